From an optimization exercise on the open Yosys and OpenROAD flow, aimed at small area, a short achievable clock period and few clock cycles; shortcuts taken in it are not production practice.
Where RTL was checked, it was by simulation tests only, not by an equivalence proof against the original.
The runs stand in the order in which they began. Some may have run side by side, so a run need not build on the results above it, and the first need not be the original design.
The series may have gaps, and a smaller design here may also do less where the tests do not look.
No functional check of the RTL was part of runs 2 to 12, 19, 26, 27, 34 to 38, 40, 43, 45, 51, 55, 58, 59, 61 and 63.
Power figures rest on the tool's default switching activity, not on a simulated workload.

==> flow/design.v <==
module mac(
    input [15:0] m,
    input [15:0] x,
    input [15:0] k,
    output [15:0] s,
    output o
);
    reg [20:0] acc;
    reg [15:0] row;
    reg hi;
    integer i;
    always @(*) begin
        acc = {5'd0, k};
        hi = 1'b0;
        for (i = 0; i < 16; i = i + 1) begin
            row = x << i;
            acc = acc + {5'd0, {16{m[i]}} & row};
            if (i > 0) hi = hi | (m[i] & (|(x >> (16 - i))));
        end
    end
    assign s = acc[15:0];
    assign o = hi | (|acc[20:16]);
endmodule
module projeto(
    input ck,
    input inicio,
    input rst,
    input [15:0] X,
    input [15:0] A,
    input [15:0] B,
    input [15:0] C,
    output pronto,
    output overflow,
    output [15:0] resultado
);
    reg busy, pr, ov;
    reg [15:0] r;
    wire [15:0] m = busy ? r : A;
    wire [15:0] k = busy ? C : B;
    wire [15:0] s;
    wire o;
    mac u(.m(m), .x(X), .k(k), .s(s), .o(o));
    always @(posedge ck) begin
        r  <= s;
        ov <= o | (busy & ov);
        if (rst) begin
            busy <= 1'b0;
            pr   <= 1'b0;
        end else begin
            busy <= ~busy & inicio;
            pr   <= busy;
        end
    end
    assign pronto = pr;
    assign resultado = r;
    assign overflow = ov;
endmodule
==> flow/run.sh <==
#!/bin/bash
# synth_recipe.tcl (not shown) runs the flow's synth.tcl, then flattens the netlist and writes it again
# the make line also repeats each setting of config.mk as NAME=value (left out here)
make -C /OpenROAD-flow-scripts/flow DESIGN_CONFIG=/design/flow/config.mk WORK_HOME=/design/flow/orfs CLKGATE_MAP_FILE= SYNTH_SCRIPT=/design/flow/synth_recipe.tcl finish
==> flow/config.mk <==
export PLATFORM = sky130hd
export DESIGN_NAME = projeto
export DESIGN_NICKNAME = projeto
export VERILOG_FILES = /design/flow/design.v
export SDC_FILE = /design/flow/constraint.sdc
export NUM_CORES = 4
export LEC_CHECK = 0
export CAP_MARGIN = 20
export CORE_MARGIN = 2
export CORE_UTILIZATION = 40
export SLEW_MARGIN = 20
==> flow/constraint.sdc <==
create_clock -name core_clock -period 9.5 [get_ports {ck}]
set_input_delay 1.9000 -clock core_clock [delete_from_list [all_inputs] [get_ports {ck}]]
set_output_delay 1.9000 -clock core_clock [all_outputs]
set_load 0.01 [all_outputs]
==> results of run 1 <==
## cells by family after synthesis
group           synth area share
compound gates            0.0910
xor+xnor                  0.0240
fa+ha+maj                  0.505
buf+inv                   0.0781
flops                     0.0652
mux                       0.0624
simple gates               0.175
## per-layer routing
metal	track usage	vias to the layer above	wire [um]
met5	0	-	0
met4	0.0364	0	242
met3	0.0309	16	1070
met2	0.360	169	7660
met1	0.287	2316	7070
li1	-	2195	-
## flip-flops by register name (all words and copies together) (netlist names)
name  flops
ov        1
busy      1
pr        1
r        16
## synth_stat cells (all sizes together) (6+ instances only)
library cell / count / area [um2]
nor2: 27 / 101
fa: 107 / 2140
o21ai: 17 / 85.1
xor2: 6 / 52.6
nor2b: 55 / 344
a21o: 6 / 45.0
ha: 64 / 801
mux2i: 6 / 60.1
and2: 25 / 156
a211oi: 9 / 67.6
clkbuf: 15 / 56.3
nand2: 67 / 251
mux2: 27 / 304
a21oi: 15 / 75.1
inv: 100 / 375
dfxtp: 19 / 380
xnor2: 10 / 87.6
## cells in the final DEF (no fill, tap or decap), drive strengths merged, types with 3 or more instances in the layout
cell           instances
ha                    64
xor2                   6
fa                   107
a21o                   6
mux2i                  6
nor3b                  3
o21a                   5
o21ai                 17
a2bb2oi                3
a22oi                  3
mux2                  27
a21oi                 15
nor3                   5
and2                  25
nor2b                 55
nand2                 67
dfxtp                 19
nor2                  27
nand2b                 3
inv                  100
xnor2                 10
clkbuf                 3
buf                   15
clkdlybuf4s50         84
a211oi                 9
## cell type report
cell class	count	area [um2]	area share
Tap cell	184	230	0.0328
Inverter	100	375	0.0534
Clock inverter	1	5.00	0.000712
Multi-Input combinational cell	494	5000	0.712
Sequential cell	19	382	0.0543
Clock buffer	3	75.1	0.0107
Timing Repair Buffer	99	953	0.136
## worst register-to-register path: stages, from the launching register on
cell	delay, ps
dfxtp_2	970
mux2_2	430
ha_1	250
fa_1	490
a211oi_1	240
nor2_1	120
o41ai_1	260
buf_4	190
o311ai_1	140
a21oi_1	190
xor2_1	240
fa_1	460
fa_1	580
fa_1	450
fa_1	450
fa_1	430
fa_1	510
inv_1	40
ha_1	350
a21oi_1	200
nor3b_2	180
o221ai_1	140
a2111oi_2	290
and4bb_1	230
o2111ai_1	90
## final timing paths
| path | to | slack [ps] | cells past startpoint |
|---|---|---|---|
| worst max-delay path | ov | 550 | 25 |
| worst min-delay path | r[0] | 690 | 3 |
| worst max register to register | ov | 1460 | 24 |
| worst min register to register | r[0] | 690 | 3 |
## through the flow
step	hold slack, ps	std cells
after floorplan	695	633
after global placement	697	896
after detailed placement	688	896
after CTS	712	900
after global routing	789	900
final	695	900
==> impl_metrics.json, run 1 <==
{
  "cts.sinks": 19,
  "ys_warn_count": 2,
  "synth_flop_cell": "dfxtp_1",
  "final-setup-viol-count": 0,
  "clock-root-buffer": "clkbuf_16",
  "core-area_um2": 14400,
  "grt_pass1_vias": 4935,
  "die_x_um": 125,
  "overflow": 0,
  "ios": 85,
  "via_per_inst": 5.22,
  "fin_ws_ps": 546,
  "drt_wl_total_um": 16000,
  "async_flop_share": 0,
  "worst_ep_required_time_ps": 9630,
  "crit_type": "in2reg",
  "hold_buffers": 0,
  "portBuffers": 84,
  "hp-start": "r[0]",
  "grt.total_usage": 0.210,
  "syn_inst": 633,
  "path_clk_slew_ps": 70,
  "grt_max_degree": 43,
  "diodes": 0,
  "rows": 44,
  "post-cts-setup-buffer-count": 0,
  "fin_crit_sh": 0.943,
  "syn_avg_cell_area_um2": 9.21,
  "clockBufferDepth": 2,
  "drt_iter0_markers": 203,
  "cts_max_level": 1,
  "post-place-ws_ps": 152,
  "crit_path_start": "C[0]",
  "max_freq_mhz": 112,
  "path_max_fanout": 5,
  "place_congestion": 0.901,
  "ys_seq_area_frac": 0.0652,
  "rsz0062_at_grt": "no",
  "grt_pass1_wl_um": 25800,
  "arrival_ps": 9090,
  "fin_crit_ps": 8950,
  "drt_pass1_iterations": 4,
  "drive_gt1_frac": 0.0754,
  "synth_edf_count": 0,
  "fin_area_um2": 7030,
  "final_util": 0.489,
  "worst_setup_path_end_kind": "flop",
  "synth-seq-cells": 19,
  "nets": 955,
  "post-route-drc-count": 0,
  "outcome": "complete, no violations",
  "worstReg2RegStart": "busy",
  "post_drt_wl_per_cell_um": 17.8,
  "maxSlewHeadroom": 0.346,
  "cpPeakStageDelay_ps": 580,
  "antenna_found_initial": 0,
  "crit_path_frequent_cell": "fa_1",
  "start_util": 0.406,
  "dp_hpwl_um": 13100,
  "area_growth_pct": 20.5,
  "hold_path.class": "reg2reg",
  "yosysUniqueCellTypes": 48,
  "vias": 4696,
  "path_buf_inv": 3,
  "syn_area_um2": 5830,
  "ctsResizeCount": 0,
  "syn-num-nets": 871,
  "dieHeight_um": 125,
  "cts_made_buffers": 3,
  "crit_family": "adder cells",
  "clk-insertion-delay-late_ps": 260,
  "clock_skew_ps": 10.1,
  "cts_tree": "built",
  "slew_violations": 0,
  "dpl_cell_area_um2": 6940,
  "drv_cap": 0,
  "critPathLaunchType": "input port",
  "tns_ps": 0,
  "critPathSlowestCell": "fa_1",
  "die_area_um2": 15600,
  "fillCellCount": 1376,
  "hold_violations": 0,
  "ant_nets": 0,
  "worst_pin_slew_ps": 981
}
Testbench counts, summed over its fixed seeds: cycles 4,800.
Power of run 1 is not shown: default switching activity piles up to over one toggle a cycle in this logic, so the estimate is an artifact.
--- run 2: outline of the changes from run 1 ---
flow/design.v: 57 -> 424 lines; modules unchanged: 1
  mac: edited, 23 -> 390 lines, shown in part
==> module mac, changes in run 2, first 37 of 401 lines <==
@@ -6,18 +6,385 @@
     output o
 );
-    reg [20:0] acc;
-    reg [15:0] row;
-    reg hi;
-    integer i;
-    always @(*) begin
-        acc = {5'd0, k};
-        hi = 1'b0;
-        for (i = 0; i < 16; i = i + 1) begin
-            row = x << i;
-            acc = acc + {5'd0, {16{m[i]}} & row};
-            if (i > 0) hi = hi | (m[i] & (|(x >> (16 - i))));
-        end
-    end
-    assign s = acc[15:0];
-    assign o = hi | (|acc[20:16]);
+    wire pp_0_0 = m[0] & x[0];
+    wire pp_0_1 = m[0] & x[1];
+    wire pp_0_2 = m[0] & x[2];
+    wire pp_0_3 = m[0] & x[3];
+    wire pp_0_4 = m[0] & x[4];
+    wire pp_0_5 = m[0] & x[5];
+    wire pp_0_6 = m[0] & x[6];
+    wire pp_0_7 = m[0] & x[7];
+    wire pp_0_8 = m[0] & x[8];
+    wire pp_0_9 = m[0] & x[9];
+    wire pp_0_10 = m[0] & x[10];
+    wire pp_0_11 = m[0] & x[11];
+    wire pp_0_12 = m[0] & x[12];
+    wire pp_0_13 = m[0] & x[13];
+    wire pp_0_14 = m[0] & x[14];
+    wire pp_0_15 = m[0] & x[15];
+    wire pp_1_0 = m[1] & x[0];
+    wire pp_1_1 = m[1] & x[1];
+    wire pp_1_2 = m[1] & x[2];
==> run 2 against run 1 <==
Global-route usage rose by 2.5 points. Critical path depth fell by 6. Core utilization rose by 0.75 points. Via count fell by 8.0%. Final cell count fell by 9.8%. Die area fell by 10%. First-iteration DRC count rose by 30%. Design area fell by 10%. Critical path type unchanged. Register-to-register slack improved by 1000 ps. Synthesized cell count fell by 11%. Critical endpoint unchanged.
==> impl_metrics.json, run 2 <==
{
  "outcome": "complete, no violations",
  "antenna_found_initial": 0,
  "rr_worst_depth": 19,
  "synth-seq-cells": 19,
  "place_congestion": 0.919,
  "nets": 845,
  "synthMostInstantiatedCell": "fa_1",
  "worst_setup_path_end_kind": "flop",
  "whs_endpoint": "ov",
  "clock-root-buffer": "clkbuf_16",
  "core-area_um2": 12700,
  "grt.total_usage": 0.236,
  "syn_area_um2": 5200,
  "cpPeakStageDelay_ps": 640,
  "die_area_um2": 13900,
  "critPathLaunchType": "input port",
  "grt_pass1_vias": 4580,
  "die_x_um": 118,
  "hold_violations": 0,
  "worst_pin_slew_ps": 844,
  "final-setup-viol-count": 0,
  "synth_flop_cell": "dfxtp_1",
  "max_flop_register": "r",
  "final_cell_mix": "106 x fa_1, 102 x inv_1, 84 x clkdlybuf4s50_1",
  "grt_pass1_wl_um": 25400,
  "rsz0062_at_grt": "no",
  "dp_hpwl_um": 12100,
  "drt_wl_total_um": 15900,
  "ys_seq_area_frac": 0.0731,
  "drt_iter0_markers": 264,
  "worst_ep_required_time_ps": 9630,
  "diodes": 0,
  "clk-insertion-delay-late_ps": 250,
  "path_buf_inv": 5,
  "yosys-top-cells-area": "fa_1 41%, ha_1 7.5%, inv_1 7.4%",
  "portBuffers": 84,
  "yosys.area.top_type": "fa_1",
  "hold_depth": 5,
  "slew_violations": 0,
  "synth_commonest_cells": "106 x fa_1, 102 x inv_1, 56 x nand2_1, 41 x and2_1, 32 x nor2b_1",
  "path_max_fanout": 8,
  "tns_ps": 0,
  "rows": 41,
  "path_clk_slew_ps": 60,
  "final_common_cell": "fa_1",
  "synth_top_area_frac": 0.408,
  "fin_crit_sh": 0.815,
  "largest_reg_flops": 16,
  "hp-start": "ov",
  "overflow": 0,
  "ios": 85,
  "area_growth_pct": 20.9,
  "ctsResizeCount": 0,
  "crit_path_start": "A[0]",
  "syn_avg_cell_area_um2": 9.21,
  "ant_nets": 0,
  "start_util": 0.411,
  "cp_cell_sequence": "clkdlybuf4s50_1 -> mux2i_1 -> nor2b_1 -> fa_1 -> fa_1 -> inv_1 -> fa_1 -> inv_1 -> fa_1 -> inv_1 -> fa_1 -> inv_1 -> fa_1 -> ha_1 -> a22oi_2 -> nand3_1 -> a2111oi_0 -> nand4_1 -> or4_1",
  "ys_warn_count": 1,
  "vias": 4320,
  "async_flop_share": 0,
  "worstReg2RegStart": "busy",
  "crit_type": "in2reg",
  "crit_path_frequent_cell": "fa_1",
  "syn-num-nets": 769,
  "drive_gt1_frac": 0.0547,
  "max_freq_mhz": 129,
  "via_per_inst": 5.32,
  "post-cts-setup-buffer-count": 0,
  "r2r_slack_ps": 2480,
  "arrival_ps": 7870,
  "hold_buffers": 0,
  "clockBufferDepth": 2,
  "cts_max_level": 1,
  "drt_pass1_iterations": 7,
  "cts_tree": "built",
  "post_drt_wl_per_cell_um": 19.6,
  "dieHeight_um": 118,
  "hold_path.class": "reg2reg",
  "fin_crit_ps": 7740,
  "critPathSlowestCell": "mux2i_1",
  "drv_cap": 0,
  "crit_family": "adder cells",
  "synth_edf_count": 0,
  "grt_max_degree": 25,
  "cts.sinks": 19,
  "post-route-drc-count": 0,
  "syn_inst": 565,
  "maxSlewHeadroom": 0.421,
  "reg2reg_to": "ov",
  "clock_skew_ps": 5.03,
  "cts_made_buffers": 3,
  "yosysUniqueCellTypes": 47
}
## run 2: cell count changes after synthesis, sizes merged, moves of 6 or more
cell    delta
mux2i      +7
nand2b     +9
nand2     -11
and2      +16
mux2       -6
a211oi     -8
nor2b     -23
o21ai     -11
ha        -33
## run 2: per-stage QoR
stage               setup slack (ps)  std cells   util  area, um2  hold WS [ps]
floorplan                       2250        565      -       5200           708
global placement                1590        808  0.490       6210           750
detailed placement              1470        808  0.490       6210           760
CTS                             1740        812  0.496       6290           774
global route                    1430        812  0.496       6290           810
finish                          1760        812  0.496       6290           780
## run 2: how the worst max path moves through the flow
stage | slack, ps | cells past startpoint | endpoint
after floorplan | 2250 | 15 | ov
after global placement | 1590 | 19 | ov
after detailed placement | 1470 | 19 | ov
after CTS | 1740 | 19 | ov
after global routing | 1430 | 19 | ov
final | 1760 | 19 | ov
## run 2: cell type report
class	instances	area, um2
fillers	1244	6380
well taps	172	215
repair buffers	90	886
multi-input cells	425	4350
flip-flops and latches	19	382
inverters	102	383
clock buffers	4	78.8
## run 2: per-layer routing
layer | wire (um) | global-route usage | vias to the layer above
met5 | 0 | 0 | -
met4 | 505 | 0.0753 | 0
met3 | 932 | 0.0213 | 40
met2 | 7530 | 0.384 | 178
met1 | 6950 | 0.332 | 2182
li1 | - | - | 1920
## run 2: worst reg2reg max path, delay by kind of cell (launching register included)
kind | cells | cell delay, ps
DFF | 1 | 770
muxes | 1 | 760
AOI/OAI and AO/OA | 2 | 550
buffers and inverters | 5 | 640
and+or+nand+nor | 4 | 840
adders and majority gates | 7 | 3330
## run 2: cell families after synthesis
kind of cell / after synthesis / share of synthesized area
adders and majority gates: 137 / 0.482
muxes: 34 / 0.0734
DFF: 19 / 0.0731
and+or+nand+nor: 192 / 0.193
buffers and inverters: 121 / 0.0916
xor gates and xnor gates: 12 / 0.0202
AOI/OAI and AO/OA: 50 / 0.0666
Power of run 2 is left out for the same reason.
==> run 3, diff against run 2 <==
--- a/flow/config.mk
+++ b/flow/config.mk
@@ -6,6 +6,8 @@
 export NUM_CORES = 4
 export LEC_CHECK = 0
+export ABC_CLOCK_PERIOD_IN_PS = 5500
 export CAP_MARGIN = 20
 export CORE_MARGIN = 2
 export CORE_UTILIZATION = 40
+export SETUP_SLACK_MARGIN = 3.5
 export SLEW_MARGIN = 20
==> run 3 against run 2 <==
Die area unchanged. Hold slack better by 8.9 ps. Register-to-register slack better by 660 ps. Global-route usage increased by 1.7 points. Count of clock-buffer cells in the layout is the same. Via count is 4.7% higher. First-iteration DRC count is 2.3% higher. Non-clock buffer count increased by 48. Design area grew 13%. Wire length increased by 7.1%. Core utilization grew 6.3 points. Critical path type unchanged. Still clean on timing, DRC and antenna.
==> impl_metrics.json, run 3 <==
{
  "post_drt_wl_per_cell_um": 19.8,
  "drv_cap": 0,
  "grt.total_usage": 0.253,
  "tns_ps": 0,
  "synth-seq-cells": 19,
  "hold_path.class": "reg2reg",
  "ctsResizeCount": 104,
  "grt_max_degree": 23,
  "rows": 41,
  "post-cts-setup-buffer-count": 44,
  "post-route-drc-count": 0,
  "path_clk_slew_ps": 50,
  "yosys.area.top_type": "fa_1",
  "die_area_um2": 13900,
  "clock_skew_ps": 2.62,
  "critPathLaunchType": "input port",
  "core-area_um2": 12700,
  "antenna_found_initial": 0,
  "portBuffers": 84,
  "cts_max_level": 1,
  "start_util": 0.411,
  "dp_hpwl_um": 12000,
  "hold_buffers": 0,
  "final_cell_mix": "100 x fa_1, 88 x inv_1, 58 x clkdlybuf4s50_1",
  "async_flop_share": 0,
  "slew_violations": 0,
  "yosys-top-cells-area": "fa_1 41%, ha_1 7.5%, inv_1 7.4%",
  "crit_type": "in2reg",
  "syn_inst": 565,
  "diodes": 0,
  "clockBufferDepth": 2,
  "grt_pass1_wl_um": 26900,
  "syn_avg_cell_area_um2": 9.21,
  "worst_setup_path_end_kind": "flop",
  "drt_pass1_iterations": 5,
  "max_flop_register": "r",
  "cts.sinks": 19,
  "synth_flop_cell": "dfxtp_1",
  "max_freq_mhz": 145,
  "hold_violations": 0,
  "fin_area_um2": 7090,
  "drt_wl_total_um": 17100,
  "syn_area_um2": 5200,
  "largest_reg_flops": 16,
  "area_growth_pct": 36.2,
  "yosysUniqueCellTypes": 47,
  "ys_seq_area_frac": 0.0731,
  "drt_iter0_markers": 270,
  "via_per_inst": 5.26,
  "grt_pass1_vias": 4899,
  "clk-insertion-delay-late_ps": 250,
  "maxSlewHeadroom": 0.516,
  "outcome": "complete, no violations",
  "worst_ep_required_time_ps": 9630,
  "synth_top_area_frac": 0.408,
  "die_x_um": 118,
  "final_common_cell": "fa_1",
  "fillCellCount": 1152,
  "vias": 4525,
  "cts_tree": "built",
  "fin_crit_sh": 0.724,
  "arrival_ps": 7000,
  "dieHeight_um": 118,
  "dpl_cell_area_um2": 6330,
  "ys_warn_count": 1,
  "nets": 893,
  "synth_commonest_cells": "106 x fa_1, 102 x inv_1, 56 x nand2_1, 41 x and2_1, 32 x nor2b_1",
  "ios": 85,
  "synthMostInstantiatedCell": "fa_1",
  "worst_pin_slew_ps": 726,
  "syn-num-nets": 769,
  "place_congestion": 0.938,
  "clock-root-buffer": "clkbuf_16",
  "path_max_fanout": 3,
  "cts_made_buffers": 3,
  "rsz0062_at_grt": "yes",
  "final-setup-viol-count": 0,
  "timing.hold.ws_ps": 789,
  "ant_nets": 0,
  "overflow": 0,
  "drive_gt1_frac": 0.254,
  "synth_edf_count": 0,
  "fin_crit_ps": 6870
}
-- run 3: cells by family (layout without fill, tap and decap cells) --
| family | after synthesis | in the layout | share of synthesized area |
|---|---|---|---|
| simple gates | 192 | 192 | 0.193 |
| fa+ha+maj | 137 | 137 | 0.482 |
| buf+inv | 121 | 244 | 0.0916 |
| compound gates | 50 | 50 | 0.0666 |
| mux | 34 | 34 | 0.0734 |
| flops | 19 | 19 | 0.0731 |
| xor+xnor | 12 | 12 | 0.0202 |
-- run 3: area by class of cell --
class / instances / area (um2) / area share
multi-input combinational: 425 / 4760 / 0.671
inverter: 102 / 385 / 0.0544
timing repair buffer: 138 / 1270 / 0.179
sequential: 19 / 382 / 0.0538
clock buffer: 4 / 78.8 / 0.0111
tap: 172 / 215 / 0.0304
-- run 3: routing by layer --
layer | global-route usage | up-vias | part of all wire
li1 | - | 2018 | -
met1 | 0.333 | 2242 | 0.41
met2 | 0.426 | 213 | 0.48
met3 | 0.0286 | 52 | 0.070
met4 | 0.0979 | 0 | 0.042
met5 | 0 | - | 0
-- run 3: path summary, 6_finish.rpt --
check | slack [ps] | from | to | cells past startpoint
worst max-delay path | 2630 | A[2] | ov | 19
worst min-delay path | 790 | ov | ov | 5
worst max register to register | 3140 | busy | ov | 15
worst min register to register | 790 | ov | ov | 5
-- run 3: through the flow --
stage          utilization  setup slack, ps  std cells
5_1_grt              0.559             2500        860
3_3_place_gp         0.500             1910        805
4_1_cts              0.552             2510        853
3_5_place_dp         0.500             1810        805
6_report             0.559             2630        860
2_1_floorplan            -             2680        565
-- run 3: worst max-delay path: stages --
cell and delay [ps]:
buf_6 90, mux2_4 300, and2_4 170, fa_1 460, fa_1 510, inv_2 50, fa_2 570, inv_2 40
fa_2 520, inv_2 40, fa_1 490, inv_2 40, fa_2 350, ha_4 260, a22oi_2 180, nand3_1 110
a2111oi_2 290, nand4_1 110, or4_1 520
Power of run 3 is left out for the same reason.
==> run 4, diff against run 3 <==
==> flow/flow/run.sh (new file) <==
#!/bin/bash
# Standard ORFS layout with two changes: Yosys's early "abc -fast" is skipped so the
# explicit adder tree in the RTL maps straight onto full-adder cells, and port buffers
# use the smallest buffer.
set -euo pipefail
export SYNTH_ARGS="-noabc"
export BUFFER_PORTS_ARGS="-buffer_cell sky130_fd_sc_hd__buf_1"
bash standard.sh > standard.log 2>&1
==> flow/standard.sh (new file) <==
#!/bin/bash
# synth_recipe.tcl (not shown) runs the flow's synth.tcl, then flattens the netlist and writes it again
# the make line also repeats each setting of config.mk as NAME=value (left out here)
make -C /OpenROAD-flow-scripts/flow DESIGN_CONFIG=/design/flow/config.mk WORK_HOME=/design/flow/orfs CLKGATE_MAP_FILE= SYNTH_SCRIPT=/design/flow/synth_recipe.tcl "${@:-finish}"
--- a/flow/config.mk
+++ b/flow/config.mk
@@ -6,8 +6,6 @@
 export NUM_CORES = 4
 export LEC_CHECK = 0
-export ABC_CLOCK_PERIOD_IN_PS = 5500
 export CAP_MARGIN = 20
 export CORE_MARGIN = 2
 export CORE_UTILIZATION = 40
-export SETUP_SLACK_MARGIN = 3.5
 export SLEW_MARGIN = 20
removed: flow/run.sh
==> run 4 against run 3 <==
Still clean on timing, DRC and antenna. Die area is 5.4% lower. Final cell count is 19% lower. Design area is 23% lower. Global-route usage fell by 2.6 points. Core utilization is 10 points lower. Clock skew is essentially flat. First-iteration DRC count is 29% lower. Register-to-register slack gained 230 ps. Critical path depth fell by 7. Sequential share of layout area increased by 1.6 points. Via count down 15%.
==> impl_metrics.json, run 4 <==
{
  "outcome": "complete, no violations",
  "drt_wl_total_um": 14100,
  "drive_gt1_frac": 0.0402,
  "drt_pass1_iterations": 4,
  "cts_made_buffers": 3,
  "cts.sinks": 19,
  "async_flop_share": 0,
  "post-route-drc-count": 0,
  "synthMostInstantiatedCell": "nor2b_1",
  "overflow": 0,
  "largest_reg_flops": 16,
  "rows": 40,
  "fin_crit_sh": 0.716,
  "critPathLaunchType": "input port",
  "dp_hpwl_um": 11000,
  "ant_nets": 0,
  "clock_skew_ps": 3.02,
  "ios": 85,
  "grt.total_usage": 0.227,
  "fin_crit_ps": 6800,
  "cts_tree": "built",
  "ctsResizeCount": 0,
  "area_growth_pct": 11.7,
  "start_util": 0.409,
  "synth_top_area_frac": 0.432,
  "nets": 752,
  "ys_warn_count": 1,
  "yosys.area.top_type": "fa_1",
  "syn_avg_cell_area_um2": 10.4,
  "maxSlewHeadroom": 0.404,
  "max_freq_mhz": 147,
  "cp_cell_sequence": "buf_1 -> nor2b_1 -> fa_1 -> fa_1 -> fa_1 -> fa_1 -> fa_1 -> ha_1 -> nand2_1 -> nor4_1 -> nor4b_1 -> or3b_1",
  "post-cts-setup-buffer-count": 0,
  "crit_path_frequent_cell": "fa_1",
  "path_buf_inv": 1,
  "path_clk_slew_ps": 60,
  "final-setup-viol-count": 0,
  "grt_max_degree": 31,
  "yosys-top-cells-area": "fa_1 43%, nor2b_1 15%, ha_1 7.9%",
  "ys_seq_area_frac": 0.0775,
  "place_congestion": 0.870,
  "arrival_ps": 6930,
  "crit_type": "in2reg",
  "worst_pin_slew_ps": 894,
  "syn_inst": 471,
  "max_flop_register": "r",
  "diodes": 0,
  "crit_family": "adder cells",
  "hold_buffers": 0,
  "clock-root-buffer": "clkbuf_16",
  "yosysUniqueCellTypes": 45,
  "die_area_um2": 13200,
  "antenna_found_initial": 0,
  "grt_pass1_wl_um": 22600,
  "drt_iter0_markers": 191,
  "dieHeight_um": 115,
  "clk-insertion-delay-late_ps": 260,
  "fillCellCount": 1177,
  "synth_commonest_cells": "121 x nor2b_1, 106 x fa_1, 36 x nor2_1, 31 x ha_1",
  "vias": 3824,
  "cts_max_level": 1,
  "path_depth": 12,
  "core-area_um2": 12000,
  "syn-num-nets": 675,
  "final_cell_mix": "121 x nor2b_1, 106 x fa_1, 84 x buf_1",
  "hold_depth": 1,
  "final_common_cell": "nor2b_1",
  "via_per_inst": 5.51,
  "slew_violations": 0,
  "syn_area_um2": 4910,
  "path_max_fanout": 13,
  "worst_setup_path_end_kind": "flop",
  "synth-seq-cells": 19,
  "clockBufferDepth": 2,
  "worst_ep_required_time_ps": 9630,
  "critPathSlowestCell": "nor4_1",
  "drv_cap": 0,
  "die_x_um": 115,
  "cpPeakStageDelay_ps": 560,
  "hold_path.class": "reg2reg",
  "tns_ps": 0,
  "synth_edf_count": 0,
  "portBuffers": 84,
  "post_drt_wl_per_cell_um": 20.3,
  "hold_violations": 0,
  "rr_worst_depth": 16,
  "grt_pass1_vias": 4178,
  "synth_flop_cell": "dfxtp_1",
  "rsz0062_at_grt": "no"
}
[run 4: changes by cell type after synthesis, moves of 16 or more]
| cell | change |
|---|---|
| mux2_2 | -17 |
| and2_1 | -41 |
| mux2_1 | +16 |
| nand2_1 | -45 |
| inv_1 | -96 |
| nor2b_1 | +89 |
[run 4: kinds of logic after synthesis]
kind of cell | Yosys count | synth area share
AO/OA/AOI/OAI | 50 | 0.0665
XOR/XNOR | 12 | 0.0214
adder cells (fa/ha/maj) | 137 | 0.511
buffers and inverters | 29 | 0.0232
flip-flops | 19 | 0.0775
multiplexers | 32 | 0.0752
AND/OR/NAND/NOR | 192 | 0.225
[run 4: stage by stage]
| step | cells | cell area [um2] | utilization | worst slack, ps | hold WS (ps) |
|---|---|---|---|---|---|
| CTS | 694 | 5490 | 0.457 | 2700 | 594 |
| global placement | 690 | 5400 | 0.450 | 2570 | 568 |
| detailed placement | 690 | 5400 | 0.450 | 2440 | 582 |
| floorplan | 471 | 4910 | - | 2510 | 668 |
| global route | 694 | 5490 | 0.457 | 2440 | 611 |
| finish | 694 | 5490 | 0.457 | 2700 | 579 |
[run 4: layout make-up]
cell class,count,area [um2],share of cell area
clock buffer,3,75.1,0.0137
clock inverter,1,7.51,0.00137
inverter,6,22.5,0.00411
multi-input combinational,423,4420,0.805
sequential,19,382,0.0696
tap,147,184,0.0335
timing repair buffer,95,398,0.0725
[run 4: final timing paths]
| check | startpoint | endpoint | slack (ps) |
|---|---|---|---|
| min reg2reg | busy | busy | 580 |
| max | X[4] | r[13] | 2700 |
| max reg2reg | busy | ov | 3370 |
| min | busy | busy | 580 |
[run 4: per-layer routing]
metal	up-vias	wire [um]	global-route usage	share of wire
met4	0	271	0.0538	0.019
met1	1923	6040	0.323	0.43
met3	21	984	0.0395	0.070
met5	-	0	0	0
li1	1722	-	-	-
met2	158	6780	0.365	0.48
Power of run 4 is left out for the same reason.
## Run 5: large edit since run 4, in outline
flow/design.v: 424 -> 424 lines; modules unchanged: 1
  mac: edited, 390 -> 390 lines, shown in part
==> module mac as of run 5, first 37 of 390 lines <==
module mac(
    input [15:0] m,
    input [15:0] x,
    input [15:0] k,
    output [15:0] s,
    output o
);
    wire pp_0_0 = m[0] & x[0];
    wire pp_0_1 = m[0] & x[1];
    wire pp_0_2 = m[0] & x[2];
    wire pp_0_3 = m[0] & x[3];
    wire pp_0_4 = m[0] & x[4];
    wire pp_0_5 = m[0] & x[5];
    wire pp_0_6 = m[0] & x[6];
    wire pp_0_7 = m[0] & x[7];
    wire pp_0_8 = m[0] & x[8];
    wire pp_0_9 = m[0] & x[9];
    wire pp_0_10 = m[0] & x[10];
    wire pp_0_11 = m[0] & x[11];
    wire pp_0_12 = m[0] & x[12];
    wire pp_0_13 = m[0] & x[13];
    wire pp_0_14 = m[0] & x[14];
    wire pp_0_15 = m[0] & x[15];
    wire pp_1_0 = m[1] & x[0];
    wire pp_1_1 = m[1] & x[1];
    wire pp_1_2 = m[1] & x[2];
    wire pp_1_3 = m[1] & x[3];
    wire pp_1_4 = m[1] & x[4];
    wire pp_1_5 = m[1] & x[5];
    wire pp_1_6 = m[1] & x[6];
    wire pp_1_7 = m[1] & x[7];
    wire pp_1_8 = m[1] & x[8];
    wire pp_1_9 = m[1] & x[9];
    wire pp_1_10 = m[1] & x[10];
    wire pp_1_11 = m[1] & x[11];
    wire pp_1_12 = m[1] & x[12];
    wire pp_1_13 = m[1] & x[13];
==> run 5 against run 4 <==
Sequential share of layout area up 0.35 points. Critical endpoint is now ov. Via count shrank 8.1%. Critical path depth is 2 higher. Still clean.
==> impl_metrics.json, run 5 <==
{
  "max_freq_mhz": 145,
  "hold_violations": 0,
  "worst_pin_slew_ps": 950,
  "ios": 85,
  "syn_avg_cell_area_um2": 11.0,
  "fin_crit_sh": 0.728,
  "cts_made_buffers": 3,
  "syn_inst": 425,
  "nets": 695,
  "path_depth": 14,
  "final_cell_mix": "116 x fa_1, 97 x nor2b_1, 84 x buf_1",
  "crit_path_end": "ov",
  "drt_pass1_iterations": 4,
  "grt_max_degree": 42,
  "cts_max_level": 1,
  "crit_path_start": "A[5]",
  "clock-root-buffer": "clkbuf_16",
  "final-setup-viol-count": 0,
  "diodes": 0,
  "rsz0062_at_grt": "no",
  "fin_crit_ps": 6910,
  "ys_seq_area_frac": 0.0812,
  "rr_worst_depth": 14,
  "synth_edf_count": 0,
  "largest_reg_flops": 16,
  "grt_pass1_vias": 3909,
  "cts_tree": "built",
  "post-cts-setup-buffer-count": 0,
  "worst_ep_required_time_ps": 9630,
  "clk-insertion-delay-late_ps": 250,
  "timing.hold.ws_ps": 688,
  "critPathSlowestCell": "mux2i_2",
  "tns_ps": 0,
  "portBuffers": 84,
  "synth_commonest_cells": "116 x fa_1, 97 x nor2b_1, 46 x nor2_1, 19 x dfxtp_1, 16 x mux2_2",
  "dp.cells": 640,
  "clock_skew_ps": 9.67,
  "slew_violations": 0,
  "dieHeight_um": 112,
  "crit_path_frequent_cell": "fa_1",
  "worst_setup_path_end_kind": "flop",
  "hp-start": "ov",
  "synth_flop_cell": "dfxtp_1",
  "cp_cell_sequence": "buf_1 -> mux2i_2 -> nor2b_1 -> fa_1 -> fa_1 -> fa_1 -> fa_1 -> fa_1 -> fa_1 -> fa_1 -> a221oi_2 -> o2111ai_1 -> a2111oi_2 -> nand2_1",
  "critPathLaunchType": "input port",
  "maxSlewHeadroom": 0.348,
  "hold_path.class": "reg2reg",
  "antenna_found_initial": 0,
  "grt.total_usage": 0.218,
  "max_flop_register": "r",
  "arrival_ps": 7050,
  "synthMostInstantiatedCell": "fa_1",
  "drt_wl_total_um": 13000,
  "overflow": 0,
  "syn_area_um2": 4690,
  "final_util": 0.457,
  "die_x_um": 112,
  "r2r_slack_ps": 3340,
  "start_util": 0.410,
  "dp_hpwl_um": 9960,
  "cts.sinks": 19,
  "drive_gt1_frac": 0.0778,
  "post_drt_wl_per_cell_um": 20.2,
  "yosys.area.top_type": "fa_1",
  "die_area_um2": 12600,
  "syn-num-nets": 618,
  "layoutNonFillerInstCount": 644,
  "place_congestion": 0.879,
  "clockBufferDepth": 2,
  "reg2reg_to": "ov",
  "synth_top_area_frac": 0.495,
  "path_buf_inv": 1,
  "final_common_cell": "fa_1",
  "post-route-drc-count": 0,
  "drv_cap": 0,
  "core-area_um2": 11400,
  "ctsResizeCount": 0,
  "async_flop_share": 0,
  "crit_family": "adder cells",
  "yosys-top-cells-area": "fa_1 50%, nor2b_1 13%, dfxtp_1 8.1%",
  "path_clk_slew_ps": 60,
  "path_max_fanout": 12,
  "ant_nets": 0,
  "synth-seq-cells": 19,
  "rows": 39,
  "worstReg2RegStart": "busy",
  "crit_type": "in2reg",
  "outcome": "complete, no violations",
  "hold_buffers": 0,
  "area_growth_pct": 11.4,
  "vias": 3514,
  "cpPeakStageDelay_ps": 740,
  "yosysUniqueCellTypes": 47,
  "ys_warn_count": 1,
  "drt_iter0_markers": 180,
  "grt_pass1_wl_um": 21100,
  "via_per_inst": 5.46
}
[run 5: cells by family after synthesis]
| kind of cell | after synthesis | share of synthesized area |
|---|---|---|
| muxes | 32 | 0.0753 |
| buffers and inverters | 27 | 0.0299 |
| adders and majority gates | 126 | 0.522 |
| AOI/OAI and AO/OA | 29 | 0.0470 |
| and+or+nand+nor | 178 | 0.218 |
| DFF | 19 | 0.0812 |
| xor gates and xnor gates | 14 | 0.0262 |
[run 5: tightest hold or removal path: cells and delay by family (launching register included)]
family,cells,cell delay [ps]
flops,1,370
compound gates,3,230
simple gates,1,50
[run 5: cell type report]
cell class	count	area [um2]
Clock buffer	3	75.1
Multi-Input combinational cell	379	4170
Timing Repair Buffer	94	390
Tap cell	143	179
Fill cell	1125	6200
Inverter	5	18.8
Sequential cell	19	382
Clock inverter	1	7.51
[run 5: worst min-delay path by stage]
stage,endpoint,slack [ps],depth (start not counted)
floorplan,ov,650,4
global route,ov,730,4
finish,ov,690,4
CTS,ov,690,4
detailed placement,ov,660,4
global placement,ov,680,4
[run 5: layer usage]
metal / wire [um] / vias to the layer above / global-route usage
li1: - / 1537 / -
met5: 0 / - / 0
met3: 851 / 13 / 0.0232
met4: 210 / 0 / 0.0423
met1: 5400 / 1817 / 0.305
met2: 6520 / 147 / 0.371
[run 5: metrics by stage]
step	area, um2	setup WS (ps)
2_1_floorplan	4690	2740
3_3_place_gp	5140	2400
3_5_place_dp	5140	2340
4_1_cts	5220	2590
5_1_grt	5220	2290
6_report	5220	2590
Power of run 5 is not shown: the default activity estimate is doubtful for this run.
==> run 6, diff against run 5 <==
==> flow/design.v: back to that of run 2 <==
--- a/flow/config.mk
+++ b/flow/config.mk
@@ -9,3 +9,4 @@
 export CORE_MARGIN = 2
 export CORE_UTILIZATION = 40
+export SETUP_SLACK_MARGIN = 3.2
 export SLEW_MARGIN = 20
==> run 6 against run 5 <==
Register-to-register slack improved by 450 ps. Worst setup slack improved by 540 ps. First-iteration DRC count up 37%. Wire length up 17%. Clock skew decreased by 6.7 ps. Critical path type unchanged. Critical endpoint unchanged. Largest cell class unchanged. Highest routed layer unchanged.
==> impl_metrics.json, run 6 <==
{
  "core-area_um2": 12000,
  "synth_flop_cell": "dfxtp_1",
  "fin_crit_sh": 0.671,
  "drive_gt1_frac": 0.154,
  "hold_depth": 1,
  "path_max_fanout": 10,
  "max_freq_mhz": 157,
  "cts.sinks": 19,
  "slew_violations": 0,
  "final-setup-viol-count": 0,
  "seq_area_um2": 382,
  "drv_cap": 0,
  "reg2reg_to": "ov",
  "start_util": 0.409,
  "synth_commonest_cells": "121 x nor2b_1, 106 x fa_1, 36 x nor2_1, 31 x ha_1",
  "rsz0062_at_grt": "yes",
  "cpPeakStageDelay_ps": 580,
  "ios": 85,
  "post_drt_wl_per_cell_um": 21.0,
  "vias": 3960,
  "tns_ps": 0,
  "final_util": 0.501,
  "ys_warn_count": 1,
  "largest_reg_flops": 16,
  "crit_path_start": "X[7]",
  "clock_skew_ps": 2.98,
  "syn_inst": 471,
  "nets": 782,
  "grt_pass1_wl_um": 23900,
  "rr_worst_depth": 15,
  "multi_input_area_um2": 4650,
  "syn_area_um2": 4910,
  "grt_max_degree": 36,
  "final_cell_mix": "118 x nor2b_1, 104 x fa_1, 74 x buf_1",
  "synthMostInstantiatedCell": "nor2b_1",
  "overflow": 0,
  "synth_edf_count": 0,
  "grt.total_usage": 0.242,
  "place_congestion": 0.865,
  "final_common_cell": "nor2b_1",
  "async_flop_share": 0,
  "fin_crit_ps": 6370,
  "post-place-ws_ps": 2410,
  "area_growth_pct": 22.5,
  "crit_type": "in2reg",
  "antenna_found_initial": 0,
  "critPathSlowestCell": "fa_1",
  "path_clk_slew_ps": 60,
  "cts_max_level": 1,
  "via_per_inst": 5.47,
  "synth_top_area_frac": 0.432,
  "dp_hpwl_um": 11000,
  "diodes": 0,
  "ant_nets": 0,
  "arrival_ps": 6490,
  "dieHeight_um": 115,
  "maxSlewHeadroom": 0.514,
  "ys_seq_area_frac": 0.0775,
  "yosysUniqueCellTypes": 45,
  "yosys.area.top_type": "fa_1",
  "die_x_um": 115,
  "syn_avg_cell_area_um2": 10.4,
  "outcome": "complete, no violations",
  "crit_path_end": "ov",
  "r2r_slack_ps": 3790,
  "cts_made_buffers": 3,
  "die_area_um2": 13200,
  "worst_ep_required_time_ps": 9620,
  "max_flop_register": "r",
  "clock-root-buffer": "clkbuf_16",
  "drt_wl_total_um": 15200,
  "clk-insertion-delay-late_ps": 250,
  "timing.hold.ws_ps": 422,
  "worst_setup_path_end_kind": "flop",
  "yosys-top-cells-area": "fa_1 43%, nor2b_1 15%, ha_1 7.9%",
  "post-route-drc-count": 0,
  "fillCellCount": 1129,
  "hold_path.class": "reg2reg",
  "worstReg2RegStart": "busy",
  "drt_pass1_iterations": 4,
  "clockBufferDepth": 2,
  "portBuffers": 84,
  "fin_ws_ps": 3130,
  "cts_tree": "built",
  "hold_violations": 0,
  "grt_pass1_vias": 4308,
  "syn-num-nets": 675,
  "drt_iter0_markers": 246,
  "rows": 40,
  "crit_path_frequent_cell": "fa_1",
  "synth-seq-cells": 19,
  "cp_cell_sequence": "buf_2 -> nor2b_1 -> fa_1 -> fa_1 -> fa_1 -> fa_1 -> fa_1 -> fa_1 -> ha_4 -> nor4_2 -> o2111ai_1 -> a21oi_1 -> o2111a_1 -> nand4_1",
  "critPathLaunchType": "input port",
  "hold_buffers": 0,
  "worst_pin_slew_ps": 728
}
run 6: cell types whose count changed after synthesis, sizes merged, moves of 10 or more:
cell and change:
a21oi +14, ha +21, nor2 -10, nor2b +24
fa -10
run 6: how the worst min path moves through the flow:
| stage | start | to | slack [ps] |
|---|---|---|---|
| floorplan | ov | ov | 640 |
| global placement | busy | busy | 400 |
| detailed placement | busy | busy | 420 |
| CTS | busy | busy | 420 |
| global route | busy | busy | 440 |
| finish | busy | busy | 420 |
run 6: metal layers:
layer / wire length, um / part of all wire / GRT usage / vias up
li1: - / - / - / 1782
met1: 6560 / 0.43 / 0.337 / 1995
met2: 7340 / 0.48 / 0.409 / 159
met3: 960 / 0.063 / 0.0285 / 24
met4: 318 / 0.021 / 0.0538 / 0
met5: 0 / 0 / 0 / -
run 6: through the flow:
stage          cells  area [um2]
3_3_place_gp     685        5480
4_1_cts          712        5830
5_1_grt          724        6020
2_1_floorplan    471        5080
6_report         724        6020
3_5_place_dp     685        5480
run 6: cell type report:
cell class,instances,share of cell area
multi-input combinational,423,0.772
sequential,19,0.0634
tap,147,0.0306
timing repair buffer,125,0.116
clock buffer,4,0.0131
inverter,6,0.00437
run 6: timing repair:
action / in CTS / in global routing
gates cloned: 0 / 0
buffers inserted: 23 / 12
gates resized for setup: 21 / 23
setup endpoints to repair: 5 / 4
pin swaps: 0 / 15
run 6: cells by family after synthesis:
kind of cell    share of synthesized area
fa+ha+maj                           0.511
mux                                0.0752
simple gates                        0.225
buf+inv                            0.0232
xor+xnor                           0.0214
flops                              0.0775
compound gates                     0.0665
run 6: worst max-delay path: cells and delay by family:
kind / cells / cell delay [ps]
fa+ha+maj: 7 / 3170
simple gates: 3 / 650
compound gates: 3 / 510
buf+inv: 1 / 260
Power of run 6 is not shown: default switching activity piles up to over one toggle a cycle in this logic, so the estimate is an artifact.
==> run 7, diff against run 6 <==
==> flow/design.v: back to that of run 5 <==
--- a/flow/config.mk
+++ b/flow/config.mk
@@ -9,4 +9,4 @@
 export CORE_MARGIN = 2
 export CORE_UTILIZATION = 40
-export SETUP_SLACK_MARGIN = 3.2
+export SETUP_SLACK_MARGIN = 2.0
 export SLEW_MARGIN = 20
==> run 7 against run 6 <==
Synthesized cell count down 9.8%. Worst setup slack worse by 540 ps. Via count down 11%. Global-route usage down 2.4 points. Wire length down 14%. Non-clock buffer count down 31. Flip-flop and latch count unchanged. Die area down 4.4%. Clock skew up 6.7 ps.
==> impl_metrics.json, run 7 <==
{
  "syn_avg_cell_area_um2": 11.0,
  "synth_commonest_cells": "116 x fa_1, 97 x nor2b_1, 46 x nor2_1, 19 x dfxtp_1, 16 x mux2_2",
  "drive_gt1_frac": 0.0778,
  "via_per_inst": 5.46,
  "clockBufferDepth": 2,
  "dp.cells": 640,
  "maxSlewHeadroom": 0.348,
  "diodes": 0,
  "fin_area_um2": 5220,
  "cts_made_buffers": 3,
  "ant_nets": 0,
  "grt_max_degree": 42,
  "antenna_found_initial": 0,
  "tns_ps": 0,
  "clock_skew_ps": 9.67,
  "worst_pin_slew_ps": 950,
  "drv_cap": 0,
  "cts.sinks": 19,
  "yosys-top-cells-area": "fa_1 50%, nor2b_1 13%, dfxtp_1 8.1%",
  "hold_violations": 0,
  "final-setup-viol-count": 0,
  "area_growth_pct": 11.4,
  "async_flop_share": 0,
  "start_util": 0.410,
  "syn_inst": 425,
  "critPathLaunchType": "input port",
  "place_congestion": 0.879,
  "path_clk_slew_ps": 60,
  "portBuffers": 84,
  "clk-insertion-delay-late_ps": 250,
  "grt_pass1_vias": 3909,
  "slew_violations": 0,
  "nets": 695,
  "die_x_um": 112,
  "die_area_um2": 12600,
  "ios": 85,
  "drt_iter0_markers": 180,
  "path_max_fanout": 12,
  "largest_reg_flops": 16,
  "overflow": 0,
  "max_freq_mhz": 145,
  "max_flop_register": "r",
  "worst_setup_path_end_kind": "flop",
  "clock-root-buffer": "clkbuf_16",
  "rsz0062_at_grt": "no",
  "synth-seq-cells": 19,
  "syn-num-nets": 618,
  "ctsResizeCount": 0,
  "cts_max_level": 1,
  "fin_crit_sh": 0.728,
  "final_cell_mix": "116 x fa_1, 97 x nor2b_1, 84 x buf_1",
  "core-area_um2": 11400,
  "hold_path.class": "reg2reg",
  "outcome": "complete, no violations",
  "timing.hold.ws_ps": 688,
  "dpl_cell_area_um2": 5140,
  "grt.total_usage": 0.218,
  "synth_edf_count": 0,
  "cts_tree": "built",
  "synthMostInstantiatedCell": "fa_1",
  "vias": 3514,
  "post-cts-setup-buffer-count": 0,
  "rows": 39,
  "hold_buffers": 0,
  "yosysUniqueCellTypes": 47,
  "drt_wl_total_um": 13000,
  "layoutNonFillerInstCount": 644,
  "dieHeight_um": 112,
  "ys_seq_area_frac": 0.0812,
  "yosys.area.top_type": "fa_1",
  "post-route-drc-count": 0,
  "final_common_cell": "fa_1",
  "post_drt_wl_per_cell_um": 20.2,
  "worst_ep_required_time_ps": 9630,
  "synth_flop_cell": "dfxtp_1",
  "fin_crit_ps": 6910,
  "synth_top_area_frac": 0.495,
  "syn_area_um2": 4690,
  "ys_warn_count": 1,
  "arrival_ps": 7050,
  "dp_hpwl_um": 9960,
  "grt_pass1_wl_um": 21100,
  "crit_type": "in2reg",
  "drt_pass1_iterations": 4
}
run 7: cell count changes after synthesis, moves of 3 or more:
cell      delta
nand2_1      -5
clkbuf_1     -6
fa_1        +10
or3_1        -3
a31oi_1      +3
a21oi_1     -14
mux2_2      +16
nor2b_1     -24
o21ai_1      -4
nor2_1      +10
mux2_1      -16
xor2_1       +3
a21o_1       -5
ha_1        -21
run 7: worst max-delay path, stage by stage:
cell and delay [ps]:
buf_1 80, mux2i_2 740, nor2b_1 160, fa_1 480
fa_1 430, fa_1 430, fa_1 400, fa_1 470
fa_1 510, fa_1 570, a221oi_2 270, o2111ai_1 160
a2111oi_2 340, nand2_1 90
run 7: layout make-up:
| class | count | area (um2) |
|---|---|---|
| fillers | 1125 | 6200 |
| well taps | 143 | 179 |
| clock buffers | 3 | 75.1 |
| repair buffers | 94 | 390 |
| clock inverters | 1 | 7.51 |
| inverters | 5 | 18.8 |
| flip-flops and latches | 19 | 382 |
| multi-input cells | 379 | 4170 |
run 7: final timing paths:
kind / depth (start not counted) / slack, ps / end / from
max: 14 / 2590 / ov / A[5]
min: 4 / 690 / ov / ov
max reg2reg: 14 / 3340 / ov / busy
min reg2reg: 4 / 690 / ov / ov
run 7: kinds of logic after synthesis:
kind of cell / after synthesis / synth area share
adder cells (fa/ha/maj): 126 / 0.522
multiplexers: 32 / 0.0753
flip-flops: 19 / 0.0812
AO/OA/AOI/OAI: 29 / 0.0470
buffers and inverters: 27 / 0.0299
AND/OR/NAND/NOR: 178 / 0.218
XOR/XNOR: 14 / 0.0262
run 7: layer usage:
metal  global-route usage  share of wire
met5                    0              0
met4               0.0423          0.016
met3               0.0232          0.066
met2                0.371           0.50
met1                0.305           0.42
run 7: stage by stage:
stage / setup slack, ps / utilization
detailed placement: 2340 / 0.450
finish: 2590 / 0.457
CTS: 2590 / 0.457
global placement: 2400 / 0.450
floorplan: 2740 / -
global route: 2290 / 0.457
Power of run 7 is not shown: the default activity estimate is doubtful for this run.
==> run 8, diff against run 7 <==
--- a/flow/config.mk
+++ b/flow/config.mk
@@ -9,4 +9,4 @@
 export CORE_MARGIN = 2
 export CORE_UTILIZATION = 40
-export SETUP_SLACK_MARGIN = 2.0
+export SETUP_SLACK_MARGIN = 2.7
 export SLEW_MARGIN = 20
==> run 8 against run 7 <==
Clock skew is 1.6 ps lower. Register-to-register slack gained 270 ps. Fmax increased by 4.8%. Design area rose by 3.4%. Critical path depth stayed put. Hold slack lost 3.7 ps. Still clean. Count of clock-buffer cells in the layout unchanged. Non-clock buffer count up 9. Core utilization is 1.5 points higher.
==> impl_metrics.json, run 8 <==
{
  "outcome": "complete, no violations",
  "fin_crit_ps": 6590,
  "yosysUniqueCellTypes": 47,
  "synth_simple_gate_area_share": 0.218,
  "grt.total_usage": 0.220,
  "fin_crit_sh": 0.694,
  "largest_reg_flops": 16,
  "dieHeight_um": 112,
  "final-setup-viol-count": 0,
  "critPathLaunchType": "input port",
  "post-route-drc-count": 0,
  "arrival_ps": 6720,
  "die_area_um2": 12600,
  "worst_ep_required_time_ps": 9630,
  "path_clk_slew_ps": 60,
  "synth_fa_ha_area_frac": 0.522,
  "ios": 85,
  "diodes": 0,
  "drt_wl_total_um": 13100,
  "grt_pass1_wl_um": 21300,
  "synth_edf_count": 0,
  "synth-seq-cells": 19,
  "muxShareOfSynthArea": 0.0753,
  "syn_inst": 425,
  "yosys.area.top_type": "fa_1",
  "nets": 704,
  "syn-num-nets": 618,
  "slew_violations": 0,
  "drt_iter0_markers": 185,
  "max_freq_mhz": 152,
  "overflow": 0,
  "final_cell_mix": "116 x fa_1, 97 x nor2b_1, 79 x buf_1",
  "portBuffers": 84,
  "area_growth_pct": 15.2,
  "hold_violations": 0,
  "cts_made_buffers": 3,
  "reg2reg_to": "ov",
  "grt_pass1_vias": 3938,
  "rows": 39,
  "worst_pin_slew_ps": 855,
  "yosys-top-cells-area": "fa_1 50%, nor2b_1 13%, dfxtp_1 8.1%",
  "synth_flop_cell": "dfxtp_1",
  "ys_seq_area_frac": 0.0812,
  "rsz0062_at_grt": "no",
  "worstReg2RegStart": "busy",
  "place_congestion": 0.879,
  "ant_nets": 0,
  "crit_path_end": "ov",
  "synth_xor_area_frac": 0.0262,
  "tns_ps": 0,
  "drv_cap": 0,
  "drt_pass1_iterations": 4,
  "crit_path_start": "X[9]",
  "final_common_cell": "fa_1",
  "post_drt_wl_per_cell_um": 20.1,
  "synthMostInstantiatedCell": "fa_1",
  "ys_warn_count": 1,
  "hold_path.class": "reg2reg",
  "synth_top_family_by_area": "adder cells",
  "fin_area_um2": 5400,
  "synth_compound_area_frac": 0.0470,
  "clock-root-buffer": "clkbuf_16",
  "cts.sinks": 19,
  "vias": 3503,
  "max_flop_register": "r",
  "die_x_um": 112,
  "start_util": 0.410,
  "antenna_found_initial": 0,
  "syn_avg_cell_area_um2": 11.0,
  "dpl_cell_area_um2": 5140,
  "cts_tree": "built",
  "core-area_um2": 11400,
  "rr_worst_depth": 14,
  "worst_setup_path_end_kind": "flop",
  "async_flop_share": 0,
  "synth_commonest_cells": "116 x fa_1, 97 x nor2b_1, 46 x nor2_1, 19 x dfxtp_1, 16 x mux2_2",
  "clock_skew_ps": 8.12,
  "grt_max_degree": 42,
  "path_max_fanout": 8,
  "syn_area_um2": 4690,
  "via_per_inst": 5.36,
  "crit_type": "in2reg",
  "dp_hpwl_um": 9960,
  "cts_max_level": 1,
  "fillCellCount": 1099,
  "clockBufferDepth": 2,
  "synth_top_area_frac": 0.495,
  "maxSlewHeadroom": 0.425,
  "drive_gt1_frac": 0.114,
  "hold_depth": 4,
  "clk-insertion-delay-late_ps": 250,
  "r2r_slack_ps": 3610
}
## run 8: cell types whose count changed in the layout (fill, tap and decap cells not counted), moves of 2 or more
cell | before | now
buf_1 | 84 | 79
clkbuf_2 | 0 | 5
buf_4 | 10 | 14
mux2i_4 | 1 | 5
buf_12 | 0 | 3
mux2i_1 | 14 | 11
buf_6 | 0 | 2
## run 8: worst min-delay path by stage
stage          from  to  slack [ps]
3_3_place_gp     ov  ov         680
6_report         ov  ov         680
3_5_place_dp     ov  ov         660
4_1_cts          ov  ov         690
5_1_grt          ov  ov         730
2_1_floorplan    ov  ov         650
## run 8: per-stage QoR
| step | utilization | setup slack (ps) | hold WS, ps | instances |
|---|---|---|---|---|
| 2_1_floorplan | - | 2740 | 654 | 425 |
| 3_3_place_gp | 0.450 | 2400 | 680 | 640 |
| 3_5_place_dp | 0.450 | 2340 | 655 | 640 |
| 4_1_cts | 0.462 | 2750 | 687 | 647 |
| 5_1_grt | 0.473 | 2710 | 728 | 653 |
| 6_report | 0.473 | 2910 | 685 | 653 |
## run 8: worst max-delay path, cell delays in order
cell	delay, ps
buf_1	90
inv_1	350
nor2_1	130
fa_1	510
fa_1	470
fa_1	460
fa_1	400
fa_1	470
fa_1	510
fa_1	570
a221oi_2	270
o2111ai_1	160
a2111oi_2	340
nand2_1	90
## run 8: layout make-up
type,instances,area (um2),share of cell area
Multi-Input combinational cell,379,4220,0.782
Timing Repair Buffer,103,509,0.0943
Sequential cell,19,382,0.0707
Tap cell,143,179,0.0331
Clock buffer,3,75.1,0.0139
Inverter,5,22.5,0.00417
Clock inverter,1,7.51,0.00139
## run 8: timing repair
action                                  in CTS  in global routing
hold endpoints to repair                     0                  0
gates resized for setup                      4                 12
hold buffers                                 0                  0
endpoints found under the setup margin       2                  2
setup buffers                                3                  6
## run 8: per-layer routing
layer	vias to the layer above	wire length, um	GRT usage
li1	1554	-	-
met1	1798	5410	0.309
met2	135	6520	0.372
met3	16	915	0.0243
met4	0	252	0.0455
met5	-	0	0
Power of run 8 is not shown: the default activity estimate is doubtful for this run.
==> run 9, diff against run 8 <==
--- a/flow/config.mk
+++ b/flow/config.mk
@@ -9,4 +9,4 @@
 export CORE_MARGIN = 2
 export CORE_UTILIZATION = 40
-export SETUP_SLACK_MARGIN = 2.7
+export SETUP_SLACK_MARGIN = 3.2
 export SLEW_MARGIN = 20
==> run 9 against run 8 <==
Critical path depth up 2. Hold slack better by 43 ps. Register-to-register slack lost 110 ps. Non-clock buffer count rose by 35. Design area up 13%. Critical path type unchanged. Critical endpoint unchanged. Highest routed layer unchanged.
==> impl_metrics.json, run 9 <==
{
  "worst_ep_required_time_ps": 9640,
  "cts_max_level": 1,
  "crit_path_frequent_cell": "fa_1",
  "final-setup-viol-count": 0,
  "crit_type": "in2reg",
  "hold_depth": 4,
  "final_common_cell": "nor2b_1",
  "dieHeight_um": 112,
  "worst_pin_slew_ps": 737,
  "synth-seq-cells": 19,
  "syn_inst": 425,
  "drt_pass1_iterations": 5,
  "drv_cap": 0,
  "rr_worst_depth": 16,
  "syn_area_um2": 4690,
  "path_clk_slew_ps": 60,
  "slew_violations": 0,
  "yosys.area.top_type": "fa_1",
  "tns_ps": 0,
  "grt_max_degree": 35,
  "clock-root-buffer": "clkbuf_16",
  "max_flop_register": "r",
  "antenna_found_initial": 1,
  "fillCellCount": 1036,
  "cts_made_buffers": 3,
  "cpPeakStageDelay_ps": 570,
  "worst_setup_path_end_kind": "flop",
  "clockBufferDepth": 2,
  "clock_skew_ps": 3.18,
  "synth_top_area_frac": 0.495,
  "post-route-drc-count": 0,
  "final_cell_mix": "85 x nor2b_1, 83 x fa_1, 73 x buf_1",
  "arrival_ps": 6460,
  "multi_input_area_um2": 4540,
  "area_growth_pct": 30.6,
  "ios": 85,
  "synth_flop_cell": "dfxtp_1",
  "ys_seq_area_frac": 0.0812,
  "fin_crit_ps": 6320,
  "place_congestion": 0.901,
  "syn-num-nets": 618,
  "clk-insertion-delay-late_ps": 260,
  "drt_iter0_markers": 178,
  "ant_nets": 0,
  "synth_commonest_cells": "116 x fa_1, 97 x nor2b_1, 46 x nor2_1, 19 x dfxtp_1, 16 x mux2_2",
  "ys_warn_count": 1,
  "yosys-top-cells-area": "fa_1 50%, nor2b_1 13%, dfxtp_1 8.1%",
  "maxSlewHeadroom": 0.504,
  "critPathSlowestCell": "fa_1",
  "grt.total_usage": 0.239,
  "post_drt_wl_per_cell_um": 22.2,
  "synthMostInstantiatedCell": "fa_1",
  "core-area_um2": 11400,
  "rsz0062_at_grt": "yes",
  "vias": 3789,
  "die_area_um2": 12600,
  "die_x_um": 112,
  "path_max_fanout": 5,
  "nets": 739,
  "cts.sinks": 19,
  "diodes": 0,
  "seq_area_um2": 382,
  "max_freq_mhz": 158,
  "outcome": "complete, no violations",
  "fin_crit_sh": 0.665,
  "syn_avg_cell_area_um2": 11.0,
  "overflow": 0,
  "largest_reg_flops": 16,
  "hold_path.class": "reg2reg",
  "critPathLaunchType": "input port",
  "yosysUniqueCellTypes": 47,
  "cp_cell_sequence": "buf_6 -> mux2i_4 -> buf_6 -> clkbuf_16 -> nor2_4 -> fa_1 -> fa_2 -> fa_1 -> fa_1 -> fa_1 -> ha_2 -> fa_2 -> a221oi_2 -> o2111ai_2 -> a2111oi_2 -> nand2_1",
  "portBuffers": 84,
  "dp_hpwl_um": 10300,
  "grt_pass1_vias": 4143,
  "drt_wl_total_um": 15300,
  "hold_buffers": 0,
  "hold_violations": 0,
  "start_util": 0.410,
  "drive_gt1_frac": 0.312,
  "grt_pass1_wl_um": 22800,
  "via_per_inst": 5.51,
  "rows": 39,
  "async_flop_share": 0,
  "synth_edf_count": 0,
  "cts_tree": "built"
}
## run 9: cell counts after synthesis
No cell type changed its count.
## run 9: kinds of logic after synthesis
family                   after synthesis  synth area share
buffers and inverters                 27            0.0299
AND/OR/NAND/NOR                      178             0.218
flip-flops                            19            0.0812
XOR/XNOR                              14            0.0262
multiplexers                          32            0.0753
AO/OA/AOI/OAI                         29            0.0470
adder cells (fa/ha/maj)              126             0.522
## run 9: cell type report
type                    count  area share
flip-flops and latches     19      0.0623
inverters                   5     0.00388
clock inverters             1     0.00123
clock buffers               3      0.0123
well taps                 143      0.0292
multi-input cells         379       0.741
repair buffers            138       0.150
## run 9: through the flow
stage	cell area [um2]	hold slack [ps]	cells	utilization	setup slack [ps]
4_1_cts	5700	717	670	0.500	3160
6_report	6120	728	688	0.536	3180
5_1_grt	6120	728	688	0.536	3090
2_1_floorplan	4850	641	425	-	3180
3_3_place_gp	5160	675	631	0.452	2260
3_5_place_dp	5170	699	631	0.453	2190
## run 9: metal layers
metal | track usage | routed length (um)
met3 | 0.0200 | 822
met4 | 0.0650 | 437
met1 | 0.321 | 6100
met2 | 0.418 | 7890
met5 | 0 | 0
## run 9: what timing repair did
action	CTS	global route
resized for setup	27	67
pin swaps	3	51
cloned	0	2
setup buffers	35	16
setup endpoints to repair	6	6
## run 9: worst max-delay path, delay by kind of cell
kind	cells	cell delay, ps
fa+ha+maj	7	3040
buf+inv	3	400
compound gates	3	800
simple gates	2	140
mux	1	200
## run 9: path summary, 6_finish.rpt
check             start  to  slack (ps)
setup / recovery   A[4]  ov        3180
hold / removal       ov  ov         730
setup reg to reg   busy  ov        3500
hold reg to reg      ov  ov         730
Power of run 9 is not shown: the default activity estimate is doubtful for this run.
==> run 10, diff against run 9 <==
--- a/flow/config.mk
+++ b/flow/config.mk
@@ -9,4 +9,4 @@
 export CORE_MARGIN = 2
 export CORE_UTILIZATION = 40
-export SETUP_SLACK_MARGIN = 3.2
+export SETUP_SLACK_MARGIN = 3.7
 export SLEW_MARGIN = 20
==> run 10 against run 9 <==
Via count is 0.77% lower. Still clean on timing, DRC and antenna. Fmax rose by 2.6%. Non-clock buffer count is 3 higher.
==> impl_metrics.json, run 10 <==
{
  "fin_ws_ps": 3340,
  "drive_gt1_frac": 0.341,
  "hold_violations": 0,
  "yosysUniqueCellTypes": 47,
  "synth_commonest_cells": "116 x fa_1, 97 x nor2b_1, 46 x nor2_1, 19 x dfxtp_1, 16 x mux2_2",
  "critPathLaunchType": "input port",
  "grt_pass1_wl_um": 23400,
  "synth_edf_count": 0,
  "outcome": "complete, no violations",
  "drv_cap": 0,
  "worst_ep_required_time_ps": 9630,
  "clock_skew_ps": 2.72,
  "post_drt_wl_per_cell_um": 21.6,
  "syn_avg_cell_area_um2": 11.0,
  "cts.sinks": 19,
  "drt_wl_total_um": 14900,
  "rr_worst_depth": 15,
  "portBuffers": 84,
  "path_clk_slew_ps": 60,
  "worst_setup_path_end_kind": "flop",
  "yosys-top-cells-area": "fa_1 50%, nor2b_1 13%, dfxtp_1 8.1%",
  "synthMostInstantiatedCell": "fa_1",
  "reg2reg_to": "ov",
  "ys_seq_area_frac": 0.0812,
  "syn-num-nets": 618,
  "antenna_found_initial": 0,
  "die_area_um2": 12600,
  "syn_inst": 425,
  "clk-insertion-delay-late_ps": 250,
  "grt_pass1_vias": 4265,
  "hold_depth": 4,
  "hold_path.class": "reg2reg",
  "max_flop_register": "r",
  "async_flop_share": 0,
  "worst_pin_slew_ps": 927,
  "syn_area_um2": 4690,
  "rows": 39,
  "post-route-drc-count": 0,
  "diodes": 0,
  "tns_ps": 0,
  "via_per_inst": 5.44,
  "place_congestion": 0.876,
  "final_cell_mix": "88 x nor2b_1, 80 x fa_1, 72 x buf_1",
  "grtUsageMet2": 0.439,
  "yosys.area.top_type": "fa_1",
  "worstReg2RegStart": "busy",
  "critPathSlowestCell": "fa_1",
  "crit_type": "in2reg",
  "cts_tree": "built",
  "post-place-ws_ps": 2400,
  "overflow": 0,
  "ios": 85,
  "synth-seq-cells": 19,
  "grt_use_met1": 0.317,
  "clock-root-buffer": "clkbuf_16",
  "whs_endpoint": "ov",
  "vias": 3760,
  "maxSlewHeadroom": 0.382,
  "path_max_fanout": 3,
  "final_common_cell": "nor2b_1",
  "synth_flop_cell": "dfxtp_1",
  "fin_crit_ps": 6160,
  "slew_violations": 0,
  "synth_top_area_frac": 0.495,
  "clockBufferDepth": 2,
  "final-setup-viol-count": 0,
  "timing.hold.ws_ps": 707,
  "ant_nets": 0,
  "cts_max_level": 1,
  "max_freq_mhz": 162,
  "area_growth_pct": 34.1,
  "crit_path_frequent_cell": "fa_2",
  "ys_warn_count": 1,
  "nets": 742,
  "cts_made_buffers": 3,
  "cp_cell_sequence": "buf_6 -> mux2i_4 -> and2b_1 -> fa_1 -> fa_2 -> fa_2 -> fa_2 -> fa_1 -> fa_1 -> fa_2 -> a221oi_2 -> o2111ai_1 -> a2111oi_2 -> nand2_1",
  "dp_hpwl_um": 10500,
  "start_util": 0.410,
  "dieHeight_um": 112,
  "die_x_um": 112,
  "hp-start": "ov",
  "rsz0062_at_grt": "yes",
  "path_buf_inv": 1,
  "crit_family": "adder cells",
  "grt_max_degree": 27,
  "met3_usage": 0.0227,
  "fin_crit_sh": 0.649,
  "core-area_um2": 11400,
  "largest_reg_flops": 16,
  "final_util": 0.550,
  "arrival_ps": 6300,
  "r2r_slack_ps": 3490,
  "busiest_layer": "met2",
  "grt.total_usage": 0.245,
  "drt_iter0_markers": 209,
  "drt_pass1_iterations": 4,
  "cpPeakStageDelay_ps": 550
}
run 10: routing by layer:
| metal | wire, um | up-vias |
|---|---|---|
| met3 | 611 | 22 |
| met2 | 7850 | 134 |
| met1 | 6000 | 1967 |
| li1 | - | 1637 |
| met5 | 0 | - |
| met4 | 434 | 0 |
run 10: cell type report:
type | count | area, um2
multi-input combinational | 379 | 4630
fill | 1004 | 5130
tap | 143 | 179
sequential | 19 | 382
timing repair buffer | 141 | 993
inverter | 5 | 23.8
clock inverter | 1 | 5.00
clock buffer | 3 | 75.1
run 10: logic make-up after synthesis:
logic type,after synthesis,synth area share
adder cells (fa/ha/maj),126,0.522
multiplexers,32,0.0753
AO/OA/AOI/OAI,29,0.0470
AND/OR/NAND/NOR,178,0.218
buffers and inverters,27,0.0299
flip-flops,19,0.0812
XOR/XNOR,14,0.0262
run 10: worst max path at each step:
stage	startpoint	endpoint	cells after the start
6_report	A[12]	ov	14
5_1_grt	A[11]	ov	14
4_1_cts	A[12]	ov	14
3_5_place_dp	A[6]	ov	15
3_3_place_gp	A[9]	ov	14
2_1_floorplan	A[0]	ov	14
run 10: metrics by stage:
step,area (um2),instances
3_3_place_gp,5270,631
5_1_grt,6280,691
4_1_cts,6160,688
3_5_place_dp,5270,631
2_1_floorplan,4960,425
6_report,6280,691
run 10: worst register-to-register path, stage by stage, from the launching register on:
cell and delay (ps):
dfxtp_2 940, buf_4 510, mux2i_4 350, buf_12 160, nor2b_1 70, fa_1 510
fa_2 410, fa_2 370, fa_2 340, fa_1 460, fa_1 550, fa_2 460
a221oi_2 240, o2111ai_1 150, a2111oi_2 300, nand2_1 80
run 10: timing repair:
item | CTS | global route
setup endpoints to repair | 9 | 8
gates cloned | 1 | 0
resized for setup | 71 | 25
hold endpoints to repair | 0 | 0
setup buffers | 52 | 3
hold buffers | 0 | 0
pin swaps | 42 | 18
Power of run 10 is not shown: default switching activity piles up to over one toggle a cycle in this logic, so the estimate is an artifact.
==> run 11, diff against run 10 <==
--- a/flow/design.v
+++ b/flow/design.v
@@ -3,6 +3,7 @@
     input [15:0] x,
     input [15:0] k,
-    output [15:0] s,
-    output o
+    output [15:0] ra,
+    output [15:0] rb,
+    output po
 );
     wire pp_0_0 = m[0] & x[0];
@@ -382,10 +383,8 @@
     wire s239 = c208 ^ c210 ^ s237;
     wire c240 = (c208 & c210) | (c208 & s237) | (c210 & s237);
-    wire [15:0] ra = {s239, s209, s181, s155, s131, s109, s89, s71, s55, s41, s29, s19, s11, s5, s1, k[0]};
-    wire [15:0] rb = {1'b0, c182, 1'b0, c132, 1'b0, 1'b0, c72, 1'b0, 1'b0, c30, 1'b0, 1'b0, 1'b0, 1'b0, 1'b0, pp_0_0};
-    wire [16:0] sum = ra + rb;
-    assign s = sum[15:0];
+    assign ra = {s239, s209, s181, s155, s131, s109, s89, s71, s55, s41, s29, s19, s11, s5, s1, k[0]};
+    assign rb = {1'b0, c182, 1'b0, c132, 1'b0, 1'b0, c72, 1'b0, 1'b0, c30, 1'b0, 1'b0, 1'b0, 1'b0, 1'b0, pp_0_0};
     wire hi = (m[1] & (|x[15:15])) | (m[2] & (|x[15:14])) | (m[3] & (|x[15:13])) | (m[4] & (|x[15:12])) | (m[5] & (|x[15:11])) | (m[6] & (|x[15:10])) | (m[7] & (|x[15:9])) | (m[8] & (|x[15:8])) | (m[9] & (|x[15:7])) | (m[10] & (|x[15:6])) | (m[11] & (|x[15:5])) | (m[12] & (|x[15:4])) | (m[13] & (|x[15:3])) | (m[14] & (|x[15:2])) | (m[15] & (|x[15:1]));
-    assign o = hi | sum[16] | c212 | c214 | c216 | c218 | c220 | c222 | c224 | c226 | c228 | c230 | c232 | c234 | c236 | c238 | c240;
+    assign po = hi | c212 | c214 | c216 | c218 | c220 | c222 | c224 | c226 | c228 | c230 | c232 | c234 | c236 | c238 | c240;
 endmodule
 module projeto(
@@ -402,13 +401,15 @@
 );
     reg busy, pr, ov;
-    reg [15:0] r;
-    wire [15:0] m = busy ? r : A;
+    reg [15:0] qa, qb;
+    wire [16:0] v = qa + qb;
+    wire [15:0] m = busy ? v[15:0] : A;
     wire [15:0] k = busy ? C : B;
-    wire [15:0] s;
-    wire o;
-    mac u(.m(m), .x(X), .k(k), .s(s), .o(o));
+    wire [15:0] ra, rb;
+    wire po;
+    mac u(.m(m), .x(X), .k(k), .ra(ra), .rb(rb), .po(po));
     always @(posedge ck) begin
-        r  <= s;
-        ov <= o | (busy & ov);
+        qa <= ra;
+        qb <= rb;
+        ov <= po | (busy & (ov | v[16]));
         if (rst) begin
             busy <= 1'b0;
@@ -420,5 +421,5 @@
     end
     assign pronto = pr;
-    assign resultado = r;
-    assign overflow = ov;
+    assign resultado = v[15:0];
+    assign overflow = ov | v[16];
 endmodule
--- a/flow/config.mk
+++ b/flow/config.mk
@@ -9,4 +9,3 @@
 export CORE_MARGIN = 2
 export CORE_UTILIZATION = 40
-export SETUP_SLACK_MARGIN = 3.7
 export SLEW_MARGIN = 20
==> run 11 against run 10 <==
Design area fell by 10%. Hold slack improved by 110 ps. Clock skew rose by 0.88 ps. Global-route usage fell by 2.6 points. Flip-flop and latch count rose by 5. Register-to-register slack got worse by 660 ps. Still clean on timing, DRC and antenna. Synthesized cell count rose by 14%. Critical path depth rose by 3.
==> impl_metrics.json, run 11 <==
{
  "outcome": "complete, no violations",
  "synth_fa_ha_area_frac": 0.473,
  "dp.cells": 712,
  "ys_seq_area_frac": 0.0928,
  "synth_xor_area_frac": 0.0169,
  "synth_edf_count": 0,
  "ctsResizeCount": 0,
  "worst_setup_path_end_kind": "flop",
  "synth_simple_gate_area_share": 0.242,
  "fin_area_um2": 5660,
  "crit_path_start": "A[6]",
  "clock_skew_ps": 3.60,
  "drt_wl_total_um": 14500,
  "final_common_cell": "fa_1",
  "fin_crit_sh": 0.735,
  "rsz0062_at_grt": "no",
  "clock-root-buffer": "clkbuf_16",
  "die_area_um2": 13900,
  "maxSlewHeadroom": 0.300,
  "grt_max_degree": 53,
  "slew_violations": 0,
  "hold_buffers": 0,
  "critPathLaunchType": "input port",
  "syn_inst": 484,
  "grt.total_usage": 0.219,
  "fin_crit_ps": 6980,
  "cts_tree": "built",
  "leakage_nw": 2.21,
  "cp_cell_sequence": "buf_1 -> nor2_1 -> a31oi_1 -> and2_1 -> fa_1 -> fa_1 -> fa_1 -> fa_1 -> fa_1 -> ha_1 -> fa_1 -> nor4_1 -> nand2_1 -> nor4_2 -> nand4_1 -> a211oi_2 -> nand4_1",
  "area_growth_pct": 9.28,
  "worstReg2RegStart": "busy",
  "crit_path_frequent_cell": "fa_1",
  "yosysUniqueCellTypes": 63,
  "dpl_cell_area_um2": 5570,
  "largest_reg_flops": 16,
  "rows": 41,
  "muxShareOfSynthArea": 0.0554,
  "final-setup-viol-count": 0,
  "core-area_um2": 12600,
  "start_util": 0.410,
  "drv_cap": 0,
  "dieHeight_um": 118,
  "max_flop_register": "qa",
  "crit_type": "in2reg",
  "path_max_fanout": 11,
  "synth_top_family_by_area": "adder cells",
  "synth_top_area_frac": 0.449,
  "clk-insertion-delay-late_ps": 260,
  "diodes": 0,
  "nets": 738,
  "post_drt_wl_per_cell_um": 20.3,
  "drt_iter0_markers": 194,
  "fin_ws_ps": 2520,
  "antenna_found_initial": 0,
  "tns_ps": 0,
  "syn-num-nets": 677,
  "path_clk_slew_ps": 60,
  "arrival_ps": 7120,
  "die_x_um": 118,
  "critPathSlowestCell": "a31oi_1",
  "worst_ep_required_time_ps": 9640,
  "overflow": 0,
  "post-route-drc-count": 0,
  "drive_gt1_frac": 0.0956,
  "layoutNonFillerInstCount": 716,
  "cpPeakStageDelay_ps": 790,
  "r2r_slack_ps": 2830,
  "vias": 3843,
  "crit_path_end": "ov",
  "ios": 85,
  "grt_pass1_vias": 4341,
  "synth_flop_cell": "dfxtp_1",
  "final_cell_mix": "116 x fa_1, 89 x nor2b_1, 84 x buf_1",
  "portBuffers": 84,
  "rr_worst_depth": 17,
  "reg2reg_to": "ov",
  "worst_pin_slew_ps": 1050,
  "synth-seq-cells": 24,
  "syn_area_um2": 5180,
  "post-place-ws_ps": 2110,
  "cts.sinks": 24,
  "yosys-top-cells-area": "fa_1 45%, nor2b_1 11%, dfxtp_1 9.3%",
  "yosys.area.top_type": "fa_1",
  "max_freq_mhz": 143,
  "synth_compound_area_frac": 0.0742,
  "via_per_inst": 5.37,
  "drt_pass1_iterations": 4,
  "hold_violations": 0,
  "post-cts-setup-buffer-count": 0,
  "final_util": 0.448,
  "async_flop_share": 0,
  "cts_max_level": 1,
  "synth_commonest_cells": "116 x fa_1, 89 x nor2b_1, 33 x and2_1, 31 x nor2_1, 24 x dfxtp_1",
  "reg_top3": "qa: 16 flops, qb: 5 flops",
  "syn_avg_cell_area_um2": 10.7,
  "fillCellCount": 1254,
  "clockBufferDepth": 2,
  "cts_made_buffers": 3,
  "place_congestion": 0.892,
  "ys_warn_count": 1,
  "grt_pass1_wl_um": 23500,
  "timing.hold.ws_ps": 821
}
[run 11: changes by cell type after synthesis, moves of 5 or more]
cell | previous run | this run
and2_1 | 2 | 33
buf_4 | 0 | 16
dfxtp_1 | 19 | 24
nor2_1 | 46 | 31
nand2_1 | 6 | 12
nor2b_1 | 97 | 89
mux2i_1 | 15 | 7
[run 11: layer usage]
metal | share of wire | wire length [um] | global-route usage
met5 | 0 | 0 | 0
met4 | 0.022 | 320 | 0.0602
met3 | 0.054 | 776 | 0.0213
met2 | 0.50 | 7260 | 0.375
met1 | 0.42 | 6140 | 0.296
[run 11: layout make-up]
cell class                      instances  area [um2]  share of cell area
Sequential cell                        24         482              0.0852
Timing Repair Buffer                   93         383              0.0677
Inverter                                8        30.0             0.00531
Multi-Input combinational cell        415        4460               0.788
Tap cell                              172         215              0.0380
Clock buffer                            4        88.8              0.0157
[run 11: worst min-delay path by stage]
| stage | start | endpoint | cells past startpoint |
|---|---|---|---|
| 3_5_place_dp | ov | ov | 5 |
| 5_1_grt | ov | ov | 5 |
| 6_report | ov | ov | 5 |
| 4_1_cts | ov | ov | 5 |
| 2_1_floorplan | busy | pr | 3 |
| 3_3_place_gp | qa[15] | ov | 3 |
[run 11: cell families after synthesis]
group / after synthesis
adders and majority gates: 126
muxes: 25
xor gates and xnor gates: 10
AOI/OAI and AO/OA: 45
buffers and inverters: 45
DFF: 24
and+or+nand+nor: 209
[run 11: report_power, final]
group	internal, mW	switching (mW)	leakage, nW	total [mW]
registers	0.176	0.0436	0.202	0.220
logic	0.685	0.862	1.96	1.55
clock network	0.0644	0.0362	0.0442	0.101
[run 11: worst max-delay path: cells and delay by family]
| kind | cells | cell delay, ps |
|---|---|---|
| adders and majority gates | 7 | 2980 |
| and+or+nand+nor | 7 | 1140 |
| buffers and inverters | 1 | 110 |
| AOI/OAI and AO/OA | 2 | 1000 |
==> run 12, diff against run 11 <==
--- a/flow/design.v
+++ b/flow/design.v
@@ -5,5 +5,6 @@
     output [15:0] ra,
     output [15:0] rb,
-    output po
+    output po,
+    output [2:0] pl
 );
     wire pp_0_0 = m[0] & x[0];
@@ -386,5 +387,6 @@
     assign rb = {1'b0, c182, 1'b0, c132, 1'b0, 1'b0, c72, 1'b0, 1'b0, c30, 1'b0, 1'b0, 1'b0, 1'b0, 1'b0, pp_0_0};
     wire hi = (m[1] & (|x[15:15])) | (m[2] & (|x[15:14])) | (m[3] & (|x[15:13])) | (m[4] & (|x[15:12])) | (m[5] & (|x[15:11])) | (m[6] & (|x[15:10])) | (m[7] & (|x[15:9])) | (m[8] & (|x[15:8])) | (m[9] & (|x[15:7])) | (m[10] & (|x[15:6])) | (m[11] & (|x[15:5])) | (m[12] & (|x[15:4])) | (m[13] & (|x[15:3])) | (m[14] & (|x[15:2])) | (m[15] & (|x[15:1]));
-    assign po = hi | c212 | c214 | c216 | c218 | c220 | c222 | c224 | c226 | c228 | c230 | c232 | c234 | c236 | c238 | c240;
+    assign po = hi | c212 | c214 | c216 | c218 | c220 | c222 | c224 | c226 | c228 | c230 | c232 | c234;
+    assign pl = {c236, c238, c240};
 endmodule
 module projeto(
@@ -402,4 +404,5 @@
     reg busy, pr, ov;
     reg [15:0] qa, qb;
+    reg [2:0] ql;        
     wire [16:0] v = qa + qb;
     wire [15:0] m = busy ? v[15:0] : A;
@@ -407,9 +410,11 @@
     wire [15:0] ra, rb;
     wire po;
-    mac u(.m(m), .x(X), .k(k), .ra(ra), .rb(rb), .po(po));
+    wire [2:0] pl;
+    mac u(.m(m), .x(X), .k(k), .ra(ra), .rb(rb), .po(po), .pl(pl));
     always @(posedge ck) begin
         qa <= ra;
         qb <= rb;
-        ov <= po | (busy & (ov | v[16]));
+        ql <= pl;
+        ov <= po | (busy & (ov | v[16] | (|ql)));
         if (rst) begin
             busy <= 1'b0;
@@ -422,4 +427,4 @@
     assign pronto = pr;
     assign resultado = v[15:0];
-    assign overflow = ov | v[16];
+    assign overflow = ov | v[16] | (|ql);
 endmodule
==> run 12 against run 11 <==
Non-clock buffer count down 1. Worst setup slack better by 560 ps. Critical path depth down 1. Total power down 4.2%. Hold slack better by 69 ps. Largest cell class unchanged. Highest routed layer unchanged.
==> impl_metrics.json, run 12 <==
{
  "outcome": "complete, no violations",
  "worst_ep_required_time_ps": 9630,
  "post-route-drc-count": 0,
  "dp_hpwl_um": 11500,
  "fin_crit_ps": 6420,
  "synth_top_area_frac": 0.455,
  "nets": 736,
  "critPathSlowestCell": "nor2_1",
  "place_congestion": 0.907,
  "yosys.area.top_type": "fa_1",
  "crit_path_frequent_cell": "fa_1",
  "syn_avg_cell_area_um2": 10.6,
  "core-area_um2": 12500,
  "cp_cell_sequence": "buf_1 -> nor2b_1 -> a31o_2 -> nor2_1 -> nor2b_1 -> fa_1 -> fa_1 -> fa_1 -> fa_1 -> nor4_1 -> nand2_1 -> a311oi_1 -> o211ai_1 -> or4_4 -> a2111oi_2 -> nand4_1",
  "post-cts-setup-buffer-count": 0,
  "ios": 85,
  "synth_commonest_cells": "116 x fa_1, 85 x nor2b_1, 35 x nor2_1, 27 x dfxtp_1, 26 x and2_1",
  "fin_ws_ps": 3080,
  "drive_gt1_frac": 0.0849,
  "maxSlewHeadroom": 0.271,
  "synth-seq-cells": 27,
  "hold_path.class": "reg2reg",
  "overflow": 0,
  "max_freq_mhz": 156,
  "ys_warn_count": 1,
  "grt_max_degree": 32,
  "cpPeakStageDelay_ps": 720,
  "worst_pin_slew_ps": 1090,
  "drt_pass1_iterations": 5,
  "synthMostInstantiatedCell": "fa_1",
  "grt_pass1_wl_um": 23300,
  "cts.sinks": 27,
  "clkPwrFrac": 0.055,
  "grt_pass1_vias": 4162,
  "clock_skew_ps": 2.43,
  "reg_top3": "qa: 16 flops, qb: 5 flops, ql: 3 flops",
  "cts_max_level": 1,
  "ys_seq_area_frac": 0.106,
  "final-setup-viol-count": 0,
  "final_common_cell": "fa_1",
  "ant_nets": 0,
  "cts_made_buffers": 3,
  "final_cell_mix": "116 x fa_1, 85 x nor2b_1, 84 x buf_1",
  "rsz0062_at_grt": "no",
  "seq_power_share": 0.136,
  "ctsResizeCount": 0,
  "antenna_found_initial": 0,
  "portBuffers": 84,
  "synth_edf_count": 0,
  "vias": 3818,
  "largest_reg_flops": 16,
  "synth_flop_cell": "dfxtp_1",
  "critPathLaunchType": "input port",
  "dpl_cell_area_um2": 5490,
  "combPwrFrac": 0.809,
  "clk-insertion-delay-late_ps": 260,
  "path_buf_inv": 1,
  "multi_input_area_um2": 4330,
  "clockBufferDepth": 2,
  "rows": 41,
  "slew_violations": 0,
  "leakage_nw": 2.19,
  "syn_inst": 482,
  "async_flop_share": 0,
  "start_util": 0.408,
  "path_clk_slew_ps": 70,
  "crit_family": "simple AND/OR/NAND/NOR gates",
  "internal-power_mw": 0.903,
  "worst_setup_path_end_kind": "flop",
  "fin_area_um2": 5580,
  "area_growth_pct": 9.24,
  "max_flop_register": "qa",
  "cts_tree": "built",
  "hold_buffers": 0,
  "drt_iter0_markers": 207,
  "fin_crit_sh": 0.676,
  "final_util": 0.445,
  "seq_area_um2": 542,
  "via_per_inst": 5.35,
  "tns_ps": 0,
  "die_area_um2": 13700,
  "grt.total_usage": 0.231,
  "yosysUniqueCellTypes": 59,
  "drt_wl_total_um": 15000,
  "drv_cap": 0,
  "fillCellCount": 1258,
  "crit_type": "in2reg",
  "path_max_fanout": 11,
  "hold_violations": 0,
  "dieHeight_um": 117,
  "syn-num-nets": 675,
  "syn_area_um2": 5100,
  "max-vdd-ir-drop_mv": 0.202,
  "p_sw_frac": 0.495,
  "clock-root-buffer": "clkbuf_16",
  "yosys-top-cells-area": "fa_1 46%, dfxtp_1 11%, nor2b_1 10%",
  "post_drt_wl_per_cell_um": 20.9,
  "p_switching_mw": 0.885,
  "post-place-ws_ps": 2810,
  "diodes": 0,
  "die_x_um": 117,
  "arrival_ps": 6550
}
==> run 12: worst min-delay path, delay by kind of cell, from the launching register on <==
kind                       cells  cell delay (ps)
adders and majority gates      1              130
buffers and inverters          1              220
DFF                            1              310
muxes                          1               70
and+or+nand+nor                1              120
==> run 12: path summary, 6_finish.rpt <==
path / end / from / slack (ps) / cells after the start
max: ov / A[6] / 3080 / 16
min: qb[0] / qb[0] / 890 / 4
max reg2reg: ov / qa[0] / 3500 / 19
min reg2reg: qb[0] / qb[0] / 890 / 4
==> run 12: through the flow <==
stage | hold slack (ps) | cells | total power, mW
finish | 890 | 714 | 1.79
global route | 936 | 714 | 2.04
CTS | 903 | 713 | 1.81
detailed placement | 890 | 709 | 1.70
global placement | 869 | 709 | 1.66
floorplan | 505 | 482 | 1.36
==> run 12: power by group through the flow <==
stage	Combinational, mW	Sequential (mW)	Clock (mW)
2_1_floorplan	1.12	0.232	0
3_3_place_gp	1.41	0.244	0
3_5_place_dp	1.46	0.245	0
4_1_cts	1.47	0.244	0.0999
5_1_grt	1.69	0.250	0.104
6_report	1.45	0.244	0.0979
==> run 12: layer usage <==
layer	vias up	part of all wire	routed length, um	GRT usage
li1	1692	-	-	-
met1	1937	0.42	6290	0.316
met2	162	0.49	7380	0.394
met3	27	0.060	892	0.0268
met4	0	0.026	391	0.0604
met5	-	0	0	0
==> run 12: area by class of cell <==
cell class / instances / share of cell area
Clock buffer: 4 / 0.0141
Tap cell: 172 / 0.0386
Multi-Input combinational cell: 410 / 0.777
Sequential cell: 27 / 0.0972
Timing Repair Buffer: 92 / 0.0673
Inverter: 9 / 0.00606
==> run 12: kinds of logic (layout without fill, tap and decap cells) <==
kind of cell             count (synthesis)  count (layout)  synth area share
XOR/XNOR                                13              13            0.0223
flip-flops                              27              27             0.106
multiplexers                            25              25            0.0532
buffers and inverters                   45             105            0.0456
adder cells (fa/ha/maj)                126             126             0.480
AO/OA/AOI/OAI                           49              49            0.0706
AND/OR/NAND/NOR                        197             197             0.223
==> run 13, diff against run 12 <==
--- a/flow/design.v
+++ b/flow/design.v
@@ -5,6 +5,7 @@
     output [15:0] ra,
     output [15:0] rb,
+    output hi,
     output po,
-    output [2:0] pl
+    output [3:0] pl
 );
     wire pp_0_0 = m[0] & x[0];
@@ -386,7 +387,7 @@
     assign ra = {s239, s209, s181, s155, s131, s109, s89, s71, s55, s41, s29, s19, s11, s5, s1, k[0]};
     assign rb = {1'b0, c182, 1'b0, c132, 1'b0, 1'b0, c72, 1'b0, 1'b0, c30, 1'b0, 1'b0, 1'b0, 1'b0, 1'b0, pp_0_0};
-    wire hi = (m[1] & (|x[15:15])) | (m[2] & (|x[15:14])) | (m[3] & (|x[15:13])) | (m[4] & (|x[15:12])) | (m[5] & (|x[15:11])) | (m[6] & (|x[15:10])) | (m[7] & (|x[15:9])) | (m[8] & (|x[15:8])) | (m[9] & (|x[15:7])) | (m[10] & (|x[15:6])) | (m[11] & (|x[15:5])) | (m[12] & (|x[15:4])) | (m[13] & (|x[15:3])) | (m[14] & (|x[15:2])) | (m[15] & (|x[15:1]));
-    assign po = hi | c212 | c214 | c216 | c218 | c220 | c222 | c224 | c226 | c228 | c230 | c232 | c234;
-    assign pl = {c236, c238, c240};
+    assign hi = (m[1] & (|x[15:15])) | (m[2] & (|x[15:14])) | (m[3] & (|x[15:13])) | (m[4] & (|x[15:12])) | (m[5] & (|x[15:11])) | (m[6] & (|x[15:10])) | (m[7] & (|x[15:9])) | (m[8] & (|x[15:8])) | (m[9] & (|x[15:7])) | (m[10] & (|x[15:6])) | (m[11] & (|x[15:5])) | (m[12] & (|x[15:4])) | (m[13] & (|x[15:3])) | (m[14] & (|x[15:2])) | (m[15] & (|x[15:1]));
+    assign po = c212 | c214 | c216 | c218 | c220 | c222 | c224 | c226 | c228;
+    assign pl = {c230 | c232, c234 | c236, c238, c240};
 endmodule
 module projeto(
@@ -402,19 +403,21 @@
     output [15:0] resultado
 );
-    reg busy, pr, ov;
+    reg busy, pr, ov, qh;
     reg [15:0] qa, qb;
-    reg [2:0] ql;        
+    reg [3:0] ql;
     wire [16:0] v = qa + qb;
+    wire vo = ov | qh | (|ql) | v[16];
     wire [15:0] m = busy ? v[15:0] : A;
     wire [15:0] k = busy ? C : B;
     wire [15:0] ra, rb;
-    wire po;
-    wire [2:0] pl;
-    mac u(.m(m), .x(X), .k(k), .ra(ra), .rb(rb), .po(po), .pl(pl));
+    wire [3:0] pl;
+    wire hi, po;
+    mac u(.m(m), .x(X), .k(k), .ra(ra), .rb(rb), .hi(hi), .po(po), .pl(pl));
     always @(posedge ck) begin
         qa <= ra;
         qb <= rb;
+        qh <= hi;
         ql <= pl;
-        ov <= po | (busy & (ov | v[16] | (|ql)));
+        ov <= po | (busy & vo);
         if (rst) begin
             busy <= 1'b0;
@@ -427,4 +430,4 @@
     assign pronto = pr;
     assign resultado = v[15:0];
-    assign overflow = ov | v[16] | (|ql);
+    assign overflow = vo;
 endmodule
==> run 13 against run 12 <==
Core utilization is 0.82 points higher. Global-route usage is 0.64 points lower. Register-to-register slack better by 170 ps. Design area is 1.8% higher. Sequential share of layout area is 0.53 points higher. Hold slack worse by 310 ps. Critical endpoint is now qa[15]. Total power is 6.5% higher. Non-clock buffer count is 3 higher.
==> impl_metrics.json, run 13 <==
{
  "outcome": "complete, no violations",
  "fin_area_um2": 5680,
  "grt_use_met1": 0.300,
  "via_per_inst": 5.29,
  "ant_nets": 0,
  "path_max_fanout": 7,
  "slew_violations": 0,
  "core-area_um2": 12500,
  "cts_made_buffers": 5,
  "yosysUniqueCellTypes": 47,
  "synth_flop_cell": "dfxtp_1",
  "cp_cell_sequence": "buf_1 -> inv_1 -> o221ai_1 -> a211oi_2 -> nor2b_1 -> fa_1 -> fa_1 -> fa_1 -> fa_1 -> fa_1 -> fa_1 -> fa_1",
  "path_buf_inv": 2,
  "clock-root-buffer": "clkbuf_16",
  "max_freq_mhz": 166,
  "ctsResizeCount": 0,
  "worst_pin_slew_ps": 815,
  "max_flop_register": "qa",
  "start_util": 0.407,
  "rows": 41,
  "drt_wl_total_um": 14100,
  "yosys-top-cells-area": "fa_1 46%, nor2b_1 12%, dfxtp_1 11%",
  "synth-seq-cells": 29,
  "internal-power_mw": 1.01,
  "post_drt_wl_per_cell_um": 19.9,
  "critPathLaunchType": "input port",
  "r2r_slack_ps": 3670,
  "hold_violations": 0,
  "dp.cells": 704,
  "hold_path.class": "reg2reg",
  "worstReg2RegStart": "qb[0]",
  "grt_pass1_vias": 4078,
  "met3_usage": 0.0371,
  "grt_pass1_wl_um": 22500,
  "drt_iter0_markers": 288,
  "syn_area_um2": 5100,
  "arrival_ps": 6180,
  "synth_edf_count": 0,
  "antenna_found_initial": 0,
  "pg_comb_mw": 1.46,
  "hp-start": "ov",
  "final_cell_mix": "116 x fa_1, 98 x nor2b_1, 84 x buf_1",
  "grtUsageMet2": 0.392,
  "fin_crit_ps": 6020,
  "fin_ws_ps": 3480,
  "rsz0062_at_grt": "no",
  "tns_ps": 0,
  "crit_type": "in2reg",
  "worst_setup_path_end_kind": "flop",
  "grt.total_usage": 0.225,
  "seq_cell_power_mw": 0.263,
  "clkPwrFrac": 0.098,
  "final_common_cell": "fa_1",
  "syn-num-nets": 670,
  "clk-insertion-delay-late_ps": 280,
  "syn_avg_cell_area_um2": 10.7,
  "worst_ep_required_time_ps": 9660,
  "post-route-drc-count": 0,
  "cpPeakStageDelay_ps": 620,
  "whs_endpoint": "ov",
  "maxSlewHeadroom": 0.456,
  "critPathSlowestCell": "a211oi_2",
  "dieHeight_um": 117,
  "die_area_um2": 13700,
  "crit_path_frequent_cell": "fa_1",
  "synth_commonest_cells": "116 x fa_1, 98 x nor2b_1, 31 x and2_1, 29 x dfxtp_1, 22 x nor2_1",
  "drt_pass1_iterations": 4,
  "post-place-ws_ps": 3190,
  "async_flop_share": 0,
  "largest_reg_flops": 16,
  "combPwrFrac": 0.764,
  "clockBufferDepth": 2,
  "p_sw_frac": 0.470,
  "ys_warn_count": 1,
  "nets": 732,
  "fin_crit_sh": 0.634,
  "vias": 3763,
  "seq_power_share": 0.138,
  "post-cts-setup-buffer-count": 0,
  "rr_worst_depth": 14,
  "clock_skew_ps": 4.38,
  "dpl_cell_area_um2": 5510,
  "busiest_layer": "met2",
  "cts_tree": "built",
  "final-setup-viol-count": 0,
  "dp_hpwl_um": 11000,
  "synth_top_area_frac": 0.455,
  "synthMostInstantiatedCell": "fa_1",
  "p_switching_mw": 0.895,
  "syn_inst": 477,
  "diodes": 0,
  "path_clk_slew_ps": 50,
  "drive_gt1_frac": 0.0852,
  "reg_top3": "qa: 16 flops, qb: 5 flops, ql: 4 flops",
  "portBuffers": 84,
  "cts_max_level": 2,
  "pwr.group.clock_mw": 0.187,
  "ys_seq_area_frac": 0.114,
  "cts.sinks": 29,
  "hold_buffers": 0,
  "hold_depth": 4,
  "overflow": 0
}
==> run 13: cell count changes in the layout (fill, tap and decap cells not counted), moves of 3 or more <==
cell / previous run / this run
nor2_1: 35 / 22
nor2b_1: 85 / 98
and2_1: 26 / 31
and2_2: 5 / 0
o21ai_0: 5 / 10
o21ai_1: 5 / 0
a21oi_1: 11 / 7
nor3_1: 5 / 1
buf_4: 8 / 11
mux2_2: 17 / 20
or3_1: 3 / 6
==> run 13: how the worst max path moves through the flow <==
stage | slack (ps) | depth (start not counted) | endpoint | start
floorplan | 3580 | 11 | qa[15] | A[10]
CTS | 3480 | 12 | qa[15] | A[10]
detailed placement | 3190 | 12 | qa[15] | A[10]
finish | 3480 | 12 | qa[15] | A[10]
global route | 3240 | 12 | qa[15] | A[10]
global placement | 2850 | 12 | qa[15] | A[10]
==> run 13: area by class of cell <==
class | count | area, um2
clock buffers | 7 | 143
clock inverters | 1 | 30.0
fillers | 1230 | 6840
inverters | 7 | 26.3
multi-input cells | 401 | 4280
flip-flops and latches | 29 | 582
well taps | 172 | 215
repair buffers | 95 | 398
==> run 13: metal layers <==
layer / vias to the layer above / routed length [um]
met2: 124 / 7260
li1: 1663 / -
met3: 14 / 878
met1: 1962 / 5840
met5: - / 0
met4: 0 / 166
==> run 13: kinds of logic (layout without fill, tap and decap cells) <==
kind of cell,after synthesis,in the layout,share of synthesized area
AO/OA/AOI/OAI,42,42,0.0542
XOR/XNOR,11,11,0.0189
adder cells (fa/ha/maj),126,126,0.480
buffers and inverters,47,110,0.0471
flip-flops,29,29,0.114
multiplexers,27,27,0.0579
AND/OR/NAND/NOR,195,195,0.228
==> run 13: per-stage QoR <==
step	total power [mW]	utilization
2_1_floorplan	1.35	-
3_3_place_gp	1.69	0.439
3_5_place_dp	1.73	0.440
4_1_cts	1.94	0.454
5_1_grt	2.16	0.454
6_report	1.90	0.454
Testbench counts for the RTL of run 13, summed over its fixed seeds: cycles 4,800.
==> run 14, diff against run 13 <==
--- a/flow/config.mk
+++ b/flow/config.mk
@@ -9,3 +9,4 @@
 export CORE_MARGIN = 2
 export CORE_UTILIZATION = 40
+export SETUP_SLACK_MARGIN = 4.2
 export SLEW_MARGIN = 20
==> run 14 against run 13 <==
Synthesized area did not move. Critical endpoint unchanged. First-iteration DRC count shrank 21%. Hold slack better by 2.9 ps. Sequential power barely moved. Count of clock-buffer cells in the layout shrank 2. Global-route usage rose by 0.77 points. Combinational power up about 10%. Sequential share of layout area decreased by 0.86 points. Design area is 9.2% higher. Critical path depth increased by 1. Non-clock buffer count increased by 21. Wire length increased by 5.9%. Largest cell class unchanged.
==> impl_metrics.json, run 14 <==
{
  "drt_wl_total_um": 15000,
  "seq_cell_power_mw": 0.261,
  "drt_iter0_markers": 228,
  "combPwrFrac": 0.794,
  "area_growth_pct": 21.5,
  "synth_flop_cell": "dfxtp_1",
  "cts.sinks": 29,
  "dp.cells": 695,
  "yosysUniqueCellTypes": 47,
  "critPathSlowestCell": "fa_1",
  "start_util": 0.407,
  "drt_pass1_iterations": 6,
  "ant_nets": 0,
  "grt.total_usage": 0.233,
  "clkPwrFrac": 0.077,
  "rsz0062_at_grt": "yes",
  "ys_seq_area_frac": 0.114,
  "reg_top3": "qa: 16 flops, qb: 5 flops, ql: 4 flops",
  "syn_area_um2": 5100,
  "grt_pass1_vias": 4372,
  "arrival_ps": 5650,
  "max_flop_register": "qa",
  "drive_gt1_frac": 0.235,
  "place_congestion": 0.857,
  "yosys-top-cells-area": "fa_1 46%, nor2b_1 12%, dfxtp_1 11%",
  "dp_hpwl_um": 11200,
  "dpl_cell_area_um2": 5580,
  "clk-insertion-delay-late_ps": 280,
  "crit_path_frequent_cell": "fa_1",
  "largest_reg_flops": 16,
  "grt_pass1_wl_um": 23400,
  "pg_comb_mw": 1.61,
  "max-vdd-ir-drop_mv": 0.195,
  "final_cell_mix": "92 x fa_1, 90 x nor2b_1, 73 x buf_1",
  "via_per_inst": 5.25,
  "antenna_found_initial": 0,
  "max_freq_mhz": 182,
  "syn_avg_cell_area_um2": 10.7,
  "hold_depth": 4,
  "post-cts-setup-buffer-count": 30,
  "vias": 3848,
  "critPathLaunchType": "input port",
  "ios": 85,
  "ys_warn_count": 1,
  "path_max_fanout": 7,
  "synth_top_area_frac": 0.455,
  "grt_max_degree": 47,
  "pwr.group.clock_mw": 0.156,
  "dieHeight_um": 117,
  "crit_type": "in2reg",
  "synth-seq-cells": 29,
  "hold_buffers": 0,
  "clock-root-buffer": "clkbuf_16",
  "path_buf_inv": 3,
  "tns_ps": 0,
  "post_drt_wl_per_cell_um": 20.4,
  "outcome": "complete, no violations",
  "internal-power_mw": 1.06,
  "rows": 41,
  "yosys.area.top_type": "fa_1",
  "cts_made_buffers": 5,
  "die_area_um2": 13700,
  "diodes": 0,
  "fillCellCount": 1151,
  "nets": 753,
  "core-area_um2": 12500,
  "worst_pin_slew_ps": 769,
  "cp_cell_sequence": "buf_8 -> inv_8 -> o221ai_4 -> a211oi_4 -> buf_12 -> nor2b_4 -> fa_2 -> fa_2 -> fa_1 -> fa_1 -> fa_1 -> ha_2 -> fa_1",
  "async_flop_share": 0,
  "worst_setup_path_end_kind": "flop",
  "maxSlewHeadroom": 0.487
}
## run 14: changes by cell type in the layout (fill, tap and decap cells not counted), moves of 7 or more
| cell | change |
|---|---|
| fa_1 | -24 |
| fa_2 | +24 |
| buf_1 | -11 |
| buf_4 | +11 |
| buf_2 | +10 |
| nor2b_1 | -8 |
| nor2b_2 | +7 |
## run 14: through the flow
| step | hold WS (ps) | total power [mW] | utilization | setup slack [ps] |
|---|---|---|---|---|
| floorplan | 584 | 1.40 | - | 3900 |
| global placement | 576 | 1.73 | 0.446 | 3290 |
| detailed placement | 577 | 1.78 | 0.446 | 3180 |
| CTS | 590 | 2.03 | 0.494 | 4020 |
| global route | 631 | 2.24 | 0.495 | 3940 |
| finish | 580 | 2.03 | 0.495 | 4010 |
## run 14: cell type report
type,instances,area [um2],area share
clock buffer,5,125,0.0202
multi-input combinational,401,4560,0.735
inverter,7,33.8,0.00545
sequential,29,582,0.0939
clock inverter,3,17.5,0.00283
timing repair buffer,116,669,0.108
tap,172,215,0.0347
## run 14: routing by layer
metal | wire, um | vias to the layer above | part of all wire | track usage
met2 | 7960 | 115 | 0.53 | 0.418
met3 | 696 | 29 | 0.046 | 0.0340
li1 | - | 1699 | - | -
met5 | 0 | - | 0 | 0
met1 | 5970 | 2005 | 0.40 | 0.289
met4 | 355 | 0 | 0.024 | 0.0753
## run 14: worst register-to-register path: cells and delay by family, from the launching register on
kind	cells	cell delay (ps)
fa+ha+maj	9	3530
simple gates	3	960
compound gates	2	410
flops	1	310
## run 14: final timing paths
path | from | end | slack [ps]
max | A[10] | qa[15] | 4010
min | ov | ov | 580
max reg2reg | qa[0] | qa[15] | 4170
min reg2reg | ov | ov | 580
## run 14: cell families after synthesis
logic type,count (synthesis),share of synthesized area
AND/OR/NAND/NOR,195,0.228
adder cells (fa/ha/maj),126,0.480
buffers and inverters,47,0.0471
AO/OA/AOI/OAI,42,0.0542
flip-flops,29,0.114
multiplexers,27,0.0579
XOR/XNOR,11,0.0189
==> run 15, diff against run 14 <==
==> flow/flow/run.sh (replaced) <==
#!/bin/bash
# The standard layout (standard.sh) with three changes:
#  - synthesis skips Yosys's early "abc -fast" (SYNTH_ARGS=-noabc), so the
#    explicit full-adder tree of the RTL maps straight onto full-adder cells;
#  - extract_fa looks for full adders only (flow/synth_fa.tcl), so the
#    carry-propagate adder is left to abc instead of chains of half adders;
#  - port buffers use the smallest buffer.
# Registers and their names are the same as in the standard synthesis.
set -euo pipefail
export SYNTH_ARGS="-noabc"
export BUFFER_PORTS_ARGS="-buffer_cell sky130_fd_sc_hd__buf_1"
sed "s#SYNTH_SCRIPT=[^ ]*#SYNTH_SCRIPT=$PWD/flow/synth_fa.tcl#" standard.sh > standard_fa.sh
grep -q "SYNTH_SCRIPT=$PWD/flow/synth_fa.tcl" standard_fa.sh
bash standard_fa.sh > standard.log 2>&1
==> flow/flow/synth_fa.tcl (new file) <==
proc synth {args} { yosys synth -nofsm -noshare {*}$args }
proc extract_fa {args} { yosys extract_fa -fa }
source $::env(SCRIPTS_DIR)/synth.tcl
# left out here: clear keep_hierarchy, flatten, clean up, hide names made inside functions, write 1_2_yosys.v
--- a/flow/config.mk
+++ b/flow/config.mk
@@ -9,4 +9,3 @@
 export CORE_MARGIN = 2
 export CORE_UTILIZATION = 40
-export SETUP_SLACK_MARGIN = 4.2
 export SLEW_MARGIN = 20
==> run 15 against run 14 <==
Sequential power rose by 7%. Largest power group unchanged. Fmax decreased by 11%. Global-route usage is 0.12 points lower. Register-to-register slack got worse by 330 ps. Worst setup slack lost 680 ps. Still clean on timing, DRC and antenna. Critical endpoint unchanged. Critical path type unchanged. Count of clock-buffer cells in the layout is 2 higher. Clock skew decreased by 0.83 ps. Largest cell class unchanged. Design area decreased by 5.1%. Synthesized cell count is 7.1% higher.
==> impl_metrics.json, run 15 <==
{
  "vias": 4065,
  "worst_pin_slew_ps": 949,
  "synth_fa_ha_area_frac": 0.439,
  "maxSlewHeadroom": 0.368,
  "area_growth_pct": 10.7,
  "final-setup-viol-count": 0,
  "via_per_inst": 5.42,
  "cts_made_buffers": 5,
  "rows": 42,
  "die_x_um": 119,
  "hold_depth": 2,
  "path_clk_slew_ps": 50,
  "post-place-ws_ps": 3100,
  "crit_type": "in2reg",
  "tns_ps": 0,
  "worst_ep_required_time_ps": 9660,
  "cts_max_level": 2,
  "largest_reg_flops": 16,
  "synth_commonest_cells": "116 x fa_1, 82 x nor2b_1, 59 x and2_1, 29 x dfxtp_1, 29 x nor2_1",
  "ys_warn_count": 1,
  "synth_simple_gate_area_share": 0.258,
  "post-cts-setup-buffer-count": 0,
  "hold_violations": 0,
  "drv_cap": 0,
  "reg2reg_to": "qa[15]",
  "synth_xor_area_frac": 0.0330,
  "syn_area_um2": 5310,
  "muxShareOfSynthArea": 0.0473,
  "outcome": "complete, no violations",
  "slew_violations": 0,
  "whs_endpoint": "ov",
  "async_flop_share": 0,
  "syn_inst": 511,
  "grt.total_usage": 0.231,
  "max_freq_mhz": 162,
  "max_flop_register": "qa",
  "hold_path.class": "reg2reg",
  "clk-insertion-delay-late_ps": 280,
  "final_util": 0.449,
  "final_common_cell": "fa_1",
  "synth_compound_area_frac": 0.0716,
  "dieHeight_um": 119,
  "diodes": 0,
  "drt_iter0_markers": 228,
  "path_max_fanout": 13,
  "ctsResizeCount": 0,
  "fin_crit_ps": 6170,
  "clockBufferDepth": 2,
  "max-vdd-ir-drop_mv": 0.331,
  "hp-start": "ov",
  "core-area_um2": 13100,
  "reg_top3": "qa: 16 flops, qb: 5 flops, ql: 4 flops",
  "ios": 85,
  "grt_pass1_vias": 4529,
  "yosysUniqueCellTypes": 60,
  "synth_flop_cell": "dfxtp_1",
  "rsz0062_at_grt": "no",
  "fin_crit_sh": 0.650,
  "drive_gt1_frac": 0.0801,
  "portBuffers": 84,
  "power_mw": 1.93,
  "drt_pass1_iterations": 6,
  "worst_setup_path_end_kind": "flop",
  "yosys.area.top_type": "fa_1",
  "overflow": 0,
  "leakage_nw": 2.23,
  "antenna_found_initial": 0,
  "grt_pass1_wl_um": 24800,
  "post-route-drc-count": 0,
  "yosys-top-cells-area": "fa_1 44%, dfxtp_1 11%, nor2b_1 9.7%",
  "fin_ws_ps": 3330,
  "place_congestion": 0.886,
  "syn_avg_cell_area_um2": 10.4,
  "grt_max_degree": 30,
  "synth_top_family_by_area": "adder cells",
  "synthMostInstantiatedCell": "fa_1",
  "start_util": 0.406,
  "cts_tree": "built",
  "nets": 756,
  "synth_top_area_frac": 0.437,
  "synth-seq-cells": 29,
  "synth_edf_count": 0,
  "post_drt_wl_per_cell_um": 20.7,
  "syn-num-nets": 694,
  "clock-root-buffer": "clkbuf_16",
  "clock_skew_ps": 4.66,
  "r2r_slack_ps": 3840,
  "hold_buffers": 0,
  "dp_hpwl_um": 12000,
  "worstReg2RegStart": "busy",
  "arrival_ps": 6330,
  "ys_seq_area_frac": 0.109,
  "final_cell_mix": "116 x fa_1, 84 x buf_1, 82 x nor2b_1",
  "drt_wl_total_um": 15500,
  "powerDensity_nw_per_um2": 328,
  "cts.sinks": 29,
  "die_area_um2": 14200,
  "ant_nets": 0,
  "rr_worst_depth": 13,
  "critPathLaunchType": "input port"
}
==> run 15: worst max path at each step <==
stage,cells after the start,to,from
6_report,11,qa[15],A[2]
5_1_grt,11,qa[15],A[2]
4_1_cts,11,qa[15],A[2]
2_1_floorplan,10,qa[15],A[4]
3_5_place_dp,11,qa[15],A[2]
3_3_place_gp,11,qa[15],A[2]
==> run 15: kinds of logic after synthesis <==
group	count (synthesis)
compound gates	46
flops	29
buf+inv	43
fa+ha+maj	117
xor+xnor	20
mux	23
simple gates	233
==> run 15: power breakdown <==
group / switching, mW / internal, mW / total, mW
clock network: 0.0591 / 0.131 / 0.190
registers: 0.0660 / 0.213 / 0.279
logic: 0.801 / 0.660 / 1.46
==> run 15: worst max-delay path, cell delays in order <==
cell and delay [ps]:
buf_1 160, nor2_1 90, nor2_1 660, and2_1 250, fa_1 460, fa_1 480
fa_1 470, fa_1 400, fa_1 470, fa_1 510, fa_1 480
==> run 15: per-stage QoR <==
step	hold slack [ps]	instance area (um2)	instances
2_1_floorplan	570	5310	511
3_3_place_gp	525	5710	742
3_5_place_dp	532	5710	742
4_1_cts	545	5880	750
5_1_grt	566	5880	750
6_report	535	5880	750
==> run 15: cell type report <==
| type | count | area [um2] |
|---|---|---|
| Timing Repair Buffer | 91 | 368 |
| Inverter | 7 | 26.3 |
| Clock inverter | 1 | 30.0 |
| Tap cell | 176 | 220 |
| Multi-Input combinational cell | 439 | 4510 |
| Fill cell | 1286 | 7210 |
| Clock buffer | 7 | 143 |
| Sequential cell | 29 | 582 |
==> run 15: metal layers <==
| layer | vias to the layer above | GRT usage | share of wire | routed length, um |
|---|---|---|---|---|
| met1 | 2064 | 0.303 | 0.42 | 6540 |
| li1 | 1792 | - | - | - |
| met2 | 175 | 0.385 | 0.48 | 7430 |
| met3 | 34 | 0.0522 | 0.073 | 1140 |
| met5 | - | 0 | 0 | 0 |
| met4 | 0 | 0.0692 | 0.027 | 426 |
==> run 16, diff against run 15 <==
==> flow/flow/run.sh (replaced) <==
#!/bin/bash
# Standard ORFS layout with two changes: Yosys's early "abc -fast" is skipped so the
# explicit adder tree in the RTL maps straight onto full-adder cells, and port buffers
# use the smallest buffer.
set -euo pipefail
export SYNTH_ARGS="-noabc"
export BUFFER_PORTS_ARGS="-buffer_cell sky130_fd_sc_hd__buf_1"
bash standard.sh > standard.log 2>&1
--- a/flow/config.mk
+++ b/flow/config.mk
@@ -9,3 +9,4 @@
 export CORE_MARGIN = 2
 export CORE_UTILIZATION = 40
+export SETUP_SLACK_MARGIN = 3.8
 export SLEW_MARGIN = 20
removed: flow/flow/synth_fa.tcl
==> run 16 against run 15 <==
Flip-flop and latch count stayed put. Final cell count shrank 4.5%. Synthesized area is 4.0% lower. Design area shrank 1.4%. Global-route usage fell by 1.2 points. Still clean on timing, DRC and antenna. Worst setup slack better by 560 ps. Clock skew up 2.9 ps. First-iteration DRC count is 18% lower. Wire length shrank 10%. Count of clock-buffer cells in the layout unchanged. Non-clock buffer count is 7 higher. Critical path type unchanged. Fmax rose by 9.9%.
==> impl_metrics.json, run 16 <==
{
  "post_drt_wl_per_cell_um": 19.4,
  "synthMostInstantiatedCell": "fa_1",
  "power_mw": 1.89,
  "clockBufferDepth": 2,
  "dieHeight_um": 117,
  "rsz0062_at_grt": "yes",
  "final_common_cell": "fa_1",
  "max-vdd-ir-drop_mv": 0.287,
  "drt_iter0_markers": 188,
  "powerDensity_nw_per_um2": 326,
  "grt_max_degree": 27,
  "path_clk_slew_ps": 50,
  "hold_buffers": 0,
  "core-area_um2": 12500,
  "fillCellCount": 1229,
  "power_leader": "combinational logic",
  "yosysUniqueCellTypes": 47,
  "worst_pin_slew_ps": 697,
  "outcome": "complete, no violations",
  "cts.sinks": 29,
  "arrival_ps": 5770,
  "crit_type": "in2reg",
  "final_cell_mix": "113 x fa_1, 98 x nor2b_1, 77 x buf_1",
  "seq_cell_power_mw": 0.264,
  "diodes": 0,
  "syn_inst": 477,
  "nets": 736,
  "p_sw_frac": 0.474,
  "drv_cap": 0,
  "slew_violations": 0,
  "async_flop_share": 0,
  "synth-seq-cells": 29,
  "vias": 3753,
  "drt_wl_total_um": 13900,
  "portBuffers": 84,
  "seq_power_share": 0.140,
  "internal-power_mw": 0.995,
  "synth_commonest_cells": "116 x fa_1, 98 x nor2b_1, 31 x and2_1, 29 x dfxtp_1, 22 x nor2_1",
  "post-route-drc-count": 0,
  "antenna_found_initial": 0,
  "synth_edf_count": 0,
  "grt.total_usage": 0.220,
  "met3_usage": 0.0530,
  "path_max_fanout": 7,
  "syn_avg_cell_area_um2": 10.7,
  "place_congestion": 0.815,
  "ys_seq_area_frac": 0.114,
  "cts_tree": "built",
  "critPathLaunchType": "input port",
  "tns_ps": 0,
  "dp_hpwl_um": 10800,
  "leakage_nw": 2.30,
  "cts_made_buffers": 5,
  "ios": 85,
  "yosys.area.top_type": "fa_1",
  "hold_depth": 4,
  "post-place-ws_ps": 3130,
  "fin_crit_ps": 5610,
  "maxSlewHeadroom": 0.535,
  "clock_skew_ps": 7.55,
  "area_growth_pct": 13.6,
  "syn-num-nets": 670,
  "fin_crit_sh": 0.591,
  "yosys-top-cells-area": "fa_1 46%, nor2b_1 12%, dfxtp_1 11%",
  "die_area_um2": 13700,
  "cts_max_level": 2,
  "via_per_inst": 5.24,
  "synth_top_area_frac": 0.455,
  "final-setup-viol-count": 0,
  "hold_path.class": "reg2reg",
  "reg_top3": "qa: 16 flops, qb: 5 flops, ql: 4 flops",
  "grt_pass1_wl_um": 22100,
  "grt_pass1_vias": 4063,
  "max_freq_mhz": 178,
  "rows": 41,
  "busiest_layer": "met2",
  "grtUsageMet2": 0.376,
  "ctsResizeCount": 9,
  "pg_comb_mw": 1.46,
  "drt_pass1_iterations": 5,
  "combPwrFrac": 0.771,
  "clkPwrFrac": 0.089,
  "worst_setup_path_end_kind": "flop",
  "largest_reg_flops": 16,
  "overflow": 0,
  "rr_worst_depth": 14,
  "ys_warn_count": 1,
  "clock-root-buffer": "clkbuf_16",
  "post-cts-setup-buffer-count": 4,
  "p_switching_mw": 0.897,
  "drive_gt1_frac": 0.132,
  "synth_flop_cell": "dfxtp_1",
  "clk-insertion-delay-late_ps": 280,
  "dp.cells": 700,
  "start_util": 0.407,
  "die_x_um": 117,
  "syn_area_um2": 5100,
  "hold_violations": 0,
  "grt_use_met1": 0.288,
  "pwr.group.clock_mw": 0.168,
  "worst_ep_required_time_ps": 9660,
  "layoutNonFillerInstCount": 716,
  "max_flop_register": "qa",
  "fin_ws_ps": 3890,
  "ant_nets": 0
}
[run 16: changes by cell type in the layout (fill, tap and decap cells not counted), moves of 5 or more]
cell and delta:
xnor2_1 -5, clkbuf_2 +5, and2_1 -28, nor2b_1 +16
nor3_1 -11, mux2i_1 -5, nor2_1 -8, buf_1 -7
buf_4 +6, ha_1 +10
[run 16: metrics by stage]
stage,hold slack (ps),util,area [um2]
2_1_floorplan,584,-,5140
3_3_place_gp,568,0.439,5500
3_5_place_dp,561,0.439,5500
4_1_cts,573,0.459,5740
5_1_grt,601,0.463,5800
6_report,566,0.463,5800
[run 16: layer usage]
layer / routed length, um / share of wire
met1: 5770 / 0.41
met4: 167 / 0.012
met5: 0 / 0
met3: 868 / 0.062
met2: 7120 / 0.51
[run 16: worst paths after layout]
check	start	to	slack (ps)
setup reg to reg	qa[0]	qa[15]	4040
hold / removal	qh	ov	570
hold reg to reg	qh	ov	570
setup / recovery	A[10]	qa[15]	3890
[run 16: cells by family (layout without fill, tap and decap cells)]
family | after synthesis | after routing | synth area share
AOI/OAI and AO/OA | 42 | 42 | 0.0542
xor gates and xnor gates | 11 | 11 | 0.0189
adders and majority gates | 126 | 126 | 0.480
buffers and inverters | 47 | 113 | 0.0471
DFF | 29 | 29 | 0.114
muxes | 27 | 27 | 0.0579
and+or+nand+nor | 195 | 196 | 0.228
[run 16: layout make-up]
type	count	area (um2)	area share
clock inverter	1	5.00	0.000864
sequential	29	582	0.100
clock buffer	7	153	0.0263
tap	172	215	0.0371
inverter	7	26.3	0.00453
timing repair buffer	98	442	0.0762
multi-input combinational	402	4370	0.755
[run 16: worst max-delay path, stage by stage]
cell      delay [ps]
buf_1             70
inv_1             60
o221ai_2         120
a211oi_4         270
buf_12           160
nor2b_1           60
fa_1             490
fa_2             360
fa_1             450
fa_1             390
fa_1             520
fa_1             440
fa_1             480
==> run 17, diff against run 16 <==
--- a/flow/config.mk
+++ b/flow/config.mk
@@ -8,5 +8,5 @@
 export CAP_MARGIN = 20
 export CORE_MARGIN = 2
-export CORE_UTILIZATION = 40
+export CORE_UTILIZATION = 60
 export SETUP_SLACK_MARGIN = 3.8
 export SLEW_MARGIN = 20
==> run 17 against run 16 <==
Via count rose by 2.1%. Synthesized cell count did not move. Combinational power barely moved. Wire length fell by 1.1%. Fmax rose by 0.30%. Total power fell by 4.6%. Worst setup slack improved by 17 ps.
==> impl_metrics.json, run 17 <==
{
  "outcome": "complete, no violations",
  "portBuffers": 84,
  "nets": 738,
  "yosysUniqueCellTypes": 47,
  "start_util": 0.621,
  "place_congestion": 0.880,
  "fin_area_um2": 5650,
  "async_flop_share": 0,
  "ios": 85,
  "synthMostInstantiatedCell": "fa_1",
  "post-place-ws_ps": 3140,
  "cts.sinks": 29,
  "final-setup-viol-count": 0,
  "final_common_cell": "fa_1",
  "drt_wl_total_um": 13800,
  "leakage_nw": 2.27,
  "synth_edf_count": 0,
  "tns_ps": 0,
  "syn_area_um2": 5100,
  "clk-insertion-delay-late_ps": 290,
  "worstReg2RegStart": "qa[0]",
  "busiest_layer": "met2",
  "max-vdd-ir-drop_mv": 0.352,
  "rsz0062_at_grt": "no",
  "cts_tree": "built",
  "core-area_um2": 8220,
  "hold_path.class": "reg2reg",
  "power_mw": 1.80,
  "synth-seq-cells": 29,
  "reg_top3": "qa: 16 flops, qb: 5 flops, ql: 4 flops",
  "grtUsageMet2": 0.553,
  "clock_skew_ps": 3.45,
  "area_growth_pct": 10.9,
  "cts_made_buffers": 5,
  "arrival_ps": 5770,
  "grt_pass1_vias": 3970,
  "grt_pass1_wl_um": 21500,
  "hold_depth": 4,
  "post-cts-setup-buffer-count": 5,
  "ys_seq_area_frac": 0.114,
  "clock-root-buffer": "clkbuf_8",
  "via_per_inst": 5.88,
  "dpl_cell_area_um2": 5440,
  "post_drt_wl_per_cell_um": 21.2,
  "drt_pass1_iterations": 4,
  "syn_inst": 477,
  "diodes": 0,
  "synth_top_area_frac": 0.455,
  "hold_violations": 0,
  "synth_commonest_cells": "116 x fa_1, 98 x nor2b_1, 31 x and2_1, 29 x dfxtp_1, 22 x nor2_1",
  "maxSlewHeadroom": 0.527,
  "grt_use_met1": 0.427,
  "drv_cap": 0,
  "antenna_found_initial": 0,
  "slew_violations": 0,
  "clockBufferDepth": 2,
  "max_flop_register": "qa",
  "grt.total_usage": 0.324,
  "fin_crit_ps": 5600,
  "path_max_fanout": 11,
  "overflow": 0,
  "grt_max_degree": 26,
  "fillCellCount": 668,
  "cts_max_level": 2,
  "hp-start": "ov",
  "post-route-drc-count": 0,
  "die_area_um2": 9250,
  "path_clk_slew_ps": 70,
  "reg2reg_to": "qa[15]",
  "hold_buffers": 0,
  "max_freq_mhz": 179,
  "fin_crit_sh": 0.589,
  "rr_worst_depth": 14,
  "yosys.area.top_type": "fa_1",
  "fin_ws_ps": 3900,
  "synth_flop_cell": "dfxtp_1",
  "final_cell_mix": "114 x fa_1, 97 x nor2b_1, 80 x buf_1",
  "drive_gt1_frac": 0.125,
  "drt_iter0_markers": 251,
  "whs_endpoint": "ov",
  "worst_setup_path_end_kind": "flop",
  "syn-num-nets": 670,
  "ant_nets": 0,
  "vias": 3831,
  "rows": 33,
  "dp_hpwl_um": 10300,
  "worst_ep_required_time_ps": 9670,
  "ctsResizeCount": 5,
  "largest_reg_flops": 16,
  "critPathLaunchType": "input port",
  "powerDensity_nw_per_um2": 319,
  "met3_usage": 0.0595,
  "r2r_slack_ps": 4070,
  "crit_type": "in2reg",
  "worst_pin_slew_ps": 710,
  "die_x_um": 96.2,
  "yosys-top-cells-area": "fa_1 46%, nor2b_1 12%, dfxtp_1 11%",
  "dieHeight_um": 96.2,
  "ys_warn_count": 1,
  "syn_avg_cell_area_um2": 10.7
}
## run 17: cell counts after synthesis
No cell type changed its count.
## run 17: logic make-up (layout without fill, tap and decap cells)
logic type / Yosys count / in the layout / synth area share
mux: 27 / 27 / 0.0579
xor+xnor: 11 / 11 / 0.0189
flops: 29 / 29 / 0.114
simple gates: 195 / 195 / 0.228
compound gates: 42 / 42 / 0.0542
buf+inv: 47 / 116 / 0.0471
fa+ha+maj: 126 / 126 / 0.480
## run 17: critical path: stages
cell and delay, ps:
buf_1 530, nor2b_1 240, fa_1 460, fa_1 460, fa_1 490, fa_1 520, fa_1 490, ha_1 230
fa_1 440
## run 17: worst max-delay path by stage
stage	cells past startpoint	slack [ps]	end	start
after floorplan	11	3790	qa[15]	A[10]
after global placement	12	3160	qa[15]	A[6]
after detailed placement	10	3140	qa[15]	A[3]
after CTS	9	3820	qa[15]	X[2]
after global routing	9	3800	qa[15]	X[6]
final	9	3900	qa[15]	X[6]
## run 17: final cells by class
cell class                      instances  area [um2]  area share
Multi-Input combinational cell        401        4360       0.770
Clock buffer                            5        68.8      0.0122
Sequential cell                        29         582       0.103
Clock inverter                          3        17.5     0.00310
Tap cell                              105         131      0.0232
Timing Repair Buffer                  101         473      0.0836
Inverter                                7        26.3     0.00465
## run 17: stage by stage
step | std cells | util | hold slack (ps)
3_3_place_gp | 636 | 0.661 | 571
6_report | 651 | 0.688 | 595
5_1_grt | 651 | 0.688 | 642
2_1_floorplan | 477 | - | 584
3_5_place_dp | 636 | 0.661 | 576
4_1_cts | 649 | 0.683 | 592
## run 17: report_power, final
part / total, mW / leakage (nW) / internal, mW / switching (mW)
combinational: 1.44 / 1.99 / 0.659 / 0.781
clock: 0.102 / 0.0439 / 0.0504 / 0.0519
sequential: 0.262 / 0.244 / 0.215 / 0.0466
## run 17: per-layer routing
metal,up-vias,part of all wire
li1,1673,-
met1,1962,0.39
met2,167,0.51
met3,29,0.072
met4,0,0.025
met5,-,0
==> run 18, diff against run 17 <==
--- a/flow/config.mk
+++ b/flow/config.mk
@@ -6,7 +6,7 @@
 export NUM_CORES = 4
 export LEC_CHECK = 0
-export CAP_MARGIN = 20
+export CAP_MARGIN = 0
 export CORE_MARGIN = 2
-export CORE_UTILIZATION = 60
+export CORE_UTILIZATION = 40
 export SETUP_SLACK_MARGIN = 3.8
-export SLEW_MARGIN = 20
+export SLEW_MARGIN = 0
==> run 18 against run 17 <==
Still clean. Synthesized cell count unchanged. Fmax down 0.30%. Clock power up 65%. Count of clock-buffer cells in the layout up 2. Sequential power about the same. Die area up 48%. Global-route usage down 10 points. Total power up 4.9%. Design area up 2.5%. Clock skew up 4.1 ps. Critical path type unchanged.
==> impl_metrics.json, run 18 <==
{
  "synthMostInstantiatedCell": "fa_1",
  "worst_pin_slew_ps": 697,
  "outcome": "complete, no violations",
  "crit_family": "adder cells",
  "grt_use_met1": 0.288,
  "cp_cell_sequence": "buf_1 -> inv_1 -> o221ai_2 -> a211oi_4 -> buf_12 -> nor2b_1 -> fa_1 -> fa_2 -> fa_1 -> fa_1 -> fa_1 -> fa_1 -> fa_1",
  "post_drt_wl_per_cell_um": 19.4,
  "max_flop_register": "qa",
  "antenna_found_initial": 0,
  "maxSlewHeadroom": 0.535,
  "dp_hpwl_um": 10800,
  "dieHeight_um": 117,
  "seq_power_share": 0.140,
  "ant_nets": 0,
  "ys_seq_area_frac": 0.114,
  "p_sw_frac": 0.474,
  "busiest_layer": "met2",
  "drt_wl_total_um": 13900,
  "synth_top_area_frac": 0.455,
  "grt_pass1_vias": 4063,
  "cpPeakStageDelay_ps": 520,
  "post-route-drc-count": 0,
  "synth_commonest_cells": "116 x fa_1, 98 x nor2b_1, 31 x and2_1, 29 x dfxtp_1, 22 x nor2_1",
  "syn_area_um2": 5100,
  "critPathSlowestCell": "fa_1",
  "clockBufferDepth": 2,
  "largest_reg_flops": 16,
  "hold_path.class": "reg2reg",
  "crit_type": "in2reg",
  "synth_flop_cell": "dfxtp_1",
  "arrival_ps": 5770,
  "drt_iter0_markers": 188,
  "cts.sinks": 29,
  "reg_top3": "qa: 16 flops, qb: 5 flops, ql: 4 flops",
  "synth-seq-cells": 29,
  "drv_cap": 0,
  "worst_setup_path_end_kind": "flop",
  "powerDensity_nw_per_um2": 326,
  "final_cell_mix": "113 x fa_1, 98 x nor2b_1, 77 x buf_1",
  "drt_pass1_iterations": 5,
  "async_flop_share": 0,
  "place_congestion": 0.815,
  "final_common_cell": "fa_1",
  "p_switching_mw": 0.897,
  "ios": 85,
  "max-vdd-ir-drop_mv": 0.287,
  "via_per_inst": 5.24,
  "max_freq_mhz": 178,
  "final-setup-viol-count": 0,
  "syn_avg_cell_area_um2": 10.7,
  "grt_max_degree": 27,
  "die_area_um2": 13700,
  "fin_crit_sh": 0.591,
  "diodes": 0,
  "leakage_nw": 2.30,
  "fillCellCount": 1229,
  "path_buf_inv": 3,
  "clkPwrFrac": 0.089,
  "cts_tree": "built",
  "rows": 41,
  "cts_max_level": 2,
  "portBuffers": 84,
  "core-area_um2": 12500,
  "clock-root-buffer": "clkbuf_16",
  "grt.total_usage": 0.220,
  "die_x_um": 117,
  "clock_skew_ps": 7.55,
  "syn-num-nets": 670,
  "yosys.area.top_type": "fa_1",
  "ys_warn_count": 1,
  "met3_usage": 0.0530,
  "synth_edf_count": 0,
  "vias": 3753,
  "internal-power_mw": 0.995,
  "cts_made_buffers": 5,
  "nets": 736,
  "power_mw": 1.89,
  "clk-insertion-delay-late_ps": 280,
  "syn_inst": 477,
  "grtUsageMet2": 0.376,
  "fin_crit_ps": 5610,
  "drive_gt1_frac": 0.132,
  "path_max_fanout": 7,
  "yosysUniqueCellTypes": 47,
  "rsz0062_at_grt": "yes",
  "overflow": 0,
  "critPathLaunchType": "input port",
  "crit_path_frequent_cell": "fa_1",
  "slew_violations": 0,
  "tns_ps": 0,
  "worst_ep_required_time_ps": 9660,
  "start_util": 0.407,
  "hold_violations": 0,
  "combPwrFrac": 0.771,
  "yosys-top-cells-area": "fa_1 46%, nor2b_1 12%, dfxtp_1 11%",
  "area_growth_pct": 13.6,
  "grt_pass1_wl_um": 22100,
  "path_clk_slew_ps": 50
}
[run 18: cell counts after synthesis]
No cell type changed its count.
[run 18: repair_timing]
item,4_1_cts,5_1_grt
pin swaps,1,2
resized for setup,9,11
hold buffers,0,0
setup endpoints to repair,7,4
gates cloned,0,1
setup buffers,4,3
[run 18: cell families after synthesis]
kind of cell / count (synthesis) / share of synthesized area
AND/OR/NAND/NOR: 195 / 0.228
adder cells (fa/ha/maj): 126 / 0.480
buffers and inverters: 47 / 0.0471
AO/OA/AOI/OAI: 42 / 0.0542
flip-flops: 29 / 0.114
multiplexers: 27 / 0.0579
XOR/XNOR: 11 / 0.0189
[run 18: power by group through the flow]
stage	clock network, mW	registers (mW)	logic (mW)
3_3_place_gp	0	0.264	1.40
3_5_place_dp	0	0.265	1.44
2_1_floorplan	0	0.240	1.12
6_report	0.168	0.264	1.46
5_1_grt	0.178	0.268	1.68
4_1_cts	0.171	0.263	1.48
[run 18: final timing paths]
| kind | start | to | slack [ps] | cells after the start |
|---|---|---|---|---|
| max reg2reg | qa[0] | qa[15] | 4040 | 14 |
| min | qh | ov | 570 | 4 |
| min reg2reg | qh | ov | 570 | 4 |
| max | A[10] | qa[15] | 3890 | 13 |
[run 18: area by class of cell]
type                       instances  area (um2)  share of cell area
clock buffer                       7         153              0.0263
clock inverter                     1        5.00            0.000864
inverter                           7        26.3             0.00453
multi-input combinational        402        4370               0.755
sequential                        29         582               0.100
tap                              172         215              0.0371
timing repair buffer              98         442              0.0762
[run 18: metal layers]
layer,wire [um],vias up,share of wire
met2,7120,129,0.51
met5,0,-,0
li1,-,1667,-
met3,868,16,0.062
met1,5770,1941,0.41
met4,167,0,0.012
[run 18: stage by stage]
step                hold slack (ps)  instance area, um2   util  instances  setup slack [ps]
floorplan                       584                5140      -        477              3790
global placement                568                5500  0.439        700              3200
detailed placement              561                5500  0.439        700              3130
CTS                             573                5740  0.459        712              3810
global route                    601                5800  0.463        716              3790
finish                          566                5800  0.463        716              3890
## Run 19: large edit since run 18, in outline
flow/design.v: 433 -> 420 lines; modules unchanged: 0
  mac: edited, 392 -> 378 lines, not shown
  projeto: edited, 41 -> 42 lines, not shown
--- a/flow/config.mk
+++ b/flow/config.mk
@@ -6,7 +6,7 @@
 export NUM_CORES = 4
 export LEC_CHECK = 0
-export CAP_MARGIN = 0
+export CAP_MARGIN = 20
 export CORE_MARGIN = 2
 export CORE_UTILIZATION = 40
 export SETUP_SLACK_MARGIN = 3.8
-export SLEW_MARGIN = 0
+export SLEW_MARGIN = 20
==> run 19 against run 18 <==
Fmax is 3.6% higher. Critical path depth is 3 lower. Via count is 8.6% higher. Non-clock buffer count is 5 lower. Global-route usage is 1.6 points lower. Clock skew is 3.4 ps lower. Sequential share of layout area is 1.4 points higher. Largest cell class unchanged. Highest routed layer unchanged.
==> impl_metrics.json, run 19 <==
{
  "outcome": "complete, no violations",
  "reg_top3": "qa: 16 flops, qb: 10 flops, ql: 4 flops",
  "internal-power_mw": 1.04,
  "synth_compound_area_frac": 0.0858,
  "post-route-drc-count": 0,
  "worst_setup_path_end_kind": "flop",
  "hold_path.class": "reg2reg",
  "dieHeight_um": 122,
  "seq_power_share": 0.132,
  "slew_violations": 0,
  "final-setup-viol-count": 0,
  "fin_crit_sh": 0.570,
  "vias": 4076,
  "drv_cap": 0,
  "max-vdd-ir-drop_mv": 0.135,
  "diodes": 0,
  "yosysUniqueCellTypes": 60,
  "worst_pin_slew_ps": 904,
  "core-area_um2": 13800,
  "met3_usage": 0.0214,
  "rows": 43,
  "combPwrFrac": 0.789,
  "cts_tree": "built",
  "crit_type": "in2reg",
  "final_cell_mix": "121 x nor2b_1, 112 x fa_1, 84 x buf_1",
  "hold_violations": 0,
  "largest_reg_flops": 16,
  "synth-seq-cells": 35,
  "cts.sinks": 35,
  "fillCellCount": 1348,
  "ys_warn_count": 1,
  "clk-insertion-delay-late_ps": 280,
  "final_common_cell": "nor2b_1",
  "synth_fa_ha_area_frac": 0.444,
  "drt_wl_total_um": 14400,
  "ant_nets": 0,
  "critPathSlowestCell": "fa_1",
  "clkPwrFrac": 0.078,
  "worst_ep_required_time_ps": 9650,
  "syn_avg_cell_area_um2": 10.7,
  "grt_pass1_vias": 4310,
  "clock-root-buffer": "clkbuf_16",
  "whs_endpoint": "ov",
  "syn-num-nets": 724,
  "nets": 781,
  "path_buf_inv": 1,
  "ios": 85,
  "ys_seq_area_frac": 0.125,
  "powerDensity_nw_per_um2": 332,
  "cp_cell_sequence": "buf_1 -> nor2_1 -> a21o_1 -> nor2b_1 -> fa_1 -> fa_1 -> fa_1 -> fa_1 -> fa_1 -> fa_1",
  "leakage_nw": 2.46,
  "synthMostInstantiatedCell": "nor2b_1",
  "arrival_ps": 5570,
  "max_freq_mhz": 185,
  "tns_ps": 0,
  "cts_max_level": 2,
  "grtUsageMet2": 0.336,
  "drt_pass1_iterations": 4,
  "cts_made_buffers": 5,
  "async_flop_share": 0,
  "max_flop_register": "qa",
  "clock_skew_ps": 4.18,
  "via_per_inst": 5.35,
  "reg2reg_to": "qb[15]",
  "crit_family": "adder cells",
  "r2r_slack_ps": 4420,
  "met2_length_um": 6710,
  "synth_simple_gate_area_share": 0.236,
  "grt_max_degree": 47,
  "crit_path_frequent_cell": "fa_1",
  "synth_top_family_by_area": "adder cells",
  "synth_top_area_frac": 0.400,
  "p_sw_frac": 0.493,
  "maxSlewHeadroom": 0.395,
  "seq_area_um2": 702,
  "synth_xor_area_frac": 0.0172,
  "busiest_layer": "met2",
  "syn_inst": 525,
  "drt_iter0_markers": 238,
  "portBuffers": 84,
  "hp-start": "qh",
  "muxShareOfSynthArea": 0.0428,
  "synth_flop_cell": "dfxtp_1",
  "path_clk_slew_ps": 50,
  "hold_depth": 3,
  "routed.top_layer": "met4",
  "grt_pass1_wl_um": 23000,
  "area_growth_pct": 9.70,
  "multi_input_area_um2": 4650,
  "die_x_um": 122,
  "cpPeakStageDelay_ps": 520,
  "yosys-top-cells-area": "fa_1 40%, nor2b_1 13%, dfxtp_1 12%",
  "critPathLaunchType": "input port",
  "worstReg2RegStart": "qa[0]",
  "post_drt_wl_per_cell_um": 18.9,
  "rr_worst_depth": 14,
  "synth_commonest_cells": "121 x nor2b_1, 112 x fa_1, 35 x dfxtp_1, 24 x nor2_1, 20 x ha_1",
  "clockBufferDepth": 2,
  "rsz0062_at_grt": "no",
  "place_congestion": 0.858,
  "fin_crit_ps": 5420,
  "start_util": 0.407
}
## run 19: stage by stage
stage	utilization	instances	setup slack (ps)	total power [mW]	cell area, um2
final	0.447	762	4080	2.04	6160
after detailed placement	0.433	752	3370	1.90	5970
after global placement	0.433	752	3400	1.85	5970
after global routing	0.447	762	3940	2.28	6160
after CTS	0.444	759	3890	2.07	6120
after floorplan	-	525	3910	1.59	5610
## run 19: how the worst max path moves through the flow
stage / from / to / slack, ps / cells after the start
floorplan: A[5] / qb[15] / 3910 / 10
global placement: A[7] / qb[15] / 3400 / 9
detailed placement: A[7] / qb[15] / 3370 / 9
CTS: A[7] / qb[15] / 3890 / 9
global route: A[3] / qb[15] / 3940 / 10
finish: A[3] / qb[15] / 4080 / 10
## run 19: area by class of cell
cell class | instances | area share
Tap cell | 180 | 0.0366
Multi-Input combinational cell | 437 | 0.756
Clock inverter | 1 | 0.000813
Clock buffer | 6 | 0.0226
Timing Repair Buffer | 93 | 0.0642
Sequential cell | 35 | 0.114
Inverter | 10 | 0.00610
## run 19: what timing repair did
action / in CTS / in global routing
pin swaps: 0 / 1
resized for setup: 1 / 0
buffers inserted: 0 / 3
setup endpoints to repair: 2 / 1
## run 19: logic make-up (layout without fill, tap and decap cells)
| group | after synthesis | after routing |
|---|---|---|
| AND/OR/NAND/NOR | 218 | 218 |
| adder cells (fa/ha/maj) | 132 | 132 |
| AO/OA/AOI/OAI | 54 | 54 |
| buffers and inverters | 53 | 110 |
| flip-flops | 35 | 35 |
| multiplexers | 22 | 22 |
| XOR/XNOR | 11 | 11 |
## run 19: power groups by stage
stage          clock [mW]  combinational, mW  sequential (mW)
6_report            0.160               1.61            0.270
3_3_place_gp            0               1.58            0.272
5_1_grt             0.170               1.83            0.279
2_1_floorplan           0               1.33            0.266
4_1_cts             0.164               1.64            0.271
3_5_place_dp            0               1.62            0.274
==> run 20, diff against run 19 <==
==> flow/design.v: back to that of run 13 <==
--- a/flow/config.mk
+++ b/flow/config.mk
@@ -8,5 +8,6 @@
 export CAP_MARGIN = 20
 export CORE_MARGIN = 2
-export CORE_UTILIZATION = 40
+export CORE_UTILIZATION = 60
+export CTS_BUF_LIST = sky130_fd_sc_hd__clkbuf_4
 export SETUP_SLACK_MARGIN = 3.8
 export SLEW_MARGIN = 20
==> run 20 against run 19 <==
Still clean. Fmax down 2.9%. Count of clock-buffer cells in the layout fell by 1. Sequential power shrank 3%. Die area down 38%. Worst setup slack got worse by 160 ps. First-iteration DRC count shrank 23%. Critical path depth is 1 lower. Combinational power shrank 11%. Synthesized area down 9.1%. Via count shrank 6.3%. Highest routed layer unchanged.
==> impl_metrics.json, run 20 <==
{
  "outcome": "complete, no violations",
  "worst_pin_slew_ps": 703,
  "place_congestion": 0.880,
  "wl_met3_um": 837,
  "synth_xor_area_frac": 0.0189,
  "cts_made_buffers": 5,
  "busiest_layer": "met2",
  "overflow": 0,
  "ys_seq_area_frac": 0.114,
  "cts_max_level": 2,
  "max_flop_register": "qa",
  "drt_pass1_iterations": 7,
  "cts.sinks": 29,
  "hold_buffers": 0,
  "dp_hpwl_um": 10300,
  "cts_tree": "built",
  "ys_warn_count": 1,
  "via_per_inst": 5.89,
  "leakage_nw": 2.25,
  "drt_iter0_markers": 184,
  "core-area_um2": 8220,
  "p_sw_frac": 0.493,
  "grt_pass1_wl_um": 21400,
  "area_growth_pct": 9.81,
  "synthMostInstantiatedCell": "fa_1",
  "muxShareOfSynthArea": 0.0579,
  "final_cell_mix": "115 x fa_1, 98 x nor2b_1, 82 x buf_1",
  "hold_violations": 0,
  "clkPwrFrac": 0.043,
  "critPathLaunchType": "input port",
  "fin_crit_ps": 5580,
  "diodes": 0,
  "rows": 33,
  "post_drt_wl_per_cell_um": 21.2,
  "drt_wl_total_um": 13700,
  "drv_cap": 0,
  "maxSlewHeadroom": 0.531,
  "portBuffers": 84,
  "rr_worst_depth": 14,
  "syn_area_um2": 5100,
  "met3_usage": 0.0368,
  "clock_skew_ps": 2.89,
  "combPwrFrac": 0.810,
  "yosysUniqueCellTypes": 47,
  "arrival_ps": 5870,
  "die_x_um": 96.2,
  "routed.top_layer": "met4",
  "syn-num-nets": 670,
  "final_common_cell": "fa_1",
  "synth_compound_area_frac": 0.0542,
  "reg_top3": "qa: 16 flops, qb: 5 flops, ql: 4 flops",
  "fillCellCount": 671,
  "clk-insertion-delay-late_ps": 340,
  "p_switching_mw": 0.875,
  "async_flop_share": 0,
  "syn_inst": 477,
  "clock-root-buffer": "clkbuf_4",
  "met2_length_um": 7170,
  "power_mw": 1.77,
  "worst_ep_required_time_ps": 9790,
  "yosys.area.top_type": "fa_1",
  "multi_input_area_um2": 4350,
  "vias": 3820,
  "internal-power_mw": 0.899,
  "start_util": 0.621,
  "grt_use_met1": 0.437,
  "path_clk_slew_ps": 100,
  "rsz0062_at_grt": "no",
  "hold_path.class": "reg2reg",
  "powerDensity_nw_per_um2": 317,
  "dieHeight_um": 96.2,
  "path_max_fanout": 10,
  "tns_ps": 0,
  "grt.total_usage": 0.323,
  "clockBufferDepth": 2,
  "die_area_um2": 9250,
  "ios": 85,
  "grt_pass1_vias": 3919,
  "final-setup-viol-count": 0,
  "met1_length_um": 5460,
  "largest_reg_flops": 16,
  "hold_depth": 4,
  "worst_setup_path_end_kind": "flop",
  "post-route-drc-count": 0,
  "nets": 736,
  "slew_violations": 0,
  "syn_avg_cell_area_um2": 10.7,
  "antenna_found_initial": 0,
  "max_freq_mhz": 179,
  "max-vdd-ir-drop_mv": 0.351,
  "synth_edf_count": 0,
  "ant_nets": 0,
  "crit_type": "in2reg",
  "grt_max_degree": 26,
  "synth_top_area_frac": 0.455,
  "drive_gt1_frac": 0.114,
  "synth_simple_gate_area_share": 0.228,
  "synth-seq-cells": 29,
  "grtUsageMet2": 0.557,
  "yosys-top-cells-area": "fa_1 46%, nor2b_1 12%, dfxtp_1 11%",
  "synth_top_family_by_area": "adder cells",
  "synth_commonest_cells": "116 x fa_1, 98 x nor2b_1, 31 x and2_1, 29 x dfxtp_1, 22 x nor2_1",
  "seq_area_um2": 582,
  "fin_crit_sh": 0.587,
  "seq_power_share": 0.147,
  "synth_flop_cell": "dfxtp_1",
  "synth_fa_ha_area_frac": 0.480
}
run 20: cells by family after synthesis:
| family | Yosys count |
|---|---|
| AO/OA/AOI/OAI | 42 |
| XOR/XNOR | 11 |
| adder cells (fa/ha/maj) | 126 |
| buffers and inverters | 47 |
| flip-flops | 29 |
| multiplexers | 27 |
| AND/OR/NAND/NOR | 195 |
run 20: area by class of cell:
| class | count | share of cell area |
|---|---|---|
| multi-input combinational | 401 | 0.777 |
| tap | 105 | 0.0235 |
| sequential | 29 | 0.104 |
| clock inverter | 3 | 0.00313 |
| timing repair buffer | 99 | 0.0813 |
| clock buffer | 5 | 0.00670 |
| inverter | 7 | 0.00469 |
run 20: worst paths after layout:
check	start	slack (ps)	endpoint
worst max-delay path	X[8]	3920	qa[15]
worst min-delay path	ov	600	ov
worst max register to register	qa[0]	4010	qa[15]
worst min register to register	ov	600	ov
run 20: through the flow:
stage / hold WS, ps / utilization / cell area (um2) / setup slack (ps) / cells
6_report: 595 / 0.682 / 5600 / 3920 / 649
5_1_grt: 651 / 0.682 / 5600 / 3800 / 649
4_1_cts: 600 / 0.675 / 5550 / 3820 / 646
3_5_place_dp: 576 / 0.661 / 5440 / 3140 / 636
3_3_place_gp: 571 / 0.661 / 5440 / 3160 / 636
2_1_floorplan: 584 / - / 5140 / 3790 / 477
run 20: worst max-delay path, cell delays in order:
cell and delay, ps:
buf_1 460, nor2b_1 280, fa_1 450, fa_2 410, fa_1 480, fa_1 400
fa_1 510, fa_1 440, fa_1 530
run 20: power by group through the flow:
stage                     sequential (mW)  clock [mW]  combinational (mW)
after floorplan                     0.240           0                1.12
after global placement              0.262           0                1.39
after detailed placement            0.262           0                1.43
after CTS                           0.260      0.0767                1.45
after global routing                0.267      0.0839                1.65
final                               0.261      0.0763                1.44
run 20: what timing repair did:
item	4_1_cts	5_1_grt
endpoints found under the setup margin	6	6
pin swaps	1	0
resized for setup	5	5
endpoints found under the hold margin	0	0
buffers inserted	2	3
Testbench counts for the RTL of run 20, summed over its fixed seeds: cycles 4,800.
==> run 21, diff against run 20 <==
--- a/flow/config.mk
+++ b/flow/config.mk
@@ -9,5 +9,5 @@
 export CORE_MARGIN = 2
 export CORE_UTILIZATION = 60
-export CTS_BUF_LIST = sky130_fd_sc_hd__clkbuf_4
+export CTS_BUF_LIST = sky130_fd_sc_hd__clkbuf_8
 export SETUP_SLACK_MARGIN = 3.8
 export SLEW_MARGIN = 20
==> run 21 against run 20 <==
Total power increased by 1.7%. Critical path depth unchanged. Die area unchanged. Sequential share of layout area decreased by 0.099 points. Design area increased by 0.96%. Sequential power about the same. Final cell count increased by 0.31%. Critical path type unchanged. Largest power group unchanged. Highest routed layer unchanged.
==> impl_metrics.json, run 21 <==
{
  "pg_comb_mw": 1.44,
  "cts.sinks": 29,
  "fin_area_um2": 5650,
  "worst_pin_slew_ps": 710,
  "crit_family": "adder cells",
  "drt_iter0_markers": 251,
  "seq_area_um2": 582,
  "cts_made_buffers": 5,
  "syn-num-nets": 670,
  "slew_violations": 0,
  "final_cell_mix": "114 x fa_1, 97 x nor2b_1, 80 x buf_1",
  "die_area_um2": 9250,
  "yosys-top-cells-area": "fa_1 46%, nor2b_1 12%, dfxtp_1 11%",
  "cts_max_level": 2,
  "synth_commonest_cells": "116 x fa_1, 98 x nor2b_1, 31 x and2_1, 29 x dfxtp_1, 22 x nor2_1",
  "fin_crit_sh": 0.589,
  "yosys.area.top_type": "fa_1",
  "path_buf_inv": 1,
  "seq_cell_power_mw": 0.262,
  "drt_wl_total_um": 13800,
  "crit_type": "in2reg",
  "synth_flop_cell": "dfxtp_1",
  "max_freq_mhz": 179,
  "max_flop_register": "qa",
  "syn_area_um2": 5100,
  "rows": 33,
  "vias": 3831,
  "leakage_nw": 2.27,
  "synth-seq-cells": 29,
  "fillCellCount": 668,
  "dieHeight_um": 96.2,
  "clockBufferDepth": 2,
  "start_util": 0.621,
  "synth_top_area_frac": 0.455,
  "nets": 738,
  "drive_gt1_frac": 0.125,
  "clkPwrFrac": 0.057,
  "worst_setup_path_end_kind": "flop",
  "overflow": 0,
  "synth_top_family_by_area": "adder cells",
  "die_x_um": 96.2,
  "hold_violations": 0,
  "drv_cap": 0,
  "critPathSlowestCell": "buf_1",
  "drt_pass1_iterations": 4,
  "synth_simple_gate_area_share": 0.228,
  "ios": 85,
  "ant_nets": 0,
  "dpl_cell_area_um2": 5440,
  "via_per_inst": 5.88,
  "hold_buffers": 0,
  "grt_pass1_vias": 3970,
  "area_growth_pct": 10.9,
  "rsz0062_at_grt": "no",
  "largest_reg_flops": 16,
  "cpPeakStageDelay_ps": 530,
  "portBuffers": 84,
  "cp_cell_sequence": "buf_1 -> nor2b_1 -> fa_1 -> fa_1 -> fa_1 -> fa_1 -> fa_1 -> ha_1 -> fa_1",
  "pwr.group.clock_mw": 0.102,
  "synth_compound_area_frac": 0.0542,
  "muxShareOfSynthArea": 0.0579,
  "seq_power_share": 0.145,
  "p_switching_mw": 0.880,
  "clk-insertion-delay-late_ps": 290,
  "path_max_fanout": 11,
  "multi_input_area_um2": 4360,
  "post_drt_wl_per_cell_um": 21.2,
  "grt_max_degree": 26,
  "cts_tree": "built",
  "core-area_um2": 8220,
  "ys_warn_count": 1,
  "path_clk_slew_ps": 70,
  "post-route-drc-count": 0,
  "final-setup-viol-count": 0,
  "power_leader": "combinational logic",
  "synthMostInstantiatedCell": "fa_1",
  "grt_pass1_wl_um": 21500,
  "dp_hpwl_um": 10300,
  "hold_path.class": "reg2reg",
  "worst_ep_required_time_ps": 9670,
  "syn_avg_cell_area_um2": 10.7,
  "combPwrFrac": 0.798,
  "internal-power_mw": 0.924,
  "diodes": 0,
  "place_congestion": 0.880,
  "arrival_ps": 5770,
  "p_sw_frac": 0.488,
  "synth_edf_count": 0,
  "yosysUniqueCellTypes": 47,
  "maxSlewHeadroom": 0.527,
  "synth_fa_ha_area_frac": 0.480,
  "fin_crit_ps": 5600,
  "max-vdd-ir-drop_mv": 0.352,
  "outcome": "complete, no violations",
  "tns_ps": 0,
  "clock_skew_ps": 3.45,
  "clock-root-buffer": "clkbuf_8",
  "antenna_found_initial": 0,
  "ys_seq_area_frac": 0.114,
  "synth_xor_area_frac": 0.0189,
  "grt.total_usage": 0.324,
  "reg_top3": "qa: 16 flops, qb: 5 flops, ql: 4 flops"
}
==> run 21: area by class of cell <==
| class | instances | area share |
|---|---|---|
| Timing Repair Buffer | 101 | 0.0836 |
| Clock buffer | 5 | 0.0122 |
| Tap cell | 105 | 0.0232 |
| Sequential cell | 29 | 0.103 |
| Multi-Input combinational cell | 401 | 0.770 |
| Inverter | 7 | 0.00465 |
| Clock inverter | 3 | 0.00310 |
==> run 21: cell families (layout without fill, tap and decap cells) <==
logic type                 after synthesis  in the layout
buffers and inverters                   47            116
muxes                                   27             27
AOI/OAI and AO/OA                       42             42
xor gates and xnor gates                11             11
and+or+nand+nor                        195            195
DFF                                     29             29
adders and majority gates              126            126
==> run 21: what timing repair did <==
action	4_1_cts	5_1_grt
buffers inserted	5	2
resized for setup	5	9
pin swaps	1	2
endpoints found under the setup margin	6	4
==> run 21: routing by layer <==
layer,routed length (um),global-route usage,up-vias
met3,998,0.0595,29
met4,347,0.0821,0
met5,0,0,-
met2,7090,0.553,167
li1,-,-,1673
met1,5340,0.427,1962
==> run 21: worst register-to-register path, stage by stage, from the launching register on <==
cell	delay [ps]
dfxtp_1	320
ha_1	200
ha_1	310
and2_1	310
a21boi_0	150
o21ai_0	430
a31oi_4	200
and2_1	240
fa_1	540
fa_2	400
fa_2	420
fa_1	390
fa_1	510
fa_1	440
fa_1	470
==> run 21: per-stage QoR <==
step	util	hold slack (ps)	setup WS [ps]	instances	power, mW
detailed placement	0.661	576	3140	636	1.69
global placement	0.661	571	3160	636	1.65
floorplan	-	584	3790	477	1.36
global route	0.688	642	3800	651	2.04
finish	0.688	595	3900	651	1.80
CTS	0.683	592	3820	649	1.82
==> run 21: final timing paths <==
kind	slack, ps	to	from	cells past startpoint
worst max-delay path	3900	qa[15]	X[6]	9
worst min-delay path	600	ov	ov	4
worst max register to register	4070	qa[15]	qa[0]	14
worst min register to register	600	ov	ov	4
==> run 22, diff against run 21 <==
--- a/flow/config.mk
+++ b/flow/config.mk
@@ -8,6 +8,6 @@
 export CAP_MARGIN = 20
 export CORE_MARGIN = 2
-export CORE_UTILIZATION = 60
-export CTS_BUF_LIST = sky130_fd_sc_hd__clkbuf_8
+export CORE_UTILIZATION = 70
+export CTS_BUF_LIST = sky130_fd_sc_hd__clkbuf_4
 export SETUP_SLACK_MARGIN = 3.8
 export SLEW_MARGIN = 20
==> run 22 against run 21 <==
Die area down 14%. Clock power down 26%. Hold slack worse by 11 ps. Global-route usage up 3.9 points. Design area down 1.3%. Via count up 1.8%. Sequential power about the same. First-iteration DRC count up 1.6%. Sequential share of layout area up 0.13 points. Wire length down 0.99%.
==> impl_metrics.json, run 22 <==
{
  "area_growth_pct": 9.47,
  "synth_compound_area_frac": 0.0542,
  "synth_edf_count": 0,
  "rsz0062_at_grt": "no",
  "clockBufferDepth": 2,
  "leakage_nw": 2.24,
  "muxShareOfSynthArea": 0.0579,
  "synth_top_area_frac": 0.455,
  "synth-seq-cells": 29,
  "overflow": 0,
  "synth_xor_area_frac": 0.0189,
  "final-setup-viol-count": 0,
  "tns_ps": 0,
  "synth_flop_cell": "dfxtp_1",
  "antenna_found_initial": 0,
  "hold_buffers": 0,
  "via_per_inst": 6.07,
  "syn_avg_cell_area_um2": 10.7,
  "cts_made_buffers": 5,
  "place_congestion": 0.864,
  "outcome": "complete, no violations",
  "die_x_um": 89.4,
  "post_drt_wl_per_cell_um": 21.2,
  "crit_type": "in2reg",
  "synth_fa_ha_area_frac": 0.480,
  "grt_max_degree": 25,
  "start_util": 0.715,
  "fin_crit_ps": 5600,
  "max_flop_register": "qa",
  "path_clk_slew_ps": 100,
  "grt_pass1_wl_um": 20800,
  "synthMostInstantiatedCell": "fa_1",
  "ys_warn_count": 1,
  "worst_setup_path_end_kind": "flop",
  "drive_gt1_frac": 0.122,
  "ios": 85,
  "drv_cap": 0,
  "core-area_um2": 7140,
  "final_common_cell": "fa_1",
  "syn_area_um2": 5100,
  "maxSlewHeadroom": 0.461,
  "clock_skew_ps": 17.4,
  "fillCellCount": 521,
  "largest_reg_flops": 16,
  "die_area_um2": 7980,
  "cts_max_level": 2,
  "hold_violations": 0,
  "dieHeight_um": 89.4,
  "arrival_ps": 5820,
  "slew_violations": 0,
  "dp.cells": 628,
  "ant_nets": 0,
  "max-vdd-ir-drop_mv": 0.348,
  "max_freq_mhz": 179,
  "nets": 735,
  "dp_hpwl_um": 10300,
  "drt_iter0_markers": 255,
  "final_cell_mix": "114 x fa_1, 97 x nor2b_1, 80 x buf_1",
  "fin_crit_sh": 0.589,
  "rows": 31,
  "layoutNonFillerInstCount": 642,
  "multi_input_area_um2": 4360,
  "synth_commonest_cells": "116 x fa_1, 98 x nor2b_1, 31 x and2_1, 29 x dfxtp_1, 22 x nor2_1",
  "seq_area_um2": 582,
  "yosys-top-cells-area": "fa_1 46%, nor2b_1 12%, dfxtp_1 11%",
  "grt_pass1_vias": 4012,
  "ys_seq_area_frac": 0.114,
  "synth_top_family_by_area": "adder cells",
  "grt.total_usage": 0.362,
  "synth_simple_gate_area_share": 0.228,
  "drt_wl_total_um": 13600,
  "vias": 3900,
  "cts_tree": "built",
  "drt_pass1_iterations": 5,
  "async_flop_share": 0,
  "worst_pin_slew_ps": 808,
  "critPathLaunchType": "input port",
  "powerDensity_nw_per_um2": 323,
  "post-route-drc-count": 0,
  "path_max_fanout": 5,
  "clk-insertion-delay-late_ps": 340,
  "syn-num-nets": 670,
  "reg_top3": "qa: 16 flops, qb: 5 flops, ql: 4 flops",
  "portBuffers": 84,
  "cts.sinks": 29,
  "hold_path.class": "reg2reg",
  "yosysUniqueCellTypes": 47,
  "syn_inst": 477,
  "diodes": 0,
  "clock-root-buffer": "clkbuf_4",
  "worst_ep_required_time_ps": 9720,
  "yosys.area.top_type": "fa_1"
}
run 22: cell counts after synthesis:
No cell type changed its count.
run 22: layout make-up:
| class | count | share of cell area |
|---|---|---|
| inverters | 7 | 0.00471 |
| well taps | 99 | 0.0222 |
| repair buffers | 98 | 0.0784 |
| multi-input cells | 401 | 0.781 |
| clock buffers | 5 | 0.00672 |
| clock inverters | 3 | 0.00314 |
| flip-flops and latches | 29 | 0.104 |
run 22: per-stage QoR:
step	util	area [um2]	hold slack (ps)	setup WS, ps	power, mW
6_report	0.782	5580	584	3900	1.80
5_1_grt	0.782	5580	632	3790	2.01
4_1_cts	0.779	5560	576	3810	1.80
3_5_place_dp	0.758	5410	554	3120	1.70
3_3_place_gp	0.758	5410	551	3230	1.63
2_1_floorplan	-	5140	584	3790	1.36
run 22: metal layers:
layer / GRT usage / vias up / share of wire
met5: 0 / - / 0
li1: - / 1659 / -
met2: 0.626 / 225 / 0.52
met4: 0.126 / 0 / 0.036
met1: 0.457 / 1973 / 0.37
met3: 0.0729 / 43 / 0.075
run 22: what timing repair did:
| item | in CTS | in global routing |
|---|---|---|
| pin swaps | 1 | 0 |
| resized for setup | 7 | 9 |
| setup buffers | 6 | 0 |
| endpoints found under the setup margin | 6 | 3 |
run 22: power by group:
part | total (mW) | switching [mW] | internal (mW) | leakage, nW
registers | 0.261 | 0.0467 | 0.215 | 0.244
logic | 1.47 | 0.800 | 0.668 | 1.97
clock network | 0.0754 | 0.0475 | 0.0279 | 0.0310
run 22: worst max-delay path, stage by stage:
cell and delay (ps):
buf_1 70, inv_1 50, o221ai_2 210, a211oi_4 50
buf_4 190, buf_4 150, nor2b_1 160, fa_1 460
fa_1 430, fa_1 480, fa_1 520, fa_1 490
ha_1 230, fa_1 440
run 22: worst paths after layout:
check | end | start | slack [ps] | cells after the start
worst max-delay path | qa[15] | A[10] | 3900 | 14
worst min-delay path | ov | ov | 580 | 4
worst max register to register | qa[15] | qa[0] | 4030 | 14
worst min register to register | ov | ov | 580 | 4
==> run 23, diff against run 22 <==
--- a/flow/config.mk
+++ b/flow/config.mk
@@ -8,6 +8,6 @@
 export CAP_MARGIN = 20
 export CORE_MARGIN = 2
-export CORE_UTILIZATION = 70
+export CORE_UTILIZATION = 60
 export CTS_BUF_LIST = sky130_fd_sc_hd__clkbuf_4
-export SETUP_SLACK_MARGIN = 3.8
+export SETUP_SLACK_MARGIN = 4.0
 export SLEW_MARGIN = 20
==> run 23 against run 22 <==
Global-route usage down 4.5 points. Combinational power grew 3%. Die area is 16% higher. Core utilization down 6.3 points. Worst setup slack improved by 120 ps. Hold slack improved by 17 ps. Final cell count increased by 2.6%. Critical path depth decreased by 1. Register-to-register slack improved by 140 ps. Synthesized area did not move. Design area up 5.9%. Fmax increased by 2.3%. Critical path type unchanged.
==> impl_metrics.json, run 23 <==
{
  "outcome": "complete, no violations",
  "powerDensity_nw_per_um2": 318,
  "syn_inst": 477,
  "overflow": 0,
  "worst_pin_slew_ps": 747,
  "dp_hpwl_um": 10100,
  "worst_setup_path_end_kind": "flop",
  "p_switching_mw": 0.901,
  "reg_top3": "qa: 16 flops, qb: 5 flops, ql: 4 flops",
  "syn_area_um2": 5100,
  "yosys-top-cells-area": "fa_1 46%, nor2b_1 12%, dfxtp_1 11%",
  "clock-root-buffer": "clkbuf_4",
  "maxSlewHeadroom": 0.502,
  "start_util": 0.621,
  "via_per_inst": 5.86,
  "hp-start": "ov",
  "path_clk_slew_ps": 100,
  "hold_path.class": "reg2reg",
  "antenna_found_initial": 0,
  "synth_top_area_frac": 0.455,
  "clk-insertion-delay-late_ps": 330,
  "fin_crit_sh": 0.576,
  "grt_pass1_wl_um": 21100,
  "power_mw": 1.88,
  "worstReg2RegStart": "qa[0]",
  "fin_crit_ps": 5470,
  "diodes": 0,
  "die_x_um": 96.2,
  "final_common_cell": "fa_1",
  "nets": 746,
  "power_leader": "combinational logic",
  "core-area_um2": 8220,
  "cts_max_level": 2,
  "synthMostInstantiatedCell": "fa_1",
  "final_cell_mix": "102 x fa_1, 93 x nor2b_1, 75 x buf_1",
  "clkPwrFrac": 0.054,
  "grt_max_degree": 47,
  "seq_cell_power_mw": 0.260,
  "crit_path_start": "A[10]",
  "syn-num-nets": 670,
  "rows": 33,
  "synth-seq-cells": 29,
  "max-vdd-ir-drop_mv": 0.323,
  "crit_type": "in2reg",
  "final-setup-viol-count": 0,
  "portBuffers": 84,
  "async_flop_share": 0,
  "grt.total_usage": 0.317,
  "final_util": 0.720,
  "hold_buffers": 0,
  "synth_flop_cell": "dfxtp_1",
  "drt_pass1_iterations": 5,
  "p_sw_frac": 0.480,
  "seq_power_share": 0.138,
  "pwr.group.clock_mw": 0.102,
  "leakage_nw": 2.34,
  "place_congestion": 0.877,
  "rsz0062_at_grt": "yes",
  "combPwrFrac": 0.807,
  "drv_cap": 0,
  "largest_reg_flops": 16,
  "tns_ps": 0,
  "post_drt_wl_per_cell_um": 20.6,
  "ant_nets": 0,
  "ios": 85,
  "worst_ep_required_time_ps": 9710,
  "clockBufferDepth": 2,
  "synth_edf_count": 0,
  "cts.sinks": 29,
  "arrival_ps": 5680,
  "drt_wl_total_um": 13600,
  "yosysUniqueCellTypes": 47,
  "cts_tree": "built",
  "internal-power_mw": 0.978,
  "cts_made_buffers": 5,
  "max_freq_mhz": 183,
  "clock_skew_ps": 17.6,
  "post-route-drc-count": 0,
  "drive_gt1_frac": 0.190,
  "die_area_um2": 9250,
  "max_flop_register": "qa",
  "area_growth_pct": 15.9,
  "ys_warn_count": 1,
  "synth_commonest_cells": "116 x fa_1, 98 x nor2b_1, 31 x and2_1, 29 x dfxtp_1, 22 x nor2_1",
  "slew_violations": 0,
  "dieHeight_um": 96.2,
  "critPathLaunchType": "input port",
  "yosys.area.top_type": "fa_1",
  "ys_seq_area_frac": 0.114,
  "hold_violations": 0,
  "vias": 3862,
  "grt_pass1_vias": 3944,
  "syn_avg_cell_area_um2": 10.7,
  "pg_comb_mw": 1.52,
  "path_max_fanout": 7,
  "drt_iter0_markers": 286
}
-- run 23: cell counts after synthesis --
No cell type changed its count.
-- run 23: per-stage QoR --
stage	cells	hold WS, ps	cell area (um2)	worst slack, ps
2_1_floorplan	477	584	5280	3900
3_3_place_gp	628	584	5470	3260
3_5_place_dp	628	586	5470	3240
4_1_cts	655	612	5790	3960
5_1_grt	659	642	5910	3950
6_report	659	601	5910	4030
-- run 23: final timing paths --
path              endpoint  slack [ps]  cells past startpoint
hold reg to reg         ov         600                      4
hold / removal          ov         600                      4
setup reg to reg    qa[15]        4170                     14
setup / recovery    qa[15]        4030                     13
-- run 23: layer usage --
metal | vias to the layer above | part of all wire | GRT usage
li1 | 1690 | - | -
met1 | 1987 | 0.40 | 0.419
met2 | 158 | 0.50 | 0.538
met3 | 27 | 0.066 | 0.0697
met4 | 0 | 0.027 | 0.0738
met5 | - | 0 | 0
-- run 23: cell families (layout without fill, tap and decap cells) --
group                      after synthesis  in the layout  share of synthesized area
AOI/OAI and AO/OA                       42             42                     0.0542
xor gates and xnor gates                11             11                     0.0189
adders and majority gates              126            126                      0.480
buffers and inverters                   47            123                     0.0471
DFF                                     29             29                      0.114
muxes                                   27             27                     0.0579
and+or+nand+nor                        195            196                      0.228
-- run 23: critical path: stages --
cell and delay (ps):
buf_8 110, clkinv_8 40, o221ai_4 100, a211oi_4 270
buf_12 170, nor2b_4 40, fa_1 470, fa_2 360
fa_2 420, fa_2 360, fa_1 500, fa_1 530
fa_1 410
-- run 23: what timing repair did --
item | 4_1_cts | 5_1_grt
buffers inserted | 19 | 3
resized for setup | 9 | 30
cloned | 0 | 1
endpoints found under the setup margin | 8 | 6
pin swaps | 1 | 14
-- run 23: layout make-up --
cell class | count | area (um2)
clock buffer | 6 | 45.0
clock inverter | 2 | 33.8
fill | 643 | 2300
inverter | 7 | 38.8
multi-input combinational | 402 | 4510
sequential | 29 | 582
tap | 105 | 131
timing repair buffer | 108 | 567
--- run 24: outline of the changes from run 23 ---
flow/design.v: 433 -> 437 lines; modules unchanged: 0
  mac: edited, 392 -> 388 lines, not shown
  projeto: edited, 41 -> 49 lines, not shown
new, not shown: flow/flow/mac_cells.v
==> flow/flow/run.sh (replaced) <==
#!/bin/bash
# The standard layout (standard.sh) with these changes:
#  - the multiply-add tree, module mac, is laid out from flow/mac_cells.v, the
#    same circuit as mac in rtl/ula.v built from cells by hand (both are
#    generated by gen/mkhand.py), so that its partial products are single
#    NAND gates feeding full-adder cells of inverted polarity;
#  - synthesis skips Yosys's early "abc -fast" (SYNTH_ARGS=-noabc);
#  - port buffers use the smallest buffer.
# Registers and their names are those of the standard synthesis.
set -euo pipefail
export SYNTH_ARGS="-noabc"
export BUFFER_PORTS_ARGS="-buffer_cell sky130_fd_sc_hd__buf_1"
# design.v with module mac replaced by the cell-level one
awk '/^module mac\(/ {skip = 1} !skip {print} skip && /^endmodule/ {skip = 0}' design.v > design_cells.v
grep -q '^module mac(' design_cells.v && { echo "module mac still in design_cells.v"; exit 1; }
cat flow/mac_cells.v >> design_cells.v
sed "s#CLKGATE_MAP_FILE= #CLKGATE_MAP_FILE= VERILOG_FILES=$PWD/design_cells.v #" standard.sh > standard_cells.sh
grep -q "VERILOG_FILES=$PWD/design_cells.v" standard_cells.sh
bash standard_cells.sh > standard.log 2>&1
--- a/flow/config.mk
+++ b/flow/config.mk
@@ -10,4 +10,3 @@
 export CORE_UTILIZATION = 60
 export CTS_BUF_LIST = sky130_fd_sc_hd__clkbuf_4
-export SETUP_SLACK_MARGIN = 4.0
 export SLEW_MARGIN = 20
==> run 24 against run 23 <==
Total power up 5.0%. Synthesized area down 5.8%. Core utilization is 5.1 points lower. Synthesized cell count shrank 1.5%. Non-clock buffer count fell by 21. Die area decreased by 5.5%.
==> impl_metrics.json, run 24 <==
{
  "yosysUniqueCellTypes": 56,
  "ant_nets": 0,
  "overflow": 0,
  "post_drt_wl_per_cell_um": 20.7,
  "dp_hpwl_um": 10100,
  "ctsResizeCount": 0,
  "critPathSlowestCell": "fa_1",
  "fin_crit_sh": 0.616,
  "cts.sinks": 29,
  "tns_ps": 0,
  "max_flop_register": "qa",
  "via_per_inst": 6.13,
  "post-cts-setup-buffer-count": 0,
  "ios": 85,
  "final_util": 0.669,
  "reg_top3": "qa: 16 flops, qb: 5 flops, ql: 4 flops",
  "grt_use_met1": 0.416,
  "cpPeakStageDelay_ps": 530,
  "maxSlewHeadroom": 0.398,
  "start_util": 0.622,
  "path_max_fanout": 6,
  "crit_path_start": "A[7]",
  "worst_pin_slew_ps": 903,
  "met3_usage": 0.0685,
  "synth_edf_count": 0,
  "dieHeight_um": 93.5,
  "core-area_um2": 7730,
  "die_area_um2": 8740,
  "final_cell_mix": "152 x nand2_1, 116 x fa_1, 84 x buf_1",
  "portBuffers": 84,
  "cts_made_buffers": 5,
  "worst_ep_required_time_ps": 9700,
  "combPwrFrac": 0.832,
  "synth_commonest_cells": "152 x nand2_1, 116 x fa_1, 29 x dfxtp_1, 16 x buf_4, 16 x mux2i_1",
  "max-vdd-ir-drop_mv": 0.352,
  "yosys-top-cells-area": "fa_1 48%, dfxtp_1 12%, nand2_1 12%",
  "p_sw_frac": 0.504,
  "hold_buffers": 0,
  "hp-start": "ov",
  "ys_seq_area_frac": 0.121,
  "slew_violations": 0,
  "grt_pass1_wl_um": 21100,
  "grt_pass1_vias": 4193,
  "seq_power_share": 0.128,
  "clock-root-buffer": "clkbuf_4",
  "ys_warn_count": 1,
  "critPathLaunchType": "input port",
  "largest_reg_flops": 16,
  "arrival_ps": 6050,
  "internal-power_mw": 0.980,
  "drive_gt1_frac": 0.0500,
  "busiest_layer": "met2",
  "cp_cell_sequence": "buf_1 -> nor2b_1 -> a311oi_1 -> o211ai_1 -> buf_4 -> nand2_1 -> fa_1 -> fa_1 -> fa_1 -> fa_1 -> fa_1 -> or2_1 -> fa_1",
  "p_switching_mw": 0.994,
  "die_x_um": 93.5,
  "vias": 3935,
  "worstReg2RegStart": "busy",
  "synth_flop_cell": "dfxtp_1",
  "rsz0062_at_grt": "no",
  "layoutNonFillerInstCount": 642,
  "syn-num-nets": 659,
  "yosys.area.top_type": "fa_1",
  "area_growth_pct": 7.52,
  "synthMostInstantiatedCell": "nand2_1",
  "nets": 728,
  "grt.total_usage": 0.326,
  "drt_iter0_markers": 191,
  "post-route-drc-count": 0,
  "path_clk_slew_ps": 100,
  "timing.hold.ws_ps": 565,
  "hold_path.class": "reg2reg",
  "syn_inst": 470,
  "grt_max_degree": 45,
  "max_freq_mhz": 171,
  "crit_type": "in2reg",
  "hold_violations": 0,
  "final_common_cell": "nand2_1",
  "place_congestion": 0.928,
  "syn_avg_cell_area_um2": 10.2,
  "crit_path_frequent_cell": "fa_1",
  "final-setup-viol-count": 0,
  "drv_cap": 0,
  "clkPwrFrac": 0.040,
  "clk-insertion-delay-late_ps": 330,
  "fin_crit_ps": 5850,
  "worst_setup_path_end_kind": "flop",
  "grtUsageMet2": 0.543,
  "cts_max_level": 2,
  "drt_wl_total_um": 13300,
  "rows": 32,
  "clockBufferDepth": 2,
  "cts_tree": "built",
  "leakage_nw": 1.75,
  "synth-seq-cells": 29,
  "dp.cells": 633,
  "synth_top_area_frac": 0.483,
  "diodes": 0,
  "clock_skew_ps": 18.0,
  "outcome": "complete, no violations",
  "async_flop_share": 0,
  "antenna_found_initial": 0,
  "powerDensity_nw_per_um2": 382,
  "drt_pass1_iterations": 5,
  "syn_area_um2": 4810
}
==> run 24: logic make-up after synthesis <==
family / synth area share
xor gates and xnor gates: 0.0219
DFF: 0.121
muxes: 0.0521
adders and majority gates: 0.499
buffers and inverters: 0.0411
AOI/OAI and AO/OA: 0.0765
and+or+nand+nor: 0.189
==> run 24: final timing paths <==
path              endpoint  slack, ps  depth (start not counted)
hold reg to reg         ov        570                          2
setup / recovery    qa[15]       3650                         13
setup reg to reg    qa[15]       3660                         13
hold / removal          ov        570                          2
==> run 24: cell type report <==
cell class / instances / area [um2]
fillers: 645 / 2560
inverters: 10 / 37.5
multi-input cells: 406 / 4030
well taps: 102 / 128
repair buffers: 87 / 338
clock inverters: 2 / 10.0
flip-flops and latches: 29 / 582
clock buffers: 6 / 45.0
==> run 24: layer usage <==
metal  vias up  wire [um]
met2       228       6550
met1      1978       4960
met3        49       1200
met5         -          0
met4         0        565
li1       1680          -
==> run 24: through the flow <==
stage	setup WS [ps]	power (mW)	cell area, um2
floorplan	3820	1.50	4810
global placement	3370	1.82	5100
detailed placement	3210	1.89	5100
CTS	3440	1.97	5160
global route	3400	2.21	5170
finish	3650	1.97	5170
==> run 24: worst max-delay path, delay by kind of cell <==
kind	cells	cell delay (ps)
AO/OA/AOI/OAI	2	600
adder cells (fa/ha/maj)	6	2730
buffers and inverters	2	350
AND/OR/NAND/NOR	3	450
==> run 24: power by group through the flow <==
| stage | Combinational (mW) | Clock (mW) | Sequential (mW) |
|---|---|---|---|
| 2_1_floorplan | 1.26 | 0 | 0.240 |
| 3_3_place_gp | 1.57 | 0 | 0.254 |
| 3_5_place_dp | 1.63 | 0 | 0.255 |
| 4_1_cts | 1.64 | 0.0810 | 0.252 |
| 5_1_grt | 1.87 | 0.0849 | 0.259 |
| 6_report | 1.64 | 0.0786 | 0.252 |
Testbench counts for the RTL of run 24, summed over its fixed seeds: cycles 4,800.
==> run 25, diff against run 24 <==
--- a/flow/config.mk
+++ b/flow/config.mk
@@ -10,3 +10,4 @@
 export CORE_UTILIZATION = 60
 export CTS_BUF_LIST = sky130_fd_sc_hd__clkbuf_4
+export SETUP_SLACK_MARGIN = 3.8
 export SLEW_MARGIN = 20
==> run 25 against run 24 <==
Hold slack gained 1.5 ps. Core utilization grew 0.84 points. Flip-flop and latch count is the same. Synthesized area is the same. Global-route usage is essentially flat. Sequential power is essentially flat. Non-clock buffer count grew 4. Critical path type unchanged. Largest cell class unchanged.
==> impl_metrics.json, run 25 <==
{
  "final_cell_mix": "152 x nand2_1, 116 x fa_1, 78 x buf_1",
  "core-area_um2": 7730,
  "crit_type": "in2reg",
  "slew_violations": 0,
  "reg_top3": "qa: 16 flops, qb: 5 flops, ql: 4 flops",
  "ys_seq_area_frac": 0.121,
  "ios": 85,
  "power_mw": 2.00,
  "syn-num-nets": 659,
  "dp_hpwl_um": 10100,
  "cts.sinks": 29,
  "crit_path_frequent_cell": "fa_1",
  "yosys.area.top_type": "fa_1",
  "max_freq_mhz": 180,
  "dieHeight_um": 93.5,
  "drt_pass1_iterations": 4,
  "muxShareOfSynthArea": 0.0521,
  "synth_commonest_cells": "152 x nand2_1, 116 x fa_1, 29 x dfxtp_1, 16 x buf_4, 16 x mux2i_1",
  "clock_skew_ps": 20.7,
  "synth_simple_gate_area_share": 0.189,
  "grt_max_degree": 45,
  "async_flop_share": 0,
  "maxSlewHeadroom": 0.454,
  "critPathLaunchType": "input port",
  "multi_input_area_um2": 4050,
  "worst_ep_required_time_ps": 9700,
  "die_x_um": 93.5,
  "dpl_cell_area_um2": 5100,
  "rr_worst_depth": 14,
  "synthMostInstantiatedCell": "nand2_1",
  "worstReg2RegStart": "qa[3]",
  "path_max_fanout": 14,
  "syn_area_um2": 4810,
  "start_util": 0.622,
  "cts_made_buffers": 5,
  "powerDensity_nw_per_um2": 381,
  "antenna_found_initial": 0,
  "synth_edf_count": 0,
  "cp_cell_sequence": "buf_1 -> nand2_1 -> fa_1 -> fa_1 -> fa_1 -> fa_1 -> fa_1 -> fa_1 -> fa_1",
  "diodes": 0,
  "clock-root-buffer": "clkbuf_4",
  "clk-insertion-delay-late_ps": 340,
  "hold_violations": 0,
  "grt_pass1_wl_um": 21100,
  "post-route-drc-count": 0,
  "place_congestion": 0.928,
  "r2r_slack_ps": 4040,
  "ant_nets": 0,
  "final-setup-viol-count": 0,
  "grt.total_usage": 0.326,
  "layoutNonFillerInstCount": 647,
  "die_area_um2": 8740,
  "seq_area_um2": 582,
  "dp.cells": 633,
  "fin_crit_sh": 0.586,
  "cpPeakStageDelay_ps": 600,
  "max-vdd-ir-drop_mv": 0.357,
  "synth_compound_area_frac": 0.0765,
  "synth_top_family_by_area": "adder cells",
  "post_drt_wl_per_cell_um": 21.2,
  "leakage_nw": 1.79,
  "worst_setup_path_end_kind": "flop",
  "final_common_cell": "nand2_1",
  "largest_reg_flops": 16,
  "crit_path_start": "X[4]",
  "synth_xor_area_frac": 0.0219,
  "synth_flop_cell": "dfxtp_1",
  "synth_fa_ha_area_frac": 0.499,
  "via_per_inst": 6.15,
  "yosys-top-cells-area": "fa_1 48%, dfxtp_1 12%, nand2_1 12%",
  "syn_inst": 470,
  "syn_avg_cell_area_um2": 10.2,
  "arrival_ps": 5760,
  "reg2reg_to": "qa[15]",
  "cts_max_level": 2,
  "cts_tree": "built",
  "clockBufferDepth": 2,
  "path_clk_slew_ps": 100,
  "rows": 32,
  "vias": 3979,
  "drt_iter0_markers": 262,
  "ys_warn_count": 1,
  "synth_top_area_frac": 0.483,
  "tns_ps": 0,
  "nets": 733,
  "overflow": 0,
  "drv_cap": 0,
  "worst_pin_slew_ps": 819,
  "fillCellCount": 638,
  "outcome": "complete, no violations",
  "fin_area_um2": 5230,
  "yosysUniqueCellTypes": 56,
  "area_growth_pct": 8.88,
  "critPathSlowestCell": "buf_1",
  "drive_gt1_frac": 0.0771,
  "crit_path_end": "qa[15]",
  "portBuffers": 84,
  "synth-seq-cells": 29,
  "grt_pass1_vias": 4192,
  "fin_crit_ps": 5560,
  "hold_path.class": "reg2reg",
  "rsz0062_at_grt": "no"
}
[run 25: critical path: cells and delay by family]
kind,cells,cell delay [ps]
adder cells (fa/ha/maj),7,3050
buffers and inverters,1,600
AND/OR/NAND/NOR,1,210
[run 25: power breakdown]
group          switching [mW]  total (mW)  internal [mW]  leakage, nW
clock network          0.0476      0.0786         0.0310       0.0354
registers              0.0379       0.253          0.215        0.244
logic                   0.921        1.66          0.743         1.51
[run 25: worst min path at each step]
stage | from | end | slack (ps) | depth (start not counted)
detailed placement | ov | ov | 550 | 2
floorplan | ov | ov | 600 | 2
global route | ov | ov | 610 | 2
CTS | ov | ov | 570 | 2
finish | ov | ov | 570 | 2
global placement | ov | ov | 550 | 2
[run 25: final cells by class]
class / count / share of cell area
multi-input cells: 407 / 0.774
repair buffers: 91 / 0.0717
clock inverters: 2 / 0.00191
inverters: 10 / 0.00789
clock buffers: 6 / 0.00861
flip-flops and latches: 29 / 0.111
well taps: 102 / 0.0244
[run 25: through the flow]
step           hold WS, ps   util  worst slack (ps)
6_report               567  0.677              3940
5_1_grt                610  0.677              3810
4_1_cts                574  0.670              3800
3_5_place_dp           549  0.661              3210
3_3_place_gp           548  0.661              3370
2_1_floorplan          596      -              3820
[run 25: what timing repair did]
item | 4_1_cts | 5_1_grt
pin swaps | 1 | 1
hold buffers | 0 | 0
setup endpoints to repair | 6 | 5
gates resized for setup | 0 | 15
setup buffers | 2 | 3
gates cloned | 0 | 1
[run 25: metal layers]
metal / up-vias / track usage / share of wire
met5: - / 0 / 0
met4: 0 / 0.135 / 0.037
met3: 42 / 0.0661 / 0.090
met2: 246 / 0.544 / 0.50
met1: 1996 / 0.416 / 0.37
li1: 1695 / - / -
[run 25: logic make-up (layout without fill, tap and decap cells)]
| group | after synthesis | count (layout) |
|---|---|---|
| flops | 29 | 29 |
| simple gates | 207 | 207 |
| compound gates | 41 | 42 |
| xor+xnor | 12 | 12 |
| buf+inv | 35 | 109 |
| fa+ha+maj | 122 | 122 |
| mux | 24 | 24 |
==> run 26, diff against run 25 <==
--- a/flow/design.v
+++ b/flow/design.v
@@ -1,4 +1,7 @@
 module mac(
-    input [15:0] m,
+    input [15:0] a,
+    input [15:0] v,
+    input sel,
+    output [15:0] m,
     input [15:0] x,
     input [15:0] kn,
@@ -7,4 +10,5 @@
     output [14:0] cn
 );
+    assign m = sel ? v : a;
     wire pp_0_0 = ~(m[0] & x[0]);
     wire pp_0_1 = ~(m[0] & x[1]);
@@ -404,9 +408,9 @@
     wire [16:0] v = ~(qa + qb + 17'd1);
     wire vo = ov | qh | (|ql) | v[16];
-    wire [15:0] m = busy ? v[15:0] : A;
+    wire [15:0] m;       
     wire [15:0] kn = ~(busy ? C : B);
     wire [15:0] ra, rb;
     wire [14:0] cn;
-    mac u(.m(m), .x(X), .kn(kn), .ra(ra), .rb(rb), .cn(cn));
+    mac u(.a(A), .v(v[15:0]), .sel(busy), .m(m), .x(X), .kn(kn), .ra(ra), .rb(rb), .cn(cn));
     reg hi;
     integer i;
--- a/flow/flow/mac_cells.v
+++ b/flow/flow/mac_cells.v
@@ -2,5 +2,8 @@
 // rtl/ula.v (generated by mkhand.py), built from sky130_fd_sc_hd cells.
 module mac(
-    input [15:0] m,
+    input [15:0] a,
+    input [15:0] v,
+    input sel,
+    output [15:0] m,
     input [15:0] x,
     input [15:0] kn,
@@ -9,4 +12,20 @@
     output [14:0] cn
 );
+    sky130_fd_sc_hd__mux2_1 g_m0 (.A0(a[0]), .A1(v[0]), .S(sel), .X(m[0]));
+    sky130_fd_sc_hd__mux2_1 g_m1 (.A0(a[1]), .A1(v[1]), .S(sel), .X(m[1]));
+    sky130_fd_sc_hd__mux2_1 g_m2 (.A0(a[2]), .A1(v[2]), .S(sel), .X(m[2]));
+    sky130_fd_sc_hd__mux2_1 g_m3 (.A0(a[3]), .A1(v[3]), .S(sel), .X(m[3]));
+    sky130_fd_sc_hd__mux2_1 g_m4 (.A0(a[4]), .A1(v[4]), .S(sel), .X(m[4]));
+    sky130_fd_sc_hd__mux2_1 g_m5 (.A0(a[5]), .A1(v[5]), .S(sel), .X(m[5]));
+    sky130_fd_sc_hd__mux2_1 g_m6 (.A0(a[6]), .A1(v[6]), .S(sel), .X(m[6]));
+    sky130_fd_sc_hd__mux2_1 g_m7 (.A0(a[7]), .A1(v[7]), .S(sel), .X(m[7]));
+    sky130_fd_sc_hd__mux2_1 g_m8 (.A0(a[8]), .A1(v[8]), .S(sel), .X(m[8]));
+    sky130_fd_sc_hd__mux2_1 g_m9 (.A0(a[9]), .A1(v[9]), .S(sel), .X(m[9]));
+    sky130_fd_sc_hd__mux2_1 g_m10 (.A0(a[10]), .A1(v[10]), .S(sel), .X(m[10]));
+    sky130_fd_sc_hd__mux2_1 g_m11 (.A0(a[11]), .A1(v[11]), .S(sel), .X(m[11]));
+    sky130_fd_sc_hd__mux2_1 g_m12 (.A0(a[12]), .A1(v[12]), .S(sel), .X(m[12]));
+    sky130_fd_sc_hd__mux2_1 g_m13 (.A0(a[13]), .A1(v[13]), .S(sel), .X(m[13]));
+    sky130_fd_sc_hd__mux2_1 g_m14 (.A0(a[14]), .A1(v[14]), .S(sel), .X(m[14]));
+    sky130_fd_sc_hd__mux2_1 g_m15 (.A0(a[15]), .A1(v[15]), .S(sel), .X(m[15]));
     wire pp_0_0;
     sky130_fd_sc_hd__nand2_1 g_pp_0_0 (.A(m[0]), .B(x[0]), .Y(pp_0_0));
--- a/flow/config.mk
+++ b/flow/config.mk
@@ -9,5 +9,5 @@
 export CORE_MARGIN = 2
 export CORE_UTILIZATION = 60
-export CTS_BUF_LIST = sky130_fd_sc_hd__clkbuf_4
+export CTS_BUF_LIST = sky130_fd_sc_hd__clkbuf_4 sky130_fd_sc_hd__clkbuf_8
 export SETUP_SLACK_MARGIN = 3.8
 export SLEW_MARGIN = 20
==> run 26 against run 25 <==
Synthesized cell count fell by 3.8%. Count of clock-buffer cells in the layout grew 1. Register-to-register slack got worse by 30 ps. Highest routed layer unchanged.
==> impl_metrics.json, run 26 <==
{
  "hold_path.class": "reg2reg",
  "ios": 85,
  "fillCellCount": 641,
  "ys_seq_area_frac": 0.124,
  "routed.top_layer": "met4",
  "met1_length_um": 4740,
  "portBuffers": 84,
  "post_drt_wl_per_cell_um": 20.6,
  "die_area_um2": 8530,
  "hold_violations": 0,
  "arrival_ps": 5820,
  "grt_use_met1": 0.405,
  "via_per_inst": 6.08,
  "start_util": 0.613,
  "fin_crit_ps": 5660,
  "final-setup-viol-count": 0,
  "reg_top3": "qa: 16 flops, qb: 5 flops, ql: 4 flops",
  "drt_iter0_markers": 256,
  "worstReg2RegStart": "qa[9]",
  "ant_nets": 0,
  "syn_avg_cell_area_um2": 10.4,
  "crit_path_start": "X[7]",
  "die_x_um": 92.4,
  "cts_max_level": 2,
  "tns_ps": 0,
  "r2r_slack_ps": 4010,
  "yosys.area.top_type": "fa_1",
  "clock-root-buffer": "clkbuf_8",
  "diodes": 0,
  "cts_made_buffers": 5,
  "seq_area_um2": 582,
  "ys_warn_count": 1,
  "place_congestion": 0.938,
  "drv_cap": 0,
  "cts.sinks": 29,
  "syn-num-nets": 641,
  "syn_inst": 452,
  "path_clk_slew_ps": 70,
  "synth_top_area_frac": 0.496,
  "final_common_cell": "nand2_1",
  "met2_length_um": 6420,
  "dieHeight_um": 92.4,
  "maxSlewHeadroom": 0.518,
  "worst_ep_required_time_ps": 9660,
  "crit_type": "in2reg",
  "yosys-top-cells-area": "fa_1 50%, dfxtp_1 12%, nand2_1 12%",
  "hp-start": "ov",
  "async_flop_share": 0,
  "clockBufferDepth": 2,
  "grt.total_usage": 0.325,
  "drive_gt1_frac": 0.0531,
  "slew_violations": 0,
  "grt_pass1_vias": 4076,
  "rsz0062_at_grt": "no",
  "synthMostInstantiatedCell": "nand2_1",
  "overflow": 0,
  "vias": 3824,
  "wl_met3_um": 1360,
  "worst_setup_path_end_kind": "flop",
  "post-route-drc-count": 0,
  "dp_hpwl_um": 10100,
  "path_max_fanout": 12,
  "clock_skew_ps": 12.7,
  "synth_edf_count": 0,
  "nets": 715,
  "max_flop_register": "qa",
  "synth_flop_cell": "dfxtp_1",
  "clk-insertion-delay-late_ps": 290,
  "grt_max_degree": 37,
  "multi_input_area_um2": 3950,
  "max_freq_mhz": 177,
  "busiest_layer": "met2",
  "final_cell_mix": "146 x nand2_1, 116 x fa_1, 79 x buf_1",
  "synth_commonest_cells": "146 x nand2_1, 116 x fa_1, 29 x dfxtp_1",
  "core-area_um2": 7650,
  "area_growth_pct": 9.96,
  "drt_pass1_iterations": 5,
  "met3_usage": 0.0871,
  "worst_pin_slew_ps": 724,
  "cts_tree": "built",
  "largest_reg_flops": 16,
  "yosysUniqueCellTypes": 44,
  "synth-seq-cells": 29,
  "grtUsageMet2": 0.547,
  "antenna_found_initial": 0,
  "rows": 32,
  "grt_pass1_wl_um": 20400,
  "outcome": "complete, no violations",
  "fin_crit_sh": 0.596,
  "syn_area_um2": 4680,
  "critPathLaunchType": "input port",
  "drt_wl_total_um": 12900
}
[run 26: cell count changes in the layout (fill, tap and decap cells not counted), sizes merged, moves of 4 or more]
cell / delta
nor3: +6
or4: -4
nand2: -6
buf: -4
a211oi: -7
mux2: +8
o21ai: +9
[run 26: logic make-up after synthesis]
group,share of synthesized area
AOI/OAI and AO/OA,0.0470
adders and majority gates,0.512
DFF,0.124
muxes,0.0726
and+or+nand+nor,0.187
buffers and inverters,0.0329
xor gates and xnor gates,0.0243
[run 26: worst paths after layout]
kind	endpoint	depth (start not counted)
setup / recovery	qa[15]	9
hold / removal	ov	4
setup reg to reg	qa[15]	14
hold reg to reg	ov	4
[run 26: per-stage QoR]
stage           util  area [um2]  std cells  hold WS (ps)  setup WS (ps)
2_1_floorplan      -        4680        452           534           3920
5_1_grt        0.674        5150        629           722           3810
6_report       0.674        5150        629           638           3840
3_5_place_dp   0.655        5010        621           617           3420
4_1_cts        0.673        5150        629           635           3820
3_3_place_gp   0.655        5010        621           595           3550
[run 26: worst max-delay path, cell delays in order]
cell and delay (ps):
buf_1 520, nand2_1 180, fa_1 520, fa_1 490
fa_1 570, fa_1 430, fa_1 470, or2_1 260
fa_1 470
[run 26: area by class of cell]
cell class                 count  area share
timing repair buffer          86      0.0678
clock inverter                 1     0.00583
sequential                    29       0.113
clock buffer                   7      0.0175
inverter                       6     0.00437
multi-input combinational    398       0.767
tap                          102      0.0248
[run 26: what timing repair did]
| item | 4_1_cts | 5_1_grt |
|---|---|---|
| hold buffers | 0 | 0 |
| setup endpoints to repair | 2 | 5 |
| resized for setup | 5 | 10 |
| setup buffers | 0 | 0 |
Power of run 26 is not shown: the default activity estimate is doubtful for this run.
==> run 27: too many edits to list; what changed since run 26 <==
changed, not shown: flow/flow/mac_cells.v
==> run 27 against run 26 <==
First-iteration DRC count down 13%. Critical path type unchanged. Via count down 3.9%. Core utilization down 1.1 points. Flip-flop and latch count unchanged. Still clean on timing, DRC and antenna. Non-clock buffer count down 2. Hold slack worse by 8.2 ps. Critical endpoint is now qa[11]. Clock skew down 4.7 ps. Global-route usage down 1.2 points. Wire length down 2.2%. Die area up 1.5%.
==> impl_metrics.json, run 27 <==
{
  "fin_crit_sh": 0.586,
  "hold_path.class": "reg2reg",
  "slew_violations": 0,
  "crit_type": "in2reg",
  "yosysUniqueCellTypes": 44,
  "overflow": 0,
  "clock-root-buffer": "clkbuf_8",
  "dp_hpwl_um": 9920,
  "cts_max_level": 2,
  "cts_tree": "built",
  "outcome": "complete, no violations",
  "dieHeight_um": 93.1,
  "synth_commonest_cells": "146 x nand2_1, 116 x fa_1, 29 x dfxtp_1, 26 x buf_4",
  "portBuffers": 84,
  "hold_depth": 3,
  "die_area_um2": 8660,
  "post-route-drc-count": 0,
  "clockBufferDepth": 2,
  "vias": 3673,
  "drive_gt1_frac": 0.0667,
  "place_congestion": 0.914,
  "hp-start": "qa[15]",
  "via_per_inst": 5.86,
  "maxSlewHeadroom": 0.351,
  "ys_seq_area_frac": 0.122,
  "synthMostInstantiatedCell": "nand2_1",
  "worstReg2RegStart": "qa[0]",
  "crit_path_start": "X[4]",
  "clock_skew_ps": 7.95,
  "synth_top_area_frac": 0.488,
  "start_util": 0.619,
  "syn_area_um2": 4760,
  "final-setup-viol-count": 0,
  "ctsResizeCount": 0,
  "ys_warn_count": 1,
  "drt_wl_total_um": 12600,
  "ios": 85,
  "core-area_um2": 7690,
  "drt_pass1_iterations": 5,
  "max_flop_register": "qa",
  "final_cell_mix": "146 x nand2_1, 116 x fa_1, 79 x buf_1",
  "max_freq_mhz": 180,
  "reg2reg_to": "qa[15]",
  "rows": 32,
  "synth-seq-cells": 29,
  "r2r_slack_ps": 4170,
  "arrival_ps": 5730,
  "critPathLaunchType": "input port",
  "grt_pass1_wl_um": 20000,
  "syn-num-nets": 651,
  "syn_avg_cell_area_um2": 10.3,
  "syn_inst": 462,
  "tns_ps": 0,
  "clk-insertion-delay-late_ps": 290,
  "rsz0062_at_grt": "no",
  "cts_made_buffers": 5,
  "reg_top3": "qa: 16 flops, qb: 5 flops, ql: 4 flops",
  "fillCellCount": 667,
  "die_x_um": 93.1,
  "worst_pin_slew_ps": 974,
  "async_flop_share": 0,
  "hold_violations": 0,
  "worst_setup_path_end_kind": "flop",
  "fin_crit_ps": 5570,
  "grt_pass1_vias": 3839,
  "grt_max_degree": 37,
  "path_clk_slew_ps": 80,
  "path_max_fanout": 13,
  "synth_flop_cell": "dfxtp_1",
  "hold_buffers": 0,
  "rr_worst_depth": 15,
  "drv_cap": 0,
  "cts.sinks": 29,
  "yosys.area.top_type": "fa_1",
  "antenna_found_initial": 0,
  "nets": 713,
  "drt_iter0_markers": 224,
  "whs_endpoint": "ov",
  "post-cts-setup-buffer-count": 0,
  "grt.total_usage": 0.313,
  "ant_nets": 0,
  "diodes": 0,
  "area_growth_pct": 6.94,
  "yosys-top-cells-area": "fa_1 49%, dfxtp_1 12%, nand2_1 12%",
  "largest_reg_flops": 16,
  "synth_edf_count": 0,
  "worst_ep_required_time_ps": 9660,
  "final_common_cell": "nand2_1",
  "post_drt_wl_per_cell_um": 20.2
}
==> run 27: cell types whose count changed after synthesis <==
cell,delta
buf_4,+10
mux2_1,-16
mux2_2,+16
==> run 27: per-stage QoR <==
step           hold WS (ps)  setup slack [ps]  area (um2)  utilization  cells
5_1_grt                 707              3820        5090        0.662    627
3_5_place_dp            623              3520        5000        0.650    619
4_1_cts                 633              3850        5080        0.661    627
2_1_floorplan           534              4030        4760            -    462
3_3_place_gp            620              3580        5000        0.650    619
6_report                630              3930        5090        0.662    627
==> run 27: worst max-delay path by stage <==
stage,to
6_report,qa[11]
5_1_grt,qa[15]
4_1_cts,qa[15]
3_5_place_dp,qa[15]
3_3_place_gp,qa[15]
2_1_floorplan,qa[15]
==> run 27: layout make-up <==
cell class / instances / area [um2] / share of cell area
Clock inverter: 2 / 10.0 / 0.00197
Sequential cell: 29 / 582 / 0.114
Clock buffer: 6 / 76.3 / 0.0150
Multi-Input combinational cell: 398 / 3950 / 0.776
Inverter: 6 / 22.5 / 0.00442
Timing Repair Buffer: 84 / 322 / 0.0632
Tap cell: 102 / 128 / 0.0251
==> run 27: logic make-up (layout without fill, tap and decap cells) <==
group / after synthesis / in the layout / synth area share
flops: 29 / 29 / 0.122
compound gates: 32 / 32 / 0.0463
simple gates: 199 / 199 / 0.185
buf+inv: 35 / 98 / 0.0481
fa+ha+maj: 122 / 122 / 0.504
mux: 32 / 32 / 0.0715
xor+xnor: 13 / 13 / 0.0239
==> run 27: metal layers <==
layer  routed length (um)  track usage  part of all wire  vias to the layer above
li1                     -            -                 -                     1623
met1                 5120        0.431              0.40                     1827
met2                 6080        0.509              0.48                      192
met3                 1130       0.0645             0.089                       31
met4                  319       0.0907             0.025                        0
met5                    0            0                 0                        -
==> run 27: critical path, cell delays in order <==
cell and delay, ps:
buf_1 590, nand2_1 190, fa_1 440, fa_1 400, fa_1 400, fa_1 520, fa_1 440, fa_1 390
fa_1 450
Power of run 27 is not shown: the default activity estimate is doubtful for this run.
==> run 28, diff against run 27 <==
--- a/flow/design.v
+++ b/flow/design.v
@@ -403,9 +403,9 @@
     output [15:0] resultado
 );
-    reg busy, pr, ov, qh;
+    reg busy, pr, ov;
     reg [15:0] qa, qb;
-    reg [3:0] ql;
+    reg [1:0] ql;
     wire [16:0] v = ~(qa + qb + 17'd1);
-    wire vo = ov | qh | (|ql) | v[16];
+    wire vo = ov | (|ql) | v[16];
     wire [15:0] m;       
     wire [15:0] kn = ~(busy ? C : B);
@@ -420,10 +420,9 @@
             hi = hi | (m[i] & (|(X >> (16 - i))));
     end
-    wire po = ~&cn[8:0];
-    wire [3:0] pl = {~(cn[9] & cn[10]), ~(cn[11] & cn[12]), ~cn[13], ~cn[14]};
+    wire po = hi | ~&cn[11:0];
+    wire [1:0] pl = {~(cn[12] & cn[13]), ~cn[14]};
     always @(posedge ck) begin
         qa <= ra;
         qb <= rb;
-        qh <= hi;
         ql <= pl;
         ov <= po | (busy & vo);
==> run 28 against run 27 <==
Sequential share of layout area shrank 0.81 points. Still clean on timing, DRC and antenna. Largest cell class unchanged. Clock skew down 6.1 ps. Count of clock-buffer cells in the layout decreased by 3. Flip-flop and latch count is 3 lower. Worst setup slack worse by 49 ps. Fmax decreased by 0.87%. Synthesized cell count shrank 5.2%. Critical path depth decreased by 1. First-iteration DRC count increased by 14%.
==> impl_metrics.json, run 28 <==
{
  "post_drt_wl_per_cell_um": 20.2,
  "final_common_cell": "nand2_1",
  "synth_compound_area_frac": 0.0400,
  "worst_ep_required_time_ps": 9670,
  "worst_pin_slew_ps": 978,
  "hold_violations": 0,
  "crit_type": "in2reg",
  "dpl_cell_area_um2": 4830,
  "die_x_um": 91.6,
  "dp_hpwl_um": 9420,
  "clk-insertion-delay-late_ps": 270,
  "die_area_um2": 8380,
  "cts_max_level": 1,
  "hp-start": "ql[1]",
  "path_clk_slew_ps": 100,
  "synth_simple_gate_area_share": 0.168,
  "post-route-drc-count": 0,
  "hold_depth": 3,
  "synth_fa_ha_area_frac": 0.521,
  "slew_violations": 0,
  "drive_gt1_frac": 0.0584,
  "outcome": "complete, no violations",
  "grt.total_usage": 0.296,
  "final_cell_mix": "143 x nand2_1, 116 x fa_1, 81 x buf_1",
  "grt_max_degree": 36,
  "syn_area_um2": 4600,
  "r2r_slack_ps": 4090,
  "syn_avg_cell_area_um2": 10.5,
  "path_max_fanout": 13,
  "area_growth_pct": 6.77,
  "rows": 31,
  "synth_edf_count": 0,
  "cts_tree": "built",
  "portBuffers": 84,
  "syn_inst": 438,
  "arrival_ps": 5780,
  "syn-num-nets": 627,
  "synth_top_family_by_area": "adder cells",
  "cts_made_buffers": 3,
  "drt_iter0_markers": 255,
  "cts.sinks": 26,
  "tns_ps": 0,
  "drv_cap": 0,
  "ios": 85,
  "reg_top3": "qa: 16 flops, qb: 5 flops, ql: 2 flops",
  "grt_pass1_vias": 3587,
  "yosysUniqueCellTypes": 39,
  "synth-seq-cells": 26,
  "synth_xor_area_frac": 0.0305,
  "final_util": 0.670,
  "place_congestion": 0.916,
  "yosys.area.top_type": "fa_1",
  "max_flop_register": "qa",
  "fin_area_um2": 4910,
  "fillCellCount": 608,
  "grt_pass1_wl_um": 18600,
  "synth_top_area_frac": 0.505,
  "post-cts-setup-buffer-count": 0,
  "rsz0062_at_grt": "no",
  "whs_endpoint": "ov",
  "drt_wl_total_um": 12000,
  "synthMostInstantiatedCell": "nand2_1",
  "hold_path.class": "reg2reg",
  "worstReg2RegStart": "qa[3]",
  "overflow": 0,
  "core-area_um2": 7330,
  "reg2reg_to": "qa[15]",
  "fin_crit_ps": 5620,
  "yosys-top-cells-area": "fa_1 50%, nand2_1 12%, dfxtp_1 11%",
  "critPathLaunchType": "input port",
  "antenna_found_initial": 0,
  "nets": 687,
  "vias": 3548,
  "synth_commonest_cells": "143 x nand2_1, 116 x fa_1, 27 x buf_4, 26 x dfxtp_1, 17 x mux2i_1",
  "clock-root-buffer": "clkbuf_8",
  "hold_buffers": 0,
  "final-setup-viol-count": 0,
  "drt_pass1_iterations": 4,
  "fin_crit_sh": 0.591,
  "max_freq_mhz": 178,
  "ctsResizeCount": 0,
  "muxShareOfSynthArea": 0.0762,
  "clockBufferDepth": 2,
  "ys_seq_area_frac": 0.113,
  "dieHeight_um": 91.6,
  "maxSlewHeadroom": 0.348,
  "worst_setup_path_end_kind": "flop",
  "ys_warn_count": 1,
  "diodes": 0,
  "clock_skew_ps": 1.85,
  "ant_nets": 0,
  "largest_reg_flops": 16,
  "async_flop_share": 0,
  "synth_flop_cell": "dfxtp_1",
  "rr_worst_depth": 14,
  "start_util": 0.627,
  "via_per_inst": 5.95
}
-- run 28: changes by cell type after synthesis, moves of 3 or more --
cell      before  now
nand3_1        4    0
nor3_1         9    5
clkbuf_1       3    0
dfxtp_1       29   26
nand2_1      146  143
nor2_1         9    6
o21ai_1        3    0
-- run 28: critical path: stages --
cell     delay (ps)
buf_1           600
nand2_1         220
fa_1            630
fa_1            450
fa_1            610
fa_1            460
fa_1            510
fa_1            400
-- run 28: cell type report --
class / count / area, um2 / area share
Clock inverter: 1 / 30.0 / 0.00611
Inverter: 6 / 22.5 / 0.00459
Multi-Input combinational cell: 377 / 3850 / 0.784
Tap cell: 99 / 124 / 0.0252
Timing Repair Buffer: 84 / 319 / 0.0650
Sequential cell: 26 / 522 / 0.106
Clock buffer: 3 / 41.3 / 0.00841
-- run 28: through the flow --
step / instances / setup slack [ps] / hold slack [ps]
2_1_floorplan: 438 / 4030 / 556
3_5_place_dp: 592 / 3530 / 597
6_report: 596 / 3880 / 630
3_3_place_gp: 592 / 3600 / 610
4_1_cts: 596 / 3830 / 625
5_1_grt: 596 / 3820 / 673
-- run 28: routing by layer --
layer | track usage | part of all wire | vias to the layer above
li1 | - | - | 1529
met1 | 0.399 | 0.38 | 1771
met3 | 0.0398 | 0.081 | 36
met5 | 0 | 0 | -
met2 | 0.476 | 0.49 | 212
met4 | 0.141 | 0.047 | 0
-- run 28: how the worst max path moves through the flow --
stage	slack, ps	startpoint	depth (start not counted)	endpoint
after CTS	3830	X[0]	9	qa[15]
after global routing	3820	A[1]	10	qa[15]
after floorplan	4030	A[0]	9	qa[15]
final	3880	X[4]	8	qa[15]
after global placement	3600	X[2]	9	qa[15]
after detailed placement	3530	X[0]	9	qa[15]
-- run 28: kinds of logic after synthesis --
family,after synthesis
compound gates,24
xor+xnor,16
fa+ha+maj,122
buf+inv,35
flops,26
mux,33
simple gates,182
Testbench counts for the RTL of run 28, summed over its fixed seeds: cycles 4,800.
Power of run 28 is not shown: the default activity estimate is doubtful for this run.
==> run 29, diff against run 28 <==
--- a/flow/config.mk
+++ b/flow/config.mk
@@ -10,4 +10,4 @@
 export CORE_UTILIZATION = 60
 export CTS_BUF_LIST = sky130_fd_sc_hd__clkbuf_4 sky130_fd_sc_hd__clkbuf_8
-export SETUP_SLACK_MARGIN = 3.8
+export SETUP_SLACK_MARGIN = 4.3
 export SLEW_MARGIN = 20
==> run 29 against run 28 <==
Worst setup slack gained 340 ps. Clock skew is 2.3 ps higher. Synthesized cell count unchanged. Critical path type unchanged.
==> impl_metrics.json, run 29 <==
{
  "outcome": "complete, no violations",
  "die_x_um": 91.6,
  "clockBufferDepth": 2,
  "ios": 85,
  "r2r_slack_ps": 4310,
  "ys_seq_area_frac": 0.113,
  "tns_ps": 0,
  "core-area_um2": 7330,
  "hold_buffers": 0,
  "post_drt_wl_per_cell_um": 21.1,
  "antenna_found_initial": 0,
  "ant_nets": 0,
  "timing.hold.ws_ps": 653,
  "syn_inst": 438,
  "syn_area_um2": 4600,
  "grt_pass1_wl_um": 20300,
  "drt_wl_total_um": 13300,
  "drive_gt1_frac": 0.220,
  "start_util": 0.627,
  "cts_made_buffers": 3,
  "critPathSlowestCell": "fa_1",
  "cts_tree": "built",
  "synth_compound_area_frac": 0.0400,
  "drv_cap": 0,
  "drt_iter0_markers": 322,
  "max_freq_mhz": 190,
  "portBuffers": 84,
  "hold_violations": 0,
  "reg2reg_to": "qa[15]",
  "layoutNonFillerInstCount": 630,
  "arrival_ps": 5500,
  "worst_ep_required_time_ps": 9730,
  "synth_top_area_frac": 0.505,
  "post-route-drc-count": 0,
  "grt_pass1_vias": 3873,
  "worst_pin_slew_ps": 673,
  "rr_worst_depth": 14,
  "vias": 3790,
  "fin_crit_ps": 5280,
  "syn_avg_cell_area_um2": 10.5,
  "worstReg2RegStart": "qa[3]",
  "final_common_cell": "nand2_1",
  "clk-insertion-delay-late_ps": 280,
  "overflow": 0,
  "path_clk_slew_ps": 100,
  "critPathLaunchType": "input port",
  "hold_path.class": "reg2reg",
  "clock-root-buffer": "clkbuf_8",
  "slew_violations": 0,
  "synth_xor_area_frac": 0.0305,
  "via_per_inst": 6.02,
  "dp.cells": 592,
  "drt_pass1_iterations": 5,
  "final-setup-viol-count": 0,
  "cpPeakStageDelay_ps": 560,
  "fin_ws_ps": 4220,
  "yosysUniqueCellTypes": 39,
  "rows": 31,
  "dp_hpwl_um": 9490,
  "grt.total_usage": 0.324,
  "fillCellCount": 567,
  "cts_max_level": 1,
  "muxShareOfSynthArea": 0.0762,
  "synth_commonest_cells": "143 x nand2_1, 116 x fa_1, 27 x buf_4, 26 x dfxtp_1, 17 x mux2i_1",
  "max_flop_register": "qa",
  "hp-start": "ql[1]",
  "cp_cell_sequence": "clkbuf_2 -> mux2_4 -> nand2_2 -> fa_1 -> fa_2 -> fa_2 -> fa_1 -> fa_1 -> or2_1 -> fa_2",
  "crit_type": "in2reg",
  "hold_depth": 3,
  "yosys-top-cells-area": "fa_1 50%, nand2_1 12%, dfxtp_1 11%",
  "diodes": 0,
  "worst_setup_path_end_kind": "flop",
  "rsz0062_at_grt": "yes",
  "dieHeight_um": 91.6,
  "largest_reg_flops": 16,
  "post-place-ws_ps": 3530,
  "cts.sinks": 26,
  "die_area_um2": 8380,
  "path_max_fanout": 6,
  "synth_simple_gate_area_share": 0.168,
  "synth-seq-cells": 26,
  "synth_fa_ha_area_frac": 0.521,
  "yosys.area.top_type": "fa_1",
  "final_cell_mix": "130 x nand2_1, 97 x fa_1, 68 x buf_1",
  "reg_top3": "qa: 16 flops, qb: 5 flops, ql: 2 flops",
  "maxSlewHeadroom": 0.551,
  "clock_skew_ps": 4.16,
  "ys_warn_count": 1,
  "async_flop_share": 0,
  "area_growth_pct": 17.2,
  "synthMostInstantiatedCell": "nand2_1",
  "fin_crit_sh": 0.555,
  "place_congestion": 0.959,
  "grt_max_degree": 38,
  "synth_edf_count": 0,
  "multi_input_area_um2": 4080,
  "nets": 721,
  "seq_area_um2": 526,
  "whs_endpoint": "ov",
  "syn-num-nets": 627,
  "synth_flop_cell": "dfxtp_1",
  "synth_top_family_by_area": "adder cells"
}
[run 29: changes by cell type in the layout (fill, tap and decap cells not counted), sizes merged]
cell	previous run	this run
buf	81	108
clkbuf	6	10
bufinv	1	0
mux2	16	20
[run 29: stage by stage]
stage / utilization / cell area [um2]
2_1_floorplan: - / 4680
4_1_cts: 0.715 / 5240
5_1_grt: 0.736 / 5390
3_5_place_dp: 0.669 / 4910
6_report: 0.736 / 5390
3_3_place_gp: 0.669 / 4910
[run 29: what timing repair did]
action                     4_1_cts  5_1_grt
gates resized for setup         29       30
pin swaps                       21       24
cloned                           2        2
setup endpoints to repair        7        7
buffers inserted                25        5
[run 29: final cells by class]
| type | instances | share of cell area |
|---|---|---|
| clock buffer | 4 | 0.0102 |
| sequential | 26 | 0.0974 |
| multi-input combinational | 381 | 0.757 |
| tap | 99 | 0.0230 |
| inverter | 6 | 0.00418 |
| timing repair buffer | 114 | 0.108 |
[run 29: routing by layer]
layer,vias to the layer above,global-route usage,routed length [um]
met5,-,0,0
met4,0,0.136,579
met3,48,0.0797,1500
met2,277,0.507,6330
met1,1866,0.436,4880
li1,1599,-,-
[run 29: logic make-up (layout without fill, tap and decap cells)]
kind of cell,count (synthesis),count (layout)
XOR/XNOR,16,16
AND/OR/NAND/NOR,182,182
multiplexers,33,37
adder cells (fa/ha/maj),122,122
buffers and inverters,35,124
AO/OA/AOI/OAI,24,24
flip-flops,26,26
[run 29: worst max-delay path, delay by kind of cell]
family | cells | cell delay [ps]
adders and majority gates | 6 | 2780
and+or+nand+nor | 2 | 340
muxes | 1 | 360
buffers and inverters | 1 | 110
[run 29: worst max path at each step]
stage	from	to	slack [ps]	cells past startpoint
CTS	A[0]	qa[15]	4200	10
global route	qa[3]	qa[15]	4100	14
detailed placement	X[0]	qa[15]	3530	9
global placement	X[1]	qa[15]	3660	9
floorplan	A[9]	qa[15]	4190	9
finish	A[3]	qa[15]	4220	10
Power of run 29 is not shown: the default activity estimate is doubtful for this run.
==> run 30, diff against run 29 <==
--- a/flow/config.mk
+++ b/flow/config.mk
@@ -10,4 +10,4 @@
 export CORE_UTILIZATION = 60
 export CTS_BUF_LIST = sky130_fd_sc_hd__clkbuf_4 sky130_fd_sc_hd__clkbuf_8
-export SETUP_SLACK_MARGIN = 4.3
+export SETUP_SLACK_MARGIN = 4.0
 export SLEW_MARGIN = 20
==> run 30 against run 29 <==
Wire length is 9.1% lower. Hold slack got worse by 23 ps. Synthesized area did not move.
==> impl_metrics.json, run 30 <==
{
  "outcome": "complete, no violations",
  "antenna_found_initial": 0,
  "place_congestion": 0.916,
  "final_common_cell": "nand2_1",
  "cts_max_level": 1,
  "grt_max_degree": 36,
  "overflow": 0,
  "start_util": 0.627,
  "cts_made_buffers": 3,
  "core-area_um2": 7330,
  "max_freq_mhz": 185,
  "synthMostInstantiatedCell": "nand2_1",
  "hold_path.class": "reg2reg",
  "dp_hpwl_um": 9420,
  "ys_warn_count": 1,
  "clock_skew_ps": 2.33,
  "met2_length_um": 5880,
  "synth_flop_cell": "dfxtp_1",
  "drt_iter0_markers": 254,
  "slew_violations": 0,
  "final_cell_mix": "143 x nand2_1, 116 x fa_1, 74 x buf_1",
  "via_per_inst": 5.93,
  "wl_met3_um": 1050,
  "post_drt_wl_per_cell_um": 20.0,
  "ant_nets": 0,
  "worst_setup_path_end_kind": "flop",
  "path_max_fanout": 9,
  "async_flop_share": 0,
  "dpl_cell_area_um2": 4830,
  "worst_ep_required_time_ps": 9670,
  "hp-start": "ql[1]",
  "synth_edf_count": 0,
  "syn-num-nets": 627,
  "ys_seq_area_frac": 0.113,
  "yosys.area.top_type": "fa_1",
  "grt_pass1_wl_um": 18700,
  "hold_buffers": 0,
  "ios": 85,
  "area_growth_pct": 9.11,
  "final-setup-viol-count": 0,
  "reg_top3": "qa: 16 flops, qb: 5 flops, ql: 2 flops",
  "fin_area_um2": 5020,
  "largest_reg_flops": 16,
  "fin_crit_ps": 5410,
  "crit_path_start": "X[8]",
  "maxSlewHeadroom": 0.293,
  "cts.sinks": 26,
  "routed.top_layer": "met4",
  "synth_top_area_frac": 0.505,
  "arrival_ps": 5580,
  "yosys-top-cells-area": "fa_1 50%, nand2_1 12%, dfxtp_1 11%",
  "drt_pass1_iterations": 5,
  "cts_tree": "built",
  "critPathLaunchType": "input port",
  "die_x_um": 91.6,
  "vias": 3583,
  "worst_pin_slew_ps": 1060,
  "crit_type": "in2reg",
  "multi_input_area_um2": 3890,
  "syn_inst": 438,
  "tns_ps": 0,
  "yosysUniqueCellTypes": 39,
  "portBuffers": 84,
  "die_area_um2": 8380,
  "synth-seq-cells": 26,
  "post-route-drc-count": 0,
  "rows": 31,
  "rsz0062_at_grt": "no",
  "fillCellCount": 601,
  "clock-root-buffer": "clkbuf_8",
  "nets": 695,
  "clockBufferDepth": 2,
  "layoutNonFillerInstCount": 604,
  "hold_violations": 0,
  "grt_pass1_vias": 3595,
  "dp.cells": 592,
  "drt_wl_total_um": 12100,
  "fin_crit_sh": 0.570,
  "syn_area_um2": 4600,
  "fin_ws_ps": 4090,
  "grt.total_usage": 0.296,
  "diodes": 0,
  "clk-insertion-delay-late_ps": 270,
  "post-place-ws_ps": 3530,
  "seq_area_um2": 522,
  "synth_commonest_cells": "143 x nand2_1, 116 x fa_1, 27 x buf_4, 26 x dfxtp_1, 17 x mux2i_1",
  "dieHeight_um": 91.6,
  "met1_length_um": 4520,
  "path_clk_slew_ps": 100,
  "drv_cap": 0,
  "max_flop_register": "qa",
  "worstReg2RegStart": "qa[3]",
  "syn_avg_cell_area_um2": 10.5,
  "drive_gt1_frac": 0.0911
}
-- run 30: worst max-delay path, cell delays in order --
cell	delay (ps)
buf_1	400
nand2_1	150
fa_1	510
fa_1	440
fa_1	490
fa_1	550
fa_1	450
or2_1	250
fa_1	440
-- run 30: layout make-up --
type	count	area share
flip-flops and latches	26	0.104
multi-input cells	377	0.775
well taps	99	0.0247
clock buffers	3	0.00823
clock inverters	1	0.00598
repair buffers	92	0.0773
inverters	6	0.00449
-- run 30: final timing paths --
check / end / slack (ps) / cells after the start
max: qa[15] / 4090 / 9
min: ov / 630 / 3
max reg2reg: qa[15] / 4180 / 12
min reg2reg: ov / 630 / 3
-- run 30: repair_timing --
action                                  4_1_cts  5_1_grt
hold endpoints to repair                      0        0
gates resized for setup                       8       16
buffers inserted                              0        8
endpoints found under the setup margin        4        5
pin swaps                                     0        0
-- run 30: stage by stage --
step | hold slack (ps) | utilization
2_1_floorplan | 556 | -
3_3_place_gp | 610 | 0.659
3_5_place_dp | 597 | 0.659
4_1_cts | 625 | 0.670
5_1_grt | 673 | 0.685
6_report | 631 | 0.685
-- run 30: metal layers --
layer | vias to the layer above | global-route usage
li1 | 1538 | -
met1 | 1753 | 0.401
met2 | 247 | 0.474
met3 | 45 | 0.0398
met4 | 0 | 0.141
met5 | - | 0
-- run 30: kinds of logic after synthesis --
| logic type | synth area share |
|---|---|
| AO/OA/AOI/OAI | 0.0400 |
| XOR/XNOR | 0.0305 |
| adder cells (fa/ha/maj) | 0.521 |
| buffers and inverters | 0.0509 |
| flip-flops | 0.113 |
| multiplexers | 0.0762 |
| AND/OR/NAND/NOR | 0.168 |
Power of run 30 is not shown: the default activity estimate is doubtful for this run.
==> run 31, diff against run 30 <==
--- a/flow/flow/run.sh
+++ b/flow/flow/run.sh
@@ -6,9 +6,11 @@
 #    NAND gates feeding full-adder cells of inverted polarity;
 #  - synthesis skips Yosys's early "abc -fast" (SYNTH_ARGS=-noabc);
-#  - port buffers use the smallest buffer.
+#  - port buffers use the smallest buffer, but for the X ports (buf_4).
 # Registers and their names are those of the standard synthesis.
 set -euo pipefail
 export SYNTH_ARGS="-noabc"
 export BUFFER_PORTS_ARGS="-buffer_cell sky130_fd_sc_hd__buf_1"
+# ... except the X ports, whose buffers drive many gates (flow/xbuf.tcl)
+export POST_GLOBAL_PLACE_TCL="$PWD/flow/xbuf.tcl"
 # design.v with module mac replaced by the cell-level one
 awk '/^module mac\(/ {skip = 1} !skip {print} skip && /^endmodule/ {skip = 0}' design.v > design_cells.v
==> flow/flow/xbuf.tcl (new file) <==
set db [ord::get_db]
set block [ord::get_db_block]
set big [$db findMaster sky130_fd_sc_hd__buf_4]
foreach bterm [$block getBTerms] {
  if { ![string match {X\[*} [$bterm getName]] } { continue }
  set net [$bterm getNet]
  foreach iterm [$net getITerms] {
    set inst [$iterm getInst]
    if { [string match sky130_fd_sc_hd__buf_* [[$inst getMaster] getName]] } {
      $inst swapMaster $big
      puts "xbuf: [$inst getName] of [$bterm getName] -> sky130_fd_sc_hd__buf_4"
    }
  }
}
==> run 31 against run 30 <==
First-iteration DRC count grew 9.1%. Flip-flop and latch count is the same. Hold slack gained 4.8 ps. Wire length is 0.37% lower. Design area grew 0.65%. Clock skew grew 3.7 ps. Critical path depth rose by 1. Worst setup slack improved by 31 ps. Synthesized area stayed put. Non-clock buffer count shrank 2. Count of clock-buffer cells in the layout unchanged. Synthesized cell count stayed put. Critical endpoint unchanged.
==> impl_metrics.json, run 31 <==
{
  "layoutNonFillerInstCount": 602,
  "yosys-top-cells-area": "fa_1 50%, nand2_1 12%, dfxtp_1 11%",
  "ant_nets": 0,
  "yosys.area.top_type": "fa_1",
  "diodes": 0,
  "reg2reg_to": "qa[15]",
  "drv_cap": 0,
  "critPathLaunchType": "input port",
  "reg_top3": "qa: 16 flops, qb: 5 flops, ql: 2 flops",
  "drt_iter0_markers": 277,
  "vias": 3553,
  "arrival_ps": 5550,
  "die_area_um2": 8380,
  "cts_tree": "built",
  "outcome": "complete, no violations",
  "synthMostInstantiatedCell": "nand2_1",
  "cts_made_buffers": 3,
  "portBuffers": 84,
  "r2r_slack_ps": 4220,
  "final_common_cell": "nand2_1",
  "grt_pass1_wl_um": 18800,
  "synth_edf_count": 0,
  "overflow": 0,
  "rr_worst_depth": 12,
  "ys_seq_area_frac": 0.113,
  "cp_cell_sequence": "buf_1 -> mux2_4 -> nand2_1 -> fa_1 -> fa_1 -> fa_1 -> fa_1 -> fa_1 -> or2_1 -> fa_1",
  "worst_ep_required_time_ps": 9670,
  "hp-start": "ql[1]",
  "whs_endpoint": "ov",
  "dieHeight_um": 91.6,
  "cts_max_level": 1,
  "cts.sinks": 26,
  "final_cell_mix": "143 x nand2_1, 116 x fa_1, 68 x buf_1",
  "path_clk_slew_ps": 100,
  "post-route-drc-count": 0,
  "clk-insertion-delay-late_ps": 270,
  "critPathSlowestCell": "fa_1",
  "dp_hpwl_um": 9520,
  "final-setup-viol-count": 0,
  "hold_violations": 0,
  "rsz0062_at_grt": "no",
  "tns_ps": 0,
  "path_max_fanout": 15,
  "worstReg2RegStart": "qa[3]",
  "syn-num-nets": 627,
  "rows": 31,
  "yosysUniqueCellTypes": 39,
  "worst_setup_path_end_kind": "flop",
  "largest_reg_flops": 16,
  "fin_crit_sh": 0.567,
  "syn_area_um2": 4600,
  "crit_type": "in2reg",
  "hold_buffers": 0,
  "antenna_found_initial": 0,
  "crit_family": "adder cells",
  "hold_depth": 3,
  "fin_ws_ps": 4120,
  "hold_path.class": "reg2reg",
  "maxSlewHeadroom": 0.295,
  "via_per_inst": 5.90,
  "syn_inst": 438,
  "clock-root-buffer": "clkbuf_8",
  "dp.cells": 592,
  "core-area_um2": 7330,
  "max_freq_mhz": 186,
  "nets": 693,
  "ys_warn_count": 1,
  "fin_crit_ps": 5380,
  "timing.hold.ws_ps": 636,
  "clockBufferDepth": 2,
  "fin_area_um2": 5050,
  "grt_max_degree": 36,
  "area_growth_pct": 9.82,
  "synth_commonest_cells": "143 x nand2_1, 116 x fa_1, 27 x buf_4, 26 x dfxtp_1, 17 x mux2i_1",
  "synth_flop_cell": "dfxtp_1",
  "grt.total_usage": 0.297,
  "grt_pass1_vias": 3592,
  "syn_avg_cell_area_um2": 10.5,
  "crit_path_frequent_cell": "fa_1",
  "ios": 85,
  "post-place-ws_ps": 3680,
  "synth_top_area_frac": 0.505,
  "async_flop_share": 0,
  "drt_pass1_iterations": 5,
  "drive_gt1_frac": 0.0994,
  "crit_path_start": "A[2]",
  "path_buf_inv": 1,
  "final_util": 0.689,
  "drt_wl_total_um": 12000,
  "dpl_cell_area_um2": 4890,
  "die_x_um": 91.6,
  "slew_violations": 0,
  "worst_pin_slew_ps": 1060,
  "synth-seq-cells": 26,
  "max_flop_register": "qa",
  "cpPeakStageDelay_ps": 540,
  "post_drt_wl_per_cell_um": 20.0,
  "clock_skew_ps": 6.04,
  "start_util": 0.627
}
==> run 31: worst max path at each step <==
stage,to,cells past startpoint
6_report,qa[15],10
5_1_grt,qa[15],10
4_1_cts,qa[15],10
3_5_place_dp,qa[15],10
3_3_place_gp,qa[15],9
2_1_floorplan,qa[15],9
==> run 31: what timing repair did <==
item | CTS | global route
buffers inserted | 0 | 6
endpoints found under the setup margin | 2 | 4
gates resized for setup | 2 | 12
endpoints found under the hold margin | 0 | 0
==> run 31: final cells by class <==
class	instances	area, um2
inverter	6	22.5
fill	613	2280
clock inverter	1	30.0
sequential	26	522
multi-input combinational	377	3890
timing repair buffer	90	420
clock buffer	3	41.3
tap	99	124
==> run 31: worst register-to-register path, stage by stage (launching register included) <==
cell      delay [ps]
dfxtp_1          360
or4_4            580
o2111a_1         290
nor4_1           280
xor2_1           340
mux2_2           280
nand2_1          100
fa_1             450
fa_1             490
fa_1             630
fa_1             460
fa_1             510
fa_1             400
==> run 31: logic make-up (layout without fill, tap and decap cells) <==
| kind of cell | Yosys count | in the layout | synth area share |
|---|---|---|---|
| AO/OA/AOI/OAI | 24 | 24 | 0.0400 |
| XOR/XNOR | 16 | 16 | 0.0305 |
| adder cells (fa/ha/maj) | 122 | 122 | 0.521 |
| buffers and inverters | 35 | 100 | 0.0509 |
| flip-flops | 26 | 26 | 0.113 |
| multiplexers | 33 | 33 | 0.0762 |
| AND/OR/NAND/NOR | 182 | 182 | 0.168 |
==> run 31: layer usage <==
metal  vias up  track usage  share of wire
met5         -            0              0
met3        48       0.0515          0.086
met4         0        0.130          0.051
li1       1531            -              -
met2       230        0.479           0.49
met1      1744        0.399           0.37
Power of run 31 is not shown: the default activity estimate is doubtful for this run.
==> run 32, diff against run 31 <==
--- a/flow/config.mk
+++ b/flow/config.mk
@@ -9,5 +9,7 @@
 export CORE_MARGIN = 2
 export CORE_UTILIZATION = 60
-export CTS_BUF_LIST = sky130_fd_sc_hd__clkbuf_4 sky130_fd_sc_hd__clkbuf_8
+export CTS_BUF_LIST = sky130_fd_sc_hd__clkbuf_8
+export CTS_CLUSTER_DIAMETER = 60
+export CTS_CLUSTER_SIZE = 30
 export SETUP_SLACK_MARGIN = 4.0
 export SLEW_MARGIN = 20
==> run 32 against run 31 <==
Still clean. Register-to-register slack about the same. Die area unchanged. Via count unchanged. Wire length unchanged. Critical path depth unchanged. Non-clock buffer count unchanged. Count of clock-buffer cells in the layout unchanged. Flip-flop and latch count unchanged. Global-route usage unchanged.
==> impl_metrics.json, run 32 <==
{
  "outcome": "complete, no violations",
  "drive_gt1_frac": 0.0994,
  "fin_crit_sh": 0.567,
  "fin_area_um2": 5050,
  "yosys.area.top_type": "fa_1",
  "slew_violations": 0,
  "area_growth_pct": 9.82,
  "synth-seq-cells": 26,
  "drv_cap": 0,
  "met3_usage": 0.0515,
  "syn-num-nets": 627,
  "core-area_um2": 7330,
  "yosysUniqueCellTypes": 39,
  "antenna_found_initial": 0,
  "final_cell_mix": "143 x nand2_1, 116 x fa_1, 68 x buf_1",
  "ys_seq_area_frac": 0.113,
  "grt.total_usage": 0.297,
  "max_freq_mhz": 186,
  "dpl_cell_area_um2": 4890,
  "dieHeight_um": 91.6,
  "largest_reg_flops": 16,
  "path_clk_slew_ps": 100,
  "cpPeakStageDelay_ps": 540,
  "crit_path_frequent_cell": "fa_1",
  "reg_top3": "qa: 16 flops, qb: 5 flops, ql: 2 flops",
  "nets": 693,
  "synthMostInstantiatedCell": "nand2_1",
  "die_x_um": 91.6,
  "worst_ep_required_time_ps": 9670,
  "synth_flop_cell": "dfxtp_1",
  "ant_nets": 0,
  "grt_max_degree": 36,
  "drt_wl_total_um": 12000,
  "hold_violations": 0,
  "post_drt_wl_per_cell_um": 20.0,
  "synth_commonest_cells": "143 x nand2_1, 116 x fa_1, 27 x buf_4, 26 x dfxtp_1, 17 x mux2i_1",
  "timing.hold.ws_ps": 636,
  "portBuffers": 84,
  "syn_inst": 438,
  "clk-insertion-delay-late_ps": 270,
  "ys_warn_count": 1,
  "clockBufferDepth": 2,
  "maxSlewHeadroom": 0.295,
  "die_area_um2": 8380,
  "drt_pass1_iterations": 5,
  "synth_edf_count": 0,
  "dp_hpwl_um": 9520,
  "clock_skew_ps": 6.04,
  "crit_type": "in2reg",
  "diodes": 0,
  "cts_made_buffers": 3,
  "cts_max_level": 1,
  "grt_pass1_wl_um": 18800,
  "tns_ps": 0,
  "final_common_cell": "nand2_1",
  "max_flop_register": "qa",
  "overflow": 0,
  "cts_tree": "built",
  "grt_use_met1": 0.399,
  "hold_path.class": "reg2reg",
  "syn_avg_cell_area_um2": 10.5,
  "cp_cell_sequence": "buf_1 -> mux2_4 -> nand2_1 -> fa_1 -> fa_1 -> fa_1 -> fa_1 -> fa_1 -> or2_1 -> fa_1",
  "critPathSlowestCell": "fa_1",
  "vias": 3553,
  "cts.sinks": 26,
  "synth_top_area_frac": 0.505,
  "path_max_fanout": 15,
  "via_per_inst": 5.90,
  "grtUsageMet2": 0.479,
  "busiest_layer": "met2",
  "post-route-drc-count": 0,
  "final_util": 0.689,
  "path_buf_inv": 1,
  "rsz0062_at_grt": "no",
  "crit_family": "adder cells",
  "rows": 31,
  "ios": 85,
  "final-setup-viol-count": 0,
  "drt_iter0_markers": 277,
  "critPathLaunchType": "input port",
  "yosys-top-cells-area": "fa_1 50%, nand2_1 12%, dfxtp_1 11%",
  "async_flop_share": 0,
  "worst_setup_path_end_kind": "flop",
  "fillCellCount": 613,
  "clock-root-buffer": "clkbuf_8",
  "grt_pass1_vias": 3592,
  "worst_pin_slew_ps": 1060,
  "syn_area_um2": 4600,
  "arrival_ps": 5550,
  "start_util": 0.627,
  "fin_crit_ps": 5380
}
## run 32: worst min-delay path, delay by kind of cell, from the launching register on
family | cells | cell delay [ps]
AND/OR/NAND/NOR | 1 | 70
flip-flops | 1 | 320
AO/OA/AOI/OAI | 2 | 220
## run 32: repair_timing
item	4_1_cts	5_1_grt
hold endpoints to repair	0	0
hold buffers	0	0
buffers inserted	0	6
setup endpoints to repair	2	4
pin swaps	0	0
resized for setup	2	12
## run 32: area by class of cell
class / instances / area, um2 / share of cell area
Tap cell: 99 / 124 / 0.0245
Timing Repair Buffer: 90 / 420 / 0.0832
Inverter: 6 / 22.5 / 0.00446
Sequential cell: 26 / 522 / 0.103
Clock buffer: 3 / 41.3 / 0.00817
Clock inverter: 1 / 30.0 / 0.00595
Multi-Input combinational cell: 377 / 3890 / 0.770
## run 32: metal layers
layer / vias up / wire, um
met5: - / 0
met4: 0 / 609
met3: 48 / 1040
met2: 230 / 5900
met1: 1744 / 4500
li1: 1531 / -
## run 32: path summary, 6_finish.rpt
kind | startpoint | to | slack, ps | depth (start not counted)
worst min register to register | ql[1] | ov | 640 | 3
worst max-delay path | A[2] | qa[15] | 4120 | 10
worst max register to register | qa[3] | qa[15] | 4220 | 12
worst min-delay path | ql[1] | ov | 640 | 3
## run 32: metrics by stage
| stage | instances | worst slack, ps |
|---|---|---|
| finish | 602 | 4120 |
| global route | 602 | 4010 |
| CTS | 596 | 4010 |
| detailed placement | 592 | 3680 |
| global placement | 592 | 3600 |
| floorplan | 438 | 4030 |
## run 32: logic make-up (layout without fill, tap and decap cells)
| kind of cell | after synthesis | count (layout) | synth area share |
|---|---|---|---|
| and+or+nand+nor | 182 | 182 | 0.168 |
| xor gates and xnor gates | 16 | 16 | 0.0305 |
| adders and majority gates | 122 | 122 | 0.521 |
| DFF | 26 | 26 | 0.113 |
| buffers and inverters | 35 | 100 | 0.0509 |
| AOI/OAI and AO/OA | 24 | 24 | 0.0400 |
| muxes | 33 | 33 | 0.0762 |
Power of run 32 is not shown: the default activity estimate is doubtful for this run.
==> run 33, diff against run 32 <==
--- a/flow/config.mk
+++ b/flow/config.mk
@@ -8,8 +8,6 @@
 export CAP_MARGIN = 20
 export CORE_MARGIN = 2
-export CORE_UTILIZATION = 60
-export CTS_BUF_LIST = sky130_fd_sc_hd__clkbuf_8
-export CTS_CLUSTER_DIAMETER = 60
-export CTS_CLUSTER_SIZE = 30
+export CORE_UTILIZATION = 75
+export CTS_BUF_LIST = sky130_fd_sc_hd__clkbuf_4 sky130_fd_sc_hd__clkbuf_8
 export SETUP_SLACK_MARGIN = 4.0
 export SLEW_MARGIN = 20
==> run 33 against run 32 <==
Worst setup slack worse by 48 ps. Count of clock-buffer cells in the layout stayed put. Synthesized cell count stayed put. Critical path depth stayed put. Sequential share of layout area is 0.12 points higher. Global-route usage is 9.5 points higher. Fmax is 0.89% lower. Final cell count is 4.7% lower. Die area is 19% lower. Synthesized area stayed put. Clock skew is 2.2 ps lower. Hold slack better by 5.6 ps. Critical path type unchanged. Highest routed layer unchanged.
==> impl_metrics.json, run 33 <==
{
  "grt.total_usage": 0.392,
  "synth-seq-cells": 26,
  "crit_type": "in2reg",
  "antenna_found_initial": 0,
  "start_util": 0.777,
  "synthMostInstantiatedCell": "nand2_1",
  "ys_seq_area_frac": 0.113,
  "area_growth_pct": 8.51,
  "synth_flop_cell": "dfxtp_1",
  "layoutNonFillerInstCount": 574,
  "drv_cap": 0,
  "largest_reg_flops": 16,
  "grt_max_degree": 36,
  "final_common_cell": "nand2_1",
  "whs_endpoint": "ov",
  "yosys-top-cells-area": "fa_1 50%, nand2_1 12%, dfxtp_1 11%",
  "fin_area_um2": 4990,
  "synth_edf_count": 0,
  "dpl_cell_area_um2": 4860,
  "worst_pin_slew_ps": 1050,
  "async_flop_share": 0,
  "path_max_fanout": 12,
  "drt_wl_total_um": 12800,
  "post-place-ws_ps": 3720,
  "arrival_ps": 5600,
  "slew_violations": 0,
  "critPathLaunchType": "input port",
  "syn_avg_cell_area_um2": 10.5,
  "cts_tree": "built",
  "cts_max_level": 1,
  "cts_made_buffers": 3,
  "rr_worst_depth": 14,
  "timing.hold.ws_ps": 641,
  "nets": 689,
  "dp.cells": 568,
  "yosysUniqueCellTypes": 39,
  "reg2reg_to": "qa[15]",
  "syn_area_um2": 4600,
  "fin_crit_sh": 0.572,
  "rsz0062_at_grt": "no",
  "final_cell_mix": "143 x nand2_1, 116 x fa_1, 68 x buf_1",
  "hold_path.class": "reg2reg",
  "synth_commonest_cells": "143 x nand2_1, 116 x fa_1, 27 x buf_4, 26 x dfxtp_1, 17 x mux2i_1",
  "hp-start": "ql[1]",
  "dieHeight_um": 82.3,
  "clock_skew_ps": 3.82,
  "grt_pass1_vias": 3845,
  "fillCellCount": 331,
  "max_freq_mhz": 184,
  "die_area_um2": 6770,
  "max_flop_register": "qa",
  "yosys.area.top_type": "fa_1",
  "hold_depth": 3,
  "ios": 85,
  "worst_ep_required_time_ps": 9670,
  "final_util": 0.843,
  "tns_ps": 0,
  "overflow": 0,
  "drt_pass1_iterations": 5,
  "via_per_inst": 6.55,
  "ys_warn_count": 1,
  "synth_top_area_frac": 0.505,
  "syn_inst": 438,
  "drt_iter0_markers": 461,
  "cts.sinks": 26,
  "grt_pass1_wl_um": 18700,
  "outcome": "complete, no violations",
  "core-area_um2": 5920,
  "reg_top3": "qa: 16 flops, qb: 5 flops, ql: 2 flops",
  "drive_gt1_frac": 0.0922,
  "syn-num-nets": 627,
  "maxSlewHeadroom": 0.301,
  "diodes": 0,
  "fin_crit_ps": 5430,
  "vias": 3761,
  "ant_nets": 0,
  "fin_ws_ps": 4070,
  "worst_setup_path_end_kind": "flop",
  "die_x_um": 82.3,
  "dp_hpwl_um": 9680,
  "portBuffers": 84,
  "clockBufferDepth": 2,
  "path_clk_slew_ps": 100,
  "worstReg2RegStart": "qa[3]",
  "r2r_slack_ps": 4080,
  "post_drt_wl_per_cell_um": 22.3,
  "clk-insertion-delay-late_ps": 280,
  "final-setup-viol-count": 0,
  "post-route-drc-count": 0,
  "clock-root-buffer": "clkbuf_8",
  "rows": 28,
  "hold_violations": 0
}
[run 33: cell counts after synthesis]
Identical to the previous run, type by type.
[run 33: what timing repair did]
item / CTS / global route
hold buffers: 0 / 0
resized for setup: 3 / 10
pin swaps: 0 / 1
buffers inserted: 0 / 2
endpoints found under the setup margin: 2 / 4
[run 33: cells by family (layout without fill, tap and decap cells)]
logic type | after synthesis | after routing | synth area share
multiplexers | 33 | 33 | 0.0762
buffers and inverters | 35 | 96 | 0.0509
XOR/XNOR | 16 | 16 | 0.0305
AO/OA/AOI/OAI | 24 | 24 | 0.0400
AND/OR/NAND/NOR | 182 | 182 | 0.168
flip-flops | 26 | 26 | 0.113
adder cells (fa/ha/maj) | 122 | 122 | 0.521
[run 33: final cells by class]
cell class / count / area, um2 / share of cell area
Inverter: 6 / 22.5 / 0.00451
Multi-Input combinational cell: 377 / 3890 / 0.780
Sequential cell: 26 / 522 / 0.105
Timing Repair Buffer: 86 / 390 / 0.0782
Clock inverter: 1 / 30.0 / 0.00602
Clock buffer: 3 / 41.3 / 0.00827
Tap cell: 75 / 93.8 / 0.0188
[run 33: worst max path at each step]
stage,start,to,slack [ps],cells after the start
after floorplan,A[0],qa[15],4030,9
after detailed placement,A[1],qa[15],3720,10
after CTS,A[1],qa[15],4020,10
final,A[6],qa[15],4070,10
after global placement,X[0],qa[15],3640,9
after global routing,qa[0],qa[15],3980,15
[run 33: critical path, cell delays in order]
cell and delay, ps:
buf_1 60, mux2_2 340, nand2_1 150, fa_1 460, fa_1 460, fa_1 570
fa_1 450, fa_1 490, or2_1 250, fa_1 450
[run 33: layer usage]
| layer | up-vias | share of wire | track usage |
|---|---|---|---|
| met5 | - | 0 | 0 |
| met4 | 0 | 0.079 | 0.287 |
| met3 | 90 | 0.10 | 0.0728 |
| met2 | 347 | 0.49 | 0.639 |
| met1 | 1801 | 0.33 | 0.469 |
| li1 | 1523 | - | - |
Power of run 33 is not shown: the default activity estimate is doubtful for this run.
==> run 34, diff against run 33 <==
--- a/flow/design.v
+++ b/flow/design.v
@@ -157,6 +157,6 @@
     wire s9 = pp_2_1 ^ pp_3_0 ^ c4;
     wire c10 = (pp_2_1 & pp_3_0) | (pp_2_1 & c4) | (pp_3_0 & c4);
-    wire s11 = s7 ^ c6 ^ s9;
-    wire c12 = (s7 & c6) | (s7 & s9) | (c6 & s9);
+    wire s11 = s7 ^ s9 ^ c6;
+    wire c12 = (s7 & s9) | (s7 & c6) | (s9 & c6);
     wire s13 = kn[4] ^ pp_0_4 ^ pp_1_3;
     wire c14 = (kn[4] & pp_0_4) | (kn[4] & pp_1_3) | (pp_0_4 & pp_1_3);
@@ -185,6 +185,6 @@
     wire s37 = c24 ^ s31 ^ s33;
     wire c38 = (c24 & s31) | (c24 & s33) | (s31 & s33);
-    wire s39 = c26 ^ s35 ^ s37;
-    wire c40 = (c26 & s35) | (c26 & s37) | (s35 & s37);
+    wire s39 = s35 ^ c26 ^ s37;
+    wire c40 = (s35 & c26) | (s35 & s37) | (c26 & s37);
     wire s41 = ~(c28 ^ s39);
     wire c42 = c28 | s39;
@@ -229,10 +229,10 @@
     wire s81 = c60 ^ c62 ^ s73;
     wire c82 = (c60 & c62) | (c60 & s73) | (c62 & s73);
-    wire s83 = s75 ^ s77 ^ c64;
-    wire c84 = (s75 & s77) | (s75 & c64) | (s77 & c64);
-    wire s85 = c66 ^ s79 ^ s81;
-    wire c86 = (c66 & s79) | (c66 & s81) | (s79 & s81);
-    wire s87 = c68 ^ s83 ^ s85;
-    wire c88 = (c68 & s83) | (c68 & s85) | (s83 & s85);
+    wire s83 = s75 ^ s77 ^ s79;
+    wire c84 = (s75 & s77) | (s75 & s79) | (s77 & s79);
+    wire s85 = c64 ^ c66 ^ s81;
+    wire c86 = (c64 & c66) | (c64 & s81) | (c66 & s81);
+    wire s87 = s83 ^ c68 ^ s85;
+    wire c88 = (s83 & c68) | (s83 & s85) | (c68 & s85);
     wire s89 = ~(c70 ^ s87);
     wire c90 = c70 | s87;
@@ -253,8 +253,8 @@
     wire s105 = s99 ^ s101 ^ c84;
     wire c106 = (s99 & s101) | (s99 & c84) | (s101 & c84);
-    wire s107 = c86 ^ s103 ^ s105;
-    wire c108 = (c86 & s103) | (c86 & s105) | (s103 & s105);
-    wire s109 = c88 ^ c90 ^ s107;
-    wire c110 = (c88 & c90) | (c88 & s107) | (c90 & s107);
+    wire s107 = s103 ^ c86 ^ s105;
+    wire c108 = (s103 & c86) | (s103 & s105) | (c86 & s105);
+    wire s109 = c88 ^ s107 ^ c90;
+    wire c110 = (c88 & s107) | (c88 & c90) | (s107 & c90);
     wire s111 = kn[11] ^ pp_0_11 ^ pp_10_1;
     wire c112 = (kn[11] & pp_0_11) | (kn[11] & pp_10_1) | (pp_0_11 & pp_10_1);
@@ -293,10 +293,10 @@
     wire s145 = s133 ^ s135 ^ s137;
     wire c146 = (s133 & s135) | (s133 & s137) | (s135 & s137);
-    wire s147 = s139 ^ c120 ^ c122;
-    wire c148 = (s139 & c120) | (s139 & c122) | (c120 & c122);
-    wire s149 = c124 ^ s141 ^ s143;
-    wire c150 = (c124 & s141) | (c124 & s143) | (s141 & s143);
-    wire s151 = s145 ^ c126 ^ s147;
-    wire c152 = (s145 & c126) | (s145 & s147) | (c126 & s147);
+    wire s147 = s139 ^ s141 ^ c120;
+    wire c148 = (s139 & s141) | (s139 & c120) | (s141 & c120);
+    wire s149 = c122 ^ c124 ^ s143;
+    wire c150 = (c122 & c124) | (c122 & s143) | (c124 & s143);
+    wire s151 = s145 ^ s147 ^ c126;
+    wire c152 = (s145 & s147) | (s145 & c126) | (s147 & c126);
     wire s153 = s149 ^ c128 ^ s151;
     wire c154 = (s149 & c128) | (s149 & s151) | (c128 & s151);
@@ -349,10 +349,10 @@
     wire s201 = c170 ^ c172 ^ s193;
     wire c202 = (c170 & c172) | (c170 & s193) | (c172 & s193);
-    wire s203 = s195 ^ s197 ^ c174;
-    wire c204 = (s195 & s197) | (s195 & c174) | (s197 & c174);
-    wire s205 = s199 ^ c176 ^ s201;
-    wire c206 = (s199 & c176) | (s199 & s201) | (c176 & s201);
-    wire s207 = c178 ^ s203 ^ s205;
-    wire c208 = (c178 & s203) | (c178 & s205) | (s203 & s205);
+    wire s203 = s195 ^ s197 ^ s199;
+    wire c204 = (s195 & s197) | (s195 & s199) | (s197 & s199);
+    wire s205 = c174 ^ c176 ^ s201;
+    wire c206 = (c174 & c176) | (c174 & s201) | (c176 & s201);
+    wire s207 = s203 ^ c178 ^ s205;
+    wire c208 = (s203 & c178) | (s203 & s205) | (c178 & s205);
     wire s209 = ~(c180 ^ s207);
     wire c210 = c180 | s207;
@@ -375,16 +375,16 @@
     wire s227 = s215 ^ s217 ^ s219;
     wire c228 = (s215 & s217) | (s215 & s219) | (s217 & s219);
-    wire s229 = c194 ^ c196 ^ c198;
-    wire c230 = (c194 & c196) | (c194 & c198) | (c196 & c198);
-    wire s231 = s221 ^ s223 ^ s225;
-    wire c232 = (s221 & s223) | (s221 & s225) | (s223 & s225);
+    wire s229 = s221 ^ c194 ^ c196;
+    wire c230 = (s221 & c194) | (s221 & c196) | (c194 & c196);
+    wire s231 = c198 ^ s223 ^ s225;
+    wire c232 = (c198 & s223) | (c198 & s225) | (s223 & s225);
     wire s233 = s227 ^ c200 ^ c202;
     wire c234 = (s227 & c200) | (s227 & c202) | (c200 & c202);
     wire s235 = s229 ^ s231 ^ c204;
     wire c236 = (s229 & s231) | (s229 & c204) | (s231 & c204);
-    wire s237 = c206 ^ s233 ^ s235;
-    wire c238 = (c206 & s233) | (c206 & s235) | (s233 & s235);
-    wire s239 = c208 ^ c210 ^ s237;
-    wire c240 = (c208 & c210) | (c208 & s237) | (c210 & s237);
+    wire s237 = s233 ^ c206 ^ s235;
+    wire c238 = (s233 & c206) | (s233 & s235) | (c206 & s235);
+    wire s239 = c208 ^ s237 ^ c210;
+    wire c240 = (c208 & s237) | (c208 & c210) | (s237 & c210);
     assign ra = {s239, s209, s181, s155, s131, s109, s89, s71, s55, s41, s29, s19, s11, s5, s1, kn[0]};
     assign rb = {1'b1, c182, 1'b1, c132, 1'b1, 1'b1, c72, 1'b1, 1'b1, c30, 1'b1, 1'b1, 1'b1, 1'b1, 1'b1, pp_0_0};
--- a/flow/flow/mac_cells.v
+++ b/flow/flow/mac_cells.v
@@ -331,5 +331,5 @@
     sky130_fd_sc_hd__fa_1 g_s9 (.A(pp_2_1), .B(pp_3_0), .CIN(c4), .COUT(c10), .SUM(s9));
     wire s11, c12;
-    sky130_fd_sc_hd__fa_1 g_s11 (.A(s7), .B(c6), .CIN(s9), .COUT(c12), .SUM(s11));
+    sky130_fd_sc_hd__fa_1 g_s11 (.A(s7), .B(s9), .CIN(c6), .COUT(c12), .SUM(s11));
     wire s13, c14;
     sky130_fd_sc_hd__fa_1 g_s13 (.A(kn[4]), .B(pp_0_4), .CIN(pp_1_3), .COUT(c14), .SUM(s13));
@@ -359,5 +359,5 @@
     sky130_fd_sc_hd__fa_1 g_s37 (.A(c24), .B(s31), .CIN(s33), .COUT(c38), .SUM(s37));
     wire s39, c40;
-    sky130_fd_sc_hd__fa_1 g_s39 (.A(c26), .B(s35), .CIN(s37), .COUT(c40), .SUM(s39));
+    sky130_fd_sc_hd__fa_1 g_s39 (.A(s35), .B(c26), .CIN(s37), .COUT(c40), .SUM(s39));
     wire s41, c42;
     sky130_fd_sc_hd__xnor2_1 g_s41 (.A(c28), .B(s39), .Y(s41));
@@ -404,9 +404,9 @@
     sky130_fd_sc_hd__fa_1 g_s81 (.A(c60), .B(c62), .CIN(s73), .COUT(c82), .SUM(s81));
     wire s83, c84;
-    sky130_fd_sc_hd__fa_1 g_s83 (.A(s75), .B(s77), .CIN(c64), .COUT(c84), .SUM(s83));
+    sky130_fd_sc_hd__fa_1 g_s83 (.A(s75), .B(s77), .CIN(s79), .COUT(c84), .SUM(s83));
     wire s85, c86;
-    sky130_fd_sc_hd__fa_1 g_s85 (.A(c66), .B(s79), .CIN(s81), .COUT(c86), .SUM(s85));
+    sky130_fd_sc_hd__fa_1 g_s85 (.A(c64), .B(c66), .CIN(s81), .COUT(c86), .SUM(s85));
     wire s87, c88;
-    sky130_fd_sc_hd__fa_1 g_s87 (.A(c68), .B(s83), .CIN(s85), .COUT(c88), .SUM(s87));
+    sky130_fd_sc_hd__fa_1 g_s87 (.A(s83), .B(c68), .CIN(s85), .COUT(c88), .SUM(s87));
     wire s89, c90;
     sky130_fd_sc_hd__xnor2_1 g_s89 (.A(c70), .B(s87), .Y(s89));
@@ -429,7 +429,7 @@
     sky130_fd_sc_hd__fa_1 g_s105 (.A(s99), .B(s101), .CIN(c84), .COUT(c106), .SUM(s105));
     wire s107, c108;
-    sky130_fd_sc_hd__fa_1 g_s107 (.A(c86), .B(s103), .CIN(s105), .COUT(c108), .SUM(s107));
+    sky130_fd_sc_hd__fa_1 g_s107 (.A(s103), .B(c86), .CIN(s105), .COUT(c108), .SUM(s107));
     wire s109, c110;
-    sky130_fd_sc_hd__fa_1 g_s109 (.A(c88), .B(c90), .CIN(s107), .COUT(c110), .SUM(s109));
+    sky130_fd_sc_hd__fa_1 g_s109 (.A(c88), .B(s107), .CIN(c90), .COUT(c110), .SUM(s109));
     wire s111, c112;
     sky130_fd_sc_hd__fa_1 g_s111 (.A(kn[11]), .B(pp_0_11), .CIN(pp_10_1), .COUT(c112), .SUM(s111));
@@ -469,9 +469,9 @@
     sky130_fd_sc_hd__fa_1 g_s145 (.A(s133), .B(s135), .CIN(s137), .COUT(c146), .SUM(s145));
     wire s147, c148;
-    sky130_fd_sc_hd__fa_1 g_s147 (.A(s139), .B(c120), .CIN(c122), .COUT(c148), .SUM(s147));
+    sky130_fd_sc_hd__fa_1 g_s147 (.A(s139), .B(s141), .CIN(c120), .COUT(c148), .SUM(s147));
     wire s149, c150;
-    sky130_fd_sc_hd__fa_1 g_s149 (.A(c124), .B(s141), .CIN(s143), .COUT(c150), .SUM(s149));
+    sky130_fd_sc_hd__fa_1 g_s149 (.A(c122), .B(c124), .CIN(s143), .COUT(c150), .SUM(s149));
     wire s151, c152;
-    sky130_fd_sc_hd__fa_1 g_s151 (.A(s145), .B(c126), .CIN(s147), .COUT(c152), .SUM(s151));
+    sky130_fd_sc_hd__fa_1 g_s151 (.A(s145), .B(s147), .CIN(c126), .COUT(c152), .SUM(s151));
     wire s153, c154;
     sky130_fd_sc_hd__fa_1 g_s153 (.A(s149), .B(c128), .CIN(s151), .COUT(c154), .SUM(s153));
@@ -526,9 +526,9 @@
     sky130_fd_sc_hd__fa_1 g_s201 (.A(c170), .B(c172), .CIN(s193), .COUT(c202), .SUM(s201));
     wire s203, c204;
-    sky130_fd_sc_hd__fa_1 g_s203 (.A(s195), .B(s197), .CIN(c174), .COUT(c204), .SUM(s203));
+    sky130_fd_sc_hd__fa_1 g_s203 (.A(s195), .B(s197), .CIN(s199), .COUT(c204), .SUM(s203));
     wire s205, c206;
-    sky130_fd_sc_hd__fa_1 g_s205 (.A(s199), .B(c176), .CIN(s201), .COUT(c206), .SUM(s205));
+    sky130_fd_sc_hd__fa_1 g_s205 (.A(c174), .B(c176), .CIN(s201), .COUT(c206), .SUM(s205));
     wire s207, c208;
-    sky130_fd_sc_hd__fa_1 g_s207 (.A(c178), .B(s203), .CIN(s205), .COUT(c208), .SUM(s207));
+    sky130_fd_sc_hd__fa_1 g_s207 (.A(s203), .B(c178), .CIN(s205), .COUT(c208), .SUM(s207));
     wire s209, c210;
     sky130_fd_sc_hd__xnor2_1 g_s209 (.A(c180), .B(s207), .Y(s209));
@@ -553,7 +553,7 @@
     sky130_fd_sc_hd__fa_1 g_s227 (.A(s215), .B(s217), .CIN(s219), .COUT(c228), .SUM(s227));
     wire s229, c230;
-    sky130_fd_sc_hd__fa_1 g_s229 (.A(c194), .B(c196), .CIN(c198), .COUT(c230), .SUM(s229));
+    sky130_fd_sc_hd__fa_1 g_s229 (.A(s221), .B(c194), .CIN(c196), .COUT(c230), .SUM(s229));
     wire s231, c232;
-    sky130_fd_sc_hd__fa_1 g_s231 (.A(s221), .B(s223), .CIN(s225), .COUT(c232), .SUM(s231));
+    sky130_fd_sc_hd__fa_1 g_s231 (.A(c198), .B(s223), .CIN(s225), .COUT(c232), .SUM(s231));
     wire s233, c234;
     sky130_fd_sc_hd__fa_1 g_s233 (.A(s227), .B(c200), .CIN(c202), .COUT(c234), .SUM(s233));
@@ -561,7 +561,7 @@
     sky130_fd_sc_hd__fa_1 g_s235 (.A(s229), .B(s231), .CIN(c204), .COUT(c236), .SUM(s235));
     wire s237, c238;
-    sky130_fd_sc_hd__fa_1 g_s237 (.A(c206), .B(s233), .CIN(s235), .COUT(c238), .SUM(s237));
+    sky130_fd_sc_hd__fa_1 g_s237 (.A(s233), .B(c206), .CIN(s235), .COUT(c238), .SUM(s237));
     wire s239, c240;
-    sky130_fd_sc_hd__fa_1 g_s239 (.A(c208), .B(c210), .CIN(s237), .COUT(c240), .SUM(s239));
+    sky130_fd_sc_hd__fa_1 g_s239 (.A(c208), .B(s237), .CIN(c210), .COUT(c240), .SUM(s239));
     assign ra = {s239, s209, s181, s155, s131, s109, s89, s71, s55, s41, s29, s19, s11, s5, s1, kn[0]};
     assign rb = {1'b1, c182, 1'b1, c132, 1'b1, 1'b1, c72, 1'b1, 1'b1, c30, 1'b1, 1'b1, 1'b1, 1'b1, 1'b1, pp_0_0};
--- a/flow/config.mk
+++ b/flow/config.mk
@@ -8,5 +8,5 @@
 export CAP_MARGIN = 20
 export CORE_MARGIN = 2
-export CORE_UTILIZATION = 75
+export CORE_UTILIZATION = 60
 export CTS_BUF_LIST = sky130_fd_sc_hd__clkbuf_4 sky130_fd_sc_hd__clkbuf_8
 export SETUP_SLACK_MARGIN = 4.0
==> run 34 against run 33 <==
Final cell count increased by 3.8%. Global-route usage fell by 9.0 points. Sequential share of layout area about the same. Core utilization decreased by 16 points. Hold slack better by 79 ps. Critical endpoint unchanged.
==> impl_metrics.json, run 34 <==
{
  "outcome": "complete, no violations",
  "worstReg2RegStart": "qa[3]",
  "drt_pass1_iterations": 5,
  "hold_violations": 0,
  "post-cts-setup-buffer-count": 0,
  "ys_seq_area_frac": 0.113,
  "clock-root-buffer": "clkbuf_8",
  "crit_type": "in2reg",
  "antenna_found_initial": 0,
  "crit_path_end": "qa[15]",
  "ys_warn_count": 1,
  "path_clk_slew_ps": 100,
  "rsz0062_at_grt": "no",
  "clockBufferDepth": 2,
  "synth_commonest_cells": "143 x nand2_1, 116 x fa_1, 27 x buf_4, 26 x dfxtp_1, 17 x mux2i_1",
  "post-route-drc-count": 0,
  "fillCellCount": 610,
  "cts.sinks": 26,
  "synth_top_area_frac": 0.505,
  "cts_max_level": 1,
  "hold_depth": 3,
  "syn_avg_cell_area_um2": 10.5,
  "rows": 31,
  "async_flop_share": 0,
  "grt_pass1_vias": 3763,
  "slew_violations": 0,
  "vias": 3527,
  "portBuffers": 84,
  "via_per_inst": 5.92,
  "cts_tree": "built",
  "r2r_slack_ps": 4160,
  "fin_crit_ps": 5430,
  "drt_wl_total_um": 12000,
  "maxSlewHeadroom": 0.312,
  "dieHeight_um": 91.6,
  "ios": 85,
  "largest_reg_flops": 16,
  "area_growth_pct": 8.41,
  "final-setup-viol-count": 0,
  "yosys-top-cells-area": "fa_1 50%, nand2_1 12%, dfxtp_1 11%",
  "yosys.area.top_type": "fa_1",
  "crit_path_start": "A[3]",
  "max_freq_mhz": 184,
  "die_x_um": 91.6,
  "fin_crit_sh": 0.571,
  "yosysUniqueCellTypes": 39,
  "nets": 687,
  "drive_gt1_frac": 0.0845,
  "reg_top3": "qa: 16 flops, qb: 5 flops, ql: 2 flops",
  "arrival_ps": 5590,
  "grt.total_usage": 0.303,
  "drt_iter0_markers": 252,
  "path_max_fanout": 14,
  "synth_flop_cell": "dfxtp_1",
  "synthMostInstantiatedCell": "nand2_1",
  "hold_path.class": "reg2reg",
  "synth-seq-cells": 26,
  "syn_area_um2": 4600,
  "synth_edf_count": 0,
  "grt_max_degree": 36,
  "clock_skew_ps": 9.13,
  "grt_pass1_wl_um": 19200,
  "drv_cap": 0,
  "critPathLaunchType": "input port",
  "ant_nets": 0,
  "final_common_cell": "nand2_1",
  "die_area_um2": 8380,
  "syn-num-nets": 627,
  "core-area_um2": 7330,
  "worst_setup_path_end_kind": "flop",
  "overflow": 0,
  "max_flop_register": "qa",
  "worst_pin_slew_ps": 1030,
  "tns_ps": 0,
  "cts_made_buffers": 3,
  "dp_hpwl_um": 9710,
  "final_cell_mix": "143 x nand2_1, 116 x fa_1, 68 x buf_1",
  "syn_inst": 438,
  "start_util": 0.627,
  "post_drt_wl_per_cell_um": 20.2,
  "clk-insertion-delay-late_ps": 280,
  "diodes": 0,
  "reg2reg_to": "qa[15]",
  "worst_ep_required_time_ps": 9660,
  "rr_worst_depth": 14
}
run 34: layer usage:
layer  part of all wire  global-route usage  vias up  wire [um]
met4              0.036               0.125        0        438
met1               0.39               0.402     1786       4690
met3              0.074              0.0473       32        888
li1                   -                   -     1521          -
met5                  0                   0        -          0
met2               0.50               0.498      188       6000
run 34: cells by family (layout without fill, tap and decap cells):
family          after synthesis  in the layout  share of synthesized area
simple gates                182            182                      0.168
fa+ha+maj                   122            122                      0.521
buf+inv                      35             94                     0.0509
mux                          33             33                     0.0762
flops                        26             26                      0.113
compound gates               24             24                     0.0400
xor+xnor                     16             16                     0.0305
run 34: worst min path at each step:
| stage | from | endpoint |
|---|---|---|
| after floorplan | ql[1] | ov |
| after global placement | ql[1] | ov |
| after detailed placement | ql[1] | ov |
| after CTS | ql[1] | ov |
| after global routing | ql[1] | ov |
| final | ql[1] | ov |
run 34: worst max-delay path: stages:
cell	delay, ps
buf_1	70
mux2_2	410
nand2_1	130
fa_1	450
fa_1	480
fa_1	560
fa_1	430
fa_1	470
or2_1	240
fa_1	430
run 34: final cells by class:
class	instances	area, um2	area share
inverters	6	22.5	0.00452
multi-input cells	377	3870	0.776
clock buffers	3	41.3	0.00828
clock inverters	1	30.0	0.00602
repair buffers	84	375	0.0753
well taps	99	124	0.0248
flip-flops and latches	26	522	0.105
run 34: through the flow:
stage,setup slack [ps],utilization,cells,hold WS [ps],area (um2)
6_report,4070,0.680,596,720,4990
3_3_place_gp,3630,0.659,592,699,4830
2_1_floorplan,4050,-,438,556,4600
5_1_grt,3970,0.680,596,750,4990
3_5_place_dp,3730,0.667,592,701,4890
4_1_cts,4020,0.677,596,726,4960
run 34: repair_timing:
action | 4_1_cts | 5_1_grt
endpoints found under the setup margin | 2 | 3
hold buffers | 0 | 0
gates resized for setup | 1 | 8
Power of run 34 is not shown: the default activity estimate is doubtful for this run.
==> run 35: too many edits to list; what changed since run 34 <==
flow/design.v: 440 -> 439 lines; modules unchanged: 0
  mac: edited, 392 -> 391 lines, shown in part
  projeto: edited, 48 -> 48 lines
==> module mac as of run 35, first 20 of 391 lines <==
module mac(
    input [15:0] a,
    input [15:0] v,
    input sel,
    output [15:0] m,
    input [15:0] x,
    input [15:0] kn,
    output [15:0] ra,
    output [15:0] rb,
    output [6:0] cn
);
    assign m = sel ? v : a;
    wire pp_0_0 = ~(m[0] & x[0]);
    wire pp_0_1 = ~(m[0] & x[1]);
    wire pp_0_2 = ~(m[0] & x[2]);
    wire pp_0_3 = ~(m[0] & x[3]);
    wire pp_0_4 = ~(m[0] & x[4]);
    wire pp_0_5 = ~(m[0] & x[5]);
    wire pp_0_6 = ~(m[0] & x[6]);
    wire pp_0_7 = ~(m[0] & x[7]);
==> module projeto, changes in run 35 <==
@@ -19,5 +19,5 @@
     wire [15:0] kn = ~(busy ? C : B);
     wire [15:0] ra, rb;
-    wire [14:0] cn;
+    wire [6:0] cn;
     mac u(.a(A), .v(v[15:0]), .sel(busy), .m(m), .x(X), .kn(kn), .ra(ra), .rb(rb), .cn(cn));
     reg hi;
@@ -28,6 +28,6 @@
             hi = hi | (m[i] & (|(X >> (16 - i))));
     end
-    wire po = hi | ~&cn[11:0];
-    wire [1:0] pl = {~(cn[12] & cn[13]), ~cn[14]};
+    wire po = hi | ~&cn[4:0];
+    wire [1:0] pl = {~cn[5], ~cn[6]};
     always @(posedge ck) begin
         qa <= ra;
changed, not shown: flow/flow/mac_cells.v
==> run 35 against run 34 <==
Count of clock-buffer cells in the layout unchanged. Fmax up 0.11%. Synthesized cell count increased by 3.9%. Design area barely moved. Worst setup slack better by 5.7 ps. Flip-flop and latch count grew 1. Via count rose by 1.9%. Critical path type unchanged.
==> impl_metrics.json, run 35 <==
{
  "drt_wl_total_um": 12500,
  "fin_crit_sh": 0.571,
  "path_buf_inv": 1,
  "grt.total_usage": 0.309,
  "clockBufferDepth": 2,
  "post-cts-setup-buffer-count": 0,
  "dp_hpwl_um": 9680,
  "synthMostInstantiatedCell": "nand2_1",
  "drv_cap": 0,
  "die_x_um": 91.9,
  "largest_reg_flops": 16,
  "nonClockBufferCount": 84,
  "outcome": "complete, no violations",
  "dieHeight_um": 91.9,
  "ios": 85,
  "path_max_fanout": 15,
  "maxSlewHeadroom": 0.305,
  "tapCellCount": 102,
  "critPathSlowestCell": "fa_1",
  "async_flop_share": 0,
  "hold_depth": 5,
  "ctsResizeCount": 0,
  "ys_warn_count": 1,
  "dp.cells": 613,
  "tns_ps": 0,
  "crit_family": "adder cells",
  "grt_pass1_vias": 3706,
  "cpPeakStageDelay_ps": 570,
  "drive_gt1_frac": 0.0835,
  "worst_setup_path_end_kind": "flop",
  "grt_max_degree": 38,
  "drt_pass1_iterations": 4,
  "multi_input_area_share": 0.775,
  "reg_top3": "qa: 16 flops, qb: 6 flops, ql: 2 flops",
  "grt_pass1_wl_um": 19300,
  "yosysUniqueCellTypes": 44,
  "drt_iter0_markers": 260,
  "cts_made_buffers": 3,
  "seq_area_frac": 0.109,
  "max_freq_mhz": 184,
  "multi_input_gates": 392,
  "vias": 3594,
  "rr_worst_depth": 13,
  "synth_top_area_frac": 0.467,
  "synth_edf_count": 0,
  "layoutNonFillerInstCount": 617,
  "overflow": 0,
  "multi_input_area_um2": 3860,
  "cts_max_level": 1,
  "die_area_um2": 8440,
  "final-setup-viol-count": 0,
  "antenna_found_initial": 0,
  "final_cell_mix": "149 x nand2_1, 108 x fa_1, 68 x buf_1",
  "ys_seq_area_frac": 0.117,
  "worstReg2RegStart": "qa[2]",
  "r2r_slack_ps": 4320,
  "clkbuf_count": 3,
  "cts.sinks": 27,
  "fin_ws_ps": 4080,
  "final_common_cell": "nand2_1",
  "via_per_inst": 5.82,
  "hold_path.class": "reg2reg",
  "rows": 32,
  "clk_share": 0.00929,
  "max_flop_register": "qa",
  "cp_cell_sequence": "buf_1 -> mux2_2 -> nand2_1 -> fa_1 -> fa_1 -> fa_1 -> fa_1 -> or2_1 -> fa_1 -> fa_1",
  "worst_ep_required_time_ps": 9670,
  "worst_pin_slew_ps": 1040,
  "syn-num-nets": 637,
  "ant_nets": 0,
  "hold_buffers": 0,
  "post-place-ws_ps": 3760,
  "rsz0062_at_grt": "yes",
  "design.seq.count": 27,
  "biggestCellCategory": "multi-input combinational cells",
  "hp-start": "ql[1]",
  "post-route-drc-count": 0,
  "synth-seq-cells": 27,
  "fin_crit_ps": 5420,
  "clock_skew_ps": 4.47,
  "critPathLaunchType": "input port",
  "seq_area_um2": 542,
  "arrival_ps": 5600,
  "clock-root-buffer": "clkbuf_8",
  "cts_tree": "built",
  "yosys-top-cells-area": "fa_1 47%, nand2_1 12%, dfxtp_1 12%",
  "start_util": 0.609,
  "synth_flop_cell": "dfxtp_1",
  "crit_path_frequent_cell": "fa_1",
  "syn_inst": 455,
  "syn_area_um2": 4630,
  "reg2reg_to": "qa[13]",
  "post_drt_wl_per_cell_um": 20.2,
  "crit_type": "in2reg",
  "portBuffers": 84,
  "slew_violations": 0,
  "timing.hold.ws_ps": 748,
  "clk-insertion-delay-late_ps": 280,
  "yosys.area.top_type": "fa_1",
  "fillCellCount": 632,
  "syn_avg_cell_area_um2": 10.2,
  "path_clk_slew_ps": 100,
  "diodes": 0,
  "nets": 698,
  "synth_commonest_cells": "149 x nand2_1, 108 x fa_1, 27 x dfxtp_1, 26 x buf_4, 17 x mux2i_1",
  "core-area_um2": 7610,
  "area_growth_pct": 7.65,
  "inv_count": 8,
  "hold_violations": 0,
  "whs_endpoint": "ov",
  "buf_share": 0.0753
}
-- run 35: cell types whose count changed in the layout (fill, tap and decap cells not counted), sizes merged, moves of 2 or more --
cell / delta
inv: +2
a21oi: -3
nand2: +6
fa: -8
a22o: -2
o32ai: +2
xnor2: +2
nor2: +5
xor2: +12
or4: -3
-- run 35: cell families after synthesis --
| logic type | count (synthesis) | synth area share |
|---|---|---|
| compound gates | 22 | 0.0359 |
| xor+xnor | 30 | 0.0567 |
| fa+ha+maj | 115 | 0.486 |
| buf+inv | 36 | 0.0505 |
| flops | 27 | 0.117 |
| mux | 33 | 0.0757 |
| simple gates | 192 | 0.179 |
-- run 35: per-layer routing --
metal,part of all wire,up-vias,global-route usage
met5,0,-,0
met4,0.029,0,0.104
met3,0.081,30,0.0666
met2,0.51,190,0.534
met1,0.38,1806,0.389
li1,-,1568,-
-- run 35: per-stage QoR --
step | utilization | area [um2]
final | 0.655 | 4980
after global routing | 0.655 | 4980
after CTS | 0.654 | 4980
after detailed placement | 0.648 | 4930
after global placement | 0.640 | 4870
after floorplan | - | 4630
-- run 35: worst reg2reg max path: stages (launching register included) --
cell      delay [ps]
dfxtp_1          370
or4_4            540
o21ai_2          180
nand2_1          140
a211oi_2         270
xnor2_1          210
mux2_2           370
nand2_1          140
fa_1             520
fa_1             460
fa_1             450
fa_1             530
fa_1             430
fa_1             460
-- run 35: worst max path at each step --
| stage | start | end | slack, ps | cells past startpoint |
|---|---|---|---|---|
| finish | A[2] | qa[11] | 4080 | 10 |
| global route | A[2] | qa[11] | 3980 | 10 |
| CTS | A[1] | qa[13] | 4070 | 10 |
| detailed placement | A[1] | qa[13] | 3760 | 10 |
| global placement | X[2] | qa[11] | 3680 | 9 |
| floorplan | A[0] | qa[13] | 4110 | 9 |
Power of run 35 is not shown: the default activity estimate is doubtful for this run.
==> run 36, diff against run 35 <==
--- a/flow/config.mk
+++ b/flow/config.mk
@@ -10,4 +10,4 @@
 export CORE_UTILIZATION = 60
 export CTS_BUF_LIST = sky130_fd_sc_hd__clkbuf_4 sky130_fd_sc_hd__clkbuf_8
-export SETUP_SLACK_MARGIN = 4.0
+export SETUP_SLACK_MARGIN = 4.2
 export SLEW_MARGIN = 20
==> run 36 against run 35 <==
First-iteration DRC count up 7.7%. Highest routed layer unchanged. Final cell count up 2.8%. Synthesized area did not move. Via count grew 3.7%. Core utilization up 2.6 points. Wire length up 3.9%. Register-to-register slack better by 100 ps. Largest cell class unchanged. Worst setup slack improved by 150 ps.
==> impl_metrics.json, run 36 <==
{
  "outcome": "complete, no violations",
  "crit_family": "adder cells",
  "grt_pass1_wl_um": 20100,
  "start_util": 0.609,
  "crit_path_frequent_cell": "fa_1",
  "diodes": 0,
  "path_clk_slew_ps": 100,
  "fin_crit_ps": 5280,
  "final-setup-viol-count": 0,
  "clock_skew_ps": 3.98,
  "synth_edf_count": 0,
  "whs_endpoint": "qa[0]",
  "drive_gt1_frac": 0.128,
  "rsz0062_at_grt": "yes",
  "reg2reg_to": "qa[13]",
  "maxSlewHeadroom": 0.492,
  "worstReg2RegStart": "qa[6]",
  "crit_type": "in2reg",
  "post-cts-setup-buffer-count": 10,
  "r2r_slack_ps": 4420,
  "syn-num-nets": 637,
  "clockBufferDepth": 2,
  "final_common_cell": "nand2_1",
  "ys_warn_count": 1,
  "ctsResizeCount": 5,
  "worst_pin_slew_ps": 743,
  "drv_cap": 0,
  "worst_ep_required_time_ps": 9660,
  "yosys.area.top_type": "fa_1",
  "cp_cell_sequence": "clkbuf_2 -> mux2_4 -> nand2_2 -> fa_2 -> fa_1 -> fa_1 -> fa_1 -> or2_1 -> fa_2 -> fa_1",
  "path_buf_inv": 1,
  "hold_violations": 0,
  "grt.total_usage": 0.316,
  "ant_nets": 0,
  "critPathLaunchType": "input port",
  "vias": 3727,
  "post_drt_wl_per_cell_um": 20.5,
  "synth_top_area_frac": 0.467,
  "final_util": 0.681,
  "portBuffers": 84,
  "area_growth_pct": 11.9,
  "grt_max_degree": 22,
  "async_flop_share": 0,
  "arrival_ps": 5440,
  "core-area_um2": 7610,
  "tns_ps": 0,
  "die_x_um": 91.9,
  "yosys-top-cells-area": "fa_1 47%, nand2_1 12%, dfxtp_1 12%",
  "syn_area_um2": 4630,
  "rows": 32,
  "critPathSlowestCell": "fa_1",
  "cts.sinks": 27,
  "slew_violations": 0,
  "final_cell_mix": "148 x nand2_1, 104 x fa_1, 67 x buf_1",
  "via_per_inst": 5.88,
  "synth-seq-cells": 27,
  "drt_pass1_iterations": 5,
  "antenna_found_initial": 0,
  "worst_setup_path_end_kind": "flop",
  "overflow": 0,
  "hold_path.class": "reg2reg",
  "ys_seq_area_frac": 0.117,
  "clk-insertion-delay-late_ps": 280,
  "grt_pass1_vias": 3991,
  "max_freq_mhz": 189,
  "reg_top3": "qa: 16 flops, qb: 6 flops, ql: 2 flops",
  "synth_flop_cell": "dfxtp_1",
  "max_flop_register": "qa",
  "die_area_um2": 8440,
  "syn_avg_cell_area_um2": 10.2,
  "drt_iter0_markers": 280,
  "cts_made_buffers": 3,
  "yosysUniqueCellTypes": 44,
  "cts_max_level": 1,
  "fin_crit_sh": 0.556,
  "hp-start": "busy",
  "crit_path_start": "A[0]",
  "dp_hpwl_um": 9740,
  "cts_tree": "built",
  "nets": 715,
  "hold_buffers": 0,
  "synth_commonest_cells": "149 x nand2_1, 108 x fa_1, 27 x dfxtp_1, 26 x buf_4, 17 x mux2i_1",
  "path_max_fanout": 5,
  "path_depth": 10,
  "rr_worst_depth": 14,
  "ios": 85,
  "clock-root-buffer": "clkbuf_8",
  "largest_reg_flops": 16,
  "synthMostInstantiatedCell": "nand2_1",
  "syn_inst": 455,
  "cpPeakStageDelay_ps": 530,
  "drt_wl_total_um": 13000,
  "dieHeight_um": 91.9,
  "post-route-drc-count": 0,
  "hold_depth": 1
}
==> run 36: cell count changes in the layout (fill, tap and decap cells not counted), moves of 4 or more <==
cell	delta
buf_4	+16
fa_2	+4
mux2_2	-8
fa_1	-4
mux2_4	+9
==> run 36: worst register-to-register path: stages, from the launching register on <==
cell and delay [ps]:
dfxtp_1 320, ha_1 350, o41ai_2 380, a41oi_2 130
nor2_1 180, xnor2_1 200, mux2_4 300, nand2_1 100
fa_1 420, fa_1 460, fa_1 500, fa_1 520
fa_1 440, or2_1 240, fa_1 440
==> run 36: metrics by stage <==
step | worst slack, ps | cell area, um2 | cells | hold slack (ps)
finish | 4220 | 5180 | 634 | 719
global route | 4180 | 5180 | 634 | 739
CTS | 4210 | 5120 | 630 | 717
detailed placement | 3800 | 4970 | 616 | 703
global placement | 3740 | 4910 | 616 | 672
floorplan | 4200 | 4650 | 455 | 665
==> run 36: routing by layer <==
layer  up-vias  wire [um]  GRT usage
met2       241       6630      0.550
met1      1858       4830      0.401
met5         -          0          0
met4         0        291      0.114
met3        26       1220     0.0493
li1       1602          -          -
==> run 36: how the worst max path moves through the flow <==
stage,end
finish,qa[11]
global route,qa[13]
CTS,qa[11]
detailed placement,qa[11]
global placement,qa[11]
floorplan,qa[11]
==> run 36: kinds of logic (layout without fill, tap and decap cells) <==
group,after synthesis,after routing,synth area share
simple gates,192,192,0.179
xor+xnor,30,30,0.0567
mux,33,34,0.0757
fa+ha+maj,115,115,0.486
buf+inv,36,112,0.0505
flops,27,27,0.117
compound gates,22,22,0.0359
==> run 36: layout make-up <==
| cell class | count | area (um2) |
|---|---|---|
| Clock buffer | 3 | 41.3 |
| Clock inverter | 1 | 7.51 |
| Fill cell | 644 | 2430 |
| Inverter | 8 | 30.0 |
| Multi-Input combinational cell | 393 | 3940 |
| Sequential cell | 27 | 542 |
| Tap cell | 102 | 128 |
| Timing Repair Buffer | 100 | 497 |
Power of run 36 is not shown: the default activity estimate is doubtful for this run.
==> run 37: too many edits to list; what changed since run 36 <==
flow/design.v: 439 -> 440 lines; modules unchanged: 0
  mac: edited, 391 -> 391 lines, not shown
  projeto: edited, 48 -> 49 lines, not shown
changed, not shown: flow/flow/mac_cells.v
--- a/flow/config.mk
+++ b/flow/config.mk
@@ -10,4 +10,4 @@
 export CORE_UTILIZATION = 60
 export CTS_BUF_LIST = sky130_fd_sc_hd__clkbuf_4 sky130_fd_sc_hd__clkbuf_8
-export SETUP_SLACK_MARGIN = 4.2
+export SETUP_SLACK_MARGIN = 4.0
 export SLEW_MARGIN = 20
==> run 37 against run 36 <==
Still clean. Fmax shrank 14%. Synthesized cell count shrank 1.5%. Design area grew 7.5%. Count of clock-buffer cells in the layout is the same. Non-clock buffer count grew 27. Synthesized area shrank 0.19%. First-iteration DRC count grew 32%. Clock skew grew 9.0 ps. Sequential share of layout area shrank 0.76 points. Highest routed layer unchanged.
==> impl_metrics.json, run 37 <==
{
  "rsz0062_at_grt": "yes",
  "rr_worst_depth": 14,
  "fillCellCount": 579,
  "critPathSlowestCell": "nor4_4",
  "largest_reg_flops": 16,
  "crit_type": "in2reg",
  "ios": 85,
  "path_clk_slew_ps": 120,
  "crit_path_frequent_cell": "buf_6",
  "busiest_layer": "met2",
  "muxShareOfSynthArea": 0.0736,
  "fin_area_um2": 5570,
  "cts_made_buffers": 3,
  "worst_pin_slew_ps": 845,
  "synth_edf_count": 0,
  "ys_seq_area_frac": 0.117,
  "rows": 32,
  "hold_depth": 4,
  "die_x_um": 91.8,
  "yosysUniqueCellTypes": 39,
  "hold_path.class": "reg2reg",
  "multi_input_area_um2": 4010,
  "post_drt_wl_per_cell_um": 20.8,
  "grt_use_met1": 0.443,
  "fin_crit_sh": 0.643,
  "hp-start": "qa[14]",
  "yosys.area.top_type": "fa_1",
  "clock_skew_ps": 13.0,
  "hold_buffers": 0,
  "ant_nets": 0,
  "final-setup-viol-count": 0,
  "dieHeight_um": 91.8,
  "async_flop_share": 0,
  "ys_warn_count": 1,
  "synth_flop_cell": "dfxtp_1",
  "timing.hold.ws_ps": 843,
  "final_util": 0.732,
  "seq_area_um2": 541,
  "syn_inst": 448,
  "grt_pass1_wl_um": 21200,
  "clk-insertion-delay-late_ps": 290,
  "synth_xor_area_frac": 0.0625,
  "core-area_um2": 7610,
  "path_max_fanout": 4,
  "final_cell_mix": "142 x nand2_1, 87 x fa_1, 68 x buf_1",
  "synth-seq-cells": 27,
  "area_growth_pct": 20.5,
  "dp_hpwl_um": 9690,
  "maxSlewHeadroom": 0.436,
  "hold_violations": 0,
  "synth_fa_ha_area_frac": 0.487,
  "clock-root-buffer": "clkbuf_8",
  "overflow": 0,
  "syn-num-nets": 630,
  "cpPeakStageDelay_ps": 310,
  "die_area_um2": 8420,
  "synth_simple_gate_area_share": 0.166,
  "grtUsageMet2": 0.555,
  "slew_violations": 0,
  "dpl_cell_area_um2": 4950,
  "cts.sinks": 27,
  "reg_top3": "qa: 16 flops, qb: 6 flops, ql: 2 flops",
  "met3_usage": 0.0575,
  "synth_compound_area_frac": 0.0398,
  "yosys-top-cells-area": "fa_1 47%, dfxtp_1 12%, nand2_1 12%",
  "fin_crit_ps": 6110,
  "synthMostInstantiatedCell": "nand2_1",
  "worst_setup_path_end_kind": "flop",
  "path_buf_inv": 30,
  "outcome": "complete, no violations",
  "vias": 3814,
  "portBuffers": 84,
  "drt_wl_total_um": 13600,
  "grt_pass1_vias": 4053,
  "crit_path_start": "X[12]",
  "via_per_inst": 5.84,
  "worstReg2RegStart": "qa[2]",
  "final_common_cell": "nand2_1",
  "synth_top_area_frac": 0.468,
  "cts_tree": "built",
  "drt_pass1_iterations": 6,
  "nets": 734,
  "worst_ep_required_time_ps": 9660,
  "grt.total_usage": 0.335,
  "critPathLaunchType": "input port",
  "arrival_ps": 6270,
  "grt_max_degree": 19,
  "syn_avg_cell_area_um2": 10.3,
  "diodes": 0,
  "synth_commonest_cells": "142 x nand2_1, 108 x fa_1, 27 x dfxtp_1, 26 x buf_4, 17 x xor2_1",
  "tns_ps": 0,
  "clockBufferDepth": 2,
  "drt_iter0_markers": 369,
  "post-route-drc-count": 0,
  "synth_top_family_by_area": "adder cells",
  "syn_area_um2": 4620,
  "max_freq_mhz": 164,
  "crit_family": "buffers and inverters",
  "drive_gt1_frac": 0.223,
  "antenna_found_initial": 0,
  "max_flop_register": "qa",
  "path_depth": 35,
  "start_util": 0.608,
  "drv_cap": 0,
  "cts_max_level": 1
}
## run 37: worst paths after layout
kind	end	slack [ps]
max	ov	3390
min	ov	840
max reg2reg	qa[13]	3910
min reg2reg	ov	840
## run 37: timing repair
item	in CTS	in global routing
gates resized for setup	35	28
pin swaps	27	12
setup endpoints to repair	16	17
buffers inserted	37	3
## run 37: routing by layer
layer | vias up | part of all wire
met5 | - | 0
met4 | 0 | 0.045
met3 | 49 | 0.094
met2 | 232 | 0.50
met1 | 1898 | 0.36
li1 | 1635 | -
## run 37: through the flow
step | setup slack, ps | cells
6_report | 3390 | 653
5_1_grt | 3350 | 653
4_1_cts | 3440 | 650
3_5_place_dp | 2870 | 609
3_3_place_gp | 2850 | 609
2_1_floorplan | 3340 | 448
## run 37: logic make-up after synthesis
| group | Yosys count |
|---|---|
| multiplexers | 32 |
| AO/OA/AOI/OAI | 27 |
| buffers and inverters | 35 |
| AND/OR/NAND/NOR | 179 |
| adder cells (fa/ha/maj) | 115 |
| flip-flops | 27 |
| XOR/XNOR | 33 |
## run 37: cell type report
cell class / count / area share
sequential: 27 / 0.0970
multi-input combinational: 386 / 0.720
clock inverter: 1 / 0.00135
clock buffer: 3 / 0.00741
timing repair buffer: 127 / 0.147
inverter: 7 / 0.00472
tap: 102 / 0.0229
## run 37: tightest hold or removal path: stages (launching register included)
cell and delay [ps]:
dfxtp_1 330, ha_1 160, nor2_1 40, o21ai_0 130, o2111ai_2 130
Power of run 37 is not shown: the default activity estimate is doubtful for this run.
==> run 38: too many edits to list; what changed since run 37 <==
flow/design.v: 440 -> 444 lines; modules unchanged: 0
  mac: edited, 391 -> 396 lines, shown in part
  projeto: edited, 49 -> 48 lines
==> module mac, changes in run 38, first 21 of 315 lines <==
@@ -5,5 +5,7 @@
     output [15:0] m,
     input [15:0] x,
-    input [15:0] kn,
+    input [15:0] b,
+    input [15:0] c,
+    output xz,
     output [15:0] ra,
     output [15:0] rb,
@@ -11,4 +13,7 @@
 );
     assign m = sel ? v : a;
+    assign xz = ~|x;
+    wire ksel = sel | xz;
+    wire [15:0] kn = ~(ksel ? c : b);
     wire pp_0_0 = ~(m[0] & x[0]);
     wire pp_0_1 = ~(m[0] & x[1]);
@@ -162,22 +167,22 @@
     wire px14 = px12 ^ px9;
     wire px15 = ~(px13 ^ px14);
-    wire s16 = pp_0_1 ^ pp_1_0 ^ kn[1];
==> module projeto, changes in run 38 <==
@@ -17,9 +17,8 @@
     wire vo = ov | (|ql) | v[16];
     wire [15:0] m;       
-    wire xz = ~|X;       
-    wire [15:0] kn = ~((busy | xz) ? C : B);
+    wire xz;             
     wire [15:0] ra, rb;
     wire [6:0] cn;
-    mac u(.a(A), .v(v[15:0]), .sel(busy), .m(m), .x(X), .kn(kn), .ra(ra), .rb(rb), .cn(cn));
+    mac u(.a(A), .v(v[15:0]), .sel(busy), .m(m), .x(X), .b(B), .c(C), .xz(xz), .ra(ra), .rb(rb), .cn(cn));
     reg hi;
     integer i;
changed, not shown: flow/flow/mac_cells.v
==> run 38 against run 37 <==
Hold slack improved by 44 ps. Still clean. Flip-flop and latch count up 2. Synthesized area grew 1.9%. Fmax grew 14%. Synthesized cell count up 3.8%. Die area grew 1.9%.
==> impl_metrics.json, run 38 <==
{
  "drt_iter0_markers": 210,
  "ys_warn_count": 1,
  "post-route-drc-count": 0,
  "yosysUniqueCellTypes": 39,
  "inv_count": 7,
  "synth_flop_cell": "dfxtp_1",
  "cts_made_buffers": 5,
  "fin_crit_ps": 5380,
  "design.seq.count": 29,
  "reg2reg_to": "qa[13]",
  "final_common_cell": "nand2_1",
  "biggestCellCategory": "multi-input combinational cells",
  "synth_top_area_frac": 0.455,
  "clk_share": 0.0226,
  "maxSlewHeadroom": 0.232,
  "multi_input_area_share": 0.757,
  "arrival_ps": 5540,
  "nonClockBufferCount": 92,
  "hold_path.class": "reg2reg",
  "rsz0062_at_grt": "yes",
  "tapCellCount": 102,
  "crit_path_end": "qa[13]",
  "dieHeight_um": 92.6,
  "outcome": "complete, no violations",
  "cpPeakStageDelay_ps": 530,
  "synthMostInstantiatedCell": "nand2_1",
  "crit_type": "in2reg",
  "vias": 3694,
  "clockBufferDepth": 2,
  "rows": 32,
  "start_util": 0.613,
  "syn_avg_cell_area_um2": 10.1,
  "grt_max_degree": 23,
  "syn_inst": 465,
  "path_clk_slew_ps": 60,
  "multi_input_gates": 404,
  "max_flop_register": "qa",
  "post_drt_wl_per_cell_um": 18.9,
  "die_area_um2": 8580,
  "core-area_um2": 7690,
  "worst_ep_required_time_ps": 9660,
  "final-setup-viol-count": 0,
  "cts_tree": "built",
  "clock-root-buffer": "clkbuf_8",
  "reg_top3": "qa: 16 flops, qb: 8 flops, ql: 2 flops",
  "clock_skew_ps": 7.57,
  "path_depth": 10,
  "yosys.area.top_type": "fa_1",
  "crit_family": "adder cells",
  "die_x_um": 92.6,
  "grt_pass1_vias": 3785,
  "drive_gt1_frac": 0.131,
  "hold_violations": 0,
  "worst_setup_path_end_kind": "flop",
  "hold_buffers": 0,
  "yosys-top-cells-area": "fa_1 45%, dfxtp_1 12%, nand2_1 12%",
  "fin_crit_sh": 0.566,
  "diodes": 0,
  "worstReg2RegStart": "qb[0]",
  "via_per_inst": 5.75,
  "buf_share": 0.0820,
  "largest_reg_flops": 16,
  "clkbuf_count": 7,
  "drv_cap": 0,
  "antenna_found_initial": 0,
  "ys_seq_area_frac": 0.123,
  "max_freq_mhz": 186,
  "ios": 85,
  "seq_area_frac": 0.109,
  "nets": 721,
  "drt_pass1_iterations": 5,
  "grt_pass1_wl_um": 19000,
  "synth_edf_count": 0,
  "syn_area_um2": 4710,
  "crit_path_frequent_cell": "fa_1",
  "rr_worst_depth": 17,
  "syn-num-nets": 647,
  "path_buf_inv": 1,
  "seq_area_um2": 581,
  "cts_max_level": 2,
  "clk-insertion-delay-late_ps": 280,
  "area_growth_pct": 12.6,
  "drt_wl_total_um": 12200,
  "async_flop_share": 0,
  "synth_commonest_cells": "147 x nand2_1, 107 x fa_1, 29 x dfxtp_1, 26 x buf_4, 19 x xor2_1",
  "multi_input_area_um2": 4020,
  "overflow": 0,
  "synth-seq-cells": 29,
  "dp_hpwl_um": 9330,
  "path_max_fanout": 16,
  "crit_path_start": "A[0]",
  "final_cell_mix": "146 x nand2_1, 98 x fa_1, 68 x buf_1",
  "critPathSlowestCell": "fa_1",
  "slew_violations": 0,
  "r2r_slack_ps": 4130,
  "cp_cell_sequence": "buf_1 -> mux2_2 -> nand2_1 -> fa_1 -> fa_1 -> fa_1 -> fa_1 -> fa_1 -> or2_1 -> fa_1",
  "grt.total_usage": 0.297,
  "portBuffers": 84,
  "tns_ps": 0,
  "cts.sinks": 29,
  "fillCellCount": 656,
  "worst_pin_slew_ps": 1150,
  "critPathLaunchType": "input port",
  "ant_nets": 0
}
[run 38: cell types whose count changed in the layout (fill, tap and decap cells not counted), moves of 4 or more]
cell,before,now
buf_4,35,24
buf_6,19,0
fa_1,87,98
fa_2,21,9
mux2i_1,6,16
mux2i_2,5,0
mux2i_4,5,0
nand2_1,142,146
o31ai_1,2,6
[run 38: metal layers]
layer	global-route usage	routed length (um)
met1	0.396	4810
met2	0.500	6080
met3	0.0366	831
met4	0.119	438
met5	0	0
[run 38: cell families after synthesis]
logic type                 after synthesis  synth area share
and+or+nand+nor                        192             0.172
adders and majority gates              115             0.476
xor gates and xnor gates                34            0.0632
buffers and inverters                   33            0.0470
muxes                                   32            0.0722
AOI/OAI and AO/OA                       30            0.0462
DFF                                     29             0.123
[run 38: how the worst min path moves through the flow]
stage	from	to	slack, ps	cells after the start
floorplan	ql[1]	ov	660	5
global placement	ql[1]	ov	880	5
detailed placement	ql[1]	ov	860	5
CTS	ql[1]	ov	900	5
global route	ql[1]	ov	950	5
finish	ql[1]	ov	890	5
[run 38: worst reg2reg max path, stage by stage (launching register included)]
cell,delay (ps)
dfxtp_1,310
inv_2,70
ha_4,130
inv_2,30
fa_2,370
o41a_1,420
nand2b_4,190
a21boi_2,170
xor2_1,210
mux2_4,240
nand2_1,90
fa_1,490
fa_1,450
fa_1,510
fa_1,430
fa_1,480
or2_1,240
fa_1,430
[run 38: per-stage QoR]
step / worst slack [ps] / hold WS, ps / std cells / area [um2] / utilization
after floorplan: 4120 / 660 / 465 / 4710 / -
after global placement: 3400 / 880 / 625 / 4960 / 0.645
after detailed placement: 3480 / 856 / 625 / 5020 / 0.653
after CTS: 4060 / 896 / 639 / 5220 / 0.679
after global routing: 3980 / 949 / 642 / 5310 / 0.690
final: 4120 / 888 / 642 / 5310 / 0.690
[run 38: what timing repair did]
item | in CTS | in global routing
pin swaps | 4 | 12
endpoints found under the setup margin | 6 | 5
resized for setup | 8 | 20
gates cloned | 1 | 0
buffers inserted | 5 | 3
Power of run 38 is not shown: the default activity estimate is doubtful for this run.
## Run 39: large edit since run 38, in outline
flow/design.v: 444 -> 444 lines; modules unchanged: 1
  mac: edited, 396 -> 396 lines, not shown
changed, not shown: flow/flow/mac_cells.v
==> run 39 against run 38 <==
Worst setup slack got worse by 110 ps. Via count is 1.2% higher. Non-clock buffer count is the same. Core utilization decreased by 1.2 points. Design area shrank 2.2%. Critical endpoint is now qa[11]. Critical path depth rose by 1. Critical path type unchanged.
==> impl_metrics.json, run 39 <==
{
  "critPathLaunchType": "input port",
  "synth_simple_gate_area_share": 0.186,
  "synth-seq-cells": 27,
  "path_max_fanout": 7,
  "vias": 3740,
  "clock-root-buffer": "clkbuf_8",
  "core-area_um2": 7650,
  "overflow": 0,
  "largest_reg_flops": 16,
  "ys_seq_area_frac": 0.116,
  "final-setup-viol-count": 0,
  "clk-insertion-delay-late_ps": 290,
  "maxSlewHeadroom": 0.323,
  "cts_tree": "built",
  "hold_path.class": "reg2reg",
  "drive_gt1_frac": 0.117,
  "grt_pass1_wl_um": 20500,
  "worst_setup_path_end_kind": "flop",
  "synth_compound_area_frac": 0.0367,
  "synth_edf_count": 0,
  "cts.sinks": 27,
  "cts_made_buffers": 3,
  "post-route-drc-count": 0,
  "synth_fa_ha_area_frac": 0.482,
  "drt_iter0_markers": 317,
  "synth_commonest_cells": "149 x nand2_1, 108 x fa_1, 27 x dfxtp_1, 26 x buf_4, 17 x mux2i_1",
  "crit_path_start": "X[15]",
  "final_common_cell": "nand2_1",
  "worst_ep_required_time_ps": 9670,
  "fin_crit_sh": 0.578,
  "diodes": 0,
  "drt_wl_total_um": 12800,
  "antenna_found_initial": 0,
  "ios": 85,
  "path_clk_slew_ps": 110,
  "die_x_um": 92.2,
  "post_drt_wl_per_cell_um": 20.3,
  "arrival_ps": 5660,
  "drv_cap": 0,
  "clockBufferDepth": 2,
  "start_util": 0.610,
  "outcome": "complete, no violations",
  "max_freq_mhz": 182,
  "syn_inst": 460,
  "portBuffers": 84,
  "synthMostInstantiatedCell": "nand2_1",
  "cpPeakStageDelay_ps": 500,
  "synth_xor_area_frac": 0.0563,
  "crit_path_frequent_cell": "fa_1",
  "ys_warn_count": 1,
  "dp_hpwl_um": 10000,
  "crit_type": "in2reg",
  "grt_max_degree": 23,
  "cts_max_level": 1,
  "critPathSlowestCell": "fa_1",
  "yosys-top-cells-area": "fa_1 46%, nand2_1 12%, dfxtp_1 12%",
  "area_growth_pct": 11.2,
  "async_flop_share": 0,
  "max_flop_register": "qa",
  "worstReg2RegStart": "qa[9]",
  "cp_cell_sequence": "buf_4 -> nor4_2 -> and4_1 -> or2_4 -> mux2i_4 -> fa_1 -> fa_2 -> fa_1 -> fa_1 -> fa_2 -> fa_1",
  "path_buf_inv": 1,
  "via_per_inst": 5.92,
  "tns_ps": 0,
  "syn_area_um2": 4670,
  "yosys.area.top_type": "fa_1",
  "slew_violations": 0,
  "muxShareOfSynthArea": 0.0751,
  "rows": 32,
  "syn-num-nets": 642,
  "reg_top3": "qa: 16 flops, qb: 6 flops, ql: 2 flops",
  "nets": 713,
  "hp-start": "ql[1]",
  "final_cell_mix": "149 x nand2_1, 104 x fa_1, 68 x buf_1",
  "clock_skew_ps": 3.55,
  "crit_family": "adder cells",
  "dieHeight_um": 92.2,
  "ant_nets": 0,
  "timing.hold.ws_ps": 736,
  "die_area_um2": 8500,
  "synth_top_family_by_area": "adder cells",
  "syn_avg_cell_area_um2": 10.1,
  "hold_violations": 0,
  "worst_pin_slew_ps": 1010,
  "synth_flop_cell": "dfxtp_1",
  "grt_pass1_vias": 3944,
  "drt_pass1_iterations": 6,
  "grt.total_usage": 0.322,
  "yosysUniqueCellTypes": 43,
  "synth_top_area_frac": 0.463,
  "fin_crit_ps": 5490,
  "rsz0062_at_grt": "yes"
}
run 39: metal layers:
metal / share of wire / vias to the layer above / global-route usage / wire, um
li1: - / 1624 / - / -
met1: 0.39 / 1886 / 0.431 / 4960
met2: 0.51 / 200 / 0.556 / 6550
met3: 0.074 / 30 / 0.0386 / 942
met4: 0.028 / 0 / 0.0958 / 355
met5: 0 / - / 0 / 0
run 39: per-stage QoR:
step | area [um2] | setup WS [ps] | std cells | util
2_1_floorplan | 4680 | 3910 | 460 | -
3_3_place_gp | 4930 | 3320 | 621 | 0.645
3_5_place_dp | 4990 | 3360 | 621 | 0.653
4_1_cts | 5100 | 4010 | 630 | 0.667
5_1_grt | 5190 | 3920 | 632 | 0.679
6_report | 5190 | 4010 | 632 | 0.679
run 39: what timing repair did:
action | in CTS | in global routing
hold buffers | 0 | 0
resized for setup | 5 | 16
endpoints found under the setup margin | 9 | 8
pin swaps | 5 | 6
hold endpoints to repair | 0 | 0
buffers inserted | 5 | 2
run 39: worst paths after layout:
kind,end,slack (ps),depth (start not counted)
worst max-delay path,qa[11],4010,11
worst min-delay path,ov,740,5
worst max register to register,ov,4190,19
worst min register to register,ov,740,5
run 39: final cells by class:
| class | instances | area (um2) |
|---|---|---|
| Timing Repair Buffer | 92 | 473 |
| Clock inverter | 1 | 7.51 |
| Multi-Input combinational cell | 399 | 3970 |
| Tap cell | 102 | 128 |
| Inverter | 8 | 30.0 |
| Clock buffer | 3 | 41.3 |
| Fill cell | 639 | 2460 |
| Sequential cell | 27 | 541 |
run 39: cells by family after synthesis:
| kind of cell | Yosys count |
|---|---|
| buffers and inverters | 34 |
| xor gates and xnor gates | 30 |
| and+or+nand+nor | 198 |
| muxes | 33 |
| adders and majority gates | 115 |
| DFF | 27 |
| AOI/OAI and AO/OA | 23 |
Testbench counts for the RTL of run 39, summed over its fixed seeds: cycles 4,523.
Power of run 39 is not shown: the default activity estimate is doubtful for this run.
--- run 40: outline of the changes from run 39 ---
flow/design.v: 444 -> 444 lines; modules unchanged: 1
  mac: edited, 396 -> 396 lines, not shown
changed, not shown: flow/flow/mac_cells.v
==> run 40 against run 39 <==
Still clean. Global-route usage down 0.79 points. Synthesized cell count grew 0.43%. Sequential share of layout area up 0.29 points. Design area grew 0.87%. Clock skew increased by 1.1 ps. Largest cell class unchanged.
==> impl_metrics.json, run 40 <==
{
  "grt_max_degree": 23,
  "diodes": 0,
  "overflow": 0,
  "rsz0062_at_grt": "yes",
  "post_drt_wl_per_cell_um": 19.7,
  "die_x_um": 92.5,
  "worstReg2RegStart": "qa[2]",
  "r2r_slack_ps": 4170,
  "yosys.area.top_type": "fa_1",
  "via_per_inst": 5.86,
  "cts_made_buffers": 3,
  "grt.total_usage": 0.314,
  "crit_type": "in2reg",
  "synth_edf_count": 0,
  "drv_cap": 0,
  "reg2reg_to": "qb[15]",
  "fin_area_um2": 5240,
  "syn_inst": 462,
  "arrival_ps": 5600,
  "ios": 85,
  "layoutNonFillerInstCount": 634,
  "yosysUniqueCellTypes": 40,
  "synthMostInstantiatedCell": "nand2_1",
  "cts_tree": "built",
  "max_freq_mhz": 184,
  "hold_buffers": 0,
  "final-setup-viol-count": 0,
  "clock-root-buffer": "clkbuf_8",
  "fin_crit_sh": 0.572,
  "post-place-ws_ps": 3490,
  "path_max_fanout": 12,
  "post-route-drc-count": 0,
  "worst_setup_path_end_kind": "flop",
  "worst_pin_slew_ps": 1130,
  "hold_path.class": "reg2reg",
  "crit_path_end": "qa[11]",
  "clockBufferDepth": 2,
  "area_growth_pct": 11.4,
  "yosys-top-cells-area": "fa_1 46%, dfxtp_1 12%, nand2_1 12%",
  "synth_flop_cell": "dfxtp_1",
  "final_common_cell": "nand2_1",
  "synth_top_area_frac": 0.460,
  "drt_pass1_iterations": 5,
  "slew_violations": 0,
  "rows": 32,
  "drt_iter0_markers": 202,
  "clock_skew_ps": 4.65,
  "grt_pass1_wl_um": 20200,
  "tns_ps": 0,
  "synth-seq-cells": 28,
  "max_flop_register": "qa",
  "drive_gt1_frac": 0.117,
  "start_util": 0.614,
  "async_flop_share": 0,
  "core-area_um2": 7650,
  "portBuffers": 84,
  "timing.hold.ws_ps": 884,
  "outcome": "complete, no violations",
  "grt_pass1_vias": 3980,
  "path_clk_slew_ps": 110,
  "worst_ep_required_time_ps": 9670,
  "cts_max_level": 1,
  "ant_nets": 0,
  "final_util": 0.685,
  "drt_wl_total_um": 12500,
  "dpl_cell_area_um2": 5010,
  "vias": 3714,
  "fin_crit_ps": 5440,
  "dieHeight_um": 92.5,
  "syn_avg_cell_area_um2": 10.2,
  "dp.cells": 622,
  "syn-num-nets": 644,
  "clk-insertion-delay-late_ps": 280,
  "rr_worst_depth": 14,
  "syn_area_um2": 4700,
  "critPathLaunchType": "input port",
  "ys_seq_area_frac": 0.119,
  "crit_path_start": "X[8]",
  "reg_top3": "qa: 16 flops, qb: 7 flops, ql: 2 flops",
  "ys_warn_count": 1,
  "hold_violations": 0,
  "dp_hpwl_um": 9890,
  "antenna_found_initial": 0,
  "fin_ws_ps": 4060,
  "maxSlewHeadroom": 0.243,
  "final_cell_mix": "145 x nand2_1, 105 x fa_1, 68 x buf_1",
  "synth_commonest_cells": "145 x nand2_1, 108 x fa_1, 28 x dfxtp_1, 26 x buf_4, 17 x mux2i_1",
  "largest_reg_flops": 16,
  "die_area_um2": 8550,
  "cts.sinks": 28,
  "nets": 715
}
[run 40: cell count changes after synthesis, moves of 2 or more]
cell	previous run	this run
or3_1	4	6
a31oi_1	0	2
o31ai_1	2	4
nor4_1	7	9
nand2_1	149	145
or4_1	0	2
o32ai_1	2	0
a211oi_1	0	3
[run 40: worst max-delay path, cell delays in order]
cell and delay [ps]:
buf_4 160, nor4_1 300, and4_1 280, or2_4 240
mux2i_2 250, fa_1 460, fa_1 520, fa_1 440
or2_1 250, fa_2 360, fa_1 440
[run 40: kinds of logic (layout without fill, tap and decap cells)]
logic type               count (synthesis)  in the layout  synth area share
buffers and inverters                   33            103            0.0471
XOR/XNOR                                30             30            0.0559
AO/OA/AOI/OAI                           25             25            0.0373
AND/OR/NAND/NOR                        198            198             0.187
flip-flops                              28             28             0.119
multiplexers                            33             33            0.0746
adder cells (fa/ha/maj)                115            115             0.479
[run 40: metal layers]
layer | wire [um] | GRT usage
met5 | 0 | 0
met4 | 546 | 0.137
met3 | 910 | 0.0415
met2 | 6150 | 0.519
met1 | 4910 | 0.419
[run 40: worst min path at each step]
stage	startpoint	endpoint	slack, ps	cells after the start
2_1_floorplan	ql[1]	ov	690	5
3_3_place_gp	qb[0]	qa[0]	940	4
5_1_grt	qb[0]	qa[0]	940	4
6_report	qb[0]	qa[0]	880	4
4_1_cts	ql[1]	ov	960	5
3_5_place_dp	ql[1]	ov	920	5
[run 40: cell type report]
class,instances,area (um2)
repair buffers,92,435
well taps,102,128
flip-flops and latches,28,561
clock inverters,1,30.0
inverters,7,26.3
fillers,625,2410
multi-input cells,401,4010
clock buffers,3,41.3
[run 40: timing repair]
item,4_1_cts,5_1_grt
pin swaps,1,3
endpoints found under the setup margin,8,8
setup buffers,5,3
gates resized for setup,5,18
Power of run 40 is not shown: the default activity estimate is doubtful for this run.
==> run 41, diff against run 40 <==
==> flow/design.v: back to that of run 39 <==
==> flow/flow/mac_cells.v: back to that of run 39 <==
--- a/flow/config.mk
+++ b/flow/config.mk
@@ -10,4 +10,4 @@
 export CORE_UTILIZATION = 60
 export CTS_BUF_LIST = sky130_fd_sc_hd__clkbuf_4 sky130_fd_sc_hd__clkbuf_8
-export SETUP_SLACK_MARGIN = 4.0
+export SETUP_SLACK_MARGIN = 4.2
 export SLEW_MARGIN = 20
==> run 41 against run 40 <==
Sequential share of layout area shrank 0.90 points. Design area is 5.2% higher. Global-route usage is 0.057 points higher. Wire length up 6.2%. Critical path type unchanged.
==> impl_metrics.json, run 41 <==
{
  "crit_path_frequent_cell": "fa_1",
  "outcome": "complete, no violations",
  "maxSlewHeadroom": 0.327,
  "grt_pass1_wl_um": 20100,
  "hold_violations": 0,
  "ios": 85,
  "slew_violations": 0,
  "synth-seq-cells": 27,
  "drive_gt1_frac": 0.164,
  "fin_crit_sh": 0.587,
  "r2r_slack_ps": 4170,
  "synth_xor_area_frac": 0.0563,
  "synthMostInstantiatedCell": "nand2_1",
  "synth_fa_ha_area_frac": 0.482,
  "post-route-drc-count": 0,
  "worst_pin_slew_ps": 1010,
  "hp-start": "ov",
  "synth_top_area_frac": 0.463,
  "cpPeakStageDelay_ps": 540,
  "drv_cap": 0,
  "synth_compound_area_frac": 0.0367,
  "ys_seq_area_frac": 0.116,
  "via_per_inst": 5.94,
  "crit_family": "adder cells",
  "post_drt_wl_per_cell_um": 20.6,
  "arrival_ps": 5800,
  "post-place-ws_ps": 3290,
  "synth_top_family_by_area": "adder cells",
  "final_util": 0.720,
  "final_cell_mix": "149 x nand2_1, 95 x fa_1, 68 x buf_1",
  "diodes": 0,
  "worst_ep_required_time_ps": 9730,
  "worstReg2RegStart": "qa[2]",
  "die_x_um": 92.2,
  "critPathLaunchType": "input port",
  "clock-root-buffer": "clkbuf_8",
  "tns_ps": 0,
  "muxShareOfSynthArea": 0.0751,
  "synth_flop_cell": "dfxtp_1",
  "yosys.area.top_type": "fa_1",
  "cts_max_level": 1,
  "yosys-top-cells-area": "fa_1 46%, nand2_1 12%, dfxtp_1 12%",
  "synth_simple_gate_area_share": 0.186,
  "yosysUniqueCellTypes": 43,
  "path_buf_inv": 3,
  "rsz0062_at_grt": "yes",
  "whs_endpoint": "ov",
  "fin_crit_ps": 5570,
  "drt_wl_total_um": 13300,
  "cts_tree": "built",
  "grt_max_degree": 23,
  "path_max_fanout": 5,
  "dpl_cell_area_um2": 5000,
  "worst_setup_path_end_kind": "flop",
  "cts.sinks": 27,
  "grt_pass1_vias": 3834,
  "final-setup-viol-count": 0,
  "final_common_cell": "nand2_1",
  "core-area_um2": 7650,
  "critPathSlowestCell": "fa_1",
  "synth_commonest_cells": "149 x nand2_1, 108 x fa_1, 27 x dfxtp_1, 26 x buf_4, 17 x mux2i_1",
  "clk-insertion-delay-late_ps": 280,
  "hold_buffers": 0,
  "syn-num-nets": 642,
  "dp_hpwl_um": 9690,
  "ant_nets": 0,
  "synth_edf_count": 0,
  "ys_warn_count": 1,
  "area_growth_pct": 18.1,
  "grt.total_usage": 0.315,
  "fin_area_um2": 5510,
  "die_area_um2": 8500,
  "crit_type": "in2reg",
  "reg_top3": "qa: 16 flops, qb: 6 flops, ql: 2 flops",
  "portBuffers": 84,
  "dieHeight_um": 92.2,
  "nets": 726,
  "rows": 32,
  "hold_depth": 5,
  "max_flop_register": "qa",
  "largest_reg_flops": 16,
  "hold_path.class": "reg2reg",
  "clock_skew_ps": 5.09,
  "async_flop_share": 0,
  "reg2reg_to": "qa[13]",
  "fin_ws_ps": 3930,
  "overflow": 0,
  "syn_inst": 460,
  "antenna_found_initial": 0,
  "syn_area_um2": 4670,
  "max_freq_mhz": 179,
  "start_util": 0.610,
  "syn_avg_cell_area_um2": 10.1,
  "path_clk_slew_ps": 110,
  "cp_cell_sequence": "buf_4 -> buf_12 -> nor4_4 -> and4_1 -> or2_4 -> buf_6 -> mux2i_4 -> fa_1 -> fa_1 -> fa_1 -> fa_1 -> or2_1 -> fa_2",
  "clockBufferDepth": 2,
  "rr_worst_depth": 14,
  "vias": 3833,
  "fillCellCount": 563,
  "drt_pass1_iterations": 7,
  "drt_iter0_markers": 356,
  "cts_made_buffers": 3
}
## run 41: metrics by stage
stage | hold slack (ps) | std cells
3_5_place_dp | 719 | 621
6_report | 757 | 645
4_1_cts | 753 | 640
2_1_floorplan | 665 | 460
5_1_grt | 836 | 645
3_3_place_gp | 720 | 621
## run 41: what timing repair did
| item | in CTS | in global routing |
|---|---|---|
| resized for setup | 51 | 16 |
| pin swaps | 18 | 17 |
| buffers inserted | 15 | 5 |
| setup endpoints to repair | 13 | 11 |
## run 41: worst min-delay path, delay by kind of cell, from the launching register on
| family | cells | cell delay, ps |
|---|---|---|
| AND/OR/NAND/NOR | 3 | 200 |
| flip-flops | 1 | 350 |
| AO/OA/AOI/OAI | 2 | 190 |
## run 41: final cells by class
| cell class | count | area (um2) | area share |
|---|---|---|---|
| timing repair buffer | 105 | 693 | 0.126 |
| clock buffer | 3 | 41.3 | 0.00749 |
| multi-input combinational | 399 | 4070 | 0.739 |
| sequential | 27 | 541 | 0.0981 |
| tap | 102 | 128 | 0.0232 |
| inverter | 8 | 30.0 | 0.00545 |
| clock inverter | 1 | 5.00 | 0.000908 |
## run 41: per-layer routing
layer	up-vias	part of all wire	track usage	wire length (um)
met2	254	0.51	0.537	6730
met4	0	0.031	0.0759	412
li1	1650	-	-	-
met5	-	0	0	0
met3	26	0.10	0.0452	1370
met1	1903	0.36	0.430	4780
## run 41: how the worst max path moves through the flow
stage | cells past startpoint | end | slack [ps] | from
finish | 13 | qa[13] | 3930 | X[1]
global route | 12 | qb[15] | 3860 | X[1]
CTS | 12 | qa[13] | 4050 | X[12]
detailed placement | 12 | qb[15] | 3290 | X[1]
global placement | 11 | qb[15] | 3310 | X[0]
floorplan | 10 | qb[15] | 3910 | X[0]
## run 41: logic make-up (layout without fill, tap and decap cells)
family	after synthesis	after routing
xor+xnor	30	30
fa+ha+maj	115	115
flops	27	27
buf+inv	34	117
simple gates	198	198
compound gates	23	23
mux	33	33
Testbench counts for the RTL of run 41, summed over its fixed seeds: cycles 4,523.
Power of run 41 is not shown: the default activity estimate is doubtful for this run.
==> run 42, diff against run 41 <==
--- a/flow/config.mk
+++ b/flow/config.mk
@@ -10,4 +10,4 @@
 export CORE_UTILIZATION = 60
 export CTS_BUF_LIST = sky130_fd_sc_hd__clkbuf_4 sky130_fd_sc_hd__clkbuf_8
-export SETUP_SLACK_MARGIN = 4.2
+export SETUP_SLACK_MARGIN = 3.8
 export SLEW_MARGIN = 20
==> run 42 against run 41 <==
Design area decreased by 6.9%. Flip-flop and latch count unchanged. Clock skew hardly changed. Register-to-register slack is essentially flat. Worst setup slack lost 120 ps. Fmax fell by 2.2%. Non-clock buffer count down 15. Critical path depth shrank 1. Highest routed layer unchanged. Wire length shrank 7.6%. Die area unchanged. First-iteration DRC count shrank 15%.
==> impl_metrics.json, run 42 <==
{
  "outcome": "complete, no violations",
  "synth_top_area_frac": 0.463,
  "start_util": 0.610,
  "critPathLaunchType": "input port",
  "crit_path_frequent_cell": "fa_1",
  "crit_type": "in2reg",
  "max_flop_register": "qa",
  "slew_violations": 0,
  "syn_avg_cell_area_um2": 10.1,
  "yosys-top-cells-area": "fa_1 46%, nand2_1 12%, dfxtp_1 12%",
  "fin_crit_ps": 5700,
  "cts_max_level": 1,
  "syn_area_um2": 4670,
  "syn_inst": 460,
  "path_max_fanout": 14,
  "ys_seq_area_frac": 0.116,
  "cp_cell_sequence": "buf_4 -> nor4_1 -> and4_1 -> or2_4 -> buf_4 -> mux2i_2 -> fa_1 -> fa_1 -> fa_1 -> fa_1 -> or2_1 -> fa_1",
  "hold_violations": 0,
  "die_x_um": 92.2,
  "hold_path.class": "reg2reg",
  "dp.cells": 620,
  "grt.total_usage": 0.310,
  "max_freq_mhz": 176,
  "yosysUniqueCellTypes": 43,
  "rsz0062_at_grt": "yes",
  "final_cell_mix": "149 x nand2_1, 107 x fa_1, 68 x buf_1",
  "final_common_cell": "nand2_1",
  "yosys.area.top_type": "fa_1",
  "routed.top_layer": "met4",
  "worstReg2RegStart": "qa[2]",
  "synth_edf_count": 0,
  "drive_gt1_frac": 0.108,
  "cts.sinks": 27,
  "ios": 85,
  "dieHeight_um": 92.2,
  "synth_commonest_cells": "149 x nand2_1, 108 x fa_1, 27 x dfxtp_1, 26 x buf_4, 17 x mux2i_1",
  "maxSlewHeadroom": 0.355,
  "reg_top3": "qa: 16 flops, qb: 6 flops, ql: 2 flops",
  "path_clk_slew_ps": 100,
  "hp-start": "ov",
  "cts_made_buffers": 3,
  "post_drt_wl_per_cell_um": 19.5,
  "worst_setup_path_end_kind": "flop",
  "clock_skew_ps": 4.88,
  "cpPeakStageDelay_ps": 510,
  "drt_pass1_iterations": 8,
  "wl_met3_um": 956,
  "largest_reg_flops": 16,
  "critPathSlowestCell": "fa_1",
  "synth-seq-cells": 27,
  "worst_ep_required_time_ps": 9650,
  "clk-insertion-delay-late_ps": 280,
  "syn-num-nets": 642,
  "met1_length_um": 4690,
  "layoutNonFillerInstCount": 630,
  "core-area_um2": 7650,
  "rows": 32,
  "ys_warn_count": 1,
  "drt_wl_total_um": 12300,
  "final-setup-viol-count": 0,
  "antenna_found_initial": 0,
  "drv_cap": 0,
  "fin_crit_sh": 0.599,
  "met2_length_um": 6260,
  "async_flop_share": 0,
  "vias": 3729,
  "portBuffers": 84,
  "tns_ps": 0,
  "dp_hpwl_um": 9890,
  "grt_pass1_vias": 3883,
  "drt_iter0_markers": 302,
  "arrival_ps": 5850,
  "nets": 711,
  "overflow": 0,
  "diodes": 0,
  "die_area_um2": 8500,
  "clockBufferDepth": 2,
  "synth_flop_cell": "dfxtp_1",
  "grt_pass1_wl_um": 19600,
  "grt_max_degree": 23,
  "ant_nets": 0,
  "worst_pin_slew_ps": 943,
  "clock-root-buffer": "clkbuf_8",
  "synthMostInstantiatedCell": "nand2_1",
  "crit_path_start": "X[4]",
  "via_per_inst": 5.92,
  "post-route-drc-count": 0,
  "cts_tree": "built",
  "area_growth_pct": 9.90
}
-- run 42: cell counts after synthesis --
No cell type changed its count.
-- run 42: logic make-up (layout without fill, tap and decap cells) --
kind of cell    Yosys count  count (layout)  synth area share
fa+ha+maj               115             115             0.482
flops                    27              27             0.116
compound gates           23              23            0.0367
buf+inv                  34             102            0.0483
xor+xnor                 30              30            0.0563
simple gates            198             198             0.186
mux                      33              33            0.0751
-- run 42: final timing paths --
check	endpoint	slack (ps)	cells after the start
min reg2reg	ov	780	5
min	ov	780	5
max	qa[13]	3800	12
max reg2reg	qa[13]	4170	14
-- run 42: cell type report --
type | instances | area, um2
fillers | 620 | 2520
clock buffers | 3 | 41.3
flip-flops and latches | 27 | 541
inverters | 8 | 30.0
multi-input cells | 399 | 3960
clock inverters | 1 | 5.00
well taps | 102 | 128
repair buffers | 90 | 420
-- run 42: metrics by stage --
stage                     cell area, um2  utilization  worst slack, ps  hold WS [ps]
after floorplan                     4670            -             3880           665
after global placement              4920        0.643             3310           716
after detailed placement            4980        0.651             3380           756
after CTS                           5040        0.660             3850           788
after global routing                5130        0.670             3760           802
final                               5130        0.670             3800           782
-- run 42: critical path: cells and delay by family --
kind	cells	cell delay, ps
simple gates	4	1130
buf+inv	2	340
fa+ha+maj	5	2250
mux	1	230
-- run 42: layer usage --
layer | up-vias | GRT usage
li1 | 1620 | -
met1 | 1815 | 0.399
met2 | 252 | 0.540
met3 | 42 | 0.0485
met4 | 0 | 0.0983
met5 | - | 0
-- run 42: timing repair --
item / 4_1_cts / 5_1_grt
hold buffers: 0 / 0
buffers inserted: 3 / 3
pin swaps: 0 / 3
setup endpoints to repair: 6 / 5
gates resized for setup: 0 / 11
gates cloned: 0 / 0
Power of run 42 is not shown: the default activity estimate is doubtful for this run.
==> run 43, diff against run 42 <==
--- a/flow/design.v
+++ b/flow/design.v
@@ -167,16 +167,16 @@
     wire px14 = px12 ^ px9;
     wire px15 = ~(px13 ^ px14);
-    wire s16 = pp_0_1 ^ pp_1_0 ^ kn[1];
-    wire c17 = (pp_0_1 & pp_1_0) | (pp_0_1 & kn[1]) | (pp_1_0 & kn[1]);
+    wire s16 = ~(pp_0_1 ^ pp_1_0);
+    wire c17 = pp_0_1 | pp_1_0;
     wire s18 = pp_0_2 ^ pp_1_1 ^ pp_2_0;
     wire c19 = (pp_0_2 & pp_1_1) | (pp_0_2 & pp_2_0) | (pp_1_1 & pp_2_0);
-    wire s20 = kn[2] ^ s18 ^ c17;
-    wire c21 = (kn[2] & s18) | (kn[2] & c17) | (s18 & c17);
+    wire s20 = c17 ^ kn[2] ^ s18;
+    wire c21 = (c17 & kn[2]) | (c17 & s18) | (kn[2] & s18);
     wire s22 = pp_0_3 ^ pp_1_2 ^ pp_2_1;
     wire c23 = (pp_0_3 & pp_1_2) | (pp_0_3 & pp_2_1) | (pp_1_2 & pp_2_1);
     wire s24 = pp_3_0 ^ kn[3] ^ c19;
     wire c25 = (pp_3_0 & kn[3]) | (pp_3_0 & c19) | (kn[3] & c19);
-    wire s26 = s22 ^ s24 ^ c21;
-    wire c27 = (s22 & s24) | (s22 & c21) | (s24 & c21);
+    wire s26 = s22 ^ c21 ^ s24;
+    wire c27 = (s22 & c21) | (s22 & s24) | (c21 & s24);
     wire s28 = pp_0_4 ^ pp_1_3 ^ pp_2_2;
     wire c29 = (pp_0_4 & pp_1_3) | (pp_0_4 & pp_2_2) | (pp_1_3 & pp_2_2);
@@ -195,6 +195,6 @@
     wire s42 = s38 ^ c31 ^ s40;
     wire c43 = (s38 & c31) | (s38 & s40) | (c31 & s40);
-    wire s44 = c33 ^ s42 ^ c35;
-    wire c45 = (c33 & s42) | (c33 & c35) | (s42 & c35);
+    wire s44 = ~(c33 ^ s42);
+    wire c45 = c33 | s42;
     wire s46 = pp_0_6 ^ pp_1_5 ^ pp_2_4;
     wire c47 = (pp_0_6 & pp_1_5) | (pp_0_6 & pp_2_4) | (pp_1_5 & pp_2_4);
@@ -207,6 +207,6 @@
     wire s54 = s50 ^ c41 ^ s52;
     wire c55 = (s50 & c41) | (s50 & s52) | (c41 & s52);
-    wire s56 = ~(c43 ^ s54);
-    wire c57 = c43 | s54;
+    wire s56 = c43 ^ s54 ^ c45;
+    wire c57 = (c43 & s54) | (c43 & c45) | (s54 & c45);
     wire s58 = pp_0_7 ^ pp_1_6 ^ pp_2_5;
     wire c59 = (pp_0_7 & pp_1_6) | (pp_0_7 & pp_2_5) | (pp_1_6 & pp_2_5);
@@ -221,6 +221,6 @@
     wire s68 = c53 ^ s64 ^ s66;
     wire c69 = (c53 & s64) | (c53 & s66) | (s64 & s66);
-    wire s70 = c55 ^ c57 ^ s68;
-    wire c71 = (c55 & c57) | (c55 & s68) | (c57 & s68);
+    wire s70 = c55 ^ s68 ^ c57;
+    wire c71 = (c55 & s68) | (c55 & c57) | (s68 & c57);
     wire s72 = pp_0_8 ^ pp_1_7 ^ pp_2_6;
     wire c73 = (pp_0_8 & pp_1_7) | (pp_0_8 & pp_2_6) | (pp_1_7 & pp_2_6);
@@ -237,6 +237,6 @@
     wire s84 = s80 ^ c67 ^ s82;
     wire c85 = (s80 & c67) | (s80 & s82) | (c67 & s82);
-    wire s86 = c69 ^ s84 ^ c71;
-    wire c87 = (c69 & s84) | (c69 & c71) | (s84 & c71);
+    wire s86 = ~(c69 ^ s84);
+    wire c87 = c69 | s84;
     wire s88 = pp_0_9 ^ pp_1_8 ^ pp_2_7;
     wire c89 = (pp_0_9 & pp_1_8) | (pp_0_9 & pp_2_7) | (pp_1_8 & pp_2_7);
@@ -255,6 +255,6 @@
     wire s102 = s98 ^ c83 ^ s100;
     wire c103 = (s98 & c83) | (s98 & s100) | (c83 & s100);
-    wire s104 = ~(c85 ^ s102);
-    wire c105 = c85 | s102;
+    wire s104 = c85 ^ s102 ^ c87;
+    wire c105 = (c85 & s102) | (c85 & c87) | (s102 & c87);
     wire s106 = pp_0_10 ^ pp_10_0 ^ pp_1_9;
     wire c107 = (pp_0_10 & pp_10_0) | (pp_0_10 & pp_1_9) | (pp_10_0 & pp_1_9);
@@ -275,6 +275,6 @@
     wire s122 = s118 ^ c101 ^ s120;
     wire c123 = (s118 & c101) | (s118 & s120) | (c101 & s120);
-    wire s124 = c103 ^ s122 ^ c105;
-    wire c125 = (c103 & s122) | (c103 & c105) | (s122 & c105);
+    wire s124 = ~(c103 ^ s122);
+    wire c125 = c103 | s122;
     wire s126 = pp_0_11 ^ pp_10_1 ^ pp_11_0;
     wire c127 = (pp_0_11 & pp_10_1) | (pp_0_11 & pp_11_0) | (pp_10_1 & pp_11_0);
@@ -315,8 +315,8 @@
     wire s162 = s154 ^ s156 ^ c135;
     wire c163 = (s154 & s156) | (s154 & c135) | (s156 & c135);
-    wire s164 = c137 ^ c139 ^ s158;
-    wire c165 = (c137 & c139) | (c137 & s158) | (c139 & s158);
-    wire s166 = s160 ^ s162 ^ c141;
-    wire c167 = (s160 & s162) | (s160 & c141) | (s162 & c141);
+    wire s164 = c137 ^ s158 ^ s160;
+    wire c165 = (c137 & s158) | (c137 & s160) | (s158 & s160);
+    wire s166 = c139 ^ s162 ^ c141;
+    wire c167 = (c139 & s162) | (c139 & c141) | (s162 & c141);
     wire s168 = s164 ^ c143 ^ s166;
     wire c169 = (s164 & c143) | (s164 & s166) | (c143 & s166);
@@ -369,8 +369,8 @@
     wire s216 = c185 ^ s208 ^ s210;
     wire c217 = (c185 & s208) | (c185 & s210) | (s208 & s210);
-    wire s218 = c187 ^ s212 ^ s214;
-    wire c219 = (c187 & s212) | (c187 & s214) | (s212 & s214);
-    wire s220 = c189 ^ c191 ^ s216;
-    wire c221 = (c189 & c191) | (c189 & s216) | (c191 & s216);
+    wire s218 = s212 ^ c187 ^ s214;
+    wire c219 = (s212 & c187) | (s212 & s214) | (c187 & s214);
+    wire s220 = c189 ^ s216 ^ c191;
+    wire c221 = (c189 & s216) | (c189 & c191) | (s216 & c191);
     wire s222 = s218 ^ c193 ^ s220;
     wire c223 = (s218 & c193) | (s218 & s220) | (c193 & s220);
@@ -387,10 +387,10 @@
     wire s234 = c215 ^ c217 ^ s230;
     wire c235 = (c215 & c217) | (c215 & s230) | (c217 & s230);
-    wire s236 = s232 ^ c219 ^ c221;
-    wire c237 = (s232 & c219) | (s232 & c221) | (c219 & c221);
-    wire s238 = s234 ^ s236 ^ c223;
-    wire c239 = (s234 & s236) | (s234 & c223) | (s236 & c223);
+    wire s236 = s232 ^ c219 ^ s234;
+    wire c237 = (s232 & c219) | (s232 & s234) | (c219 & s234);
+    wire s238 = c221 ^ s236 ^ c223;
+    wire c239 = (c221 & s236) | (c221 & c223) | (s236 & c223);
     assign ra = {c225, s224, s196, s170, s146, s124, s104, s86, s70, s56, s44, s34, s26, s20, s16, pp_0_0};
-    assign rb = {s238, c197, 1'b1, c147, 1'b1, 1'b1, c87, 1'b1, 1'b1, c45, 1'b1, 1'b1, 1'b1, 1'b1, 1'b1, kn[0]};
+    assign rb = {s238, c197, 1'b1, c147, 1'b1, c105, 1'b1, c71, 1'b1, 1'b1, c35, 1'b1, 1'b1, 1'b1, kn[1], kn[0]};
     assign cn = {c239, c237, c235, c233, c231, c229, c227};
 endmodule
--- a/flow/flow/mac_cells.v
+++ b/flow/flow/mac_cells.v
@@ -36,22 +36,25 @@
     sky130_fd_sc_hd__nor4_1 g_z2 (.A(x[8]), .B(x[9]), .C(x[10]), .D(x[11]), .Y(z2));
     sky130_fd_sc_hd__nor4_1 g_z3 (.A(x[12]), .B(x[13]), .C(x[14]), .D(x[15]), .Y(z3));
-    sky130_fd_sc_hd__and4_1 g_xz (.A(z0), .B(z1), .C(z2), .D(z3), .X(xz));
-    sky130_fd_sc_hd__or2_1 g_ksel (.A(sel), .B(xz), .X(ksel));
-    sky130_fd_sc_hd__mux2i_1 g_k0 (.A0(b[0]), .A1(c[0]), .S(ksel), .Y(kn[0]));
-    sky130_fd_sc_hd__mux2i_1 g_k1 (.A0(b[1]), .A1(c[1]), .S(ksel), .Y(kn[1]));
-    sky130_fd_sc_hd__mux2i_1 g_k2 (.A0(b[2]), .A1(c[2]), .S(ksel), .Y(kn[2]));
-    sky130_fd_sc_hd__mux2i_1 g_k3 (.A0(b[3]), .A1(c[3]), .S(ksel), .Y(kn[3]));
-    sky130_fd_sc_hd__mux2i_1 g_k4 (.A0(b[4]), .A1(c[4]), .S(ksel), .Y(kn[4]));
-    sky130_fd_sc_hd__mux2i_1 g_k5 (.A0(b[5]), .A1(c[5]), .S(ksel), .Y(kn[5]));
-    sky130_fd_sc_hd__mux2i_1 g_k6 (.A0(b[6]), .A1(c[6]), .S(ksel), .Y(kn[6]));
-    sky130_fd_sc_hd__mux2i_1 g_k7 (.A0(b[7]), .A1(c[7]), .S(ksel), .Y(kn[7]));
-    sky130_fd_sc_hd__mux2i_1 g_k8 (.A0(b[8]), .A1(c[8]), .S(ksel), .Y(kn[8]));
-    sky130_fd_sc_hd__mux2i_1 g_k9 (.A0(b[9]), .A1(c[9]), .S(ksel), .Y(kn[9]));
-    sky130_fd_sc_hd__mux2i_1 g_k10 (.A0(b[10]), .A1(c[10]), .S(ksel), .Y(kn[10]));
-    sky130_fd_sc_hd__mux2i_1 g_k11 (.A0(b[11]), .A1(c[11]), .S(ksel), .Y(kn[11]));
-    sky130_fd_sc_hd__mux2i_1 g_k12 (.A0(b[12]), .A1(c[12]), .S(ksel), .Y(kn[12]));
-    sky130_fd_sc_hd__mux2i_1 g_k13 (.A0(b[13]), .A1(c[13]), .S(ksel), .Y(kn[13]));
-    sky130_fd_sc_hd__mux2i_1 g_k14 (.A0(b[14]), .A1(c[14]), .S(ksel), .Y(kn[14]));
-    sky130_fd_sc_hd__mux2i_1 g_k15 (.A0(b[15]), .A1(c[15]), .S(ksel), .Y(kn[15]));
+    wire xzn, kg, kh;
+    sky130_fd_sc_hd__nand4_1 g_xzn (.A(z0), .B(z1), .C(z2), .D(z3), .Y(xzn));
+    sky130_fd_sc_hd__inv_1 g_xz (.A(xzn), .Y(xz));
+    sky130_fd_sc_hd__nor2b_1 g_kg (.A(sel), .B_N(xzn), .Y(kg));
+    sky130_fd_sc_hd__nand2b_1 g_kh (.A_N(sel), .B(xzn), .Y(kh));
+    sky130_fd_sc_hd__a22oi_1 g_k0 (.A1(c[0]), .A2(kh), .B1(b[0]), .B2(kg), .Y(kn[0]));
+    sky130_fd_sc_hd__a22oi_1 g_k1 (.A1(c[1]), .A2(kh), .B1(b[1]), .B2(kg), .Y(kn[1]));
+    sky130_fd_sc_hd__a22oi_1 g_k2 (.A1(c[2]), .A2(kh), .B1(b[2]), .B2(kg), .Y(kn[2]));
+    sky130_fd_sc_hd__a22oi_1 g_k3 (.A1(c[3]), .A2(kh), .B1(b[3]), .B2(kg), .Y(kn[3]));
+    sky130_fd_sc_hd__a22oi_1 g_k4 (.A1(c[4]), .A2(kh), .B1(b[4]), .B2(kg), .Y(kn[4]));
+    sky130_fd_sc_hd__a22oi_1 g_k5 (.A1(c[5]), .A2(kh), .B1(b[5]), .B2(kg), .Y(kn[5]));
+    sky130_fd_sc_hd__a22oi_1 g_k6 (.A1(c[6]), .A2(kh), .B1(b[6]), .B2(kg), .Y(kn[6]));
+    sky130_fd_sc_hd__a22oi_1 g_k7 (.A1(c[7]), .A2(kh), .B1(b[7]), .B2(kg), .Y(kn[7]));
+    sky130_fd_sc_hd__a22oi_1 g_k8 (.A1(c[8]), .A2(kh), .B1(b[8]), .B2(kg), .Y(kn[8]));
+    sky130_fd_sc_hd__a22oi_1 g_k9 (.A1(c[9]), .A2(kh), .B1(b[9]), .B2(kg), .Y(kn[9]));
+    sky130_fd_sc_hd__a22oi_1 g_k10 (.A1(c[10]), .A2(kh), .B1(b[10]), .B2(kg), .Y(kn[10]));
+    sky130_fd_sc_hd__a22oi_1 g_k11 (.A1(c[11]), .A2(kh), .B1(b[11]), .B2(kg), .Y(kn[11]));
+    sky130_fd_sc_hd__a22oi_1 g_k12 (.A1(c[12]), .A2(kh), .B1(b[12]), .B2(kg), .Y(kn[12]));
+    sky130_fd_sc_hd__a22oi_1 g_k13 (.A1(c[13]), .A2(kh), .B1(b[13]), .B2(kg), .Y(kn[13]));
+    sky130_fd_sc_hd__a22oi_1 g_k14 (.A1(c[14]), .A2(kh), .B1(b[14]), .B2(kg), .Y(kn[14]));
+    sky130_fd_sc_hd__a22oi_1 g_k15 (.A1(c[15]), .A2(kh), .B1(b[15]), .B2(kg), .Y(kn[15]));
     wire xb0;
     sky130_fd_sc_hd__buf_4 g_xb0 (.A(x[0]), .X(xb0));
@@ -377,9 +380,10 @@
     sky130_fd_sc_hd__xnor2_1 g_px15 (.A(px13), .B(px14), .Y(px15));
     wire s16, c17;
-    sky130_fd_sc_hd__fa_1 g_s16 (.A(pp_0_1), .B(pp_1_0), .CIN(kn[1]), .COUT(c17), .SUM(s16));
+    sky130_fd_sc_hd__xnor2_1 g_s16 (.A(pp_0_1), .B(pp_1_0), .Y(s16));
+    sky130_fd_sc_hd__or2_1 g_c17 (.A(pp_0_1), .B(pp_1_0), .X(c17));
     wire s18, c19;
     sky130_fd_sc_hd__fa_1 g_s18 (.A(pp_0_2), .B(pp_1_1), .CIN(pp_2_0), .COUT(c19), .SUM(s18));
     wire s20, c21;
-    sky130_fd_sc_hd__fa_1 g_s20 (.A(kn[2]), .B(s18), .CIN(c17), .COUT(c21), .SUM(s20));
+    sky130_fd_sc_hd__fa_1 g_s20 (.A(c17), .B(kn[2]), .CIN(s18), .COUT(c21), .SUM(s20));
     wire s22, c23;
     sky130_fd_sc_hd__fa_1 g_s22 (.A(pp_0_3), .B(pp_1_2), .CIN(pp_2_1), .COUT(c23), .SUM(s22));
@@ -387,5 +391,5 @@
     sky130_fd_sc_hd__fa_1 g_s24 (.A(pp_3_0), .B(kn[3]), .CIN(c19), .COUT(c25), .SUM(s24));
     wire s26, c27;
-    sky130_fd_sc_hd__fa_1 g_s26 (.A(s22), .B(s24), .CIN(c21), .COUT(c27), .SUM(s26));
+    sky130_fd_sc_hd__fa_1 g_s26 (.A(s22), .B(c21), .CIN(s24), .COUT(c27), .SUM(s26));
     wire s28, c29;
     sky130_fd_sc_hd__fa_1 g_s28 (.A(pp_0_4), .B(pp_1_3), .CIN(pp_2_2), .COUT(c29), .SUM(s28));
@@ -405,5 +409,6 @@
     sky130_fd_sc_hd__fa_1 g_s42 (.A(s38), .B(c31), .CIN(s40), .COUT(c43), .SUM(s42));
     wire s44, c45;
-    sky130_fd_sc_hd__fa_1 g_s44 (.A(c33), .B(s42), .CIN(c35), .COUT(c45), .SUM(s44));
+    sky130_fd_sc_hd__xnor2_1 g_s44 (.A(c33), .B(s42), .Y(s44));
+    sky130_fd_sc_hd__or2_1 g_c45 (.A(c33), .B(s42), .X(c45));
     wire s46, c47;
     sky130_fd_sc_hd__fa_1 g_s46 (.A(pp_0_6), .B(pp_1_5), .CIN(pp_2_4), .COUT(c47), .SUM(s46));
@@ -417,6 +422,5 @@
     sky130_fd_sc_hd__fa_1 g_s54 (.A(s50), .B(c41), .CIN(s52), .COUT(c55), .SUM(s54));
     wire s56, c57;
-    sky130_fd_sc_hd__xnor2_1 g_s56 (.A(c43), .B(s54), .Y(s56));
-    sky130_fd_sc_hd__or2_1 g_c57 (.A(c43), .B(s54), .X(c57));
+    sky130_fd_sc_hd__fa_1 g_s56 (.A(c43), .B(s54), .CIN(c45), .COUT(c57), .SUM(s56));
     wire s58, c59;
     sky130_fd_sc_hd__fa_1 g_s58 (.A(pp_0_7), .B(pp_1_6), .CIN(pp_2_5), .COUT(c59), .SUM(s58));
@@ -432,5 +436,5 @@
     sky130_fd_sc_hd__fa_1 g_s68 (.A(c53), .B(s64), .CIN(s66), .COUT(c69), .SUM(s68));
     wire s70, c71;
-    sky130_fd_sc_hd__fa_1 g_s70 (.A(c55), .B(c57), .CIN(s68), .COUT(c71), .SUM(s70));
+    sky130_fd_sc_hd__fa_1 g_s70 (.A(c55), .B(s68), .CIN(c57), .COUT(c71), .SUM(s70));
     wire s72, c73;
     sky130_fd_sc_hd__fa_1 g_s72 (.A(pp_0_8), .B(pp_1_7), .CIN(pp_2_6), .COUT(c73), .SUM(s72));
@@ -448,5 +452,6 @@
     sky130_fd_sc_hd__fa_1 g_s84 (.A(s80), .B(c67), .CIN(s82), .COUT(c85), .SUM(s84));
     wire s86, c87;
-    sky130_fd_sc_hd__fa_1 g_s86 (.A(c69), .B(s84), .CIN(c71), .COUT(c87), .SUM(s86));
+    sky130_fd_sc_hd__xnor2_1 g_s86 (.A(c69), .B(s84), .Y(s86));
+    sky130_fd_sc_hd__or2_1 g_c87 (.A(c69), .B(s84), .X(c87));
     wire s88, c89;
     sky130_fd_sc_hd__fa_1 g_s88 (.A(pp_0_9), .B(pp_1_8), .CIN(pp_2_7), .COUT(c89), .SUM(s88));
@@ -466,6 +471,5 @@
     sky130_fd_sc_hd__fa_1 g_s102 (.A(s98), .B(c83), .CIN(s100), .COUT(c103), .SUM(s102));
     wire s104, c105;
-    sky130_fd_sc_hd__xnor2_1 g_s104 (.A(c85), .B(s102), .Y(s104));
-    sky130_fd_sc_hd__or2_1 g_c105 (.A(c85), .B(s102), .X(c105));
+    sky130_fd_sc_hd__fa_1 g_s104 (.A(c85), .B(s102), .CIN(c87), .COUT(c105), .SUM(s104));
     wire s106, c107;
     sky130_fd_sc_hd__fa_1 g_s106 (.A(pp_0_10), .B(pp_10_0), .CIN(pp_1_9), .COUT(c107), .SUM(s106));
@@ -487,5 +491,6 @@
     sky130_fd_sc_hd__fa_1 g_s122 (.A(s118), .B(c101), .CIN(s120), .COUT(c123), .SUM(s122));
     wire s124, c125;
-    sky130_fd_sc_hd__fa_1 g_s124 (.A(c103), .B(s122), .CIN(c105), .COUT(c125), .SUM(s124));
+    sky130_fd_sc_hd__xnor2_1 g_s124 (.A(c103), .B(s122), .Y(s124));
+    sky130_fd_sc_hd__or2_1 g_c125 (.A(c103), .B(s122), .X(c125));
     wire s126, c127;
     sky130_fd_sc_hd__fa_1 g_s126 (.A(pp_0_11), .B(pp_10_1), .CIN(pp_11_0), .COUT(c127), .SUM(s126));
@@ -527,7 +532,7 @@
     sky130_fd_sc_hd__fa_1 g_s162 (.A(s154), .B(s156), .CIN(c135), .COUT(c163), .SUM(s162));
     wire s164, c165;
-    sky130_fd_sc_hd__fa_1 g_s164 (.A(c137), .B(c139), .CIN(s158), .COUT(c165), .SUM(s164));
+    sky130_fd_sc_hd__fa_1 g_s164 (.A(c137), .B(s158), .CIN(s160), .COUT(c165), .SUM(s164));
     wire s166, c167;
-    sky130_fd_sc_hd__fa_1 g_s166 (.A(s160), .B(s162), .CIN(c141), .COUT(c167), .SUM(s166));
+    sky130_fd_sc_hd__fa_1 g_s166 (.A(c139), .B(s162), .CIN(c141), .COUT(c167), .SUM(s166));
     wire s168, c169;
     sky130_fd_sc_hd__fa_1 g_s168 (.A(s164), .B(c143), .CIN(s166), .COUT(c169), .SUM(s168));
@@ -582,7 +587,7 @@
     sky130_fd_sc_hd__fa_1 g_s216 (.A(c185), .B(s208), .CIN(s210), .COUT(c217), .SUM(s216));
     wire s218, c219;
-    sky130_fd_sc_hd__fa_1 g_s218 (.A(c187), .B(s212), .CIN(s214), .COUT(c219), .SUM(s218));
+    sky130_fd_sc_hd__fa_1 g_s218 (.A(s212), .B(c187), .CIN(s214), .COUT(c219), .SUM(s218));
     wire s220, c221;
-    sky130_fd_sc_hd__fa_1 g_s220 (.A(c189), .B(c191), .CIN(s216), .COUT(c221), .SUM(s220));
+    sky130_fd_sc_hd__fa_1 g_s220 (.A(c189), .B(s216), .CIN(c191), .COUT(c221), .SUM(s220));
     wire s222, c223;
     sky130_fd_sc_hd__fa_1 g_s222 (.A(s218), .B(c193), .CIN(s220), .COUT(c223), .SUM(s222));
@@ -601,9 +606,9 @@
     sky130_fd_sc_hd__fa_1 g_s234 (.A(c215), .B(c217), .CIN(s230), .COUT(c235), .SUM(s234));
     wire s236, c237;
-    sky130_fd_sc_hd__fa_1 g_s236 (.A(s232), .B(c219), .CIN(c221), .COUT(c237), .SUM(s236));
+    sky130_fd_sc_hd__fa_1 g_s236 (.A(s232), .B(c219), .CIN(s234), .COUT(c237), .SUM(s236));
     wire s238, c239;
-    sky130_fd_sc_hd__fa_1 g_s238 (.A(s234), .B(s236), .CIN(c223), .COUT(c239), .SUM(s238));
+    sky130_fd_sc_hd__fa_1 g_s238 (.A(c221), .B(s236), .CIN(c223), .COUT(c239), .SUM(s238));
     assign ra = {c225, s224, s196, s170, s146, s124, s104, s86, s70, s56, s44, s34, s26, s20, s16, pp_0_0};
-    assign rb = {s238, c197, 1'b1, c147, 1'b1, 1'b1, c87, 1'b1, 1'b1, c45, 1'b1, 1'b1, 1'b1, 1'b1, 1'b1, kn[0]};
+    assign rb = {s238, c197, 1'b1, c147, 1'b1, c105, 1'b1, c71, 1'b1, 1'b1, c35, 1'b1, 1'b1, 1'b1, kn[1], kn[0]};
     assign cn = {c239, c237, c235, c233, c231, c229, c227};
 endmodule
--- a/flow/config.mk
+++ b/flow/config.mk
@@ -10,4 +10,4 @@
 export CORE_UTILIZATION = 60
 export CTS_BUF_LIST = sky130_fd_sc_hd__clkbuf_4 sky130_fd_sc_hd__clkbuf_8
-export SETUP_SLACK_MARGIN = 3.8
+export SETUP_SLACK_MARGIN = 4.0
 export SLEW_MARGIN = 20
==> run 43 against run 42 <==
Worst setup slack improved by 220 ps. Register-to-register slack got worse by 140 ps. Largest cell class unchanged. Die area rose by 0.28%. Synthesized cell count rose by 1.5%. Core utilization rose by 3.0 points. Critical path depth rose by 8. Design area rose by 4.5%. Count of clock-buffer cells in the layout rose by 4. Hold slack improved by 6.0 ps. Final cell count rose by 3.3%.
==> impl_metrics.json, run 43 <==
{
  "outcome": "complete, no violations",
  "async_flop_share": 0,
  "post-route-drc-count": 0,
  "grt_pass1_vias": 3962,
  "hold_buffers": 0,
  "drive_gt1_frac": 0.146,
  "synth_commonest_cells": "147 x nand2_1, 107 x fa_1, 29 x dfxtp_1, 26 x buf_4, 19 x xor2_1",
  "worst_pin_slew_ps": 585,
  "syn_avg_cell_area_um2": 10.0,
  "yosysUniqueCellTypes": 37,
  "final_common_cell": "nand2_1",
  "hold_violations": 0,
  "clock_skew_ps": 11.0,
  "die_x_um": 92.3,
  "ios": 85,
  "syn-num-nets": 649,
  "rows": 32,
  "dp_hpwl_um": 9770,
  "yosys.area.top_type": "fa_1",
  "arrival_ps": 5640,
  "grt.total_usage": 0.321,
  "largest_reg_flops": 16,
  "hold_depth": 5,
  "portBuffers": 84,
  "synth_edf_count": 0,
  "grt_max_degree": 23,
  "cts.sinks": 29,
  "tns_ps": 0,
  "timing.hold.ws_ps": 788,
  "path_clk_slew_ps": 80,
  "fin_crit_sh": 0.576,
  "slew_violations": 0,
  "clock-root-buffer": "clkbuf_8",
  "rsz0062_at_grt": "yes",
  "final-setup-viol-count": 0,
  "clk-insertion-delay-late_ps": 290,
  "vias": 3892,
  "drt_iter0_markers": 275,
  "core-area_um2": 7650,
  "rr_worst_depth": 20,
  "synth_flop_cell": "dfxtp_1",
  "final_cell_mix": "146 x nand2_1, 100 x fa_1, 68 x buf_1",
  "cts_max_level": 2,
  "post_drt_wl_per_cell_um": 19.6,
  "syn_area_um2": 4680,
  "r2r_slack_ps": 4030,
  "synth_top_area_frac": 0.458,
  "worst_ep_required_time_ps": 9660,
  "via_per_inst": 5.98,
  "drv_cap": 0,
  "synthMostInstantiatedCell": "nand2_1",
  "drt_wl_total_um": 12800,
  "area_growth_pct": 14.5,
  "worst_setup_path_end_kind": "flop",
  "max_flop_register": "qa",
  "max_freq_mhz": 183,
  "critPathLaunchType": "flop",
  "path_max_fanout": 3,
  "maxSlewHeadroom": 0.608,
  "ys_warn_count": 1,
  "clockBufferDepth": 2,
  "nets": 730,
  "dieHeight_um": 92.3,
  "overflow": 0,
  "hold_path.class": "reg2reg",
  "ys_seq_area_frac": 0.124,
  "syn_inst": 467,
  "cts_tree": "built",
  "drt_pass1_iterations": 6,
  "start_util": 0.612,
  "grt_pass1_wl_um": 20500,
  "antenna_found_initial": 0,
  "synth-seq-cells": 29,
  "cts_made_buffers": 5,
  "yosys-top-cells-area": "fa_1 46%, dfxtp_1 12%, nand2_1 12%",
  "ant_nets": 0,
  "reg_top3": "qa: 16 flops, qb: 8 flops, ql: 2 flops",
  "die_area_um2": 8520,
  "crit_type": "reg2reg",
  "diodes": 0,
  "fin_crit_ps": 5470
}
run 43: per-layer routing:
layer	vias to the layer above	global-route usage	wire, um
met3	52	0.0618	1170
met1	1921	0.423	4830
met2	244	0.523	6140
met5	-	0	0
met4	0	0.137	637
li1	1675	-	-
run 43: stage by stage:
stage / cells / utilization / area [um2] / setup WS, ps
floorplan: 467 / - / 4690 / 4040
global placement: 628 / 0.647 / 4940 / 3090
detailed placement: 628 / 0.654 / 5000 / 3370
CTS: 645 / 0.681 / 5210 / 4010
global route: 651 / 0.700 / 5360 / 3880
finish: 651 / 0.700 / 5360 / 4030
run 43: layout make-up:
type / instances / area, um2
Tap cell: 102 / 128
Inverter: 8 / 30.0
Sequential cell: 29 / 581
Timing Repair Buffer: 100 / 495
Clock buffer: 7 / 96.3
Clock inverter: 1 / 5.00
Multi-Input combinational cell: 404 / 4020
Fill cell: 617 / 2290
run 43: timing repair:
action                     4_1_cts  5_1_grt
gates cloned                     0        0
gates resized for setup          8       23
buffers inserted                 9        6
setup endpoints to repair        8        7
pin swaps                        5       20
run 43: worst max-delay path, stage by stage (launching register included):
cell and delay [ps]:
dfxtp_1 300, inv_1 50, ha_2 190, inv_2 40, fa_2 380, o41a_1 420, nand2b_4 190, a2bb2oi_4 190
a21boi_2 180, xor2_1 90, buf_4 160, mux2_4 290, nand2_2 70, xor2_1 170, xor2_1 190, xor2_1 280
xnor2_2 190, fa_1 480, fa_1 500, fa_1 550, fa_1 420
run 43: kinds of logic after synthesis:
logic type	Yosys count	share of synthesized area
XOR/XNOR	34	0.0636
buffers and inverters	34	0.0481
AO/OA/AOI/OAI	46	0.0722
AND/OR/NAND/NOR	193	0.174
multiplexers	16	0.0385
adder cells (fa/ha/maj)	115	0.479
flip-flops	29	0.124
run 43: final timing paths:
| check | start | end |
|---|---|---|
| hold reg to reg | ql[1] | ov |
| hold / removal | ql[1] | ov |
| setup reg to reg | qb[0] | qb[15] |
| setup / recovery | qb[0] | qb[15] |
Power of run 43 is not shown: the default activity estimate is doubtful for this run.
==> run 44, diff against run 43 <==
==> flow/design.v: back to that of run 39 <==
==> flow/flow/mac_cells.v: back to that of run 39 <==
--- a/flow/config.mk
+++ b/flow/config.mk
@@ -6,4 +6,5 @@
 export NUM_CORES = 4
 export LEC_CHECK = 0
+export ABC_AREA = 1
 export CAP_MARGIN = 20
 export CORE_MARGIN = 2
==> run 44 against run 43 <==
Worst setup slack worse by 61 ps. Die area grew 2.9%. Wire length grew 4.8%. Largest cell class unchanged. Core utilization up 0.62 points. First-iteration DRC count is 23% higher. Via count increased by 3.5%. Design area grew 2.5%. Final cell count up 6.6%. Clock skew down 7.3 ps. Synthesized area up 3.0%. Global-route usage is 1.0 points lower. Count of clock-buffer cells in the layout down 4. Highest routed layer unchanged.
==> impl_metrics.json, run 44 <==
{
  "outcome": "complete, no violations",
  "worst_ep_required_time_ps": 9660,
  "syn_area_um2": 4820,
  "multi_input_area_um2": 4040,
  "core-area_um2": 7770,
  "crit_type": "in2reg",
  "synth-seq-cells": 27,
  "final_cell_mix": "175 x nand2_1, 102 x fa_1, 68 x buf_1",
  "nets": 775,
  "worst_pin_slew_ps": 385,
  "clock-root-buffer": "clkbuf_8",
  "post_drt_wl_per_cell_um": 19.3,
  "rsz0062_at_grt": "yes",
  "fin_crit_sh": 0.583,
  "drt_pass1_iterations": 5,
  "cts_max_level": 1,
  "tns_ps": 0,
  "overflow": 0,
  "antenna_found_initial": 0,
  "cts_tree": "built",
  "grt_max_degree": 18,
  "max_flop_register": "qa",
  "hold_violations": 0,
  "ys_seq_area_frac": 0.112,
  "hp-start": "busy",
  "synth_top_area_frac": 0.448,
  "clockBufferDepth": 2,
  "cpPeakStageDelay_ps": 520,
  "path_clk_slew_ps": 90,
  "grtUsageMet2": 0.519,
  "maxSlewHeadroom": 0.743,
  "die_x_um": 93.6,
  "whs_endpoint": "busy",
  "grt.total_usage": 0.311,
  "dieHeight_um": 93.6,
  "grt_pass1_vias": 4052,
  "max_freq_mhz": 181,
  "via_per_inst": 5.81,
  "grt_pass1_wl_um": 20300,
  "final-setup-viol-count": 0,
  "drt_iter0_markers": 338,
  "reg_top3": "qa: 16 flops, qb: 6 flops, ql: 2 flops",
  "fillCellCount": 598,
  "path_buf_inv": 1,
  "busiest_layer": "met2",
  "synthMostInstantiatedCell": "nand2_1",
  "rows": 32,
  "hold_buffers": 0,
  "hold_path.class": "reg2reg",
  "dp_hpwl_um": 9950,
  "arrival_ps": 5690,
  "critPathLaunchType": "input port",
  "clock_skew_ps": 3.64,
  "met3_usage": 0.0282,
  "worst_setup_path_end_kind": "flop",
  "crit_path_frequent_cell": "fa_1",
  "async_flop_share": 0,
  "critPathSlowestCell": "fa_1",
  "vias": 4029,
  "rr_worst_depth": 17,
  "cts.sinks": 27,
  "slew_violations": 0,
  "final_util": 0.707,
  "syn_avg_cell_area_um2": 9.32,
  "synth_flop_cell": "dfxtp_1",
  "cts_made_buffers": 3,
  "clk-insertion-delay-late_ps": 280,
  "ios": 85,
  "final_common_cell": "nand2_1",
  "crit_family": "adder cells",
  "drive_gt1_frac": 0.130,
  "die_area_um2": 8770,
  "drv_cap": 0,
  "yosys.area.top_type": "fa_1",
  "largest_reg_flops": 16,
  "hold_depth": 1,
  "synth_commonest_cells": "175 x nand2_1, 108 x fa_1, 37 x inv_1, 27 x dfxtp_1, 26 x buf_4",
  "drt_wl_total_um": 13400,
  "area_growth_pct": 13.9,
  "ant_nets": 0,
  "yosysUniqueCellTypes": 36,
  "yosys-top-cells-area": "fa_1 45%, nand2_1 14%, dfxtp_1 11%",
  "seq_area_um2": 541,
  "diodes": 0,
  "syn-num-nets": 699,
  "grt_use_met1": 0.439,
  "portBuffers": 84,
  "synth_edf_count": 0,
  "ys_warn_count": 1,
  "fin_crit_ps": 5540,
  "start_util": 0.621,
  "cp_cell_sequence": "buf_8 -> nor4_4 -> and4_1 -> or2_4 -> mux2i_4 -> fa_1 -> fa_1 -> fa_2 -> fa_2 -> fa_1 -> fa_1",
  "syn_inst": 517,
  "post-route-drc-count": 0,
  "r2r_slack_ps": 4360,
  "worstReg2RegStart": "qa[0]",
  "reg2reg_to": "qa[13]",
  "path_max_fanout": 9
}
-- run 44: cell type report --
class / count / area share
clock buffer: 3 / 0.00752
clock inverter: 1 / 0.000912
inverter: 39 / 0.0267
multi-input combinational: 425 / 0.736
sequential: 27 / 0.0985
tap: 102 / 0.0233
timing repair buffer: 97 / 0.107
-- run 44: cells by family after synthesis --
| kind of cell | after synthesis | synth area share |
|---|---|---|
| and+or+nand+nor | 234 | 0.207 |
| AOI/OAI and AO/OA | 15 | 0.0202 |
| muxes | 32 | 0.0706 |
| DFF | 27 | 0.112 |
| buffers and inverters | 65 | 0.0709 |
| xor gates and xnor gates | 29 | 0.0527 |
| adders and majority gates | 115 | 0.467 |
-- run 44: repair_timing --
action,4_1_cts,5_1_grt
endpoints found under the setup margin,11,10
gates resized for setup,6,32
pin swaps,4,10
buffers inserted,4,8
-- run 44: worst max-delay path by stage --
stage	cells after the start	startpoint	to	slack [ps]
floorplan	10	X[0]	qb[15]	3910
global placement	11	X[2]	qa[13]	3310
detailed placement	11	X[12]	qb[15]	3330
CTS	11	X[0]	qa[11]	4000
global route	13	X[12]	qa[11]	3920
finish	11	X[9]	qb[15]	3960
-- run 44: worst register-to-register path, stage by stage (launching register included) --
cell,delay (ps)
dfxtp_1,310
inv_1,50
ha_1,180
ha_1,230
nand4_2,150
nand2_2,110
nand3b_2,90
a21oi_2,220
xor2_1,200
mux2_2,320
nand2_1,110
fa_1,420
fa_1,550
fa_1,450
fa_1,540
fa_1,440
or2_1,240
fa_1,420
-- run 44: layer usage --
metal	up-vias	wire (um)
met4	0	256
met2	201	6720
met1	2050	5510
li1	1751	-
met5	-	0
met3	27	905
-- run 44: per-stage QoR --
step / hold slack, ps / worst slack [ps] / cells / cell area, um2
finish: 554 / 3960 / 694 / 5490
global route: 581 / 3920 / 694 / 5490
CTS: 516 / 4000 / 686 / 5280
detailed placement: 502 / 3330 / 678 / 5150
global placement: 502 / 3310 / 678 / 5090
floorplan: 592 / 3910 / 517 / 4830
Testbench counts for the RTL of run 44, summed over its fixed seeds: cycles 4,523.
Power of run 44 is not shown: the default activity estimate is doubtful for this run.
## Run 45: large edit since run 44, in outline
changed, not shown: flow/flow/mac_cells.v
==> flow/design.v: back to that of run 40 <==
--- a/flow/config.mk
+++ b/flow/config.mk
@@ -6,5 +6,4 @@
 export NUM_CORES = 4
 export LEC_CHECK = 0
-export ABC_AREA = 1
 export CAP_MARGIN = 20
 export CORE_MARGIN = 2
==> run 45 against run 44 <==
Synthesized cell count shrank 10%. Design area shrank 2.5%. Still clean on timing, DRC and antenna. Count of clock-buffer cells in the layout is the same. Register-to-register slack lost 200 ps. Synthesized area shrank 3.2%. Via count shrank 4.4%. First-iteration DRC count shrank 9.8%. Sequential share of layout area grew 0.68 points. Largest cell class unchanged. Flip-flop and latch count grew 1. Clock skew grew 1.6 ps.
==> impl_metrics.json, run 45 <==
{
  "grt_max_degree": 24,
  "synth-seq-cells": 28,
  "drv_cap": 0,
  "ys_seq_area_frac": 0.120,
  "post_drt_wl_per_cell_um": 20.1,
  "yosys.area.top_type": "fa_1",
  "vias": 3853,
  "worst_setup_path_end_kind": "flop",
  "die_x_um": 92.2,
  "synth_commonest_cells": "145 x nand2_1, 108 x fa_1, 28 x dfxtp_1, 26 x buf_4",
  "post-route-drc-count": 0,
  "synth_edf_count": 0,
  "hold_depth": 2,
  "arrival_ps": 5600,
  "hp-start": "busy",
  "cts.sinks": 28,
  "final_util": 0.700,
  "largest_reg_flops": 16,
  "overflow": 0,
  "fillCellCount": 636,
  "clk-insertion-delay-late_ps": 280,
  "hold_path.class": "reg2reg",
  "reg_top3": "qa: 16 flops, qb: 7 flops, ql: 2 flops",
  "diodes": 0,
  "seq_area_um2": 563,
  "final-setup-viol-count": 0,
  "ant_nets": 0,
  "cts_max_level": 1,
  "r2r_slack_ps": 4160,
  "outcome": "complete, no violations",
  "start_util": 0.610,
  "nets": 725,
  "final_cell_mix": "144 x nand2_1, 105 x fa_1, 68 x buf_1",
  "ios": 85,
  "fin_area_um2": 5350,
  "reg2reg_to": "ov",
  "drt_pass1_iterations": 6,
  "worstReg2RegStart": "qa[4]",
  "crit_type": "in2reg",
  "cts_made_buffers": 3,
  "async_flop_share": 0,
  "syn_inst": 464,
  "maxSlewHeadroom": 0.555,
  "path_max_fanout": 16,
  "slew_violations": 0,
  "worst_pin_slew_ps": 668,
  "hold_violations": 0,
  "yosysUniqueCellTypes": 41,
  "rsz0062_at_grt": "yes",
  "rows": 32,
  "drt_iter0_markers": 305,
  "ys_warn_count": 1,
  "whs_endpoint": "pr",
  "max_freq_mhz": 184,
  "dp_hpwl_um": 10100,
  "post-place-ws_ps": 3250,
  "dpl_cell_area_um2": 5000,
  "drt_wl_total_um": 13000,
  "worst_ep_required_time_ps": 9670,
  "hold_buffers": 0,
  "fin_ws_ps": 4060,
  "syn_avg_cell_area_um2": 10.1,
  "syn_area_um2": 4670,
  "multi_input_area_um2": 4060,
  "synth_flop_cell": "dfxtp_1",
  "fin_crit_sh": 0.572,
  "core-area_um2": 7650,
  "tns_ps": 0,
  "die_area_um2": 8500,
  "max_flop_register": "qa",
  "drive_gt1_frac": 0.146,
  "clock_skew_ps": 5.22,
  "area_growth_pct": 14.7,
  "antenna_found_initial": 1,
  "via_per_inst": 5.98,
  "path_clk_slew_ps": 110,
  "cts_tree": "built",
  "yosys-top-cells-area": "fa_1 46%, dfxtp_1 12%, nand2_1 12%",
  "grt_pass1_vias": 3803,
  "synth_top_area_frac": 0.463,
  "rr_worst_depth": 19,
  "clock-root-buffer": "clkbuf_8",
  "synthMostInstantiatedCell": "nand2_1",
  "grt.total_usage": 0.307,
  "grt_pass1_wl_um": 19700,
  "portBuffers": 84,
  "final_common_cell": "nand2_1",
  "clockBufferDepth": 2,
  "fin_crit_ps": 5440,
  "syn-num-nets": 646,
  "dieHeight_um": 92.2,
  "critPathLaunchType": "input port"
}
## run 45: worst max-delay path, stage by stage
cell and delay (ps):
buf_4 180, nor4_4 310, nand4_1 200, nor2b_4 190, buf_6 160, a22oi_2 150
fa_1 460, fa_1 550, fa_1 440, or2_1 270, fa_2 360, fa_1 430
## run 45: how the worst max path moves through the flow
| stage | start | end | depth (start not counted) | slack [ps] |
|---|---|---|---|---|
| finish | X[4] | qa[11] | 12 | 4060 |
| global route | qa[0] | qb[15] | 17 | 3990 |
| CTS | X[0] | qa[11] | 13 | 4040 |
| detailed placement | X[0] | qa[11] | 12 | 3250 |
| global placement | X[1] | qa[11] | 12 | 3110 |
| floorplan | X[9] | qa[13] | 10 | 4040 |
## run 45: area by class of cell
class                      instances  share of cell area
multi-input combinational        403               0.759
sequential                        28               0.105
timing repair buffer              99              0.0933
tap                              102              0.0239
clock buffer                       3             0.00772
clock inverter                     1             0.00561
inverter                           8             0.00561
## run 45: repair_timing
item | CTS | global route
endpoints found under the hold margin | 0 | 0
endpoints found under the setup margin | 11 | 9
setup buffers | 7 | 5
pin swaps | 1 | 14
gates resized for setup | 11 | 27
cloned | 0 | 1
## run 45: cells by family after synthesis
family	Yosys count	synth area share
muxes	17	0.0408
DFF	28	0.120
AOI/OAI and AO/OA	41	0.0633
xor gates and xnor gates	30	0.0563
and+or+nand+nor	199	0.189
buffers and inverters	34	0.0483
adders and majority gates	115	0.482
## run 45: stage by stage
step / hold slack [ps] / cells
CTS: 961 / 638
detailed placement: 938 / 627
finish: 823 / 644
floorplan: 688 / 464
global route: 917 / 644
global placement: 954 / 627
## run 45: routing by layer
| layer | part of all wire | GRT usage | wire length [um] |
|---|---|---|---|
| met1 | 0.38 | 0.408 | 4950 |
| met3 | 0.075 | 0.0370 | 978 |
| met4 | 0.037 | 0.107 | 486 |
| met2 | 0.50 | 0.524 | 6540 |
| met5 | 0.0010 | 0 | 13 |
Power of run 45 is not shown: the default activity estimate is doubtful for this run.
==> run 46, diff against run 45 <==
==> flow/design.v: back to that of run 39 <==
==> flow/flow/mac_cells.v: back to that of run 39 <==
--- a/flow/config.mk
+++ b/flow/config.mk
@@ -10,4 +10,5 @@
 export CORE_UTILIZATION = 60
 export CTS_BUF_LIST = sky130_fd_sc_hd__clkbuf_4 sky130_fd_sc_hd__clkbuf_8
+export PLACE_DENSITY = 0.75
 export SETUP_SLACK_MARGIN = 4.0
 export SLEW_MARGIN = 20
==> run 46 against run 45 <==
Design area rose by 0.47%. Register-to-register slack got worse by 50 ps. Clock skew fell by 1.8 ps. Die area did not move. Fmax fell by 2.5%. Synthesized cell count fell by 0.86%. Final cell count fell by 0.78%. Still clean. Synthesized area did not move. Wire length fell by 3.2%. Count of clock-buffer cells in the layout did not move. Critical endpoint unchanged. Non-clock buffer count did not move. Critical path depth did not move. Largest cell class unchanged.
==> impl_metrics.json, run 46 <==
{
  "ys_seq_area_frac": 0.116,
  "ys_warn_count": 1,
  "arrival_ps": 5820,
  "diodes": 0,
  "path_clk_slew_ps": 110,
  "hold_path.class": "reg2reg",
  "drive_gt1_frac": 0.147,
  "dp_hpwl_um": 9740,
  "synth_compound_area_frac": 0.0367,
  "cts_tree": "built",
  "via_per_inst": 6.09,
  "final_common_cell": "nand2_1",
  "post_drt_wl_per_cell_um": 19.7,
  "outcome": "complete, no violations",
  "vias": 3889,
  "yosys-top-cells-area": "fa_1 46%, nand2_1 12%, dfxtp_1 12%",
  "r2r_slack_ps": 4110,
  "die_area_um2": 8500,
  "ant_nets": 0,
  "grt_pass1_vias": 3804,
  "synth_edf_count": 0,
  "cts_max_level": 1,
  "overflow": 0,
  "drv_cap": 0,
  "area_growth_pct": 15.2,
  "hold_violations": 0,
  "antenna_found_initial": 0,
  "dieHeight_um": 92.2,
  "final_cell_mix": "149 x nand2_1, 97 x fa_1, 68 x buf_1",
  "grt.total_usage": 0.302,
  "ios": 85,
  "yosys.area.top_type": "fa_1",
  "slew_violations": 0,
  "clock_skew_ps": 3.44,
  "cts_made_buffers": 3,
  "grt_pass1_wl_um": 19400,
  "syn_avg_cell_area_um2": 10.1,
  "start_util": 0.610,
  "async_flop_share": 0,
  "max_freq_mhz": 179,
  "largest_reg_flops": 16,
  "reg_top3": "qa: 16 flops, qb: 6 flops, ql: 2 flops",
  "grt_max_degree": 23,
  "synth_top_family_by_area": "adder cells",
  "clock-root-buffer": "clkbuf_8",
  "synth_simple_gate_area_share": 0.186,
  "cts.sinks": 27,
  "muxShareOfSynthArea": 0.0751,
  "syn_inst": 460,
  "synth_flop_cell": "dfxtp_1",
  "die_x_um": 92.2,
  "crit_type": "in2reg",
  "max_flop_register": "qa",
  "synth_xor_area_frac": 0.0563,
  "maxSlewHeadroom": 0.413,
  "rows": 32,
  "worst_pin_slew_ps": 859,
  "synth_fa_ha_area_frac": 0.482,
  "tns_ps": 0,
  "syn-num-nets": 642,
  "drt_pass1_iterations": 6,
  "fin_crit_sh": 0.587,
  "yosysUniqueCellTypes": 43,
  "synthMostInstantiatedCell": "nand2_1",
  "path_max_fanout": 8,
  "critPathLaunchType": "input port",
  "fillCellCount": 586,
  "syn_area_um2": 4670,
  "worst_setup_path_end_kind": "flop",
  "multi_input_area_um2": 4020,
  "core-area_um2": 7650,
  "synth-seq-cells": 27,
  "rsz0062_at_grt": "yes",
  "clockBufferDepth": 2,
  "drt_wl_total_um": 12600,
  "fin_crit_ps": 5580,
  "nets": 720,
  "clk-insertion-delay-late_ps": 290,
  "final_util": 0.703,
  "hold_buffers": 0,
  "worst_ep_required_time_ps": 9740,
  "drt_iter0_markers": 464,
  "final-setup-viol-count": 0,
  "portBuffers": 84,
  "synth_top_area_frac": 0.463,
  "post-route-drc-count": 0,
  "seq_area_um2": 541,
  "synth_commonest_cells": "149 x nand2_1, 108 x fa_1, 27 x dfxtp_1, 26 x buf_4, 17 x mux2i_1"
}
## run 46: cell count changes after synthesis, moves of 3 or more
cell | before | now
mux2i_1 | 1 | 17
nand2_1 | 145 | 149
a211oi_1 | 3 | 0
a22oi_1 | 16 | 1
## run 46: logic make-up (layout without fill, tap and decap cells)
family                   after synthesis  count (layout)
AND/OR/NAND/NOR                      198             198
adder cells (fa/ha/maj)              115             115
buffers and inverters                 34             111
multiplexers                          33              33
XOR/XNOR                              30              30
flip-flops                            27              27
AO/OA/AOI/OAI                         23              23
## run 46: per-layer routing
layer,vias to the layer above,GRT usage,part of all wire
met5,-,0,0
met4,0,0.0858,0.036
met3,46,0.0649,0.11
met2,302,0.519,0.51
met1,1904,0.390,0.34
li1,1637,-,-
## run 46: per-stage QoR
| stage | worst slack, ps | hold WS (ps) | cell area [um2] | std cells |
|---|---|---|---|---|
| final | 3920 | 813 | 5380 | 639 |
| after global placement | 3330 | 725 | 4920 | 620 |
| after CTS | 4000 | 756 | 5200 | 634 |
| after global routing | 3830 | 863 | 5380 | 639 |
| after floorplan | 3910 | 665 | 4680 | 460 |
| after detailed placement | 3440 | 715 | 4980 | 620 |
## run 46: path summary, 6_finish.rpt
path	cells past startpoint	from	end
hold reg to reg	5	ov	ov
hold / removal	5	ov	ov
setup reg to reg	19	qa[9]	ov
setup / recovery	12	X[3]	qa[11]
## run 46: layout make-up
type                            count  share of cell area
Clock inverter                      1             0.00140
Clock buffer                        3             0.00768
Tap cell                          102              0.0237
Multi-Input combinational cell    399               0.748
Timing Repair Buffer               99               0.113
Sequential cell                    27               0.101
Inverter                            8             0.00559
## run 46: what timing repair did
action                     in CTS  in global routing
pin swaps                      11                 10
buffers inserted               10                  5
gates resized for setup        18                 28
setup endpoints to repair       8                  8
## run 46: critical path, stage by stage
cell and delay (ps):
buf_12 120, nor4_4 290, and4_1 260, or2_4 230
buf_12 140, mux2i_4 220, fa_1 460, fa_2 360
fa_1 510, fa_1 450, fa_2 370, fa_2 510
Testbench counts for the RTL of run 46, summed over its fixed seeds: cycles 4,523.
Power of run 46 is not shown: the default activity estimate is doubtful for this run.
==> run 47, diff against run 46 <==
--- a/flow/config.mk
+++ b/flow/config.mk
@@ -10,5 +10,5 @@
 export CORE_UTILIZATION = 60
 export CTS_BUF_LIST = sky130_fd_sc_hd__clkbuf_4 sky130_fd_sc_hd__clkbuf_8
-export PLACE_DENSITY = 0.75
+export GPL_ROUTABILITY_DRIVEN = 0
 export SETUP_SLACK_MARGIN = 4.0
 export SLEW_MARGIN = 20
==> run 47 against run 46 <==
Register-to-register slack better by 150 ps. Synthesized cell count stayed put. Flip-flop and latch count did not move. Synthesized area unchanged. Design area is 0.54% higher. Critical path depth decreased by 1. Sequential share of layout area shrank 0.054 points. Count of clock-buffer cells in the layout stayed put. Wire length up 3.6%. Critical endpoint is now qb[15].
==> impl_metrics.json, run 47 <==
{
  "outcome": "complete, no violations",
  "ios": 85,
  "area_growth_pct": 15.8,
  "final_common_cell": "nand2_1",
  "worstReg2RegStart": "qa[2]",
  "ant_nets": 0,
  "drive_gt1_frac": 0.143,
  "via_per_inst": 5.97,
  "hold_path.class": "reg2reg",
  "yosys-top-cells-area": "fa_1 46%, nand2_1 12%, dfxtp_1 12%",
  "fin_crit_sh": 0.587,
  "drt_iter0_markers": 278,
  "syn-num-nets": 642,
  "ys_seq_area_frac": 0.116,
  "max_freq_mhz": 179,
  "largest_reg_flops": 16,
  "wl_met3_um": 1270,
  "maxSlewHeadroom": 0.315,
  "start_util": 0.610,
  "met3_usage": 0.0575,
  "arrival_ps": 5750,
  "busiest_layer": "met2",
  "syn_inst": 460,
  "syn_avg_cell_area_um2": 10.1,
  "final_cell_mix": "149 x nand2_1, 103 x fa_1, 68 x buf_1",
  "path_clk_slew_ps": 110,
  "synthMostInstantiatedCell": "nand2_1",
  "cts.sinks": 27,
  "overflow": 0,
  "layoutNonFillerInstCount": 646,
  "hold_buffers": 0,
  "portBuffers": 84,
  "yosys.area.top_type": "fa_1",
  "fillCellCount": 594,
  "synth_flop_cell": "dfxtp_1",
  "dieHeight_um": 92.2,
  "tns_ps": 0,
  "path_max_fanout": 9,
  "antenna_found_initial": 0,
  "grt_max_degree": 23,
  "grt_pass1_vias": 3893,
  "grt.total_usage": 0.316,
  "worst_ep_required_time_ps": 9670,
  "clockBufferDepth": 2,
  "synth_commonest_cells": "149 x nand2_1, 108 x fa_1, 27 x dfxtp_1, 26 x buf_4, 17 x mux2i_1",
  "dpl_cell_area_um2": 4990,
  "dp.cells": 621,
  "reg_top3": "qa: 16 flops, qb: 6 flops, ql: 2 flops",
  "async_flop_share": 0,
  "synth_top_area_frac": 0.463,
  "die_x_um": 92.2,
  "fin_area_um2": 5400,
  "crit_type": "in2reg",
  "met1_length_um": 4790,
  "post_drt_wl_per_cell_um": 20.1,
  "met2_length_um": 6670,
  "fin_crit_ps": 5570,
  "grtUsageMet2": 0.534,
  "ys_warn_count": 1,
  "syn_area_um2": 4670,
  "cts_max_level": 1,
  "rr_worst_depth": 14,
  "cts_made_buffers": 3,
  "whs_endpoint": "ov",
  "reg2reg_to": "qa[13]",
  "drt_wl_total_um": 13000,
  "routed.top_layer": "met4",
  "cts_tree": "built",
  "diodes": 0,
  "clock-root-buffer": "clkbuf_8",
  "rsz0062_at_grt": "yes",
  "nets": 727,
  "clock_skew_ps": 7.24,
  "r2r_slack_ps": 4260,
  "yosysUniqueCellTypes": 43,
  "post-route-drc-count": 0,
  "worst_pin_slew_ps": 1030,
  "rows": 32,
  "max_flop_register": "qa",
  "hp-start": "ov",
  "hold_depth": 5,
  "grt_use_met1": 0.426,
  "synth_edf_count": 0,
  "vias": 3858,
  "core-area_um2": 7650,
  "clk-insertion-delay-late_ps": 280,
  "hold_violations": 0,
  "final_util": 0.707,
  "grt_pass1_wl_um": 20200,
  "drv_cap": 0,
  "die_area_um2": 8500,
  "worst_setup_path_end_kind": "flop",
  "dp_hpwl_um": 9650,
  "final-setup-viol-count": 0,
  "drt_pass1_iterations": 5,
  "critPathLaunchType": "input port",
  "synth-seq-cells": 27,
  "slew_violations": 0
}
## run 47: cell types whose count changed in the layout (fill, tap and decap cells not counted), sizes merged
cell	change
buf	+7
## run 47: area by class of cell
class,instances,area [um2],share of cell area
well taps,102,128,0.0236
multi-input cells,399,3990,0.739
clock buffers,3,41.3,0.00764
repair buffers,106,666,0.123
clock inverters,1,7.51,0.00139
inverters,8,30.0,0.00556
flip-flops and latches,27,541,0.100
## run 47: what timing repair did
action,in CTS,in global routing
buffers inserted,5,16
endpoints found under the setup margin,10,8
gates resized for setup,18,24
pin swaps,14,11
## run 47: kinds of logic (layout without fill, tap and decap cells)
logic type                 after synthesis  count (layout)  synth area share
DFF                                     27              27             0.116
buffers and inverters                   34             118            0.0483
AOI/OAI and AO/OA                       23              23            0.0367
adders and majority gates              115             115             0.482
muxes                                   33              33            0.0751
xor gates and xnor gates                30              30            0.0563
and+or+nand+nor                        198             198             0.186
## run 47: metrics by stage
step | hold WS, ps | setup WS, ps
2_1_floorplan | 665 | 3910
3_3_place_gp | 704 | 3320
3_5_place_dp | 719 | 3300
4_1_cts | 754 | 4000
5_1_grt | 777 | 3840
6_report | 756 | 3930
## run 47: how the worst max path moves through the flow
| stage | startpoint | to | slack [ps] | cells after the start |
|---|---|---|---|---|
| 6_report | X[11] | qb[15] | 3930 | 11 |
| 5_1_grt | X[0] | qb[15] | 3840 | 11 |
| 4_1_cts | X[0] | qa[11] | 4000 | 11 |
| 3_5_place_dp | X[1] | qb[15] | 3300 | 12 |
| 3_3_place_gp | X[0] | qb[15] | 3320 | 11 |
| 2_1_floorplan | X[0] | qb[15] | 3910 | 10 |
## run 47: worst max-delay path: stages
cell,delay [ps]
buf_6,130
nor4_4,260
and4_1,250
or2_4,200
mux2i_2,290
fa_1,500
fa_1,530
fa_2,400
fa_2,350
fa_1,530
fa_1,400
Power of run 47 is not shown: the default activity estimate is doubtful for this run.
==> run 48, diff against run 47 <==
--- a/flow/flow/run.sh
+++ b/flow/flow/run.sh
@@ -5,5 +5,7 @@
 #    generated by gen/mkhand.py), so that its partial products are single
 #    NAND gates feeding full-adder cells of inverted polarity;
-#  - synthesis skips Yosys's early "abc -fast" (SYNTH_ARGS=-noabc);
+#  - synthesis skips Yosys's early "abc -fast" (SYNTH_ARGS=-noabc), and its
+#    extract_fa looks for full adders only (flow/synth_fa.tcl), leaving the
+#    carry-propagate adder to abc;
 #  - port buffers use the smallest buffer, but for the X ports (buf_4).
 # Registers and their names are those of the standard synthesis.
@@ -17,5 +19,6 @@
 grep -q '^module mac(' design_cells.v && { echo "module mac still in design_cells.v"; exit 1; }
 cat flow/mac_cells.v >> design_cells.v
-sed "s#CLKGATE_MAP_FILE= #CLKGATE_MAP_FILE= VERILOG_FILES=$PWD/design_cells.v #" standard.sh > standard_cells.sh
+sed "s#CLKGATE_MAP_FILE= #CLKGATE_MAP_FILE= VERILOG_FILES=$PWD/design_cells.v #; s#SYNTH_SCRIPT=[^ ]*#SYNTH_SCRIPT=$PWD/flow/synth_fa.tcl#" standard.sh > standard_cells.sh
 grep -q "VERILOG_FILES=$PWD/design_cells.v" standard_cells.sh
+grep -q "SYNTH_SCRIPT=$PWD/flow/synth_fa.tcl" standard_cells.sh
 bash standard_cells.sh > standard.log 2>&1
==> flow/flow/synth_fa.tcl (new file) <==
proc synth {args} { yosys synth -nofsm -noshare {*}$args }
proc extract_fa {args} { yosys extract_fa -fa }
source $::env(SCRIPTS_DIR)/synth.tcl
# left out here: clear keep_hierarchy, flatten, clean up, hide names made inside functions, write 1_2_yosys.v
--- a/flow/config.mk
+++ b/flow/config.mk
@@ -10,5 +10,4 @@
 export CORE_UTILIZATION = 60
 export CTS_BUF_LIST = sky130_fd_sc_hd__clkbuf_4 sky130_fd_sc_hd__clkbuf_8
-export GPL_ROUTABILITY_DRIVEN = 0
 export SETUP_SLACK_MARGIN = 4.0
 export SLEW_MARGIN = 20
==> run 48 against run 47 <==
Sequential share of layout area increased by 0.46 points. Flip-flop and latch count unchanged. Hold slack got worse by 110 ps. First-iteration DRC count increased by 32%. Fmax increased by 0.34%. Synthesized cell count decreased by 3.3%. Critical endpoint is now qa[11]. Largest cell class unchanged.
==> impl_metrics.json, run 48 <==
{
  "cp_cell_sequence": "buf_6 -> buf_12 -> nor4_4 -> and4_1 -> or2_4 -> buf_12 -> mux2i_4 -> fa_1 -> fa_2 -> fa_1 -> fa_1 -> fa_2 -> fa_1",
  "synth_fa_ha_area_frac": 0.471,
  "synth_flop_cell": "dfxtp_1",
  "crit_family": "adder cells",
  "core-area_um2": 7330,
  "synth-seq-cells": 27,
  "max_freq_mhz": 180,
  "fin_crit_ps": 5550,
  "clk-insertion-delay-late_ps": 280,
  "crit_path_frequent_cell": "fa_1",
  "synth_top_family_by_area": "adder cells",
  "grt_pass1_wl_um": 20100,
  "seq_power_share": 0.135,
  "dp_hpwl_um": 9520,
  "grt_pass1_vias": 3939,
  "via_per_inst": 5.94,
  "cts_tree": "built",
  "powerDensity_nw_per_um2": 364,
  "die_area_um2": 8370,
  "syn_avg_cell_area_um2": 10.3,
  "crit_type": "in2reg",
  "arrival_ps": 5720,
  "yosys.area.top_type": "fa_1",
  "rsz0062_at_grt": "yes",
  "fin_ws_ps": 3950,
  "syn_inst": 445,
  "outcome": "complete, no violations",
  "slew_violations": 0,
  "grt_max_degree": 21,
  "ios": 85,
  "cpPeakStageDelay_ps": 500,
  "final_common_cell": "nand2_1",
  "overflow": 0,
  "antenna_found_initial": 0,
  "hold_violations": 0,
  "diodes": 0,
  "internal-power_mw": 0.958,
  "largest_reg_flops": 16,
  "yosys-top-cells-area": "fa_1 47%, dfxtp_1 12%, nand2_1 11%",
  "syn-num-nets": 620,
  "async_flop_share": 0,
  "synthMostInstantiatedCell": "nand2_1",
  "clock-root-buffer": "clkbuf_8",
  "reg_top3": "qa: 16 flops, qb: 6 flops, ql: 2 flops",
  "critPathSlowestCell": "fa_1",
  "vias": 3648,
  "multi_input_area_um2": 3950,
  "path_buf_inv": 3,
  "clockBufferDepth": 2,
  "leakage_nw": 1.76,
  "area_growth_pct": 12.6,
  "ys_warn_count": 1,
  "max-vdd-ir-drop_mv": 0.464,
  "clkPwrFrac": 0.037,
  "muxShareOfSynthArea": 0.0741,
  "ant_nets": 0,
  "p_switching_mw": 0.924,
  "syn_area_um2": 4590,
  "seq_area_um2": 541,
  "drt_pass1_iterations": 7,
  "timing.hold.ws_ps": 648,
  "clock_skew_ps": 2.76,
  "seq_cell_power_mw": 0.254,
  "max_flop_register": "qa",
  "cts_max_level": 1,
  "power_leader": "combinational logic",
  "start_util": 0.626,
  "fillCellCount": 574,
  "fin_crit_sh": 0.585,
  "pwr.group.clock_mw": 0.0702,
  "post_drt_wl_per_cell_um": 20.2,
  "synth_simple_gate_area_share": 0.169,
  "cts.sinks": 27,
  "drt_wl_total_um": 12400,
  "drive_gt1_frac": 0.140,
  "tns_ps": 0,
  "synth_top_area_frac": 0.471,
  "grt.total_usage": 0.313,
  "hold_path.class": "reg2reg",
  "yosysUniqueCellTypes": 40,
  "synth_edf_count": 0,
  "rows": 31,
  "ys_seq_area_frac": 0.118,
  "post-place-ws_ps": 3280,
  "synth_compound_area_frac": 0.0504,
  "final_cell_mix": "139 x nand2_1, 101 x fa_1, 68 x buf_1",
  "portBuffers": 84,
  "drv_cap": 0,
  "cts_made_buffers": 3,
  "worst_pin_slew_ps": 929,
  "combPwrFrac": 0.828,
  "path_max_fanout": 4,
  "synth_commonest_cells": "139 x nand2_1, 108 x fa_1, 27 x dfxtp_1, 26 x buf_4, 19 x xor2_1",
  "pg_comb_mw": 1.56,
  "critPathLaunchType": "input port",
  "post-route-drc-count": 0,
  "worst_setup_path_end_kind": "flop",
  "dieHeight_um": 91.5,
  "worst_ep_required_time_ps": 9670,
  "path_clk_slew_ps": 100,
  "final-setup-viol-count": 0,
  "hold_buffers": 0
}
run 48: cell count changes in the layout (fill, tap and decap cells not counted), sizes merged, moves of 3 or more:
| cell | previous run | this run |
|---|---|---|
| inv | 8 | 3 |
| xnor2 | 15 | 18 |
| ha | 7 | 0 |
| nand2 | 149 | 139 |
| buf | 106 | 93 |
| xor2 | 15 | 19 |
| a211oi | 1 | 4 |
| or4 | 1 | 4 |
| or3 | 4 | 1 |
run 48: timing repair:
| item | CTS | global route |
|---|---|---|
| setup endpoints to repair | 8 | 7 |
| pin swaps | 10 | 11 |
| resized for setup | 16 | 15 |
| setup buffers | 6 | 1 |
run 48: area by class of cell:
type	instances	area share
repair buffers	93	0.0963
well taps	99	0.0240
multi-input cells	388	0.764
flip-flops and latches	27	0.105
inverters	3	0.00218
clock inverters	1	0.000968
clock buffers	3	0.00799
run 48: worst paths after layout:
path,start,end,slack (ps),depth (start not counted)
worst max-delay path,X[1],qa[11],3950,13
worst min-delay path,qa[15],ov,650,2
worst max register to register,qa[1],qb[15],4220,15
worst min register to register,qa[15],ov,650,2
run 48: cells by family (layout without fill, tap and decap cells):
group	Yosys count	in the layout
xor gates and xnor gates	37	37
AOI/OAI and AO/OA	27	27
muxes	32	32
DFF	27	27
adders and majority gates	108	108
and+or+nand+nor	184	184
buffers and inverters	30	100
run 48: metal layers:
layer | wire [um] | global-route usage
met3 | 1040 | 0.0539
met5 | 0 | 0
met4 | 413 | 0.0997
met1 | 4920 | 0.426
met2 | 6050 | 0.515
run 48: per-stage QoR:
stage	power (mW)	cell area (um2)	utilization	instances
global placement	1.70	4850	0.662	603
detailed placement	1.75	4910	0.670	603
CTS	1.86	5090	0.694	613
finish	1.88	5170	0.705	614
floorplan	1.42	4600	-	445
global route	2.11	5170	0.705	614
run 48: tightest hold or removal path, delay by kind of cell, from the launching register on:
family | cells | cell delay (ps)
DFF | 1 | 360
AOI/OAI and AO/OA | 2 | 250
==> run 49, diff against run 48 <==
==> flow/flow/run.sh (replaced) <==
#!/bin/bash
# The standard layout (standard.sh) with these changes:
#  - the multiply-add tree, module mac, is laid out from flow/mac_cells.v, the
#    same circuit as mac in rtl/ula.v built from cells by hand (both are
#    generated by gen/mkhand.py), so that its partial products are single
#    NAND gates feeding full-adder cells of inverted polarity;
#  - port buffers use the smallest buffer, but for the X ports (buf_4).
# Registers and their names are those of the standard synthesis.
set -euo pipefail
export BUFFER_PORTS_ARGS="-buffer_cell sky130_fd_sc_hd__buf_1"
# ... except the X ports, whose buffers drive many gates (flow/xbuf.tcl)
export POST_GLOBAL_PLACE_TCL="$PWD/flow/xbuf.tcl"
# design.v with module mac replaced by the cell-level one
awk '/^module mac\(/ {skip = 1} !skip {print} skip && /^endmodule/ {skip = 0}' design.v > design_cells.v
grep -q '^module mac(' design_cells.v && { echo "module mac still in design_cells.v"; exit 1; }
cat flow/mac_cells.v >> design_cells.v
sed "s#CLKGATE_MAP_FILE= #CLKGATE_MAP_FILE= VERILOG_FILES=$PWD/design_cells.v #" standard.sh > standard_cells.sh
grep -q "VERILOG_FILES=$PWD/design_cells.v" standard_cells.sh
bash standard_cells.sh > standard.log 2>&1
removed: flow/flow/synth_fa.tcl
==> run 49 against run 48 <==
Final cell count rose by 2.3%. Hold slack improved by 37 ps. Wire length rose by 4.2%. Flip-flop and latch count did not move. Non-clock buffer count fell by 1. Fmax fell by 0.46%. Clock skew rose by 4.3 ps. Critical path type unchanged. Critical endpoint unchanged. Via count rose by 2.6%. Largest cell class unchanged.
==> impl_metrics.json, run 49 <==
{
  "grtUsageMet2": 0.564,
  "final_cell_mix": "144 x nand2_1, 100 x fa_1, 68 x buf_1",
  "ys_warn_count": 1,
  "crit_type": "in2reg",
  "rsz0062_at_grt": "yes",
  "dp.cells": 617,
  "syn_inst": 442,
  "yosysUniqueCellTypes": 39,
  "synth-seq-cells": 27,
  "met3_usage": 0.0593,
  "drt_pass1_iterations": 5,
  "synth_commonest_cells": "144 x nand2_1, 108 x fa_1, 27 x dfxtp_1, 17 x mux2i_1",
  "clock-root-buffer": "clkbuf_8",
  "cp_cell_sequence": "buf_6 -> nor4_2 -> and4_4 -> or2_4 -> mux2i_2 -> fa_1 -> fa_2 -> fa_1 -> fa_1 -> fa_2 -> fa_2",
  "grt_pass1_wl_um": 20600,
  "fin_crit_sh": 0.587,
  "tns_ps": 0,
  "critPathLaunchType": "input port",
  "arrival_ps": 5800,
  "max_flop_register": "qa",
  "reg2reg_to": "qa[13]",
  "ant_nets": 0,
  "die_area_um2": 8260,
  "clk-insertion-delay-late_ps": 280,
  "cts_tree": "built",
  "max_freq_mhz": 179,
  "slew_violations": 0,
  "fillCellCount": 594,
  "fin_crit_ps": 5580,
  "r2r_slack_ps": 4170,
  "dp_hpwl_um": 9770,
  "drt_iter0_markers": 347,
  "grt.total_usage": 0.329,
  "ios": 85,
  "rr_worst_depth": 14,
  "reg_top3": "qa: 16 flops, qb: 6 flops, ql: 2 flops",
  "yosys-top-cells-area": "fa_1 48%, dfxtp_1 12%, nand2_1 12%",
  "drt_wl_total_um": 12900,
  "drive_gt1_frac": 0.132,
  "post-route-drc-count": 0,
  "layoutNonFillerInstCount": 628,
  "crit_path_end": "qa[11]",
  "cpPeakStageDelay_ps": 530,
  "synth_edf_count": 0,
  "portBuffers": 84,
  "via_per_inst": 5.96,
  "hold_path.class": "reg2reg",
  "antenna_found_initial": 0,
  "clockBufferDepth": 2,
  "nets": 712,
  "outcome": "complete, no violations",
  "async_flop_share": 0,
  "grt_use_met1": 0.434,
  "synth_top_area_frac": 0.477,
  "drv_cap": 0,
  "core-area_um2": 7290,
  "clock_skew_ps": 7.02,
  "path_depth": 11,
  "final_common_cell": "nand2_1",
  "worst_setup_path_end_kind": "flop",
  "path_max_fanout": 11,
  "path_buf_inv": 1,
  "cts_max_level": 1,
  "dieHeight_um": 90.9,
  "start_util": 0.621,
  "hold_violations": 0,
  "syn-num-nets": 624,
  "cts_made_buffers": 3,
  "yosys.area.top_type": "fa_1",
  "cts.sinks": 27,
  "diodes": 0,
  "die_x_um": 90.9,
  "ys_seq_area_frac": 0.119,
  "hold_buffers": 0,
  "syn_area_um2": 4530,
  "hold_depth": 2,
  "worstReg2RegStart": "qa[3]",
  "worst_ep_required_time_ps": 9720,
  "syn_avg_cell_area_um2": 10.3,
  "worst_pin_slew_ps": 990,
  "grt_pass1_vias": 3924,
  "path_clk_slew_ps": 110,
  "final-setup-viol-count": 0,
  "busiest_layer": "met2",
  "synth_flop_cell": "dfxtp_1",
  "area_growth_pct": 15.1,
  "overflow": 0,
  "crit_family": "adder cells",
  "vias": 3743,
  "rows": 31,
  "crit_path_start": "X[7]",
  "grt_max_degree": 23,
  "largest_reg_flops": 16,
  "synthMostInstantiatedCell": "nand2_1",
  "maxSlewHeadroom": 0.339,
  "post_drt_wl_per_cell_um": 20.6,
  "critPathSlowestCell": "fa_2"
}
[run 49: cell count changes after synthesis, sizes merged, moves of 3 or more]
cell   previous run  this run
buf              27        10
ha                0         7
inv               3         9
nand2           139       144
nor2b             0         4
or3               1         5
xnor2            18        14
o21a              3         0
or4               4         1
xor2             19        16
[run 49: worst min-delay path by stage]
stage / start / endpoint / slack, ps
2_1_floorplan: qb[15] / ov / 600
3_3_place_gp: qa[15] / ov / 660
3_5_place_dp: qa[15] / ov / 660
4_1_cts: qa[15] / ov / 680
5_1_grt: qb[15] / ov / 730
6_report: qa[15] / ov / 680
[run 49: final cells by class]
cell class	instances	area [um2]	share of cell area
Timing Repair Buffer	92	474	0.0909
Multi-Input combinational cell	397	3990	0.766
Sequential cell	27	541	0.104
Clock buffer	3	41.3	0.00792
Inverter	9	33.8	0.00648
Clock inverter	1	7.51	0.00144
Tap cell	99	124	0.0238
[run 49: stage by stage]
stage	hold slack [ps]	area (um2)	setup WS, ps	utilization
2_1_floorplan	597	4540	3910	-
3_3_place_gp	658	4920	3300	0.675
3_5_place_dp	658	4980	3290	0.683
4_1_cts	680	5170	3980	0.709
5_1_grt	727	5220	3880	0.715
6_report	685	5220	3920	0.715
[run 49: tightest hold or removal path: stages (launching register included)]
cell,delay [ps]
dfxtp_1,340
ha_1,210
o41ai_2,100
[run 49: cells by family after synthesis]
family	after synthesis	share of synthesized area
compound gates	25	0.0428
buf+inv	19	0.0240
simple gates	193	0.182
fa+ha+maj	115	0.497
xor+xnor	30	0.0580
flops	27	0.119
mux	33	0.0773
[run 49: metal layers]
metal	share of wire	vias up	routed length, um
met5	0	-	0
met4	0.025	0	323
met3	0.090	26	1160
met2	0.51	230	6610
met1	0.37	1884	4850
li1	-	1603	-
[run 49: what timing repair did]
action,4_1_cts,5_1_grt
setup buffers,5,1
gates resized for setup,23,10
setup endpoints to repair,10,9
gates cloned,1,0
pin swaps,13,6
Power of run 49 is not shown: the default activity estimate is doubtful for this run.
## Run 50: large edit since run 49, in outline
flow/design.v: 444 -> 439 lines; modules unchanged: 0
  mac: edited, 396 -> 391 lines, shown in part
  projeto: edited, 48 -> 48 lines, not shown
==> module mac, changes in run 50, first 21 of 316 lines <==
@@ -5,7 +5,5 @@
     output [15:0] m,
     input [15:0] x,
-    input [15:0] b,
-    input [15:0] c,
-    output xz,
+    input [15:0] kn,
     output [15:0] ra,
     output [15:0] rb,
@@ -13,7 +11,4 @@
 );
     assign m = sel ? v : a;
-    assign xz = ~|x;
-    wire ksel = sel | xz;
-    wire [15:0] kn = ~(ksel ? c : b);
     wire pp_0_0 = ~(m[0] & x[0]);
     wire pp_0_1 = ~(m[0] & x[1]);
@@ -167,40 +162,40 @@
     wire px14 = px12 ^ px9;
     wire px15 = ~(px13 ^ px14);
-    wire s16 = pp_0_1 ^ pp_1_0 ^ kn[1];
changed, not shown: flow/flow/mac_cells.v
--- a/flow/flow/run.sh
+++ b/flow/flow/run.sh
@@ -5,7 +5,9 @@
 #    generated by gen/mkhand.py), so that its partial products are single
 #    NAND gates feeding full-adder cells of inverted polarity;
+#  - synthesis skips Yosys's early "abc -fast" (SYNTH_ARGS=-noabc);
 #  - port buffers use the smallest buffer, but for the X ports (buf_4).
 # Registers and their names are those of the standard synthesis.
 set -euo pipefail
+export SYNTH_ARGS="-noabc"
 export BUFFER_PORTS_ARGS="-buffer_cell sky130_fd_sc_hd__buf_1"
 # ... except the X ports, whose buffers drive many gates (flow/xbuf.tcl)
==> run 50 against run 49 <==
Still clean. Global-route usage shrank 1.5 points. Clock skew grew 1.7 ps. Fmax grew 3.4%. Synthesized cell count grew 2.9%. Critical path depth shrank 1. Largest cell class unchanged. Highest routed layer unchanged.
==> impl_metrics.json, run 50 <==
{
  "hold_violations": 0,
  "synth_commonest_cells": "149 x nand2_1, 108 x fa_1, 27 x dfxtp_1, 26 x buf_4, 17 x mux2i_1",
  "yosys-top-cells-area": "fa_1 47%, nand2_1 12%, dfxtp_1 12%",
  "clock_skew_ps": 8.70,
  "die_area_um2": 8440,
  "portBuffers": 84,
  "hold_depth": 5,
  "grt_pass1_wl_um": 20100,
  "critPathLaunchType": "input port",
  "reg_top3": "qa: 16 flops, qb: 6 flops, ql: 2 flops",
  "syn-num-nets": 637,
  "core-area_um2": 7610,
  "ant_nets": 0,
  "hp-start": "ql[1]",
  "worst_pin_slew_ps": 1040,
  "clockBufferDepth": 2,
  "hold_path.class": "reg2reg",
  "worst_ep_required_time_ps": 9660,
  "drt_iter0_markers": 286,
  "cts_tree": "built",
  "slew_violations": 0,
  "fillCellCount": 660,
  "post_drt_wl_per_cell_um": 20.1,
  "worstReg2RegStart": "qa[6]",
  "clk-insertion-delay-late_ps": 280,
  "crit_type": "in2reg",
  "grt_max_degree": 38,
  "synth_top_area_frac": 0.467,
  "met1_length_um": 4780,
  "r2r_slack_ps": 4320,
  "vias": 3638,
  "clock-root-buffer": "clkbuf_8",
  "async_flop_share": 0,
  "fin_crit_sh": 0.568,
  "drv_cap": 0,
  "multi_input_area_um2": 3860,
  "hold_buffers": 0,
  "tns_ps": 0,
  "ys_seq_area_frac": 0.117,
  "yosysUniqueCellTypes": 44,
  "rr_worst_depth": 14,
  "outcome": "complete, no violations",
  "grt_pass1_vias": 3957,
  "met2_length_um": 6360,
  "seq_area_um2": 542,
  "dpl_cell_area_um2": 4930,
  "synthMostInstantiatedCell": "nand2_1",
  "routed.top_layer": "met4",
  "post-route-drc-count": 0,
  "fin_area_um2": 4990,
  "diodes": 0,
  "path_clk_slew_ps": 110,
  "ctsResizeCount": 0,
  "antenna_found_initial": 0,
  "ys_warn_count": 1,
  "rsz0062_at_grt": "no",
  "overflow": 0,
  "arrival_ps": 5560,
  "wl_met3_um": 959,
  "worst_setup_path_end_kind": "flop",
  "syn_area_um2": 4630,
  "start_util": 0.609,
  "ios": 85,
  "final_cell_mix": "149 x nand2_1, 108 x fa_1, 68 x buf_1",
  "fin_crit_ps": 5400,
  "drive_gt1_frac": 0.0835,
  "max_flop_register": "qa",
  "largest_reg_flops": 16,
  "timing.hold.ws_ps": 725,
  "maxSlewHeadroom": 0.305,
  "post-cts-setup-buffer-count": 0,
  "syn_inst": 455,
  "synth-seq-cells": 27,
  "area_growth_pct": 7.67,
  "nets": 698,
  "grt.total_usage": 0.315,
  "final-setup-viol-count": 0,
  "reg2reg_to": "qa[13]",
  "whs_endpoint": "ov",
  "drt_pass1_iterations": 5,
  "via_per_inst": 5.90,
  "dieHeight_um": 91.9,
  "final_common_cell": "nand2_1",
  "cts.sinks": 27,
  "path_max_fanout": 15,
  "die_x_um": 91.9,
  "cts_made_buffers": 3,
  "synth_flop_cell": "dfxtp_1",
  "cts_max_level": 1,
  "yosys.area.top_type": "fa_1",
  "rows": 32,
  "synth_edf_count": 0,
  "syn_avg_cell_area_um2": 10.2,
  "max_freq_mhz": 185,
  "dp_hpwl_um": 9700,
  "drt_wl_total_um": 12400
}
-- run 50: changes by cell type after synthesis, sizes merged, moves of 3 or more --
cell and change:
a21oi -3, buf +18, nand2 +5, and4 -3
-- run 50: metrics by stage --
step	util	cells	setup slack [ps]
final	0.655	617	4100
after global routing	0.655	617	4010
after CTS	0.654	617	4010
after detailed placement	0.648	613	3720
after global placement	0.640	613	3730
after floorplan	-	455	4120
-- run 50: cell type report --
class,instances,area share
repair buffers,84,0.0753
well taps,102,0.0256
multi-input cells,392,0.775
inverters,8,0.00602
flip-flops and latches,27,0.109
clock buffers,3,0.00828
clock inverters,1,0.00100
-- run 50: worst max path at each step --
| stage | endpoint | slack [ps] | depth (start not counted) | start |
|---|---|---|---|---|
| after floorplan | qa[11] | 4120 | 9 | A[0] |
| after global placement | qa[13] | 3730 | 9 | X[0] |
| after detailed placement | qa[11] | 3720 | 10 | A[0] |
| after CTS | qa[11] | 4010 | 10 | A[0] |
| after global routing | qa[11] | 4010 | 10 | A[2] |
| final | qa[11] | 4100 | 10 | A[2] |
-- run 50: worst max-delay path, stage by stage --
cell	delay, ps
buf_1	70
mux2_2	400
nand2_1	140
fa_1	480
fa_1	590
fa_1	430
fa_1	460
or2_1	240
fa_1	380
fa_1	460
-- run 50: layer usage --
| metal | GRT usage | up-vias |
|---|---|---|
| li1 | - | 1572 |
| met1 | 0.402 | 1822 |
| met2 | 0.555 | 216 |
| met3 | 0.0518 | 28 |
| met4 | 0.0908 | 0 |
| met5 | 0 | - |
-- run 50: kinds of logic after synthesis --
family | after synthesis | share of synthesized area
buf+inv | 36 | 0.0505
fa+ha+maj | 115 | 0.486
mux | 33 | 0.0757
compound gates | 22 | 0.0359
flops | 27 | 0.117
xor+xnor | 30 | 0.0567
simple gates | 192 | 0.179
Testbench counts for the RTL of run 50, summed over its fixed seeds: cycles 4,800.
Power of run 50 is not shown: the default activity estimate is doubtful for this run.
## Run 51: large edit since run 50, in outline
flow/design.v: 439 -> 430 lines; modules unchanged: 0
  mac: edited, 391 -> 377 lines, not shown
  projeto: edited, 48 -> 53 lines, not shown
changed, not shown: flow/flow/mac_cells.v
==> run 51 against run 50 <==
Design area increased by 6.9%. Count of clock-buffer cells in the layout grew 4. Final cell count rose by 5.7%. Clock skew grew 4.4 ps. Worst setup slack better by 410 ps. Via count grew 1.3%. Largest cell class unchanged. Highest routed layer unchanged.
==> impl_metrics.json, run 51 <==
{
  "cpPeakStageDelay_ps": 530,
  "synthMostInstantiatedCell": "nand2_1",
  "die_x_um": 94.5,
  "nets": 739,
  "leakage_nw": 2.04,
  "p_sw_frac": 0.502,
  "worst_pin_slew_ps": 686,
  "vias": 3685,
  "drt_pass1_iterations": 4,
  "crit_family": "adder cells",
  "yosys-top-cells-area": "fa_1 43%, dfxtp_1 13%, nand2_1 11%",
  "critPathSlowestCell": "or4_4",
  "syn_area_um2": 4910,
  "overflow": 0,
  "drv_cap": 0,
  "fin_ws_ps": 4510,
  "maxSlewHeadroom": 0.543,
  "path_depth": 18,
  "syn_inst": 484,
  "post-place-ws_ps": 4220,
  "ys_warn_count": 1,
  "fin_area_um2": 5330,
  "post-cts-setup-buffer-count": 0,
  "critPathLaunchType": "flop",
  "reg2reg_to": "ov",
  "outcome": "complete, no violations",
  "cts_max_level": 2,
  "antenna_found_initial": 0,
  "tns_ps": 0,
  "syn_avg_cell_area_um2": 10.1,
  "ios": 85,
  "start_util": 0.626,
  "synth_commonest_cells": "142 x nand2_1, 105 x fa_1, 33 x dfxtp_1, 28 x inv_1, 26 x buf_4",
  "area_growth_pct": 8.51,
  "synth_edf_count": 0,
  "p_switching_mw": 0.971,
  "diodes": 0,
  "rows": 32,
  "arrival_ps": 5130,
  "power_mw": 1.94,
  "r2r_slack_ps": 4510,
  "path_clk_slew_ps": 70,
  "fin_crit_ps": 4990,
  "max_flop_register": "qa",
  "hold_violations": 0,
  "synth_top_area_frac": 0.428,
  "worstReg2RegStart": "qb[9]",
  "dp_hpwl_um": 9700,
  "hold_path.class": "reg2reg",
  "cts_made_buffers": 5,
  "final-setup-viol-count": 0,
  "powerDensity_nw_per_um2": 363,
  "crit_type": "reg2reg",
  "core-area_um2": 7850,
  "path_max_fanout": 4,
  "hold_buffers": 0,
  "drt_wl_total_um": 12100,
  "reg_top3": "qa: 16 flops, qb: 10 flops",
  "fin_crit_sh": 0.525,
  "final_cell_mix": "142 x nand2_1, 105 x fa_1, 68 x buf_1",
  "yosys.area.top_type": "fa_1",
  "max_freq_mhz": 200,
  "post_drt_wl_per_cell_um": 18.5,
  "max-vdd-ir-drop_mv": 0.200,
  "crit_path_frequent_cell": "fa_1",
  "cts_tree": "built",
  "drt_iter0_markers": 241,
  "ys_seq_area_frac": 0.135,
  "dpl_cell_area_um2": 5230,
  "combPwrFrac": 0.802,
  "rr_worst_depth": 18,
  "clkPwrFrac": 0.062,
  "cts.sinks": 33,
  "path_buf_inv": 1,
  "via_per_inst": 5.65,
  "drive_gt1_frac": 0.0927,
  "yosysUniqueCellTypes": 49,
  "grt.total_usage": 0.293,
  "cp_cell_sequence": "inv_1 -> ha_1 -> ha_1 -> or3_1 -> a31oi_1 -> o31ai_1 -> a21oi_1 -> xnor2_1 -> mux2_2 -> nand2_1 -> fa_1 -> fa_1 -> fa_1 -> and4_1 -> nand3_1 -> or4_4 -> a2111oi_4 -> o311ai_1",
  "post-route-drc-count": 0,
  "worst_setup_path_end_kind": "flop",
  "async_flop_share": 0,
  "crit_path_start": "qb[9]",
  "portBuffers": 84,
  "syn-num-nets": 674,
  "grt_pass1_vias": 3967,
  "ctsResizeCount": 0,
  "grt_max_degree": 24,
  "worst_ep_required_time_ps": 9640,
  "seq_power_share": 0.135,
  "die_area_um2": 8920,
  "synth_flop_cell": "dfxtp_1",
  "final_common_cell": "nand2_1",
  "clk-insertion-delay-late_ps": 290,
  "clockBufferDepth": 2,
  "dieHeight_um": 94.5,
  "grt_pass1_wl_um": 19400,
  "slew_violations": 0,
  "clock_skew_ps": 13.1,
  "rsz0062_at_grt": "no",
  "internal-power_mw": 0.965,
  "largest_reg_flops": 16
}
run 51: worst min path at each step:
stage                     slack (ps)  to   from  cells after the start
final                            790  ov  ql[1]                      5
after global routing             840  ov  ql[1]                      5
after CTS                        810  ov  ql[1]                      5
after detailed placement         780  ov  ql[1]                      5
after global placement           780  ov  ql[1]                      5
after floorplan                  710  ov  ql[1]                      5
run 51: per-layer routing:
| layer | routed length (um) | share of wire | global-route usage |
|---|---|---|---|
| met3 | 961 | 0.080 | 0.0543 |
| met2 | 5970 | 0.49 | 0.486 |
| met4 | 110 | 0.0091 | 0.0857 |
| met1 | 5030 | 0.42 | 0.398 |
| met5 | 0 | 0 | 0 |
run 51: power groups by stage:
stage | logic (mW) | registers [mW] | clock network [mW]
after floorplan | 1.27 | 0.259 | 0
after global placement | 1.49 | 0.264 | 0
after detailed placement | 1.56 | 0.266 | 0
after CTS | 1.56 | 0.263 | 0.123
after global routing | 1.80 | 0.268 | 0.128
final | 1.55 | 0.262 | 0.121
run 51: final cells by class:
cell class	count	area [um2]
clock buffers	7	96.3
clock inverters	1	5.00
fillers	648	2520
inverters	28	105
multi-input cells	395	3940
flip-flops and latches	33	662
well taps	102	128
repair buffers	86	390
run 51: cells by family after synthesis:
family          after synthesis  synth area share
simple gates                176             0.154
fa+ha+maj                   123             0.474
buf+inv                      56            0.0627
compound gates               36            0.0558
flops                        33             0.135
mux                          32            0.0693
xor+xnor                     28            0.0499
run 51: per-stage QoR:
stage | util | hold WS (ps) | std cells
2_1_floorplan | - | 708 | 484
3_3_place_gp | 0.658 | 775 | 644
3_5_place_dp | 0.666 | 784 | 644
4_1_cts | 0.679 | 807 | 652
5_1_grt | 0.679 | 843 | 652
6_report | 0.679 | 794 | 652
run 51: tightest hold or removal path: stages, from the launching register on:
cell,delay [ps]
dfxtp_1,330
o31ai_1,80
o211ai_1,90
or4_4,140
a2111oi_4,40
o311ai_1,80
==> run 52, diff against run 51 <==
--- a/flow/design.v
+++ b/flow/design.v
@@ -390,5 +390,5 @@
     reg busy, pr, ov;
     reg [15:0] qa, qb, qc;
-    reg [1:0] ql;
+    reg [2:0] ql;
     wire [15:0] ta = ~qa, tb = ~qb, tc = ~qc;
     wire [15:0] cs = ta ^ tb ^ tc;
@@ -409,6 +409,6 @@
             hi = hi | (m[i] & (|(X >> (16 - i))));
     end
-    wire po = hi | ~&cn[3:0];
-    wire [1:0] pl = {~cn[4], ~cn[5]};
+    wire po = hi;
+    wire [2:0] pl = {~&cn[3:0], ~cn[4], ~cn[5]};
     always @(posedge ck) begin
         qa <= ra;
--- a/flow/flow/run.sh
+++ b/flow/flow/run.sh
@@ -5,5 +5,7 @@
 #    generated by gen/mkhand.py), so that its partial products are single
 #    NAND gates feeding full-adder cells of inverted polarity;
-#  - synthesis skips Yosys's early "abc -fast" (SYNTH_ARGS=-noabc);
+#  - synthesis skips Yosys's early "abc -fast" (SYNTH_ARGS=-noabc), and its
+#    extract_fa looks for full adders only (flow/synth_fa.tcl), leaving the
+#    carry-propagate adder to abc;
 #  - port buffers use the smallest buffer, but for the X ports (buf_4).
 # Registers and their names are those of the standard synthesis.
@@ -17,5 +19,6 @@
 grep -q '^module mac(' design_cells.v && { echo "module mac still in design_cells.v"; exit 1; }
 cat flow/mac_cells.v >> design_cells.v
-sed "s#CLKGATE_MAP_FILE= #CLKGATE_MAP_FILE= VERILOG_FILES=$PWD/design_cells.v #" standard.sh > standard_cells.sh
+sed "s#CLKGATE_MAP_FILE= #CLKGATE_MAP_FILE= VERILOG_FILES=$PWD/design_cells.v #; s#SYNTH_SCRIPT=[^ ]*#SYNTH_SCRIPT=$PWD/flow/synth_fa.tcl#" standard.sh > standard_cells.sh
 grep -q "VERILOG_FILES=$PWD/design_cells.v" standard_cells.sh
+grep -q "SYNTH_SCRIPT=$PWD/flow/synth_fa.tcl" standard_cells.sh
 bash standard_cells.sh > standard.log 2>&1
==> flow/flow/synth_fa.tcl (new file) <==
proc synth {args} { yosys synth -nofsm -noshare {*}$args }
proc extract_fa {args} { yosys extract_fa -fa }
source $::env(SCRIPTS_DIR)/synth.tcl
# left out here: clear keep_hierarchy, flatten, clean up, hide names made inside functions, write 1_2_yosys.v
==> run 52 against run 51 <==
Still clean on timing, DRC and antenna. First-iteration DRC count is 30% lower. Wire length is 3.7% higher. Die area is 1.2% higher. Flip-flop and latch count is 1 higher. Via count is 4.6% higher. Count of clock-buffer cells in the layout stayed put. Final cell count is 2.9% higher. Critical endpoint is now qb[14].
==> impl_metrics.json, run 52 <==
{
  "final_cell_mix": "147 x nand2_1, 105 x fa_1, 68 x buf_1",
  "synth_compound_area_frac": 0.0577,
  "max_flop_register": "qa",
  "final_common_cell": "nand2_1",
  "fin_crit_ps": 5290,
  "die_x_um": 95.0,
  "crit_type": "reg2reg",
  "dp_hpwl_um": 9720,
  "synth_top_family_by_area": "adder cells",
  "grtUsageMet2": 0.489,
  "via_per_inst": 5.74,
  "yosys-top-cells-area": "fa_1 42%, dfxtp_1 14%, nand2_1 11%",
  "worstReg2RegStart": "qb[8]",
  "met2_length_um": 6050,
  "cts_max_level": 2,
  "async_flop_share": 0,
  "ys_warn_count": 1,
  "post-cts-setup-buffer-count": 0,
  "worst_setup_path_end_kind": "flop",
  "cts_made_buffers": 5,
  "fin_ws_ps": 4210,
  "overflow": 0,
  "nets": 737,
  "max-vdd-ir-drop_mv": 0.171,
  "die_area_um2": 9030,
  "syn-num-nets": 675,
  "busiest_layer": "met2",
  "hp-start": "ql[2]",
  "drt_pass1_iterations": 5,
  "synth_fa_ha_area_frac": 0.431,
  "clock_skew_ps": 7.35,
  "core-area_um2": 8130,
  "syn_avg_cell_area_um2": 9.88,
  "leakage_nw": 1.88,
  "ant_nets": 0,
  "synthMostInstantiatedCell": "nand2_1",
  "drv_cap": 0,
  "post-place-ws_ps": 4220,
  "arrival_ps": 5450,
  "hold_violations": 0,
  "dieHeight_um": 95.0,
  "tns_ps": 0,
  "grt.total_usage": 0.294,
  "grt_use_met1": 0.428,
  "start_util": 0.611,
  "fillCellCount": 698,
  "crit_family": "adder cells",
  "reg2reg_to": "qb[14]",
  "path_buf_inv": 0,
  "clockBufferDepth": 2,
  "synth_xor_area_frac": 0.0705,
  "wl_met3_um": 882,
  "crit_path_frequent_cell": "fa_1",
  "largest_reg_flops": 16,
  "drt_wl_total_um": 12500,
  "seq_area_um2": 682,
  "vias": 3854,
  "ys_seq_area_frac": 0.137,
  "yosysUniqueCellTypes": 44,
  "rsz0062_at_grt": "no",
  "rows": 33,
  "area_growth_pct": 8.51,
  "post_drt_wl_per_cell_um": 18.7,
  "max_freq_mhz": 189,
  "cts_tree": "built",
  "fin_crit_sh": 0.557,
  "multi_input_area_um2": 4060,
  "synth_flop_cell": "dfxtp_1",
  "post-route-drc-count": 0,
  "grt_max_degree": 36,
  "ctsResizeCount": 0,
  "worst_ep_required_time_ps": 9650,
  "maxSlewHeadroom": 0.547,
  "powerDensity_nw_per_um2": 368,
  "routed.top_layer": "met4",
  "grt_pass1_wl_um": 19700,
  "drive_gt1_frac": 0.0954,
  "path_max_fanout": 6,
  "r2r_slack_ps": 4210,
  "muxShareOfSynthArea": 0.0685,
  "syn_inst": 503,
  "ios": 85,
  "critPathSlowestCell": "fa_1",
  "clk-insertion-delay-late_ps": 280,
  "cpPeakStageDelay_ps": 520,
  "antenna_found_initial": 0,
  "outcome": "complete, no violations",
  "synth-seq-cells": 34,
  "diodes": 0,
  "syn_area_um2": 4970,
  "cp_cell_sequence": "fa_1 -> or2_2 -> or3_1 -> or4_1 -> o21ai_0 -> xnor2_1 -> mux2_2 -> nand2_1 -> fa_1 -> fa_1 -> fa_1 -> fa_1 -> fa_1",
  "drt_iter0_markers": 168,
  "grt_pass1_vias": 3758,
  "synth_simple_gate_area_share": 0.189,
  "met3_usage": 0.0308,
  "whs_endpoint": "ov",
  "hold_depth": 2,
  "yosys.area.top_type": "fa_1",
  "worst_pin_slew_ps": 677,
  "slew_violations": 0,
  "hold_buffers": 0,
  "clock-root-buffer": "clkbuf_8"
}
run 52: changes by cell type after synthesis, moves of 5 or more:
cell     previous run  this run
inv_1              28         4
xnor2_1            11        20
ha_1               18         0
nor3_1              3         8
nand2_1           142       147
o21ai_0             3        14
nor2_1             10        15
run 52: worst max path at each step:
stage	endpoint	startpoint	cells past startpoint
6_report	qb[14]	qb[8]	13
5_1_grt	qb[14]	qb[8]	13
4_1_cts	qb[14]	qb[8]	13
3_5_place_dp	qb[14]	A[0]	9
3_3_place_gp	qb[14]	A[0]	9
2_1_floorplan	qb[14]	A[0]	8
run 52: area by class of cell:
type                    count  share of cell area
multi-input cells         434               0.753
flip-flops and latches     34               0.126
repair buffers             86              0.0724
well taps                 105              0.0244
clock buffers               7              0.0155
clock inverters             1             0.00557
inverters                   4             0.00278
run 52: worst register-to-register path, delay by kind of cell, from the launching register on:
kind                       cells  cell delay (ps)
muxes                          1              370
xor gates and xnor gates       1              160
AOI/OAI and AO/OA              1              270
DFF                            1              320
and+or+nand+nor                4             1310
adders and majority gates      6             2750
run 52: stage by stage:
stage | total power, mW | hold WS (ps) | cells | cell area, um2 | util
final | 1.98 | 617 | 671 | 5390 | 0.663
after global routing | 2.23 | 670 | 671 | 5390 | 0.663
after CTS | 1.99 | 626 | 671 | 5390 | 0.663
after detailed placement | 1.85 | 609 | 663 | 5280 | 0.649
after global placement | 1.79 | 605 | 663 | 5220 | 0.642
after floorplan | 1.53 | 578 | 503 | 4970 | -
run 52: kinds of logic after synthesis:
kind of cell | count (synthesis)
AOI/OAI and AO/OA | 43
xor gates and xnor gates | 40
adders and majority gates | 109
buffers and inverters | 35
DFF | 34
muxes | 32
and+or+nand+nor | 210
run 52: where the power goes:
group	total, mW	switching, mW	internal (mW)
sequential	0.309	0.0706	0.239
clock	0.134	0.0497	0.0842
combinational	1.54	0.863	0.676
total	1.98	0.983	0.999
Testbench counts for the RTL of run 52, summed over its fixed seeds: cycles 4,800.
==> run 53, diff against run 52 <==
--- a/flow/flow/run.sh
+++ b/flow/flow/run.sh
@@ -5,7 +5,5 @@
 #    generated by gen/mkhand.py), so that its partial products are single
 #    NAND gates feeding full-adder cells of inverted polarity;
-#  - synthesis skips Yosys's early "abc -fast" (SYNTH_ARGS=-noabc), and its
-#    extract_fa looks for full adders only (flow/synth_fa.tcl), leaving the
-#    carry-propagate adder to abc;
+#  - synthesis skips Yosys's early "abc -fast" (SYNTH_ARGS=-noabc);
 #  - port buffers use the smallest buffer, but for the X ports (buf_4).
 # Registers and their names are those of the standard synthesis.
@@ -19,6 +17,5 @@
 grep -q '^module mac(' design_cells.v && { echo "module mac still in design_cells.v"; exit 1; }
 cat flow/mac_cells.v >> design_cells.v
-sed "s#CLKGATE_MAP_FILE= #CLKGATE_MAP_FILE= VERILOG_FILES=$PWD/design_cells.v #; s#SYNTH_SCRIPT=[^ ]*#SYNTH_SCRIPT=$PWD/flow/synth_fa.tcl#" standard.sh > standard_cells.sh
+sed "s#CLKGATE_MAP_FILE= #CLKGATE_MAP_FILE= VERILOG_FILES=$PWD/design_cells.v #" standard.sh > standard_cells.sh
 grep -q "VERILOG_FILES=$PWD/design_cells.v" standard_cells.sh
-grep -q "SYNTH_SCRIPT=$PWD/flow/synth_fa.tcl" standard_cells.sh
 bash standard_cells.sh > standard.log 2>&1
removed: flow/flow/synth_fa.tcl
==> run 53 against run 52 <==
First-iteration DRC count up 21%. Final cell count is 3.7% lower. Sequential power shrank 15%. Count of clock-buffer cells in the layout unchanged. Design area is 2.9% lower. Via count down 6.7%. Clock power decreased by 13%. Die area down 2.8%. Flip-flop and latch count stayed put.
==> impl_metrics.json, run 53 <==
{
  "crit_type": "in2reg",
  "cts_made_buffers": 5,
  "worst_setup_path_end_kind": "flop",
  "crit_family": "adder cells",
  "tns_ps": 0,
  "path_clk_slew_ps": 70,
  "cts.sinks": 34,
  "clk-insertion-delay-late_ps": 290,
  "syn-num-nets": 668,
  "arrival_ps": 5070,
  "hold_path.class": "reg2reg",
  "cts_max_level": 2,
  "overflow": 0,
  "path_buf_inv": 1,
  "ys_seq_area_frac": 0.141,
  "cpPeakStageDelay_ps": 510,
  "rows": 32,
  "multi_input_area_um2": 3850,
  "vias": 3597,
  "syn_avg_cell_area_um2": 10.1,
  "hp-start": "ql[2]",
  "critPathSlowestCell": "fa_1",
  "post-place-ws_ps": 4280,
  "cp_cell_sequence": "buf_1 -> mux2_2 -> nand2_1 -> fa_1 -> fa_1 -> fa_1 -> fa_1 -> fa_1 -> fa_1",
  "portBuffers": 84,
  "die_area_um2": 8780,
  "syn_area_um2": 4830,
  "crit_path_frequent_cell": "fa_1",
  "drt_iter0_markers": 203,
  "seq_area_um2": 682,
  "synth_commonest_cells": "143 x nand2_1, 105 x fa_1, 34 x dfxtp_1, 26 x buf_4, 24 x inv_1",
  "drv_cap": 0,
  "powerDensity_nw_per_um2": 353,
  "nets": 733,
  "diodes": 0,
  "clock-root-buffer": "clkbuf_8",
  "die_x_um": 93.7,
  "fillCellCount": 653,
  "fin_crit_sh": 0.516,
  "synth_edf_count": 0,
  "fin_crit_ps": 4910,
  "leakage_nw": 2.00,
  "max_flop_register": "qa",
  "drt_wl_total_um": 11100,
  "grt.total_usage": 0.270,
  "ios": 85,
  "rr_worst_depth": 14,
  "clockBufferDepth": 2,
  "ys_warn_count": 1,
  "critPathLaunchType": "input port",
  "dp_hpwl_um": 8870,
  "cts_tree": "built",
  "synth-seq-cells": 34,
  "hold_buffers": 0,
  "synthMostInstantiatedCell": "nand2_1",
  "r2r_slack_ps": 4680,
  "drt_pass1_iterations": 6,
  "async_flop_share": 0,
  "worst_pin_slew_ps": 551,
  "yosysUniqueCellTypes": 38,
  "max-vdd-ir-drop_mv": 0.290,
  "worstReg2RegStart": "qc[8]",
  "grt_pass1_vias": 3580,
  "drive_gt1_frac": 0.0864,
  "rsz0062_at_grt": "no",
  "fin_ws_ps": 4590,
  "ant_nets": 0,
  "max_freq_mhz": 204,
  "largest_reg_flops": 16,
  "grt_pass1_wl_um": 17900,
  "area_growth_pct": 8.50,
  "syn_inst": 478,
  "maxSlewHeadroom": 0.629,
  "synth_top_area_frac": 0.436,
  "yosys.area.top_type": "fa_1",
  "post_drt_wl_per_cell_um": 17.2,
  "grt_max_degree": 36,
  "hold_depth": 3,
  "hold_violations": 0,
  "clock_skew_ps": 7.71,
  "synth_flop_cell": "dfxtp_1",
  "start_util": 0.621,
  "final_cell_mix": "143 x nand2_1, 105 x fa_1, 68 x buf_1",
  "whs_endpoint": "ov",
  "outcome": "complete, no violations",
  "yosys-top-cells-area": "fa_1 44%, dfxtp_1 14%, nand2_1 11%",
  "core-area_um2": 7770,
  "via_per_inst": 5.57,
  "reg2reg_to": "qb[14]",
  "post-route-drc-count": 0,
  "reg_top3": "qa: 16 flops, qb: 10 flops, ql: 3 flops",
  "worst_ep_required_time_ps": 9670,
  "final-setup-viol-count": 0,
  "ctsResizeCount": 0,
  "post-cts-setup-buffer-count": 0,
  "antenna_found_initial": 0,
  "path_max_fanout": 16,
  "dieHeight_um": 93.7,
  "final_common_cell": "nand2_1",
  "slew_violations": 0
}
## run 53: per-layer routing
layer  global-route usage  part of all wire  vias to the layer above
met5                    0                 0                        -
met4               0.0568             0.018                        0
met3               0.0586             0.078                       18
met2                0.424              0.47                      170
met1                0.392              0.43                     1771
li1                     -                 -                     1638
## run 53: final cells by class
| cell class | instances | share of cell area |
|---|---|---|
| timing repair buffer | 86 | 0.0746 |
| tap | 102 | 0.0244 |
| clock buffer | 7 | 0.0172 |
| multi-input combinational | 392 | 0.735 |
| clock inverter | 1 | 0.000956 |
| sequential | 34 | 0.130 |
| inverter | 24 | 0.0172 |
## run 53: stage by stage
step                power [mW]  hold WS, ps  cells  cell area, um2   util
CTS                       1.87          648    646            5240  0.674
global placement          1.70          635    638            5080  0.654
floorplan                 1.49          551    478            4830      -
finish                    1.85          667    646            5240  0.674
detailed placement        1.75          623    638            5140  0.662
global route              2.11          688    646            5240  0.674
## run 53: kinds of logic after synthesis
group	Yosys count	share of synthesized area
mux	32	0.0705
fa+ha+maj	123	0.482
compound gates	29	0.0386
xor+xnor	29	0.0526
flops	34	0.141
simple gates	179	0.154
buf+inv	52	0.0609
## run 53: worst register-to-register path, stage by stage (launching register included)
cell,delay (ps)
dfxtp_1,320
fa_1,410
inv_1,60
ha_1,180
nor2_1,60
a21oi_1,340
a21boi_1,430
xor2_1,200
mux2_2,300
nand2_1,120
fa_1,510
fa_1,450
fa_1,390
fa_1,510
fa_1,400
## run 53: worst max path at each step
stage,slack (ps),endpoint,startpoint,cells after the start
2_1_floorplan,4560,qb[14],A[0],8
3_3_place_gp,4350,qb[14],A[0],9
3_5_place_dp,4280,qb[14],A[0],9
4_1_cts,4590,qb[14],A[0],9
5_1_grt,4430,qb[14],qc[8],14
6_report,4590,qb[14],A[0],9
## run 53: power breakdown
group	internal, mW	switching [mW]	leakage [nW]
combinational	0.638	0.834	1.66
sequential	0.239	0.0243	0.286
clock	0.0614	0.0542	0.0517
==> run 54, diff against run 53 <==
--- a/flow/config.mk
+++ b/flow/config.mk
@@ -10,4 +10,4 @@
 export CORE_UTILIZATION = 60
 export CTS_BUF_LIST = sky130_fd_sc_hd__clkbuf_4 sky130_fd_sc_hd__clkbuf_8
-export SETUP_SLACK_MARGIN = 4.0
+export SETUP_SLACK_MARGIN = 5.0
 export SLEW_MARGIN = 20
==> run 54 against run 53 <==
Critical endpoint unchanged. Via count rose by 4.3%. Synthesized cell count did not move. Core utilization rose by 5.0 points. Sequential share of layout area fell by 0.90 points. Total power rose by 13%. Critical path depth fell by 1. Fmax rose by 6.0%. Count of clock-buffer cells in the layout did not move. First-iteration DRC count rose by 85%. Final cell count rose by 2.9%. Register-to-register slack improved by 360 ps. Flip-flop and latch count did not move. Critical path type unchanged.
==> impl_metrics.json, run 54 <==
{
  "outcome": "complete, no violations",
  "async_flop_share": 0,
  "final_common_cell": "nand2_1",
  "synth_simple_gate_area_share": 0.154,
  "combPwrFrac": 0.817,
  "fin_crit_sh": 0.487,
  "drt_pass1_iterations": 5,
  "slew_violations": 0,
  "final-setup-viol-count": 0,
  "fin_crit_ps": 4630,
  "grt_pass1_wl_um": 19100,
  "ys_warn_count": 1,
  "dp.cells": 638,
  "post-cts-setup-buffer-count": 8,
  "synth_xor_area_frac": 0.0526,
  "start_util": 0.621,
  "reg_top3": "qa: 16 flops, qb: 10 flops, ql: 3 flops",
  "power_mw": 2.10,
  "grt_pass1_vias": 3834,
  "rsz0062_at_grt": "yes",
  "synth_commonest_cells": "143 x nand2_1, 105 x fa_1, 34 x dfxtp_1, 26 x buf_4, 24 x inv_1",
  "largest_reg_flops": 16,
  "hold_path.class": "reg2reg",
  "syn_avg_cell_area_um2": 10.1,
  "worst_setup_path_end_kind": "flop",
  "clock-root-buffer": "clkbuf_8",
  "tns_ps": 0,
  "drt_iter0_markers": 376,
  "synth_top_family_by_area": "adder cells",
  "final_cell_mix": "136 x nand2_1, 80 x fa_1, 64 x buf_1",
  "clockBufferDepth": 2,
  "yosys.area.top_type": "fa_1",
  "worst_pin_slew_ps": 646,
  "drv_cap": 0,
  "cts_made_buffers": 5,
  "critPathLaunchType": "input port",
  "synth_top_area_frac": 0.436,
  "p_sw_frac": 0.485,
  "worst_ep_required_time_ps": 9670,
  "internal-power_mw": 1.08,
  "dp_hpwl_um": 9310,
  "cts_tree": "built",
  "post_drt_wl_per_cell_um": 18.4,
  "cpPeakStageDelay_ps": 540,
  "timing.hold.ws_ps": 648,
  "drt_wl_total_um": 12300,
  "cts.sinks": 34,
  "powerDensity_nw_per_um2": 373,
  "ios": 85,
  "crit_type": "in2reg",
  "path_max_fanout": 6,
  "max-vdd-ir-drop_mv": 0.281,
  "yosysUniqueCellTypes": 38,
  "whs_endpoint": "ov",
  "grt_max_degree": 37,
  "fillCellCount": 589,
  "max_freq_mhz": 216,
  "grt.total_usage": 0.288,
  "crit_path_frequent_cell": "fa_1",
  "yosys-top-cells-area": "fa_1 44%, dfxtp_1 14%, nand2_1 11%",
  "cts_max_level": 2,
  "antenna_found_initial": 0,
  "area_growth_pct": 16.5,
  "via_per_inst": 5.64,
  "rows": 32,
  "synth_edf_count": 0,
  "cp_cell_sequence": "buf_6 -> mux2_4 -> nand2_2 -> fa_1 -> fa_1 -> fa_2 -> fa_1 -> fa_1",
  "ctsResizeCount": 6,
  "clk-insertion-delay-late_ps": 290,
  "synthMostInstantiatedCell": "nand2_1",
  "muxShareOfSynthArea": 0.0705
}
[run 54: cell counts after synthesis]
No cell type changed its count.
[run 54: worst max-delay path: cells and delay by family]
kind,cells,cell delay [ps]
buffers and inverters,1,90
multiplexers,1,320
AND/OR/NAND/NOR,1,90
adder cells (fa/ha/maj),5,2390
[run 54: worst max path at each step]
| stage | from | slack [ps] | cells past startpoint | end |
|---|---|---|---|---|
| 3_5_place_dp | A[2] | 4540 | 9 | qb[14] |
| 5_1_grt | A[4] | 4860 | 8 | qb[14] |
| 4_1_cts | A[1] | 4910 | 8 | qb[14] |
| 6_report | A[1] | 4870 | 8 | qb[14] |
| 2_1_floorplan | A[1] | 4760 | 7 | qb[14] |
| 3_3_place_gp | X[6] | 4480 | 8 | qb[14] |
[run 54: power by group through the flow]
| stage | combinational (mW) | clock [mW] | sequential, mW |
|---|---|---|---|
| after detailed placement | 1.54 | 0 | 0.268 |
| after floorplan | 1.25 | 0 | 0.263 |
| after global routing | 1.92 | 0.125 | 0.273 |
| final | 1.71 | 0.118 | 0.266 |
| after global placement | 1.46 | 0 | 0.268 |
| after CTS | 1.56 | 0.120 | 0.265 |
[run 54: area by class of cell]
class / instances / area, um2 / share of cell area
clock buffers: 7 / 90.1 / 0.0160
clock inverters: 1 / 5.00 / 0.000890
inverters: 24 / 90.1 / 0.0160
multi-input cells: 395 / 4100 / 0.729
flip-flops and latches: 34 / 682 / 0.121
well taps: 102 / 128 / 0.0227
repair buffers: 102 / 529 / 0.0941
[run 54: stage by stage]
stage	setup WS (ps)	utilization	area, um2
6_report	4870	0.724	5620
3_5_place_dp	4540	0.671	5210
2_1_floorplan	4760	-	4890
3_3_place_gp	4480	0.663	5150
5_1_grt	4860	0.724	5620
4_1_cts	4910	0.695	5400
[run 54: per-layer routing]
layer,GRT usage,vias to the layer above,wire length (um)
met5,0,-,0
met4,0.0676,0,191
met3,0.0506,20,869
met2,0.471,185,6010
met1,0.406,1869,5180
li1,-,1676,-
--- run 55: outline of the changes from run 54 ---
flow/design.v: 430 -> 428 lines; modules unchanged: 0
  mac: edited, 377 -> 371 lines, not shown
  projeto: edited, 53 -> 57 lines, not shown
changed, not shown: flow/flow/mac_cells.v
--- a/flow/config.mk
+++ b/flow/config.mk
@@ -10,4 +10,4 @@
 export CORE_UTILIZATION = 60
 export CTS_BUF_LIST = sky130_fd_sc_hd__clkbuf_4 sky130_fd_sc_hd__clkbuf_8
-export SETUP_SLACK_MARGIN = 5.0
+export SETUP_SLACK_MARGIN = 4.0
 export SLEW_MARGIN = 20
==> run 55 against run 54 <==
Clock skew is 1.0 ps higher. Synthesized cell count is 2.9% higher. Still clean on timing, DRC and antenna. Core utilization is 5.6 points lower. Highest routed layer unchanged. Global-route usage is 0.91 points lower. Die area is 5.0% higher. Count of clock-buffer cells in the layout is 1 lower. Critical path type is now reg2out. Design area is 2.4% lower. Synthesized area is 5.2% higher.
==> impl_metrics.json, run 55 <==
{
  "synth_edf_count": 0,
  "drt_iter0_markers": 250,
  "ant_nets": 0,
  "synth_flop_cell": "dfxtp_1",
  "fin_ws_ps": 4170,
  "rr_worst_depth": 14,
  "drt_pass1_iterations": 4,
  "start_util": 0.618,
  "via_per_inst": 5.65,
  "grt_pass1_vias": 3994,
  "reg_top3": "qa: 16 flops, qb: 10 flops, qc: 5 flops",
  "syn_area_um2": 5080,
  "dieHeight_um": 96.0,
  "crit_path_frequent_cell": "fa_1",
  "ys_seq_area_frac": 0.154,
  "synth_xor_area_frac": 0.0466,
  "synth_simple_gate_area_share": 0.149,
  "syn_avg_cell_area_um2": 10.3,
  "r2r_slack_ps": 5000,
  "ctsResizeCount": 0,
  "die_x_um": 96.0,
  "clockBufferDepth": 2,
  "cts_tree": "built",
  "post-route-drc-count": 0,
  "drv_cap": 0,
  "maxSlewHeadroom": 0.363,
  "cts_max_level": 2,
  "critPathLaunchType": "flop",
  "final-setup-viol-count": 0,
  "reg2reg_to": "qc[14]",
  "max_flop_register": "qa",
  "synthMostInstantiatedCell": "nand2_1",
  "synth-seq-cells": 39,
  "yosys-top-cells-area": "fa_1 42%, dfxtp_1 15%, nand2_1 10%",
  "dp_hpwl_um": 9540,
  "clock-root-buffer": "clkbuf_8",
  "antenna_found_initial": 0,
  "rows": 33,
  "critPathSlowestCell": "fa_1",
  "clk-insertion-delay-late_ps": 290,
  "final_common_cell": "nand2_1",
  "drt_wl_total_um": 11600,
  "portBuffers": 84,
  "crit_family": "adder cells",
  "worst_pin_slew_ps": 955,
  "worst_ep_required_time_ps": 7600,
  "worst_setup_path_end_kind": "primary output",
  "path_max_fanout": 4,
  "tns_ps": 0,
  "fin_crit_sh": 0.561,
  "hold_depth": 4,
  "path_buf_inv": 2,
  "rsz0062_at_grt": "no",
  "diodes": 0,
  "ys_warn_count": 1,
  "async_flop_share": 0,
  "grt_pass1_wl_um": 19100,
  "hold_buffers": 0,
  "synth_compound_area_frac": 0.0471,
  "ios": 85,
  "post-place-ws_ps": 4480,
  "hold_violations": 0,
  "die_area_um2": 9210,
  "grt.total_usage": 0.279,
  "synth_fa_ha_area_frac": 0.472,
  "area_growth_pct": 8.06,
  "crit_type": "reg2out",
  "synth_commonest_cells": "142 x nand2_1, 106 x fa_1, 39 x dfxtp_1, 30 x inv_1, 26 x buf_4",
  "overflow": 0,
  "post_drt_wl_per_cell_um": 17.5,
  "vias": 3747,
  "yosysUniqueCellTypes": 48,
  "synth_top_family_by_area": "adder cells",
  "cts_made_buffers": 5,
  "dp.cells": 655,
  "hp-start": "ql[2]",
  "worstReg2RegStart": "qb[10]",
  "clock_skew_ps": 6.92,
  "hold_path.class": "reg2reg",
  "nets": 752,
  "grt_max_degree": 37,
  "final_cell_mix": "142 x nand2_1, 106 x fa_1, 68 x buf_1",
  "muxShareOfSynthArea": 0.0690,
  "cpPeakStageDelay_ps": 520,
  "yosys.area.top_type": "fa_1",
  "layoutNonFillerInstCount": 663,
  "slew_violations": 0,
  "path_clk_slew_ps": 80,
  "largest_reg_flops": 16,
  "syn-num-nets": 687,
  "core-area_um2": 8220,
  "outcome": "complete, no violations",
  "syn_inst": 492,
  "cp_cell_sequence": "fa_1 -> fa_1 -> inv_1 -> ha_1 -> and3_1 -> a221o_1 -> a22oi_1 -> mux2i_1 -> or3_1 -> buf_1",
  "drive_gt1_frac": 0.0842,
  "arrival_ps": 3430,
  "cts.sinks": 39,
  "max_freq_mhz": 188,
  "fin_crit_ps": 5330,
  "post-cts-setup-buffer-count": 0,
  "whs_endpoint": "ov",
  "synth_top_area_frac": 0.418
}
run 55: stage by stage:
stage          hold slack [ps]   util  cell area, um2
2_1_floorplan              698      -            5080
3_3_place_gp               792  0.650            5340
3_5_place_dp               814  0.657            5400
4_1_cts                    839  0.668            5490
5_1_grt                    861  0.668            5490
6_report                   826  0.668            5490
run 55: metal layers:
layer  vias up  GRT usage  routed length (um)
met3        15     0.0392                 785
met2       146      0.498                5900
met1      1893      0.359                4750
met4         0     0.0679                 199
li1       1693          -                   -
met5         -          0                   0
run 55: cell type report:
class,count,area (um2)
multi-input combinational,395,3980
fill,693,2730
sequential,39,782
timing repair buffer,86,390
tap,105,131
inverter,30,113
clock buffer,6,76.3
clock inverter,2,12.5
run 55: worst max path at each step:
| stage | slack, ps | endpoint | depth (start not counted) | from |
|---|---|---|---|---|
| CTS | 4170 | overflow | 10 | qc[12] |
| detailed placement | 4480 | overflow | 10 | qc[12] |
| floorplan | 4790 | qb[11] | 7 | A[0] |
| global route | 4060 | overflow | 10 | qc[12] |
| finish | 4170 | overflow | 10 | qc[12] |
| global placement | 4520 | qb[11] | 7 | X[3] |
run 55: worst reg2reg max path: stages, from the launching register on:
cell      delay [ps]
dfxtp_1          310
inv_1             40
ha_1             290
ha_1             310
ha_1             370
and4_1           220
a211o_1          340
a21oi_1          270
nor2_1            70
o311ai_1         310
mux2_2           320
nand2_1          100
fa_1             530
fa_1             450
fa_1             460
run 55: cells by family after synthesis:
group | after synthesis
AND/OR/NAND/NOR | 177
adder cells (fa/ha/maj) | 128
buffers and inverters | 58
flip-flops | 39
multiplexers | 33
AO/OA/AOI/OAI | 30
XOR/XNOR | 27
Power of run 55 is not shown: the default activity estimate is doubtful for this run.
==> run 56, diff against run 55 <==
==> flow/design.v: back to that of run 52 <==
==> flow/flow/mac_cells.v: back to that of run 51 <==
--- a/flow/config.mk
+++ b/flow/config.mk
@@ -10,4 +10,4 @@
 export CORE_UTILIZATION = 60
 export CTS_BUF_LIST = sky130_fd_sc_hd__clkbuf_4 sky130_fd_sc_hd__clkbuf_8
-export SETUP_SLACK_MARGIN = 4.0
+export SETUP_SLACK_MARGIN = 4.5
 export SLEW_MARGIN = 20
==> run 56 against run 55 <==
Synthesized area fell by 5.0%. Critical endpoint is now qb[14]. Sequential share of layout area fell by 1.3 points. Still clean on timing, DRC and antenna. Clock skew barely moved. Final cell count fell by 2.6%. Largest cell class unchanged. Design area fell by 4.4%. Worst setup slack improved by 480 ps.
==> impl_metrics.json, run 56 <==
{
  "routed.top_layer": "met4",
  "cts_max_level": 2,
  "synth_edf_count": 0,
  "critPathLaunchType": "input port",
  "yosys-top-cells-area": "fa_1 44%, dfxtp_1 14%, nand2_1 11%",
  "final_util": 0.676,
  "reg2reg_to": "qb[14]",
  "hold_violations": 0,
  "final-setup-viol-count": 0,
  "synth-seq-cells": 34,
  "synth_top_area_frac": 0.436,
  "worst_ep_required_time_ps": 9670,
  "dp_hpwl_um": 8870,
  "clock-root-buffer": "clkbuf_8",
  "dp.cells": 638,
  "met1_length_um": 4790,
  "tns_ps": 0,
  "maxSlewHeadroom": 0.634,
  "dpl_cell_area_um2": 5140,
  "post-cts-setup-buffer-count": 0,
  "post-route-drc-count": 0,
  "synth_commonest_cells": "143 x nand2_1, 105 x fa_1, 34 x dfxtp_1, 26 x buf_4, 24 x inv_1",
  "wl_met3_um": 872,
  "final_cell_mix": "143 x nand2_1, 105 x fa_1, 68 x buf_1",
  "cts_made_buffers": 5,
  "post_drt_wl_per_cell_um": 17.1,
  "final_common_cell": "nand2_1",
  "die_x_um": 93.7,
  "antenna_found_initial": 0,
  "vias": 3601,
  "hold_path.class": "reg2reg",
  "fin_ws_ps": 4650,
  "rr_worst_depth": 14,
  "drv_cap": 0,
  "fin_crit_ps": 4850,
  "die_area_um2": 8780,
  "hold_depth": 3,
  "ys_warn_count": 1,
  "grt_pass1_vias": 3580,
  "ant_nets": 0,
  "syn_inst": 478,
  "outcome": "complete, no violations",
  "arrival_ps": 5020,
  "largest_reg_flops": 16,
  "syn_avg_cell_area_um2": 10.1,
  "ios": 85,
  "timing.hold.ws_ps": 661,
  "path_clk_slew_ps": 70,
  "slew_violations": 0,
  "diodes": 0,
  "path_max_fanout": 16,
  "worst_pin_slew_ps": 545,
  "hp-start": "ql[2]",
  "syn-num-nets": 668,
  "layoutNonFillerInstCount": 646,
  "drt_iter0_markers": 221,
  "synthMostInstantiatedCell": "nand2_1",
  "area_growth_pct": 8.74,
  "portBuffers": 84,
  "worstReg2RegStart": "qc[8]",
  "r2r_slack_ps": 4790,
  "max_flop_register": "qa",
  "grt_pass1_wl_um": 17900,
  "crit_type": "in2reg",
  "whs_endpoint": "ov",
  "grt.total_usage": 0.270,
  "core-area_um2": 7770,
  "yosys.area.top_type": "fa_1",
  "clock_skew_ps": 6.48,
  "via_per_inst": 5.57,
  "max-vdd-ir-drop_mv": 0.290,
  "power_mw": 1.85,
  "syn_area_um2": 4830,
  "met2_length_um": 5220,
  "clockBufferDepth": 2,
  "clk-insertion-delay-late_ps": 290,
  "max_freq_mhz": 206,
  "fin_area_um2": 5250,
  "fin_crit_sh": 0.511,
  "rsz0062_at_grt": "no",
  "drive_gt1_frac": 0.0882,
  "cts_tree": "built",
  "cts.sinks": 34,
  "ys_seq_area_frac": 0.141,
  "yosysUniqueCellTypes": 38,
  "overflow": 0,
  "synth_flop_cell": "dfxtp_1",
  "powerDensity_nw_per_um2": 353,
  "nets": 733,
  "leakage_nw": 2.01,
  "drt_wl_total_um": 11000,
  "worst_setup_path_end_kind": "flop",
  "drt_pass1_iterations": 5,
  "start_util": 0.621,
  "rows": 32,
  "reg_top3": "qa: 16 flops, qb: 10 flops, ql: 3 flops",
  "dieHeight_um": 93.7,
  "async_flop_share": 0,
  "post-place-ws_ps": 4280,
  "grt_max_degree": 36
}
-- run 56: cell count changes after synthesis, moves of 3 or more --
cell,before,now
ha_1,22,18
nor2b_1,1,4
and3_1,4,0
a21oi_1,3,9
dfxtp_1,39,34
o21ai_0,4,7
inv_1,30,24
-- run 56: cell families (layout without fill, tap and decap cells) --
logic type	after synthesis	after routing	synth area share
AOI/OAI and AO/OA	29	29	0.0386
xor gates and xnor gates	29	29	0.0526
adders and majority gates	123	123	0.482
buffers and inverters	52	118	0.0609
DFF	34	34	0.141
muxes	32	32	0.0705
and+or+nand+nor	179	179	0.154
-- run 56: worst max path at each step --
stage | from | slack [ps] | to | cells after the start
floorplan | A[0] | 4560 | qb[14] | 8
global placement | A[0] | 4350 | qb[14] | 9
detailed placement | A[0] | 4280 | qb[14] | 9
CTS | A[0] | 4590 | qb[14] | 9
global route | A[2] | 4520 | qb[14] | 9
finish | A[2] | 4650 | qb[14] | 9
-- run 56: cell type report --
type | count | area [um2]
inverters | 24 | 90.1
repair buffers | 86 | 390
fillers | 653 | 2520
clock buffers | 7 | 90.1
clock inverters | 1 | 5.00
multi-input cells | 392 | 3860
well taps | 102 | 128
flip-flops and latches | 34 | 682
-- run 56: report_power, final --
part | total, mW | internal [mW] | switching (mW)
Sequential | 0.263 | 0.239 | 0.0241
Clock | 0.115 | 0.0614 | 0.0539
Combinational | 1.48 | 0.641 | 0.835
-- run 56: critical path, cell delays in order --
cell and delay, ps:
buf_1 70, mux2_2 340, nand2_1 140, fa_1 460
fa_1 400, fa_1 400, fa_1 400, fa_1 510
fa_1 400
-- run 56: layer usage --
layer,global-route usage,vias up
met5,0,-
met4,0.0568,0
met3,0.0586,11
met2,0.424,165
met1,0.392,1787
li1,-,1638
-- run 56: timing repair --
item / in CTS / in global routing
hold buffers: 0 / 0
gates resized for setup: 0 / 3
setup endpoints to repair: 0 / 1
Testbench counts for the RTL of run 56, summed over its fixed seeds: cycles 4,800.
==> run 57, diff against run 56 <==
--- a/flow/config.mk
+++ b/flow/config.mk
@@ -10,4 +10,4 @@
 export CORE_UTILIZATION = 60
 export CTS_BUF_LIST = sky130_fd_sc_hd__clkbuf_4 sky130_fd_sc_hd__clkbuf_8
-export SETUP_SLACK_MARGIN = 4.5
+export SETUP_SLACK_MARGIN = 4.85
 export SLEW_MARGIN = 20
==> run 57 against run 56 <==
Die area stayed put. Still clean. Design area increased by 4.5%. Worst setup slack improved by 240 ps. Wire length increased by 6.5%. Critical path depth is 1 lower. Count of clock-buffer cells in the layout rose by 1. Largest power group unchanged. Clock skew increased by 6.6 ps. Total power grew 8.4%.
==> impl_metrics.json, run 57 <==
{
  "outcome": "complete, no violations",
  "ys_warn_count": 1,
  "clk-insertion-delay-late_ps": 290,
  "ys_seq_area_frac": 0.141,
  "synth_fa_ha_area_frac": 0.482,
  "max_freq_mhz": 217,
  "synth_flop_cell": "dfxtp_1",
  "worst_ep_required_time_ps": 9660,
  "clockBufferDepth": 2,
  "met1_length_um": 5170,
  "grt.total_usage": 0.277,
  "grt_pass1_wl_um": 18300,
  "path_clk_slew_ps": 60,
  "drt_iter0_markers": 238,
  "post-route-drc-count": 0,
  "async_flop_share": 0,
  "rr_worst_depth": 14,
  "critPathSlowestCell": "fa_1",
  "cp_cell_sequence": "buf_1 -> mux2_4 -> nand2_1 -> fa_1 -> fa_1 -> fa_1 -> fa_1 -> fa_1",
  "r2r_slack_ps": 5010,
  "max_flop_register": "qa",
  "routed.top_layer": "met4",
  "path_depth": 8,
  "synth_commonest_cells": "143 x nand2_1, 105 x fa_1, 34 x dfxtp_1, 26 x buf_4, 24 x inv_1",
  "muxShareOfSynthArea": 0.0705,
  "syn_avg_cell_area_um2": 10.1,
  "rsz0062_at_grt": "no",
  "ios": 85,
  "drv_cap": 0,
  "yosys.area.top_type": "fa_1",
  "final_common_cell": "nand2_1",
  "clock_skew_ps": 13.1,
  "via_per_inst": 5.51,
  "synth_compound_area_frac": 0.0386,
  "synthMostInstantiatedCell": "nand2_1",
  "hold_violations": 0,
  "yosysUniqueCellTypes": 38,
  "crit_path_start": "A[1]",
  "area_growth_pct": 13.7,
  "diodes": 0,
  "vias": 3645,
  "final-setup-viol-count": 0,
  "yosys-top-cells-area": "fa_1 44%, dfxtp_1 14%, nand2_1 11%",
  "worst_setup_path_end_kind": "flop",
  "grt_max_degree": 36,
  "path_max_fanout": 9,
  "drive_gt1_frac": 0.138,
  "synth_top_area_frac": 0.436,
  "rows": 32,
  "wl_met3_um": 808,
  "crit_family": "adder cells",
  "internal-power_mw": 1.03,
  "reg_top3": "qa: 16 flops, qb: 10 flops, ql: 3 flops",
  "synth-seq-cells": 34,
  "largest_reg_flops": 16,
  "fin_crit_ps": 4610,
  "worst_pin_slew_ps": 1120,
  "seq_power_share": 0.134,
  "post_drt_wl_per_cell_um": 17.8,
  "synth_xor_area_frac": 0.0526,
  "hold_path.class": "reg2reg",
  "cts_max_level": 2,
  "critPathLaunchType": "input port",
  "maxSlewHeadroom": 0.255,
  "ant_nets": 0,
  "drt_pass1_iterations": 5,
  "start_util": 0.621,
  "combPwrFrac": 0.802,
  "cpPeakStageDelay_ps": 550,
  "synth_top_family_by_area": "adder cells",
  "die_x_um": 93.7,
  "path_buf_inv": 1,
  "powerDensity_nw_per_um2": 366,
  "crit_type": "in2reg",
  "syn-num-nets": 668,
  "cts.sinks": 34,
  "grt_pass1_vias": 3688,
  "leakage_nw": 2.14,
  "timing.hold.ws_ps": 698,
  "max-vdd-ir-drop_mv": 0.292,
  "layoutNonFillerInstCount": 662,
  "syn_inst": 478,
  "crit_path_end": "qb[14]",
  "die_area_um2": 8780,
  "dp_hpwl_um": 9080,
  "portBuffers": 84,
  "dp.cells": 637,
  "nets": 749,
  "crit_path_frequent_cell": "fa_1",
  "p_sw_frac": 0.485,
  "cts_tree": "built",
  "hold_buffers": 0,
  "drt_wl_total_um": 11800,
  "met2_length_um": 5700,
  "clkPwrFrac": 0.064,
  "p_switching_mw": 0.975,
  "antenna_found_initial": 0,
  "reg2reg_to": "qb[14]",
  "tns_ps": 0,
  "dieHeight_um": 93.7,
  "synth_edf_count": 0,
  "slew_violations": 0
}
==> run 57: cell types whose count changed in the layout (fill, tap and decap cells not counted), moves of 2 or more <==
cell      previous run  this run
mux2_2              14         5
fa_1               105        99
buf_4               18        32
nand2_2              0         2
mux2_4               2        12
nand2_1            143       141
fa_2                 0         6
clkbuf_8             6         8
==> run 57: layout make-up <==
cell class / count / area, um2 / share of cell area
timing repair buffer: 101 / 500 / 0.0912
multi-input combinational: 393 / 3980 / 0.725
inverter: 24 / 90.1 / 0.0164
tap: 102 / 128 / 0.0233
sequential: 34 / 682 / 0.124
clock buffer: 8 / 110 / 0.0201
==> run 57: power by group through the flow <==
stage,registers (mW),logic [mW],clock network (mW)
finish,0.269,1.61,0.128
global route,0.275,1.83,0.137
CTS,0.268,1.55,0.131
detailed placement,0.272,1.53,0
global placement,0.270,1.45,0
floorplan,0.263,1.24,0
==> run 57: repair_timing <==
action,in CTS,in global routing
setup buffers,9,7
hold endpoints to repair,0,0
gates cloned,0,1
setup endpoints to repair,6,7
gates resized for setup,5,13
pin swaps,0,3
==> run 57: worst min path at each step <==
stage | startpoint | depth (start not counted) | endpoint | slack, ps
detailed placement | ql[2] | 3 | ov | 650
floorplan | ql[2] | 3 | ov | 550
CTS | ql[2] | 3 | ov | 670
global placement | ql[2] | 3 | ov | 660
global route | ql[2] | 3 | ov | 710
finish | ql[2] | 3 | ov | 700
==> run 57: metrics by stage <==
stage	cell area, um2	worst slack [ps]	power (mW)	util
final	5490	4890	2.01	0.706
after global routing	5490	4850	2.25	0.706
after CTS	5370	4860	1.95	0.691
after detailed placement	5170	4460	1.80	0.665
after global placement	5110	4470	1.72	0.658
after floorplan	4860	4760	1.50	-
==> run 57: per-layer routing <==
layer	global-route usage	vias up
li1	-	1667
met1	0.382	1812
met2	0.470	157
met3	0.0530	9
met4	0.0447	0
met5	0	-
--- run 58: outline of the changes from run 57 ---
flow/design.v: 430 -> 435 lines; modules unchanged: 0
  mac: edited, 377 -> 382 lines, not shown
  projeto: edited, 53 -> 53 lines, not shown
changed, not shown: flow/flow/mac_cells.v
--- a/flow/config.mk
+++ b/flow/config.mk
@@ -10,4 +10,4 @@
 export CORE_UTILIZATION = 60
 export CTS_BUF_LIST = sky130_fd_sc_hd__clkbuf_4 sky130_fd_sc_hd__clkbuf_8
-export SETUP_SLACK_MARGIN = 4.85
+export SETUP_SLACK_MARGIN = 4.0
 export SLEW_MARGIN = 20
==> run 58 against run 57 <==
Worst setup slack got worse by 650 ps. Clock power decreased by 15%. Critical path depth increased by 9. Highest routed layer unchanged. Die area increased by 2.0%. Combinational power decreased by 2%. Still clean on timing, DRC and antenna. Final cell count decreased by 0.76%. Largest power group unchanged.
==> impl_metrics.json, run 58 <==
{
  "dp_hpwl_um": 9390,
  "via_per_inst": 5.57,
  "rsz0062_at_grt": "no",
  "clk_share": 0.0166,
  "crit_path_frequent_cell": "fa_1",
  "drive_gt1_frac": 0.0851,
  "cts_made_buffers": 5,
  "critPathSlowestCell": "fa_1",
  "path_clk_slew_ps": 70,
  "max-vdd-ir-drop_mv": 0.299,
  "worstReg2RegStart": "qb[1]",
  "rows": 33,
  "die_area_um2": 8950,
  "fillCellCount": 692,
  "path_max_fanout": 5,
  "synth_edf_count": 0,
  "reg2reg_to": "qb[14]",
  "tns_ps": 0,
  "ctsResizeCount": 2,
  "nonClockBufferCount": 84,
  "core-area_um2": 8090,
  "final-setup-viol-count": 0,
  "dieHeight_um": 94.6,
  "syn_area_um2": 4930,
  "cp_cell_sequence": "inv_1 -> ha_1 -> ha_1 -> inv_1 -> fa_1 -> nor4_4 -> a31oi_2 -> o21ai_1 -> a21oi_1 -> xnor2_1 -> mux2_2 -> nand2_1 -> fa_1 -> fa_1 -> fa_1 -> fa_1 -> fa_1",
  "antenna_found_initial": 0,
  "syn_avg_cell_area_um2": 10.1,
  "reg_top3": "qa: 16 flops, qb: 11 flops, ql: 3 flops",
  "hold_violations": 0,
  "fin_crit_ps": 5260,
  "synth_flop_cell": "dfxtp_1",
  "synthMostInstantiatedCell": "nand2_1",
  "start_util": 0.609,
  "max_flop_register": "qa",
  "multi_input_gates": 397,
  "yosysUniqueCellTypes": 39,
  "yosys.area.top_type": "fa_1",
  "powerDensity_nw_per_um2": 366,
  "post_drt_wl_per_cell_um": 17.6,
  "post-cts-setup-buffer-count": 0,
  "rr_worst_depth": 17,
  "cpPeakStageDelay_ps": 510,
  "crit_path_start": "qb[1]",
  "drt_wl_total_um": 11500,
  "clkbuf_count": 7,
  "outcome": "complete, no violations",
  "drt_iter0_markers": 127,
  "worst_setup_path_end_kind": "flop",
  "leakage_nw": 2.06,
  "design.seq.count": 35,
  "maxSlewHeadroom": 0.315,
  "path_depth": 17,
  "nets": 742,
  "ys_seq_area_frac": 0.142,
  "diodes": 0,
  "cts.sinks": 35,
  "syn-num-nets": 677,
  "multi_input_area_um2": 3950,
  "overflow": 0,
  "drt_pass1_iterations": 5,
  "grt_pass1_vias": 3718,
  "clockBufferDepth": 2,
  "vias": 3659,
  "synth-seq-cells": 35,
  "ant_nets": 0,
  "fin_crit_sh": 0.554,
  "hold_path.class": "reg2reg",
  "buf_share": 0.0702,
  "synth_commonest_cells": "140 x nand2_1, 105 x fa_1, 35 x dfxtp_1, 28 x inv_1, 26 x buf_4",
  "multi_input_area_share": 0.738,
  "clock-root-buffer": "clkbuf_8"
}
==> run 58: cell types whose count changed after synthesis, sizes merged, moves of 3 or more <==
cell    delta
a21o       +3
nand2      -3
nand3      -3
xnor2      -3
a21boi     -3
xor2       +3
inv        +4
a21oi      +3
nor4       +4
nor3b      -3
or3        +3
==> run 58: cells by family (layout without fill, tap and decap cells) <==
kind of cell / count (synthesis) / in the layout / share of synthesized area
buffers and inverters: 54 / 120 / 0.0609
flip-flops: 35 / 35 / 0.142
XOR/XNOR: 29 / 29 / 0.0515
AND/OR/NAND/NOR: 177 / 177 / 0.157
adder cells (fa/ha/maj): 124 / 124 / 0.475
AO/OA/AOI/OAI: 35 / 35 / 0.0444
multiplexers: 32 / 32 / 0.0691
==> run 58: stage by stage <==
stage | instances | setup WS (ps) | area (um2) | hold slack (ps)
after detailed placement | 649 | 3600 | 5240 | 979
final | 657 | 4240 | 5350 | 974
after global routing | 657 | 4010 | 5350 | 1040
after CTS | 657 | 4090 | 5340 | 1000
after floorplan | 486 | 4270 | 4930 | 703
after global placement | 649 | 3510 | 5180 | 944
==> run 58: power breakdown <==
part           internal [mW]  switching [mW]  total, mW
combinational          0.680           0.892       1.57
sequential             0.246          0.0312      0.277
clock                 0.0571          0.0517      0.109
total                  0.983           0.975       1.96
==> run 58: worst min path at each step <==
stage | from | endpoint | slack [ps] | cells after the start
floorplan | ql[2] | ov | 700 | 6
global placement | ql[2] | ov | 940 | 6
detailed placement | qa[0] | qa[0] | 980 | 4
CTS | ql[2] | ov | 1000 | 6
global route | ql[2] | ov | 1040 | 6
finish | ql[2] | ov | 970 | 6
==> run 58: worst min-delay path: stages, from the launching register on <==
cell	delay [ps]
dfxtp_1	300
or4_1	100
o21ai_0	120
o21ai_0	130
a21oi_1	60
nand4_1	130
a2111o_1	110
==> run 58: metal layers <==
metal	wire [um]	global-route usage	up-vias
met5	0	0	-
li1	-	-	1676
met2	5810	0.470	120
met4	198	0.0640	0
met1	5000	0.402	1847
met3	544	0.0311	16
==> run 59, diff against run 58 <==
--- a/flow/config.mk
+++ b/flow/config.mk
@@ -10,4 +10,4 @@
 export CORE_UTILIZATION = 60
 export CTS_BUF_LIST = sky130_fd_sc_hd__clkbuf_4 sky130_fd_sc_hd__clkbuf_8
-export SETUP_SLACK_MARGIN = 4.0
+export SETUP_SLACK_MARGIN = 4.7
 export SLEW_MARGIN = 20
==> run 59 against run 58 <==
Design area is 8.6% higher. Clock skew grew 2.4 ps. Still clean on timing, DRC and antenna. Total power rose by 7.9%. Combinational power increased by 9.6%. Synthesized area unchanged. Synthesized cell count stayed put. Critical endpoint unchanged. Critical path type unchanged. Global-route usage fell by 0.11 points. Worst setup slack better by 410 ps. Core utilization is 5.7 points higher.
==> impl_metrics.json, run 59 <==
{
  "grt_pass1_wl_um": 18500,
  "outcome": "complete, no violations",
  "dp.cells": 649,
  "post-route-drc-count": 0,
  "met3_usage": 0.0423,
  "fin_ws_ps": 4650,
  "die_area_um2": 8950,
  "yosysUniqueCellTypes": 39,
  "synth_flop_cell": "dfxtp_1",
  "clock-root-buffer": "clkbuf_8",
  "dp_hpwl_um": 9520,
  "area_growth_pct": 17.9,
  "clk-insertion-delay-late_ps": 300,
  "cts_made_buffers": 5,
  "start_util": 0.609,
  "max_freq_mhz": 206,
  "critPathLaunchType": "flop",
  "worst_ep_required_time_ps": 9670,
  "diodes": 0,
  "cpPeakStageDelay_ps": 590,
  "ant_nets": 0,
  "yosys-top-cells-area": "fa_1 43%, dfxtp_1 14%, nand2_1 11%",
  "largest_reg_flops": 16,
  "critPathSlowestCell": "fa_1",
  "synth-seq-cells": 35,
  "synthMostInstantiatedCell": "nand2_1",
  "synth_commonest_cells": "140 x nand2_1, 105 x fa_1, 35 x dfxtp_1, 28 x inv_1, 26 x buf_4",
  "rsz0062_at_grt": "yes",
  "path_buf_inv": 2,
  "max_flop_register": "qa",
  "synth_top_area_frac": 0.427,
  "crit_family": "adder cells",
  "worst_pin_slew_ps": 1320,
  "path_clk_slew_ps": 70,
  "drt_pass1_iterations": 7,
  "final-setup-viol-count": 0,
  "slew_violations": 0,
  "max-vdd-ir-drop_mv": 0.382,
  "cts_tree": "built",
  "crit_type": "reg2reg",
  "syn_inst": 486,
  "final_cell_mix": "135 x nand2_1, 94 x fa_1, 67 x buf_1",
  "drive_gt1_frac": 0.181,
  "multi_input_area_um2": 4140,
  "post-place-ws_ps": 4090,
  "hold_violations": 0,
  "fin_crit_ps": 4850,
  "cp_cell_sequence": "inv_1 -> ha_1 -> ha_2 -> inv_2 -> fa_2 -> nor4_4 -> a31oi_4 -> o21bai_1 -> a21oi_1 -> xnor2_1 -> mux2_4 -> nand2_2 -> fa_1 -> fa_1 -> fa_2 -> fa_1 -> fa_1",
  "drt_wl_total_um": 12800,
  "nets": 769,
  "drv_cap": 0,
  "ys_warn_count": 1,
  "via_per_inst": 5.65,
  "cts_max_level": 2,
  "rows": 33,
  "drt_iter0_markers": 175,
  "cts.sinks": 35,
  "crit_path_frequent_cell": "fa_1",
  "antenna_found_initial": 0,
  "core-area_um2": 8090,
  "ys_seq_area_frac": 0.142,
  "worst_setup_path_end_kind": "flop",
  "path_max_fanout": 6,
  "hold_path.class": "reg2reg",
  "portBuffers": 84,
  "yosys.area.top_type": "fa_1",
  "ios": 85,
  "clockBufferDepth": 2,
  "grt_max_degree": 22,
  "dieHeight_um": 94.6,
  "power_mw": 2.11,
  "syn_avg_cell_area_um2": 10.1,
  "grt_use_met1": 0.390,
  "synth_edf_count": 0,
  "layoutNonFillerInstCount": 684,
  "vias": 3868,
  "tns_ps": 0,
  "fin_crit_sh": 0.511,
  "maxSlewHeadroom": 0.122,
  "grt_pass1_vias": 3645,
  "syn-num-nets": 677,
  "powerDensity_nw_per_um2": 363,
  "seq_area_um2": 701,
  "grtUsageMet2": 0.459,
  "arrival_ps": 5020,
  "leakage_nw": 2.28,
  "grt.total_usage": 0.281,
  "busiest_layer": "met2",
  "reg_top3": "qa: 16 flops, qb: 11 flops, ql: 3 flops",
  "post_drt_wl_per_cell_um": 18.7,
  "die_x_um": 94.6,
  "fillCellCount": 627,
  "syn_area_um2": 4930,
  "overflow": 0,
  "final_common_cell": "nand2_1",
  "clock_skew_ps": 6.88,
  "async_flop_share": 0
}
==> run 59: logic make-up after synthesis <==
| kind of cell | Yosys count | share of synthesized area |
|---|---|---|
| compound gates | 35 | 0.0444 |
| simple gates | 177 | 0.157 |
| fa+ha+maj | 124 | 0.475 |
| buf+inv | 54 | 0.0609 |
| mux | 32 | 0.0691 |
| xor+xnor | 29 | 0.0515 |
| flops | 35 | 0.142 |
==> run 59: metal layers <==
layer / vias up / wire length, um
met4: 0 / 329
met1: 1933 / 5280
met3: 23 / 861
met2: 175 / 6350
met5: - / 0
li1: 1737 / -
==> run 59: final timing paths <==
kind,cells past startpoint,to,startpoint,slack (ps)
max reg2reg,17,qb[14],qb[1],4650
min reg2reg,4,qa[0],qa[0],920
min,4,qa[0],qa[0],920
max,17,qb[14],qb[1],4650
==> run 59: area by class of cell <==
| type | count | share of cell area |
|---|---|---|
| Inverter | 28 | 0.0181 |
| Tap cell | 105 | 0.0226 |
| Clock inverter | 1 | 0.000861 |
| Multi-Input combinational cell | 398 | 0.712 |
| Timing Repair Buffer | 110 | 0.111 |
| Clock buffer | 7 | 0.0144 |
| Sequential cell | 35 | 0.121 |
==> run 59: report_power, final <==
part / internal, mW / total [mW] / switching, mW
clock: 0.0572 / 0.113 / 0.0560
sequential: 0.246 / 0.277 / 0.0317
combinational: 0.764 / 1.72 / 0.957
==> run 59: timing repair <==
action                                  in CTS  in global routing
hold buffers                                 0                  0
buffers inserted                             6                 20
gates cloned                                 0                  1
pin swaps                                    2                 30
gates resized for setup                      9                 57
endpoints found under the setup margin      15                 17
==> run 59: metrics by stage <==
step / util / hold slack (ps) / instance area (um2)
3_3_place_gp: 0.642 / 875 / 5200
6_report: 0.718 / 915 / 5810
4_1_cts: 0.672 / 909 / 5440
2_1_floorplan: - / 703 / 4950
5_1_grt: 0.718 / 955 / 5810
3_5_place_dp: 0.650 / 891 / 5260
==> run 60, diff against run 59 <==
==> flow/design.v: back to that of run 52 <==
==> flow/flow/mac_cells.v: back to that of run 51 <==
==> run 60 against run 59 <==
Via count is 8.0% lower. Global-route usage is 0.15 points lower. Critical path type is now in2reg. Still clean on timing, DRC and antenna. Total power is 10% lower. Design area is 8.1% lower. Highest routed layer unchanged. First-iteration DRC count is 35% higher. Worst setup slack better by 150 ps. Die area is 2.0% lower. Combinational power is 12% lower.
==> impl_metrics.json, run 60 <==
{
  "crit_type": "in2reg",
  "yosysUniqueCellTypes": 38,
  "max_flop_register": "qa",
  "synth_flop_cell": "dfxtp_1",
  "hold_violations": 0,
  "fin_crit_sh": 0.495,
  "ys_warn_count": 1,
  "fillCellCount": 649,
  "vias": 3557,
  "synth-seq-cells": 34,
  "powerDensity_nw_per_um2": 354,
  "post_drt_wl_per_cell_um": 17.3,
  "clk-insertion-delay-late_ps": 290,
  "clock-root-buffer": "clkbuf_8",
  "diodes": 0,
  "path_clk_slew_ps": 70,
  "outcome": "complete, no violations",
  "dp_hpwl_um": 9200,
  "arrival_ps": 4870,
  "clock_skew_ps": 3.65,
  "synthMostInstantiatedCell": "nand2_1",
  "grt_pass1_wl_um": 18500,
  "drt_pass1_iterations": 4,
  "dp.cells": 638,
  "drt_iter0_markers": 236,
  "hold_buffers": 0,
  "tns_ps": 0,
  "drt_wl_total_um": 11300,
  "rr_worst_depth": 14,
  "overflow": 0,
  "die_area_um2": 8780,
  "clockBufferDepth": 2,
  "crit_path_start": "A[4]",
  "worstReg2RegStart": "qb[9]",
  "antenna_found_initial": 0,
  "fin_ws_ps": 4800,
  "portBuffers": 84,
  "post-place-ws_ps": 4380,
  "yosys.area.top_type": "fa_1",
  "synth_edf_count": 0,
  "drive_gt1_frac": 0.112,
  "via_per_inst": 5.43,
  "max_freq_mhz": 213,
  "synth_top_area_frac": 0.436,
  "final_common_cell": "nand2_1",
  "reg_top3": "qa: 16 flops, qb: 10 flops, ql: 3 flops",
  "drv_cap": 0,
  "fin_crit_ps": 4700,
  "final_cell_mix": "142 x nand2_1, 103 x fa_1, 68 x buf_1",
  "post-route-drc-count": 0,
  "hold_depth": 3,
  "cts.sinks": 34,
  "worst_setup_path_end_kind": "flop",
  "grt_max_degree": 23,
  "rows": 32,
  "cts_made_buffers": 5,
  "worst_pin_slew_ps": 513,
  "slew_violations": 0,
  "core-area_um2": 7770,
  "leakage_nw": 2.06,
  "dieHeight_um": 93.7,
  "yosys-top-cells-area": "fa_1 44%, dfxtp_1 14%, nand2_1 11%",
  "final-setup-viol-count": 0,
  "hold_path.class": "reg2reg",
  "async_flop_share": 0,
  "cts_tree": "built",
  "worst_ep_required_time_ps": 9670,
  "final_util": 0.688,
  "hp-start": "ql[2]",
  "ios": 85,
  "die_x_um": 93.7,
  "area_growth_pct": 10.7,
  "power_mw": 1.89,
  "fin_area_um2": 5340,
  "rsz0062_at_grt": "no",
  "syn_area_um2": 4830,
  "syn_inst": 478,
  "syn-num-nets": 668,
  "syn_avg_cell_area_um2": 10.1,
  "ys_seq_area_frac": 0.141,
  "r2r_slack_ps": 4910,
  "cts_max_level": 2,
  "critPathLaunchType": "input port",
  "grt.total_usage": 0.279,
  "dpl_cell_area_um2": 5160,
  "ant_nets": 0,
  "synth_commonest_cells": "143 x nand2_1, 105 x fa_1, 34 x dfxtp_1, 26 x buf_4, 24 x inv_1",
  "nets": 742,
  "timing.hold.ws_ps": 670,
  "max-vdd-ir-drop_mv": 0.299,
  "largest_reg_flops": 16,
  "grt_pass1_vias": 3651,
  "start_util": 0.621,
  "layoutNonFillerInstCount": 655,
  "path_max_fanout": 13,
  "maxSlewHeadroom": 0.655
}
[run 60: changes by cell type after synthesis, moves of 3 or more]
cell,previous run,this run
nand2_1,140,143
nand3_1,1,4
a21o_1,3,0
xnor2_1,8,11
nor4_1,6,3
a21oi_1,12,9
inv_1,28,24
xor2_1,21,18
[run 60: cell families after synthesis]
family | count (synthesis) | share of synthesized area
adder cells (fa/ha/maj) | 123 | 0.482
multiplexers | 32 | 0.0705
XOR/XNOR | 29 | 0.0526
AND/OR/NAND/NOR | 179 | 0.154
flip-flops | 34 | 0.141
AO/OA/AOI/OAI | 29 | 0.0386
buffers and inverters | 52 | 0.0609
[run 60: report_power, final]
group          total (mW)  internal (mW)  switching, mW  leakage (nW)
Sequential          0.266          0.239         0.0269         0.286
Clock               0.116         0.0614         0.0546        0.0517
Combinational        1.51          0.661          0.847          1.72
Total                1.89          0.962          0.929          2.06
[run 60: per-layer routing]
metal	part of all wire	global-route usage	vias up
met5	0	0	-
met1	0.43	0.418	1747
met3	0.071	0.0409	11
met4	0.014	0.0507	0
met2	0.48	0.445	148
li1	-	-	1651
[run 60: area by class of cell]
type                            count  area, um2  share of cell area
Clock buffer                        7       90.1              0.0169
Clock inverter                      1       5.00            0.000937
Inverter                           24       90.1              0.0169
Multi-Input combinational cell    392       3890               0.728
Sequential cell                    34        682               0.128
Tap cell                          102        128              0.0239
Timing Repair Buffer               95        458              0.0857
[run 60: what timing repair did]
action                                  4_1_cts  5_1_grt
endpoints found under the setup margin        2        4
gates resized for setup                       2        3
setup buffers                                 0        9
[run 60: final timing paths]
path,end
worst max-delay path,qb[14]
worst min-delay path,ov
worst max register to register,qb[14]
worst min register to register,ov
[run 60: worst max-delay path: stages]
cell and delay (ps):
buf_1 60, mux2_2 340, nand2_1 110, fa_1 390
fa_1 410, fa_2 350, fa_1 380, fa_1 510
fa_1 410
Testbench counts for the RTL of run 60, summed over its fixed seeds: cycles 4,800.
==> run 61, diff against run 60 <==
--- a/flow/design.v
+++ b/flow/design.v
@@ -9,5 +9,6 @@
     output [15:0] rb,
     output [15:0] rc,
-    output [5:0] cn
+    output [15:0] rd,
+    output [4:0] cn
 );
     assign m = sel ? v : a;
@@ -154,6 +155,6 @@
     wire px5 = pp_10_5 ^ pp_11_4;
     wire px6 = pp_12_3 ^ pp_13_2;
-    wire px7 = pp_14_1 ^ pp_15_0;
-    wire px8 = pp_8_7 ^ pp_9_6;
+    wire px7 = pp_8_7 ^ pp_9_6;
+    wire px8 = pp_14_1 ^ pp_15_0;
     wire px9 = px1 ^ px2;
     wire px10 = px3 ^ px4;
@@ -341,38 +342,35 @@
     wire s192 = pp_10_4 ^ pp_11_3 ^ pp_12_2;
     wire c193 = (pp_10_4 & pp_11_3) | (pp_10_4 & pp_12_2) | (pp_11_3 & pp_12_2);
-    wire s194 = pp_13_1 ^ pp_14_0 ^ pp_8_6;
-    wire c195 = (pp_13_1 & pp_14_0) | (pp_13_1 & pp_8_6) | (pp_14_0 & pp_8_6);
-    wire s196 = pp_9_5 ^ c163 ^ c165;
-    wire c197 = (pp_9_5 & c163) | (pp_9_5 & c165) | (c163 & c165);
-    wire s198 = c167 ^ s186 ^ s188;
-    wire c199 = (c167 & s186) | (c167 & s188) | (s186 & s188);
-    wire s200 = s190 ^ c169 ^ c171;
-    wire c201 = (s190 & c169) | (s190 & c171) | (c169 & c171);
-    wire s202 = s192 ^ s194 ^ c173;
-    wire c203 = (s192 & s194) | (s192 & c173) | (s194 & c173);
+    wire s194 = pp_13_1 ^ pp_8_6 ^ pp_9_5;
+    wire c195 = (pp_13_1 & pp_8_6) | (pp_13_1 & pp_9_5) | (pp_8_6 & pp_9_5);
+    wire s196 = c163 ^ c165 ^ c167;
+    wire c197 = (c163 & c165) | (c163 & c167) | (c165 & c167);
+    wire s198 = s186 ^ s188 ^ s190;
+    wire c199 = (s186 & s188) | (s186 & s190) | (s188 & s190);
+    wire s200 = c169 ^ c171 ^ s192;
+    wire c201 = (c169 & c171) | (c169 & s192) | (c171 & s192);
+    wire s202 = s194 ^ c173 ^ pp_14_0;
+    wire c203 = (s194 & c173) | (s194 & pp_14_0) | (c173 & pp_14_0);
     wire s204 = c175 ^ s196 ^ s198;
     wire c205 = (c175 & s196) | (c175 & s198) | (s196 & s198);
-    wire s206 = c177 ^ s200 ^ s202;
-    wire c207 = (c177 & s200) | (c177 & s202) | (s200 & s202);
-    wire s208 = c179 ^ s204 ^ c181;
-    wire c209 = (c179 & s204) | (c179 & c181) | (s204 & c181);
-    wire s210 = s206 ^ c183 ^ s208;
-    wire c211 = (s206 & c183) | (s206 & s208) | (c183 & s208);
-    wire s212 = kn[15] ^ c187 ^ c189;
-    wire c213 = (kn[15] & c187) | (kn[15] & c189) | (c187 & c189);
-    wire s214 = c191 ^ c193 ^ c195;
-    wire c215 = (c191 & c193) | (c191 & c195) | (c193 & c195);
-    wire s216 = c197 ^ c199 ^ s212;
-    wire c217 = (c197 & c199) | (c197 & s212) | (c199 & s212);
-    wire s218 = px15 ^ c201 ^ s214;
-    wire c219 = (px15 & c201) | (px15 & s214) | (c201 & s214);
-    wire s220 = c203 ^ c205 ^ s216;
-    wire c221 = (c203 & c205) | (c203 & s216) | (c205 & s216);
-    wire s222 = c207 ^ s218 ^ s220;
-    wire c223 = (c207 & s218) | (c207 & s220) | (s218 & s220);
-    assign ra = {c209, c185, c161, c139, c119, c101, c85, c69, s70, s56, s44, s34, s26, s20, s16, kn[0]};
-    assign rb = {s222, s210, s184, s160, s138, s118, s100, s84, 1'b1, c45, 1'b1, 1'b1, 1'b1, 1'b1, 1'b1, pp_0_0};
-    assign rc = {c211, 1'b1, 1'b1, 1'b1, 1'b1, 1'b1, 1'b1, c71, 1'b1, 1'b1, 1'b1, 1'b1, 1'b1, 1'b1, 1'b1, 1'b1};
-    assign cn = {c223, c221, c219, c217, c215, c213};
+    wire s206 = c177 ^ s200 ^ c179;
+    wire c207 = (c177 & s200) | (c177 & c179) | (s200 & c179);
+    wire s208 = s202 ^ s204 ^ c181;
+    wire c209 = (s202 & s204) | (s202 & c181) | (s204 & c181);
+    wire s210 = kn[15] ^ c187 ^ c189;
+    wire c211 = (kn[15] & c187) | (kn[15] & c189) | (c187 & c189);
+    wire s212 = c191 ^ c193 ^ c195;
+    wire c213 = (c191 & c193) | (c191 & c195) | (c193 & c195);
+    wire s214 = c197 ^ c199 ^ s210;
+    wire c215 = (c197 & c199) | (c197 & s210) | (c199 & s210);
+    wire s216 = c201 ^ s212 ^ c203;
+    wire c217 = (c201 & s212) | (c201 & c203) | (s212 & c203);
+    wire s218 = c205 ^ s214 ^ c207;
+    wire c219 = (c205 & s214) | (c205 & c207) | (s214 & c207);
+    assign ra = {px15, s206, c161, c139, c119, c101, c85, c69, s70, s56, s44, s34, s26, s20, s16, kn[0]};
+    assign rb = {s216, c183, s184, s160, s138, s118, s100, s84, 1'b1, c45, 1'b1, 1'b1, 1'b1, 1'b1, 1'b1, pp_0_0};
+    assign rc = {c209, s208, 1'b1, 1'b1, 1'b1, 1'b1, 1'b1, c71, 1'b1, 1'b1, 1'b1, 1'b1, 1'b1, 1'b1, 1'b1, 1'b1};
+    assign rd = {s218, c185, 1'b1, 1'b1, 1'b1, 1'b1, 1'b1, 1'b1, 1'b1, 1'b1, 1'b1, 1'b1, 1'b1, 1'b1, 1'b1, 1'b1};
+    assign cn = {c219, c217, c215, c213, c211};
 endmodule
 module projeto(
@@ -389,17 +387,18 @@
 );
     reg busy, pr, ov;
-    reg [15:0] qa, qb, qc;
+    reg [15:0] qa, qb, qc, qd;
     reg [2:0] ql;
-    wire [15:0] ta = ~qa, tb = ~qb, tc = ~qc;
+    wire [15:0] ta = ~qa, tb = ~qb, tc = ~qc, td = ~qd;
     wire [15:0] cs = ta ^ tb ^ tc;
     wire [15:0] cm = (ta & tb) | (ta & tc) | (tb & tc);
-    wire [17:0] vs = {2'b00, cs} + {1'b0, cm, 1'b0};
+    wire [17:0] v3 = {2'b00, cs} + {1'b0, cm, 1'b0};
+    wire [17:0] vs = v3 + {2'b00, td[15:14], 14'd0};
     wire [16:0] v = {|vs[17:16], vs[15:0]};
     wire vo = ov | (|ql) | v[16];
     wire [15:0] m;       
     wire [15:0] kn = ~(busy ? C : B);
-    wire [15:0] ra, rb, rc;
-    wire [5:0] cn;
-    mac u(.a(A), .v(v[15:0]), .sel(busy), .m(m), .x(X), .kn(kn), .ra(ra), .rb(rb), .rc(rc), .cn(cn));
+    wire [15:0] ra, rb, rc, rd;
+    wire [4:0] cn;
+    mac u(.a(A), .v(v[15:0]), .sel(busy), .m(m), .x(X), .kn(kn), .ra(ra), .rb(rb), .rc(rc), .rd(rd), .cn(cn));
     reg hi;
     integer i;
@@ -410,9 +409,10 @@
     end
     wire po = hi;
-    wire [2:0] pl = {~&cn[3:0], ~cn[4], ~cn[5]};
+    wire [2:0] pl = {~&cn[2:0], ~cn[3], ~cn[4]};
     always @(posedge ck) begin
         qa <= ra;
         qb <= rb;
         qc <= rc;
+        qd <= rd;
         ql <= pl;
         ov <= po | (busy & vo);
--- a/flow/flow/mac_cells.v
+++ b/flow/flow/mac_cells.v
@@ -11,5 +11,6 @@
     output [15:0] rb,
     output [15:0] rc,
-    output [5:0] cn
+    output [15:0] rd,
+    output [4:0] cn
 );
     sky130_fd_sc_hd__mux2_2 g_m0 (.A0(a[0]), .A1(v[0]), .S(sel), .X(m[0]));
@@ -334,7 +335,7 @@
     sky130_fd_sc_hd__xor2_1 g_px6 (.A(pp_12_3), .B(pp_13_2), .X(px6));
     wire px7;
-    sky130_fd_sc_hd__xor2_1 g_px7 (.A(pp_14_1), .B(pp_15_0), .X(px7));
+    sky130_fd_sc_hd__xor2_1 g_px7 (.A(pp_8_7), .B(pp_9_6), .X(px7));
     wire px8;
-    sky130_fd_sc_hd__xor2_1 g_px8 (.A(pp_8_7), .B(pp_9_6), .X(px8));
+    sky130_fd_sc_hd__xor2_1 g_px8 (.A(pp_14_1), .B(pp_15_0), .X(px8));
     wire px9;
     sky130_fd_sc_hd__xor2_1 g_px9 (.A(px1), .B(px2), .X(px9));
@@ -531,36 +532,33 @@
     sky130_fd_sc_hd__fa_1 g_s192 (.A(pp_10_4), .B(pp_11_3), .CIN(pp_12_2), .COUT(c193), .SUM(s192));
     wire s194, c195;
-    sky130_fd_sc_hd__fa_1 g_s194 (.A(pp_13_1), .B(pp_14_0), .CIN(pp_8_6), .COUT(c195), .SUM(s194));
+    sky130_fd_sc_hd__fa_1 g_s194 (.A(pp_13_1), .B(pp_8_6), .CIN(pp_9_5), .COUT(c195), .SUM(s194));
     wire s196, c197;
-    sky130_fd_sc_hd__fa_1 g_s196 (.A(pp_9_5), .B(c163), .CIN(c165), .COUT(c197), .SUM(s196));
+    sky130_fd_sc_hd__fa_1 g_s196 (.A(c163), .B(c165), .CIN(c167), .COUT(c197), .SUM(s196));
     wire s198, c199;
-    sky130_fd_sc_hd__fa_1 g_s198 (.A(c167), .B(s186), .CIN(s188), .COUT(c199), .SUM(s198));
+    sky130_fd_sc_hd__fa_1 g_s198 (.A(s186), .B(s188), .CIN(s190), .COUT(c199), .SUM(s198));
     wire s200, c201;
-    sky130_fd_sc_hd__fa_1 g_s200 (.A(s190), .B(c169), .CIN(c171), .COUT(c201), .SUM(s200));
+    sky130_fd_sc_hd__fa_1 g_s200 (.A(c169), .B(c171), .CIN(s192), .COUT(c201), .SUM(s200));
     wire s202, c203;
-    sky130_fd_sc_hd__fa_1 g_s202 (.A(s192), .B(s194), .CIN(c173), .COUT(c203), .SUM(s202));
+    sky130_fd_sc_hd__fa_1 g_s202 (.A(s194), .B(c173), .CIN(pp_14_0), .COUT(c203), .SUM(s202));
     wire s204, c205;
     sky130_fd_sc_hd__fa_1 g_s204 (.A(c175), .B(s196), .CIN(s198), .COUT(c205), .SUM(s204));
     wire s206, c207;
-    sky130_fd_sc_hd__fa_1 g_s206 (.A(c177), .B(s200), .CIN(s202), .COUT(c207), .SUM(s206));
+    sky130_fd_sc_hd__fa_1 g_s206 (.A(c177), .B(s200), .CIN(c179), .COUT(c207), .SUM(s206));
     wire s208, c209;
-    sky130_fd_sc_hd__fa_1 g_s208 (.A(c179), .B(s204), .CIN(c181), .COUT(c209), .SUM(s208));
+    sky130_fd_sc_hd__fa_1 g_s208 (.A(s202), .B(s204), .CIN(c181), .COUT(c209), .SUM(s208));
     wire s210, c211;
-    sky130_fd_sc_hd__fa_1 g_s210 (.A(s206), .B(c183), .CIN(s208), .COUT(c211), .SUM(s210));
+    sky130_fd_sc_hd__fa_1 g_s210 (.A(kn[15]), .B(c187), .CIN(c189), .COUT(c211), .SUM(s210));
     wire s212, c213;
-    sky130_fd_sc_hd__fa_1 g_s212 (.A(kn[15]), .B(c187), .CIN(c189), .COUT(c213), .SUM(s212));
+    sky130_fd_sc_hd__fa_1 g_s212 (.A(c191), .B(c193), .CIN(c195), .COUT(c213), .SUM(s212));
     wire s214, c215;
-    sky130_fd_sc_hd__fa_1 g_s214 (.A(c191), .B(c193), .CIN(c195), .COUT(c215), .SUM(s214));
+    sky130_fd_sc_hd__fa_1 g_s214 (.A(c197), .B(c199), .CIN(s210), .COUT(c215), .SUM(s214));
     wire s216, c217;
-    sky130_fd_sc_hd__fa_1 g_s216 (.A(c197), .B(c199), .CIN(s212), .COUT(c217), .SUM(s216));
+    sky130_fd_sc_hd__fa_1 g_s216 (.A(c201), .B(s212), .CIN(c203), .COUT(c217), .SUM(s216));
     wire s218, c219;
-    sky130_fd_sc_hd__fa_1 g_s218 (.A(px15), .B(c201), .CIN(s214), .COUT(c219), .SUM(s218));
-    wire s220, c221;
-    sky130_fd_sc_hd__fa_1 g_s220 (.A(c203), .B(c205), .CIN(s216), .COUT(c221), .SUM(s220));
-    wire s222, c223;
-    sky130_fd_sc_hd__fa_1 g_s222 (.A(c207), .B(s218), .CIN(s220), .COUT(c223), .SUM(s222));
-    assign ra = {c209, c185, c161, c139, c119, c101, c85, c69, s70, s56, s44, s34, s26, s20, s16, kn[0]};
-    assign rb = {s222, s210, s184, s160, s138, s118, s100, s84, 1'b1, c45, 1'b1, 1'b1, 1'b1, 1'b1, 1'b1, pp_0_0};
-    assign rc = {c211, 1'b1, 1'b1, 1'b1, 1'b1, 1'b1, 1'b1, c71, 1'b1, 1'b1, 1'b1, 1'b1, 1'b1, 1'b1, 1'b1, 1'b1};
-    assign cn = {c223, c221, c219, c217, c215, c213};
+    sky130_fd_sc_hd__fa_1 g_s218 (.A(c205), .B(s214), .CIN(c207), .COUT(c219), .SUM(s218));
+    assign ra = {px15, s206, c161, c139, c119, c101, c85, c69, s70, s56, s44, s34, s26, s20, s16, kn[0]};
+    assign rb = {s216, c183, s184, s160, s138, s118, s100, s84, 1'b1, c45, 1'b1, 1'b1, 1'b1, 1'b1, 1'b1, pp_0_0};
+    assign rc = {c209, s208, 1'b1, 1'b1, 1'b1, 1'b1, 1'b1, c71, 1'b1, 1'b1, 1'b1, 1'b1, 1'b1, 1'b1, 1'b1, 1'b1};
+    assign rd = {s218, c185, 1'b1, 1'b1, 1'b1, 1'b1, 1'b1, 1'b1, 1'b1, 1'b1, 1'b1, 1'b1, 1'b1, 1'b1, 1'b1, 1'b1};
+    assign cn = {c219, c217, c215, c213, c211};
 endmodule
==> run 61 against run 60 <==
Global-route usage increased by 0.60 points. Via count increased by 5.2%. Sequential share of layout area increased by 0.52 points. Largest cell class unchanged. Wire length increased by 4.6%. Clock skew increased by 8.1 ps. Critical endpoint is now overflow. Fmax decreased by 3.2%.
==> impl_metrics.json, run 61 <==
{
  "outcome": "complete, no violations",
  "max_flop_register": "qa",
  "dp_hpwl_um": 9450,
  "synth-seq-cells": 37,
  "synth_flop_cell": "dfxtp_1",
  "yosys-top-cells-area": "fa_1 42%, dfxtp_1 15%, nand2_1 11%",
  "final_cell_mix": "146 x nand2_1, 106 x fa_1, 66 x buf_1",
  "grt_max_degree": 37,
  "cts_max_level": 2,
  "drt_pass1_iterations": 5,
  "area_growth_pct": 10.2,
  "multi_input_area_um2": 4090,
  "nets": 757,
  "rows": 33,
  "crit_type": "reg2out",
  "reg2reg_to": "qb[12]",
  "hold_path.class": "reg2reg",
  "maxSlewHeadroom": 0.312,
  "post_drt_wl_per_cell_um": 17.8,
  "core-area_um2": 8220,
  "fin_crit_sh": 0.511,
  "synth_commonest_cells": "146 x nand2_1, 106 x fa_1, 37 x dfxtp_1, 30 x inv_1, 26 x buf_4",
  "portBuffers": 84,
  "fin_crit_ps": 4850,
  "seq_area_um2": 742,
  "reg_top3": "qa: 16 flops, qb: 10 flops",
  "clock_skew_ps": 11.7,
  "grt_pass1_vias": 3938,
  "synth_edf_count": 0,
  "cts.sinks": 37,
  "critPathLaunchType": "flop",
  "path_max_fanout": 5,
  "grt_pass1_wl_um": 19300,
  "grt.total_usage": 0.285,
  "syn-num-nets": 691,
  "via_per_inst": 5.62,
  "die_area_um2": 9200,
  "ys_warn_count": 1,
  "worst_pin_slew_ps": 1030,
  "synthMostInstantiatedCell": "nand2_1",
  "drt_wl_total_um": 11800,
  "antenna_found_initial": 0,
  "ys_seq_area_frac": 0.146,
  "max_freq_mhz": 206,
  "cts_tree": "built",
  "worstReg2RegStart": "qc[8]",
  "slew_violations": 0,
  "largest_reg_flops": 16,
  "fillCellCount": 690,
  "start_util": 0.617,
  "ant_nets": 0,
  "hold_depth": 5,
  "final-setup-viol-count": 0,
  "syn_area_um2": 5070,
  "hp-start": "ov",
  "synth_top_area_frac": 0.419,
  "ios": 85,
  "async_flop_share": 0,
  "path_clk_slew_ps": 90,
  "rr_worst_depth": 13,
  "arrival_ps": 2950,
  "post-route-drc-count": 0,
  "die_x_um": 95.9,
  "syn_inst": 494,
  "r2r_slack_ps": 4890,
  "clk-insertion-delay-late_ps": 310,
  "diodes": 0,
  "cts_made_buffers": 5,
  "whs_endpoint": "ov",
  "yosysUniqueCellTypes": 42,
  "tns_ps": 0,
  "drive_gt1_frac": 0.114,
  "hold_violations": 0,
  "yosys.area.top_type": "fa_1",
  "final_common_cell": "nand2_1",
  "dieHeight_um": 95.9,
  "rsz0062_at_grt": "yes",
  "vias": 3743,
  "drt_iter0_markers": 304,
  "overflow": 0,
  "clockBufferDepth": 2,
  "clock-root-buffer": "clkbuf_8",
  "drv_cap": 0,
  "worst_setup_path_end_kind": "primary output",
  "worst_ep_required_time_ps": 7600,
  "syn_avg_cell_area_um2": 10.3
}
run 61: metal layers:
layer  track usage  share of wire  vias to the layer above
met5             0              0                        -
met4        0.0917          0.024                        0
met3        0.0486          0.063                       22
met2         0.488           0.50                      152
met1         0.372           0.41                     1873
li1              -              -                     1696
run 61: critical path, cell delays in order (launching register included):
cell and delay (ps):
dfxtp_1 330, fa_1 530, fa_1 520, inv_1 70, ha_4 290, nand4_1 120, o32a_1 350, nor4b_2 240
o21ai_1 90, buf_1 130
run 61: worst max-delay path by stage:
stage               startpoint  cells past startpoint  endpoint  slack [ps]
floorplan                 A[0]                      7    qb[13]        4790
global placement          X[1]                      7    qb[13]        4510
detailed placement        A[2]                      8    qb[13]        4480
CTS                     qc[14]                      9  overflow        4640
global route            qc[14]                      9  overflow        4490
finish                  qc[14]                      9  overflow        4650
run 61: kinds of logic after synthesis:
group / Yosys count / share of synthesized area
AOI/OAI and AO/OA: 28 / 0.0437
xor gates and xnor gates: 27 / 0.0467
adders and majority gates: 130 / 0.478
buffers and inverters: 58 / 0.0637
DFF: 37 / 0.146
muxes: 32 / 0.0672
and+or+nand+nor: 182 / 0.155
run 61: area by class of cell:
cell class	instances	share of cell area
Multi-Input combinational cell	399	0.731
Sequential cell	37	0.133
Timing Repair Buffer	87	0.0717
Tap cell	105	0.0235
Inverter	30	0.0202
Clock buffer	5	0.0123
Clock inverter	3	0.00829
run 61: stage by stage:
step	instance area, um2	setup WS (ps)	hold slack (ps)	util	cells
after CTS	5510	4640	848	0.671	663
final	5590	4650	842	0.680	666
after global routing	5590	4490	897	0.680	666
after detailed placement	5370	4480	826	0.653	655
after floorplan	5070	4790	684	-	494
after global placement	5310	4510	822	0.646	655
run 61: what timing repair did:
action                                 CTS  global route
buffers inserted                         0             3
endpoints found under the hold margin    0             0
pin swaps                                0             1
hold buffers                             0             0
setup endpoints to repair                2             5
gates resized for setup                  3            15
Power of run 61 is not shown: the default activity estimate is doubtful for this run.
==> run 62, diff against run 61 <==
==> flow/design.v: back to that of run 52 <==
==> flow/flow/mac_cells.v: back to that of run 51 <==
--- a/flow/config.mk
+++ b/flow/config.mk
@@ -8,5 +8,5 @@
 export CAP_MARGIN = 20
 export CORE_MARGIN = 2
-export CORE_UTILIZATION = 60
+export CORE_UTILIZATION = 70
 export CTS_BUF_LIST = sky130_fd_sc_hd__clkbuf_4 sky130_fd_sc_hd__clkbuf_8
 export SETUP_SLACK_MARGIN = 4.7
==> run 62 against run 61 <==
Flip-flop and latch count shrank 3. Synthesized area decreased by 4.8%. Clock skew fell by 4.3 ps. Global-route usage up 3.7 points. Synthesized cell count fell by 3.2%. Hold slack got worse by 200 ps. Fmax rose by 3.3%. Wire length shrank 3.4%. Worst setup slack better by 160 ps. Design area fell by 5.2%. Critical path depth down 1. Die area shrank 18%. Critical path type is now in2reg.
==> impl_metrics.json, run 62 <==
{
  "yosysUniqueCellTypes": 38,
  "drt_pass1_iterations": 5,
  "ios": 85,
  "vias": 3666,
  "clockBufferDepth": 2,
  "synth_top_area_frac": 0.436,
  "met1_length_um": 4370,
  "largest_reg_flops": 16,
  "synth_flop_cell": "dfxtp_1",
  "cts_tree": "built",
  "grt.total_usage": 0.322,
  "syn-num-nets": 668,
  "drt_iter0_markers": 359,
  "hold_path.class": "reg2reg",
  "clock-root-buffer": "clkbuf_8",
  "yosys.area.top_type": "fa_1",
  "worst_setup_path_end_kind": "flop",
  "dp.cells": 615,
  "outcome": "complete, no violations",
  "portBuffers": 84,
  "max_freq_mhz": 213,
  "grt_pass1_vias": 3776,
  "maxSlewHeadroom": 0.335,
  "die_area_um2": 7570,
  "syn_inst": 478,
  "diodes": 0,
  "power_mw": 1.92,
  "leakage_nw": 2.05,
  "hold_buffers": 0,
  "fin_crit_ps": 4690,
  "cts_made_buffers": 5,
  "synth-seq-cells": 34,
  "dpl_cell_area_um2": 5120,
  "r2r_slack_ps": 4910,
  "rows": 30,
  "final_cell_mix": "142 x nand2_1, 103 x fa_1, 68 x buf_1",
  "dp_hpwl_um": 9190,
  "yosys-top-cells-area": "fa_1 44%, dfxtp_1 14%, nand2_1 11%",
  "drive_gt1_frac": 0.106,
  "whs_endpoint": "ov",
  "ys_warn_count": 1,
  "final-setup-viol-count": 0,
  "core-area_um2": 6720,
  "die_x_um": 87.0,
  "start_util": 0.718,
  "hold_depth": 3,
  "async_flop_share": 0,
  "critPathLaunchType": "input port",
  "powerDensity_nw_per_um2": 361,
  "routed.top_layer": "met4",
  "crit_type": "in2reg",
  "max_flop_register": "qa",
  "grt_max_degree": 36,
  "path_max_fanout": 11,
  "wl_met3_um": 1180,
  "syn_avg_cell_area_um2": 10.1,
  "max-vdd-ir-drop_mv": 0.290,
  "synthMostInstantiatedCell": "nand2_1",
  "cts.sinks": 34,
  "rsz0062_at_grt": "no",
  "drv_cap": 0,
  "fin_area_um2": 5300,
  "reg2reg_to": "qb[14]",
  "fillCellCount": 475,
  "fin_ws_ps": 4810,
  "worst_pin_slew_ps": 998,
  "dieHeight_um": 87.0,
  "met3_usage": 0.0844,
  "drt_wl_total_um": 11400,
  "grt_pass1_wl_um": 18200,
  "met2_length_um": 5560,
  "clock_skew_ps": 7.40,
  "via_per_inst": 5.83,
  "reg_top3": "qa: 16 flops, qb: 10 flops, ql: 3 flops",
  "area_growth_pct": 9.77,
  "post-place-ws_ps": 4430,
  "cts_max_level": 2,
  "clk-insertion-delay-late_ps": 290,
  "arrival_ps": 4860,
  "grt_use_met1": 0.433,
  "tns_ps": 0,
  "path_clk_slew_ps": 70,
  "post-route-drc-count": 0,
  "overflow": 0,
  "ant_nets": 0,
  "layoutNonFillerInstCount": 629,
  "worst_ep_required_time_ps": 9670,
  "synth_commonest_cells": "143 x nand2_1, 105 x fa_1, 34 x dfxtp_1, 26 x buf_4, 24 x inv_1",
  "ys_seq_area_frac": 0.141,
  "fin_crit_sh": 0.494,
  "syn_area_um2": 4830,
  "worstReg2RegStart": "qa[0]",
  "synth_edf_count": 0,
  "final_common_cell": "nand2_1",
  "hold_violations": 0,
  "antenna_found_initial": 0,
  "slew_violations": 0,
  "post_drt_wl_per_cell_um": 18.2,
  "rr_worst_depth": 15,
  "nets": 738,
  "grtUsageMet2": 0.523,
  "hp-start": "ql[2]",
  "busiest_layer": "met2"
}
run 62: cells by family after synthesis:
kind of cell / share of synthesized area
AND/OR/NAND/NOR: 0.154
adder cells (fa/ha/maj): 0.482
buffers and inverters: 0.0609
flip-flops: 0.141
multiplexers: 0.0705
AO/OA/AOI/OAI: 0.0386
XOR/XNOR: 0.0526
run 62: worst max-delay path by stage:
stage	startpoint	to	slack [ps]	cells past startpoint
floorplan	A[3]	qb[14]	4710	8
global placement	X[6]	qb[14]	4440	8
detailed placement	A[3]	qb[14]	4430	9
CTS	A[3]	qb[14]	4730	9
global route	qb[0]	qb[14]	4700	15
finish	A[6]	qb[14]	4810	8
run 62: cell type report:
cell class	count	area, um2	share of cell area
Multi-Input combinational cell	392	3900	0.737
Inverter	24	90.1	0.0170
Timing Repair Buffer	91	428	0.0808
Clock inverter	1	5.00	0.000945
Sequential cell	34	682	0.129
Tap cell	80	100	0.0189
Clock buffer	7	90.1	0.0170
run 62: per-stage QoR:
| step | utilization | hold slack, ps |
|---|---|---|
| after floorplan | - | 551 |
| after global placement | 0.754 | 630 |
| after detailed placement | 0.763 | 608 |
| after CTS | 0.777 | 636 |
| after global routing | 0.788 | 663 |
| final | 0.788 | 646 |
run 62: critical path: stages:
cell	delay [ps]
buf_1	90
mux2_2	330
nand2_1	150
fa_1	440
fa_1	560
fa_1	430
fa_1	530
fa_1	420
run 62: what timing repair did:
action,in CTS,in global routing
buffers inserted,0,6
endpoints found under the setup margin,1,3
resized for setup,1,6
hold endpoints to repair,0,0
run 62: where the power goes:
| part | total, mW | switching (mW) | internal, mW |
|---|---|---|---|
| Combinational | 1.53 | 0.858 | 0.669 |
| Sequential | 0.270 | 0.0312 | 0.239 |
| Clock | 0.117 | 0.0559 | 0.0614 |
Testbench counts for the RTL of run 62, summed over its fixed seeds: cycles 4,800.
--- run 63: outline of the changes from run 62 ---
flow/design.v: 430 -> 434 lines; modules unchanged: 1
  mac: edited, 377 -> 381 lines, not shown
changed, not shown: flow/flow/mac_cells.v
--- a/flow/config.mk
+++ b/flow/config.mk
@@ -8,5 +8,5 @@
 export CAP_MARGIN = 20
 export CORE_MARGIN = 2
-export CORE_UTILIZATION = 70
+export CORE_UTILIZATION = 60
 export CTS_BUF_LIST = sky130_fd_sc_hd__clkbuf_4 sky130_fd_sc_hd__clkbuf_8
 export SETUP_SLACK_MARGIN = 4.7
==> run 63 against run 62 <==
Still clean on timing, DRC and antenna. Fmax shrank 0.76%. Final cell count grew 6.8%. Core utilization shrank 9.6 points. Clock power grew 24%. Count of clock-buffer cells in the layout is the same. Die area grew 18%. Critical path type is now reg2out. Critical endpoint is now overflow. Largest power group unchanged. Highest routed layer unchanged.
==> impl_metrics.json, run 63 <==
{
  "drt_iter0_markers": 230,
  "async_flop_share": 0,
  "maxSlewHeadroom": 0.715,
  "timing.hold.ws_ps": 666,
  "diodes": 0,
  "drt_pass1_iterations": 5,
  "worst_setup_path_end_kind": "primary output",
  "yosys-top-cells-area": "fa_1 43%, dfxtp_1 13%, nand2_1 11%",
  "portBuffers": 84,
  "post_drt_wl_per_cell_um": 17.2,
  "max_freq_mhz": 211,
  "dp.cells": 647,
  "core-area_um2": 8090,
  "path_clk_slew_ps": 80,
  "cts_tree": "built",
  "critPathLaunchType": "flop",
  "yosys.area.top_type": "fa_1",
  "vias": 3713,
  "ios": 85,
  "grt_max_degree": 25,
  "worst_pin_slew_ps": 416,
  "synth_commonest_cells": "142 x nand2_1, 106 x fa_1, 33 x dfxtp_1, 26 x buf_4, 26 x inv_1",
  "synth_flop_cell": "dfxtp_1",
  "yosysUniqueCellTypes": 46,
  "rsz0062_at_grt": "yes",
  "dieHeight_um": 94.6,
  "path_max_fanout": 5,
  "syn_area_um2": 4930,
  "drt_wl_total_um": 11500,
  "ant_nets": 0,
  "rr_worst_depth": 14,
  "dp_hpwl_um": 9310,
  "fin_crit_ps": 4730,
  "largest_reg_flops": 16,
  "start_util": 0.609,
  "syn_avg_cell_area_um2": 10.2,
  "synth_top_area_frac": 0.431,
  "reg2reg_to": "qb[14]",
  "worstReg2RegStart": "qc[10]",
  "clock_skew_ps": 9.16,
  "rows": 33,
  "max-vdd-ir-drop_mv": 0.326,
  "grt_pass1_wl_um": 18000,
  "outcome": "complete, no violations",
  "final_common_cell": "nand2_1",
  "hold_buffers": 0,
  "synthMostInstantiatedCell": "nand2_1",
  "synth-seq-cells": 33,
  "fin_crit_sh": 0.498,
  "arrival_ps": 2830,
  "cts_made_buffers": 5,
  "leakage_nw": 2.19,
  "cts_max_level": 2,
  "die_area_um2": 8950,
  "cts.sinks": 33,
  "drv_cap": 0,
  "nets": 755,
  "synth_edf_count": 0,
  "overflow": 0,
  "hold_depth": 2,
  "syn-num-nets": 672,
  "slew_violations": 0,
  "path_buf_inv": 2,
  "post-route-drc-count": 0,
  "syn_inst": 483,
  "clk-insertion-delay-late_ps": 290,
  "r2r_slack_ps": 4880,
  "worst_ep_required_time_ps": 7600,
  "grt_pass1_vias": 3635,
  "drive_gt1_frac": 0.145,
  "clockBufferDepth": 2,
  "reg_top3": "qa: 16 flops, qb: 9 flops, ql: 3 flops",
  "final_cell_mix": "138 x nand2_1, 105 x fa_1, 68 x buf_1",
  "area_growth_pct": 13.8,
  "grt.total_usage": 0.268,
  "whs_endpoint": "pr",
  "ys_warn_count": 1,
  "crit_family": "compound AO/OA/AOI/OAI gates",
  "final-setup-viol-count": 0,
  "antenna_found_initial": 0,
  "hp-start": "busy",
  "layoutNonFillerInstCount": 672,
  "crit_type": "reg2out",
  "max_flop_register": "qa",
  "clock-root-buffer": "clkbuf_8",
  "powerDensity_nw_per_um2": 348,
  "critPathSlowestCell": "fa_1",
  "ys_seq_area_frac": 0.134,
  "hold_violations": 0,
  "tns_ps": 0,
  "cpPeakStageDelay_ps": 530,
  "hold_path.class": "reg2reg",
  "die_x_um": 94.6,
  "power_mw": 1.95,
  "cp_cell_sequence": "fa_1 -> inv_1 -> ha_1 -> a21o_1 -> a2111oi_0 -> o22ai_1 -> o32ai_2 -> nand2_1 -> buf_1",
  "via_per_inst": 5.53
}
==> run 63: kinds of logic (layout without fill, tap and decap cells) <==
family	Yosys count	count (layout)	share of synthesized area
compound gates	29	29	0.0495
xor+xnor	30	30	0.0533
fa+ha+maj	122	122	0.471
buf+inv	54	138	0.0615
flops	33	33	0.134
mux	32	32	0.0691
simple gates	183	183	0.161
==> run 63: worst max path at each step <==
stage	depth (start not counted)	start	to
floorplan	8	A[4]	qa[8]
global placement	8	X[3]	qa[8]
detailed placement	9	A[4]	qa[8]
CTS	16	qa[0]	qb[14]
global route	17	qb[0]	qb[14]
finish	9	qc[10]	overflow
==> run 63: stage by stage <==
stage          setup WS (ps)  utilization  cell area [um2]
3_5_place_dp            4430        0.653             5280
4_1_cts                 4700        0.669             5420
5_1_grt                 4680        0.693             5610
6_report                4770        0.693             5610
3_3_place_gp            4250        0.645             5220
2_1_floorplan           4660            -             4960
==> run 63: final cells by class <==
| cell class | instances | area, um2 |
|---|---|---|
| Inverter | 26 | 97.6 |
| Sequential cell | 33 | 662 |
| Clock buffer | 7 | 90.1 |
| Tap cell | 105 | 131 |
| Multi-Input combinational cell | 396 | 4050 |
| Fill cell | 669 | 2490 |
| Timing Repair Buffer | 104 | 551 |
| Clock inverter | 1 | 30.0 |
==> run 63: power breakdown <==
part	internal, mW	switching, mW	total [mW]	leakage [nW]
logic	0.685	0.858	1.54	1.85
registers	0.231	0.0312	0.263	0.277
clock network	0.0885	0.0569	0.145	0.0619
==> run 63: timing repair <==
action,in CTS,in global routing
pin swaps,1,2
endpoints found under the setup margin,2,5
gates resized for setup,1,10
setup buffers,1,16
==> run 63: layer usage <==
metal / share of wire / up-vias / GRT usage
met5: 0 / - / 0
met4: 0.0094 / 0 / 0.0411
met3: 0.054 / 11 / 0.0399
met2: 0.50 / 127 / 0.445
met1: 0.44 / 1872 / 0.386
li1: - / 1703 / -

afterwards: timing with drivers on the ports:
How much do the figures lean on ideal ports? The routed layouts below were timed once more, with nothing changed but the port constraints. Step 1 (the two cells are an assumption about what drives the block):
set clk [get_ports {ck}]
set_driving_cell -lib_cell sky130_fd_sc_hd__clkbuf_16 $clk
set_driving_cell -lib_cell sky130_fd_sc_hd__buf_2 [delete_from_list [all_inputs] $clk]
Step 2 moves the port delays by t, midway between the first and last clock arrival at a register: inputs arrive t later, outputs are due t later. That takes back most of the time a late clock gives input paths. Slacks: no drivers / after step 1 / after step 2; pairs: no drivers / after step 1.
| run | t (ns) | setup slack, ns | pins driven straight from the clock port |
|---|---|---|---|
| run 1 | 0.291 | 0.546 / 0.541 / 0.250 | 1 |
| run 2 | 0.281 | 1.756 / 1.766 / 1.484 | 1 |
| run 3 | 0.278 | 2.625 / 2.619 / 2.342 | 1 |
| run 4 | 0.289 | 2.702 / 2.709 / 2.419 | 1 |
| run 5 | 0.279 | 2.588 / 2.599 / 2.320 | 1 |
| run 6 | 0.283 | 3.130 / 3.140 / 2.856 | 1 |
| run 7 | 0.279 | 2.588 / 2.599 / 2.320 | 1 |
| run 8 | 0.279 | 2.908 / 2.919 / 2.640 | 1 |
| run 9 | 0.293 | 3.180 / 3.177 / 2.884 | 1 |
| run 10 | 0.282 | 3.338 / 3.335 / 3.053 | 1 |
| run 11 | 0.289 | 2.518 / 2.522 / 2.233 | 1 |
| run 12 | 0.289 | 3.081 / 3.090 / 2.801 | 1 |
| run 13 | 0.315 | 3.479 / 3.493 / 3.178 | 1 |
| run 14 | 0.312 | 4.013 / 4.012 / 3.699 | 1 |
| run 15 | 0.318 | 3.329 / 3.340 / 3.023 | 1 |
| run 16 | 0.314 | 3.887 / 3.901 / 3.587 | 1 |
| run 17 | 0.315 | 3.904 / 3.902 / 3.587 | 1 |
| run 18 | 0.314 | 3.887 / 3.901 / 3.587 | 1 |
| run 19 | 0.310 | 4.083 / 4.097 / 3.787 | 1 |
| run 20 | 0.366 | 3.919 / 3.926 / 3.560 | 1 |
| run 21 | 0.315 | 3.904 / 3.902 / 3.587 | 1 |
| run 22 | 0.357 | 3.904 / 3.906 / 3.549 | 1 |
| run 23 | 0.346 | 4.029 / 4.007 / 3.661 | 1 |
| run 24 | 0.354 | 3.650 / 3.658 / 3.304 | 1 |
| run 25 | 0.357 | 3.936 / 3.941 / 3.584 | 1 |
| run 26 | 0.311 | 3.842 / 3.846 / 3.535 | 1 |
| run 27 | 0.317 | 3.932 / 3.933 / 3.616 | 1 |
| run 28 | 0.308 | 3.882 / 3.890 / 3.582 | 1 |
| run 29 | 0.307 | 4.225 / 4.226 / 3.919 | 1 |
| run 30 | 0.307 | 4.086 / 4.080 / 3.772 | 1 |
| run 31 | 0.302 | 4.117 / 4.127 / 3.825 | 1 |
| run 32 | 0.302 | 4.117 / 4.127 / 3.825 | 1 |
| run 33 | 0.305 | 4.069 / 4.073 / 3.767 | 1 |
| run 34 | 0.304 | 4.071 / 4.079 / 3.775 | 1 |
| run 35 | 0.309 | 4.076 / 4.082 / 3.772 | 1 |
| run 36 | 0.305 | 4.222 / 4.228 / 3.923 | 1 |
| run 37 | 0.317 | 3.389 / 3.376 / 3.059 | 1 |
| run 38 | 0.313 | 4.121 / 4.123 / 3.810 | 1 |
| run 39 | 0.320 | 4.009 / 4.011 / 3.692 | 1 |
| run 40 | 0.311 | 4.062 / 4.076 / 3.764 | 1 |
| run 41 | 0.307 | 3.928 / 3.911 / 3.604 | 1 |
| run 42 | 0.308 | 3.805 / 3.805 / 3.496 | 1 |
| run 43 | 0.319 | 4.025 / 4.025 / 3.727 | 1 |
| run 44 | 0.300 | 3.964 / 3.943 / 3.643 | 1 |
| run 45 | 0.312 | 4.062 / 4.072 / 3.760 | 1 |
| run 46 | 0.318 | 3.922 / 3.894 / 3.576 | 1 |
| run 47 | 0.309 | 3.927 / 3.898 / 3.589 | 1 |
| run 48 | 0.305 | 3.945 / 3.939 / 3.634 | 1 |
| run 49 | 0.308 | 3.920 / 3.920 / 3.611 | 1 |
| run 50 | 0.303 | 4.104 / 4.112 / 3.808 | 1 |
| run 51 | 0.318 | 4.511 / 4.504 / 4.222 | 1 |
| run 52 | 0.308 | 4.205 / 4.205 / 4.180 | 1 |
| run 53 | 0.315 | 4.593 / 4.601 / 4.286 | 1 |
| run 54 | 0.321 | 4.872 / 4.870 / 4.549 | 1 |
| run 55 | 0.322 | 4.170 / 4.139 / 4.460 | 1 |
| run 56 | 0.316 | 4.647 / 4.655 / 4.340 | 1 |
| run 57 | 0.317 | 4.891 / 4.900 / 4.584 | 1 |
| run 58 | 0.314 | 4.240 / 4.240 / 3.950 | 1 |
| run 59 | 0.327 | 4.649 / 4.649 / 4.365 | 1 |
| run 60 | 0.316 | 4.802 / 4.811 / 4.495 | 1 |
| run 61 | 0.334 | 4.648 / 4.616 / 4.503 | 1 |
| run 62 | 0.320 | 4.805 / 4.797 / 4.478 | 1 |
| run 63 | 0.315 | 4.770 / 4.738 / 4.468 | 1 |
After both steps every run listed still meets setup and hold. For run 23, which loses most, drivers alone change the setup slack by -0.022 ns; drivers and shift together by -0.368 ns.
